This is an optimization exercise on Yosys and OpenROAD, whose aim is small area and a short achievable clock period, not a production implementation. RTL that was checked went through simulation tests only; none was proved equivalent to the original. Order is by start time. A run may have started before the one above it ended, and the first run may already hold edits. The series may have gaps, and a smaller design here may also do less where the tests do not look. For runs 3 to 5, 7, 13 and 14, only the layout was checked, not whether the RTL still works. No activity file was given, so power comes from the tool's default toggle rates.

### design/flow/config.mk
export PLATFORM = sky130hd
export DESIGN_NAME = ALU_TOP
export DESIGN_NICKNAME = ALU_TOP
export VERILOG_FILES = /design/flow/design.v
export SDC_FILE = /design/flow/constraint.sdc
export NUM_CORES = 4
export LEC_CHECK = 0
export CAP_MARGIN = 20
export CORE_MARGIN = 2
export CORE_UTILIZATION = 40
export SLEW_MARGIN = 20
### design/flow/constraint.sdc
create_clock -name core_clock -period 110.0 [get_ports {CLK}]
set_input_delay 22.0000 -clock core_clock [delete_from_list [all_inputs] [get_ports {CLK}]]
set_output_delay 22.0000 -clock core_clock [all_outputs]
set_load 0.01 [all_outputs]
### design/flow/design.v
module Decoder_Unit (
  input wire [1:0]ALU_FUN,
  output reg Arith_Enable,
  output reg Logic_Enable,
  output reg CMP_Enable,
  output reg Shift_Enable
  );
  always @(*)
    begin
      case(ALU_FUN)
        2'b00: {Arith_Enable, Logic_Enable, CMP_Enable, Shift_Enable} = 4'b1000;
        2'b01: {Arith_Enable, Logic_Enable, CMP_Enable, Shift_Enable} = 4'b0100;
        2'b10: {Arith_Enable, Logic_Enable, CMP_Enable, Shift_Enable} = 4'b0010;
        2'b11: {Arith_Enable, Logic_Enable, CMP_Enable, Shift_Enable} = 4'b0001;
        default: {Arith_Enable, Logic_Enable, CMP_Enable, Shift_Enable} = 4'b0000;
      endcase
    end
  endmodule
module ARITHMETIC_UNIT 
#(parameter WIDTH = 16) 
(
input wire signed [WIDTH - 1 : 0]A,
input wire signed [WIDTH - 1 : 0]B,
input wire [1:0]ALU_FUN,
input wire CLK,
input wire RST,
input wire Arith_Enable,
output reg signed [2*WIDTH - 1 : 0]Arith_OUT,
output reg Carry_OUT,
output reg Arith_flag
);
reg signed [2*WIDTH - 1 : 0] Arith_OUT_comb;
reg Arith_flag_comb;
reg Carry_OUT_comb;
always @(posedge CLK or negedge RST)
begin
  if(!RST)
    begin 
      Arith_OUT <= 'b0;
      Arith_flag <= 1'b0;
      Carry_OUT <= 1'b0;
    end
  else
    begin
      Arith_OUT <= Arith_OUT_comb;
      Arith_flag <= Arith_flag_comb;
      Carry_OUT <= Carry_OUT_comb;
    end
end
always @(*)
begin
  Arith_flag_comb = 1'b0;
  Arith_OUT_comb = 'b0;
  Carry_OUT_comb = 1'b0;
  if(Arith_Enable)
    begin
      case(ALU_FUN)
        2'b00: begin
                {Carry_OUT_comb,Arith_OUT_comb} = A + B;
                Arith_flag_comb = 1'b1;
              end
        2'b01: begin
                {Carry_OUT_comb,Arith_OUT_comb} = A - B;
                Arith_flag_comb = 1'b1;
              end
        2'b10: begin
                {Carry_OUT_comb,Arith_OUT_comb} = A * B;
                Arith_flag_comb = 1'b1;
              end
        2'b11: begin
                if (B == 0)
                  {Carry_OUT_comb,Arith_OUT_comb} = 'b0;
                else
                  {Carry_OUT_comb,Arith_OUT_comb} = A / B;
                Arith_flag_comb = 1'b1;
              end                  
        default: begin
                Arith_flag_comb = 1'b0;
                Arith_OUT_comb = 'b0;
                Carry_OUT_comb = 1'b0;
               end  
          endcase      
    end
    else
      begin
        Arith_flag_comb = 1'b0;
        Arith_OUT_comb = 'b0;
        Carry_OUT_comb = 1'b0;
        end
end
endmodule
module LOGIC_UNIT
  #(parameter WIDTH = 16) 
  (
  input wire signed [WIDTH - 1 : 0] A, B,
  input wire [1:0] ALU_FUN,
  input CLK,
  input RST,
  input Logic_Enable,
  output reg signed [WIDTH - 1 : 0] Logic_OUT,
  output reg  Logic_Flag
  );
reg signed [WIDTH - 1 : 0] Logic_OUT_comb;
reg Logic_Flag_comb;
always @(posedge CLK or negedge RST)
begin
  if (!RST)
    begin
      Logic_OUT <= 'b0;
      Logic_Flag <= 1'b0;
    end
  else
    begin
      Logic_OUT <= Logic_OUT_comb;
      Logic_Flag <= Logic_Flag_comb;
    end
end
always @(*)
begin
  Logic_Flag_comb = 1'b0;
  Logic_OUT_comb = 'b0;
  if(Logic_Enable)
    begin
      case(ALU_FUN)
        2'b00: 
            begin
                Logic_OUT_comb = A & B;
                Logic_Flag_comb = 1'b1;          
            end
        2'b01: 
            begin
                Logic_OUT_comb = A | B;
                Logic_Flag_comb = 1'b1; 
            end
        2'b10: 
            begin
                Logic_OUT_comb = ~(A & B);
                Logic_Flag_comb = 1'b1; 
            end
        2'b11: 
            begin
                Logic_OUT_comb = ~(A | B);
                Logic_Flag_comb = 1'b1;           
            end      
        default: 
                begin
                  Logic_Flag_comb = 1'b0;
                  Logic_OUT_comb = 'b0;
                end
      endcase
    end
    else
        begin
            Logic_Flag_comb = 1'b0;
            Logic_OUT_comb = 'b0;
        end
end
endmodule
module CMP_UNIT
#(parameter WIDTH = 16)
(
  input wire signed [WIDTH - 1 : 0] A, B,
  input wire [1:0] ALU_FUN,
  input wire CLK, RST,
  input wire CMP_Enable,
  output reg [1:0]CMP_OUT,
  output reg CMP_Flag
);
reg [1:0]CMP_OUT_comb;
reg CMP_Flag_comb;
always @(posedge CLK or negedge RST)
  begin
    if(!RST)
      begin
        CMP_OUT <= 1'b0;
        CMP_Flag <= 1'b0;
      end
    else
      begin
        CMP_OUT <= CMP_OUT_comb;
        CMP_Flag <= CMP_Flag_comb;
      end
  end
  always @(*)
    begin
      CMP_OUT_comb = 1'b0;
      CMP_Flag_comb = 1'b0;
      if (CMP_Enable)
        begin
          case(ALU_FUN)
            2'b00:
                begin
                  CMP_OUT_comb = 1'b0;
                  CMP_Flag_comb = 1'b1;            
                end
            2'b01:
                begin
                  CMP_OUT_comb = (A == B)? 1: 0 ;
                  CMP_Flag_comb = 1'b1;
                end
            2'b10:
                begin
                  CMP_OUT_comb = (A > B)? 2: 0 ;
                  CMP_Flag_comb = 1'b1;
                end
            2'b11:
                begin
                  CMP_OUT_comb = (A < B)? 3 : 0 ;
                  CMP_Flag_comb = 1'b1;                  
                end
            default: 
                begin
                  CMP_OUT_comb = 1'b0;
                  CMP_Flag_comb = 1'b0;                    
                end                              
          endcase
        end
      else
        begin
          CMP_OUT_comb = 1'b0;
          CMP_Flag_comb = 1'b0;
        end
    end
  endmodule
module SHIFT_UNIT 
#(parameter WIDTH = 16)
(
  input wire signed [WIDTH - 1 : 0] A, B,
  input wire [1:0] ALU_FUN,
  input CLK,
  input RST,
  input Shift_Enable,
  output reg signed [WIDTH - 1 : 0] SHIFT_OUT,
  output reg  SHIFT_Flag
);
reg signed [WIDTH - 1 : 0] SHIFT_OUT_comb;
reg SHIFT_Flag_comb;
always @(posedge CLK or negedge RST)
begin
  if (!RST)
    begin
      SHIFT_OUT <= 'b0;
      SHIFT_Flag <= 1'b0;
    end
  else
    begin
      SHIFT_OUT <= SHIFT_OUT_comb;
      SHIFT_Flag <= SHIFT_Flag_comb;
    end
end
always @(*)
begin
      SHIFT_OUT_comb = 'b0;
      SHIFT_Flag_comb = 1'b0;
  if(Shift_Enable)
    begin
      case(ALU_FUN)      
        2'b00:
             begin
                SHIFT_OUT_comb = A >> 1;
                SHIFT_Flag_comb = 1'b1;
             end
        2'b01:
             begin
                SHIFT_OUT_comb = A << 1;
                SHIFT_Flag_comb = 1'b1;            
             end
        2'b10:
             begin
                SHIFT_OUT_comb = B >> 1;
                SHIFT_Flag_comb = 1'b1;             
             end                    
        2'b11:
              begin
                SHIFT_OUT_comb = B << 1;
                SHIFT_Flag_comb = 1'b1;
              end   
        default:
              begin
                SHIFT_OUT_comb = 'b0;
                SHIFT_Flag_comb = 1'b0;
              end        
      endcase
    end
else
  begin
          SHIFT_OUT_comb = 'b0;
          SHIFT_Flag_comb = 1'b0;
  end
end
endmodule
module ALU_TOP 
#(parameter WIDTH = 16) 
(
  input wire [WIDTH - 1 : 0]A, B,
  input wire [3 : 0]ALU_FUN,
  input wire CLK, RST,
  output wire [2*WIDTH - 1 : 0]Arith_OUT,
  output wire Carry_OUT,
  output wire Arith_Flag,
  output wire [WIDTH - 1 : 0]Logic_OUT,
  output wire Logic_Flag,
  output wire [1:0]CMP_OUT,
  output wire CMP_Flag,
  output wire [WIDTH - 1 : 0]SHIFT_OUT,
  output wire SHIFT_Flag
);
wire Arth_enable, Logic_enable, CMP_enable, shft_enable;
Decoder_Unit decoder (
  .ALU_FUN(ALU_FUN[3:2]),
  .Arith_Enable(Arth_enable),
  .Logic_Enable(Logic_enable),
  .CMP_Enable(CMP_enable),
  .Shift_Enable(shft_enable)
  );
ARITHMETIC_UNIT #(.WIDTH(WIDTH)) arth_unit (
        .A(A),
        .B(B),
        .ALU_FUN(ALU_FUN[1:0]),
        .CLK(CLK),
        .RST(RST),
        .Arith_Enable(Arth_enable),
        .Arith_OUT(Arith_OUT),
        .Carry_OUT(Carry_OUT),
        .Arith_flag(Arith_Flag)
);
 LOGIC_UNIT #(.WIDTH(WIDTH)) logic_unit (
  .A(A), 
  .B(B),
  .ALU_FUN(ALU_FUN[1:0]),
  .CLK(CLK),
  .RST(RST),
  .Logic_Enable(Logic_enable),
  .Logic_OUT(Logic_OUT),
  .Logic_Flag(Logic_Flag)
);  
  CMP_UNIT #(.WIDTH(WIDTH)) cmp_unit(
  .A(A),
  .B(B),
  .ALU_FUN(ALU_FUN[1 : 0]),
  .CLK(CLK), 
  .RST(RST),
  .CMP_Enable(CMP_enable),
  .CMP_OUT(CMP_OUT),
  .CMP_Flag(CMP_Flag)
);
SHIFT_UNIT #(.WIDTH(WIDTH)) shft_unit (
  .A(A), 
  .B(B),
  .ALU_FUN(ALU_FUN[1:0]),
  .CLK(CLK),
  .RST(RST),
  .Shift_Enable(shft_enable),
  .SHIFT_OUT(SHIFT_OUT),
  .SHIFT_Flag(SHIFT_Flag)
);
endmodule
### design/flow/run.sh
#!/bin/bash
# synth_recipe.tcl (not shown) runs the flow's synth.tcl, then flattens the netlist and writes it again
# the make line also repeats each setting of config.mk as NAME=value (left out here)
make -C /OpenROAD-flow-scripts/flow DESIGN_CONFIG=/design/flow/config.mk WORK_HOME=/design/flow/orfs CLKGATE_MAP_FILE= SYNTH_SCRIPT=/design/flow/synth_recipe.tcl finish
==> results of run 1 <==
cells in the final DEF (no fill, tap or decap), drive strengths merged, types with 190 or more instances in the layout:
cell type  count
fa           264
nor2         591
ha           695
nand2        650
buf          213
a21o         190
o21ai        312
a21oi        500
xnor2        295
inv          495
metrics by stage:
step	cell area, um2	hold WS (ps)	setup slack [ps]	std cells	setup TNS (ps)
2_1_floorplan	47400	21700	12480	6533	0
3_5_place_dp	51200	21890	-3470	8149	-93070
4_1_cts	51600	21460	68.8	8165	0
3_3_place_gp	51200	21880	-2200	8149	-51120
6_report	51900	21470	3910	8166	0
5_1_grt	51900	21470	-70.5	8166	-157
cells in the mapped netlist (22+ instances only):
cell type	number	share of area
or2_2	48	0.0064
nor4_1	32	0.0043
nor2_1	591	0.047
a21o_1	190	0.031
dfrtp_1	71	0.038
nor3_1	174	0.019
mux2i_1	30	0.0064
xnor2_1	295	0.055
nand2_1	649	0.052
a41oi_1	22	0.0041
nand3_1	148	0.016
o21ai_0	301	0.032
and3_1	59	0.0079
a31oi_1	68	0.0091
a221oi_1	24	0.0045
buf_1	47	0.0038
o211ai_1	88	0.014
a211o_1	34	0.0064
o31ai_1	54	0.0087
xor2_1	157	0.029
fa_1	264	0.11
o22ai_1	32	0.0043
nand4_1	64	0.0086
a21boi_0	41	0.0066
and2_1	48	0.0064
ha_1	695	0.19
mux2_2	52	0.013
or3_1	78	0.010
a211oi_1	90	0.014
o21a_1	136	0.022
a21oi_1	499	0.053
nand2b_1	45	0.0060
clkbuf_1	162	0.013
o21bai_1	43	0.0069
nor2b_1	79	0.011
inv_1	493	0.040
and4_1	23	0.0043
registers in the layout, summed over array words and instances, names as in the netlist:
name,count
cmp_unit.CMP_OUT,2
shft_unit.SHIFT_OUT,16
arth_unit.Arith_flag,1
logic_unit.Logic_OUT,16
arth_unit.Carry_OUT,1
logic_unit.Logic_Flag,1
arth_unit.Arith_OUT,32
cmp_unit.CMP_Flag,1
shft_unit.SHIFT_Flag,1
cell type report:
type | instances | share of cell area
repair buffers | 317 | 0.0512
multi-input cells | 5734 | 0.835
clock inverters | 7 | 0.00232
clock buffers | 9 | 0.00434
well taps | 1524 | 0.0368
flip-flops and latches | 71 | 0.0343
inverters | 504 | 0.0366
metal layers:
layer  track usage  wire (um)  vias to the layer above  part of all wire
met5             0         70                        -           0.00035
met1         0.464      89400                    24350              0.44
met2         0.490      84100                     2459              0.42
met4         0.119       8490                       10             0.042
met3        0.0548      19800                      427             0.098
li1              -          -                    23507                 -
cells by family (layout without fill, tap and decap cells):
family | after synthesis | in the layout | synth area share
adder cells (fa/ha/maj) | 959 | 959 | 0.299
XOR/XNOR | 452 | 452 | 0.0847
buffers and inverters | 728 | 837 | 0.0591
flip-flops | 71 | 71 | 0.0380
multiplexers | 97 | 97 | 0.0259
AND/OR/NAND/NOR | 2111 | 2111 | 0.213
AO/OA/AOI/OAI | 1945 | 1945 | 0.280
other | 2 | 170 | 0.000161
timing repair:
action / in CTS / in global routing
gates resized for setup: 15 / 55
pin swaps: 0 / 1
setup endpoints to repair: 33 / 33
buffers inserted: 0 / 1
path summary, 6_finish.rpt:
check                                      endpoint  slack, ps
min in group core_clock    logic_unit.Logic_OUT[14]      22140
min                            arth_unit.Arith_flag      21470
max                         arth_unit.Arith_OUT[30]       3910
max in group asynchronous   shft_unit.SHIFT_OUT[13]      87390
==> reports/qor.csv, run 1 <==
metric,value,unit
status,timing/DRC/antenna clean,
gp_congestion,1.03,
fp.dieW,346,um
routed_via_density,6.22,
clkTransAtPathRegs,70,ps
finalCritPeriodShare,0.964,
antenna_found_initial,6,
drv_slew,0,
synth_ff_type,dfrtp_1,
cp-end-kind,flop,
nFillCells,11934,
synth_edf_count,0,
start_util,0.403,
required,110260,ps
finalSetupViolations,0,
min_period,106090,ps
cts_tree,yes,
dr_total_vias,50753,
die-area,0.120,mm2
cts.sinks,71,
cp.arrival,106350,ps
tightestPinTransition,1030,ps
rows,125,
die_h,346,um
ys_seq_elements,71,
maxSlewHeadroom,0.303,
worstSetupStartpointType,input pin,
regArea,0.00178,mm2
grt_overflow_total,0,
critPathTopFamily,compound AO/OA/AOI/OAI gates,
final_layout_size_suffix_gt1_frac,0.0733,
critPathMaxStageDelay,780,ps
synth_cell_types,103,
async_reset_ff_frac,1.00,
coreArea,0.116,mm2
antenna_left,0,
wirelength,202000,um
grt_pass1_vias,47831,
synthCells,6365,
hold_path.class,in -> async,
crit_path_max_fanout,36,
yosysWarnings,5,
fmax,9.43,MHz
io_buffers,108,
grt_use_total,0.326,
critPathMostFrequentCell,ha_1,
fin_nets,7634,
wl_per_cell,24.7,um
ctsHoldBuffers,0,
grt_start_max_net_pins,59,
cts-root-buf,clkbuf_16,
syn_to_final_growth,10.9,%
cts_made_buffers,9,
yosysSeqAreaShare,0.0380,
hold_viol_final,0,
hpwl,163000,um
cts_htree_levels,3,
postLayoutCoreUtil,0.447,
max_cap_viol_count,0,
syn_avg_cell_area,7.34,um2
dr.pass1.iters,6,
path_buf_inv,32,
insertedDiodeCount,0,
drt-initial-drc-count,5294,
synthesis.area,0.0467,mm2
critical_path_class,in -> reg,
startpoint,B[0],
cts_buffer_depth,2,
multi_input_area,0.0433,mm2
crit_slowest_cell,clkdlybuf4s50_1,
io_pins,109,
detail_route.drc_violations,0,
path_depth,308,
grt_pass1_wl,302000,um
Power of run 1 is not shown: default switching activity piles up to over one toggle a cycle in this logic, so the estimate is an artifact.
==> run 2: changes to the inputs <==
--- a/design/flow/design.v
+++ b/design/flow/design.v
@@ -17,76 +17,614 @@
     end
   endmodule
-module ARITHMETIC_UNIT 
-#(parameter WIDTH = 16) 
-(
-input wire signed [WIDTH - 1 : 0]A,
-input wire signed [WIDTH - 1 : 0]B,
-input wire [1:0]ALU_FUN,
-input wire CLK,
-input wire RST,
-input wire Arith_Enable,
-output reg signed [2*WIDTH - 1 : 0]Arith_OUT,
-output reg Carry_OUT,
-output reg Arith_flag
+module ARITHMETIC_UNIT (
+  input  wire [15:0] A,
+  input  wire [15:0] B,
+  input  wire [1:0]  ALU_FUN,
+  input  wire        CLK,
+  input  wire        RST,
+  input  wire        Arith_Enable,
+  output reg  [31:0] Arith_OUT,
+  output reg         Carry_OUT,
+  output reg         Arith_flag
 );
-reg signed [2*WIDTH - 1 : 0] Arith_OUT_comb;
-reg Arith_flag_comb;
-reg Carry_OUT_comb;
+wire [16:0] ax = {A[15], A};
+wire bn0 = B[1];
+wire bo0 = B[0] ^ 1'b0;
+wire bt0 = (B[1] & ~B[0] & ~1'b0) | (~B[1] & B[0] & 1'b0);
+wire [16:0] pp0;
+assign pp0[0] = ((bo0 & ax[0]) | (bt0 & 1'b0)) ^ bn0;
+assign pp0[1] = ((bo0 & ax[1]) | (bt0 & ax[0])) ^ bn0;
+assign pp0[2] = ((bo0 & ax[2]) | (bt0 & ax[1])) ^ bn0;
+assign pp0[3] = ((bo0 & ax[3]) | (bt0 & ax[2])) ^ bn0;
+assign pp0[4] = ((bo0 & ax[4]) | (bt0 & ax[3])) ^ bn0;
+assign pp0[5] = ((bo0 & ax[5]) | (bt0 & ax[4])) ^ bn0;
+assign pp0[6] = ((bo0 & ax[6]) | (bt0 & ax[5])) ^ bn0;
+assign pp0[7] = ((bo0 & ax[7]) | (bt0 & ax[6])) ^ bn0;
+assign pp0[8] = ((bo0 & ax[8]) | (bt0 & ax[7])) ^ bn0;
+assign pp0[9] = ((bo0 & ax[9]) | (bt0 & ax[8])) ^ bn0;
+assign pp0[10] = ((bo0 & ax[10]) | (bt0 & ax[9])) ^ bn0;
+assign pp0[11] = ((bo0 & ax[11]) | (bt0 & ax[10])) ^ bn0;
+assign pp0[12] = ((bo0 & ax[12]) | (bt0 & ax[11])) ^ bn0;
+assign pp0[13] = ((bo0 & ax[13]) | (bt0 & ax[12])) ^ bn0;
+assign pp0[14] = ((bo0 & ax[14]) | (bt0 & ax[13])) ^ bn0;
+assign pp0[15] = ((bo0 & ax[15]) | (bt0 & ax[14])) ^ bn0;
+assign pp0[16] = ((bo0 & ax[16]) | (bt0 & ax[15])) ^ bn0;
+wire bn1 = B[3];
+wire bo1 = B[2] ^ B[1];
+wire bt1 = (B[3] & ~B[2] & ~B[1]) | (~B[3] & B[2] & B[1]);
+wire [16:0] pp1;
+assign pp1[0] = ((bo1 & ax[0]) | (bt1 & 1'b0)) ^ bn1;
+assign pp1[1] = ((bo1 & ax[1]) | (bt1 & ax[0])) ^ bn1;
+assign pp1[2] = ((bo1 & ax[2]) | (bt1 & ax[1])) ^ bn1;
+assign pp1[3] = ((bo1 & ax[3]) | (bt1 & ax[2])) ^ bn1;
+assign pp1[4] = ((bo1 & ax[4]) | (bt1 & ax[3])) ^ bn1;
+assign pp1[5] = ((bo1 & ax[5]) | (bt1 & ax[4])) ^ bn1;
+assign pp1[6] = ((bo1 & ax[6]) | (bt1 & ax[5])) ^ bn1;
+assign pp1[7] = ((bo1 & ax[7]) | (bt1 & ax[6])) ^ bn1;
+assign pp1[8] = ((bo1 & ax[8]) | (bt1 & ax[7])) ^ bn1;
+assign pp1[9] = ((bo1 & ax[9]) | (bt1 & ax[8])) ^ bn1;
+assign pp1[10] = ((bo1 & ax[10]) | (bt1 & ax[9])) ^ bn1;
+assign pp1[11] = ((bo1 & ax[11]) | (bt1 & ax[10])) ^ bn1;
+assign pp1[12] = ((bo1 & ax[12]) | (bt1 & ax[11])) ^ bn1;
+assign pp1[13] = ((bo1 & ax[13]) | (bt1 & ax[12])) ^ bn1;
+assign pp1[14] = ((bo1 & ax[14]) | (bt1 & ax[13])) ^ bn1;
+assign pp1[15] = ((bo1 & ax[15]) | (bt1 & ax[14])) ^ bn1;
+assign pp1[16] = ((bo1 & ax[16]) | (bt1 & ax[15])) ^ bn1;
+wire bn2 = B[5];
+wire bo2 = B[4] ^ B[3];
+wire bt2 = (B[5] & ~B[4] & ~B[3]) | (~B[5] & B[4] & B[3]);
+wire [16:0] pp2;
+assign pp2[0] = ((bo2 & ax[0]) | (bt2 & 1'b0)) ^ bn2;
+assign pp2[1] = ((bo2 & ax[1]) | (bt2 & ax[0])) ^ bn2;
+assign pp2[2] = ((bo2 & ax[2]) | (bt2 & ax[1])) ^ bn2;
+assign pp2[3] = ((bo2 & ax[3]) | (bt2 & ax[2])) ^ bn2;
+assign pp2[4] = ((bo2 & ax[4]) | (bt2 & ax[3])) ^ bn2;
+assign pp2[5] = ((bo2 & ax[5]) | (bt2 & ax[4])) ^ bn2;
+assign pp2[6] = ((bo2 & ax[6]) | (bt2 & ax[5])) ^ bn2;
+assign pp2[7] = ((bo2 & ax[7]) | (bt2 & ax[6])) ^ bn2;
+assign pp2[8] = ((bo2 & ax[8]) | (bt2 & ax[7])) ^ bn2;
+assign pp2[9] = ((bo2 & ax[9]) | (bt2 & ax[8])) ^ bn2;
+assign pp2[10] = ((bo2 & ax[10]) | (bt2 & ax[9])) ^ bn2;
+assign pp2[11] = ((bo2 & ax[11]) | (bt2 & ax[10])) ^ bn2;
+assign pp2[12] = ((bo2 & ax[12]) | (bt2 & ax[11])) ^ bn2;
+assign pp2[13] = ((bo2 & ax[13]) | (bt2 & ax[12])) ^ bn2;
+assign pp2[14] = ((bo2 & ax[14]) | (bt2 & ax[13])) ^ bn2;
+assign pp2[15] = ((bo2 & ax[15]) | (bt2 & ax[14])) ^ bn2;
+assign pp2[16] = ((bo2 & ax[16]) | (bt2 & ax[15])) ^ bn2;
+wire bn3 = B[7];
+wire bo3 = B[6] ^ B[5];
+wire bt3 = (B[7] & ~B[6] & ~B[5]) | (~B[7] & B[6] & B[5]);
+wire [16:0] pp3;
+assign pp3[0] = ((bo3 & ax[0]) | (bt3 & 1'b0)) ^ bn3;
+assign pp3[1] = ((bo3 & ax[1]) | (bt3 & ax[0])) ^ bn3;
+assign pp3[2] = ((bo3 & ax[2]) | (bt3 & ax[1])) ^ bn3;
+assign pp3[3] = ((bo3 & ax[3]) | (bt3 & ax[2])) ^ bn3;
+assign pp3[4] = ((bo3 & ax[4]) | (bt3 & ax[3])) ^ bn3;
+assign pp3[5] = ((bo3 & ax[5]) | (bt3 & ax[4])) ^ bn3;
+assign pp3[6] = ((bo3 & ax[6]) | (bt3 & ax[5])) ^ bn3;
+assign pp3[7] = ((bo3 & ax[7]) | (bt3 & ax[6])) ^ bn3;
+assign pp3[8] = ((bo3 & ax[8]) | (bt3 & ax[7])) ^ bn3;
+assign pp3[9] = ((bo3 & ax[9]) | (bt3 & ax[8])) ^ bn3;
+assign pp3[10] = ((bo3 & ax[10]) | (bt3 & ax[9])) ^ bn3;
+assign pp3[11] = ((bo3 & ax[11]) | (bt3 & ax[10])) ^ bn3;
+assign pp3[12] = ((bo3 & ax[12]) | (bt3 & ax[11])) ^ bn3;
+assign pp3[13] = ((bo3 & ax[13]) | (bt3 & ax[12])) ^ bn3;
+assign pp3[14] = ((bo3 & ax[14]) | (bt3 & ax[13])) ^ bn3;
+assign pp3[15] = ((bo3 & ax[15]) | (bt3 & ax[14])) ^ bn3;
+assign pp3[16] = ((bo3 & ax[16]) | (bt3 & ax[15])) ^ bn3;
+wire bn4 = B[9];
+wire bo4 = B[8] ^ B[7];
+wire bt4 = (B[9] & ~B[8] & ~B[7]) | (~B[9] & B[8] & B[7]);
+wire [16:0] pp4;
+assign pp4[0] = ((bo4 & ax[0]) | (bt4 & 1'b0)) ^ bn4;
+assign pp4[1] = ((bo4 & ax[1]) | (bt4 & ax[0])) ^ bn4;
+assign pp4[2] = ((bo4 & ax[2]) | (bt4 & ax[1])) ^ bn4;
+assign pp4[3] = ((bo4 & ax[3]) | (bt4 & ax[2])) ^ bn4;
+assign pp4[4] = ((bo4 & ax[4]) | (bt4 & ax[3])) ^ bn4;
+assign pp4[5] = ((bo4 & ax[5]) | (bt4 & ax[4])) ^ bn4;
+assign pp4[6] = ((bo4 & ax[6]) | (bt4 & ax[5])) ^ bn4;
+assign pp4[7] = ((bo4 & ax[7]) | (bt4 & ax[6])) ^ bn4;
+assign pp4[8] = ((bo4 & ax[8]) | (bt4 & ax[7])) ^ bn4;
+assign pp4[9] = ((bo4 & ax[9]) | (bt4 & ax[8])) ^ bn4;
+assign pp4[10] = ((bo4 & ax[10]) | (bt4 & ax[9])) ^ bn4;
+assign pp4[11] = ((bo4 & ax[11]) | (bt4 & ax[10])) ^ bn4;
+assign pp4[12] = ((bo4 & ax[12]) | (bt4 & ax[11])) ^ bn4;
+assign pp4[13] = ((bo4 & ax[13]) | (bt4 & ax[12])) ^ bn4;
+assign pp4[14] = ((bo4 & ax[14]) | (bt4 & ax[13])) ^ bn4;
+assign pp4[15] = ((bo4 & ax[15]) | (bt4 & ax[14])) ^ bn4;
+assign pp4[16] = ((bo4 & ax[16]) | (bt4 & ax[15])) ^ bn4;
+wire bn5 = B[11];
+wire bo5 = B[10] ^ B[9];
+wire bt5 = (B[11] & ~B[10] & ~B[9]) | (~B[11] & B[10] & B[9]);
+wire [16:0] pp5;
+assign pp5[0] = ((bo5 & ax[0]) | (bt5 & 1'b0)) ^ bn5;
+assign pp5[1] = ((bo5 & ax[1]) | (bt5 & ax[0])) ^ bn5;
+assign pp5[2] = ((bo5 & ax[2]) | (bt5 & ax[1])) ^ bn5;
+assign pp5[3] = ((bo5 & ax[3]) | (bt5 & ax[2])) ^ bn5;
+assign pp5[4] = ((bo5 & ax[4]) | (bt5 & ax[3])) ^ bn5;
+assign pp5[5] = ((bo5 & ax[5]) | (bt5 & ax[4])) ^ bn5;
+assign pp5[6] = ((bo5 & ax[6]) | (bt5 & ax[5])) ^ bn5;
+assign pp5[7] = ((bo5 & ax[7]) | (bt5 & ax[6])) ^ bn5;
+assign pp5[8] = ((bo5 & ax[8]) | (bt5 & ax[7])) ^ bn5;
+assign pp5[9] = ((bo5 & ax[9]) | (bt5 & ax[8])) ^ bn5;
+assign pp5[10] = ((bo5 & ax[10]) | (bt5 & ax[9])) ^ bn5;
+assign pp5[11] = ((bo5 & ax[11]) | (bt5 & ax[10])) ^ bn5;
+assign pp5[12] = ((bo5 & ax[12]) | (bt5 & ax[11])) ^ bn5;
+assign pp5[13] = ((bo5 & ax[13]) | (bt5 & ax[12])) ^ bn5;
+assign pp5[14] = ((bo5 & ax[14]) | (bt5 & ax[13])) ^ bn5;
+assign pp5[15] = ((bo5 & ax[15]) | (bt5 & ax[14])) ^ bn5;
+assign pp5[16] = ((bo5 & ax[16]) | (bt5 & ax[15])) ^ bn5;
+wire bn6 = B[13];
+wire bo6 = B[12] ^ B[11];
+wire bt6 = (B[13] & ~B[12] & ~B[11]) | (~B[13] & B[12] & B[11]);
+wire [16:0] pp6;
+assign pp6[0] = ((bo6 & ax[0]) | (bt6 & 1'b0)) ^ bn6;
+assign pp6[1] = ((bo6 & ax[1]) | (bt6 & ax[0])) ^ bn6;
+assign pp6[2] = ((bo6 & ax[2]) | (bt6 & ax[1])) ^ bn6;
+assign pp6[3] = ((bo6 & ax[3]) | (bt6 & ax[2])) ^ bn6;
+assign pp6[4] = ((bo6 & ax[4]) | (bt6 & ax[3])) ^ bn6;
+assign pp6[5] = ((bo6 & ax[5]) | (bt6 & ax[4])) ^ bn6;
+assign pp6[6] = ((bo6 & ax[6]) | (bt6 & ax[5])) ^ bn6;
+assign pp6[7] = ((bo6 & ax[7]) | (bt6 & ax[6])) ^ bn6;
+assign pp6[8] = ((bo6 & ax[8]) | (bt6 & ax[7])) ^ bn6;
+assign pp6[9] = ((bo6 & ax[9]) | (bt6 & ax[8])) ^ bn6;
+assign pp6[10] = ((bo6 & ax[10]) | (bt6 & ax[9])) ^ bn6;
+assign pp6[11] = ((bo6 & ax[11]) | (bt6 & ax[10])) ^ bn6;
+assign pp6[12] = ((bo6 & ax[12]) | (bt6 & ax[11])) ^ bn6;
+assign pp6[13] = ((bo6 & ax[13]) | (bt6 & ax[12])) ^ bn6;
+assign pp6[14] = ((bo6 & ax[14]) | (bt6 & ax[13])) ^ bn6;
+assign pp6[15] = ((bo6 & ax[15]) | (bt6 & ax[14])) ^ bn6;
+assign pp6[16] = ((bo6 & ax[16]) | (bt6 & ax[15])) ^ bn6;
+wire bn7 = B[15];
+wire bo7 = B[14] ^ B[13];
+wire bt7 = (B[15] & ~B[14] & ~B[13]) | (~B[15] & B[14] & B[13]);
+wire [16:0] pp7;
+assign pp7[0] = ((bo7 & ax[0]) | (bt7 & 1'b0)) ^ bn7;
+assign pp7[1] = ((bo7 & ax[1]) | (bt7 & ax[0])) ^ bn7;
+assign pp7[2] = ((bo7 & ax[2]) | (bt7 & ax[1])) ^ bn7;
+assign pp7[3] = ((bo7 & ax[3]) | (bt7 & ax[2])) ^ bn7;
+assign pp7[4] = ((bo7 & ax[4]) | (bt7 & ax[3])) ^ bn7;
+assign pp7[5] = ((bo7 & ax[5]) | (bt7 & ax[4])) ^ bn7;
+assign pp7[6] = ((bo7 & ax[6]) | (bt7 & ax[5])) ^ bn7;
+assign pp7[7] = ((bo7 & ax[7]) | (bt7 & ax[6])) ^ bn7;
+assign pp7[8] = ((bo7 & ax[8]) | (bt7 & ax[7])) ^ bn7;
+assign pp7[9] = ((bo7 & ax[9]) | (bt7 & ax[8])) ^ bn7;
+assign pp7[10] = ((bo7 & ax[10]) | (bt7 & ax[9])) ^ bn7;
+assign pp7[11] = ((bo7 & ax[11]) | (bt7 & ax[10])) ^ bn7;
+assign pp7[12] = ((bo7 & ax[12]) | (bt7 & ax[11])) ^ bn7;
+assign pp7[13] = ((bo7 & ax[13]) | (bt7 & ax[12])) ^ bn7;
+assign pp7[14] = ((bo7 & ax[14]) | (bt7 & ax[13])) ^ bn7;
+assign pp7[15] = ((bo7 & ax[15]) | (bt7 & ax[14])) ^ bn7;
+assign pp7[16] = ((bo7 & ax[16]) | (bt7 & ax[15])) ^ bn7;
+wire hs1 = pp0[10] ^ pp1[8];
+wire hc2 = pp0[10] & pp1[8];
+wire hs3 = pp0[11] ^ pp1[9];
+wire hc4 = pp0[11] & pp1[9];
+wire fs5 = pp0[12] ^ pp1[10] ^ pp2[8];
+wire fc6 = (pp0[12] & pp1[10]) | (pp0[12] & pp2[8]) | (pp1[10] & pp2[8]);
+wire hs7 = pp3[6] ^ pp4[4];
+wire hc8 = pp3[6] & pp4[4];
+wire fs9 = pp0[13] ^ pp1[11] ^ pp2[9];
+wire fc10 = (pp0[13] & pp1[11]) | (pp0[13] & pp2[9]) | (pp1[11] & pp2[9]);
+wire hs11 = pp3[7] ^ pp4[5];
+wire hc12 = pp3[7] & pp4[5];
+wire fs13 = pp0[14] ^ pp1[12] ^ pp2[10];
+wire fc14 = (pp0[14] & pp1[12]) | (pp0[14] & pp2[10]) | (pp1[12] & pp2[10]);
+wire fs15 = pp3[8] ^ pp4[6] ^ pp5[4];
+wire fc16 = (pp3[8] & pp4[6]) | (pp3[8] & pp5[4]) | (pp4[6] & pp5[4]);
+wire hs17 = pp6[2] ^ pp7[0];
+wire hc18 = pp6[2] & pp7[0];
+wire fs19 = pp0[15] ^ pp1[13] ^ pp2[11];
+wire fc20 = (pp0[15] & pp1[13]) | (pp0[15] & pp2[11]) | (pp1[13] & pp2[11]);
+wire fs21 = pp3[9] ^ pp4[7] ^ pp5[5];
+wire fc22 = (pp3[9] & pp4[7]) | (pp3[9] & pp5[5]) | (pp4[7] & pp5[5]);
+wire hs23 = pp6[3] ^ pp7[1];
+wire hc24 = pp6[3] & pp7[1];
+wire fs25 = ~pp0[16] ^ pp1[14] ^ pp2[12];
+wire fc26 = (~pp0[16] & pp1[14]) | (~pp0[16] & pp2[12]) | (pp1[14] & pp2[12]);
+wire fs27 = pp3[10] ^ pp4[8] ^ pp5[6];
+wire fc28 = (pp3[10] & pp4[8]) | (pp3[10] & pp5[6]) | (pp4[8] & pp5[6]);
+wire fs29 = pp6[4] ^ pp7[2] ^ 1'b1;
+wire fc30 = (pp6[4] & pp7[2]) | (pp6[4] & 1'b1) | (pp7[2] & 1'b1);
+wire fs31 = pp1[15] ^ pp2[13] ^ pp3[11];
+wire fc32 = (pp1[15] & pp2[13]) | (pp1[15] & pp3[11]) | (pp2[13] & pp3[11]);
+wire fs33 = pp4[9] ^ pp5[7] ^ pp6[5];
+wire fc34 = (pp4[9] & pp5[7]) | (pp4[9] & pp6[5]) | (pp5[7] & pp6[5]);
+wire hs35 = pp7[3] ^ 1'b1;
+wire hc36 = pp7[3] & 1'b1;
+wire fs37 = ~pp1[16] ^ pp2[14] ^ pp3[12];
+wire fc38 = (~pp1[16] & pp2[14]) | (~pp1[16] & pp3[12]) | (pp2[14] & pp3[12]);
+wire fs39 = pp4[10] ^ pp5[8] ^ pp6[6];
+wire fc40 = (pp4[10] & pp5[8]) | (pp4[10] & pp6[6]) | (pp5[8] & pp6[6]);
+wire fs41 = pp2[15] ^ pp3[13] ^ pp4[11];
+wire fc42 = (pp2[15] & pp3[13]) | (pp2[15] & pp4[11]) | (pp3[13] & pp4[11]);
+wire hs43 = pp5[9] ^ pp6[7];
+wire hc44 = pp5[9] & pp6[7];
+wire fs45 = ~pp2[16] ^ pp3[14] ^ pp4[12];
+wire fc46 = (~pp2[16] & pp3[14]) | (~pp2[16] & pp4[12]) | (pp3[14] & pp4[12]);
+wire hs47 = pp3[15] ^ pp4[13];
+wire hc48 = pp3[15] & pp4[13];
+wire hs49 = pp0[6] ^ pp1[4];
+wire hc50 = pp0[6] & pp1[4];
+wire hs51 = pp0[7] ^ pp1[5];
+wire hc52 = pp0[7] & pp1[5];
+wire fs53 = pp0[8] ^ pp1[6] ^ pp2[4];
+wire fc54 = (pp0[8] & pp1[6]) | (pp0[8] & pp2[4]) | (pp1[6] & pp2[4]);
+wire hs55 = pp3[2] ^ pp4[0];
+wire hc56 = pp3[2] & pp4[0];
+wire fs57 = pp0[9] ^ pp1[7] ^ pp2[5];
+wire fc58 = (pp0[9] & pp1[7]) | (pp0[9] & pp2[5]) | (pp1[7] & pp2[5]);
+wire hs59 = pp3[3] ^ pp4[1];
+wire hc60 = pp3[3] & pp4[1];
+wire fs61 = pp2[6] ^ pp3[4] ^ pp4[2];
+wire fc62 = (pp2[6] & pp3[4]) | (pp2[6] & pp4[2]) | (pp3[4] & pp4[2]);
+wire fs63 = pp5[0] ^ bn5 ^ hs1;
+wire fc64 = (pp5[0] & bn5) | (pp5[0] & hs1) | (bn5 & hs1);
+wire fs65 = pp2[7] ^ pp3[5] ^ pp4[3];
+wire fc66 = (pp2[7] & pp3[5]) | (pp2[7] & pp4[3]) | (pp3[5] & pp4[3]);
+wire fs67 = pp5[1] ^ hc2 ^ hs3;
+wire fc68 = (pp5[1] & hc2) | (pp5[1] & hs3) | (hc2 & hs3);
+wire fs69 = pp5[2] ^ pp6[0] ^ bn6;
+wire fc70 = (pp5[2] & pp6[0]) | (pp5[2] & bn6) | (pp6[0] & bn6);
+wire fs71 = hc4 ^ fs5 ^ hs7;
+wire fc72 = (hc4 & fs5) | (hc4 & hs7) | (fs5 & hs7);
+wire fs73 = pp5[3] ^ pp6[1] ^ fc6;
+wire fc74 = (pp5[3] & pp6[1]) | (pp5[3] & fc6) | (pp6[1] & fc6);
+wire fs75 = hc8 ^ fs9 ^ hs11;
+wire fc76 = (hc8 & fs9) | (hc8 & hs11) | (fs9 & hs11);
+wire fs77 = bn7 ^ fc10 ^ hc12;
+wire fc78 = (bn7 & fc10) | (bn7 & hc12) | (fc10 & hc12);
+wire fs79 = fs13 ^ fs15 ^ hs17;
+wire fc80 = (fs13 & fs15) | (fs13 & hs17) | (fs15 & hs17);
+wire fs81 = fc14 ^ fc16 ^ hc18;
+wire fc82 = (fc14 & fc16) | (fc14 & hc18) | (fc16 & hc18);
+wire fs83 = fs19 ^ fs21 ^ hs23;
+wire fc84 = (fs19 & fs21) | (fs19 & hs23) | (fs21 & hs23);
+wire fs85 = fc20 ^ fc22 ^ hc24;
+wire fc86 = (fc20 & fc22) | (fc20 & hc24) | (fc22 & hc24);
+wire fs87 = fs25 ^ fs27 ^ fs29;
+wire fc88 = (fs25 & fs27) | (fs25 & fs29) | (fs27 & fs29);
+wire fs89 = fc26 ^ fc28 ^ fc30;
+wire fc90 = (fc26 & fc28) | (fc26 & fc30) | (fc28 & fc30);
+wire fs91 = fs31 ^ fs33 ^ hs35;
+wire fc92 = (fs31 & fs33) | (fs31 & hs35) | (fs33 & hs35);
+wire fs93 = pp7[4] ^ fc32 ^ fc34;
+wire fc94 = (pp7[4] & fc32) | (pp7[4] & fc34) | (fc32 & fc34);
+wire fs95 = hc36 ^ fs37 ^ fs39;
+wire fc96 = (hc36 & fs37) | (hc36 & fs39) | (fs37 & fs39);
+wire fs97 = pp7[5] ^ 1'b1 ^ fc38;
+wire fc98 = (pp7[5] & 1'b1) | (pp7[5] & fc38) | (1'b1 & fc38);
+wire fs99 = fc40 ^ fs41 ^ hs43;
+wire fc100 = (fc40 & fs41) | (fc40 & hs43) | (fs41 & hs43);
+wire fs101 = pp5[10] ^ pp6[8] ^ pp7[6];
+wire fc102 = (pp5[10] & pp6[8]) | (pp5[10] & pp7[6]) | (pp6[8] & pp7[6]);
+wire fs103 = fc42 ^ hc44 ^ fs45;
+wire fc104 = (fc42 & hc44) | (fc42 & fs45) | (hc44 & fs45);
+wire fs105 = pp5[11] ^ pp6[9] ^ pp7[7];
+wire fc106 = (pp5[11] & pp6[9]) | (pp5[11] & pp7[7]) | (pp6[9] & pp7[7]);
+wire fs107 = 1'b1 ^ fc46 ^ hs47;
+wire fc108 = (1'b1 & fc46) | (1'b1 & hs47) | (fc46 & hs47);
+wire fs109 = ~pp3[16] ^ pp4[14] ^ pp5[12];
+wire fc110 = (~pp3[16] & pp4[14]) | (~pp3[16] & pp5[12]) | (pp4[14] & pp5[12]);
+wire fs111 = pp6[10] ^ pp7[8] ^ hc48;
+wire fc112 = (pp6[10] & pp7[8]) | (pp6[10] & hc48) | (pp7[8] & hc48);
+wire fs113 = pp4[15] ^ pp5[13] ^ pp6[11];
+wire fc114 = (pp4[15] & pp5[13]) | (pp4[15] & pp6[11]) | (pp5[13] & pp6[11]);
+wire hs115 = pp7[9] ^ 1'b1;
+wire hc116 = pp7[9] & 1'b1;
+wire fs117 = ~pp4[16] ^ pp5[14] ^ pp6[12];
+wire fc118 = (~pp4[16] & pp5[14]) | (~pp4[16] & pp6[12]) | (pp5[14] & pp6[12]);
+wire hs119 = pp5[15] ^ pp6[13];
+wire hc120 = pp5[15] & pp6[13];
+wire hs121 = pp0[4] ^ pp1[2];
+wire hc122 = pp0[4] & pp1[2];
+wire hs123 = pp0[5] ^ pp1[3];
+wire hc124 = pp0[5] & pp1[3];
+wire fs125 = pp2[2] ^ pp3[0] ^ bn3;
+wire fc126 = (pp2[2] & pp3[0]) | (pp2[2] & bn3) | (pp3[0] & bn3);
+wire fs127 = pp2[3] ^ pp3[1] ^ hc50;
+wire fc128 = (pp2[3] & pp3[1]) | (pp2[3] & hc50) | (pp3[1] & hc50);
+wire fs129 = bn4 ^ hc52 ^ fs53;
+wire fc130 = (bn4 & hc52) | (bn4 & fs53) | (hc52 & fs53);
+wire fs131 = fc54 ^ hc56 ^ fs57;
+wire fc132 = (fc54 & hc56) | (fc54 & fs57) | (hc56 & fs57);
+wire fs133 = fc58 ^ hc60 ^ fs61;
+wire fc134 = (fc58 & hc60) | (fc58 & fs61) | (hc60 & fs61);
+wire fs135 = fc62 ^ fc64 ^ fs65;
+wire fc136 = (fc62 & fc64) | (fc62 & fs65) | (fc64 & fs65);
+wire fs137 = fc66 ^ fc68 ^ fs69;
+wire fc138 = (fc66 & fc68) | (fc66 & fs69) | (fc68 & fs69);
+wire fs139 = fc70 ^ fc72 ^ fs73;
+wire fc140 = (fc70 & fc72) | (fc70 & fs73) | (fc72 & fs73);
+wire fs141 = fc74 ^ fc76 ^ fs77;
+wire fc142 = (fc74 & fc76) | (fc74 & fs77) | (fc76 & fs77);
+wire fs143 = fc78 ^ fc80 ^ fs81;
+wire fc144 = (fc78 & fc80) | (fc78 & fs81) | (fc80 & fs81);
+wire fs145 = fc82 ^ fc84 ^ fs85;
+wire fc146 = (fc82 & fc84) | (fc82 & fs85) | (fc84 & fs85);
+wire fs147 = fc86 ^ fc88 ^ fs89;
+wire fc148 = (fc86 & fc88) | (fc86 & fs89) | (fc88 & fs89);
+wire fs149 = fc90 ^ fc92 ^ fs93;
+wire fc150 = (fc90 & fc92) | (fc90 & fs93) | (fc92 & fs93);
+wire fs151 = fc94 ^ fc96 ^ fs97;
+wire fc152 = (fc94 & fc96) | (fc94 & fs97) | (fc96 & fs97);
+wire fs153 = fc98 ^ fc100 ^ fs101;
+wire fc154 = (fc98 & fc100) | (fc98 & fs101) | (fc100 & fs101);
+wire fs155 = fc102 ^ fc104 ^ fs105;
+wire fc156 = (fc102 & fc104) | (fc102 & fs105) | (fc104 & fs105);
+wire fs157 = fc106 ^ fc108 ^ fs109;
+wire fc158 = (fc106 & fc108) | (fc106 & fs109) | (fc108 & fs109);
+wire fs159 = fc110 ^ fc112 ^ fs113;
+wire fc160 = (fc110 & fc112) | (fc110 & fs113) | (fc112 & fs113);
+wire fs161 = pp7[10] ^ fc114 ^ hc116;
+wire fc162 = (pp7[10] & fc114) | (pp7[10] & hc116) | (fc114 & hc116);
+wire fs163 = pp7[11] ^ 1'b1 ^ fc118;
+wire fc164 = (pp7[11] & 1'b1) | (pp7[11] & fc118) | (1'b1 & fc118);
+wire fs165 = ~pp5[16] ^ pp6[14] ^ pp7[12];
+wire fc166 = (~pp5[16] & pp6[14]) | (~pp5[16] & pp7[12]) | (pp6[14] & pp7[12]);
+wire hs167 = pp6[15] ^ pp7[13];
+wire hc168 = pp6[15] & pp7[13];
+wire hs169 = pp0[2] ^ pp1[0];
+wire hc170 = pp0[2] & pp1[0];
+wire hs171 = pp0[3] ^ pp1[1];
+wire hc172 = pp0[3] & pp1[1];
+wire fs173 = pp2[0] ^ bn2 ^ hs121;
+wire fc174 = (pp2[0] & bn2) | (pp2[0] & hs121) | (bn2 & hs121);
+wire fs175 = pp2[1] ^ hc122 ^ hs123;
+wire fc176 = (pp2[1] & hc122) | (pp2[1] & hs123) | (hc122 & hs123);
+wire fs177 = hs49 ^ hc124 ^ fs125;
+wire fc178 = (hs49 & hc124) | (hs49 & fs125) | (hc124 & fs125);
+wire fs179 = hs51 ^ fc126 ^ fs127;
+wire fc180 = (hs51 & fc126) | (hs51 & fs127) | (fc126 & fs127);
+wire fs181 = hs55 ^ fc128 ^ fs129;
+wire fc182 = (hs55 & fc128) | (hs55 & fs129) | (fc128 & fs129);
+wire fs183 = hs59 ^ fc130 ^ fs131;
+wire fc184 = (hs59 & fc130) | (hs59 & fs131) | (fc130 & fs131);
+wire fs185 = fs63 ^ fc132 ^ fs133;
+wire fc186 = (fs63 & fc132) | (fs63 & fs133) | (fc132 & fs133);
+wire fs187 = fs67 ^ fc134 ^ fs135;
+wire fc188 = (fs67 & fc134) | (fs67 & fs135) | (fc134 & fs135);
+wire fs189 = fs71 ^ fc136 ^ fs137;
+wire fc190 = (fs71 & fc136) | (fs71 & fs137) | (fc136 & fs137);
+wire fs191 = fs75 ^ fc138 ^ fs139;
+wire fc192 = (fs75 & fc138) | (fs75 & fs139) | (fc138 & fs139);
+wire fs193 = fs79 ^ fc140 ^ fs141;
+wire fc194 = (fs79 & fc140) | (fs79 & fs141) | (fc140 & fs141);
+wire fs195 = fs83 ^ fc142 ^ fs143;
+wire fc196 = (fs83 & fc142) | (fs83 & fs143) | (fc142 & fs143);
+wire fs197 = fs87 ^ fc144 ^ fs145;
+wire fc198 = (fs87 & fc144) | (fs87 & fs145) | (fc144 & fs145);
+wire fs199 = fs91 ^ fc146 ^ fs147;
+wire fc200 = (fs91 & fc146) | (fs91 & fs147) | (fc146 & fs147);
+wire fs201 = fs95 ^ fc148 ^ fs149;
+wire fc202 = (fs95 & fc148) | (fs95 & fs149) | (fc148 & fs149);
+wire fs203 = fs99 ^ fc150 ^ fs151;
+wire fc204 = (fs99 & fc150) | (fs99 & fs151) | (fc150 & fs151);
+wire fs205 = fs103 ^ fc152 ^ fs153;
+wire fc206 = (fs103 & fc152) | (fs103 & fs153) | (fc152 & fs153);
+wire fs207 = fs107 ^ fc154 ^ fs155;
+wire fc208 = (fs107 & fc154) | (fs107 & fs155) | (fc154 & fs155);
+wire fs209 = fs111 ^ fc156 ^ fs157;
+wire fc210 = (fs111 & fc156) | (fs111 & fs157) | (fc156 & fs157);
+wire fs211 = hs115 ^ fc158 ^ fs159;
+wire fc212 = (hs115 & fc158) | (hs115 & fs159) | (fc158 & fs159);
+wire fs213 = fs117 ^ fc160 ^ fs161;
+wire fc214 = (fs117 & fc160) | (fs117 & fs161) | (fc160 & fs161);
+wire fs215 = hs119 ^ fc162 ^ fs163;
+wire fc216 = (hs119 & fc162) | (hs119 & fs163) | (fc162 & fs163);
+wire fs217 = hc120 ^ fc164 ^ fs165;
+wire fc218 = (hc120 & fc164) | (hc120 & fs165) | (fc164 & fs165);
+wire fs219 = 1'b1 ^ fc166 ^ hs167;
+wire fc220 = (1'b1 & fc166) | (1'b1 & hs167) | (fc166 & hs167);
+wire fs221 = ~pp6[16] ^ pp7[14] ^ hc168;
+wire fc222 = (~pp6[16] & pp7[14]) | (~pp6[16] & hc168) | (pp7[14] & hc168);
+wire hs223 = pp7[15] ^ 1'b1;
+wire hc224 = pp7[15] & 1'b1;
+wire [31:0] mx, my;
+assign mx[0] = pp0[0]; assign my[0] = bn0;
+assign mx[1] = pp0[1]; assign my[1] = 1'b0;
+assign mx[2] = bn1; assign my[2] = hs169;
+assign mx[3] = hc170; assign my[3] = hs171;
+assign mx[4] = hc172; assign my[4] = fs173;
+assign mx[5] = fc174; assign my[5] = fs175;
+assign mx[6] = fc176; assign my[6] = fs177;
+assign mx[7] = fc178; assign my[7] = fs179;
+assign mx[8] = fc180; assign my[8] = fs181;
+assign mx[9] = fc182; assign my[9] = fs183;
+assign mx[10] = fc184; assign my[10] = fs185;
+assign mx[11] = fc186; assign my[11] = fs187;
+assign mx[12] = fc188; assign my[12] = fs189;
+assign mx[13] = fc190; assign my[13] = fs191;
+assign mx[14] = fc192; assign my[14] = fs193;
+assign mx[15] = fc194; assign my[15] = fs195;
+assign mx[16] = fc196; assign my[16] = fs197;
+assign mx[17] = fc198; assign my[17] = fs199;
+assign mx[18] = fc200; assign my[18] = fs201;
+assign mx[19] = fc202; assign my[19] = fs203;
+assign mx[20] = fc204; assign my[20] = fs205;
+assign mx[21] = fc206; assign my[21] = fs207;
+assign mx[22] = fc208; assign my[22] = fs209;
+assign mx[23] = fc210; assign my[23] = fs211;
+assign mx[24] = fc212; assign my[24] = fs213;
+assign mx[25] = fc214; assign my[25] = fs215;
+assign mx[26] = fc216; assign my[26] = fs217;
+assign mx[27] = fc218; assign my[27] = fs219;
+assign mx[28] = fc220; assign my[28] = fs221;
+assign mx[29] = fc222; assign my[29] = hs223;
+assign mx[30] = ~pp7[16]; assign my[30] = hc224;
+assign mx[31] = 1'b1; assign my[31] = 1'b0;
+wire [32:0] mc; assign mc[0] = 1'b0;
+wire [31:0] prod;
+assign prod[0] = mx[0] ^ my[0] ^ mc[0];
+assign mc[1] = (mx[0] & my[0]) | (mx[0] & mc[0]) | (my[0] & mc[0]);
+assign prod[1] = mx[1] ^ my[1] ^ mc[1];
+assign mc[2] = (mx[1] & my[1]) | (mx[1] & mc[1]) | (my[1] & mc[1]);
+assign prod[2] = mx[2] ^ my[2] ^ mc[2];
+assign mc[3] = (mx[2] & my[2]) | (mx[2] & mc[2]) | (my[2] & mc[2]);
+assign prod[3] = mx[3] ^ my[3] ^ mc[3];
+assign mc[4] = (mx[3] & my[3]) | (mx[3] & mc[3]) | (my[3] & mc[3]);
+assign prod[4] = mx[4] ^ my[4] ^ mc[4];
+assign mc[5] = (mx[4] & my[4]) | (mx[4] & mc[4]) | (my[4] & mc[4]);
+assign prod[5] = mx[5] ^ my[5] ^ mc[5];
+assign mc[6] = (mx[5] & my[5]) | (mx[5] & mc[5]) | (my[5] & mc[5]);
+assign prod[6] = mx[6] ^ my[6] ^ mc[6];
+assign mc[7] = (mx[6] & my[6]) | (mx[6] & mc[6]) | (my[6] & mc[6]);
+assign prod[7] = mx[7] ^ my[7] ^ mc[7];
+assign mc[8] = (mx[7] & my[7]) | (mx[7] & mc[7]) | (my[7] & mc[7]);
+assign prod[8] = mx[8] ^ my[8] ^ mc[8];
+assign mc[9] = (mx[8] & my[8]) | (mx[8] & mc[8]) | (my[8] & mc[8]);
+assign prod[9] = mx[9] ^ my[9] ^ mc[9];
+assign mc[10] = (mx[9] & my[9]) | (mx[9] & mc[9]) | (my[9] & mc[9]);
+assign prod[10] = mx[10] ^ my[10] ^ mc[10];
+assign mc[11] = (mx[10] & my[10]) | (mx[10] & mc[10]) | (my[10] & mc[10]);
+assign prod[11] = mx[11] ^ my[11] ^ mc[11];
+assign mc[12] = (mx[11] & my[11]) | (mx[11] & mc[11]) | (my[11] & mc[11]);
+assign prod[12] = mx[12] ^ my[12] ^ mc[12];
+assign mc[13] = (mx[12] & my[12]) | (mx[12] & mc[12]) | (my[12] & mc[12]);
+assign prod[13] = mx[13] ^ my[13] ^ mc[13];
+assign mc[14] = (mx[13] & my[13]) | (mx[13] & mc[13]) | (my[13] & mc[13]);
+assign prod[14] = mx[14] ^ my[14] ^ mc[14];
+assign mc[15] = (mx[14] & my[14]) | (mx[14] & mc[14]) | (my[14] & mc[14]);
+assign prod[15] = mx[15] ^ my[15] ^ mc[15];
+assign mc[16] = (mx[15] & my[15]) | (mx[15] & mc[15]) | (my[15] & mc[15]);
+assign prod[16] = mx[16] ^ my[16] ^ mc[16];
+assign mc[17] = (mx[16] & my[16]) | (mx[16] & mc[16]) | (my[16] & mc[16]);
+assign prod[17] = mx[17] ^ my[17] ^ mc[17];
+assign mc[18] = (mx[17] & my[17]) | (mx[17] & mc[17]) | (my[17] & mc[17]);
+assign prod[18] = mx[18] ^ my[18] ^ mc[18];
+assign mc[19] = (mx[18] & my[18]) | (mx[18] & mc[18]) | (my[18] & mc[18]);
+assign prod[19] = mx[19] ^ my[19] ^ mc[19];
+assign mc[20] = (mx[19] & my[19]) | (mx[19] & mc[19]) | (my[19] & mc[19]);
+assign prod[20] = mx[20] ^ my[20] ^ mc[20];
+assign mc[21] = (mx[20] & my[20]) | (mx[20] & mc[20]) | (my[20] & mc[20]);
+assign prod[21] = mx[21] ^ my[21] ^ mc[21];
+assign mc[22] = (mx[21] & my[21]) | (mx[21] & mc[21]) | (my[21] & mc[21]);
+assign prod[22] = mx[22] ^ my[22] ^ mc[22];
+assign mc[23] = (mx[22] & my[22]) | (mx[22] & mc[22]) | (my[22] & mc[22]);
+assign prod[23] = mx[23] ^ my[23] ^ mc[23];
+assign mc[24] = (mx[23] & my[23]) | (mx[23] & mc[23]) | (my[23] & mc[23]);
+assign prod[24] = mx[24] ^ my[24] ^ mc[24];
+assign mc[25] = (mx[24] & my[24]) | (mx[24] & mc[24]) | (my[24] & mc[24]);
+assign prod[25] = mx[25] ^ my[25] ^ mc[25];
+assign mc[26] = (mx[25] & my[25]) | (mx[25] & mc[25]) | (my[25] & mc[25]);
+assign prod[26] = mx[26] ^ my[26] ^ mc[26];
+assign mc[27] = (mx[26] & my[26]) | (mx[26] & mc[26]) | (my[26] & mc[26]);
+assign prod[27] = mx[27] ^ my[27] ^ mc[27];
+assign mc[28] = (mx[27] & my[27]) | (mx[27] & mc[27]) | (my[27] & mc[27]);
+assign prod[28] = mx[28] ^ my[28] ^ mc[28];
+assign mc[29] = (mx[28] & my[28]) | (mx[28] & mc[28]) | (my[28] & mc[28]);
+assign prod[29] = mx[29] ^ my[29] ^ mc[29];
+assign mc[30] = (mx[29] & my[29]) | (mx[29] & mc[29]) | (my[29] & mc[29]);
+assign prod[30] = mx[30] ^ my[30] ^ mc[30];
+assign mc[31] = (mx[30] & my[30]) | (mx[30] & mc[30]) | (my[30] & mc[30]);
+assign prod[31] = mx[31] ^ my[31] ^ mc[31];
+assign mc[32] = (mx[31] & my[31]) | (mx[31] & mc[31]) | (my[31] & mc[31]);
+wire sa = A[15];
+wire sb = B[15];
+wire [15:0] ua = sa ? (~A + 16'd1) : A;
+wire [15:0] y = B ^ {16{~sb}};    
+wire cin = ~sb;
+wire [15:0] q;
+wire [15:0] r16 = ua;
+wire hz15 = sb ? ((&B[15:1]) & (|B[0:0])) : ~(|B[15:1]);
+wire [1:0] d15 = {1'b0, r16[15:15]} + {1'b0, y[0:0]} + {1'd0, cin};
+wire co15 = d15[1];
+assign q[15] = hz15 & co15;
+wire [15:0] r15 = {q[15] ? d15[0:0] : r16[15:15], r16[14:0]};
+wire hz14 = sb ? ((&B[15:2]) & (|B[1:0])) : ~(|B[15:2]);
+wire [2:0] d14 = {1'b0, r15[15:14]} + {1'b0, y[1:0]} + {2'd0, cin};
+wire co14 = d14[2];
+assign q[14] = hz14 & co14;
+wire [15:0] r14 = {q[14] ? d14[1:0] : r15[15:14], r15[13:0]};
+wire hz13 = sb ? ((&B[15:3]) & (|B[2:0])) : ~(|B[15:3]);
+wire [3:0] d13 = {1'b0, r14[15:13]} + {1'b0, y[2:0]} + {3'd0, cin};
+wire co13 = d13[3];
+assign q[13] = hz13 & co13;
+wire [15:0] r13 = {q[13] ? d13[2:0] : r14[15:13], r14[12:0]};
+wire hz12 = sb ? ((&B[15:4]) & (|B[3:0])) : ~(|B[15:4]);
+wire [4:0] d12 = {1'b0, r13[15:12]} + {1'b0, y[3:0]} + {4'd0, cin};
+wire co12 = d12[4];
+assign q[12] = hz12 & co12;
+wire [15:0] r12 = {q[12] ? d12[3:0] : r13[15:12], r13[11:0]};
+wire hz11 = sb ? ((&B[15:5]) & (|B[4:0])) : ~(|B[15:5]);
+wire [5:0] d11 = {1'b0, r12[15:11]} + {1'b0, y[4:0]} + {5'd0, cin};
+wire co11 = d11[5];
+assign q[11] = hz11 & co11;
+wire [15:0] r11 = {q[11] ? d11[4:0] : r12[15:11], r12[10:0]};
+wire hz10 = sb ? ((&B[15:6]) & (|B[5:0])) : ~(|B[15:6]);
+wire [6:0] d10 = {1'b0, r11[15:10]} + {1'b0, y[5:0]} + {6'd0, cin};
+wire co10 = d10[6];
+assign q[10] = hz10 & co10;
+wire [15:0] r10 = {q[10] ? d10[5:0] : r11[15:10], r11[9:0]};
+wire hz9 = sb ? ((&B[15:7]) & (|B[6:0])) : ~(|B[15:7]);
+wire [7:0] d9 = {1'b0, r10[15:9]} + {1'b0, y[6:0]} + {7'd0, cin};
+wire co9 = d9[7];
+assign q[9] = hz9 & co9;
+wire [15:0] r9 = {q[9] ? d9[6:0] : r10[15:9], r10[8:0]};
+wire hz8 = sb ? ((&B[15:8]) & (|B[7:0])) : ~(|B[15:8]);
+wire [8:0] d8 = {1'b0, r9[15:8]} + {1'b0, y[7:0]} + {8'd0, cin};
+wire co8 = d8[8];
+assign q[8] = hz8 & co8;
+wire [15:0] r8 = {q[8] ? d8[7:0] : r9[15:8], r9[7:0]};
+wire hz7 = sb ? ((&B[15:9]) & (|B[8:0])) : ~(|B[15:9]);
+wire [9:0] d7 = {1'b0, r8[15:7]} + {1'b0, y[8:0]} + {9'd0, cin};
+wire co7 = d7[9];
+assign q[7] = hz7 & co7;
+wire [15:0] r7 = {q[7] ? d7[8:0] : r8[15:7], r8[6:0]};
+wire hz6 = sb ? ((&B[15:10]) & (|B[9:0])) : ~(|B[15:10]);
+wire [10:0] d6 = {1'b0, r7[15:6]} + {1'b0, y[9:0]} + {10'd0, cin};
+wire co6 = d6[10];
+assign q[6] = hz6 & co6;
+wire [15:0] r6 = {q[6] ? d6[9:0] : r7[15:6], r7[5:0]};
+wire hz5 = sb ? ((&B[15:11]) & (|B[10:0])) : ~(|B[15:11]);
+wire [11:0] d5 = {1'b0, r6[15:5]} + {1'b0, y[10:0]} + {11'd0, cin};
+wire co5 = d5[11];
+assign q[5] = hz5 & co5;
+wire [15:0] r5 = {q[5] ? d5[10:0] : r6[15:5], r6[4:0]};
+wire hz4 = sb ? ((&B[15:12]) & (|B[11:0])) : ~(|B[15:12]);
+wire [12:0] d4 = {1'b0, r5[15:4]} + {1'b0, y[11:0]} + {12'd0, cin};
+wire co4 = d4[12];
+assign q[4] = hz4 & co4;
+wire [15:0] r4 = {q[4] ? d4[11:0] : r5[15:4], r5[3:0]};
+wire hz3 = sb ? ((&B[15:13]) & (|B[12:0])) : ~(|B[15:13]);
+wire [13:0] d3 = {1'b0, r4[15:3]} + {1'b0, y[12:0]} + {13'd0, cin};
+wire co3 = d3[13];
+assign q[3] = hz3 & co3;
+wire [15:0] r3 = {q[3] ? d3[12:0] : r4[15:3], r4[2:0]};
+wire hz2 = sb ? ((&B[15:14]) & (|B[13:0])) : ~(|B[15:14]);
+wire [14:0] d2 = {1'b0, r3[15:2]} + {1'b0, y[13:0]} + {14'd0, cin};
+wire co2 = d2[14];
+assign q[2] = hz2 & co2;
+wire [15:0] r2 = {q[2] ? d2[13:0] : r3[15:2], r3[1:0]};
+wire hz1 = sb ? ((&B[15:15]) & (|B[14:0])) : ~(|B[15:15]);
+wire [15:0] d1 = {1'b0, r2[15:1]} + {1'b0, y[14:0]} + {15'd0, cin};
+wire co1 = d1[15];
+assign q[1] = hz1 & co1;
+wire [15:0] r1 = {q[1] ? d1[14:0] : r2[15:1], r2[0:0]};
+wire hz0 = 1'b1;
+wire [16:0] d0 = {1'b0, r1[15:0]} + {1'b0, y[15:0]} + {16'd0, cin};
+wire co0 = d0[16];
+assign q[0] = hz0 & co0;
+wire [15:0] r0 = q[0] ? d0[15:0] : r1;
+wire bz = ~|B;
+wire [16:0] quo = (sa ^ sb) ? (~{1'b0, q} + 17'd1) : {1'b0, q};
+wire [16:0] as = {A[15], A} + ({B[15], B} ^ {17{ALU_FUN[0]}}) + {16'd0, ALU_FUN[0]};
+wire [31:0] res = ALU_FUN[1] ? (ALU_FUN[0] ? ({{15{quo[16]}}, quo} & {32{~bz}}) : prod)
+                            : {{15{as[16]}}, as};
 always @(posedge CLK or negedge RST)
 begin
-  if(!RST)
-    begin 
-      Arith_OUT <= 'b0;
+  if (!RST)
+    begin
+      Arith_OUT  <= 32'd0;
       Arith_flag <= 1'b0;
-      Carry_OUT <= 1'b0;
+      Carry_OUT  <= 1'b0;
     end
   else
     begin
-      Arith_OUT <= Arith_OUT_comb;
-      Arith_flag <= Arith_flag_comb;
-      Carry_OUT <= Carry_OUT_comb;
+      Arith_OUT  <= Arith_Enable ? res : 32'd0;
+      Carry_OUT  <= Arith_Enable & res[31];
+      Arith_flag <= Arith_Enable;
     end
 end
-always @(*)
-begin
-  Arith_flag_comb = 1'b0;
-  Arith_OUT_comb = 'b0;
-  Carry_OUT_comb = 1'b0;
-  if(Arith_Enable)
-    begin
-      case(ALU_FUN)
-        2'b00: begin
-                {Carry_OUT_comb,Arith_OUT_comb} = A + B;
-                Arith_flag_comb = 1'b1;
-              end
-        2'b01: begin
-                {Carry_OUT_comb,Arith_OUT_comb} = A - B;
-                Arith_flag_comb = 1'b1;
-              end
-        2'b10: begin
-                {Carry_OUT_comb,Arith_OUT_comb} = A * B;
-                Arith_flag_comb = 1'b1;
-              end
-        2'b11: begin
-                if (B == 0)
-                  {Carry_OUT_comb,Arith_OUT_comb} = 'b0;
-                else
-                  {Carry_OUT_comb,Arith_OUT_comb} = A / B;
-                Arith_flag_comb = 1'b1;
-              end                  
-        default: begin
-                Arith_flag_comb = 1'b0;
-                Arith_OUT_comb = 'b0;
-                Carry_OUT_comb = 1'b0;
-               end  
-          endcase      
-    end
-    else
-      begin
-        Arith_flag_comb = 1'b0;
-        Arith_OUT_comb = 'b0;
-        Carry_OUT_comb = 1'b0;
-        end
-end
 endmodule
 module LOGIC_UNIT
@@ -290,6 +828,6 @@
 end
 endmodule
-module ALU_TOP 
-#(parameter WIDTH = 16) 
+module ALU_TOP
+#(parameter WIDTH = 16)
 (
   input wire [WIDTH - 1 : 0]A, B,
@@ -314,5 +852,5 @@
   .Shift_Enable(shft_enable)
   );
-ARITHMETIC_UNIT #(.WIDTH(WIDTH)) arth_unit (
+ARITHMETIC_UNIT arth_unit (
         .A(A),
         .B(B),
@@ -325,6 +863,6 @@
         .Arith_flag(Arith_Flag)
 );
- LOGIC_UNIT #(.WIDTH(WIDTH)) logic_unit (
-  .A(A), 
+LOGIC_UNIT #(.WIDTH(WIDTH)) logic_unit (
+  .A(A),
   .B(B),
   .ALU_FUN(ALU_FUN[1:0]),
@@ -334,10 +872,10 @@
   .Logic_OUT(Logic_OUT),
   .Logic_Flag(Logic_Flag)
-);  
-  CMP_UNIT #(.WIDTH(WIDTH)) cmp_unit(
+);
+CMP_UNIT #(.WIDTH(WIDTH)) cmp_unit(
   .A(A),
   .B(B),
   .ALU_FUN(ALU_FUN[1 : 0]),
-  .CLK(CLK), 
+  .CLK(CLK),
   .RST(RST),
   .CMP_Enable(CMP_enable),
@@ -346,5 +884,5 @@
 );
 SHIFT_UNIT #(.WIDTH(WIDTH)) shft_unit (
-  .A(A), 
+  .A(A),
   .B(B),
   .ALU_FUN(ALU_FUN[1:0]),
==> reports/qor.csv, run 2 <==
metric,value,unit,change
grt_pass1_vias,18330,,was 47.8k
sw_frac_of_total,0.537,,
dr_total_vias,18994,,was 50.8k
ys_seq_elements,70,,was 71
final_common_cell,inv_1,,was ha_1
synthCells,2448,,was 6365
combPwrFrac,0.837,,
regMostFlops,arth_unit.Arith_OUT,,unchanged
cts_resized,0,,was 15
die_h,225,um,was 346 um
post-cts-setup-buffer-count,0,,unchanged
placed_area,0.0212,mm2,was 0.0512 mm2
clkPwrFrac,0.081,,
tightestPinTransition,972,ps,was 1030 ps
finalSetupViolations,0,,unchanged
postLayoutCoreUtil,0.449,,was 0.447
p_int,173,uW,
grt_use_total,0.288,,was 0.326
synth_ff_type,dfrtp_1,,unchanged
io_pins,109,,unchanged
cts_htree_levels,3,,unchanged
layout_common_cells,"inv_1 (261), ha_1 (226), xnor2_1 (224)",,"was ha_1 (695), nand2_1 (643), nor2_1 (585)"
hold_path.class,in -> async,,unchanged
coreArea,0.0479,mm2,was 0.116 mm2
synth_area_leaders,"ha_1 (14%), fa_1 (13%), xnor2_1 (10%)",,"was ha_1 (19%), fa_1 (11%), xnor2_1 (5.5%)"
synthesis.area,0.0195,mm2,was 0.0467 mm2
detail_route.drc_violations,0,,unchanged
syn_avg_cell_area,7.97,um2,was 7.34 um2
grt_start_max_net_pins,82,,was 59
final_layout_size_suffix_gt1_frac,0.0715,,was 0.0733
hpwl,55200,um,was 163000 um
yosysTopAreaCellShare,0.145,,was 0.186
yosysSeqAreaShare,0.0898,,was 0.0380
antenna_found_initial,0,,was 6
cp.arrival,58540,ps,was 106350 ps
syn_to_final_growth,10.4,%,was 10.9%
die-area,0.0505,mm2,was 0.120 mm2
cp-end-kind,flop,,unchanged
critPathMaxStageDelay,770,ps,was 780 ps
start_util,0.407,,was 0.403
regArea,0.00175,mm2,was 0.00178 mm2
nFillCells,4794,,was 11.9k
drt-initial-drc-count,2118,,was 5294
dpl_worst_slack,51760,ps,was -3470 ps
wl_per_cell,23.5,um,was 24.7 um
critPathMostFrequentCell,ha_1,,unchanged
fin_area,0.0215,mm2,was 0.0519 mm2
maxSlewHeadroom,0.335,,was 0.303
grt_pass1_wl,111000,um,was 302000 um
cts_buffer_depth,2,,unchanged
fmax,17.1,MHz,was 9.43 MHz
max_cap_viol_count,0,,unchanged
cts-root-buf,clkbuf_16,,unchanged
path_depth,131,,was 308
fin_nets,2877,,was 7634
power_density,17.3,mW/mm2,
path_buf_inv,10,,was 32
hold_viol_final,0,,unchanged
grt_overflow_total,0,,unchanged
rows,80,,was 125
crit_path_max_fanout,24,,was 36
fin_ws,51680,ps,was 3910 ps
status,timing/DRC/antenna clean,,unchanged
rsz0062_at_grt,false,,
antenna_left,0,,unchanged
async_reset_ff_frac,1.00,,unchanged
gp_congestion,0.969,,was 1.03
finalCritPeriodShare,0.530,,was 0.964
pwr-share-seq,0.082,,
top_regs,"arth_unit.Arith_OUT x32, logic_unit.Logic_OUT x16, shft_unit.SHIFT_OUT x16",,unchanged
insertedDiodeCount,0,,unchanged
cts_made_buffers,9,,unchanged
yosysMostFrequentCell,inv_1,,was ha_1
synth_edf_count,0,,unchanged
synth_cell_types,91,,was 103
critical_path_class,in -> reg,,unchanged
dr.pass1.iters,5,,was 6
drv_slew,0,,unchanged
routed_via_density,6.12,,was 6.22
ctsHoldBuffers,0,,unchanged
wirelength,73100,um,was 202000 um
leakage,9.72,nW,
crit_slowest_cell,a2111oi_1,,was clkdlybuf4s50_1
ir_drop,0.0162,mV,
synth_common_cells,"inv_1 (261), ha_1 (226), xnor2_1 (225), nand2_1 (178), nor2_1 (135)",,"was ha_1 (695), nand2_1 (649), nor2_1 (591), a21oi_1 (499), inv_1 (493)"
worstSetupStartpointType,input pin,,unchanged
cts_tree,yes,,unchanged
switching_power,200,uW,
required,110220,ps,was 110260 ps
clkTransAtPathRegs,70,ps,about the same
critPathTopFamily,compound AO/OA/AOI/OAI gates,,unchanged
multi_input_area,0.0162,mm2,was 0.0433 mm2
cts.sinks,70,,was 71
fin_total_pwr,373,uW,
synth_largest_area_cell,ha_1,,unchanged
yosysWarnings,5,,unchanged
setup_tns,0,ps,unchanged
min_period,58320,ps,was 106090 ps
io_buffers,108,,unchanged
largest_reg_flops,32,,unchanged
fp.dieW,225,um,was 346 um
[run 2: cell types whose count changed after synthesis, moves of 89 or more]
cell     previous run  this run
a21o_1            190        35
a21oi_1           499       123
fa_1              264       126
ha_1              695       226
nand2_1           649       178
nor2_1            591       135
nor3_1            174        50
xor2_1            157        46
nand3_1           148        44
inv_1             493       261
o21a_1            136        42
o21ai_0           301       116
a22oi_1            18       107
[run 2: area by class of cell]
| class | count | share of cell area |
|---|---|---|
| Multi-Input combinational cell | 1966 | 0.751 |
| Sequential cell | 70 | 0.0813 |
| Timing Repair Buffer | 172 | 0.0715 |
| Inverter | 268 | 0.0467 |
| Tap cell | 615 | 0.0357 |
| Clock buffer | 9 | 0.0105 |
| Clock inverter | 6 | 0.00296 |
[run 2: logic make-up after synthesis]
| kind of cell | count (synthesis) | share of synthesized area |
|---|---|---|
| simple gates | 605 | 0.153 |
| flops | 70 | 0.0898 |
| xor+xnor | 271 | 0.122 |
| buf+inv | 412 | 0.0814 |
| compound gates | 673 | 0.237 |
| mux | 65 | 0.0423 |
| fa+ha+maj | 352 | 0.274 |
[run 2: power groups by stage]
stage / clock network, mW / logic, mW / registers, mW
2_1_floorplan: 0 / 0.200 / 0.0324
3_3_place_gp: 0 / 0.310 / 0.0309
3_5_place_dp: 0 / 0.310 / 0.0308
4_1_cts: 0.0309 / 0.312 / 0.0305
5_1_grt: 0.0315 / 0.350 / 0.0307
6_report: 0.0303 / 0.312 / 0.0304
[run 2: stage by stage]
step	hold WS, ps	std cells
after floorplan	21700	2448
after global placement	21910	3090
after detailed placement	21920	3090
after CTS	21520	3105
after global routing	21540	3106
final	21530	3106
[run 2: final timing paths]
| kind | start | to | slack, ps |
|---|---|---|---|
| worst max-delay path | B[5] | arth_unit.Arith_OUT[30] | 51680 |
| max in group asynchronous | RST | arth_unit.Arith_OUT[23] | 87490 |
| min in group core_clock | ALU_FUN[1] | arth_unit.Arith_OUT[10] | 22040 |
| worst min-delay path | RST | arth_unit.Arith_OUT[14] | 21530 |
[run 2: routing by layer]
layer | GRT usage | wire length [um]
met1 | 0.398 | 31400
met2 | 0.456 | 32700
met3 | 0.0389 | 6200
met4 | 0.113 | 2790
met5 | 0 | 0
==> run 3: changes to the inputs <==
--- a/design/flow/design.v
+++ b/design/flow/design.v
@@ -24,4 +24,6 @@
   input  wire        RST,
   input  wire        Arith_Enable,
+  input  wire        CMP_Enable,
+  output wire [16:0] Diff,
   output reg  [31:0] Arith_OUT,
   output reg         Carry_OUT,
@@ -528,86 +530,920 @@
 wire [15:0] r16 = ua;
 wire hz15 = sb ? ((&B[15:1]) & (|B[0:0])) : ~(|B[15:1]);
-wire [1:0] d15 = {1'b0, r16[15:15]} + {1'b0, y[0:0]} + {1'd0, cin};
-wire co15 = d15[1];
+wire rw15_p0 = r16[15] ^ y[0];
+wire rw15_g0 = (r16[15] & y[0]) | (rw15_p0 & cin);
+wire rw15_s0 = rw15_p0 ^ cin;
+wire [0:0] d15 = {rw15_s0};
+wire co15 = rw15_g0;
 assign q[15] = hz15 & co15;
 wire [15:0] r15 = {q[15] ? d15[0:0] : r16[15:15], r16[14:0]};
 wire hz14 = sb ? ((&B[15:2]) & (|B[1:0])) : ~(|B[15:2]);
-wire [2:0] d14 = {1'b0, r15[15:14]} + {1'b0, y[1:0]} + {2'd0, cin};
-wire co14 = d14[2];
+wire rw14_p0 = r15[14] ^ y[0];
+wire rw14_g0 = (r15[14] & y[0]) | (rw14_p0 & cin);
+wire rw14_p1 = r15[15] ^ y[1];
+wire rw14_g1 = r15[15] & y[1];
+wire rw14_G1_1 = rw14_g1 | (rw14_p1 & rw14_g0);
+wire rw14_P1_1 = rw14_p1 & rw14_p0;
+wire rw14_s0 = rw14_p0 ^ cin;
+wire rw14_s1 = rw14_p1 ^ rw14_g0;
+wire [1:0] d14 = {rw14_s1, rw14_s0};
+wire co14 = rw14_G1_1;
 assign q[14] = hz14 & co14;
 wire [15:0] r14 = {q[14] ? d14[1:0] : r15[15:14], r15[13:0]};
 wire hz13 = sb ? ((&B[15:3]) & (|B[2:0])) : ~(|B[15:3]);
-wire [3:0] d13 = {1'b0, r14[15:13]} + {1'b0, y[2:0]} + {3'd0, cin};
-wire co13 = d13[3];
+wire rw13_p0 = r14[13] ^ y[0];
+wire rw13_g0 = (r14[13] & y[0]) | (rw13_p0 & cin);
+wire rw13_p1 = r14[14] ^ y[1];
+wire rw13_g1 = r14[14] & y[1];
+wire rw13_p2 = r14[15] ^ y[2];
+wire rw13_g2 = r14[15] & y[2];
+wire rw13_G1_1 = rw13_g1 | (rw13_p1 & rw13_g0);
+wire rw13_P1_1 = rw13_p1 & rw13_p0;
+wire rw13_G2_2 = rw13_g2 | (rw13_p2 & rw13_G1_1);
+wire rw13_P2_2 = rw13_p2 & rw13_P1_1;
+wire rw13_s0 = rw13_p0 ^ cin;
+wire rw13_s1 = rw13_p1 ^ rw13_g0;
+wire rw13_s2 = rw13_p2 ^ rw13_G1_1;
+wire [2:0] d13 = {rw13_s2, rw13_s1, rw13_s0};
+wire co13 = rw13_G2_2;
 assign q[13] = hz13 & co13;
 wire [15:0] r13 = {q[13] ? d13[2:0] : r14[15:13], r14[12:0]};
 wire hz12 = sb ? ((&B[15:4]) & (|B[3:0])) : ~(|B[15:4]);
-wire [4:0] d12 = {1'b0, r13[15:12]} + {1'b0, y[3:0]} + {4'd0, cin};
-wire co12 = d12[4];
+wire rw12_p0 = r13[12] ^ y[0];
+wire rw12_g0 = (r13[12] & y[0]) | (rw12_p0 & cin);
+wire rw12_p1 = r13[13] ^ y[1];
+wire rw12_g1 = r13[13] & y[1];
+wire rw12_p2 = r13[14] ^ y[2];
+wire rw12_g2 = r13[14] & y[2];
+wire rw12_p3 = r13[15] ^ y[3];
+wire rw12_g3 = r13[15] & y[3];
+wire rw12_G1_1 = rw12_g1 | (rw12_p1 & rw12_g0);
+wire rw12_P1_1 = rw12_p1 & rw12_p0;
+wire rw12_G1_3 = rw12_g3 | (rw12_p3 & rw12_g2);
+wire rw12_P1_3 = rw12_p3 & rw12_p2;
+wire rw12_G2_2 = rw12_g2 | (rw12_p2 & rw12_G1_1);
+wire rw12_P2_2 = rw12_p2 & rw12_P1_1;
+wire rw12_G2_3 = rw12_G1_3 | (rw12_P1_3 & rw12_G1_1);
+wire rw12_P2_3 = rw12_P1_3 & rw12_P1_1;
+wire rw12_s0 = rw12_p0 ^ cin;
+wire rw12_s1 = rw12_p1 ^ rw12_g0;
+wire rw12_s2 = rw12_p2 ^ rw12_G1_1;
+wire rw12_s3 = rw12_p3 ^ rw12_G2_2;
+wire [3:0] d12 = {rw12_s3, rw12_s2, rw12_s1, rw12_s0};
+wire co12 = rw12_G2_3;
 assign q[12] = hz12 & co12;
 wire [15:0] r12 = {q[12] ? d12[3:0] : r13[15:12], r13[11:0]};
 wire hz11 = sb ? ((&B[15:5]) & (|B[4:0])) : ~(|B[15:5]);
-wire [5:0] d11 = {1'b0, r12[15:11]} + {1'b0, y[4:0]} + {5'd0, cin};
-wire co11 = d11[5];
+wire rw11_p0 = r12[11] ^ y[0];
+wire rw11_g0 = (r12[11] & y[0]) | (rw11_p0 & cin);
+wire rw11_p1 = r12[12] ^ y[1];
+wire rw11_g1 = r12[12] & y[1];
+wire rw11_p2 = r12[13] ^ y[2];
+wire rw11_g2 = r12[13] & y[2];
+wire rw11_p3 = r12[14] ^ y[3];
+wire rw11_g3 = r12[14] & y[3];
+wire rw11_p4 = r12[15] ^ y[4];
+wire rw11_g4 = r12[15] & y[4];
+wire rw11_G1_1 = rw11_g1 | (rw11_p1 & rw11_g0);
+wire rw11_P1_1 = rw11_p1 & rw11_p0;
+wire rw11_G1_3 = rw11_g3 | (rw11_p3 & rw11_g2);
+wire rw11_P1_3 = rw11_p3 & rw11_p2;
+wire rw11_G2_2 = rw11_g2 | (rw11_p2 & rw11_G1_1);
+wire rw11_P2_2 = rw11_p2 & rw11_P1_1;
+wire rw11_G2_3 = rw11_G1_3 | (rw11_P1_3 & rw11_G1_1);
+wire rw11_P2_3 = rw11_P1_3 & rw11_P1_1;
+wire rw11_G3_4 = rw11_g4 | (rw11_p4 & rw11_G2_3);
+wire rw11_P3_4 = rw11_p4 & rw11_P2_3;
+wire rw11_s0 = rw11_p0 ^ cin;
+wire rw11_s1 = rw11_p1 ^ rw11_g0;
+wire rw11_s2 = rw11_p2 ^ rw11_G1_1;
+wire rw11_s3 = rw11_p3 ^ rw11_G2_2;
+wire rw11_s4 = rw11_p4 ^ rw11_G2_3;
+wire [4:0] d11 = {rw11_s4, rw11_s3, rw11_s2, rw11_s1, rw11_s0};
+wire co11 = rw11_G3_4;
 assign q[11] = hz11 & co11;
 wire [15:0] r11 = {q[11] ? d11[4:0] : r12[15:11], r12[10:0]};
 wire hz10 = sb ? ((&B[15:6]) & (|B[5:0])) : ~(|B[15:6]);
-wire [6:0] d10 = {1'b0, r11[15:10]} + {1'b0, y[5:0]} + {6'd0, cin};
-wire co10 = d10[6];
+wire rw10_p0 = r11[10] ^ y[0];
+wire rw10_g0 = (r11[10] & y[0]) | (rw10_p0 & cin);
+wire rw10_p1 = r11[11] ^ y[1];
+wire rw10_g1 = r11[11] & y[1];
+wire rw10_p2 = r11[12] ^ y[2];
+wire rw10_g2 = r11[12] & y[2];
+wire rw10_p3 = r11[13] ^ y[3];
+wire rw10_g3 = r11[13] & y[3];
+wire rw10_p4 = r11[14] ^ y[4];
+wire rw10_g4 = r11[14] & y[4];
+wire rw10_p5 = r11[15] ^ y[5];
+wire rw10_g5 = r11[15] & y[5];
+wire rw10_G1_1 = rw10_g1 | (rw10_p1 & rw10_g0);
+wire rw10_P1_1 = rw10_p1 & rw10_p0;
+wire rw10_G1_3 = rw10_g3 | (rw10_p3 & rw10_g2);
+wire rw10_P1_3 = rw10_p3 & rw10_p2;
+wire rw10_G1_5 = rw10_g5 | (rw10_p5 & rw10_g4);
+wire rw10_P1_5 = rw10_p5 & rw10_p4;
+wire rw10_G2_2 = rw10_g2 | (rw10_p2 & rw10_G1_1);
+wire rw10_P2_2 = rw10_p2 & rw10_P1_1;
+wire rw10_G2_3 = rw10_G1_3 | (rw10_P1_3 & rw10_G1_1);
+wire rw10_P2_3 = rw10_P1_3 & rw10_P1_1;
+wire rw10_G3_4 = rw10_g4 | (rw10_p4 & rw10_G2_3);
+wire rw10_P3_4 = rw10_p4 & rw10_P2_3;
+wire rw10_G3_5 = rw10_G1_5 | (rw10_P1_5 & rw10_G2_3);
+wire rw10_P3_5 = rw10_P1_5 & rw10_P2_3;
+wire rw10_s0 = rw10_p0 ^ cin;
+wire rw10_s1 = rw10_p1 ^ rw10_g0;
+wire rw10_s2 = rw10_p2 ^ rw10_G1_1;
+wire rw10_s3 = rw10_p3 ^ rw10_G2_2;
+wire rw10_s4 = rw10_p4 ^ rw10_G2_3;
+wire rw10_s5 = rw10_p5 ^ rw10_G3_4;
+wire [5:0] d10 = {rw10_s5, rw10_s4, rw10_s3, rw10_s2, rw10_s1, rw10_s0};
+wire co10 = rw10_G3_5;
 assign q[10] = hz10 & co10;
 wire [15:0] r10 = {q[10] ? d10[5:0] : r11[15:10], r11[9:0]};
 wire hz9 = sb ? ((&B[15:7]) & (|B[6:0])) : ~(|B[15:7]);
-wire [7:0] d9 = {1'b0, r10[15:9]} + {1'b0, y[6:0]} + {7'd0, cin};
-wire co9 = d9[7];
+wire rw9_p0 = r10[9] ^ y[0];
+wire rw9_g0 = (r10[9] & y[0]) | (rw9_p0 & cin);
+wire rw9_p1 = r10[10] ^ y[1];
+wire rw9_g1 = r10[10] & y[1];
+wire rw9_p2 = r10[11] ^ y[2];
+wire rw9_g2 = r10[11] & y[2];
+wire rw9_p3 = r10[12] ^ y[3];
+wire rw9_g3 = r10[12] & y[3];
+wire rw9_p4 = r10[13] ^ y[4];
+wire rw9_g4 = r10[13] & y[4];
+wire rw9_p5 = r10[14] ^ y[5];
+wire rw9_g5 = r10[14] & y[5];
+wire rw9_p6 = r10[15] ^ y[6];
+wire rw9_g6 = r10[15] & y[6];
+wire rw9_G1_1 = rw9_g1 | (rw9_p1 & rw9_g0);
+wire rw9_P1_1 = rw9_p1 & rw9_p0;
+wire rw9_G1_3 = rw9_g3 | (rw9_p3 & rw9_g2);
+wire rw9_P1_3 = rw9_p3 & rw9_p2;
+wire rw9_G1_5 = rw9_g5 | (rw9_p5 & rw9_g4);
+wire rw9_P1_5 = rw9_p5 & rw9_p4;
+wire rw9_G2_2 = rw9_g2 | (rw9_p2 & rw9_G1_1);
+wire rw9_P2_2 = rw9_p2 & rw9_P1_1;
+wire rw9_G2_3 = rw9_G1_3 | (rw9_P1_3 & rw9_G1_1);
+wire rw9_P2_3 = rw9_P1_3 & rw9_P1_1;
+wire rw9_G2_6 = rw9_g6 | (rw9_p6 & rw9_G1_5);
+wire rw9_P2_6 = rw9_p6 & rw9_P1_5;
+wire rw9_G3_4 = rw9_g4 | (rw9_p4 & rw9_G2_3);
+wire rw9_P3_4 = rw9_p4 & rw9_P2_3;
+wire rw9_G3_5 = rw9_G1_5 | (rw9_P1_5 & rw9_G2_3);
+wire rw9_P3_5 = rw9_P1_5 & rw9_P2_3;
+wire rw9_G3_6 = rw9_G2_6 | (rw9_P2_6 & rw9_G2_3);
+wire rw9_P3_6 = rw9_P2_6 & rw9_P2_3;
+wire rw9_s0 = rw9_p0 ^ cin;
+wire rw9_s1 = rw9_p1 ^ rw9_g0;
+wire rw9_s2 = rw9_p2 ^ rw9_G1_1;
+wire rw9_s3 = rw9_p3 ^ rw9_G2_2;
+wire rw9_s4 = rw9_p4 ^ rw9_G2_3;
+wire rw9_s5 = rw9_p5 ^ rw9_G3_4;
+wire rw9_s6 = rw9_p6 ^ rw9_G3_5;
+wire [6:0] d9 = {rw9_s6, rw9_s5, rw9_s4, rw9_s3, rw9_s2, rw9_s1, rw9_s0};
+wire co9 = rw9_G3_6;
 assign q[9] = hz9 & co9;
 wire [15:0] r9 = {q[9] ? d9[6:0] : r10[15:9], r10[8:0]};
 wire hz8 = sb ? ((&B[15:8]) & (|B[7:0])) : ~(|B[15:8]);
-wire [8:0] d8 = {1'b0, r9[15:8]} + {1'b0, y[7:0]} + {8'd0, cin};
-wire co8 = d8[8];
+wire rw8_p0 = r9[8] ^ y[0];
+wire rw8_g0 = (r9[8] & y[0]) | (rw8_p0 & cin);
+wire rw8_p1 = r9[9] ^ y[1];
+wire rw8_g1 = r9[9] & y[1];
+wire rw8_p2 = r9[10] ^ y[2];
+wire rw8_g2 = r9[10] & y[2];
+wire rw8_p3 = r9[11] ^ y[3];
+wire rw8_g3 = r9[11] & y[3];
+wire rw8_p4 = r9[12] ^ y[4];
+wire rw8_g4 = r9[12] & y[4];
+wire rw8_p5 = r9[13] ^ y[5];
+wire rw8_g5 = r9[13] & y[5];
+wire rw8_p6 = r9[14] ^ y[6];
+wire rw8_g6 = r9[14] & y[6];
+wire rw8_p7 = r9[15] ^ y[7];
+wire rw8_g7 = r9[15] & y[7];
+wire rw8_G1_1 = rw8_g1 | (rw8_p1 & rw8_g0);
+wire rw8_P1_1 = rw8_p1 & rw8_p0;
+wire rw8_G1_3 = rw8_g3 | (rw8_p3 & rw8_g2);
+wire rw8_P1_3 = rw8_p3 & rw8_p2;
+wire rw8_G1_5 = rw8_g5 | (rw8_p5 & rw8_g4);
+wire rw8_P1_5 = rw8_p5 & rw8_p4;
+wire rw8_G1_7 = rw8_g7 | (rw8_p7 & rw8_g6);
+wire rw8_P1_7 = rw8_p7 & rw8_p6;
+wire rw8_G2_2 = rw8_g2 | (rw8_p2 & rw8_G1_1);
+wire rw8_P2_2 = rw8_p2 & rw8_P1_1;
+wire rw8_G2_3 = rw8_G1_3 | (rw8_P1_3 & rw8_G1_1);
+wire rw8_P2_3 = rw8_P1_3 & rw8_P1_1;
+wire rw8_G2_6 = rw8_g6 | (rw8_p6 & rw8_G1_5);
+wire rw8_P2_6 = rw8_p6 & rw8_P1_5;
+wire rw8_G2_7 = rw8_G1_7 | (rw8_P1_7 & rw8_G1_5);
+wire rw8_P2_7 = rw8_P1_7 & rw8_P1_5;
+wire rw8_G3_4 = rw8_g4 | (rw8_p4 & rw8_G2_3);
+wire rw8_P3_4 = rw8_p4 & rw8_P2_3;
+wire rw8_G3_5 = rw8_G1_5 | (rw8_P1_5 & rw8_G2_3);
+wire rw8_P3_5 = rw8_P1_5 & rw8_P2_3;
+wire rw8_G3_6 = rw8_G2_6 | (rw8_P2_6 & rw8_G2_3);
+wire rw8_P3_6 = rw8_P2_6 & rw8_P2_3;
+wire rw8_G3_7 = rw8_G2_7 | (rw8_P2_7 & rw8_G2_3);
+wire rw8_P3_7 = rw8_P2_7 & rw8_P2_3;
+wire rw8_s0 = rw8_p0 ^ cin;
+wire rw8_s1 = rw8_p1 ^ rw8_g0;
+wire rw8_s2 = rw8_p2 ^ rw8_G1_1;
+wire rw8_s3 = rw8_p3 ^ rw8_G2_2;
+wire rw8_s4 = rw8_p4 ^ rw8_G2_3;
+wire rw8_s5 = rw8_p5 ^ rw8_G3_4;
+wire rw8_s6 = rw8_p6 ^ rw8_G3_5;
+wire rw8_s7 = rw8_p7 ^ rw8_G3_6;
+wire [7:0] d8 = {rw8_s7, rw8_s6, rw8_s5, rw8_s4, rw8_s3, rw8_s2, rw8_s1, rw8_s0};
+wire co8 = rw8_G3_7;
 assign q[8] = hz8 & co8;
 wire [15:0] r8 = {q[8] ? d8[7:0] : r9[15:8], r9[7:0]};
 wire hz7 = sb ? ((&B[15:9]) & (|B[8:0])) : ~(|B[15:9]);
-wire [9:0] d7 = {1'b0, r8[15:7]} + {1'b0, y[8:0]} + {9'd0, cin};
-wire co7 = d7[9];
+wire rw7_p0 = r8[7] ^ y[0];
+wire rw7_g0 = (r8[7] & y[0]) | (rw7_p0 & cin);
+wire rw7_p1 = r8[8] ^ y[1];
+wire rw7_g1 = r8[8] & y[1];
+wire rw7_p2 = r8[9] ^ y[2];
+wire rw7_g2 = r8[9] & y[2];
+wire rw7_p3 = r8[10] ^ y[3];
+wire rw7_g3 = r8[10] & y[3];
+wire rw7_p4 = r8[11] ^ y[4];
+wire rw7_g4 = r8[11] & y[4];
+wire rw7_p5 = r8[12] ^ y[5];
+wire rw7_g5 = r8[12] & y[5];
+wire rw7_p6 = r8[13] ^ y[6];
+wire rw7_g6 = r8[13] & y[6];
+wire rw7_p7 = r8[14] ^ y[7];
+wire rw7_g7 = r8[14] & y[7];
+wire rw7_p8 = r8[15] ^ y[8];
+wire rw7_g8 = r8[15] & y[8];
+wire rw7_G1_1 = rw7_g1 | (rw7_p1 & rw7_g0);
+wire rw7_P1_1 = rw7_p1 & rw7_p0;
+wire rw7_G1_3 = rw7_g3 | (rw7_p3 & rw7_g2);
+wire rw7_P1_3 = rw7_p3 & rw7_p2;
+wire rw7_G1_5 = rw7_g5 | (rw7_p5 & rw7_g4);
+wire rw7_P1_5 = rw7_p5 & rw7_p4;
+wire rw7_G1_7 = rw7_g7 | (rw7_p7 & rw7_g6);
+wire rw7_P1_7 = rw7_p7 & rw7_p6;
+wire rw7_G2_2 = rw7_g2 | (rw7_p2 & rw7_G1_1);
+wire rw7_P2_2 = rw7_p2 & rw7_P1_1;
+wire rw7_G2_3 = rw7_G1_3 | (rw7_P1_3 & rw7_G1_1);
+wire rw7_P2_3 = rw7_P1_3 & rw7_P1_1;
+wire rw7_G2_6 = rw7_g6 | (rw7_p6 & rw7_G1_5);
+wire rw7_P2_6 = rw7_p6 & rw7_P1_5;
+wire rw7_G2_7 = rw7_G1_7 | (rw7_P1_7 & rw7_G1_5);
+wire rw7_P2_7 = rw7_P1_7 & rw7_P1_5;
+wire rw7_G3_4 = rw7_g4 | (rw7_p4 & rw7_G2_3);
+wire rw7_P3_4 = rw7_p4 & rw7_P2_3;
+wire rw7_G3_5 = rw7_G1_5 | (rw7_P1_5 & rw7_G2_3);
+wire rw7_P3_5 = rw7_P1_5 & rw7_P2_3;
+wire rw7_G3_6 = rw7_G2_6 | (rw7_P2_6 & rw7_G2_3);
+wire rw7_P3_6 = rw7_P2_6 & rw7_P2_3;
+wire rw7_G3_7 = rw7_G2_7 | (rw7_P2_7 & rw7_G2_3);
+wire rw7_P3_7 = rw7_P2_7 & rw7_P2_3;
+wire rw7_G4_8 = rw7_g8 | (rw7_p8 & rw7_G3_7);
+wire rw7_P4_8 = rw7_p8 & rw7_P3_7;
+wire rw7_s0 = rw7_p0 ^ cin;
+wire rw7_s1 = rw7_p1 ^ rw7_g0;
+wire rw7_s2 = rw7_p2 ^ rw7_G1_1;
+wire rw7_s3 = rw7_p3 ^ rw7_G2_2;
+wire rw7_s4 = rw7_p4 ^ rw7_G2_3;
+wire rw7_s5 = rw7_p5 ^ rw7_G3_4;
+wire rw7_s6 = rw7_p6 ^ rw7_G3_5;
+wire rw7_s7 = rw7_p7 ^ rw7_G3_6;
+wire rw7_s8 = rw7_p8 ^ rw7_G3_7;
+wire [8:0] d7 = {rw7_s8, rw7_s7, rw7_s6, rw7_s5, rw7_s4, rw7_s3, rw7_s2, rw7_s1, rw7_s0};
+wire co7 = rw7_G4_8;
 assign q[7] = hz7 & co7;
 wire [15:0] r7 = {q[7] ? d7[8:0] : r8[15:7], r8[6:0]};
 wire hz6 = sb ? ((&B[15:10]) & (|B[9:0])) : ~(|B[15:10]);
-wire [10:0] d6 = {1'b0, r7[15:6]} + {1'b0, y[9:0]} + {10'd0, cin};
-wire co6 = d6[10];
+wire rw6_p0 = r7[6] ^ y[0];
+wire rw6_g0 = (r7[6] & y[0]) | (rw6_p0 & cin);
+wire rw6_p1 = r7[7] ^ y[1];
+wire rw6_g1 = r7[7] & y[1];
+wire rw6_p2 = r7[8] ^ y[2];
+wire rw6_g2 = r7[8] & y[2];
+wire rw6_p3 = r7[9] ^ y[3];
+wire rw6_g3 = r7[9] & y[3];
+wire rw6_p4 = r7[10] ^ y[4];
+wire rw6_g4 = r7[10] & y[4];
+wire rw6_p5 = r7[11] ^ y[5];
+wire rw6_g5 = r7[11] & y[5];
+wire rw6_p6 = r7[12] ^ y[6];
+wire rw6_g6 = r7[12] & y[6];
+wire rw6_p7 = r7[13] ^ y[7];
+wire rw6_g7 = r7[13] & y[7];
+wire rw6_p8 = r7[14] ^ y[8];
+wire rw6_g8 = r7[14] & y[8];
+wire rw6_p9 = r7[15] ^ y[9];
+wire rw6_g9 = r7[15] & y[9];
+wire rw6_G1_1 = rw6_g1 | (rw6_p1 & rw6_g0);
+wire rw6_P1_1 = rw6_p1 & rw6_p0;
+wire rw6_G1_3 = rw6_g3 | (rw6_p3 & rw6_g2);
+wire rw6_P1_3 = rw6_p3 & rw6_p2;
+wire rw6_G1_5 = rw6_g5 | (rw6_p5 & rw6_g4);
+wire rw6_P1_5 = rw6_p5 & rw6_p4;
+wire rw6_G1_7 = rw6_g7 | (rw6_p7 & rw6_g6);
+wire rw6_P1_7 = rw6_p7 & rw6_p6;
+wire rw6_G1_9 = rw6_g9 | (rw6_p9 & rw6_g8);
+wire rw6_P1_9 = rw6_p9 & rw6_p8;
+wire rw6_G2_2 = rw6_g2 | (rw6_p2 & rw6_G1_1);
+wire rw6_P2_2 = rw6_p2 & rw6_P1_1;
+wire rw6_G2_3 = rw6_G1_3 | (rw6_P1_3 & rw6_G1_1);
+wire rw6_P2_3 = rw6_P1_3 & rw6_P1_1;
+wire rw6_G2_6 = rw6_g6 | (rw6_p6 & rw6_G1_5);
+wire rw6_P2_6 = rw6_p6 & rw6_P1_5;
+wire rw6_G2_7 = rw6_G1_7 | (rw6_P1_7 & rw6_G1_5);
+wire rw6_P2_7 = rw6_P1_7 & rw6_P1_5;
+wire rw6_G3_4 = rw6_g4 | (rw6_p4 & rw6_G2_3);
+wire rw6_P3_4 = rw6_p4 & rw6_P2_3;
+wire rw6_G3_5 = rw6_G1_5 | (rw6_P1_5 & rw6_G2_3);
+wire rw6_P3_5 = rw6_P1_5 & rw6_P2_3;
+wire rw6_G3_6 = rw6_G2_6 | (rw6_P2_6 & rw6_G2_3);
+wire rw6_P3_6 = rw6_P2_6 & rw6_P2_3;
+wire rw6_G3_7 = rw6_G2_7 | (rw6_P2_7 & rw6_G2_3);
+wire rw6_P3_7 = rw6_P2_7 & rw6_P2_3;
+wire rw6_G4_8 = rw6_g8 | (rw6_p8 & rw6_G3_7);
+wire rw6_P4_8 = rw6_p8 & rw6_P3_7;
+wire rw6_G4_9 = rw6_G1_9 | (rw6_P1_9 & rw6_G3_7);
+wire rw6_P4_9 = rw6_P1_9 & rw6_P3_7;
+wire rw6_s0 = rw6_p0 ^ cin;
+wire rw6_s1 = rw6_p1 ^ rw6_g0;
+wire rw6_s2 = rw6_p2 ^ rw6_G1_1;
+wire rw6_s3 = rw6_p3 ^ rw6_G2_2;
+wire rw6_s4 = rw6_p4 ^ rw6_G2_3;
+wire rw6_s5 = rw6_p5 ^ rw6_G3_4;
+wire rw6_s6 = rw6_p6 ^ rw6_G3_5;
+wire rw6_s7 = rw6_p7 ^ rw6_G3_6;
+wire rw6_s8 = rw6_p8 ^ rw6_G3_7;
+wire rw6_s9 = rw6_p9 ^ rw6_G4_8;
+wire [9:0] d6 = {rw6_s9, rw6_s8, rw6_s7, rw6_s6, rw6_s5, rw6_s4, rw6_s3, rw6_s2, rw6_s1, rw6_s0};
+wire co6 = rw6_G4_9;
 assign q[6] = hz6 & co6;
 wire [15:0] r6 = {q[6] ? d6[9:0] : r7[15:6], r7[5:0]};
 wire hz5 = sb ? ((&B[15:11]) & (|B[10:0])) : ~(|B[15:11]);
-wire [11:0] d5 = {1'b0, r6[15:5]} + {1'b0, y[10:0]} + {11'd0, cin};
-wire co5 = d5[11];
+wire rw5_p0 = r6[5] ^ y[0];
+wire rw5_g0 = (r6[5] & y[0]) | (rw5_p0 & cin);
+wire rw5_p1 = r6[6] ^ y[1];
+wire rw5_g1 = r6[6] & y[1];
+wire rw5_p2 = r6[7] ^ y[2];
+wire rw5_g2 = r6[7] & y[2];
+wire rw5_p3 = r6[8] ^ y[3];
+wire rw5_g3 = r6[8] & y[3];
+wire rw5_p4 = r6[9] ^ y[4];
+wire rw5_g4 = r6[9] & y[4];
+wire rw5_p5 = r6[10] ^ y[5];
+wire rw5_g5 = r6[10] & y[5];
+wire rw5_p6 = r6[11] ^ y[6];
+wire rw5_g6 = r6[11] & y[6];
+wire rw5_p7 = r6[12] ^ y[7];
+wire rw5_g7 = r6[12] & y[7];
+wire rw5_p8 = r6[13] ^ y[8];
+wire rw5_g8 = r6[13] & y[8];
+wire rw5_p9 = r6[14] ^ y[9];
+wire rw5_g9 = r6[14] & y[9];
+wire rw5_p10 = r6[15] ^ y[10];
+wire rw5_g10 = r6[15] & y[10];
+wire rw5_G1_1 = rw5_g1 | (rw5_p1 & rw5_g0);
+wire rw5_P1_1 = rw5_p1 & rw5_p0;
+wire rw5_G1_3 = rw5_g3 | (rw5_p3 & rw5_g2);
+wire rw5_P1_3 = rw5_p3 & rw5_p2;
+wire rw5_G1_5 = rw5_g5 | (rw5_p5 & rw5_g4);
+wire rw5_P1_5 = rw5_p5 & rw5_p4;
+wire rw5_G1_7 = rw5_g7 | (rw5_p7 & rw5_g6);
+wire rw5_P1_7 = rw5_p7 & rw5_p6;
+wire rw5_G1_9 = rw5_g9 | (rw5_p9 & rw5_g8);
+wire rw5_P1_9 = rw5_p9 & rw5_p8;
+wire rw5_G2_2 = rw5_g2 | (rw5_p2 & rw5_G1_1);
+wire rw5_P2_2 = rw5_p2 & rw5_P1_1;
+wire rw5_G2_3 = rw5_G1_3 | (rw5_P1_3 & rw5_G1_1);
+wire rw5_P2_3 = rw5_P1_3 & rw5_P1_1;
+wire rw5_G2_6 = rw5_g6 | (rw5_p6 & rw5_G1_5);
+wire rw5_P2_6 = rw5_p6 & rw5_P1_5;
+wire rw5_G2_7 = rw5_G1_7 | (rw5_P1_7 & rw5_G1_5);
+wire rw5_P2_7 = rw5_P1_7 & rw5_P1_5;
+wire rw5_G2_10 = rw5_g10 | (rw5_p10 & rw5_G1_9);
+wire rw5_P2_10 = rw5_p10 & rw5_P1_9;
+wire rw5_G3_4 = rw5_g4 | (rw5_p4 & rw5_G2_3);
+wire rw5_P3_4 = rw5_p4 & rw5_P2_3;
+wire rw5_G3_5 = rw5_G1_5 | (rw5_P1_5 & rw5_G2_3);
+wire rw5_P3_5 = rw5_P1_5 & rw5_P2_3;
+wire rw5_G3_6 = rw5_G2_6 | (rw5_P2_6 & rw5_G2_3);
+wire rw5_P3_6 = rw5_P2_6 & rw5_P2_3;
+wire rw5_G3_7 = rw5_G2_7 | (rw5_P2_7 & rw5_G2_3);
+wire rw5_P3_7 = rw5_P2_7 & rw5_P2_3;
+wire rw5_G4_8 = rw5_g8 | (rw5_p8 & rw5_G3_7);
+wire rw5_P4_8 = rw5_p8 & rw5_P3_7;
+wire rw5_G4_9 = rw5_G1_9 | (rw5_P1_9 & rw5_G3_7);
+wire rw5_P4_9 = rw5_P1_9 & rw5_P3_7;
+wire rw5_G4_10 = rw5_G2_10 | (rw5_P2_10 & rw5_G3_7);
+wire rw5_P4_10 = rw5_P2_10 & rw5_P3_7;
+wire rw5_s0 = rw5_p0 ^ cin;
+wire rw5_s1 = rw5_p1 ^ rw5_g0;
+wire rw5_s2 = rw5_p2 ^ rw5_G1_1;
+wire rw5_s3 = rw5_p3 ^ rw5_G2_2;
+wire rw5_s4 = rw5_p4 ^ rw5_G2_3;
+wire rw5_s5 = rw5_p5 ^ rw5_G3_4;
+wire rw5_s6 = rw5_p6 ^ rw5_G3_5;
+wire rw5_s7 = rw5_p7 ^ rw5_G3_6;
+wire rw5_s8 = rw5_p8 ^ rw5_G3_7;
+wire rw5_s9 = rw5_p9 ^ rw5_G4_8;
+wire rw5_s10 = rw5_p10 ^ rw5_G4_9;
+wire [10:0] d5 = {rw5_s10, rw5_s9, rw5_s8, rw5_s7, rw5_s6, rw5_s5, rw5_s4, rw5_s3, rw5_s2, rw5_s1, rw5_s0};
+wire co5 = rw5_G4_10;
 assign q[5] = hz5 & co5;
 wire [15:0] r5 = {q[5] ? d5[10:0] : r6[15:5], r6[4:0]};
 wire hz4 = sb ? ((&B[15:12]) & (|B[11:0])) : ~(|B[15:12]);
-wire [12:0] d4 = {1'b0, r5[15:4]} + {1'b0, y[11:0]} + {12'd0, cin};
-wire co4 = d4[12];
+wire rw4_p0 = r5[4] ^ y[0];
+wire rw4_g0 = (r5[4] & y[0]) | (rw4_p0 & cin);
+wire rw4_p1 = r5[5] ^ y[1];
+wire rw4_g1 = r5[5] & y[1];
+wire rw4_p2 = r5[6] ^ y[2];
+wire rw4_g2 = r5[6] & y[2];
+wire rw4_p3 = r5[7] ^ y[3];
+wire rw4_g3 = r5[7] & y[3];
+wire rw4_p4 = r5[8] ^ y[4];
+wire rw4_g4 = r5[8] & y[4];
+wire rw4_p5 = r5[9] ^ y[5];
+wire rw4_g5 = r5[9] & y[5];
+wire rw4_p6 = r5[10] ^ y[6];
+wire rw4_g6 = r5[10] & y[6];
+wire rw4_p7 = r5[11] ^ y[7];
+wire rw4_g7 = r5[11] & y[7];
+wire rw4_p8 = r5[12] ^ y[8];
+wire rw4_g8 = r5[12] & y[8];
+wire rw4_p9 = r5[13] ^ y[9];
+wire rw4_g9 = r5[13] & y[9];
+wire rw4_p10 = r5[14] ^ y[10];
+wire rw4_g10 = r5[14] & y[10];
+wire rw4_p11 = r5[15] ^ y[11];
+wire rw4_g11 = r5[15] & y[11];
+wire rw4_G1_1 = rw4_g1 | (rw4_p1 & rw4_g0);
+wire rw4_P1_1 = rw4_p1 & rw4_p0;
+wire rw4_G1_3 = rw4_g3 | (rw4_p3 & rw4_g2);
+wire rw4_P1_3 = rw4_p3 & rw4_p2;
+wire rw4_G1_5 = rw4_g5 | (rw4_p5 & rw4_g4);
+wire rw4_P1_5 = rw4_p5 & rw4_p4;
+wire rw4_G1_7 = rw4_g7 | (rw4_p7 & rw4_g6);
+wire rw4_P1_7 = rw4_p7 & rw4_p6;
+wire rw4_G1_9 = rw4_g9 | (rw4_p9 & rw4_g8);
+wire rw4_P1_9 = rw4_p9 & rw4_p8;
+wire rw4_G1_11 = rw4_g11 | (rw4_p11 & rw4_g10);
+wire rw4_P1_11 = rw4_p11 & rw4_p10;
+wire rw4_G2_2 = rw4_g2 | (rw4_p2 & rw4_G1_1);
+wire rw4_P2_2 = rw4_p2 & rw4_P1_1;
+wire rw4_G2_3 = rw4_G1_3 | (rw4_P1_3 & rw4_G1_1);
+wire rw4_P2_3 = rw4_P1_3 & rw4_P1_1;
+wire rw4_G2_6 = rw4_g6 | (rw4_p6 & rw4_G1_5);
+wire rw4_P2_6 = rw4_p6 & rw4_P1_5;
+wire rw4_G2_7 = rw4_G1_7 | (rw4_P1_7 & rw4_G1_5);
+wire rw4_P2_7 = rw4_P1_7 & rw4_P1_5;
+wire rw4_G2_10 = rw4_g10 | (rw4_p10 & rw4_G1_9);
+wire rw4_P2_10 = rw4_p10 & rw4_P1_9;
+wire rw4_G2_11 = rw4_G1_11 | (rw4_P1_11 & rw4_G1_9);
+wire rw4_P2_11 = rw4_P1_11 & rw4_P1_9;
+wire rw4_G3_4 = rw4_g4 | (rw4_p4 & rw4_G2_3);
+wire rw4_P3_4 = rw4_p4 & rw4_P2_3;
+wire rw4_G3_5 = rw4_G1_5 | (rw4_P1_5 & rw4_G2_3);
+wire rw4_P3_5 = rw4_P1_5 & rw4_P2_3;
+wire rw4_G3_6 = rw4_G2_6 | (rw4_P2_6 & rw4_G2_3);
+wire rw4_P3_6 = rw4_P2_6 & rw4_P2_3;
+wire rw4_G3_7 = rw4_G2_7 | (rw4_P2_7 & rw4_G2_3);
+wire rw4_P3_7 = rw4_P2_7 & rw4_P2_3;
+wire rw4_G4_8 = rw4_g8 | (rw4_p8 & rw4_G3_7);
+wire rw4_P4_8 = rw4_p8 & rw4_P3_7;
+wire rw4_G4_9 = rw4_G1_9 | (rw4_P1_9 & rw4_G3_7);
+wire rw4_P4_9 = rw4_P1_9 & rw4_P3_7;
+wire rw4_G4_10 = rw4_G2_10 | (rw4_P2_10 & rw4_G3_7);
+wire rw4_P4_10 = rw4_P2_10 & rw4_P3_7;
+wire rw4_G4_11 = rw4_G2_11 | (rw4_P2_11 & rw4_G3_7);
+wire rw4_P4_11 = rw4_P2_11 & rw4_P3_7;
+wire rw4_s0 = rw4_p0 ^ cin;
+wire rw4_s1 = rw4_p1 ^ rw4_g0;
+wire rw4_s2 = rw4_p2 ^ rw4_G1_1;
+wire rw4_s3 = rw4_p3 ^ rw4_G2_2;
+wire rw4_s4 = rw4_p4 ^ rw4_G2_3;
+wire rw4_s5 = rw4_p5 ^ rw4_G3_4;
+wire rw4_s6 = rw4_p6 ^ rw4_G3_5;
+wire rw4_s7 = rw4_p7 ^ rw4_G3_6;
+wire rw4_s8 = rw4_p8 ^ rw4_G3_7;
+wire rw4_s9 = rw4_p9 ^ rw4_G4_8;
+wire rw4_s10 = rw4_p10 ^ rw4_G4_9;
+wire rw4_s11 = rw4_p11 ^ rw4_G4_10;
+wire [11:0] d4 = {rw4_s11, rw4_s10, rw4_s9, rw4_s8, rw4_s7, rw4_s6, rw4_s5, rw4_s4, rw4_s3, rw4_s2, rw4_s1, rw4_s0};
+wire co4 = rw4_G4_11;
 assign q[4] = hz4 & co4;
 wire [15:0] r4 = {q[4] ? d4[11:0] : r5[15:4], r5[3:0]};
 wire hz3 = sb ? ((&B[15:13]) & (|B[12:0])) : ~(|B[15:13]);
-wire [13:0] d3 = {1'b0, r4[15:3]} + {1'b0, y[12:0]} + {13'd0, cin};
-wire co3 = d3[13];
+wire rw3_p0 = r4[3] ^ y[0];
+wire rw3_g0 = (r4[3] & y[0]) | (rw3_p0 & cin);
+wire rw3_p1 = r4[4] ^ y[1];
+wire rw3_g1 = r4[4] & y[1];
+wire rw3_p2 = r4[5] ^ y[2];
+wire rw3_g2 = r4[5] & y[2];
+wire rw3_p3 = r4[6] ^ y[3];
+wire rw3_g3 = r4[6] & y[3];
+wire rw3_p4 = r4[7] ^ y[4];
+wire rw3_g4 = r4[7] & y[4];
+wire rw3_p5 = r4[8] ^ y[5];
+wire rw3_g5 = r4[8] & y[5];
+wire rw3_p6 = r4[9] ^ y[6];
+wire rw3_g6 = r4[9] & y[6];
+wire rw3_p7 = r4[10] ^ y[7];
+wire rw3_g7 = r4[10] & y[7];
+wire rw3_p8 = r4[11] ^ y[8];
+wire rw3_g8 = r4[11] & y[8];
+wire rw3_p9 = r4[12] ^ y[9];
+wire rw3_g9 = r4[12] & y[9];
+wire rw3_p10 = r4[13] ^ y[10];
+wire rw3_g10 = r4[13] & y[10];
+wire rw3_p11 = r4[14] ^ y[11];
+wire rw3_g11 = r4[14] & y[11];
+wire rw3_p12 = r4[15] ^ y[12];
+wire rw3_g12 = r4[15] & y[12];
+wire rw3_G1_1 = rw3_g1 | (rw3_p1 & rw3_g0);
+wire rw3_P1_1 = rw3_p1 & rw3_p0;
+wire rw3_G1_3 = rw3_g3 | (rw3_p3 & rw3_g2);
+wire rw3_P1_3 = rw3_p3 & rw3_p2;
+wire rw3_G1_5 = rw3_g5 | (rw3_p5 & rw3_g4);
+wire rw3_P1_5 = rw3_p5 & rw3_p4;
+wire rw3_G1_7 = rw3_g7 | (rw3_p7 & rw3_g6);
+wire rw3_P1_7 = rw3_p7 & rw3_p6;
+wire rw3_G1_9 = rw3_g9 | (rw3_p9 & rw3_g8);
+wire rw3_P1_9 = rw3_p9 & rw3_p8;
+wire rw3_G1_11 = rw3_g11 | (rw3_p11 & rw3_g10);
+wire rw3_P1_11 = rw3_p11 & rw3_p10;
+wire rw3_G2_2 = rw3_g2 | (rw3_p2 & rw3_G1_1);
+wire rw3_P2_2 = rw3_p2 & rw3_P1_1;
+wire rw3_G2_3 = rw3_G1_3 | (rw3_P1_3 & rw3_G1_1);
+wire rw3_P2_3 = rw3_P1_3 & rw3_P1_1;
+wire rw3_G2_6 = rw3_g6 | (rw3_p6 & rw3_G1_5);
+wire rw3_P2_6 = rw3_p6 & rw3_P1_5;
+wire rw3_G2_7 = rw3_G1_7 | (rw3_P1_7 & rw3_G1_5);
+wire rw3_P2_7 = rw3_P1_7 & rw3_P1_5;
+wire rw3_G2_10 = rw3_g10 | (rw3_p10 & rw3_G1_9);
+wire rw3_P2_10 = rw3_p10 & rw3_P1_9;
+wire rw3_G2_11 = rw3_G1_11 | (rw3_P1_11 & rw3_G1_9);
+wire rw3_P2_11 = rw3_P1_11 & rw3_P1_9;
+wire rw3_G3_4 = rw3_g4 | (rw3_p4 & rw3_G2_3);
+wire rw3_P3_4 = rw3_p4 & rw3_P2_3;
+wire rw3_G3_5 = rw3_G1_5 | (rw3_P1_5 & rw3_G2_3);
+wire rw3_P3_5 = rw3_P1_5 & rw3_P2_3;
+wire rw3_G3_6 = rw3_G2_6 | (rw3_P2_6 & rw3_G2_3);
+wire rw3_P3_6 = rw3_P2_6 & rw3_P2_3;
+wire rw3_G3_7 = rw3_G2_7 | (rw3_P2_7 & rw3_G2_3);
+wire rw3_P3_7 = rw3_P2_7 & rw3_P2_3;
+wire rw3_G3_12 = rw3_g12 | (rw3_p12 & rw3_G2_11);
+wire rw3_P3_12 = rw3_p12 & rw3_P2_11;
+wire rw3_G4_8 = rw3_g8 | (rw3_p8 & rw3_G3_7);
+wire rw3_P4_8 = rw3_p8 & rw3_P3_7;
+wire rw3_G4_9 = rw3_G1_9 | (rw3_P1_9 & rw3_G3_7);
+wire rw3_P4_9 = rw3_P1_9 & rw3_P3_7;
+wire rw3_G4_10 = rw3_G2_10 | (rw3_P2_10 & rw3_G3_7);
+wire rw3_P4_10 = rw3_P2_10 & rw3_P3_7;
+wire rw3_G4_11 = rw3_G2_11 | (rw3_P2_11 & rw3_G3_7);
+wire rw3_P4_11 = rw3_P2_11 & rw3_P3_7;
+wire rw3_G4_12 = rw3_G3_12 | (rw3_P3_12 & rw3_G3_7);
+wire rw3_P4_12 = rw3_P3_12 & rw3_P3_7;
+wire rw3_s0 = rw3_p0 ^ cin;
+wire rw3_s1 = rw3_p1 ^ rw3_g0;
+wire rw3_s2 = rw3_p2 ^ rw3_G1_1;
+wire rw3_s3 = rw3_p3 ^ rw3_G2_2;
+wire rw3_s4 = rw3_p4 ^ rw3_G2_3;
+wire rw3_s5 = rw3_p5 ^ rw3_G3_4;
+wire rw3_s6 = rw3_p6 ^ rw3_G3_5;
+wire rw3_s7 = rw3_p7 ^ rw3_G3_6;
+wire rw3_s8 = rw3_p8 ^ rw3_G3_7;
+wire rw3_s9 = rw3_p9 ^ rw3_G4_8;
+wire rw3_s10 = rw3_p10 ^ rw3_G4_9;
+wire rw3_s11 = rw3_p11 ^ rw3_G4_10;
+wire rw3_s12 = rw3_p12 ^ rw3_G4_11;
+wire [12:0] d3 = {rw3_s12, rw3_s11, rw3_s10, rw3_s9, rw3_s8, rw3_s7, rw3_s6, rw3_s5, rw3_s4, rw3_s3, rw3_s2, rw3_s1, rw3_s0};
+wire co3 = rw3_G4_12;
 assign q[3] = hz3 & co3;
 wire [15:0] r3 = {q[3] ? d3[12:0] : r4[15:3], r4[2:0]};
 wire hz2 = sb ? ((&B[15:14]) & (|B[13:0])) : ~(|B[15:14]);
-wire [14:0] d2 = {1'b0, r3[15:2]} + {1'b0, y[13:0]} + {14'd0, cin};
-wire co2 = d2[14];
+wire rw2_p0 = r3[2] ^ y[0];
+wire rw2_g0 = (r3[2] & y[0]) | (rw2_p0 & cin);
+wire rw2_p1 = r3[3] ^ y[1];
+wire rw2_g1 = r3[3] & y[1];
+wire rw2_p2 = r3[4] ^ y[2];
+wire rw2_g2 = r3[4] & y[2];
+wire rw2_p3 = r3[5] ^ y[3];
+wire rw2_g3 = r3[5] & y[3];
+wire rw2_p4 = r3[6] ^ y[4];
+wire rw2_g4 = r3[6] & y[4];
+wire rw2_p5 = r3[7] ^ y[5];
+wire rw2_g5 = r3[7] & y[5];
+wire rw2_p6 = r3[8] ^ y[6];
+wire rw2_g6 = r3[8] & y[6];
+wire rw2_p7 = r3[9] ^ y[7];
+wire rw2_g7 = r3[9] & y[7];
+wire rw2_p8 = r3[10] ^ y[8];
+wire rw2_g8 = r3[10] & y[8];
+wire rw2_p9 = r3[11] ^ y[9];
+wire rw2_g9 = r3[11] & y[9];
+wire rw2_p10 = r3[12] ^ y[10];
+wire rw2_g10 = r3[12] & y[10];
+wire rw2_p11 = r3[13] ^ y[11];
+wire rw2_g11 = r3[13] & y[11];
+wire rw2_p12 = r3[14] ^ y[12];
+wire rw2_g12 = r3[14] & y[12];
+wire rw2_p13 = r3[15] ^ y[13];
+wire rw2_g13 = r3[15] & y[13];
+wire rw2_G1_1 = rw2_g1 | (rw2_p1 & rw2_g0);
+wire rw2_P1_1 = rw2_p1 & rw2_p0;
+wire rw2_G1_3 = rw2_g3 | (rw2_p3 & rw2_g2);
+wire rw2_P1_3 = rw2_p3 & rw2_p2;
+wire rw2_G1_5 = rw2_g5 | (rw2_p5 & rw2_g4);
+wire rw2_P1_5 = rw2_p5 & rw2_p4;
+wire rw2_G1_7 = rw2_g7 | (rw2_p7 & rw2_g6);
+wire rw2_P1_7 = rw2_p7 & rw2_p6;
+wire rw2_G1_9 = rw2_g9 | (rw2_p9 & rw2_g8);
+wire rw2_P1_9 = rw2_p9 & rw2_p8;
+wire rw2_G1_11 = rw2_g11 | (rw2_p11 & rw2_g10);
+wire rw2_P1_11 = rw2_p11 & rw2_p10;
+wire rw2_G1_13 = rw2_g13 | (rw2_p13 & rw2_g12);
+wire rw2_P1_13 = rw2_p13 & rw2_p12;
+wire rw2_G2_2 = rw2_g2 | (rw2_p2 & rw2_G1_1);
+wire rw2_P2_2 = rw2_p2 & rw2_P1_1;
+wire rw2_G2_3 = rw2_G1_3 | (rw2_P1_3 & rw2_G1_1);
+wire rw2_P2_3 = rw2_P1_3 & rw2_P1_1;
+wire rw2_G2_6 = rw2_g6 | (rw2_p6 & rw2_G1_5);
+wire rw2_P2_6 = rw2_p6 & rw2_P1_5;
+wire rw2_G2_7 = rw2_G1_7 | (rw2_P1_7 & rw2_G1_5);
+wire rw2_P2_7 = rw2_P1_7 & rw2_P1_5;
+wire rw2_G2_10 = rw2_g10 | (rw2_p10 & rw2_G1_9);
+wire rw2_P2_10 = rw2_p10 & rw2_P1_9;
+wire rw2_G2_11 = rw2_G1_11 | (rw2_P1_11 & rw2_G1_9);
+wire rw2_P2_11 = rw2_P1_11 & rw2_P1_9;
+wire rw2_G3_4 = rw2_g4 | (rw2_p4 & rw2_G2_3);
+wire rw2_P3_4 = rw2_p4 & rw2_P2_3;
+wire rw2_G3_5 = rw2_G1_5 | (rw2_P1_5 & rw2_G2_3);
+wire rw2_P3_5 = rw2_P1_5 & rw2_P2_3;
+wire rw2_G3_6 = rw2_G2_6 | (rw2_P2_6 & rw2_G2_3);
+wire rw2_P3_6 = rw2_P2_6 & rw2_P2_3;
+wire rw2_G3_7 = rw2_G2_7 | (rw2_P2_7 & rw2_G2_3);
+wire rw2_P3_7 = rw2_P2_7 & rw2_P2_3;
+wire rw2_G3_12 = rw2_g12 | (rw2_p12 & rw2_G2_11);
+wire rw2_P3_12 = rw2_p12 & rw2_P2_11;
+wire rw2_G3_13 = rw2_G1_13 | (rw2_P1_13 & rw2_G2_11);
+wire rw2_P3_13 = rw2_P1_13 & rw2_P2_11;
+wire rw2_G4_8 = rw2_g8 | (rw2_p8 & rw2_G3_7);
+wire rw2_P4_8 = rw2_p8 & rw2_P3_7;
+wire rw2_G4_9 = rw2_G1_9 | (rw2_P1_9 & rw2_G3_7);
+wire rw2_P4_9 = rw2_P1_9 & rw2_P3_7;
+wire rw2_G4_10 = rw2_G2_10 | (rw2_P2_10 & rw2_G3_7);
+wire rw2_P4_10 = rw2_P2_10 & rw2_P3_7;
+wire rw2_G4_11 = rw2_G2_11 | (rw2_P2_11 & rw2_G3_7);
+wire rw2_P4_11 = rw2_P2_11 & rw2_P3_7;
+wire rw2_G4_12 = rw2_G3_12 | (rw2_P3_12 & rw2_G3_7);
+wire rw2_P4_12 = rw2_P3_12 & rw2_P3_7;
+wire rw2_G4_13 = rw2_G3_13 | (rw2_P3_13 & rw2_G3_7);
+wire rw2_P4_13 = rw2_P3_13 & rw2_P3_7;
+wire rw2_s0 = rw2_p0 ^ cin;
+wire rw2_s1 = rw2_p1 ^ rw2_g0;
+wire rw2_s2 = rw2_p2 ^ rw2_G1_1;
+wire rw2_s3 = rw2_p3 ^ rw2_G2_2;
+wire rw2_s4 = rw2_p4 ^ rw2_G2_3;
+wire rw2_s5 = rw2_p5 ^ rw2_G3_4;
+wire rw2_s6 = rw2_p6 ^ rw2_G3_5;
+wire rw2_s7 = rw2_p7 ^ rw2_G3_6;
+wire rw2_s8 = rw2_p8 ^ rw2_G3_7;
+wire rw2_s9 = rw2_p9 ^ rw2_G4_8;
+wire rw2_s10 = rw2_p10 ^ rw2_G4_9;
+wire rw2_s11 = rw2_p11 ^ rw2_G4_10;
+wire rw2_s12 = rw2_p12 ^ rw2_G4_11;
+wire rw2_s13 = rw2_p13 ^ rw2_G4_12;
+wire [13:0] d2 = {rw2_s13, rw2_s12, rw2_s11, rw2_s10, rw2_s9, rw2_s8, rw2_s7, rw2_s6, rw2_s5, rw2_s4, rw2_s3, rw2_s2, rw2_s1, rw2_s0};
+wire co2 = rw2_G4_13;
 assign q[2] = hz2 & co2;
 wire [15:0] r2 = {q[2] ? d2[13:0] : r3[15:2], r3[1:0]};
 wire hz1 = sb ? ((&B[15:15]) & (|B[14:0])) : ~(|B[15:15]);
-wire [15:0] d1 = {1'b0, r2[15:1]} + {1'b0, y[14:0]} + {15'd0, cin};
-wire co1 = d1[15];
+wire rw1_p0 = r2[1] ^ y[0];
+wire rw1_g0 = (r2[1] & y[0]) | (rw1_p0 & cin);
+wire rw1_p1 = r2[2] ^ y[1];
+wire rw1_g1 = r2[2] & y[1];
+wire rw1_p2 = r2[3] ^ y[2];
+wire rw1_g2 = r2[3] & y[2];
+wire rw1_p3 = r2[4] ^ y[3];
+wire rw1_g3 = r2[4] & y[3];
+wire rw1_p4 = r2[5] ^ y[4];
+wire rw1_g4 = r2[5] & y[4];
+wire rw1_p5 = r2[6] ^ y[5];
+wire rw1_g5 = r2[6] & y[5];
+wire rw1_p6 = r2[7] ^ y[6];
+wire rw1_g6 = r2[7] & y[6];
+wire rw1_p7 = r2[8] ^ y[7];
+wire rw1_g7 = r2[8] & y[7];
+wire rw1_p8 = r2[9] ^ y[8];
+wire rw1_g8 = r2[9] & y[8];
+wire rw1_p9 = r2[10] ^ y[9];
+wire rw1_g9 = r2[10] & y[9];
+wire rw1_p10 = r2[11] ^ y[10];
+wire rw1_g10 = r2[11] & y[10];
+wire rw1_p11 = r2[12] ^ y[11];
+wire rw1_g11 = r2[12] & y[11];
+wire rw1_p12 = r2[13] ^ y[12];
+wire rw1_g12 = r2[13] & y[12];
+wire rw1_p13 = r2[14] ^ y[13];
+wire rw1_g13 = r2[14] & y[13];
+wire rw1_p14 = r2[15] ^ y[14];
+wire rw1_g14 = r2[15] & y[14];
+wire rw1_G1_1 = rw1_g1 | (rw1_p1 & rw1_g0);
+wire rw1_P1_1 = rw1_p1 & rw1_p0;
+wire rw1_G1_3 = rw1_g3 | (rw1_p3 & rw1_g2);
+wire rw1_P1_3 = rw1_p3 & rw1_p2;
+wire rw1_G1_5 = rw1_g5 | (rw1_p5 & rw1_g4);
+wire rw1_P1_5 = rw1_p5 & rw1_p4;
+wire rw1_G1_7 = rw1_g7 | (rw1_p7 & rw1_g6);
+wire rw1_P1_7 = rw1_p7 & rw1_p6;
+wire rw1_G1_9 = rw1_g9 | (rw1_p9 & rw1_g8);
+wire rw1_P1_9 = rw1_p9 & rw1_p8;
+wire rw1_G1_11 = rw1_g11 | (rw1_p11 & rw1_g10);
+wire rw1_P1_11 = rw1_p11 & rw1_p10;
+wire rw1_G1_13 = rw1_g13 | (rw1_p13 & rw1_g12);
+wire rw1_P1_13 = rw1_p13 & rw1_p12;
+wire rw1_G2_2 = rw1_g2 | (rw1_p2 & rw1_G1_1);
+wire rw1_P2_2 = rw1_p2 & rw1_P1_1;
+wire rw1_G2_3 = rw1_G1_3 | (rw1_P1_3 & rw1_G1_1);
+wire rw1_P2_3 = rw1_P1_3 & rw1_P1_1;
+wire rw1_G2_6 = rw1_g6 | (rw1_p6 & rw1_G1_5);
+wire rw1_P2_6 = rw1_p6 & rw1_P1_5;
+wire rw1_G2_7 = rw1_G1_7 | (rw1_P1_7 & rw1_G1_5);
+wire rw1_P2_7 = rw1_P1_7 & rw1_P1_5;
+wire rw1_G2_10 = rw1_g10 | (rw1_p10 & rw1_G1_9);
+wire rw1_P2_10 = rw1_p10 & rw1_P1_9;
+wire rw1_G2_11 = rw1_G1_11 | (rw1_P1_11 & rw1_G1_9);
+wire rw1_P2_11 = rw1_P1_11 & rw1_P1_9;
+wire rw1_G2_14 = rw1_g14 | (rw1_p14 & rw1_G1_13);
+wire rw1_P2_14 = rw1_p14 & rw1_P1_13;
+wire rw1_G3_4 = rw1_g4 | (rw1_p4 & rw1_G2_3);
+wire rw1_P3_4 = rw1_p4 & rw1_P2_3;
+wire rw1_G3_5 = rw1_G1_5 | (rw1_P1_5 & rw1_G2_3);
+wire rw1_P3_5 = rw1_P1_5 & rw1_P2_3;
+wire rw1_G3_6 = rw1_G2_6 | (rw1_P2_6 & rw1_G2_3);
+wire rw1_P3_6 = rw1_P2_6 & rw1_P2_3;
+wire rw1_G3_7 = rw1_G2_7 | (rw1_P2_7 & rw1_G2_3);
+wire rw1_P3_7 = rw1_P2_7 & rw1_P2_3;
+wire rw1_G3_12 = rw1_g12 | (rw1_p12 & rw1_G2_11);
+wire rw1_P3_12 = rw1_p12 & rw1_P2_11;
+wire rw1_G3_13 = rw1_G1_13 | (rw1_P1_13 & rw1_G2_11);
+wire rw1_P3_13 = rw1_P1_13 & rw1_P2_11;
+wire rw1_G3_14 = rw1_G2_14 | (rw1_P2_14 & rw1_G2_11);
+wire rw1_P3_14 = rw1_P2_14 & rw1_P2_11;
+wire rw1_G4_8 = rw1_g8 | (rw1_p8 & rw1_G3_7);
+wire rw1_P4_8 = rw1_p8 & rw1_P3_7;
+wire rw1_G4_9 = rw1_G1_9 | (rw1_P1_9 & rw1_G3_7);
+wire rw1_P4_9 = rw1_P1_9 & rw1_P3_7;
+wire rw1_G4_10 = rw1_G2_10 | (rw1_P2_10 & rw1_G3_7);
+wire rw1_P4_10 = rw1_P2_10 & rw1_P3_7;
+wire rw1_G4_11 = rw1_G2_11 | (rw1_P2_11 & rw1_G3_7);
+wire rw1_P4_11 = rw1_P2_11 & rw1_P3_7;
+wire rw1_G4_12 = rw1_G3_12 | (rw1_P3_12 & rw1_G3_7);
+wire rw1_P4_12 = rw1_P3_12 & rw1_P3_7;
+wire rw1_G4_13 = rw1_G3_13 | (rw1_P3_13 & rw1_G3_7);
+wire rw1_P4_13 = rw1_P3_13 & rw1_P3_7;
+wire rw1_G4_14 = rw1_G3_14 | (rw1_P3_14 & rw1_G3_7);
+wire rw1_P4_14 = rw1_P3_14 & rw1_P3_7;
+wire rw1_s0 = rw1_p0 ^ cin;
+wire rw1_s1 = rw1_p1 ^ rw1_g0;
+wire rw1_s2 = rw1_p2 ^ rw1_G1_1;
+wire rw1_s3 = rw1_p3 ^ rw1_G2_2;
+wire rw1_s4 = rw1_p4 ^ rw1_G2_3;
+wire rw1_s5 = rw1_p5 ^ rw1_G3_4;
+wire rw1_s6 = rw1_p6 ^ rw1_G3_5;
+wire rw1_s7 = rw1_p7 ^ rw1_G3_6;
+wire rw1_s8 = rw1_p8 ^ rw1_G3_7;
+wire rw1_s9 = rw1_p9 ^ rw1_G4_8;
+wire rw1_s10 = rw1_p10 ^ rw1_G4_9;
+wire rw1_s11 = rw1_p11 ^ rw1_G4_10;
+wire rw1_s12 = rw1_p12 ^ rw1_G4_11;
+wire rw1_s13 = rw1_p13 ^ rw1_G4_12;
+wire rw1_s14 = rw1_p14 ^ rw1_G4_13;
+wire [14:0] d1 = {rw1_s14, rw1_s13, rw1_s12, rw1_s11, rw1_s10, rw1_s9, rw1_s8, rw1_s7, rw1_s6, rw1_s5, rw1_s4, rw1_s3, rw1_s2, rw1_s1, rw1_s0};
+wire co1 = rw1_G4_14;
 assign q[1] = hz1 & co1;
 wire [15:0] r1 = {q[1] ? d1[14:0] : r2[15:1], r2[0:0]};
 wire hz0 = 1'b1;
-wire [16:0] d0 = {1'b0, r1[15:0]} + {1'b0, y[15:0]} + {16'd0, cin};
-wire co0 = d0[16];
+wire rw0_p0 = r1[0] ^ y[0];
+wire rw0_g0 = (r1[0] & y[0]) | (rw0_p0 & cin);
+wire rw0_p1 = r1[1] ^ y[1];
+wire rw0_g1 = r1[1] & y[1];
+wire rw0_p2 = r1[2] ^ y[2];
+wire rw0_g2 = r1[2] & y[2];
+wire rw0_p3 = r1[3] ^ y[3];
+wire rw0_g3 = r1[3] & y[3];
+wire rw0_p4 = r1[4] ^ y[4];
+wire rw0_g4 = r1[4] & y[4];
+wire rw0_p5 = r1[5] ^ y[5];
+wire rw0_g5 = r1[5] & y[5];
+wire rw0_p6 = r1[6] ^ y[6];
+wire rw0_g6 = r1[6] & y[6];
+wire rw0_p7 = r1[7] ^ y[7];
+wire rw0_g7 = r1[7] & y[7];
+wire rw0_p8 = r1[8] ^ y[8];
+wire rw0_g8 = r1[8] & y[8];
+wire rw0_p9 = r1[9] ^ y[9];
+wire rw0_g9 = r1[9] & y[9];
+wire rw0_p10 = r1[10] ^ y[10];
+wire rw0_g10 = r1[10] & y[10];
+wire rw0_p11 = r1[11] ^ y[11];
+wire rw0_g11 = r1[11] & y[11];
+wire rw0_p12 = r1[12] ^ y[12];
+wire rw0_g12 = r1[12] & y[12];
+wire rw0_p13 = r1[13] ^ y[13];
+wire rw0_g13 = r1[13] & y[13];
+wire rw0_p14 = r1[14] ^ y[14];
+wire rw0_g14 = r1[14] & y[14];
+wire rw0_p15 = r1[15] ^ y[15];
+wire rw0_g15 = r1[15] & y[15];
+wire rw0_G1_1 = rw0_g1 | (rw0_p1 & rw0_g0);
+wire rw0_P1_1 = rw0_p1 & rw0_p0;
+wire rw0_G1_3 = rw0_g3 | (rw0_p3 & rw0_g2);
+wire rw0_P1_3 = rw0_p3 & rw0_p2;
+wire rw0_G1_5 = rw0_g5 | (rw0_p5 & rw0_g4);
+wire rw0_P1_5 = rw0_p5 & rw0_p4;
+wire rw0_G1_7 = rw0_g7 | (rw0_p7 & rw0_g6);
+wire rw0_P1_7 = rw0_p7 & rw0_p6;
+wire rw0_G1_9 = rw0_g9 | (rw0_p9 & rw0_g8);
+wire rw0_P1_9 = rw0_p9 & rw0_p8;
+wire rw0_G1_11 = rw0_g11 | (rw0_p11 & rw0_g10);
+wire rw0_P1_11 = rw0_p11 & rw0_p10;
+wire rw0_G1_13 = rw0_g13 | (rw0_p13 & rw0_g12);
+wire rw0_P1_13 = rw0_p13 & rw0_p12;
+wire rw0_G1_15 = rw0_g15 | (rw0_p15 & rw0_g14);
+wire rw0_P1_15 = rw0_p15 & rw0_p14;
+wire rw0_G2_2 = rw0_g2 | (rw0_p2 & rw0_G1_1);
+wire rw0_P2_2 = rw0_p2 & rw0_P1_1;
+wire rw0_G2_3 = rw0_G1_3 | (rw0_P1_3 & rw0_G1_1);
+wire rw0_P2_3 = rw0_P1_3 & rw0_P1_1;
+wire rw0_G2_6 = rw0_g6 | (rw0_p6 & rw0_G1_5);
+wire rw0_P2_6 = rw0_p6 & rw0_P1_5;
+wire rw0_G2_7 = rw0_G1_7 | (rw0_P1_7 & rw0_G1_5);
+wire rw0_P2_7 = rw0_P1_7 & rw0_P1_5;
+wire rw0_G2_10 = rw0_g10 | (rw0_p10 & rw0_G1_9);
+wire rw0_P2_10 = rw0_p10 & rw0_P1_9;
+wire rw0_G2_11 = rw0_G1_11 | (rw0_P1_11 & rw0_G1_9);
+wire rw0_P2_11 = rw0_P1_11 & rw0_P1_9;
+wire rw0_G2_14 = rw0_g14 | (rw0_p14 & rw0_G1_13);
+wire rw0_P2_14 = rw0_p14 & rw0_P1_13;
+wire rw0_G2_15 = rw0_G1_15 | (rw0_P1_15 & rw0_G1_13);
+wire rw0_P2_15 = rw0_P1_15 & rw0_P1_13;
+wire rw0_G3_4 = rw0_g4 | (rw0_p4 & rw0_G2_3);
+wire rw0_P3_4 = rw0_p4 & rw0_P2_3;
+wire rw0_G3_5 = rw0_G1_5 | (rw0_P1_5 & rw0_G2_3);
+wire rw0_P3_5 = rw0_P1_5 & rw0_P2_3;
+wire rw0_G3_6 = rw0_G2_6 | (rw0_P2_6 & rw0_G2_3);
+wire rw0_P3_6 = rw0_P2_6 & rw0_P2_3;
+wire rw0_G3_7 = rw0_G2_7 | (rw0_P2_7 & rw0_G2_3);
+wire rw0_P3_7 = rw0_P2_7 & rw0_P2_3;
+wire rw0_G3_12 = rw0_g12 | (rw0_p12 & rw0_G2_11);
+wire rw0_P3_12 = rw0_p12 & rw0_P2_11;
+wire rw0_G3_13 = rw0_G1_13 | (rw0_P1_13 & rw0_G2_11);
+wire rw0_P3_13 = rw0_P1_13 & rw0_P2_11;
+wire rw0_G3_14 = rw0_G2_14 | (rw0_P2_14 & rw0_G2_11);
+wire rw0_P3_14 = rw0_P2_14 & rw0_P2_11;
+wire rw0_G3_15 = rw0_G2_15 | (rw0_P2_15 & rw0_G2_11);
+wire rw0_P3_15 = rw0_P2_15 & rw0_P2_11;
+wire rw0_G4_8 = rw0_g8 | (rw0_p8 & rw0_G3_7);
+wire rw0_P4_8 = rw0_p8 & rw0_P3_7;
+wire rw0_G4_9 = rw0_G1_9 | (rw0_P1_9 & rw0_G3_7);
+wire rw0_P4_9 = rw0_P1_9 & rw0_P3_7;
+wire rw0_G4_10 = rw0_G2_10 | (rw0_P2_10 & rw0_G3_7);
+wire rw0_P4_10 = rw0_P2_10 & rw0_P3_7;
+wire rw0_G4_11 = rw0_G2_11 | (rw0_P2_11 & rw0_G3_7);
+wire rw0_P4_11 = rw0_P2_11 & rw0_P3_7;
+wire rw0_G4_12 = rw0_G3_12 | (rw0_P3_12 & rw0_G3_7);
+wire rw0_P4_12 = rw0_P3_12 & rw0_P3_7;
+wire rw0_G4_13 = rw0_G3_13 | (rw0_P3_13 & rw0_G3_7);
+wire rw0_P4_13 = rw0_P3_13 & rw0_P3_7;
+wire rw0_G4_14 = rw0_G3_14 | (rw0_P3_14 & rw0_G3_7);
+wire rw0_P4_14 = rw0_P3_14 & rw0_P3_7;
+wire rw0_G4_15 = rw0_G3_15 | (rw0_P3_15 & rw0_G3_7);
+wire rw0_P4_15 = rw0_P3_15 & rw0_P3_7;
+wire rw0_s0 = rw0_p0 ^ cin;
+wire rw0_s1 = rw0_p1 ^ rw0_g0;
+wire rw0_s2 = rw0_p2 ^ rw0_G1_1;
+wire rw0_s3 = rw0_p3 ^ rw0_G2_2;
+wire rw0_s4 = rw0_p4 ^ rw0_G2_3;
+wire rw0_s5 = rw0_p5 ^ rw0_G3_4;
+wire rw0_s6 = rw0_p6 ^ rw0_G3_5;
+wire rw0_s7 = rw0_p7 ^ rw0_G3_6;
+wire rw0_s8 = rw0_p8 ^ rw0_G3_7;
+wire rw0_s9 = rw0_p9 ^ rw0_G4_8;
+wire rw0_s10 = rw0_p10 ^ rw0_G4_9;
+wire rw0_s11 = rw0_p11 ^ rw0_G4_10;
+wire rw0_s12 = rw0_p12 ^ rw0_G4_11;
+wire rw0_s13 = rw0_p13 ^ rw0_G4_12;
+wire rw0_s14 = rw0_p14 ^ rw0_G4_13;
+wire rw0_s15 = rw0_p15 ^ rw0_G4_14;
+wire [15:0] d0 = {rw0_s15, rw0_s14, rw0_s13, rw0_s12, rw0_s11, rw0_s10, rw0_s9, rw0_s8, rw0_s7, rw0_s6, rw0_s5, rw0_s4, rw0_s3, rw0_s2, rw0_s1, rw0_s0};
+wire co0 = rw0_G4_15;
 assign q[0] = hz0 & co0;
 wire [15:0] r0 = q[0] ? d0[15:0] : r1;
 wire bz = ~|B;
 wire [16:0] quo = (sa ^ sb) ? (~{1'b0, q} + 17'd1) : {1'b0, q};
-wire [16:0] as = {A[15], A} + ({B[15], B} ^ {17{ALU_FUN[0]}}) + {16'd0, ALU_FUN[0]};
+wire sub = ALU_FUN[0] | CMP_Enable;
+wire [16:0] as = {A[15], A} + ({B[15], B} ^ {17{sub}}) + {16'd0, sub};
+assign Diff = as;
 wire [31:0] res = ALU_FUN[1] ? (ALU_FUN[0] ? ({{15{quo[16]}}, quo} & {32{~bz}}) : prod)
                             : {{15{as[16]}}, as};
@@ -695,70 +1531,30 @@
 end
 endmodule
-module CMP_UNIT
-#(parameter WIDTH = 16)
-(
-  input wire signed [WIDTH - 1 : 0] A, B,
-  input wire [1:0] ALU_FUN,
-  input wire CLK, RST,
-  input wire CMP_Enable,
-  output reg [1:0]CMP_OUT,
-  output reg CMP_Flag
+module CMP_UNIT (
+  input  wire [16:0] Diff,
+  input  wire [1:0]  ALU_FUN,
+  input  wire        CLK, RST,
+  input  wire        CMP_Enable,
+  output reg  [1:0]  CMP_OUT,
+  output reg         CMP_Flag
 );
-reg [1:0]CMP_OUT_comb;
-reg CMP_Flag_comb;
+wire lt = Diff[16];
+wire eq = ~|Diff[15:0];
+wire gt = ~lt & ~eq;
 always @(posedge CLK or negedge RST)
   begin
-    if(!RST)
+    if (!RST)
       begin
-        CMP_OUT <= 1'b0;
+        CMP_OUT  <= 2'b00;
         CMP_Flag <= 1'b0;
       end
     else
       begin
-        CMP_OUT <= CMP_OUT_comb;
-        CMP_Flag <= CMP_Flag_comb;
+        CMP_OUT[1] <= CMP_Enable & ALU_FUN[1] & (ALU_FUN[0] ? lt : gt);
+        CMP_OUT[0] <= CMP_Enable & ALU_FUN[0] & (ALU_FUN[1] ? lt : eq);
+        CMP_Flag   <= CMP_Enable;
       end
   end
-  always @(*)
-    begin
-      CMP_OUT_comb = 1'b0;
-      CMP_Flag_comb = 1'b0;
-      if (CMP_Enable)
-        begin
-          case(ALU_FUN)
-            2'b00:
-                begin
-                  CMP_OUT_comb = 1'b0;
-                  CMP_Flag_comb = 1'b1;            
-                end
-            2'b01:
-                begin
-                  CMP_OUT_comb = (A == B)? 1: 0 ;
-                  CMP_Flag_comb = 1'b1;
-                end
-            2'b10:
-                begin
-                  CMP_OUT_comb = (A > B)? 2: 0 ;
-                  CMP_Flag_comb = 1'b1;
-                end
-            2'b11:
-                begin
-                  CMP_OUT_comb = (A < B)? 3 : 0 ;
-                  CMP_Flag_comb = 1'b1;                  
-                end
-            default: 
-                begin
-                  CMP_OUT_comb = 1'b0;
-                  CMP_Flag_comb = 1'b0;                    
-                end                              
-          endcase
-        end
-      else
-        begin
-          CMP_OUT_comb = 1'b0;
-          CMP_Flag_comb = 1'b0;
-        end
-    end
-  endmodule
+endmodule
 module SHIFT_UNIT 
 #(parameter WIDTH = 16)
@@ -845,4 +1641,5 @@
 );
 wire Arth_enable, Logic_enable, CMP_enable, shft_enable;
+wire [16:0] diff;
 Decoder_Unit decoder (
   .ALU_FUN(ALU_FUN[3:2]),
@@ -859,4 +1656,6 @@
         .RST(RST),
         .Arith_Enable(Arth_enable),
+        .CMP_Enable(CMP_enable),
+        .Diff(diff),
         .Arith_OUT(Arith_OUT),
         .Carry_OUT(Carry_OUT),
@@ -873,7 +1672,6 @@
   .Logic_Flag(Logic_Flag)
 );
-CMP_UNIT #(.WIDTH(WIDTH)) cmp_unit(
-  .A(A),
-  .B(B),
+CMP_UNIT cmp_unit(
+  .Diff(diff),
   .ALU_FUN(ALU_FUN[1 : 0]),
   .CLK(CLK),
--- a/design/flow/config.mk
+++ b/design/flow/config.mk
@@ -6,6 +6,8 @@
 export NUM_CORES = 4
 export LEC_CHECK = 0
+export ABC_AREA = 1
 export CAP_MARGIN = 20
 export CORE_MARGIN = 2
-export CORE_UTILIZATION = 40
+export CORE_UTILIZATION = 60
+export PLACE_DENSITY = 0.7
 export SLEW_MARGIN = 20
==> reports/qor.csv, run 3 <==
metric,value,unit,change
grt_use_total,0.365,,was 0.288
yosysWarnings,5,,unchanged
ys_seq_elements,70,,unchanged
top_regs,"arth_unit.Arith_OUT x32, logic_unit.Logic_OUT x16, shft_unit.SHIFT_OUT x16",,unchanged
antenna_left,0,,unchanged
critPathTopFamily,simple AND/OR/NAND/NOR gates,,was compound AO/OA/AOI/OAI gates
cts_made_buffers,9,,unchanged
fp.dieW,173,um,was 225 um
async_reset_ff_frac,1.00,,unchanged
wirelength,55100,um,was 73100 um
ctsHoldBuffers,0,,unchanged
final_common_cell,inv_1,,unchanged
leakage,9.28,nW,was 9.72 nW
maxSlewHeadroom,0.309,,was 0.335
grt_overflow_total,0,,unchanged
synthCells,2192,,was 2448
worstSetupStartpointType,input pin,,unchanged
cp.arrival,56410,ps,was 58540 ps
yosysTopAreaCellShare,0.183,,was 0.145
gp_congestion,1.02,,was 0.969
cts.sinks,70,,unchanged
final_layout_size_suffix_gt1_frac,0.111,,was 0.0715
dpl_worst_slack,54080,ps,was 51760 ps
status,timing/DRC/antenna clean,,unchanged
die_h,173,um,was 225 um
required,110200,ps,was 110220 ps
synth_edf_count,0,,unchanged
ir_drop,0.0480,mV,was 0.0162 mV
regMostFlops,arth_unit.Arith_OUT,,unchanged
synth_common_cells,"inv_1 (314), nand2_1 (278), xor2_1 (208), ha_1 (166), fa_1 (157)",,"was inv_1 (261), ha_1 (226), xnor2_1 (225), nand2_1 (178), nor2_1 (135)"
critPathMostFrequentCell,nand2_1,,was ha_1
grt_pass1_wl,86500,um,was 111000 um
largest_reg_flops,32,,unchanged
synthesis.area,0.0172,mm2,was 0.0195 mm2
die-area,0.0300,mm2,was 0.0505 mm2
clkTransAtPathRegs,60,ps,was 70 ps
drv_slew,0,,unchanged
io_buffers,108,,unchanged
fmax,17.8,MHz,was 17.1 MHz
hpwl,42000,um,was 55200 um
path_depth,210,,was 131
fin_total_pwr,397,uW,was 373 uW
power_density,21.3,mW/mm2,was 17.3 mW/mm2
rsz0062_at_grt,false,,unchanged
postLayoutCoreUtil,0.664,,was 0.449
drt-initial-drc-count,1791,,was 2118
layout_common_cells,"inv_1 (314), nand2_1 (278), xor2_1 (206)",,"was inv_1 (261), ha_1 (226), xnor2_1 (224)"
detail_route.drc_violations,0,,unchanged
synth_largest_area_cell,fa_1,,was ha_1
finalHoldWorstSlack,21860,ps,was 21530 ps
min_period,56200,ps,was 58320 ps
yosysSeqAreaShare,0.102,,was 0.0898
finalCritPeriodShare,0.511,,was 0.530
hold_path.class,in -> async,,unchanged
coreArea,0.0280,mm2,was 0.0479 mm2
crit_slowest_cell,inv_1,,was a2111oi_1
grt_pass1_vias,15139,,was 18.3k
io_pins,109,,unchanged
synth_cell_types,69,,was 91
dr.pass1.iters,6,,was 5
antenna_found_initial,0,,unchanged
yosysMostFrequentCell,inv_1,,unchanged
hold_viol_final,0,,unchanged
setup_tns,0,ps,unchanged
tightestPinTransition,1030,ps,was 972 ps
cts_htree_levels,3,,unchanged
path_buf_inv,24,,was 10
critPathMaxStageDelay,570,ps,was 770 ps
synth_ff_type,dfrtp_1,,unchanged
crit_path_max_fanout,28,,was 24
routed_via_density,6.12,,about the same
fin_nets,2589,,was 2877
cp-end-kind,flop,,unchanged
cts_resized,0,,unchanged
synth_area_leaders,"fa_1 (18%), ha_1 (12%), xor2_1 (11%)",,"was ha_1 (14%), fa_1 (13%), xnor2_1 (10%)"
max_cap_viol_count,0,,unchanged
post-cts-setup-buffer-count,0,,unchanged
dr_total_vias,15988,,was 19.0k
rows,61,,was 80
critical_path_class,in -> reg,,unchanged
grt_start_max_net_pins,71,,was 82
cts_buffer_depth,2,,unchanged
fin_ws,53800,ps,was 51680 ps
syn_to_final_growth,8.40,%,was 10.4%
cts_tree,yes,,unchanged
wl_per_cell,21.1,um,was 23.5 um
start_util,0.613,,was 0.407
finalSetupViolations,0,,unchanged
cts-root-buf,clkbuf_16,,unchanged
syn_avg_cell_area,7.83,um2,was 7.97 um2
[run 3: changes by cell type in the layout (fill, tap and decap cells not counted), moves of 60 or more]
cell,previous run,this run
ha_1,226,166
o22ai_1,8,127
xor2_1,46,206
xnor2_1,224,40
nand2_1,178,278
a22oi_1,107,1
[run 3: kinds of logic (layout without fill, tap and decap cells)]
family	after synthesis	after routing	synth area share
AND/OR/NAND/NOR	568	568	0.157
XOR/XNOR	250	250	0.128
adder cells (fa/ha/maj)	323	323	0.304
flip-flops	70	70	0.102
buffers and inverters	475	516	0.121
other	0	2	0
AO/OA/AOI/OAI	502	502	0.185
multiplexers	4	4	0.00379
[run 3: per-layer routing]
layer,share of wire,GRT usage,vias up,routed length [um]
met5,0,0,-,0
met4,0.028,0.101,0,1530
met3,0.12,0.0695,144,6650
met2,0.41,0.523,1014,22600
met1,0.44,0.558,7601,24400
li1,-,-,7229,-
[run 3: power breakdown]
| part | internal (mW) | switching, mW | total, mW | leakage (nW) |
|---|---|---|---|---|
| clock network | 0.0179 | 0.0116 | 0.0295 | 0.149 |
| registers | 0.0293 | 0.00115 | 0.0304 | 0.940 |
| logic | 0.130 | 0.206 | 0.337 | 8.19 |
| total | 0.178 | 0.219 | 0.397 | 9.28 |
[run 3: layout make-up]
| cell class | instances | area [um2] |
|---|---|---|
| antenna | 2 | 5.00 |
| clock buffer | 9 | 225 |
| clock inverter | 7 | 80.1 |
| fill | 2500 | 9410 |
| inverter | 354 | 1350 |
| multi-input combinational | 1647 | 13400 |
| sequential | 70 | 1750 |
| tap | 378 | 473 |
| timing repair buffer | 146 | 1360 |
[run 3: path summary, 6_finish.rpt]
check / slack [ps] / end / from
worst max-delay path: 53800 / arth_unit.Arith_OUT[30] / A[1]
worst min-delay path: 21860 / arth_unit.Arith_OUT[25] / RST
max in group asynchronous: 87570 / arth_unit.Arith_OUT[7] / RST
min in group core_clock: 22380 / cmp_unit.CMP_Flag / ALU_FUN[3]
[run 3: per-stage QoR]
step,std cells,instance area (um2)
floorplan,2192,17200
global placement,2595,18300
detailed placement,2595,18300
CTS,2611,18600
global route,2611,18600
finish,2613,18600
==> run 4: changes to the inputs <==
--- a/design/flow/config.mk
+++ b/design/flow/config.mk
@@ -9,5 +9,4 @@
 export CAP_MARGIN = 20
 export CORE_MARGIN = 2
-export CORE_UTILIZATION = 60
-export PLACE_DENSITY = 0.7
+export CORE_UTILIZATION = 40
 export SLEW_MARGIN = 20
==> reports/qor.csv, run 4 <==
metric,value,unit,change
io_pins,109,,unchanged
wl_per_cell,21.4,um,was 21.1 um
die_h,211,um,was 173 um
cp-end-kind,flop,,unchanged
cts_buffer_depth,2,,unchanged
wirelength,59400,um,was 55100 um
fin_area,0.0189,mm2,was 0.0186 mm2
critPathTopFamily,simple AND/OR/NAND/NOR gates,,unchanged
coreArea,0.0421,mm2,was 0.0280 mm2
grt_use_total,0.272,,was 0.365
cts_tree,yes,,unchanged
synth_cell_types,69,,unchanged
required,110240,ps,was 110200 ps
detail_route.drc_violations,0,,unchanged
fin_ws,53790,ps,was 53800 ps
critical_path_class,in -> reg,,unchanged
synth_ff_type,dfrtp_1,,unchanged
syn_avg_cell_area,7.83,um2,unchanged
yosysTopAreaCellShare,0.183,,unchanged
nFillCells,4202,,was 2500
antenna_found_initial,4,,was 0
regArea,0.00175,mm2,unchanged
dr.pass1.iters,7,,was 6
start_util,0.407,,was 0.613
cp.arrival,56450,ps,was 56410 ps
max_cap_viol_count,0,,unchanged
crit_slowest_cell,inv_1,,unchanged
gp_congestion,0.948,,was 1.02
yosysSeqAreaShare,0.102,,unchanged
dr_total_vias,15668,,was 16.0k
hold_viol_final,0,,unchanged
grt_start_max_net_pins,71,,unchanged
crit_path_max_fanout,28,,unchanged
status,timing/DRC/antenna clean,,unchanged
routed_via_density,5.64,,was 6.12
finalHoldWorstSlack,21790,ps,was 21860 ps
final_layout_size_suffix_gt1_frac,0.113,,was 0.111
postLayoutCoreUtil,0.448,,was 0.664
grt_pass1_vias,15912,,was 15.1k
multi_input_area,0.0134,mm2,about the same
layout_common_cells,"inv_1 (314), nand2_1 (278), xor2_1 (206)",,unchanged
yosysWarnings,5,,unchanged
finalCritPeriodShare,0.511,,about the same
worstSetupStartpointType,input pin,,unchanged
grt_overflow_total,0,,unchanged
clkTransAtPathRegs,70,ps,was 60 ps
synthCells,2192,,unchanged
critPathMostFrequentCell,nand2_1,,unchanged
async_reset_ff_frac,1.00,,unchanged
yosysMostFrequentCell,inv_1,,unchanged
rows,75,,was 61
ir_drop,0.0313,mV,was 0.0480 mV
io_buffers,108,,unchanged
cts-root-buf,clkbuf_16,,unchanged
synth_common_cells,"inv_1 (314), nand2_1 (278), xor2_1 (208), ha_1 (166), fa_1 (157)",,unchanged
drv_slew,0,,unchanged
ys_seq_elements,70,,unchanged
synth_edf_count,0,,unchanged
power_density,19.6,mW/mm2,was 21.3 mW/mm2
synthesis.area,0.0172,mm2,unchanged
finalSetupViolations,0,,unchanged
syn_to_final_growth,9.86,%,was 8.40%
fmax,17.8,MHz,about the same
die-area,0.0446,mm2,was 0.0300 mm2
hpwl,44800,um,was 42000 um
placed_area,0.0185,mm2,was 0.0183 mm2
leakage,9.29,nW,was 9.28 nW
fp.dieW,211,um,was 173 um
setup_tns,0,ps,unchanged
rsz0062_at_grt,false,,unchanged
hold_path.class,in -> async,,unchanged
ctsHoldBuffers,0,,unchanged
cts_made_buffers,9,,unchanged
cts_htree_levels,3,,unchanged
path_buf_inv,24,,unchanged
fin_cells,2779,,was 2613
drt-initial-drc-count,1418,,was 1791
top_regs,"arth_unit.Arith_OUT x32, logic_unit.Logic_OUT x16, shft_unit.SHIFT_OUT x16",,unchanged
largest_reg_flops,32,,unchanged
final_common_cell,inv_1,,unchanged
grt_pass1_wl,92500,um,was 86500 um
regMostFlops,arth_unit.Arith_OUT,,unchanged
antenna_left,0,,unchanged
fin_total_pwr,369,uW,was 397 uW
synth_largest_area_cell,fa_1,,unchanged
tightestPinTransition,989,ps,was 1030 ps
fin_nets,2593,,was 2589
dp.cells,2760,,was 2595
synth_area_leaders,"fa_1 (18%), ha_1 (12%), xor2_1 (11%)",,unchanged
maxSlewHeadroom,0.337,,was 0.309
min_period,56210,ps,was 56200 ps
cts.sinks,70,,unchanged
critPathMaxStageDelay,600,ps,was 570 ps
cts_resized,0,,unchanged
post-cts-setup-buffer-count,0,,unchanged
dpl_worst_slack,53800,ps,was 54080 ps
-- run 4: cell counts after synthesis --
No cell type changed its count.
-- run 4: cell type report --
cell class | count | share of cell area
timing repair buffer | 150 | 0.0737
clock buffer | 10 | 0.0127
inverter | 354 | 0.0715
sequential | 70 | 0.0929
tap | 539 | 0.0358
multi-input combinational | 1647 | 0.709
clock inverter | 6 | 0.00451
antenna | 3 | 0.000398
-- run 4: final timing paths --
check / cells past startpoint / to / startpoint
worst max-delay path: 210 / arth_unit.Arith_OUT[27] / A[1]
worst min-delay path: 1 / shft_unit.SHIFT_OUT[2] / RST
max in group asynchronous: 1 / arth_unit.Arith_OUT[7] / RST
min in group core_clock: 3 / cmp_unit.CMP_Flag / ALU_FUN[3]
-- run 4: layer usage --
metal  track usage  part of all wire  routed length [um]
met5             0           0.00035                  21
met4        0.0852             0.032                1910
met1         0.367              0.43               25500
met2         0.438              0.46               27200
met3        0.0513             0.081                4800
-- run 4: logic make-up (layout without fill, tap and decap cells) --
family	Yosys count	in the layout	synth area share
adder cells (fa/ha/maj)	323	323	0.304
XOR/XNOR	250	250	0.128
AO/OA/AOI/OAI	502	502	0.185
flip-flops	70	70	0.102
multiplexers	4	4	0.00379
AND/OR/NAND/NOR	568	568	0.157
other	0	3	0
buffers and inverters	475	520	0.121
-- run 4: report_power, final --
group | internal, mW | switching [mW]
Sequential | 0.0293 | 0.00142
Combinational | 0.122 | 0.183
Clock | 0.0204 | 0.0132
==> run 5: changes to the inputs <==
==> design/flow/flow/run.sh (new file) <==
#!/bin/bash
# Layout flow: the standard synthesis and layout, with the resizer's setup
# margin raised so that repair_timing shortens the longest (divider) paths even
# though the clock period is met. Constraints (constraint.sdc) are unchanged.
set -uo pipefail
MARGIN=62
bash standard.sh synth > synth.log 2>&1 || exit 1
bash standard.sh SETUP_SLACK_MARGIN=$MARGIN finish > layout.log 2>&1 || exit 1
==> design/flow/standard.sh (new file) <==
#!/bin/bash
# synth_recipe.tcl (not shown) runs the flow's synth.tcl, then flattens the netlist and writes it again
# the make line also repeats each setting of config.mk as NAME=value (left out here)
make -C /OpenROAD-flow-scripts/flow DESIGN_CONFIG=/design/flow/config.mk WORK_HOME=/design/flow/orfs CLKGATE_MAP_FILE= SYNTH_SCRIPT=/design/flow/synth_recipe.tcl "${@:-finish}"
removed: design/flow/run.sh
==> reports/qor.csv, run 5 <==
metric,value,unit,change
yosysTopAreaCellShare,0.183,,unchanged
hold_path.class,in -> async,,unchanged
wl_per_cell,22.5,um,was 21.4 um
grt_start_max_net_pins,71,,unchanged
cts.sinks,70,,unchanged
grt_overflow_total,0,,unchanged
fin_nets,2845,,was 2593
max_cap_viol_count,0,,unchanged
drv_slew,0,,unchanged
die-area,0.0446,mm2,unchanged
maxSlewHeadroom,0.291,,was 0.337
cts-root-buf,clkbuf_16,,unchanged
synth_edf_count,0,,unchanged
final_layout_size_suffix_gt1_frac,0.297,,was 0.113
synth_area_leaders,"fa_1 (18%), ha_1 (12%), xor2_1 (11%)",,unchanged
syn_to_final_growth,30.2,%,was 9.86%
leakage,10.9,nW,was 9.29 nW
io_pins,109,,unchanged
grt_use_total,0.303,,was 0.272
hold_viol_final,0,,unchanged
cts_htree_levels,3,,unchanged
crit_path_max_fanout,14,,was 28
setup_tns,0,ps,unchanged
postLayoutCoreUtil,0.531,,was 0.448
ir_drop,0.0330,mV,was 0.0313 mV
route.met2.wl,30500,um,was 27200 um
routed_via_density,5.75,,was 5.64
critPathMostFrequentCell,nand2_2,,was nand2_1
fp.dieW,211,um,unchanged
hpwl,45100,um,was 44800 um
wirelength,68100,um,was 59400 um
drt-initial-drc-count,1833,,was 1418
wl_met1,27200,um,was 25500 um
antenna_left,0,,unchanged
route.met3.wl,6880,um,was 4800 um
cp.arrival,48540,ps,was 56450 ps
cts_tree,yes,,unchanged
synth_ff_type,dfrtp_1,,unchanged
crit_slowest_cell,clkdlybuf4s18_2,,was inv_1
finalCritPeriodShare,0.439,,was 0.511
yosysSeqAreaShare,0.102,,unchanged
dr.max_layer_used,met5,,unchanged
synth_cell_types,69,,unchanged
syn_avg_cell_area,7.83,um2,unchanged
coreArea,0.0421,mm2,unchanged
rows,75,,unchanged
finalSetupViolations,0,,unchanged
synthCells,2192,,unchanged
dr.pass1.iters,6,,was 7
rsz0062_at_grt,true,,was false
synthesis.area,0.0172,mm2,unchanged
top_regs,"arth_unit.Arith_OUT x32, logic_unit.Logic_OUT x16, shft_unit.SHIFT_OUT x16",,unchanged
worstSetupStartpointType,input pin,,unchanged
die_h,211,um,unchanged
final_common_cell,inv_1,,unchanged
synth_common_cells,"inv_1 (314), nand2_1 (278), xor2_1 (208), ha_1 (166), fa_1 (157)",,unchanged
grt_pass1_vias,17415,,was 15.9k
layout_common_cells,"inv_1 (293), buf_4 (250), nand2_1 (220)",,"was inv_1 (314), nand2_1 (278), xor2_1 (206)"
detail_route.drc_violations,0,,unchanged
gp_congestion,0.977,,was 0.948
power_density,18.6,mW/mm2,was 19.6 mW/mm2
regMostFlops,arth_unit.Arith_OUT,,unchanged
cts_buffer_depth,2,,unchanged
tightestPinTransition,1060,ps,was 989 ps
critPathMaxStageDelay,480,ps,was 600 ps
required,110240,ps,about the same
min_period,48300,ps,was 56210 ps
async_reset_ff_frac,1.00,,unchanged
antenna_found_initial,2,,was 4
yosysWarnings,5,,unchanged
yosysMostFrequentCell,inv_1,,unchanged
ys_seq_elements,70,,unchanged
clkTransAtPathRegs,60,ps,was 70 ps
synth_largest_area_cell,fa_1,,unchanged
cp-end-kind,flop,,unchanged
grt_pass1_wl,102000,um,was 92500 um
largest_reg_flops,32,,unchanged
dr_total_vias,17429,,was 15.7k
start_util,0.407,,unchanged
cts_made_buffers,9,,unchanged
io_buffers,108,,unchanged
critical_path_class,in -> reg,,unchanged
fmax,20.7,MHz,was 17.8 MHz
ctsHoldBuffers,0,,unchanged
status,timing/DRC/antenna clean,,unchanged
run 5: cell types whose count changed in the layout (fill, tap and decap cells not counted), sizes merged, moves of 4 or more:
| cell | change |
|---|---|
| buf | +250 |
| bufbuf | +4 |
| clkbuf | +6 |
| clkdlybuf4s15 | +4 |
| clkdlybuf4s50 | -30 |
| clkinvlp | +8 |
| dlygate4sd2 | +8 |
| inv | -7 |
| nand2 | +6 |
run 5: how the worst max path moves through the flow:
| stage | startpoint | end | slack, ps | cells past startpoint |
|---|---|---|---|---|
| floorplan | A[1] | arth_unit.Arith_OUT[19] | 62030 | 212 |
| global placement | A[1] | arth_unit.Arith_OUT[30] | 56480 | 206 |
| detailed placement | A[1] | arth_unit.Arith_OUT[31] | 55280 | 208 |
| CTS | B[5] | arth_unit.Arith_OUT[25] | 62010 | 209 |
| global route | A[1] | arth_unit.Arith_OUT[25] | 60310 | 204 |
| finish | A[15] | arth_unit.Arith_OUT[27] | 61700 | 195 |
run 5: report_power, final:
group	switching [mW]	leakage (nW)	internal [mW]
clock	0.0125	0.148	0.0181
sequential	0.00151	0.940	0.0293
combinational	0.202	9.78	0.152
run 5: stage by stage:
stage | instances | hold WS (ps) | instance area, um2 | setup slack [ps] | power, mW
finish | 3029 | 21800 | 22400 | 61700 | 0.415
global route | 3028 | 21890 | 22400 | 60310 | 0.460
CTS | 2961 | 21820 | 21400 | 62010 | 0.394
detailed placement | 2759 | 22220 | 18600 | 55280 | 0.331
global placement | 2759 | 22200 | 18600 | 56480 | 0.326
floorplan | 2192 | 21700 | 17300 | 62030 | 0.229
run 5: cell type report:
cell class / count / area [um2]
fill: 3907 / 19800
multi-input combinational: 1653 / 14600
clock inverter: 6 / 61.3
timing repair buffer: 393 / 3530
sequential: 70 / 1750
clock buffer: 10 / 239
inverter: 354 / 1450
tap: 539 / 674
antenna: 1 / 2.50
timing repair inverter: 3 / 16.3
run 5: timing repair:
item	4_1_cts	5_1_grt
endpoints found under the setup margin	32	32
setup buffers	173	67
gates cloned	13	0
pin swaps	100	139
resized for setup	309	150
run 5: cell families after synthesis:
group / after synthesis / synth area share
AND/OR/NAND/NOR: 568 / 0.157
AO/OA/AOI/OAI: 502 / 0.185
adder cells (fa/ha/maj): 323 / 0.304
buffers and inverters: 475 / 0.121
XOR/XNOR: 250 / 0.128
multiplexers: 4 / 0.00379
flip-flops: 70 / 0.102
run 5: critical path: cells and delay by family:
kind | cells | cell delay (ps)
AND/OR/NAND/NOR | 85 | 7840
AO/OA/AOI/OAI | 48 | 7110
adder cells (fa/ha/maj) | 20 | 6250
buffers and inverters | 34 | 3860
XOR/XNOR | 8 | 1380
run 5: layer usage:
metal,up-vias,GRT usage
li1,7768,-
met1,8466,0.405
met2,977,0.465
met3,214,0.0675
met4,4,0.140
met5,-,0
==> run 6: changes to the inputs <==
--- a/design/flow/design.v
+++ b/design/flow/design.v
@@ -524,5 +524,49 @@
 wire sa = A[15];
 wire sb = B[15];
-wire [15:0] ua = sa ? (~A + 16'd1) : A;
+wire aor1_1 = A[1] | A[0];
+wire aor1_3 = A[3] | A[2];
+wire aor1_5 = A[5] | A[4];
+wire aor1_7 = A[7] | A[6];
+wire aor1_9 = A[9] | A[8];
+wire aor1_11 = A[11] | A[10];
+wire aor1_13 = A[13] | A[12];
+wire aor2_2 = A[2] | aor1_1;
+wire aor2_3 = aor1_3 | aor1_1;
+wire aor2_6 = A[6] | aor1_5;
+wire aor2_7 = aor1_7 | aor1_5;
+wire aor2_10 = A[10] | aor1_9;
+wire aor2_11 = aor1_11 | aor1_9;
+wire aor2_14 = A[14] | aor1_13;
+wire aor3_4 = A[4] | aor2_3;
+wire aor3_5 = aor1_5 | aor2_3;
+wire aor3_6 = aor2_6 | aor2_3;
+wire aor3_7 = aor2_7 | aor2_3;
+wire aor3_12 = A[12] | aor2_11;
+wire aor3_13 = aor1_13 | aor2_11;
+wire aor3_14 = aor2_14 | aor2_11;
+wire aor4_8 = A[8] | aor3_7;
+wire aor4_9 = aor1_9 | aor3_7;
+wire aor4_10 = aor2_10 | aor3_7;
+wire aor4_11 = aor2_11 | aor3_7;
+wire aor4_12 = aor3_12 | aor3_7;
+wire aor4_13 = aor3_13 | aor3_7;
+wire aor4_14 = aor3_14 | aor3_7;
+wire [15:0] ua;
+assign ua[0] = A[0];
+assign ua[1] = A[1] ^ (sa & A[0]);
+assign ua[2] = A[2] ^ (sa & aor1_1);
+assign ua[3] = A[3] ^ (sa & aor2_2);
+assign ua[4] = A[4] ^ (sa & aor2_3);
+assign ua[5] = A[5] ^ (sa & aor3_4);
+assign ua[6] = A[6] ^ (sa & aor3_5);
+assign ua[7] = A[7] ^ (sa & aor3_6);
+assign ua[8] = A[8] ^ (sa & aor3_7);
+assign ua[9] = A[9] ^ (sa & aor4_8);
+assign ua[10] = A[10] ^ (sa & aor4_9);
+assign ua[11] = A[11] ^ (sa & aor4_10);
+assign ua[12] = A[12] ^ (sa & aor4_11);
+assign ua[13] = A[13] ^ (sa & aor4_12);
+assign ua[14] = A[14] ^ (sa & aor4_13);
+assign ua[15] = A[15] ^ (sa & aor4_14);
 wire [15:0] y = B ^ {16{~sb}};    
 wire cin = ~sb;
@@ -1442,5 +1486,48 @@
 wire [15:0] r0 = q[0] ? d0[15:0] : r1;
 wire bz = ~|B;
-wire [16:0] quo = (sa ^ sb) ? (~{1'b0, q} + 17'd1) : {1'b0, q};
+wire qor1_1 = q[3] | q[2];
+wire qor1_3 = q[5] | q[4];
+wire qor1_5 = q[7] | q[6];
+wire qor1_7 = q[9] | q[8];
+wire qor1_9 = q[11] | q[10];
+wire qor1_11 = q[13] | q[12];
+wire qor1_13 = q[15] | q[14];
+wire qor2_2 = q[4] | qor1_1;
+wire qor2_3 = qor1_3 | qor1_1;
+wire qor2_6 = q[8] | qor1_5;
+wire qor2_7 = qor1_7 | qor1_5;
+wire qor2_10 = q[12] | qor1_9;
+wire qor2_11 = qor1_11 | qor1_9;
+wire qor3_4 = q[6] | qor2_3;
+wire qor3_5 = qor1_5 | qor2_3;
+wire qor3_6 = qor2_6 | qor2_3;
+wire qor3_7 = qor2_7 | qor2_3;
+wire qor3_12 = q[14] | qor2_11;
+wire qor3_13 = qor1_13 | qor2_11;
+wire qor4_8 = q[10] | qor3_7;
+wire qor4_9 = qor1_9 | qor3_7;
+wire qor4_10 = qor2_10 | qor3_7;
+wire qor4_11 = qor2_11 | qor3_7;
+wire qor4_12 = qor3_12 | qor3_7;
+wire qor4_13 = qor3_13 | qor3_7;
+wire qneg = sa ^ sb;
+wire [16:0] quo;
+assign quo[0] = q[0];
+assign quo[1] = q[1] ^ (qneg & q[0]);
+assign quo[2] = q[2] ^ (qneg & (q[1] | q[0]));
+assign quo[3] = q[3] ^ (qneg & (q[2] | q[1] | q[0]));
+assign quo[4] = q[4] ^ (qneg & (qor1_1 | q[1] | q[0]));
+assign quo[5] = q[5] ^ (qneg & (qor2_2 | q[1] | q[0]));
+assign quo[6] = q[6] ^ (qneg & (qor2_3 | q[1] | q[0]));
+assign quo[7] = q[7] ^ (qneg & (qor3_4 | q[1] | q[0]));
+assign quo[8] = q[8] ^ (qneg & (qor3_5 | q[1] | q[0]));
+assign quo[9] = q[9] ^ (qneg & (qor3_6 | q[1] | q[0]));
+assign quo[10] = q[10] ^ (qneg & (qor3_7 | q[1] | q[0]));
+assign quo[11] = q[11] ^ (qneg & (qor4_8 | q[1] | q[0]));
+assign quo[12] = q[12] ^ (qneg & (qor4_9 | q[1] | q[0]));
+assign quo[13] = q[13] ^ (qneg & (qor4_10 | q[1] | q[0]));
+assign quo[14] = q[14] ^ (qneg & (qor4_11 | q[1] | q[0]));
+assign quo[15] = q[15] ^ (qneg & (qor4_12 | q[1] | q[0]));
+assign quo[16] = 1'b0 ^ (qneg & (qor4_13 | q[1] | q[0]));
 wire sub = ALU_FUN[0] | CMP_Enable;
 wire [16:0] as = {A[15], A} + ({B[15], B} ^ {17{sub}}) + {16'd0, sub};
==> design/flow/run.sh (new file) <==
#!/bin/bash
# synth_recipe.tcl (not shown) runs the flow's synth.tcl, then flattens the netlist and writes it again
# the make line also repeats each setting of config.mk as NAME=value (left out here)
make -C /OpenROAD-flow-scripts/flow DESIGN_CONFIG=/design/flow/config.mk WORK_HOME=/design/flow/orfs CLKGATE_MAP_FILE= SYNTH_SCRIPT=/design/flow/synth_recipe.tcl finish
removed: design/flow/flow/run.sh
removed: design/flow/standard.sh
==> reports/qor.csv, run 6 <==
metric,value,unit,change
fmax,18.6,MHz,was 20.7 MHz
top_regs,"arth_unit.Arith_OUT x32, logic_unit.Logic_OUT x16, shft_unit.SHIFT_OUT x16",,unchanged
synth_largest_area_cell,fa_1,,unchanged
rsz0062_at_grt,false,,was true
leakage,9.58,nW,was 10.9 nW
yosysWarnings,5,,unchanged
layout_common_cells,"nand2_1 (339), inv_1 (323), xor2_1 (204)",,"was inv_1 (293), buf_4 (250), nand2_1 (220)"
finalHoldWorstSlack,21780,ps,was 21800 ps
drv_slew,0,,unchanged
min_period,53670,ps,was 48300 ps
cts_htree_levels,3,,unchanged
postLayoutCoreUtil,0.445,,was 0.531
cts_made_buffers,9,,unchanged
post-cts-setup-buffer-count,0,,was 173
grt_pass1_wl,92200,um,was 102000 um
multi_input_area,0.0136,mm2,was 0.0146 mm2
yosysMostFrequentCell,nand2_1,,was inv_1
start_util,0.404,,was 0.407
setup_tns,0,ps,unchanged
required,110230,ps,was 110240 ps
critical_path_class,in -> reg,,unchanged
synthesis.area,0.0174,mm2,was 0.0172 mm2
rows,76,,was 75
final_common_cell,nand2_1,,was inv_1
die_h,213,um,was 211 um
max_cap_viol_count,0,,unchanged
synth_cell_types,68,,was 69
fin_ws,56330,ps,was 61700 ps
syn_to_final_growth,9.96,%,was 30.2%
io_buffers,108,,unchanged
synth_area_leaders,"fa_1 (18%), ha_1 (12%), xor2_1 (10%)",,"was fa_1 (18%), ha_1 (12%), xor2_1 (11%)"
worstSetupStartpointType,input pin,,unchanged
hold_path.class,in -> async,,unchanged
maxSlewHeadroom,0.293,,was 0.291
synth_common_cells,"nand2_1 (339), inv_1 (324), xor2_1 (205), ha_1 (164), fa_1 (157)",,"was inv_1 (314), nand2_1 (278), xor2_1 (208), ha_1 (166), fa_1 (157)"
gp_congestion,0.952,,was 0.977
grt_overflow_total,0,,unchanged
regMostFlops,arth_unit.Arith_OUT,,unchanged
final_layout_size_suffix_gt1_frac,0.110,,was 0.297
yosysSeqAreaShare,0.101,,was 0.102
ir_drop,0.0315,mV,was 0.0330 mV
cp.arrival,53900,ps,was 48540 ps
critPathMostFrequentCell,nand2_1,,was nand2_2
cts-root-buf,clkbuf_16,,unchanged
cp-end-kind,flop,,unchanged
cts_tree,yes,,unchanged
detail_route.drc_violations,0,,unchanged
hold_viol_final,0,,unchanged
dr_total_vias,15962,,was 17.4k
wirelength,59600,um,was 68100 um
power_density,18.2,mW/mm2,was 18.6 mW/mm2
insertedDiodeCount,0,,was 1
fin_cells,2878,,was 3029
dp.cells,2862,,was 2759
ctsHoldBuffers,0,,unchanged
crit_slowest_cell,a211oi_4,,was clkdlybuf4s18_2
critPathMaxStageDelay,670,ps,was 480 ps
drt-initial-drc-count,1630,,was 1833
async_reset_ff_frac,1.00,,unchanged
yosysTopAreaCellShare,0.180,,was 0.183
die-area,0.0452,mm2,was 0.0446 mm2
wl_per_cell,20.7,um,was 22.5 um
nFillCells,4329,,was 3907
largest_reg_flops,32,,unchanged
io_pins,109,,unchanged
crit_path_max_fanout,29,,was 14
grt_pass1_vias,16106,,was 17.4k
regArea,0.00175,mm2,unchanged
coreArea,0.0431,mm2,was 0.0421 mm2
antenna_found_initial,0,,was 2
fin_nets,2647,,was 2845
syn_avg_cell_area,7.75,um2,was 7.83 um2
status,timing/DRC/antenna clean,,unchanged
finalSetupViolations,0,,unchanged
clkTransAtPathRegs,60,ps,about the same
routed_via_density,5.55,,was 5.75
grt_start_max_net_pins,71,,unchanged
synthCells,2249,,was 2192
ys_seq_elements,70,,unchanged
dr.pass1.iters,6,,unchanged
tightestPinTransition,1060,ps,about the same
fp.dieW,213,um,was 211 um
synth_edf_count,0,,unchanged
antenna_left,0,,unchanged
cts_buffer_depth,2,,unchanged
grt_use_total,0.267,,was 0.303
cts.sinks,70,,unchanged
finalCritPeriodShare,0.488,,was 0.439
hpwl,44700,um,was 45100 um
synth_ff_type,dfrtp_1,,unchanged
cts_resized,0,,was 309
dpl_worst_slack,56170,ps,was 55280 ps
run 6: worst max-delay path by stage:
stage	startpoint	slack [ps]	endpoint	cells after the start
floorplan	B[15]	61330	arth_unit.Arith_OUT[21]	198
global placement	B[3]	57330	arth_unit.Arith_OUT[20]	200
detailed placement	B[3]	56170	arth_unit.Arith_OUT[18]	201
CTS	B[3]	56530	arth_unit.Arith_OUT[18]	201
global route	B[3]	53010	arth_unit.Arith_OUT[31]	201
finish	B[3]	56330	arth_unit.Arith_OUT[18]	201
run 6: through the flow:
step,power [mW],instance area [um2]
2_1_floorplan,0.228,17400
3_3_place_gp,0.315,18800
3_5_place_dp,0.317,18800
4_1_cts,0.351,19200
5_1_grt,0.390,19200
6_report,0.349,19200
run 6: logic make-up after synthesis:
logic type      share of synthesized area
simple gates                        0.185
fa+ha+maj                           0.298
flops                               0.101
mux                               0.00115
xor+xnor                            0.125
compound gates                      0.172
buf+inv                             0.119
run 6: per-layer routing:
layer / global-route usage / up-vias / share of wire
met4: 0.108 / 0 / 0.042
met1: 0.369 / 7650 / 0.44
met2: 0.411 / 753 / 0.44
met5: 0 / - / 0
li1: - / 7409 / -
met3: 0.0485 / 150 / 0.084
run 6: critical path, delay by kind of cell:
kind	cells	cell delay, ps
simple gates	95	10320
compound gates	46	7740
mux	1	250
buf+inv	31	4880
fa+ha+maj	19	6950
xor+xnor	9	1560
run 6: cell type report:
cell class / count / area share
flip-flops and latches: 70 / 0.0914
clock inverters: 5 / 0.00300
repair buffers: 152 / 0.0733
inverters: 354 / 0.0703
well taps: 585 / 0.0382
multi-input cells: 1701 / 0.711
clock buffers: 11 / 0.0132
run 6: report_power, final:
part,internal [mW],total (mW),leakage (nW),switching (mW)
clock network,0.0187,0.0308,0.144,0.0121
registers,0.0292,0.0309,0.939,0.00162
logic,0.114,0.287,8.50,0.173
--- run 7: outline of the changes from run 6 ---
design/flow/design.v: 1780 -> 2274 lines; modules unchanged: 5
  ARITHMETIC_UNIT: edited, 1534 -> 2028 lines, shown in part
==> module ARITHMETIC_UNIT as of run 7, first 43 of 2028 lines <==
module ARITHMETIC_UNIT (
  input  wire [15:0] A,
  input  wire [15:0] B,
  input  wire [1:0]  ALU_FUN,
  input  wire        CLK,
  input  wire        RST,
  input  wire        Arith_Enable,
  input  wire        CMP_Enable,
  output wire [16:0] Diff,
  output reg  [31:0] Arith_OUT,
  output reg         Carry_OUT,
  output reg         Arith_flag
);
wire [16:0] ax = {A[15], A};
wire bn0 = B[1];
wire bo0 = B[0] ^ 1'b0;
wire bt0 = (B[1] & ~B[0] & ~1'b0) | (~B[1] & B[0] & 1'b0);
wire [16:0] pp0;
assign pp0[0] = ((bo0 & ax[0]) | (bt0 & 1'b0)) ^ bn0;
assign pp0[1] = ((bo0 & ax[1]) | (bt0 & ax[0])) ^ bn0;
assign pp0[2] = ((bo0 & ax[2]) | (bt0 & ax[1])) ^ bn0;
assign pp0[3] = ((bo0 & ax[3]) | (bt0 & ax[2])) ^ bn0;
assign pp0[4] = ((bo0 & ax[4]) | (bt0 & ax[3])) ^ bn0;
assign pp0[5] = ((bo0 & ax[5]) | (bt0 & ax[4])) ^ bn0;
assign pp0[6] = ((bo0 & ax[6]) | (bt0 & ax[5])) ^ bn0;
assign pp0[7] = ((bo0 & ax[7]) | (bt0 & ax[6])) ^ bn0;
assign pp0[8] = ((bo0 & ax[8]) | (bt0 & ax[7])) ^ bn0;
assign pp0[9] = ((bo0 & ax[9]) | (bt0 & ax[8])) ^ bn0;
assign pp0[10] = ((bo0 & ax[10]) | (bt0 & ax[9])) ^ bn0;
assign pp0[11] = ((bo0 & ax[11]) | (bt0 & ax[10])) ^ bn0;
assign pp0[12] = ((bo0 & ax[12]) | (bt0 & ax[11])) ^ bn0;
assign pp0[13] = ((bo0 & ax[13]) | (bt0 & ax[12])) ^ bn0;
assign pp0[14] = ((bo0 & ax[14]) | (bt0 & ax[13])) ^ bn0;
assign pp0[15] = ((bo0 & ax[15]) | (bt0 & ax[14])) ^ bn0;
assign pp0[16] = ((bo0 & ax[16]) | (bt0 & ax[15])) ^ bn0;
wire bn1 = B[3];
wire bo1 = B[2] ^ B[1];
wire bt1 = (B[3] & ~B[2] & ~B[1]) | (~B[3] & B[2] & B[1]);
wire [16:0] pp1;
assign pp1[0] = ((bo1 & ax[0]) | (bt1 & 1'b0)) ^ bn1;
assign pp1[1] = ((bo1 & ax[1]) | (bt1 & ax[0])) ^ bn1;
assign pp1[2] = ((bo1 & ax[2]) | (bt1 & ax[1])) ^ bn1;
assign pp1[3] = ((bo1 & ax[3]) | (bt1 & ax[2])) ^ bn1;
==> reports/qor.csv, run 7 <==
metric,value,unit,change
critPathTopFamily,simple AND/OR/NAND/NOR gates,,unchanged
syn_to_final_growth,11.4,%,was 9.96%
cts_resized,0,,unchanged
layout_common_cells,"inv_1 (377), nand2_1 (360), ha_1 (255)",,"was nand2_1 (339), inv_1 (323), xor2_1 (204)"
status,timing/DRC/antenna clean,,unchanged
critPathMostFrequentCell,nand2_1,,unchanged
power_density,17.3,mW/mm2,was 18.2 mW/mm2
fin_nets,3163,,was 2647
hold_viol_final,0,,unchanged
io_pins,109,,unchanged
synth_ff_type,dfrtp_1,,unchanged
cts_tree,yes,,unchanged
gp_congestion,0.967,,was 0.952
drv_slew,0,,unchanged
start_util,0.403,,was 0.404
max_cap_viol_count,0,,unchanged
busiest_layer,met2,,unchanged
maxSlewHeadroom,0.276,,was 0.293
cts_made_buffers,9,,unchanged
crit_slowest_cell,o21ai_0,,was a211oi_4
leakage,10.9,nW,was 9.58 nW
met3_usage,0.0505,,was 0.0485
rows,82,,was 76
ir_drop,0.0402,mV,was 0.0315 mV
tightestPinTransition,1080,ps,was 1060 ps
antenna_found_initial,0,,unchanged
synth_largest_area_cell,fa_1,,unchanged
ys_seq_elements,70,,unchanged
nFillCells,5112,,was 4329
finalSetupViolations,0,,unchanged
fp.dieW,228,um,was 213 um
antenna_left,0,,unchanged
crit_path_max_fanout,20,,was 29
wirelength,77600,um,was 59600 um
fmax,22.4,MHz,was 18.6 MHz
synth_edf_count,0,,unchanged
die_h,228,um,was 213 um
min_period,44710,ps,was 53670 ps
yosysTopAreaCellShare,0.175,,was 0.180
cts_buffer_depth,2,,unchanged
top_regs,"arth_unit.Arith_OUT x32, logic_unit.Logic_OUT x16, shft_unit.SHIFT_OUT x16",,unchanged
synthCells,2629,,was 2249
synthesis.area,0.0201,mm2,was 0.0174 mm2
wl_per_cell,23.0,um,was 20.7 um
dr.pass1.iters,7,,was 6
required,110280,ps,was 110230 ps
insertedDiodeCount,0,,unchanged
worstSetupStartpointType,input pin,,unchanged
synth_common_cells,"inv_1 (377), nand2_1 (360), ha_1 (255), xor2_1 (217), a21oi_1 (191)",,"was nand2_1 (339), inv_1 (324), xor2_1 (205), ha_1 (164), fa_1 (157)"
final_common_cell,inv_1,,was nand2_1
syn_avg_cell_area,7.64,um2,was 7.75 um2
finalCritPeriodShare,0.406,,was 0.488
hpwl,59800,um,was 44700 um
grt_overflow_total,0,,unchanged
hold_path.class,in -> async,,unchanged
cts_htree_levels,3,,unchanged
critical_path_class,in -> reg,,unchanged
path_buf_inv,16,,was 31
setup_tns,0,ps,unchanged
met2_usage,0.467,,was 0.411
grt_use_total,0.294,,was 0.267
largest_reg_flops,32,,unchanged
synth_cell_types,75,,was 68
async_reset_ff_frac,1.00,,unchanged
synth_area_leaders,"fa_1 (17%), ha_1 (16%), xor2_1 (9.5%)",,"was fa_1 (18%), ha_1 (12%), xor2_1 (10%)"
cp.arrival,44990,ps,was 53900 ps
rsz0062_at_grt,false,,unchanged
detail_route.drc_violations,0,,unchanged
cp-end-kind,flop,,unchanged
die-area,0.0520,mm2,was 0.0452 mm2
post-cts-setup-buffer-count,0,,unchanged
postLayoutCoreUtil,0.448,,was 0.445
finalHoldWorstSlack,21880,ps,was 21780 ps
yosysWarnings,5,,unchanged
yosysSeqAreaShare,0.0873,,was 0.101
routed_via_density,5.77,,was 5.55
use_met1,0.405,,was 0.369
yosysMostFrequentCell,inv_1,,was nand2_1
ctsHoldBuffers,0,,unchanged
io_buffers,108,,unchanged
final_layout_size_suffix_gt1_frac,0.0926,,was 0.110
fin_total_pwr,386,uW,was 349 uW
cts.sinks,70,,unchanged
critPathMaxStageDelay,640,ps,was 670 ps
dr_total_vias,19463,,was 16.0k
clkTransAtPathRegs,90,ps,was 60 ps
grt_pass1_vias,19265,,was 16.1k
coreArea,0.0499,mm2,was 0.0431 mm2
grt_pass1_wl,117000,um,was 92200 um
drt-initial-drc-count,1859,,was 1630
regMostFlops,arth_unit.Arith_OUT,,unchanged
grt_start_max_net_pins,71,,unchanged
cts-root-buf,clkbuf_16,,unchanged
[run 7: cell count changes in the layout (fill, tap and decap cells not counted), sizes merged, moves of 12 or more]
cell / before / now
xor2: 205 / 217
fa: 157 / 175
inv: 348 / 411
o22ai: 121 / 136
xnor2: 41 / 54
a21oi: 126 / 207
ha: 164 / 255
nand2: 377 / 402
buf: 46 / 63
nand3: 113 / 86
nor2: 107 / 132
a211oi: 26 / 40
[run 7: metrics by stage]
stage | setup slack [ps] | std cells | cell area [um2]
after floorplan | 69070 | 2629 | 20100
after global placement | 65870 | 3355 | 22000
after detailed placement | 65270 | 3355 | 22000
after CTS | 65530 | 3371 | 22300
after global routing | 63140 | 3372 | 22400
final | 65290 | 3372 | 22400
[run 7: final timing paths]
check	end	slack, ps	cells past startpoint	from
hold / removal	arth_unit.Arith_OUT[8]	21880	2	RST
setup / recovery	arth_unit.Arith_OUT[9]	65290	122	A[7]
min in group core_clock	cmp_unit.CMP_OUT[0]	22380	3	ALU_FUN[3]
max in group asynchronous	arth_unit.Arith_OUT[15]	87490	2	RST
[run 7: kinds of logic (layout without fill, tap and decap cells)]
kind of cell    count (synthesis)  in the layout  synth area share
compound gates                639            639             0.199
fa+ha+maj                     430            430             0.333
flops                          70             70            0.0873
xor+xnor                      271            271             0.119
buf+inv                       538            609             0.104
simple gates                  678            678             0.156
mux                             3              3           0.00150
[run 7: per-layer routing]
layer	up-vias	wire length, um	share of wire
met3	159	6790	0.087
met4	0	2810	0.036
met5	-	0	0
met2	955	34500	0.44
met1	9481	33500	0.43
li1	8868	-	-
[run 7: final cells by class]
class	count	area, um2	share of cell area
Clock inverter	7	105	0.00470
Inverter	424	1610	0.0718
Timing Repair Buffer	169	1540	0.0687
Sequential cell	70	1750	0.0783
Multi-Input combinational cell	2021	16300	0.729
Tap cell	672	841	0.0376
Clock buffer	9	225	0.0101
[run 7: where the power goes]
group | internal (mW) | leakage [nW] | switching, mW
Clock | 0.0203 | 0.159 | 0.0151
Combinational | 0.125 | 9.79 | 0.194
Sequential | 0.0293 | 0.939 | 0.00257
Total | 0.175 | 10.9 | 0.211
==> run 8: changes to the inputs <==
--- a/design/flow/design.v
+++ b/design/flow/design.v
@@ -590,13 +590,14 @@
 wire hz0 = 1'b1;
 wire [17:0] b3 = {{2{B[15]}}, B} + {B[15], B, 1'b0};    
+wire signed [15:0] bsg = B;
 wire [17:0] y3 = b3 ^ {18{~sb}};
-wire hz3_14 = sb ? ($signed(B) >= -16'sd1) : (B <= 16'd1);
-wire hz3_12 = sb ? ($signed(B) >= -16'sd5) : (B <= 16'd5);
-wire hz3_10 = sb ? ($signed(B) >= -16'sd21) : (B <= 16'd21);
-wire hz3_8 = sb ? ($signed(B) >= -16'sd85) : (B <= 16'd85);
-wire hz3_6 = sb ? ($signed(B) >= -16'sd341) : (B <= 16'd341);
-wire hz3_4 = sb ? ($signed(B) >= -16'sd1365) : (B <= 16'd1365);
-wire hz3_2 = sb ? ($signed(B) >= -16'sd5461) : (B <= 16'd5461);
-wire hz3_0 = sb ? ($signed(B) >= -16'sd21845) : (B <= 16'd21845);
+wire hz3_14 = sb ? (bsg >= -16'sd1) : (B <= 16'd1);
+wire hz3_12 = sb ? (bsg >= -16'sd5) : (B <= 16'd5);
+wire hz3_10 = sb ? (bsg >= -16'sd21) : (B <= 16'd21);
+wire hz3_8 = sb ? (bsg >= -16'sd85) : (B <= 16'd85);
+wire hz3_6 = sb ? (bsg >= -16'sd341) : (B <= 16'd341);
+wire hz3_4 = sb ? (bsg >= -16'sd1365) : (B <= 16'd1365);
+wire hz3_2 = sb ? (bsg >= -16'sd5461) : (B <= 16'd5461);
+wire hz3_0 = sb ? (bsg >= -16'sd21845) : (B <= 16'd21845);
 wire ra14_p0 = r16[15] ^ y[0];
 wire ra14_g0 = (r16[15] & y[0]) | (ra14_p0 & cin);
==> reports/qor.csv, run 8 <==
metric,value,unit,change
switching_power,218,uW,was 211 uW
hold_viol_final,0,,unchanged
grt_start_max_net_pins,71,,unchanged
required,110210,ps,was 110280 ps
status,timing/DRC/antenna clean,,unchanged
hpwl,62800,um,was 59800 um
dr.max_layer_used,met4,,unchanged
cp-end-kind,flop,,unchanged
route.met3.wl,7260,um,was 6790 um
synth_common_cells,"inv_1 (372), nand2_1 (372), ha_1 (255), xor2_1 (219), a21oi_1 (201)",,"was inv_1 (377), nand2_1 (360), ha_1 (255), xor2_1 (217), a21oi_1 (191)"
critPathMostFrequentCell,nand2_1,,unchanged
maxSlewHeadroom,0.209,,was 0.276
fp.dieW,229,um,was 228 um
power_density,17.4,mW/mm2,was 17.3 mW/mm2
io_buffers,108,,unchanged
largest_reg_flops,32,,unchanged
p_int,173,uW,was 175 uW
cts_htree_levels,3,,unchanged
cts_made_buffers,9,,unchanged
regMostFlops,arth_unit.Arith_OUT,,unchanged
syn_avg_cell_area,7.63,um2,was 7.64 um2
synth_edf_count,0,,unchanged
dr.pass1.iters,8,,was 7
rsz0062_at_grt,false,,unchanged
route.met2.wl,35600,um,was 34500 um
async_reset_ff_frac,1.00,,unchanged
routed_via_density,5.82,,was 5.77
cts_buffer_depth,2,,unchanged
rows,82,,unchanged
nFillCells,5038,,was 5112
ys_seq_elements,70,,unchanged
regArea,0.00175,mm2,unchanged
post-cts-setup-buffer-count,0,,unchanged
finalHoldWorstSlack,21800,ps,was 21880 ps
critical_path_class,in -> reg,,unchanged
synth_largest_area_cell,fa_1,,unchanged
final_layout_size_suffix_gt1_frac,0.0917,,was 0.0926
finalCritPeriodShare,0.415,,was 0.406
crit_slowest_cell,clkdlybuf4s50_1,,was o21ai_0
cp.arrival,45870,ps,was 44990 ps
antenna_found_initial,1,,was 0
synthesis.area,0.0202,mm2,was 0.0201 mm2
start_util,0.404,,was 0.403
gp_congestion,1.02,,was 0.967
critPathMaxStageDelay,790,ps,was 640 ps
layout_common_cells,"inv_1 (372), nand2_1 (372), ha_1 (255)",,"was inv_1 (377), nand2_1 (360), ha_1 (255)"
grt_overflow_total,0,,unchanged
wl_per_cell,24.1,um,was 23.0 um
cts_resized,0,,unchanged
min_period,45660,ps,was 44710 ps
syn_to_final_growth,10.6,%,was 11.4%
finalSetupViolations,0,,unchanged
antenna_left,0,,unchanged
grt_use_total,0.307,,was 0.294
die-area,0.0524,mm2,was 0.0520 mm2
detail_route.drc_violations,0,,unchanged
wl_met1,34500,um,was 33500 um
leakage,10.9,nW,about the same
dr_total_vias,19724,,was 19.5k
hold_path.class,in -> async,,unchanged
yosysTopAreaCellShare,0.173,,was 0.175
cts-root-buf,clkbuf_16,,unchanged
clkTransAtPathRegs,90,ps,about the same
fin_nets,3178,,was 3163
coreArea,0.0501,mm2,was 0.0499 mm2
crit_path_max_fanout,24,,was 20
ctsHoldBuffers,0,,unchanged
drt-initial-drc-count,2169,,was 1859
yosysSeqAreaShare,0.0865,,was 0.0873
worstSetupStartpointType,input pin,,unchanged
setup_tns,0,ps,unchanged
yosysWarnings,5,,unchanged
multi_input_area,0.0165,mm2,was 0.0163 mm2
clkPwrFrac,0.083,,was 0.092
pwr-share-seq,0.082,,about the same
combPwrFrac,0.835,,was 0.826
grt_pass1_vias,19742,,was 19.3k
io_pins,109,,unchanged
cts_tree,yes,,unchanged
top_regs,"arth_unit.Arith_OUT x32, logic_unit.Logic_OUT x16, shft_unit.SHIFT_OUT x16",,unchanged
cts.sinks,70,,unchanged
fmax,21.9,MHz,was 22.4 MHz
ir_drop,0.0308,mV,was 0.0402 mV
sw_frac_of_total,0.558,,was 0.547
max_cap_viol_count,0,,unchanged
grt_pass1_wl,122000,um,was 117000 um
synth_area_leaders,"fa_1 (17%), ha_1 (16%), xor2_1 (9.5%)",,unchanged
synthCells,2655,,was 2629
die_h,229,um,was 228 um
synth_ff_type,dfrtp_1,,unchanged
drv_slew,0,,unchanged
tightestPinTransition,1190,ps,was 1080 ps
wirelength,81500,um,was 77600 um
synth_cell_types,76,,was 75
==> run 8: cell count changes after synthesis, moves of 6 or more <==
cell,before,now
nand2_1,360,372
nand3_2,8,19
a21oi_1,191,201
nand2_2,34,24
a31oi_1,4,10
o22ai_1,136,130
==> run 8: cell type report <==
cell class | instances | area share
antenna | 1 | 0.000112
clock buffer | 9 | 0.0101
clock inverter | 7 | 0.00285
inverter | 420 | 0.0706
multi-input combinational | 2051 | 0.736
sequential | 70 | 0.0782
tap | 672 | 0.0375
timing repair buffer | 158 | 0.0648
==> run 8: cell families (layout without fill, tap and decap cells) <==
logic type / count (synthesis) / after routing / share of synthesized area
AOI/OAI and AO/OA: 649 / 649 / 0.198
xor gates and xnor gates: 277 / 277 / 0.121
adders and majority gates: 430 / 430 / 0.331
buffers and inverters: 534 / 594 / 0.102
DFF: 70 / 70 / 0.0865
muxes: 2 / 2 / 0.000989
other: 0 / 1 / 0
and+or+nand+nor: 693 / 693 / 0.161
==> run 8: path summary, 6_finish.rpt <==
check,startpoint,to,slack [ps],cells past startpoint
max,A[15],arth_unit.Arith_OUT[31],64340,121
min,RST,logic_unit.Logic_OUT[1],21800,1
max in group asynchronous,RST,arth_unit.Arith_OUT[17],87590,1
min in group core_clock,ALU_FUN[2],arth_unit.Arith_flag,22270,2
==> run 8: stage by stage <==
stage / std cells / power, mW / setup WS [ps] / util / instance area [um2]
after detailed placement: 3371 / 0.356 / 64410 / 0.441 / 22100
after floorplan: 2655 / 0.238 / 68580 / - / 20200
after global routing: 3387 / 0.431 / 62370 / 0.447 / 22400
final: 3388 / 0.391 / 64340 / 0.447 / 22400
after CTS: 3387 / 0.389 / 64730 / 0.447 / 22400
after global placement: 3371 / 0.352 / 65240 / 0.441 / 22100
==> run 8: routing by layer <==
layer,vias to the layer above,global-route usage
li1,8912,-
met1,9542,0.422
met3,216,0.0504
met5,-,0.00276
met4,0,0.132
met2,1054,0.474
==> run 8: worst max-delay path: cells and delay by family <==
kind	cells	cell delay, ps
AND/OR/NAND/NOR	56	7580
AO/OA/AOI/OAI	32	5960
adder cells (fa/ha/maj)	11	4210
buffers and inverters	16	3700
XOR/XNOR	6	2330
==> run 8: power by group through the flow <==
stage | combinational [mW] | sequential, mW | clock, mW
floorplan | 0.206 | 0.0326 | 0
global placement | 0.319 | 0.0324 | 0
detailed placement | 0.323 | 0.0324 | 0
CTS | 0.324 | 0.0319 | 0.0326
global route | 0.365 | 0.0322 | 0.0336
finish | 0.326 | 0.0320 | 0.0326
--- run 9: outline of the changes from run 8 ---
design/flow/design.v: 2275 -> 2130 lines; modules unchanged: 5
  ARITHMETIC_UNIT: edited, 2029 -> 1884 lines, shown in part
==> module ARITHMETIC_UNIT as of run 9, first 43 of 1884 lines <==
module ARITHMETIC_UNIT (
  input  wire [15:0] A,
  input  wire [15:0] B,
  input  wire [1:0]  ALU_FUN,
  input  wire        CLK,
  input  wire        RST,
  input  wire        Arith_Enable,
  input  wire        CMP_Enable,
  output wire [16:0] Diff,
  output reg  [31:0] Arith_OUT,
  output reg         Carry_OUT,
  output reg         Arith_flag
);
wire [16:0] ax = {A[15], A};
wire bn0 = B[1];
wire bo0 = B[0] ^ 1'b0;
wire bt0 = (B[1] & ~B[0] & ~1'b0) | (~B[1] & B[0] & 1'b0);
wire [16:0] pp0;
assign pp0[0] = ((bo0 & ax[0]) | (bt0 & 1'b0)) ^ bn0;
assign pp0[1] = ((bo0 & ax[1]) | (bt0 & ax[0])) ^ bn0;
assign pp0[2] = ((bo0 & ax[2]) | (bt0 & ax[1])) ^ bn0;
assign pp0[3] = ((bo0 & ax[3]) | (bt0 & ax[2])) ^ bn0;
assign pp0[4] = ((bo0 & ax[4]) | (bt0 & ax[3])) ^ bn0;
assign pp0[5] = ((bo0 & ax[5]) | (bt0 & ax[4])) ^ bn0;
assign pp0[6] = ((bo0 & ax[6]) | (bt0 & ax[5])) ^ bn0;
assign pp0[7] = ((bo0 & ax[7]) | (bt0 & ax[6])) ^ bn0;
assign pp0[8] = ((bo0 & ax[8]) | (bt0 & ax[7])) ^ bn0;
assign pp0[9] = ((bo0 & ax[9]) | (bt0 & ax[8])) ^ bn0;
assign pp0[10] = ((bo0 & ax[10]) | (bt0 & ax[9])) ^ bn0;
assign pp0[11] = ((bo0 & ax[11]) | (bt0 & ax[10])) ^ bn0;
assign pp0[12] = ((bo0 & ax[12]) | (bt0 & ax[11])) ^ bn0;
assign pp0[13] = ((bo0 & ax[13]) | (bt0 & ax[12])) ^ bn0;
assign pp0[14] = ((bo0 & ax[14]) | (bt0 & ax[13])) ^ bn0;
assign pp0[15] = ((bo0 & ax[15]) | (bt0 & ax[14])) ^ bn0;
assign pp0[16] = ((bo0 & ax[16]) | (bt0 & ax[15])) ^ bn0;
wire bn1 = B[3];
wire bo1 = B[2] ^ B[1];
wire bt1 = (B[3] & ~B[2] & ~B[1]) | (~B[3] & B[2] & B[1]);
wire [16:0] pp1;
assign pp1[0] = ((bo1 & ax[0]) | (bt1 & 1'b0)) ^ bn1;
assign pp1[1] = ((bo1 & ax[1]) | (bt1 & ax[0])) ^ bn1;
assign pp1[2] = ((bo1 & ax[2]) | (bt1 & ax[1])) ^ bn1;
assign pp1[3] = ((bo1 & ax[3]) | (bt1 & ax[2])) ^ bn1;
==> reports/qor.csv, run 9 <==
metric,value,unit,change
grt_pass1_wl,132000,um,was 122000 um
tightestPinTransition,1050,ps,was 1190 ps
fmax,27.4,MHz,was 21.9 MHz
critPathMostFrequentCell,nand2_1,,unchanged
detail_route.drc_violations,0,,unchanged
yosysSeqAreaShare,0.0826,,was 0.0865
cts-root-buf,clkbuf_16,,unchanged
dr_total_vias,23688,,was 19.7k
fin_cells,4164,,was 3388
hold_viol_final,0,,unchanged
crit_path_max_fanout,18,,was 24
crit_slowest_cell,clkdlybuf4s50_1,,unchanged
syn_to_final_growth,9.37,%,was 10.6%
wirelength,86900,um,was 81500 um
max_cap_viol_count,0,,unchanged
grt_start_max_net_pins,71,,unchanged
path_buf_inv,8,,was 16
setup_tns,0,ps,unchanged
start_util,0.404,,about the same
fp.dieW,234,um,was 229 um
dp.cells,4146,,was 3371
ys_seq_elements,70,,unchanged
cts_resized,0,,unchanged
synth_largest_area_cell,nand2_1,,was fa_1
synthCells,3428,,was 2655
coreArea,0.0524,mm2,was 0.0501 mm2
rsz0062_at_grt,false,,unchanged
yosysTopAreaCellShare,0.160,,was 0.173
die_h,234,um,was 229 um
cts_made_buffers,9,,unchanged
clkTransAtPathRegs,70,ps,was 90 ps
yosysWarnings,5,,unchanged
die-area,0.0548,mm2,was 0.0524 mm2
rows,84,,was 82
antenna_left,0,,unchanged
leakage,11.9,nW,was 10.9 nW
post-cts-setup-buffer-count,0,,unchanged
io_buffers,108,,unchanged
synth_area_leaders,"nand2_1 (16%), xor2_1 (12%), fa_1 (9.4%)",,"was fa_1 (17%), ha_1 (16%), xor2_1 (9.5%)"
maxSlewHeadroom,0.296,,was 0.209
min_period,36510,ps,was 45660 ps
finalCritPeriodShare,0.332,,was 0.415
top_regs,"arth_unit.Arith_OUT x32, logic_unit.Logic_OUT x16, shft_unit.SHIFT_OUT x16",,unchanged
antenna_found_initial,1,,unchanged
critPathTopFamily,simple AND/OR/NAND/NOR gates,,unchanged
largest_reg_flops,32,,unchanged
drv_slew,0,,unchanged
hold_path.class,in -> async,,unchanged
finalSetupViolations,0,,unchanged
gp_congestion,0.983,,was 1.02
synth_cell_types,72,,was 76
cts_tree,yes,,unchanged
cts_htree_levels,3,,unchanged
critical_path_class,in -> reg,,unchanged
hpwl,66600,um,was 62800 um
syn_avg_cell_area,6.18,um2,was 7.63 um2
synth_common_cells,"nand2_1 (903), inv_1 (405), nand3_1 (377), xor2_1 (283), a21oi_1 (200)",,"was inv_1 (372), nand2_1 (372), ha_1 (255), xor2_1 (219), a21oi_1 (201)"
yosysMostFrequentCell,nand2_1,,
grt_pass1_vias,22237,,was 19.7k
synth_ff_type,dfrtp_1,,unchanged
power_density,17.5,mW/mm2,was 17.4 mW/mm2
drt-initial-drc-count,2738,,was 2169
worstSetupStartpointType,input pin,,unchanged
regMostFlops,arth_unit.Arith_OUT,,unchanged
status,timing/DRC/antenna clean,,unchanged
cp.arrival,36820,ps,was 45870 ps
async_reset_ff_frac,1.00,,unchanged
grt_overflow_total,0,,unchanged
fin_ws,73490,ps,was 64340 ps
grt_use_total,0.315,,was 0.307
cp-end-kind,flop,,unchanged
final_layout_size_suffix_gt1_frac,0.0788,,was 0.0917
synthesis.area,0.0212,mm2,was 0.0202 mm2
io_pins,109,,unchanged
fin_nets,3720,,was 3178
layout_common_cells,"nand2_1 (903), inv_1 (405), nand3_1 (377)",,"was inv_1 (372), nand2_1 (372), ha_1 (255)"
dpl_worst_slack,73590,ps,was 64410 ps
cts_buffer_depth,2,,unchanged
critPathMaxStageDelay,900,ps,was 790 ps
cts.sinks,70,,unchanged
required,110310,ps,was 110210 ps
ctsHoldBuffers,0,,unchanged
wl_per_cell,20.9,um,was 24.1 um
dr.pass1.iters,6,,was 8
routed_via_density,5.69,,was 5.82
synth_edf_count,0,,unchanged
final_common_cell,nand2_1,,
ir_drop,0.0297,mV,was 0.0308 mV
==> run 9: cell types whose count changed after synthesis, moves of 13 or more <==
cell | previous run | this run
a211oi_1 | 32 | 1
ha_1 | 255 | 112
buf_2 | 8 | 21
nand3_1 | 76 | 377
nor2_1 | 113 | 164
nand2_1 | 372 | 903
o21ai_0 | 109 | 143
o21ai_1 | 35 | 48
xnor2_1 | 56 | 11
nand2_2 | 24 | 50
clkbuf_1 | 77 | 63
xor2_1 | 219 | 283
inv_1 | 372 | 405
fa_1 | 175 | 100
==> run 9: logic make-up after synthesis <==
family / Yosys count / share of synthesized area
multiplexers: 1 / 0.000472
buffers and inverters: 602 / 0.118
XOR/XNOR: 296 / 0.124
adder cells (fa/ha/maj): 212 / 0.161
flip-flops: 70 / 0.0826
AND/OR/NAND/NOR: 1629 / 0.345
AO/OA/AOI/OAI: 618 / 0.169
==> run 9: final timing paths <==
kind / from / end / slack, ps / cells past startpoint
max: B[12] / arth_unit.Arith_OUT[2] / 73490 / 96
min: RST / logic_unit.Logic_OUT[3] / 21780 / 1
max in group asynchronous: RST / arth_unit.Arith_OUT[9] / 87570 / 1
min in group core_clock: ALU_FUN[1] / logic_unit.Logic_OUT[0] / 22240 / 3
==> run 9: cell type report <==
cell class / instances / area (um2)
diodes: 1 / 2.50
clock buffers: 10 / 229
clock inverters: 6 / 70.1
fillers: 5676 / 29300
inverters: 467 / 1760
multi-input cells: 2756 / 17000
flip-flops and latches: 70 / 1750
well taps: 688 / 861
repair buffers: 166 / 1510
==> run 9: where the power goes <==
group | internal, mW | switching [mW]
Combinational | 0.129 | 0.215
Clock | 0.0177 | 0.0144
Sequential | 0.0289 | 0.00125
==> run 9: per-stage QoR <==
step	hold WS [ps]	utilization	total power, mW	area, um2
floorplan	21700	-	0.271	21200
global placement	22230	0.436	0.368	22900
detailed placement	22220	0.436	0.368	22900
CTS	21820	0.442	0.403	23200
global route	21870	0.442	0.449	23200
finish	21780	0.442	0.406	23200
==> run 9: per-layer routing <==
| layer | track usage | part of all wire |
|---|---|---|
| met1 | 0.417 | 0.42 |
| met2 | 0.514 | 0.45 |
| met3 | 0.0379 | 0.082 |
| met4 | 0.142 | 0.052 |
| met5 | 0 | 0 |
==> run 10: changes to the inputs <==
==> design/flow/flow/run.sh (new file) <==
#!/bin/bash
# Layout flow: the standard synthesis and layout, with the resizer's setup
# margin raised so that repair_timing shortens the longest (divider) paths even
# though the clock period is met. Constraints (constraint.sdc) are unchanged.
set -uo pipefail
MARGIN=75
bash standard.sh synth > synth.log 2>&1 || exit 1
bash standard.sh SETUP_SLACK_MARGIN=$MARGIN finish > layout.log 2>&1 || exit 1
==> design/flow/standard.sh (new file) <==
#!/bin/bash
# synth_recipe.tcl (not shown) runs the flow's synth.tcl, then flattens the netlist and writes it again
# the make line also repeats each setting of config.mk as NAME=value (left out here)
make -C /OpenROAD-flow-scripts/flow DESIGN_CONFIG=/design/flow/config.mk WORK_HOME=/design/flow/orfs CLKGATE_MAP_FILE= SYNTH_SCRIPT=/design/flow/synth_recipe.tcl "${@:-finish}"
removed: design/flow/run.sh
==> reports/qor.csv, run 10 <==
metric,value,unit,change
top_regs,"arth_unit.Arith_OUT x32, logic_unit.Logic_OUT x16, shft_unit.SHIFT_OUT x16",,unchanged
synth_edf_count,0,,unchanged
drv_slew,0,,unchanged
die-area,0.0548,mm2,unchanged
cts_buffer_depth,2,,unchanged
crit_slowest_cell,clkdlybuf4s50_1,,unchanged
wl_per_cell,21.2,um,was 20.9 um
power_density,16.9,mW/mm2,was 17.5 mW/mm2
tightestPinTransition,1050,ps,about the same
async_reset_ff_frac,1.00,,unchanged
drt-initial-drc-count,2958,,was 2738
fmax,29.2,MHz,was 27.4 MHz
detail_route.drc_violations,0,,unchanged
required,110280,ps,was 110310 ps
coreArea,0.0524,mm2,unchanged
synth_compound_gate_area_share,0.169,,unchanged
synth_largest_area_cell,nand2_1,,unchanged
synthesis.area,0.0212,mm2,unchanged
clkTransAtPathRegs,80,ps,was 70 ps
regMostFlops,arth_unit.Arith_OUT,,unchanged
grt_pass1_vias,22346,,was 22.2k
synth_area_leaders,"nand2_1 (16%), xor2_1 (12%), fa_1 (9.4%)",,unchanged
dr.pass1.iters,7,,was 6
grt_start_max_net_pins,71,,unchanged
final_common_cell,nand2_1,,unchanged
clkPwrFrac,0.077,,was 0.079
setup_tns,0,ps,unchanged
fin_cells,4247,,was 4164
min_period,34270,ps,was 36510 ps
yosysSeqAreaShare,0.0826,,unchanged
cp-end-kind,flop,,unchanged
rows,84,,unchanged
critPathMaxStageDelay,790,ps,was 900 ps
largest_reg_flops,32,,unchanged
cts-root-buf,clkbuf_16,,unchanged
yosysTopAreaCellShare,0.160,,unchanged
ys_seq_elements,70,,unchanged
crit_path_max_fanout,15,,was 18
nFillCells,5556,,was 5676
combPwrFrac,0.850,,was 0.846
yosysMostFrequentCell,nand2_1,,unchanged
finalCritPeriodShare,0.312,,was 0.332
synthCells,3428,,unchanged
grt_pass1_wl,132000,um,about the same
fp.dieW,234,um,unchanged
cts_made_buffers,9,,unchanged
synth_adder_area_share,0.161,,unchanged
start_util,0.404,,unchanged
die_h,234,um,unchanged
critPathMostFrequentCell,nand2_1,,unchanged
cts_htree_levels,3,,unchanged
ir_drop,0.0295,mV,was 0.0297 mV
io_pins,109,,unchanged
insertedDiodeCount,0,,was 1
syn_to_final_growth,16.4,%,was 9.37%
worstSetupStartpointType,input pin,,unchanged
rsz0062_at_grt,false,,unchanged
cts.sinks,70,,unchanged
postLayoutCoreUtil,0.470,,was 0.442
muxShareOfSynthArea,0.000472,,unchanged
maxSlewHeadroom,0.297,,was 0.296
switching_power,235,uW,was 230 uW
leakage,12.5,nW,was 11.9 nW
cts_tree,yes,,unchanged
finalSetupViolations,0,,unchanged
fin_nets,3804,,was 3720
synth_ff_type,dfrtp_1,,unchanged
yosys.area_share.simple,0.345,,unchanged
fin_ws,75730,ps,was 73490 ps
synth-xor-area-share,0.124,,unchanged
critical_path_class,in -> reg,,unchanged
dp.cells,4146,,unchanged
gp_congestion,0.983,,unchanged
max_cap_viol_count,0,,unchanged
antenna_left,0,,unchanged
yosysWarnings,5,,unchanged
hold_path.class,in -> async,,unchanged
routed_via_density,5.69,,about the same
grt_use_total,0.317,,was 0.315
synth_common_cells,"nand2_1 (903), inv_1 (405), nand3_1 (377), xor2_1 (283), a21oi_1 (200)",,unchanged
dr_total_vias,24181,,was 23.7k
sw_frac_of_total,0.566,,was 0.567
cp.arrival,34550,ps,was 36820 ps
synth_top_family_by_area,simple AND/OR/NAND/NOR gates,,unchanged
wirelength,90000,um,was 86900 um
grt_overflow_total,0,,unchanged
hpwl,66600,um,unchanged
syn_avg_cell_area,6.18,um2,unchanged
dpl_worst_slack,73590,ps,unchanged
pwr-share-seq,0.072,,was 0.074
antenna_found_initial,1,,unchanged
p_int,181,uW,was 175 uW
synth_cell_types,72,,unchanged
io_buffers,108,,unchanged
hold_viol_final,0,,unchanged
layout_common_cells,"nand2_1 (870), inv_1 (391), nand3_1 (364)",,"was nand2_1 (903), inv_1 (405), nand3_1 (377)"
status,timing/DRC/antenna clean,,unchanged
final_layout_size_suffix_gt1_frac,0.124,,was 0.0788
==> run 10: changes by cell type in the layout (fill, tap and decap cells not counted), moves of 8 or more <==
cell             change
nand2_1             -33
inv_1               -14
clkdlybuf4s50_1      -9
nand2_2             +21
buf_12              +12
nand2_8             +12
buf_4               +49
a21oi_1              -9
nand3_2              +8
nand3_1             -13
nand2_4              +9
==> run 10: worst max path at each step <==
stage                     startpoint                       to  slack [ps]  cells past startpoint
after CTS                      B[13]  arth_unit.Arith_OUT[15]       75030                    103
after global placement         B[12]   arth_unit.Arith_OUT[2]       73840                     96
after detailed placement       B[13]   arth_unit.Arith_OUT[2]       73590                     98
final                           A[5]   arth_unit.Arith_OUT[7]       75730                     88
after global routing            B[6]  arth_unit.Arith_OUT[26]       74810                    110
after floorplan                B[15]  arth_unit.Arith_OUT[24]       77170                    106
==> run 10: cell type report <==
type	instances	area, um2	share of cell area
Sequential cell	70	1750	0.0710
Tap cell	688	861	0.0349
Inverter	467	1820	0.0738
Clock inverter	6	70.1	0.00284
Timing Repair Buffer	240	2340	0.0948
Multi-Input combinational cell	2766	17600	0.713
Clock buffer	10	229	0.00929
==> run 10: per-layer routing <==
metal	vias up	global-route usage	routed length [um]
met5	-	0	0
met4	0	0.147	4920
met3	272	0.0395	7710
met2	1255	0.514	40500
met1	11235	0.418	36800
li1	11419	-	-
==> run 10: what timing repair did <==
action,4_1_cts,5_1_grt
buffers inserted,8,61
hold buffers,0,0
pin swaps,2,28
cloned,0,15
resized for setup,34,165
setup endpoints to repair,32,32
==> run 10: power groups by stage <==
stage               combinational (mW)  sequential, mW  clock, mW
floorplan                        0.239          0.0321          0
global placement                 0.337          0.0307          0
detailed placement               0.337          0.0307          0
CTS                              0.342          0.0302     0.0325
global route                     0.396          0.0304     0.0334
finish                           0.354          0.0302     0.0321
==> run 10: cells by family after synthesis <==
group / Yosys count
adder cells (fa/ha/maj): 212
buffers and inverters: 602
XOR/XNOR: 296
AND/OR/NAND/NOR: 1629
multiplexers: 1
flip-flops: 70
AO/OA/AOI/OAI: 618
==> run 10: per-stage QoR <==
step	area (um2)	hold slack [ps]	total power, mW
2_1_floorplan	21200	21700	0.271
3_3_place_gp	22900	22230	0.368
3_5_place_dp	22900	22220	0.368
4_1_cts	23300	21820	0.404
5_1_grt	24700	21870	0.460
6_report	24700	21790	0.416
==> run 10: worst max-delay path: cells and delay by family <==
kind            cells  cell delay (ps)
compound gates     13             2600
xor+xnor            1              310
buf+inv             7             1550
simple gates       67             8060
==> run 11: changes to the inputs <==
--- a/design/flow/design.v
+++ b/design/flow/design.v
@@ -690,7 +690,123 @@
 wire hz1 = sb ? ((&B[15:15]) & (|B[14:0])) : ~(|B[15:15]);
 wire hz0 = 1'b1;
-wire [17:0] b3 = {{2{B[15]}}, B} + {B[15], B, 1'b0};    
 wire signed [15:0] bsg = B;
-wire [17:0] y3 = b3 ^ {18{~sb}};
+wire b3c_g0 = (B[1] & B[0]) | ((B[1] | B[0]) & 1'b0);
+wire b3c_g1 = B[2] & B[1];
+wire b3c_t1 = B[2] | B[1];
+wire b3c_g2 = B[3] & B[2];
+wire b3c_t2 = B[3] | B[2];
+wire b3c_g3 = B[4] & B[3];
+wire b3c_t3 = B[4] | B[3];
+wire b3c_g4 = B[5] & B[4];
+wire b3c_t4 = B[5] | B[4];
+wire b3c_g5 = B[6] & B[5];
+wire b3c_t5 = B[6] | B[5];
+wire b3c_g6 = B[7] & B[6];
+wire b3c_t6 = B[7] | B[6];
+wire b3c_g7 = B[8] & B[7];
+wire b3c_t7 = B[8] | B[7];
+wire b3c_g8 = B[9] & B[8];
+wire b3c_t8 = B[9] | B[8];
+wire b3c_g9 = B[10] & B[9];
+wire b3c_t9 = B[10] | B[9];
+wire b3c_g10 = B[11] & B[10];
+wire b3c_t10 = B[11] | B[10];
+wire b3c_g11 = B[12] & B[11];
+wire b3c_t11 = B[12] | B[11];
+wire b3c_g12 = B[13] & B[12];
+wire b3c_t12 = B[13] | B[12];
+wire b3c_g13 = B[14] & B[13];
+wire b3c_t13 = B[14] | B[13];
+wire b3c_g14 = B[15] & B[14];
+wire b3c_t14 = B[15] | B[14];
+wire b3c_g15 = B[15] & B[15];
+wire b3c_t15 = B[15] | B[15];
+wire b3c_g16 = B[15] & B[15];
+wire b3c_t16 = B[15] | B[15];
+wire b3c_G1_1 = b3c_g1 | (b3c_t1 & b3c_g0);
+wire b3c_T1_1 = b3c_t1 & 1'b0;
+wire b3c_G1_3 = b3c_g3 | (b3c_t3 & b3c_g2);
+wire b3c_T1_3 = b3c_t3 & b3c_t2;
+wire b3c_G1_5 = b3c_g5 | (b3c_t5 & b3c_g4);
+wire b3c_T1_5 = b3c_t5 & b3c_t4;
+wire b3c_G1_7 = b3c_g7 | (b3c_t7 & b3c_g6);
+wire b3c_T1_7 = b3c_t7 & b3c_t6;
+wire b3c_G1_9 = b3c_g9 | (b3c_t9 & b3c_g8);
+wire b3c_T1_9 = b3c_t9 & b3c_t8;
+wire b3c_G1_11 = b3c_g11 | (b3c_t11 & b3c_g10);
+wire b3c_T1_11 = b3c_t11 & b3c_t10;
+wire b3c_G1_13 = b3c_g13 | (b3c_t13 & b3c_g12);
+wire b3c_T1_13 = b3c_t13 & b3c_t12;
+wire b3c_G1_15 = b3c_g15 | (b3c_t15 & b3c_g14);
+wire b3c_T1_15 = b3c_t15 & b3c_t14;
+wire b3c_G2_2 = b3c_g2 | (b3c_t2 & b3c_G1_1);
+wire b3c_T2_2 = b3c_t2 & b3c_T1_1;
+wire b3c_G2_3 = b3c_G1_3 | (b3c_T1_3 & b3c_G1_1);
+wire b3c_T2_3 = b3c_T1_3 & b3c_T1_1;
+wire b3c_G2_6 = b3c_g6 | (b3c_t6 & b3c_G1_5);
+wire b3c_T2_6 = b3c_t6 & b3c_T1_5;
+wire b3c_G2_7 = b3c_G1_7 | (b3c_T1_7 & b3c_G1_5);
+wire b3c_T2_7 = b3c_T1_7 & b3c_T1_5;
+wire b3c_G2_10 = b3c_g10 | (b3c_t10 & b3c_G1_9);
+wire b3c_T2_10 = b3c_t10 & b3c_T1_9;
+wire b3c_G2_11 = b3c_G1_11 | (b3c_T1_11 & b3c_G1_9);
+wire b3c_T2_11 = b3c_T1_11 & b3c_T1_9;
+wire b3c_G2_14 = b3c_g14 | (b3c_t14 & b3c_G1_13);
+wire b3c_T2_14 = b3c_t14 & b3c_T1_13;
+wire b3c_G2_15 = b3c_G1_15 | (b3c_T1_15 & b3c_G1_13);
+wire b3c_T2_15 = b3c_T1_15 & b3c_T1_13;
+wire b3c_G3_4 = b3c_g4 | (b3c_t4 & b3c_G2_3);
+wire b3c_T3_4 = b3c_t4 & b3c_T2_3;
+wire b3c_G3_5 = b3c_G1_5 | (b3c_T1_5 & b3c_G2_3);
+wire b3c_T3_5 = b3c_T1_5 & b3c_T2_3;
+wire b3c_G3_6 = b3c_G2_6 | (b3c_T2_6 & b3c_G2_3);
+wire b3c_T3_6 = b3c_T2_6 & b3c_T2_3;
+wire b3c_G3_7 = b3c_G2_7 | (b3c_T2_7 & b3c_G2_3);
+wire b3c_T3_7 = b3c_T2_7 & b3c_T2_3;
+wire b3c_G3_12 = b3c_g12 | (b3c_t12 & b3c_G2_11);
+wire b3c_T3_12 = b3c_t12 & b3c_T2_11;
+wire b3c_G3_13 = b3c_G1_13 | (b3c_T1_13 & b3c_G2_11);
+wire b3c_T3_13 = b3c_T1_13 & b3c_T2_11;
+wire b3c_G3_14 = b3c_G2_14 | (b3c_T2_14 & b3c_G2_11);
+wire b3c_T3_14 = b3c_T2_14 & b3c_T2_11;
+wire b3c_G3_15 = b3c_G2_15 | (b3c_T2_15 & b3c_G2_11);
+wire b3c_T3_15 = b3c_T2_15 & b3c_T2_11;
+wire b3c_G4_8 = b3c_g8 | (b3c_t8 & b3c_G3_7);
+wire b3c_T4_8 = b3c_t8 & b3c_T3_7;
+wire b3c_G4_9 = b3c_G1_9 | (b3c_T1_9 & b3c_G3_7);
+wire b3c_T4_9 = b3c_T1_9 & b3c_T3_7;
+wire b3c_G4_10 = b3c_G2_10 | (b3c_T2_10 & b3c_G3_7);
+wire b3c_T4_10 = b3c_T2_10 & b3c_T3_7;
+wire b3c_G4_11 = b3c_G2_11 | (b3c_T2_11 & b3c_G3_7);
+wire b3c_T4_11 = b3c_T2_11 & b3c_T3_7;
+wire b3c_G4_12 = b3c_G3_12 | (b3c_T3_12 & b3c_G3_7);
+wire b3c_T4_12 = b3c_T3_12 & b3c_T3_7;
+wire b3c_G4_13 = b3c_G3_13 | (b3c_T3_13 & b3c_G3_7);
+wire b3c_T4_13 = b3c_T3_13 & b3c_T3_7;
+wire b3c_G4_14 = b3c_G3_14 | (b3c_T3_14 & b3c_G3_7);
+wire b3c_T4_14 = b3c_T3_14 & b3c_T3_7;
+wire b3c_G4_15 = b3c_G3_15 | (b3c_T3_15 & b3c_G3_7);
+wire b3c_T4_15 = b3c_T3_15 & b3c_T3_7;
+wire b3c_G5_16 = b3c_g16 | (b3c_t16 & b3c_G4_15);
+wire b3c_T5_16 = b3c_t16 & b3c_T4_15;
+wire [17:0] y3;
+assign y3[0] = B[0] ^ ~sb;
+assign y3[1] = (B[1] ^ ~sb) ^ (B[0] ^ 1'b0);
+assign y3[2] = (B[2] ^ ~sb) ^ (B[1] ^ b3c_g0);
+assign y3[3] = (B[3] ^ ~sb) ^ (B[2] ^ b3c_G1_1);
+assign y3[4] = (B[4] ^ ~sb) ^ (B[3] ^ b3c_G2_2);
+assign y3[5] = (B[5] ^ ~sb) ^ (B[4] ^ b3c_G2_3);
+assign y3[6] = (B[6] ^ ~sb) ^ (B[5] ^ b3c_G3_4);
+assign y3[7] = (B[7] ^ ~sb) ^ (B[6] ^ b3c_G3_5);
+assign y3[8] = (B[8] ^ ~sb) ^ (B[7] ^ b3c_G3_6);
+assign y3[9] = (B[9] ^ ~sb) ^ (B[8] ^ b3c_G3_7);
+assign y3[10] = (B[10] ^ ~sb) ^ (B[9] ^ b3c_G4_8);
+assign y3[11] = (B[11] ^ ~sb) ^ (B[10] ^ b3c_G4_9);
+assign y3[12] = (B[12] ^ ~sb) ^ (B[11] ^ b3c_G4_10);
+assign y3[13] = (B[13] ^ ~sb) ^ (B[12] ^ b3c_G4_11);
+assign y3[14] = (B[14] ^ ~sb) ^ (B[13] ^ b3c_G4_12);
+assign y3[15] = (B[15] ^ ~sb) ^ (B[14] ^ b3c_G4_13);
+assign y3[16] = (B[15] ^ ~sb) ^ (B[15] ^ b3c_G4_14);
+assign y3[17] = (B[15] ^ ~sb) ^ (B[15] ^ b3c_G4_15);
 wire hz3_14 = sb ? (bsg >= -16'sd1) : (B <= 16'd1);
 wire hz3_12 = sb ? (bsg >= -16'sd5) : (B <= 16'd5);
==> design/flow/run.sh (new file) <==
#!/bin/bash
# synth_recipe.tcl (not shown) runs the flow's synth.tcl, then flattens the netlist and writes it again
# the make line also repeats each setting of config.mk as NAME=value (left out here)
make -C /OpenROAD-flow-scripts/flow DESIGN_CONFIG=/design/flow/config.mk WORK_HOME=/design/flow/orfs CLKGATE_MAP_FILE= SYNTH_SCRIPT=/design/flow/synth_recipe.tcl finish
removed: design/flow/flow/run.sh
removed: design/flow/standard.sh
==> reports/qor.csv, run 11 <==
metric,value,unit,change
finalCritPeriodShare,0.334,,was 0.312
required,110270,ps,was 110280 ps
min_period,36750,ps,was 34270 ps
drt-initial-drc-count,2209,,was 2958
start_util,0.406,,was 0.404
ctsHoldBuffers,0,,unchanged
finalHoldWorstSlack,21470,ps,was 21790 ps
setup_tns,0,ps,unchanged
drv_slew,0,,unchanged
ys_seq_elements,70,,unchanged
crit_path_max_fanout,23,,was 15
hold_viol_final,0,,unchanged
leakage,11.5,nW,was 12.5 nW
cp.arrival,37020,ps,was 34550 ps
top_regs,"arth_unit.Arith_OUT x32, logic_unit.Logic_OUT x16, shft_unit.SHIFT_OUT x16",,unchanged
grt_pass1_vias,21944,,was 22.3k
rsz0062_at_grt,false,,unchanged
layout_common_cells,"nand2_1 (962), inv_1 (376), nand3_1 (350)",,"was nand2_1 (870), inv_1 (391), nand3_1 (364)"
insertedDiodeCount,0,,unchanged
tightestPinTransition,1050,ps,about the same
cts.sinks,70,,unchanged
coreArea,0.0502,mm2,was 0.0524 mm2
finalSetupViolations,0,,unchanged
grt_pass1_wl,128000,um,was 132000 um
clkTransAtPathRegs,60,ps,was 80 ps
critPathTopFamily,simple AND/OR/NAND/NOR gates,,unchanged
final_common_cell,nand2_1,,unchanged
critPathMostFrequentCell,nand2_1,,unchanged
hpwl,63200,um,was 66600 um
io_buffers,108,,unchanged
yosysMostFrequentCell,nand2_1,,unchanged
startpoint,B[13],,was A[5]
cts_buffer_depth,2,,unchanged
synth_edf_count,0,,unchanged
cp-end-kind,flop,,unchanged
ir_drop,0.0204,mV,was 0.0295 mV
antenna_found_initial,0,,was 1
cts-root-buf,clkbuf_16,,unchanged
hold_path.class,in -> async,,unchanged
syn_to_final_growth,9.90,%,was 16.4%
fin_nets,3642,,was 3804
yosysTopAreaCellShare,0.177,,was 0.160
wl_per_cell,20.2,um,was 21.2 um
die_h,230,um,was 234 um
cts_htree_levels,3,,unchanged
yosysSeqAreaShare,0.0860,,was 0.0826
synth_area_leaders,"nand2_1 (18%), xor2_1 (11%), fa_1 (9.7%)",,"was nand2_1 (16%), xor2_1 (12%), fa_1 (9.4%)"
synth_cell_types,64,,was 72
routed_via_density,5.70,,was 5.69
grt_overflow_total,0,,unchanged
synthCells,3405,,was 3428
cts_made_buffers,9,,unchanged
rows,82,,was 84
path_buf_inv,7,,unchanged
post-cts-setup-buffer-count,0,,was 8
maxSlewHeadroom,0.292,,was 0.297
syn_avg_cell_area,5.98,um2,was 6.18 um2
grt_use_total,0.310,,was 0.317
fin_cells,4102,,was 4247
crit_slowest_cell,clkinv_1,,was clkdlybuf4s50_1
status,timing/DRC/antenna clean,,unchanged
power_density,17.7,mW/mm2,was 16.9 mW/mm2
gp_congestion,1.01,,was 0.983
detail_route.drc_violations,0,,unchanged
fp.dieW,230,um,was 234 um
fmax,27.2,MHz,was 29.2 MHz
synth_ff_type,dfrtp_1,,unchanged
regMostFlops,arth_unit.Arith_OUT,,unchanged
cts_resized,0,,was 34
die-area,0.0528,mm2,was 0.0548 mm2
dr.pass1.iters,6,,was 7
dr_total_vias,23376,,was 24.2k
largest_reg_flops,32,,unchanged
io_pins,109,,unchanged
critPathMaxStageDelay,550,ps,was 790 ps
synthesis.area,0.0204,mm2,was 0.0212 mm2
postLayoutCoreUtil,0.446,,was 0.470
dp.cells,4086,,was 4146
nFillCells,5492,,was 5556
fin_total_pwr,397,uW,was 416 uW
final_layout_size_suffix_gt1_frac,0.0723,,was 0.124
worstSetupStartpointType,input pin,,unchanged
async_reset_ff_frac,1.00,,unchanged
antenna_left,0,,unchanged
wirelength,82900,um,was 90000 um
cts_tree,yes,,unchanged
synth_largest_area_cell,nand2_1,,unchanged
synth_common_cells,"nand2_1 (962), inv_1 (376), nand3_1 (350), xor2_1 (257), a21oi_1 (187)",,"was nand2_1 (903), inv_1 (405), nand3_1 (377), xor2_1 (283), a21oi_1 (200)"
max_cap_viol_count,0,,unchanged
yosysWarnings,5,,unchanged
critical_path_class,in -> reg,,unchanged
grt_start_max_net_pins,56,,was 71
[run 11: cell count changes in the layout (fill, tap and decap cells not counted), moves of 14 or more]
cell | before | now
buf_4 | 107 | 57
ha_1 | 110 | 80
inv_1 | 391 | 376
nand2_1 | 870 | 962
nand2_2 | 71 | 46
nand2_4 | 26 | 9
nand3_1 | 364 | 350
nor2_1 | 157 | 173
o21ai_0 | 139 | 155
xor2_1 | 278 | 254
[run 11: per-stage QoR]
step / instance area, um2 / setup slack, ps
global route: 22400 / 71770
CTS: 22400 / 73560
floorplan: 20400 / 77310
detailed placement: 22000 / 73210
finish: 22400 / 73250
global placement: 22000 / 73400
[run 11: cells by family after synthesis]
family | count (synthesis) | synth area share
xor+xnor | 276 | 0.119
buf+inv | 602 | 0.118
compound gates | 626 | 0.176
fa+ha+maj | 179 | 0.146
simple gates | 1652 | 0.355
flops | 70 | 0.0860
[run 11: path summary, 6_finish.rpt]
kind / end / slack (ps) / cells past startpoint
setup / recovery: arth_unit.Arith_OUT[7] / 73250 / 101
hold / removal: arth_unit.Arith_OUT[14] / 21470 / 1
max in group asynchronous: arth_unit.Arith_OUT[29] / 87560 / 2
min in group core_clock: cmp_unit.CMP_Flag / 22280 / 3
[run 11: cell type report]
type	instances	area, um2	area share
well taps	672	841	0.0376
multi-input cells	2733	16300	0.726
flip-flops and latches	70	1750	0.0782
inverters	447	1680	0.0749
clock inverters	5	129	0.00576
repair buffers	164	1490	0.0665
clock buffers	11	243	0.0108
[run 11: power by group]
group / switching [mW] / internal (mW)
combinational: 0.202 / 0.127
clock: 0.0124 / 0.0251
sequential: 0.000958 / 0.0291
[run 11: per-layer routing]
metal | share of wire | track usage
met3 | 0.076 | 0.0448
met5 | 0 | 0
met2 | 0.45 | 0.507
met4 | 0.049 | 0.146
met1 | 0.42 | 0.402
==> run 12: changes to the inputs <==
==> design/flow/flow/run.sh (new file) <==
#!/bin/bash
# Layout flow: the standard synthesis and layout (standard.sh), except that
# the port buffers that global placement inserts use the smallest buffer
# (buf_1) instead of the default pick; every input and output still gets its
# own buffer. Each step's full output goes to a log file in this folder.
set -uo pipefail
bash standard.sh synth > synth.log 2>&1 || exit 1
bash standard.sh "BUFFER_PORTS_ARGS=-buffer_cell sky130_fd_sc_hd__buf_1" finish > layout.log 2>&1 || exit 1
==> design/flow/standard.sh (new file) <==
#!/bin/bash
# synth_recipe.tcl (not shown) runs the flow's synth.tcl, then flattens the netlist and writes it again
# the make line also repeats each setting of config.mk as NAME=value (left out here)
make -C /OpenROAD-flow-scripts/flow DESIGN_CONFIG=/design/flow/config.mk WORK_HOME=/design/flow/orfs CLKGATE_MAP_FILE= SYNTH_SCRIPT=/design/flow/synth_recipe.tcl "${@:-finish}"
removed: design/flow/run.sh
==> reports/qor.csv, run 12 <==
metric,value,unit,change
synth_largest_area_cell,nand2_1,,unchanged
dpl_worst_slack,73450,ps,was 73210 ps
ctsHoldBuffers,0,,unchanged
crit_slowest_cell,o21ai_0,,was clkinv_1
cts_resized,0,,unchanged
cts_tree,yes,,unchanged
gp_congestion,1.02,,was 1.01
startpoint,B[15],,was B[13]
path_depth,96,,was 101
tightestPinTransition,1190,ps,was 1050 ps
power_density,18.0,mW/mm2,was 17.7 mW/mm2
worstSetupStartpointType,input pin,,unchanged
fin_ws,73400,ps,was 73250 ps
final_common_cell,nand2_1,,unchanged
finalSetupViolations,0,,unchanged
crit_path_max_fanout,33,,was 23
grt_pass1_vias,21718,,was 21.9k
rsz0062_at_grt,false,,unchanged
regArea,0.00175,mm2,unchanged
sw_frac_of_total,0.552,,was 0.542
hold_viol_final,0,,unchanged
antenna_left,0,,unchanged
synthesis.area,0.0204,mm2,unchanged
drv_slew,0,,unchanged
leakage,11.2,nW,was 11.5 nW
final_layout_size_suffix_gt1_frac,0.0739,,was 0.0723
p_int,176,uW,was 182 uW
maxSlewHeadroom,0.209,,was 0.292
io_buffers,108,,unchanged
nFillCells,5488,,was 5492
regMostFlops,arth_unit.Arith_OUT,,unchanged
switching_power,217,uW,was 215 uW
wl_per_cell,20.3,um,was 20.2 um
yosysSeqAreaShare,0.0860,,unchanged
synth_area_leaders,"nand2_1 (18%), xor2_1 (11%), fa_1 (9.7%)",,unchanged
critPathTopFamily,simple AND/OR/NAND/NOR gates,,unchanged
largest_reg_flops,32,,unchanged
drt-initial-drc-count,2447,,was 2209
synth_common_cells,"nand2_1 (962), inv_1 (376), nand3_1 (350), xor2_1 (257), a21oi_1 (187)",,unchanged
routed_via_density,5.68,,was 5.70
fmax,27.3,MHz,was 27.2 MHz
fp.dieW,230,um,unchanged
async_reset_ff_frac,1.00,,unchanged
synth_ff_type,dfrtp_1,,unchanged
cts_made_buffers,9,,unchanged
die_h,230,um,unchanged
yosysTopAreaCellShare,0.177,,unchanged
yosysMostFrequentCell,nand2_1,,unchanged
finalHoldWorstSlack,21530,ps,was 21470 ps
rows,82,,unchanged
fin_area,0.0218,mm2,was 0.0224 mm2
clkTransAtPathRegs,60,ps,about the same
syn_to_final_growth,6.93,%,was 9.90%
combPwrFrac,0.828,,was 0.830
critPathMostFrequentCell,nand2_1,,unchanged
endpoint,arth_unit.Arith_OUT[4],,was arth_unit.Arith_OUT[7]
die-area,0.0528,mm2,unchanged
hpwl,64200,um,was 63200 um
syn_avg_cell_area,5.98,um2,unchanged
setup_tns,0,ps,unchanged
synthCells,3405,,unchanged
max_cap_viol_count,0,,unchanged
synth_cell_types,64,,unchanged
cp-end-kind,flop,,unchanged
dr_total_vias,23326,,was 23.4k
cts.sinks,70,,unchanged
grt_use_total,0.310,,about the same
yosysWarnings,5,,unchanged
ys_seq_elements,70,,unchanged
min_period,36600,ps,was 36750 ps
critPathMaxStageDelay,540,ps,was 550 ps
layout_common_cells,"nand2_1 (962), inv_1 (375), nand3_1 (350)",,"was nand2_1 (962), inv_1 (376), nand3_1 (350)"
cts-root-buf,clkbuf_16,,unchanged
io_pins,109,,unchanged
top_regs,"arth_unit.Arith_OUT x32, logic_unit.Logic_OUT x16, shft_unit.SHIFT_OUT x16",,unchanged
ir_drop,0.0222,mV,was 0.0204 mV
critical_path_class,in -> reg,,unchanged
fin_nets,3647,,was 3642
grt_overflow_total,0,,unchanged
start_util,0.406,,unchanged
post-cts-setup-buffer-count,0,,unchanged
required,110200,ps,was 110270 ps
fin_cells,4108,,was 4102
clkPwrFrac,0.095,,about the same
wirelength,83400,um,was 82900 um
grt_pass1_wl,128000,um,about the same
antenna_found_initial,2,,was 0
hold_path.class,in -> async,,unchanged
path_buf_inv,6,,was 7
placed_area,0.0214,mm2,was 0.0220 mm2
synth_edf_count,0,,unchanged
finalCritPeriodShare,0.333,,was 0.334
dp.cells,4089,,was 4086
pwr-share-seq,0.077,,was 0.076
cts_buffer_depth,2,,unchanged
coreArea,0.0502,mm2,unchanged
cp.arrival,36810,ps,was 37020 ps
detail_route.drc_violations,0,,unchanged
grt_start_max_net_pins,50,,was 56
multi_input_area,0.0163,mm2,about the same
cts_htree_levels,3,,unchanged
status,timing/DRC/antenna clean,,unchanged
dr.pass1.iters,9,,was 6
## run 12: worst min-delay path by stage
stage | endpoint | slack [ps] | depth (start not counted)
floorplan | arth_unit.Arith_OUT[0] | 21700 | 0
global placement | arth_unit.Arith_flag | 21930 | 1
detailed placement | arth_unit.Arith_flag | 21930 | 1
CTS | arth_unit.Arith_OUT[6] | 21530 | 1
global route | arth_unit.Arith_OUT[6] | 21550 | 1
finish | arth_unit.Arith_OUT[6] | 21530 | 1
## run 12: kinds of logic (layout without fill, tap and decap cells)
kind of cell / count (synthesis) / after routing / share of synthesized area
other: 0 / 1 / 0
AO/OA/AOI/OAI: 626 / 626 / 0.176
AND/OR/NAND/NOR: 1652 / 1652 / 0.355
flip-flops: 70 / 70 / 0.0860
buffers and inverters: 602 / 632 / 0.118
XOR/XNOR: 276 / 276 / 0.119
adder cells (fa/ha/maj): 179 / 179 / 0.146
## run 12: stage by stage
step / utilization / power [mW]
floorplan: - / 0.260
global placement: 0.426 / 0.351
detailed placement: 0.426 / 0.350
CTS: 0.434 / 0.390
global route: 0.434 / 0.433
finish: 0.434 / 0.393
## run 12: area by class of cell
cell class	count	share of cell area
tap	672	0.0386
antenna	1	0.000115
clock buffer	9	0.0103
timing repair buffer	169	0.0403
inverter	447	0.0770
clock inverter	7	0.00666
sequential	70	0.0804
multi-input combinational	2733	0.747
## run 12: routing by layer
layer / vias to the layer above / part of all wire / global-route usage
met2: 1151 / 0.45 / 0.504
met1: 10828 / 0.42 / 0.407
met5: - / 0.00014 / 0
met4: 2 / 0.051 / 0.146
met3: 215 / 0.087 / 0.0409
li1: 11130 / - / -
## run 12: power by group through the flow
stage	Clock (mW)	Sequential (mW)	Combinational (mW)
final	0.0373	0.0301	0.326
after global placement	0	0.0306	0.320
after floorplan	0	0.0324	0.227
after CTS	0.0380	0.0302	0.322
after detailed placement	0	0.0306	0.319
after global routing	0.0389	0.0305	0.363
==> run 13: changes to the inputs <==
--- a/design/flow/design.v
+++ b/design/flow/design.v
@@ -831,6 +831,6 @@
 assign q[14] = q[15] ? (hz3_14 & rc14_G1_1) : (hz14 & rb14_G1_1);
 wire [1:0] n14;
-assign n14[0] = r16[14] ^ (q[15] ? (q[14] ? (y3[0] ^ cin) : 1'b0) : (q[14] & (y[0] ^ cin)));
-assign n14[1] = r16[15] ^ (q[15] ? (q[14] ? (y3[1] ^ rc14_g0) : (y[0] ^ cin)) : (q[14] & (y[1] ^ rb14_g0)));
+assign n14[0] = r16[14] ^ (q[14] ? (q[15] ? (y3[0] ^ cin) : (y[0] ^ cin)) : (q[15] & 1'b0));
+assign n14[1] = r16[15] ^ (q[14] ? (q[15] ? (y3[1] ^ rc14_g0) : (y[1] ^ rb14_g0)) : (q[15] & (y[0] ^ cin)));
 wire [15:0] r14 = {n14, r16[13:0]};
 wire ra12_g0 = (r14[13] & y[0]) | ((r14[13] | y[0]) & cin);
@@ -876,8 +876,8 @@
 assign q[12] = q[13] ? (hz3_12 & rc12_G2_3) : (hz12 & rb12_G2_3);
 wire [3:0] n12;
-assign n12[0] = r14[12] ^ (q[13] ? (q[12] ? (y3[0] ^ cin) : 1'b0) : (q[12] & (y[0] ^ cin)));
-assign n12[1] = r14[13] ^ (q[13] ? (q[12] ? (y3[1] ^ rc12_g0) : (y[0] ^ cin)) : (q[12] & (y[1] ^ rb12_g0)));
-assign n12[2] = r14[14] ^ (q[13] ? (q[12] ? (y3[2] ^ rc12_G1_1) : (y[1] ^ ra12_g0)) : (q[12] & (y[2] ^ rb12_G1_1)));
-assign n12[3] = r14[15] ^ (q[13] ? (q[12] ? (y3[3] ^ rc12_G2_2) : (y[2] ^ ra12_G1_1)) : (q[12] & (y[3] ^ rb12_G2_2)));
+assign n12[0] = r14[12] ^ (q[12] ? (q[13] ? (y3[0] ^ cin) : (y[0] ^ cin)) : (q[13] & 1'b0));
+assign n12[1] = r14[13] ^ (q[12] ? (q[13] ? (y3[1] ^ rc12_g0) : (y[1] ^ rb12_g0)) : (q[13] & (y[0] ^ cin)));
+assign n12[2] = r14[14] ^ (q[12] ? (q[13] ? (y3[2] ^ rc12_G1_1) : (y[2] ^ rb12_G1_1)) : (q[13] & (y[1] ^ ra12_g0)));
+assign n12[3] = r14[15] ^ (q[12] ? (q[13] ? (y3[3] ^ rc12_G2_2) : (y[3] ^ rb12_G2_2)) : (q[13] & (y[2] ^ ra12_G1_1)));
 wire [15:0] r12 = {n12, r14[11:0]};
 wire ra10_g0 = (r12[11] & y[0]) | ((r12[11] | y[0]) & cin);
@@ -953,10 +953,10 @@
 assign q[10] = q[11] ? (hz3_10 & rc10_G3_5) : (hz10 & rb10_G3_5);
 wire [5:0] n10;
-assign n10[0] = r12[10] ^ (q[11] ? (q[10] ? (y3[0] ^ cin) : 1'b0) : (q[10] & (y[0] ^ cin)));
-assign n10[1] = r12[11] ^ (q[11] ? (q[10] ? (y3[1] ^ rc10_g0) : (y[0] ^ cin)) : (q[10] & (y[1] ^ rb10_g0)));
-assign n10[2] = r12[12] ^ (q[11] ? (q[10] ? (y3[2] ^ rc10_G1_1) : (y[1] ^ ra10_g0)) : (q[10] & (y[2] ^ rb10_G1_1)));
-assign n10[3] = r12[13] ^ (q[11] ? (q[10] ? (y3[3] ^ rc10_G2_2) : (y[2] ^ ra10_G1_1)) : (q[10] & (y[3] ^ rb10_G2_2)));
-assign n10[4] = r12[14] ^ (q[11] ? (q[10] ? (y3[4] ^ rc10_G2_3) : (y[3] ^ ra10_G2_2)) : (q[10] & (y[4] ^ rb10_G2_3)));
-assign n10[5] = r12[15] ^ (q[11] ? (q[10] ? (y3[5] ^ rc10_G3_4) : (y[4] ^ ra10_G2_3)) : (q[10] & (y[5] ^ rb10_G3_4)));
+assign n10[0] = r12[10] ^ (q[10] ? (q[11] ? (y3[0] ^ cin) : (y[0] ^ cin)) : (q[11] & 1'b0));
+assign n10[1] = r12[11] ^ (q[10] ? (q[11] ? (y3[1] ^ rc10_g0) : (y[1] ^ rb10_g0)) : (q[11] & (y[0] ^ cin)));
+assign n10[2] = r12[12] ^ (q[10] ? (q[11] ? (y3[2] ^ rc10_G1_1) : (y[2] ^ rb10_G1_1)) : (q[11] & (y[1] ^ ra10_g0)));
+assign n10[3] = r12[13] ^ (q[10] ? (q[11] ? (y3[3] ^ rc10_G2_2) : (y[3] ^ rb10_G2_2)) : (q[11] & (y[2] ^ ra10_G1_1)));
+assign n10[4] = r12[14] ^ (q[10] ? (q[11] ? (y3[4] ^ rc10_G2_3) : (y[4] ^ rb10_G2_3)) : (q[11] & (y[3] ^ ra10_G2_2)));
+assign n10[5] = r12[15] ^ (q[10] ? (q[11] ? (y3[5] ^ rc10_G3_4) : (y[5] ^ rb10_G3_4)) : (q[11] & (y[4] ^ ra10_G2_3)));
 wire [15:0] r10 = {n10, r12[9:0]};
 wire ra8_g0 = (r10[9] & y[0]) | ((r10[9] | y[0]) & cin);
@@ -1072,12 +1072,12 @@
 assign q[8] = q[9] ? (hz3_8 & rc8_G3_7) : (hz8 & rb8_G3_7);
 wire [7:0] n8;
-assign n8[0] = r10[8] ^ (q[9] ? (q[8] ? (y3[0] ^ cin) : 1'b0) : (q[8] & (y[0] ^ cin)));
-assign n8[1] = r10[9] ^ (q[9] ? (q[8] ? (y3[1] ^ rc8_g0) : (y[0] ^ cin)) : (q[8] & (y[1] ^ rb8_g0)));
-assign n8[2] = r10[10] ^ (q[9] ? (q[8] ? (y3[2] ^ rc8_G1_1) : (y[1] ^ ra8_g0)) : (q[8] & (y[2] ^ rb8_G1_1)));
-assign n8[3] = r10[11] ^ (q[9] ? (q[8] ? (y3[3] ^ rc8_G2_2) : (y[2] ^ ra8_G1_1)) : (q[8] & (y[3] ^ rb8_G2_2)));
-assign n8[4] = r10[12] ^ (q[9] ? (q[8] ? (y3[4] ^ rc8_G2_3) : (y[3] ^ ra8_G2_2)) : (q[8] & (y[4] ^ rb8_G2_3)));
-assign n8[5] = r10[13] ^ (q[9] ? (q[8] ? (y3[5] ^ rc8_G3_4) : (y[4] ^ ra8_G2_3)) : (q[8] & (y[5] ^ rb8_G3_4)));
-assign n8[6] = r10[14] ^ (q[9] ? (q[8] ? (y3[6] ^ rc8_G3_5) : (y[5] ^ ra8_G3_4)) : (q[8] & (y[6] ^ rb8_G3_5)));
-assign n8[7] = r10[15] ^ (q[9] ? (q[8] ? (y3[7] ^ rc8_G3_6) : (y[6] ^ ra8_G3_5)) : (q[8] & (y[7] ^ rb8_G3_6)));
+assign n8[0] = r10[8] ^ (q[8] ? (q[9] ? (y3[0] ^ cin) : (y[0] ^ cin)) : (q[9] & 1'b0));
+assign n8[1] = r10[9] ^ (q[8] ? (q[9] ? (y3[1] ^ rc8_g0) : (y[1] ^ rb8_g0)) : (q[9] & (y[0] ^ cin)));
+assign n8[2] = r10[10] ^ (q[8] ? (q[9] ? (y3[2] ^ rc8_G1_1) : (y[2] ^ rb8_G1_1)) : (q[9] & (y[1] ^ ra8_g0)));
+assign n8[3] = r10[11] ^ (q[8] ? (q[9] ? (y3[3] ^ rc8_G2_2) : (y[3] ^ rb8_G2_2)) : (q[9] & (y[2] ^ ra8_G1_1)));
+assign n8[4] = r10[12] ^ (q[8] ? (q[9] ? (y3[4] ^ rc8_G2_3) : (y[4] ^ rb8_G2_3)) : (q[9] & (y[3] ^ ra8_G2_2)));
+assign n8[5] = r10[13] ^ (q[8] ? (q[9] ? (y3[5] ^ rc8_G3_4) : (y[5] ^ rb8_G3_4)) : (q[9] & (y[4] ^ ra8_G2_3)));
+assign n8[6] = r10[14] ^ (q[8] ? (q[9] ? (y3[6] ^ rc8_G3_5) : (y[6] ^ rb8_G3_5)) : (q[9] & (y[5] ^ ra8_G3_4)));
+assign n8[7] = r10[15] ^ (q[8] ? (q[9] ? (y3[7] ^ rc8_G3_6) : (y[7] ^ rb8_G3_6)) : (q[9] & (y[6] ^ ra8_G3_5)));
 wire [15:0] r8 = {n8, r10[7:0]};
 wire ra6_g0 = (r8[7] & y[0]) | ((r8[7] | y[0]) & cin);
@@ -1225,14 +1225,14 @@
 assign q[6] = q[7] ? (hz3_6 & rc6_G4_9) : (hz6 & rb6_G4_9);
 wire [9:0] n6;
-assign n6[0] = r8[6] ^ (q[7] ? (q[6] ? (y3[0] ^ cin) : 1'b0) : (q[6] & (y[0] ^ cin)));
-assign n6[1] = r8[7] ^ (q[7] ? (q[6] ? (y3[1] ^ rc6_g0) : (y[0] ^ cin)) : (q[6] & (y[1] ^ rb6_g0)));
-assign n6[2] = r8[8] ^ (q[7] ? (q[6] ? (y3[2] ^ rc6_G1_1) : (y[1] ^ ra6_g0)) : (q[6] & (y[2] ^ rb6_G1_1)));
-assign n6[3] = r8[9] ^ (q[7] ? (q[6] ? (y3[3] ^ rc6_G2_2) : (y[2] ^ ra6_G1_1)) : (q[6] & (y[3] ^ rb6_G2_2)));
-assign n6[4] = r8[10] ^ (q[7] ? (q[6] ? (y3[4] ^ rc6_G2_3) : (y[3] ^ ra6_G2_2)) : (q[6] & (y[4] ^ rb6_G2_3)));
-assign n6[5] = r8[11] ^ (q[7] ? (q[6] ? (y3[5] ^ rc6_G3_4) : (y[4] ^ ra6_G2_3)) : (q[6] & (y[5] ^ rb6_G3_4)));
-assign n6[6] = r8[12] ^ (q[7] ? (q[6] ? (y3[6] ^ rc6_G3_5) : (y[5] ^ ra6_G3_4)) : (q[6] & (y[6] ^ rb6_G3_5)));
-assign n6[7] = r8[13] ^ (q[7] ? (q[6] ? (y3[7] ^ rc6_G3_6) : (y[6] ^ ra6_G3_5)) : (q[6] & (y[7] ^ rb6_G3_6)));
-assign n6[8] = r8[14] ^ (q[7] ? (q[6] ? (y3[8] ^ rc6_G3_7) : (y[7] ^ ra6_G3_6)) : (q[6] & (y[8] ^ rb6_G3_7)));
-assign n6[9] = r8[15] ^ (q[7] ? (q[6] ? (y3[9] ^ rc6_G4_8) : (y[8] ^ ra6_G3_7)) : (q[6] & (y[9] ^ rb6_G4_8)));
+assign n6[0] = r8[6] ^ (q[6] ? (q[7] ? (y3[0] ^ cin) : (y[0] ^ cin)) : (q[7] & 1'b0));
+assign n6[1] = r8[7] ^ (q[6] ? (q[7] ? (y3[1] ^ rc6_g0) : (y[1] ^ rb6_g0)) : (q[7] & (y[0] ^ cin)));
+assign n6[2] = r8[8] ^ (q[6] ? (q[7] ? (y3[2] ^ rc6_G1_1) : (y[2] ^ rb6_G1_1)) : (q[7] & (y[1] ^ ra6_g0)));
+assign n6[3] = r8[9] ^ (q[6] ? (q[7] ? (y3[3] ^ rc6_G2_2) : (y[3] ^ rb6_G2_2)) : (q[7] & (y[2] ^ ra6_G1_1)));
+assign n6[4] = r8[10] ^ (q[6] ? (q[7] ? (y3[4] ^ rc6_G2_3) : (y[4] ^ rb6_G2_3)) : (q[7] & (y[3] ^ ra6_G2_2)));
+assign n6[5] = r8[11] ^ (q[6] ? (q[7] ? (y3[5] ^ rc6_G3_4) : (y[5] ^ rb6_G3_4)) : (q[7] & (y[4] ^ ra6_G2_3)));
+assign n6[6] = r8[12] ^ (q[6] ? (q[7] ? (y3[6] ^ rc6_G3_5) : (y[6] ^ rb6_G3_5)) : (q[7] & (y[5] ^ ra6_G3_4)));
+assign n6[7] = r8[13] ^ (q[6] ? (q[7] ? (y3[7] ^ rc6_G3_6) : (y[7] ^ rb6_G3_6)) : (q[7] & (y[6] ^ ra6_G3_5)));
+assign n6[8] = r8[14] ^ (q[6] ? (q[7] ? (y3[8] ^ rc6_G3_7) : (y[8] ^ rb6_G3_7)) : (q[7] & (y[7] ^ ra6_G3_6)));
+assign n6[9] = r8[15] ^ (q[6] ? (q[7] ? (y3[9] ^ rc6_G4_8) : (y[9] ^ rb6_G4_8)) : (q[7] & (y[8] ^ ra6_G3_7)));
 wire [15:0] r6 = {n6, r8[5:0]};
 wire ra4_g0 = (r6[5] & y[0]) | ((r6[5] | y[0]) & cin);
@@ -1420,16 +1420,16 @@
 assign q[4] = q[5] ? (hz3_4 & rc4_G4_11) : (hz4 & rb4_G4_11);
 wire [11:0] n4;
-assign n4[0] = r6[4] ^ (q[5] ? (q[4] ? (y3[0] ^ cin) : 1'b0) : (q[4] & (y[0] ^ cin)));
-assign n4[1] = r6[5] ^ (q[5] ? (q[4] ? (y3[1] ^ rc4_g0) : (y[0] ^ cin)) : (q[4] & (y[1] ^ rb4_g0)));
-assign n4[2] = r6[6] ^ (q[5] ? (q[4] ? (y3[2] ^ rc4_G1_1) : (y[1] ^ ra4_g0)) : (q[4] & (y[2] ^ rb4_G1_1)));
-assign n4[3] = r6[7] ^ (q[5] ? (q[4] ? (y3[3] ^ rc4_G2_2) : (y[2] ^ ra4_G1_1)) : (q[4] & (y[3] ^ rb4_G2_2)));
-assign n4[4] = r6[8] ^ (q[5] ? (q[4] ? (y3[4] ^ rc4_G2_3) : (y[3] ^ ra4_G2_2)) : (q[4] & (y[4] ^ rb4_G2_3)));
-assign n4[5] = r6[9] ^ (q[5] ? (q[4] ? (y3[5] ^ rc4_G3_4) : (y[4] ^ ra4_G2_3)) : (q[4] & (y[5] ^ rb4_G3_4)));
-assign n4[6] = r6[10] ^ (q[5] ? (q[4] ? (y3[6] ^ rc4_G3_5) : (y[5] ^ ra4_G3_4)) : (q[4] & (y[6] ^ rb4_G3_5)));
-assign n4[7] = r6[11] ^ (q[5] ? (q[4] ? (y3[7] ^ rc4_G3_6) : (y[6] ^ ra4_G3_5)) : (q[4] & (y[7] ^ rb4_G3_6)));
-assign n4[8] = r6[12] ^ (q[5] ? (q[4] ? (y3[8] ^ rc4_G3_7) : (y[7] ^ ra4_G3_6)) : (q[4] & (y[8] ^ rb4_G3_7)));
-assign n4[9] = r6[13] ^ (q[5] ? (q[4] ? (y3[9] ^ rc4_G4_8) : (y[8] ^ ra4_G3_7)) : (q[4] & (y[9] ^ rb4_G4_8)));
-assign n4[10] = r6[14] ^ (q[5] ? (q[4] ? (y3[10] ^ rc4_G4_9) : (y[9] ^ ra4_G4_8)) : (q[4] & (y[10] ^ rb4_G4_9)));
-assign n4[11] = r6[15] ^ (q[5] ? (q[4] ? (y3[11] ^ rc4_G4_10) : (y[10] ^ ra4_G4_9)) : (q[4] & (y[11] ^ rb4_G4_10)));
+assign n4[0] = r6[4] ^ (q[4] ? (q[5] ? (y3[0] ^ cin) : (y[0] ^ cin)) : (q[5] & 1'b0));
+assign n4[1] = r6[5] ^ (q[4] ? (q[5] ? (y3[1] ^ rc4_g0) : (y[1] ^ rb4_g0)) : (q[5] & (y[0] ^ cin)));
+assign n4[2] = r6[6] ^ (q[4] ? (q[5] ? (y3[2] ^ rc4_G1_1) : (y[2] ^ rb4_G1_1)) : (q[5] & (y[1] ^ ra4_g0)));
+assign n4[3] = r6[7] ^ (q[4] ? (q[5] ? (y3[3] ^ rc4_G2_2) : (y[3] ^ rb4_G2_2)) : (q[5] & (y[2] ^ ra4_G1_1)));
+assign n4[4] = r6[8] ^ (q[4] ? (q[5] ? (y3[4] ^ rc4_G2_3) : (y[4] ^ rb4_G2_3)) : (q[5] & (y[3] ^ ra4_G2_2)));
+assign n4[5] = r6[9] ^ (q[4] ? (q[5] ? (y3[5] ^ rc4_G3_4) : (y[5] ^ rb4_G3_4)) : (q[5] & (y[4] ^ ra4_G2_3)));
+assign n4[6] = r6[10] ^ (q[4] ? (q[5] ? (y3[6] ^ rc4_G3_5) : (y[6] ^ rb4_G3_5)) : (q[5] & (y[5] ^ ra4_G3_4)));
+assign n4[7] = r6[11] ^ (q[4] ? (q[5] ? (y3[7] ^ rc4_G3_6) : (y[7] ^ rb4_G3_6)) : (q[5] & (y[6] ^ ra4_G3_5)));
+assign n4[8] = r6[12] ^ (q[4] ? (q[5] ? (y3[8] ^ rc4_G3_7) : (y[8] ^ rb4_G3_7)) : (q[5] & (y[7] ^ ra4_G3_6)));
+assign n4[9] = r6[13] ^ (q[4] ? (q[5] ? (y3[9] ^ rc4_G4_8) : (y[9] ^ rb4_G4_8)) : (q[5] & (y[8] ^ ra4_G3_7)));
+assign n4[10] = r6[14] ^ (q[4] ? (q[5] ? (y3[10] ^ rc4_G4_9) : (y[10] ^ rb4_G4_9)) : (q[5] & (y[9] ^ ra4_G4_8)));
+assign n4[11] = r6[15] ^ (q[4] ? (q[5] ? (y3[11] ^ rc4_G4_10) : (y[11] ^ rb4_G4_10)) : (q[5] & (y[10] ^ ra4_G4_9)));
 wire [15:0] r4 = {n4, r6[3:0]};
 wire ra2_g0 = (r4[3] & y[0]) | ((r4[3] | y[0]) & cin);
@@ -1659,18 +1659,18 @@
 assign q[2] = q[3] ? (hz3_2 & rc2_G4_13) : (hz2 & rb2_G4_13);
 wire [13:0] n2;
-assign n2[0] = r4[2] ^ (q[3] ? (q[2] ? (y3[0] ^ cin) : 1'b0) : (q[2] & (y[0] ^ cin)));
-assign n2[1] = r4[3] ^ (q[3] ? (q[2] ? (y3[1] ^ rc2_g0) : (y[0] ^ cin)) : (q[2] & (y[1] ^ rb2_g0)));
-assign n2[2] = r4[4] ^ (q[3] ? (q[2] ? (y3[2] ^ rc2_G1_1) : (y[1] ^ ra2_g0)) : (q[2] & (y[2] ^ rb2_G1_1)));
-assign n2[3] = r4[5] ^ (q[3] ? (q[2] ? (y3[3] ^ rc2_G2_2) : (y[2] ^ ra2_G1_1)) : (q[2] & (y[3] ^ rb2_G2_2)));
-assign n2[4] = r4[6] ^ (q[3] ? (q[2] ? (y3[4] ^ rc2_G2_3) : (y[3] ^ ra2_G2_2)) : (q[2] & (y[4] ^ rb2_G2_3)));
-assign n2[5] = r4[7] ^ (q[3] ? (q[2] ? (y3[5] ^ rc2_G3_4) : (y[4] ^ ra2_G2_3)) : (q[2] & (y[5] ^ rb2_G3_4)));
-assign n2[6] = r4[8] ^ (q[3] ? (q[2] ? (y3[6] ^ rc2_G3_5) : (y[5] ^ ra2_G3_4)) : (q[2] & (y[6] ^ rb2_G3_5)));
-assign n2[7] = r4[9] ^ (q[3] ? (q[2] ? (y3[7] ^ rc2_G3_6) : (y[6] ^ ra2_G3_5)) : (q[2] & (y[7] ^ rb2_G3_6)));
-assign n2[8] = r4[10] ^ (q[3] ? (q[2] ? (y3[8] ^ rc2_G3_7) : (y[7] ^ ra2_G3_6)) : (q[2] & (y[8] ^ rb2_G3_7)));
-assign n2[9] = r4[11] ^ (q[3] ? (q[2] ? (y3[9] ^ rc2_G4_8) : (y[8] ^ ra2_G3_7)) : (q[2] & (y[9] ^ rb2_G4_8)));
-assign n2[10] = r4[12] ^ (q[3] ? (q[2] ? (y3[10] ^ rc2_G4_9) : (y[9] ^ ra2_G4_8)) : (q[2] & (y[10] ^ rb2_G4_9)));
-assign n2[11] = r4[13] ^ (q[3] ? (q[2] ? (y3[11] ^ rc2_G4_10) : (y[10] ^ ra2_G4_9)) : (q[2] & (y[11] ^ rb2_G4_10)));
-assign n2[12] = r4[14] ^ (q[3] ? (q[2] ? (y3[12] ^ rc2_G4_11) : (y[11] ^ ra2_G4_10)) : (q[2] & (y[12] ^ rb2_G4_11)));
-assign n2[13] = r4[15] ^ (q[3] ? (q[2] ? (y3[13] ^ rc2_G4_12) : (y[12] ^ ra2_G4_11)) : (q[2] & (y[13] ^ rb2_G4_12)));
+assign n2[0] = r4[2] ^ (q[2] ? (q[3] ? (y3[0] ^ cin) : (y[0] ^ cin)) : (q[3] & 1'b0));
+assign n2[1] = r4[3] ^ (q[2] ? (q[3] ? (y3[1] ^ rc2_g0) : (y[1] ^ rb2_g0)) : (q[3] & (y[0] ^ cin)));
+assign n2[2] = r4[4] ^ (q[2] ? (q[3] ? (y3[2] ^ rc2_G1_1) : (y[2] ^ rb2_G1_1)) : (q[3] & (y[1] ^ ra2_g0)));
+assign n2[3] = r4[5] ^ (q[2] ? (q[3] ? (y3[3] ^ rc2_G2_2) : (y[3] ^ rb2_G2_2)) : (q[3] & (y[2] ^ ra2_G1_1)));
+assign n2[4] = r4[6] ^ (q[2] ? (q[3] ? (y3[4] ^ rc2_G2_3) : (y[4] ^ rb2_G2_3)) : (q[3] & (y[3] ^ ra2_G2_2)));
+assign n2[5] = r4[7] ^ (q[2] ? (q[3] ? (y3[5] ^ rc2_G3_4) : (y[5] ^ rb2_G3_4)) : (q[3] & (y[4] ^ ra2_G2_3)));
+assign n2[6] = r4[8] ^ (q[2] ? (q[3] ? (y3[6] ^ rc2_G3_5) : (y[6] ^ rb2_G3_5)) : (q[3] & (y[5] ^ ra2_G3_4)));
+assign n2[7] = r4[9] ^ (q[2] ? (q[3] ? (y3[7] ^ rc2_G3_6) : (y[7] ^ rb2_G3_6)) : (q[3] & (y[6] ^ ra2_G3_5)));
+assign n2[8] = r4[10] ^ (q[2] ? (q[3] ? (y3[8] ^ rc2_G3_7) : (y[8] ^ rb2_G3_7)) : (q[3] & (y[7] ^ ra2_G3_6)));
+assign n2[9] = r4[11] ^ (q[2] ? (q[3] ? (y3[9] ^ rc2_G4_8) : (y[9] ^ rb2_G4_8)) : (q[3] & (y[8] ^ ra2_G3_7)));
+assign n2[10] = r4[12] ^ (q[2] ? (q[3] ? (y3[10] ^ rc2_G4_9) : (y[10] ^ rb2_G4_9)) : (q[3] & (y[9] ^ ra2_G4_8)));
+assign n2[11] = r4[13] ^ (q[2] ? (q[3] ? (y3[11] ^ rc2_G4_10) : (y[11] ^ rb2_G4_10)) : (q[3] & (y[10] ^ ra2_G4_9)));
+assign n2[12] = r4[14] ^ (q[2] ? (q[3] ? (y3[12] ^ rc2_G4_11) : (y[12] ^ rb2_G4_11)) : (q[3] & (y[11] ^ ra2_G4_10)));
+assign n2[13] = r4[15] ^ (q[2] ? (q[3] ? (y3[13] ^ rc2_G4_12) : (y[13] ^ rb2_G4_12)) : (q[3] & (y[12] ^ ra2_G4_11)));
 wire [15:0] r2 = {n2, r4[1:0]};
 wire ra0_g0 = (r2[1] & y[0]) | ((r2[1] | y[0]) & cin);
==> design/flow/run.sh (new file) <==
#!/bin/bash
# synth_recipe.tcl (not shown) runs the flow's synth.tcl, then flattens the netlist and writes it again
# the make line also repeats each setting of config.mk as NAME=value (left out here)
make -C /OpenROAD-flow-scripts/flow DESIGN_CONFIG=/design/flow/config.mk WORK_HOME=/design/flow/orfs CLKGATE_MAP_FILE= SYNTH_SCRIPT=/design/flow/synth_recipe.tcl finish
removed: design/flow/flow/run.sh
removed: design/flow/standard.sh
==> reports/qor.csv, run 13 <==
metric,value,unit,change
critical_path_class,in -> reg,,unchanged
synth_edf_count,0,,unchanged
grt_use_total,0.317,,was 0.310
cp.arrival,37120,ps,was 36810 ps
min_period,36930,ps,was 36600 ps
hold_viol_final,0,,unchanged
critPathMaxStageDelay,950,ps,was 540 ps
cts_htree_levels,3,,unchanged
wirelength,91300,um,was 83400 um
die_h,237,um,was 230 um
required,110190,ps,was 110200 ps
synthCells,3700,,was 3405
worstSetupStartpointType,input pin,,unchanged
regMostFlops,arth_unit.Arith_OUT,,unchanged
synth_ff_type,dfrtp_1,,unchanged
yosysTopAreaCellShare,0.193,,was 0.177
async_reset_ff_frac,1.00,,unchanged
synth_area_leaders,"nand2_1 (19%), nand3_1 (10%), fa_1 (9.1%)",,"was nand2_1 (18%), xor2_1 (11%), fa_1 (9.7%)"
cp-end-kind,flop,,unchanged
antenna_left,0,,unchanged
start_util,0.403,,was 0.406
synthesis.area,0.0217,mm2,was 0.0204 mm2
ir_drop,0.0383,mV,was 0.0222 mV
yosysMostFrequentCell,nand2_1,,unchanged
fin_nets,3927,,was 3647
leakage,12.2,nW,was 11.2 nW
grt_pass1_wl,138000,um,was 128000 um
wl_per_cell,20.7,um,was 20.3 um
cts-root-buf,clkbuf_16,,unchanged
final_layout_size_suffix_gt1_frac,0.0764,,was 0.0739
yosysSeqAreaShare,0.0809,,was 0.0860
synth_cell_types,64,,unchanged
routed_via_density,5.74,,was 5.68
finalHoldWorstSlack,21840,ps,was 21530 ps
ctsHoldBuffers,0,,unchanged
crit_slowest_cell,clkdlybuf4s50_1,,was o21ai_0
cts_resized,0,,unchanged
largest_reg_flops,32,,unchanged
synth_common_cells,"nand2_1 (1116), nand3_1 (444), inv_1 (406), nor2_1 (225), xor2_1 (212)",,"was nand2_1 (962), inv_1 (376), nand3_1 (350), xor2_1 (257), a21oi_1 (187)"
dr.pass1.iters,6,,was 9
detail_route.drc_violations,0,,unchanged
hold_path.class,in -> async,,unchanged
max_cap_viol_count,0,,unchanged
cts_buffer_depth,2,,unchanged
dr_total_vias,25322,,was 23.3k
nFillCells,5869,,was 5488
fmax,27.1,MHz,was 27.3 MHz
grt_start_max_net_pins,71,,was 50
drv_slew,0,,unchanged
final_common_cell,nand2_1,,unchanged
post-cts-setup-buffer-count,0,,unchanged
hpwl,69700,um,was 64200 um
synth_largest_area_cell,nand2_1,,unchanged
ys_seq_elements,70,,unchanged
power_density,17.8,mW/mm2,was 18.0 mW/mm2
finalSetupViolations,0,,unchanged
fin_total_pwr,418,uW,was 393 uW
io_pins,109,,unchanged
critPathMostFrequentCell,nand2_1,,unchanged
io_buffers,108,,unchanged
cts_tree,yes,,unchanged
maxSlewHeadroom,0.271,,was 0.209
drt-initial-drc-count,2837,,was 2447
gp_congestion,1.01,,was 1.02
grt_pass1_vias,23456,,was 21.7k
cts.sinks,70,,unchanged
fp.dieW,237,um,was 230 um
antenna_found_initial,5,,was 2
finalCritPeriodShare,0.336,,was 0.333
yosysWarnings,5,,unchanged
layout_common_cells,"nand2_1 (1116), nand3_1 (444), inv_1 (405)",,"was nand2_1 (962), inv_1 (375), nand3_1 (350)"
die-area,0.0560,mm2,was 0.0528 mm2
rsz0062_at_grt,false,,unchanged
top_regs,"arth_unit.Arith_OUT x32, logic_unit.Logic_OUT x16, shft_unit.SHIFT_OUT x16",,unchanged
cts_made_buffers,9,,unchanged
postLayoutCoreUtil,0.439,,was 0.434
tightestPinTransition,1090,ps,was 1190 ps
status,timing/DRC/antenna clean,,unchanged
clkTransAtPathRegs,50,ps,was 60 ps
syn_to_final_growth,8.80,%,was 6.93%
rows,85,,was 82
syn_avg_cell_area,5.85,um2,was 5.98 um2
setup_tns,0,ps,unchanged
grt_overflow_total,0,,unchanged
crit_path_max_fanout,27,,was 33
coreArea,0.0537,mm2,was 0.0502 mm2
==> run 13: cell count changes in the layout (fill, tap and decap cells not counted), moves of 7 or more <==
cell	before	now
nand2_1	962	1116
buf_1	105	0
clkdlybuf4s50_1	0	105
nand3_1	350	444
nor2_1	174	225
xor2_1	253	209
o21ai_1	56	21
inv_1	375	405
nand4_1	22	39
nand2_4	9	20
or2_2	12	19
==> run 13: worst max path at each step <==
stage               startpoint                      end  slack, ps  cells past startpoint
floorplan                B[15]  arth_unit.Arith_OUT[21]      77570                     96
global placement         A[14]  arth_unit.Arith_OUT[25]      73380                     92
detailed placement       A[14]  arth_unit.Arith_OUT[17]      73190                     92
CTS                      A[14]  arth_unit.Arith_OUT[17]      73510                     92
global route             B[13]  arth_unit.Arith_OUT[22]      71700                     99
finish                   A[14]  arth_unit.Arith_OUT[17]      73070                     92
==> run 13: routing by layer <==
metal	GRT usage	vias up	wire, um
li1	-	12027	-
met5	0	-	43
met4	0.117	6	3820
met2	0.516	1282	41100
met1	0.415	11762	37600
met3	0.0642	245	8740
==> run 13: cell families (layout without fill, tap and decap cells) <==
| family | Yosys count | after routing | share of synthesized area |
|---|---|---|---|
| buffers and inverters | 637 | 652 | 0.120 |
| other | 0 | 3 | 0 |
| and+or+nand+nor | 1995 | 1995 | 0.407 |
| adders and majority gates | 179 | 179 | 0.138 |
| AOI/OAI and AO/OA | 586 | 586 | 0.159 |
| DFF | 70 | 70 | 0.0809 |
| xor gates and xnor gates | 233 | 233 | 0.0954 |
==> run 13: where the power goes <==
part | leakage (nW) | internal [mW] | switching (mW) | total (mW)
registers | 0.940 | 0.0291 | 0.00116 | 0.0302
clock network | 0.160 | 0.0205 | 0.0117 | 0.0322
logic | 11.1 | 0.129 | 0.227 | 0.356
total | 12.2 | 0.178 | 0.240 | 0.418
==> run 13: layout make-up <==
type | instances | area, um2 | area share
multi-input cells | 2993 | 17300 | 0.736
inverters | 468 | 1760 | 0.0746
flip-flops and latches | 70 | 1750 | 0.0743
repair buffers | 168 | 1520 | 0.0643
well taps | 696 | 871 | 0.0370
clock buffers | 11 | 243 | 0.0103
clock inverters | 5 | 82.6 | 0.00350
diodes | 3 | 7.51 | 0.000319
==> run 13: stage by stage <==
step / worst slack, ps / instances / instance area (um2)
6_report: 73070 / 4414 / 23600
5_1_grt: 71700 / 4411 / 23600
4_1_cts: 73510 / 4411 / 23600
3_5_place_dp: 73190 / 4395 / 23200
3_3_place_gp: 73380 / 4395 / 23200
2_1_floorplan: 77570 / 3700 / 21700
==> run 13: critical path, delay by kind of cell <==
| family | cells | cell delay [ps] |
|---|---|---|
| simple gates | 77 | 10790 |
| buf+inv | 10 | 2810 |
| compound gates | 5 | 1410 |
==> run 14: changes to the inputs <==
--- a/design/flow/design.v
+++ b/design/flow/design.v
@@ -456,5 +456,5 @@
 assign mx[30] = ~pp7[16]; assign my[30] = hc224;
 assign mx[31] = 1'b1; assign my[31] = 1'b0;
-wire [12:0] mc; assign mc[0] = 1'b0;
+wire [20:0] mc; assign mc[0] = 1'b0;
 wire [31:0] prod;
 assign prod[0] = mx[0] ^ my[0] ^ mc[0];
@@ -482,44 +482,44 @@
 assign prod[11] = mx[11] ^ my[11] ^ mc[11];
 assign mc[12] = (mx[11] & my[11]) | (mx[11] & mc[11]) | (my[11] & mc[11]);
-wire mf_p0 = mx[12] ^ my[12];
-wire mf_g0 = (mx[12] & my[12]) | (mf_p0 & mc[12]);
-wire mf_p1 = mx[13] ^ my[13];
-wire mf_g1 = mx[13] & my[13];
-wire mf_p2 = mx[14] ^ my[14];
-wire mf_g2 = mx[14] & my[14];
-wire mf_p3 = mx[15] ^ my[15];
-wire mf_g3 = mx[15] & my[15];
-wire mf_p4 = mx[16] ^ my[16];
-wire mf_g4 = mx[16] & my[16];
-wire mf_p5 = mx[17] ^ my[17];
-wire mf_g5 = mx[17] & my[17];
-wire mf_p6 = mx[18] ^ my[18];
-wire mf_g6 = mx[18] & my[18];
-wire mf_p7 = mx[19] ^ my[19];
-wire mf_g7 = mx[19] & my[19];
-wire mf_p8 = mx[20] ^ my[20];
-wire mf_g8 = mx[20] & my[20];
-wire mf_p9 = mx[21] ^ my[21];
-wire mf_g9 = mx[21] & my[21];
-wire mf_p10 = mx[22] ^ my[22];
-wire mf_g10 = mx[22] & my[22];
-wire mf_p11 = mx[23] ^ my[23];
-wire mf_g11 = mx[23] & my[23];
-wire mf_p12 = mx[24] ^ my[24];
-wire mf_g12 = mx[24] & my[24];
-wire mf_p13 = mx[25] ^ my[25];
-wire mf_g13 = mx[25] & my[25];
-wire mf_p14 = mx[26] ^ my[26];
-wire mf_g14 = mx[26] & my[26];
-wire mf_p15 = mx[27] ^ my[27];
-wire mf_g15 = mx[27] & my[27];
-wire mf_p16 = mx[28] ^ my[28];
-wire mf_g16 = mx[28] & my[28];
-wire mf_p17 = mx[29] ^ my[29];
-wire mf_g17 = mx[29] & my[29];
-wire mf_p18 = mx[30] ^ my[30];
-wire mf_g18 = mx[30] & my[30];
-wire mf_p19 = mx[31] ^ my[31];
-wire mf_g19 = mx[31] & my[31];
+assign prod[12] = mx[12] ^ my[12] ^ mc[12];
+assign mc[13] = (mx[12] & my[12]) | (mx[12] & mc[12]) | (my[12] & mc[12]);
+assign prod[13] = mx[13] ^ my[13] ^ mc[13];
+assign mc[14] = (mx[13] & my[13]) | (mx[13] & mc[13]) | (my[13] & mc[13]);
+assign prod[14] = mx[14] ^ my[14] ^ mc[14];
+assign mc[15] = (mx[14] & my[14]) | (mx[14] & mc[14]) | (my[14] & mc[14]);
+assign prod[15] = mx[15] ^ my[15] ^ mc[15];
+assign mc[16] = (mx[15] & my[15]) | (mx[15] & mc[15]) | (my[15] & mc[15]);
+assign prod[16] = mx[16] ^ my[16] ^ mc[16];
+assign mc[17] = (mx[16] & my[16]) | (mx[16] & mc[16]) | (my[16] & mc[16]);
+assign prod[17] = mx[17] ^ my[17] ^ mc[17];
+assign mc[18] = (mx[17] & my[17]) | (mx[17] & mc[17]) | (my[17] & mc[17]);
+assign prod[18] = mx[18] ^ my[18] ^ mc[18];
+assign mc[19] = (mx[18] & my[18]) | (mx[18] & mc[18]) | (my[18] & mc[18]);
+assign prod[19] = mx[19] ^ my[19] ^ mc[19];
+assign mc[20] = (mx[19] & my[19]) | (mx[19] & mc[19]) | (my[19] & mc[19]);
+wire mf_p0 = mx[20] ^ my[20];
+wire mf_g0 = (mx[20] & my[20]) | (mf_p0 & mc[20]);
+wire mf_p1 = mx[21] ^ my[21];
+wire mf_g1 = mx[21] & my[21];
+wire mf_p2 = mx[22] ^ my[22];
+wire mf_g2 = mx[22] & my[22];
+wire mf_p3 = mx[23] ^ my[23];
+wire mf_g3 = mx[23] & my[23];
+wire mf_p4 = mx[24] ^ my[24];
+wire mf_g4 = mx[24] & my[24];
+wire mf_p5 = mx[25] ^ my[25];
+wire mf_g5 = mx[25] & my[25];
+wire mf_p6 = mx[26] ^ my[26];
+wire mf_g6 = mx[26] & my[26];
+wire mf_p7 = mx[27] ^ my[27];
+wire mf_g7 = mx[27] & my[27];
+wire mf_p8 = mx[28] ^ my[28];
+wire mf_g8 = mx[28] & my[28];
+wire mf_p9 = mx[29] ^ my[29];
+wire mf_g9 = mx[29] & my[29];
+wire mf_p10 = mx[30] ^ my[30];
+wire mf_g10 = mx[30] & my[30];
+wire mf_p11 = mx[31] ^ my[31];
+wire mf_g11 = mx[31] & my[31];
 wire mf_G1_1 = mf_g1 | (mf_p1 & mf_g0);
 wire mf_P1_1 = mf_p1 & mf_p0;
@@ -534,12 +534,4 @@
 wire mf_G1_11 = mf_g11 | (mf_p11 & mf_g10);
 wire mf_P1_11 = mf_p11 & mf_p10;
-wire mf_G1_13 = mf_g13 | (mf_p13 & mf_g12);
-wire mf_P1_13 = mf_p13 & mf_p12;
-wire mf_G1_15 = mf_g15 | (mf_p15 & mf_g14);
-wire mf_P1_15 = mf_p15 & mf_p14;
-wire mf_G1_17 = mf_g17 | (mf_p17 & mf_g16);
-wire mf_P1_17 = mf_p17 & mf_p16;
-wire mf_G1_19 = mf_g19 | (mf_p19 & mf_g18);
-wire mf_P1_19 = mf_p19 & mf_p18;
 wire mf_G2_2 = mf_g2 | (mf_p2 & mf_G1_1);
 wire mf_P2_2 = mf_p2 & mf_P1_1;
@@ -554,12 +546,4 @@
 wire mf_G2_11 = mf_G1_11 | (mf_P1_11 & mf_G1_9);
 wire mf_P2_11 = mf_P1_11 & mf_P1_9;
-wire mf_G2_14 = mf_g14 | (mf_p14 & mf_G1_13);
-wire mf_P2_14 = mf_p14 & mf_P1_13;
-wire mf_G2_15 = mf_G1_15 | (mf_P1_15 & mf_G1_13);
-wire mf_P2_15 = mf_P1_15 & mf_P1_13;
-wire mf_G2_18 = mf_g18 | (mf_p18 & mf_G1_17);
-wire mf_P2_18 = mf_p18 & mf_P1_17;
-wire mf_G2_19 = mf_G1_19 | (mf_P1_19 & mf_G1_17);
-wire mf_P2_19 = mf_P1_19 & mf_P1_17;
 wire mf_G3_4 = mf_g4 | (mf_p4 & mf_G2_3);
 wire mf_P3_4 = mf_p4 & mf_P2_3;
@@ -570,12 +554,4 @@
 wire mf_G3_7 = mf_G2_7 | (mf_P2_7 & mf_G2_3);
 wire mf_P3_7 = mf_P2_7 & mf_P2_3;
-wire mf_G3_12 = mf_g12 | (mf_p12 & mf_G2_11);
-wire mf_P3_12 = mf_p12 & mf_P2_11;
-wire mf_G3_13 = mf_G1_13 | (mf_P1_13 & mf_G2_11);
-wire mf_P3_13 = mf_P1_13 & mf_P2_11;
-wire mf_G3_14 = mf_G2_14 | (mf_P2_14 & mf_G2_11);
-wire mf_P3_14 = mf_P2_14 & mf_P2_11;
-wire mf_G3_15 = mf_G2_15 | (mf_P2_15 & mf_G2_11);
-wire mf_P3_15 = mf_P2_15 & mf_P2_11;
 wire mf_G4_8 = mf_g8 | (mf_p8 & mf_G3_7);
 wire mf_P4_8 = mf_p8 & mf_P3_7;
@@ -586,21 +562,5 @@
 wire mf_G4_11 = mf_G2_11 | (mf_P2_11 & mf_G3_7);
 wire mf_P4_11 = mf_P2_11 & mf_P3_7;
-wire mf_G4_12 = mf_G3_12 | (mf_P3_12 & mf_G3_7);
-wire mf_P4_12 = mf_P3_12 & mf_P3_7;
-wire mf_G4_13 = mf_G3_13 | (mf_P3_13 & mf_G3_7);
-wire mf_P4_13 = mf_P3_13 & mf_P3_7;
-wire mf_G4_14 = mf_G3_14 | (mf_P3_14 & mf_G3_7);
-wire mf_P4_14 = mf_P3_14 & mf_P3_7;
-wire mf_G4_15 = mf_G3_15 | (mf_P3_15 & mf_G3_7);
-wire mf_P4_15 = mf_P3_15 & mf_P3_7;
-wire mf_G5_16 = mf_g16 | (mf_p16 & mf_G4_15);
-wire mf_P5_16 = mf_p16 & mf_P4_15;
-wire mf_G5_17 = mf_G1_17 | (mf_P1_17 & mf_G4_15);
-wire mf_P5_17 = mf_P1_17 & mf_P4_15;
-wire mf_G5_18 = mf_G2_18 | (mf_P2_18 & mf_G4_15);
-wire mf_P5_18 = mf_P2_18 & mf_P4_15;
-wire mf_G5_19 = mf_G2_19 | (mf_P2_19 & mf_G4_15);
-wire mf_P5_19 = mf_P2_19 & mf_P4_15;
-wire mf_s0 = mf_p0 ^ mc[12];
+wire mf_s0 = mf_p0 ^ mc[20];
 wire mf_s1 = mf_p1 ^ mf_g0;
 wire mf_s2 = mf_p2 ^ mf_G1_1;
@@ -614,13 +574,5 @@
 wire mf_s10 = mf_p10 ^ mf_G4_9;
 wire mf_s11 = mf_p11 ^ mf_G4_10;
-wire mf_s12 = mf_p12 ^ mf_G4_11;
-wire mf_s13 = mf_p13 ^ mf_G4_12;
-wire mf_s14 = mf_p14 ^ mf_G4_13;
-wire mf_s15 = mf_p15 ^ mf_G4_14;
-wire mf_s16 = mf_p16 ^ mf_G4_15;
-wire mf_s17 = mf_p17 ^ mf_G5_16;
-wire mf_s18 = mf_p18 ^ mf_G5_17;
-wire mf_s19 = mf_p19 ^ mf_G5_18;
-assign prod[31:12] = {mf_s19, mf_s18, mf_s17, mf_s16, mf_s15, mf_s14, mf_s13, mf_s12, mf_s11, mf_s10, mf_s9, mf_s8, mf_s7, mf_s6, mf_s5, mf_s4, mf_s3, mf_s2, mf_s1, mf_s0};
+assign prod[31:20] = {mf_s11, mf_s10, mf_s9, mf_s8, mf_s7, mf_s6, mf_s5, mf_s4, mf_s3, mf_s2, mf_s1, mf_s0};
 wire sa = A[15];
 wire sb = B[15];
@@ -831,6 +783,6 @@
 assign q[14] = q[15] ? (hz3_14 & rc14_G1_1) : (hz14 & rb14_G1_1);
 wire [1:0] n14;
-assign n14[0] = r16[14] ^ (q[14] ? (q[15] ? (y3[0] ^ cin) : (y[0] ^ cin)) : (q[15] & 1'b0));
-assign n14[1] = r16[15] ^ (q[14] ? (q[15] ? (y3[1] ^ rc14_g0) : (y[1] ^ rb14_g0)) : (q[15] & (y[0] ^ cin)));
+assign n14[0] = r16[14] ^ (q[15] ? (q[14] ? (y3[0] ^ cin) : 1'b0) : (q[14] & (y[0] ^ cin)));
+assign n14[1] = r16[15] ^ (q[15] ? (q[14] ? (y3[1] ^ rc14_g0) : (y[0] ^ cin)) : (q[14] & (y[1] ^ rb14_g0)));
 wire [15:0] r14 = {n14, r16[13:0]};
 wire ra12_g0 = (r14[13] & y[0]) | ((r14[13] | y[0]) & cin);
@@ -876,8 +828,8 @@
 assign q[12] = q[13] ? (hz3_12 & rc12_G2_3) : (hz12 & rb12_G2_3);
 wire [3:0] n12;
-assign n12[0] = r14[12] ^ (q[12] ? (q[13] ? (y3[0] ^ cin) : (y[0] ^ cin)) : (q[13] & 1'b0));
-assign n12[1] = r14[13] ^ (q[12] ? (q[13] ? (y3[1] ^ rc12_g0) : (y[1] ^ rb12_g0)) : (q[13] & (y[0] ^ cin)));
-assign n12[2] = r14[14] ^ (q[12] ? (q[13] ? (y3[2] ^ rc12_G1_1) : (y[2] ^ rb12_G1_1)) : (q[13] & (y[1] ^ ra12_g0)));
-assign n12[3] = r14[15] ^ (q[12] ? (q[13] ? (y3[3] ^ rc12_G2_2) : (y[3] ^ rb12_G2_2)) : (q[13] & (y[2] ^ ra12_G1_1)));
+assign n12[0] = r14[12] ^ (q[13] ? (q[12] ? (y3[0] ^ cin) : 1'b0) : (q[12] & (y[0] ^ cin)));
+assign n12[1] = r14[13] ^ (q[13] ? (q[12] ? (y3[1] ^ rc12_g0) : (y[0] ^ cin)) : (q[12] & (y[1] ^ rb12_g0)));
+assign n12[2] = r14[14] ^ (q[13] ? (q[12] ? (y3[2] ^ rc12_G1_1) : (y[1] ^ ra12_g0)) : (q[12] & (y[2] ^ rb12_G1_1)));
+assign n12[3] = r14[15] ^ (q[13] ? (q[12] ? (y3[3] ^ rc12_G2_2) : (y[2] ^ ra12_G1_1)) : (q[12] & (y[3] ^ rb12_G2_2)));
 wire [15:0] r12 = {n12, r14[11:0]};
 wire ra10_g0 = (r12[11] & y[0]) | ((r12[11] | y[0]) & cin);
@@ -953,10 +905,10 @@
 assign q[10] = q[11] ? (hz3_10 & rc10_G3_5) : (hz10 & rb10_G3_5);
 wire [5:0] n10;
-assign n10[0] = r12[10] ^ (q[10] ? (q[11] ? (y3[0] ^ cin) : (y[0] ^ cin)) : (q[11] & 1'b0));
-assign n10[1] = r12[11] ^ (q[10] ? (q[11] ? (y3[1] ^ rc10_g0) : (y[1] ^ rb10_g0)) : (q[11] & (y[0] ^ cin)));
-assign n10[2] = r12[12] ^ (q[10] ? (q[11] ? (y3[2] ^ rc10_G1_1) : (y[2] ^ rb10_G1_1)) : (q[11] & (y[1] ^ ra10_g0)));
-assign n10[3] = r12[13] ^ (q[10] ? (q[11] ? (y3[3] ^ rc10_G2_2) : (y[3] ^ rb10_G2_2)) : (q[11] & (y[2] ^ ra10_G1_1)));
-assign n10[4] = r12[14] ^ (q[10] ? (q[11] ? (y3[4] ^ rc10_G2_3) : (y[4] ^ rb10_G2_3)) : (q[11] & (y[3] ^ ra10_G2_2)));
-assign n10[5] = r12[15] ^ (q[10] ? (q[11] ? (y3[5] ^ rc10_G3_4) : (y[5] ^ rb10_G3_4)) : (q[11] & (y[4] ^ ra10_G2_3)));
+assign n10[0] = r12[10] ^ (q[11] ? (q[10] ? (y3[0] ^ cin) : 1'b0) : (q[10] & (y[0] ^ cin)));
+assign n10[1] = r12[11] ^ (q[11] ? (q[10] ? (y3[1] ^ rc10_g0) : (y[0] ^ cin)) : (q[10] & (y[1] ^ rb10_g0)));
+assign n10[2] = r12[12] ^ (q[11] ? (q[10] ? (y3[2] ^ rc10_G1_1) : (y[1] ^ ra10_g0)) : (q[10] & (y[2] ^ rb10_G1_1)));
+assign n10[3] = r12[13] ^ (q[11] ? (q[10] ? (y3[3] ^ rc10_G2_2) : (y[2] ^ ra10_G1_1)) : (q[10] & (y[3] ^ rb10_G2_2)));
+assign n10[4] = r12[14] ^ (q[11] ? (q[10] ? (y3[4] ^ rc10_G2_3) : (y[3] ^ ra10_G2_2)) : (q[10] & (y[4] ^ rb10_G2_3)));
+assign n10[5] = r12[15] ^ (q[11] ? (q[10] ? (y3[5] ^ rc10_G3_4) : (y[4] ^ ra10_G2_3)) : (q[10] & (y[5] ^ rb10_G3_4)));
 wire [15:0] r10 = {n10, r12[9:0]};
 wire ra8_g0 = (r10[9] & y[0]) | ((r10[9] | y[0]) & cin);
@@ -1072,12 +1024,12 @@
 assign q[8] = q[9] ? (hz3_8 & rc8_G3_7) : (hz8 & rb8_G3_7);
 wire [7:0] n8;
-assign n8[0] = r10[8] ^ (q[8] ? (q[9] ? (y3[0] ^ cin) : (y[0] ^ cin)) : (q[9] & 1'b0));
-assign n8[1] = r10[9] ^ (q[8] ? (q[9] ? (y3[1] ^ rc8_g0) : (y[1] ^ rb8_g0)) : (q[9] & (y[0] ^ cin)));
-assign n8[2] = r10[10] ^ (q[8] ? (q[9] ? (y3[2] ^ rc8_G1_1) : (y[2] ^ rb8_G1_1)) : (q[9] & (y[1] ^ ra8_g0)));
-assign n8[3] = r10[11] ^ (q[8] ? (q[9] ? (y3[3] ^ rc8_G2_2) : (y[3] ^ rb8_G2_2)) : (q[9] & (y[2] ^ ra8_G1_1)));
-assign n8[4] = r10[12] ^ (q[8] ? (q[9] ? (y3[4] ^ rc8_G2_3) : (y[4] ^ rb8_G2_3)) : (q[9] & (y[3] ^ ra8_G2_2)));
-assign n8[5] = r10[13] ^ (q[8] ? (q[9] ? (y3[5] ^ rc8_G3_4) : (y[5] ^ rb8_G3_4)) : (q[9] & (y[4] ^ ra8_G2_3)));
-assign n8[6] = r10[14] ^ (q[8] ? (q[9] ? (y3[6] ^ rc8_G3_5) : (y[6] ^ rb8_G3_5)) : (q[9] & (y[5] ^ ra8_G3_4)));
-assign n8[7] = r10[15] ^ (q[8] ? (q[9] ? (y3[7] ^ rc8_G3_6) : (y[7] ^ rb8_G3_6)) : (q[9] & (y[6] ^ ra8_G3_5)));
+assign n8[0] = r10[8] ^ (q[9] ? (q[8] ? (y3[0] ^ cin) : 1'b0) : (q[8] & (y[0] ^ cin)));
+assign n8[1] = r10[9] ^ (q[9] ? (q[8] ? (y3[1] ^ rc8_g0) : (y[0] ^ cin)) : (q[8] & (y[1] ^ rb8_g0)));
+assign n8[2] = r10[10] ^ (q[9] ? (q[8] ? (y3[2] ^ rc8_G1_1) : (y[1] ^ ra8_g0)) : (q[8] & (y[2] ^ rb8_G1_1)));
+assign n8[3] = r10[11] ^ (q[9] ? (q[8] ? (y3[3] ^ rc8_G2_2) : (y[2] ^ ra8_G1_1)) : (q[8] & (y[3] ^ rb8_G2_2)));
+assign n8[4] = r10[12] ^ (q[9] ? (q[8] ? (y3[4] ^ rc8_G2_3) : (y[3] ^ ra8_G2_2)) : (q[8] & (y[4] ^ rb8_G2_3)));
+assign n8[5] = r10[13] ^ (q[9] ? (q[8] ? (y3[5] ^ rc8_G3_4) : (y[4] ^ ra8_G2_3)) : (q[8] & (y[5] ^ rb8_G3_4)));
+assign n8[6] = r10[14] ^ (q[9] ? (q[8] ? (y3[6] ^ rc8_G3_5) : (y[5] ^ ra8_G3_4)) : (q[8] & (y[6] ^ rb8_G3_5)));
+assign n8[7] = r10[15] ^ (q[9] ? (q[8] ? (y3[7] ^ rc8_G3_6) : (y[6] ^ ra8_G3_5)) : (q[8] & (y[7] ^ rb8_G3_6)));
 wire [15:0] r8 = {n8, r10[7:0]};
 wire ra6_g0 = (r8[7] & y[0]) | ((r8[7] | y[0]) & cin);
@@ -1225,14 +1177,14 @@
 assign q[6] = q[7] ? (hz3_6 & rc6_G4_9) : (hz6 & rb6_G4_9);
 wire [9:0] n6;
-assign n6[0] = r8[6] ^ (q[6] ? (q[7] ? (y3[0] ^ cin) : (y[0] ^ cin)) : (q[7] & 1'b0));
-assign n6[1] = r8[7] ^ (q[6] ? (q[7] ? (y3[1] ^ rc6_g0) : (y[1] ^ rb6_g0)) : (q[7] & (y[0] ^ cin)));
-assign n6[2] = r8[8] ^ (q[6] ? (q[7] ? (y3[2] ^ rc6_G1_1) : (y[2] ^ rb6_G1_1)) : (q[7] & (y[1] ^ ra6_g0)));
-assign n6[3] = r8[9] ^ (q[6] ? (q[7] ? (y3[3] ^ rc6_G2_2) : (y[3] ^ rb6_G2_2)) : (q[7] & (y[2] ^ ra6_G1_1)));
-assign n6[4] = r8[10] ^ (q[6] ? (q[7] ? (y3[4] ^ rc6_G2_3) : (y[4] ^ rb6_G2_3)) : (q[7] & (y[3] ^ ra6_G2_2)));
-assign n6[5] = r8[11] ^ (q[6] ? (q[7] ? (y3[5] ^ rc6_G3_4) : (y[5] ^ rb6_G3_4)) : (q[7] & (y[4] ^ ra6_G2_3)));
-assign n6[6] = r8[12] ^ (q[6] ? (q[7] ? (y3[6] ^ rc6_G3_5) : (y[6] ^ rb6_G3_5)) : (q[7] & (y[5] ^ ra6_G3_4)));
-assign n6[7] = r8[13] ^ (q[6] ? (q[7] ? (y3[7] ^ rc6_G3_6) : (y[7] ^ rb6_G3_6)) : (q[7] & (y[6] ^ ra6_G3_5)));
-assign n6[8] = r8[14] ^ (q[6] ? (q[7] ? (y3[8] ^ rc6_G3_7) : (y[8] ^ rb6_G3_7)) : (q[7] & (y[7] ^ ra6_G3_6)));
-assign n6[9] = r8[15] ^ (q[6] ? (q[7] ? (y3[9] ^ rc6_G4_8) : (y[9] ^ rb6_G4_8)) : (q[7] & (y[8] ^ ra6_G3_7)));
+assign n6[0] = r8[6] ^ (q[7] ? (q[6] ? (y3[0] ^ cin) : 1'b0) : (q[6] & (y[0] ^ cin)));
+assign n6[1] = r8[7] ^ (q[7] ? (q[6] ? (y3[1] ^ rc6_g0) : (y[0] ^ cin)) : (q[6] & (y[1] ^ rb6_g0)));
+assign n6[2] = r8[8] ^ (q[7] ? (q[6] ? (y3[2] ^ rc6_G1_1) : (y[1] ^ ra6_g0)) : (q[6] & (y[2] ^ rb6_G1_1)));
+assign n6[3] = r8[9] ^ (q[7] ? (q[6] ? (y3[3] ^ rc6_G2_2) : (y[2] ^ ra6_G1_1)) : (q[6] & (y[3] ^ rb6_G2_2)));
+assign n6[4] = r8[10] ^ (q[7] ? (q[6] ? (y3[4] ^ rc6_G2_3) : (y[3] ^ ra6_G2_2)) : (q[6] & (y[4] ^ rb6_G2_3)));
+assign n6[5] = r8[11] ^ (q[7] ? (q[6] ? (y3[5] ^ rc6_G3_4) : (y[4] ^ ra6_G2_3)) : (q[6] & (y[5] ^ rb6_G3_4)));
+assign n6[6] = r8[12] ^ (q[7] ? (q[6] ? (y3[6] ^ rc6_G3_5) : (y[5] ^ ra6_G3_4)) : (q[6] & (y[6] ^ rb6_G3_5)));
+assign n6[7] = r8[13] ^ (q[7] ? (q[6] ? (y3[7] ^ rc6_G3_6) : (y[6] ^ ra6_G3_5)) : (q[6] & (y[7] ^ rb6_G3_6)));
+assign n6[8] = r8[14] ^ (q[7] ? (q[6] ? (y3[8] ^ rc6_G3_7) : (y[7] ^ ra6_G3_6)) : (q[6] & (y[8] ^ rb6_G3_7)));
+assign n6[9] = r8[15] ^ (q[7] ? (q[6] ? (y3[9] ^ rc6_G4_8) : (y[8] ^ ra6_G3_7)) : (q[6] & (y[9] ^ rb6_G4_8)));
 wire [15:0] r6 = {n6, r8[5:0]};
 wire ra4_g0 = (r6[5] & y[0]) | ((r6[5] | y[0]) & cin);
@@ -1420,16 +1372,16 @@
 assign q[4] = q[5] ? (hz3_4 & rc4_G4_11) : (hz4 & rb4_G4_11);
 wire [11:0] n4;
-assign n4[0] = r6[4] ^ (q[4] ? (q[5] ? (y3[0] ^ cin) : (y[0] ^ cin)) : (q[5] & 1'b0));
-assign n4[1] = r6[5] ^ (q[4] ? (q[5] ? (y3[1] ^ rc4_g0) : (y[1] ^ rb4_g0)) : (q[5] & (y[0] ^ cin)));
-assign n4[2] = r6[6] ^ (q[4] ? (q[5] ? (y3[2] ^ rc4_G1_1) : (y[2] ^ rb4_G1_1)) : (q[5] & (y[1] ^ ra4_g0)));
-assign n4[3] = r6[7] ^ (q[4] ? (q[5] ? (y3[3] ^ rc4_G2_2) : (y[3] ^ rb4_G2_2)) : (q[5] & (y[2] ^ ra4_G1_1)));
-assign n4[4] = r6[8] ^ (q[4] ? (q[5] ? (y3[4] ^ rc4_G2_3) : (y[4] ^ rb4_G2_3)) : (q[5] & (y[3] ^ ra4_G2_2)));
-assign n4[5] = r6[9] ^ (q[4] ? (q[5] ? (y3[5] ^ rc4_G3_4) : (y[5] ^ rb4_G3_4)) : (q[5] & (y[4] ^ ra4_G2_3)));
-assign n4[6] = r6[10] ^ (q[4] ? (q[5] ? (y3[6] ^ rc4_G3_5) : (y[6] ^ rb4_G3_5)) : (q[5] & (y[5] ^ ra4_G3_4)));
-assign n4[7] = r6[11] ^ (q[4] ? (q[5] ? (y3[7] ^ rc4_G3_6) : (y[7] ^ rb4_G3_6)) : (q[5] & (y[6] ^ ra4_G3_5)));
-assign n4[8] = r6[12] ^ (q[4] ? (q[5] ? (y3[8] ^ rc4_G3_7) : (y[8] ^ rb4_G3_7)) : (q[5] & (y[7] ^ ra4_G3_6)));
-assign n4[9] = r6[13] ^ (q[4] ? (q[5] ? (y3[9] ^ rc4_G4_8) : (y[9] ^ rb4_G4_8)) : (q[5] & (y[8] ^ ra4_G3_7)));
-assign n4[10] = r6[14] ^ (q[4] ? (q[5] ? (y3[10] ^ rc4_G4_9) : (y[10] ^ rb4_G4_9)) : (q[5] & (y[9] ^ ra4_G4_8)));
-assign n4[11] = r6[15] ^ (q[4] ? (q[5] ? (y3[11] ^ rc4_G4_10) : (y[11] ^ rb4_G4_10)) : (q[5] & (y[10] ^ ra4_G4_9)));
+assign n4[0] = r6[4] ^ (q[5] ? (q[4] ? (y3[0] ^ cin) : 1'b0) : (q[4] & (y[0] ^ cin)));
+assign n4[1] = r6[5] ^ (q[5] ? (q[4] ? (y3[1] ^ rc4_g0) : (y[0] ^ cin)) : (q[4] & (y[1] ^ rb4_g0)));
+assign n4[2] = r6[6] ^ (q[5] ? (q[4] ? (y3[2] ^ rc4_G1_1) : (y[1] ^ ra4_g0)) : (q[4] & (y[2] ^ rb4_G1_1)));
+assign n4[3] = r6[7] ^ (q[5] ? (q[4] ? (y3[3] ^ rc4_G2_2) : (y[2] ^ ra4_G1_1)) : (q[4] & (y[3] ^ rb4_G2_2)));
+assign n4[4] = r6[8] ^ (q[5] ? (q[4] ? (y3[4] ^ rc4_G2_3) : (y[3] ^ ra4_G2_2)) : (q[4] & (y[4] ^ rb4_G2_3)));
+assign n4[5] = r6[9] ^ (q[5] ? (q[4] ? (y3[5] ^ rc4_G3_4) : (y[4] ^ ra4_G2_3)) : (q[4] & (y[5] ^ rb4_G3_4)));
+assign n4[6] = r6[10] ^ (q[5] ? (q[4] ? (y3[6] ^ rc4_G3_5) : (y[5] ^ ra4_G3_4)) : (q[4] & (y[6] ^ rb4_G3_5)));
+assign n4[7] = r6[11] ^ (q[5] ? (q[4] ? (y3[7] ^ rc4_G3_6) : (y[6] ^ ra4_G3_5)) : (q[4] & (y[7] ^ rb4_G3_6)));
+assign n4[8] = r6[12] ^ (q[5] ? (q[4] ? (y3[8] ^ rc4_G3_7) : (y[7] ^ ra4_G3_6)) : (q[4] & (y[8] ^ rb4_G3_7)));
+assign n4[9] = r6[13] ^ (q[5] ? (q[4] ? (y3[9] ^ rc4_G4_8) : (y[8] ^ ra4_G3_7)) : (q[4] & (y[9] ^ rb4_G4_8)));
+assign n4[10] = r6[14] ^ (q[5] ? (q[4] ? (y3[10] ^ rc4_G4_9) : (y[9] ^ ra4_G4_8)) : (q[4] & (y[10] ^ rb4_G4_9)));
+assign n4[11] = r6[15] ^ (q[5] ? (q[4] ? (y3[11] ^ rc4_G4_10) : (y[10] ^ ra4_G4_9)) : (q[4] & (y[11] ^ rb4_G4_10)));
 wire [15:0] r4 = {n4, r6[3:0]};
 wire ra2_g0 = (r4[3] & y[0]) | ((r4[3] | y[0]) & cin);
@@ -1659,18 +1611,18 @@
 assign q[2] = q[3] ? (hz3_2 & rc2_G4_13) : (hz2 & rb2_G4_13);
 wire [13:0] n2;
-assign n2[0] = r4[2] ^ (q[2] ? (q[3] ? (y3[0] ^ cin) : (y[0] ^ cin)) : (q[3] & 1'b0));
-assign n2[1] = r4[3] ^ (q[2] ? (q[3] ? (y3[1] ^ rc2_g0) : (y[1] ^ rb2_g0)) : (q[3] & (y[0] ^ cin)));
-assign n2[2] = r4[4] ^ (q[2] ? (q[3] ? (y3[2] ^ rc2_G1_1) : (y[2] ^ rb2_G1_1)) : (q[3] & (y[1] ^ ra2_g0)));
-assign n2[3] = r4[5] ^ (q[2] ? (q[3] ? (y3[3] ^ rc2_G2_2) : (y[3] ^ rb2_G2_2)) : (q[3] & (y[2] ^ ra2_G1_1)));
-assign n2[4] = r4[6] ^ (q[2] ? (q[3] ? (y3[4] ^ rc2_G2_3) : (y[4] ^ rb2_G2_3)) : (q[3] & (y[3] ^ ra2_G2_2)));
-assign n2[5] = r4[7] ^ (q[2] ? (q[3] ? (y3[5] ^ rc2_G3_4) : (y[5] ^ rb2_G3_4)) : (q[3] & (y[4] ^ ra2_G2_3)));
-assign n2[6] = r4[8] ^ (q[2] ? (q[3] ? (y3[6] ^ rc2_G3_5) : (y[6] ^ rb2_G3_5)) : (q[3] & (y[5] ^ ra2_G3_4)));
-assign n2[7] = r4[9] ^ (q[2] ? (q[3] ? (y3[7] ^ rc2_G3_6) : (y[7] ^ rb2_G3_6)) : (q[3] & (y[6] ^ ra2_G3_5)));
-assign n2[8] = r4[10] ^ (q[2] ? (q[3] ? (y3[8] ^ rc2_G3_7) : (y[8] ^ rb2_G3_7)) : (q[3] & (y[7] ^ ra2_G3_6)));
-assign n2[9] = r4[11] ^ (q[2] ? (q[3] ? (y3[9] ^ rc2_G4_8) : (y[9] ^ rb2_G4_8)) : (q[3] & (y[8] ^ ra2_G3_7)));
-assign n2[10] = r4[12] ^ (q[2] ? (q[3] ? (y3[10] ^ rc2_G4_9) : (y[10] ^ rb2_G4_9)) : (q[3] & (y[9] ^ ra2_G4_8)));
-assign n2[11] = r4[13] ^ (q[2] ? (q[3] ? (y3[11] ^ rc2_G4_10) : (y[11] ^ rb2_G4_10)) : (q[3] & (y[10] ^ ra2_G4_9)));
-assign n2[12] = r4[14] ^ (q[2] ? (q[3] ? (y3[12] ^ rc2_G4_11) : (y[12] ^ rb2_G4_11)) : (q[3] & (y[11] ^ ra2_G4_10)));
-assign n2[13] = r4[15] ^ (q[2] ? (q[3] ? (y3[13] ^ rc2_G4_12) : (y[13] ^ rb2_G4_12)) : (q[3] & (y[12] ^ ra2_G4_11)));
+assign n2[0] = r4[2] ^ (q[3] ? (q[2] ? (y3[0] ^ cin) : 1'b0) : (q[2] & (y[0] ^ cin)));
+assign n2[1] = r4[3] ^ (q[3] ? (q[2] ? (y3[1] ^ rc2_g0) : (y[0] ^ cin)) : (q[2] & (y[1] ^ rb2_g0)));
+assign n2[2] = r4[4] ^ (q[3] ? (q[2] ? (y3[2] ^ rc2_G1_1) : (y[1] ^ ra2_g0)) : (q[2] & (y[2] ^ rb2_G1_1)));
+assign n2[3] = r4[5] ^ (q[3] ? (q[2] ? (y3[3] ^ rc2_G2_2) : (y[2] ^ ra2_G1_1)) : (q[2] & (y[3] ^ rb2_G2_2)));
+assign n2[4] = r4[6] ^ (q[3] ? (q[2] ? (y3[4] ^ rc2_G2_3) : (y[3] ^ ra2_G2_2)) : (q[2] & (y[4] ^ rb2_G2_3)));
+assign n2[5] = r4[7] ^ (q[3] ? (q[2] ? (y3[5] ^ rc2_G3_4) : (y[4] ^ ra2_G2_3)) : (q[2] & (y[5] ^ rb2_G3_4)));
+assign n2[6] = r4[8] ^ (q[3] ? (q[2] ? (y3[6] ^ rc2_G3_5) : (y[5] ^ ra2_G3_4)) : (q[2] & (y[6] ^ rb2_G3_5)));
+assign n2[7] = r4[9] ^ (q[3] ? (q[2] ? (y3[7] ^ rc2_G3_6) : (y[6] ^ ra2_G3_5)) : (q[2] & (y[7] ^ rb2_G3_6)));
+assign n2[8] = r4[10] ^ (q[3] ? (q[2] ? (y3[8] ^ rc2_G3_7) : (y[7] ^ ra2_G3_6)) : (q[2] & (y[8] ^ rb2_G3_7)));
+assign n2[9] = r4[11] ^ (q[3] ? (q[2] ? (y3[9] ^ rc2_G4_8) : (y[8] ^ ra2_G3_7)) : (q[2] & (y[9] ^ rb2_G4_8)));
+assign n2[10] = r4[12] ^ (q[3] ? (q[2] ? (y3[10] ^ rc2_G4_9) : (y[9] ^ ra2_G4_8)) : (q[2] & (y[10] ^ rb2_G4_9)));
+assign n2[11] = r4[13] ^ (q[3] ? (q[2] ? (y3[11] ^ rc2_G4_10) : (y[10] ^ ra2_G4_9)) : (q[2] & (y[11] ^ rb2_G4_10)));
+assign n2[12] = r4[14] ^ (q[3] ? (q[2] ? (y3[12] ^ rc2_G4_11) : (y[11] ^ ra2_G4_10)) : (q[2] & (y[12] ^ rb2_G4_11)));
+assign n2[13] = r4[15] ^ (q[3] ? (q[2] ? (y3[13] ^ rc2_G4_12) : (y[12] ^ ra2_G4_11)) : (q[2] & (y[13] ^ rb2_G4_12)));
 wire [15:0] r2 = {n2, r4[1:0]};
 wire ra0_g0 = (r2[1] & y[0]) | ((r2[1] | y[0]) & cin);
==> design/flow/flow/run.sh (new file) <==
#!/bin/bash
# Layout flow: the standard synthesis and layout (standard.sh), except that
# the port buffers that global placement inserts use the smallest buffer
# (buf_1) instead of the default pick; every input and output still gets its
# own buffer. Each step's full output goes to a log file in this folder.
set -uo pipefail
bash standard.sh synth > synth.log 2>&1 || exit 1
bash standard.sh "BUFFER_PORTS_ARGS=-buffer_cell sky130_fd_sc_hd__buf_1" finish > layout.log 2>&1 || exit 1
==> design/flow/standard.sh (new file) <==
#!/bin/bash
# synth_recipe.tcl (not shown) runs the flow's synth.tcl, then flattens the netlist and writes it again
# the make line also repeats each setting of config.mk as NAME=value (left out here)
make -C /OpenROAD-flow-scripts/flow DESIGN_CONFIG=/design/flow/config.mk WORK_HOME=/design/flow/orfs CLKGATE_MAP_FILE= SYNTH_SCRIPT=/design/flow/synth_recipe.tcl "${@:-finish}"
removed: design/flow/run.sh
==> reports/qor.csv, run 14 <==
metric,value,unit,change
antenna_left,0,,unchanged
synthCells,3421,,was 3700
synth_cell_types,68,,was 64
gp_congestion,1.01,,about the same
async_reset_ff_frac,1.00,,unchanged
final_layout_size_suffix_gt1_frac,0.116,,was 0.0764
die-area,0.0557,mm2,was 0.0560 mm2
routed_via_density,5.70,,was 5.74
cts.sinks,70,,unchanged
status,timing/DRC/antenna clean,,unchanged
use_met1,0.397,,was 0.415
hpwl,65600,um,was 69700 um
max_cap_viol_count,0,,unchanged
synthesis.area,0.0215,mm2,was 0.0217 mm2
fin_total_pwr,377,uW,was 418 uW
layout_common_cells,"nand2_1 (815), inv_1 (414), nand3_1 (348)",,"was nand2_1 (1116), nand3_1 (444), inv_1 (405)"
detail_route.drc_violations,0,,unchanged
cp.arrival,37180,ps,was 37120 ps
tightestPinTransition,1160,ps,was 1090 ps
yosysSeqAreaShare,0.0813,,was 0.0809
maxSlewHeadroom,0.223,,was 0.271
ctsHoldBuffers,0,,unchanged
rows,85,,unchanged
start_util,0.403,,about the same
setup_tns,0,ps,unchanged
min_period,36900,ps,was 36930 ps
fp.dieW,236,um,was 237 um
wl_per_cell,20.6,um,was 20.7 um
grt_start_max_net_pins,71,,unchanged
finalSetupViolations,0,,unchanged
post-cts-setup-buffer-count,0,,unchanged
cts_made_buffers,9,,unchanged
wirelength,85200,um,was 91300 um
synth_common_cells,"nand2_1 (815), inv_1 (414), nand3_1 (348), xor2_1 (265), a21oi_1 (174)",,"was nand2_1 (1116), nand3_1 (444), inv_1 (406), nor2_1 (225), xor2_1 (212)"
met2_usage,0.480,,was 0.516
grt_overflow_total,0,,unchanged
clkTransAtPathRegs,70,ps,was 50 ps
ys_seq_elements,70,,unchanged
met3_usage,0.0454,,was 0.0642
busiest_layer,met2,,unchanged
syn_to_final_growth,4.51,%,was 8.80%
syn_avg_cell_area,6.30,um2,was 5.85 um2
cts_htree_levels,3,,unchanged
crit_path_max_fanout,49,,was 27
coreArea,0.0535,mm2,was 0.0537 mm2
fin_cells,4142,,was 4414
grt_use_total,0.299,,was 0.317
critPathMostFrequentCell,nand2_1,,unchanged
finalCritPeriodShare,0.335,,was 0.336
hold_viol_final,0,,unchanged
fmax,27.1,MHz,about the same
power_density,16.8,mW/mm2,was 17.8 mW/mm2
dr_total_vias,23616,,was 25.3k
drv_slew,0,,unchanged
cts_tree,yes,,unchanged
worstSetupStartpointType,input pin,,unchanged
cts_resized,0,,unchanged
antenna_found_initial,1,,was 5
fin_area,0.0225,mm2,was 0.0236 mm2
final_common_cell,nand2_1,,unchanged
regMostFlops,arth_unit.Arith_OUT,,unchanged
dp.cells,4125,,was 4395
yosysWarnings,5,,unchanged
hold_path.class,in -> async,,unchanged
largest_reg_flops,32,,unchanged
synth_area_leaders,"nand2_1 (14%), xor2_1 (11%), fa_1 (9.8%)",,"was nand2_1 (19%), nand3_1 (10%), fa_1 (9.1%)"
leakage,11.4,nW,was 12.2 nW
yosysMostFrequentCell,nand2_1,,unchanged
top_regs,"arth_unit.Arith_OUT x32, logic_unit.Logic_OUT x16, shft_unit.SHIFT_OUT x16",,unchanged
required,110270,ps,was 110190 ps
ir_drop,0.0633,mV,was 0.0383 mV
io_pins,109,,unchanged
critical_path_class,in -> reg,,unchanged
cts-root-buf,clkbuf_16,,unchanged
finalHoldWorstSlack,21850,ps,was 21840 ps
fin_nets,3656,,was 3927
critPathMaxStageDelay,730,ps,was 950 ps
io_buffers,108,,unchanged
cts_buffer_depth,2,,unchanged
grt_pass1_wl,130000,um,was 138000 um
dr.pass1.iters,8,,was 6
rsz0062_at_grt,false,,unchanged
synth_ff_type,dfrtp_1,,unchanged
synth_largest_area_cell,nand2_1,,unchanged
die_h,236,um,was 237 um
yosysTopAreaCellShare,0.142,,was 0.193
crit_slowest_cell,a21oi_2,,was clkdlybuf4s50_1
grt_pass1_vias,22240,,was 23.5k
placed_area,0.0222,mm2,was 0.0232 mm2
drt-initial-drc-count,2687,,was 2837
cp-end-kind,flop,,unchanged
synth_edf_count,0,,unchanged
-- run 14: cell count changes in the layout (fill, tap and decap cells not counted), moves of 27 or more --
| cell | delta |
|---|---|
| nand2_1 | -301 |
| clkdlybuf4s50_1 | -105 |
| buf_1 | +104 |
| nand3_1 | -96 |
| nor2_1 | -75 |
| nand2_2 | +62 |
| xor2_1 | +53 |
| o21ai_1 | +40 |
| nand3_2 | +27 |
-- run 14: critical path: cells and delay by family --
kind | cells | cell delay (ps)
XOR/XNOR | 1 | 470
AND/OR/NAND/NOR | 88 | 11670
buffers and inverters | 8 | 1580
AO/OA/AOI/OAI | 6 | 1330
-- run 14: logic make-up after synthesis --
family                   after synthesis  synth area share
AO/OA/AOI/OAI                        643             0.173
XOR/XNOR                             273             0.111
adder cells (fa/ha/maj)              178             0.140
buffers and inverters                639             0.134
flip-flops                            70            0.0813
AND/OR/NAND/NOR                     1618             0.360
-- run 14: through the flow --
step                setup WS [ps]   util
floorplan                   77560      -
global placement            73220  0.415
detailed placement          73000  0.415
CTS                         73320  0.421
global route                71860  0.421
finish                      73100  0.421
-- run 14: path summary, 6_finish.rpt --
kind,start,end,slack (ps)
max,B[15],arth_unit.Arith_OUT[6],73100
min,RST,arth_unit.Arith_OUT[30],21850
max in group asynchronous,RST,shft_unit.SHIFT_OUT[11],87530
min in group core_clock,ALU_FUN[3],cmp_unit.CMP_Flag,21950
-- run 14: layout make-up --
| class | instances | area, um2 |
|---|---|---|
| Fill cell | 5832 | 31000 |
| Multi-Input combinational cell | 2712 | 16900 |
| Inverter | 483 | 1820 |
| Sequential cell | 70 | 1750 |
| Tap cell | 696 | 871 |
| Timing Repair Buffer | 164 | 831 |
| Clock buffer | 9 | 225 |
| Clock inverter | 7 | 66.3 |
| Antenna cell | 1 | 2.50 |
-- run 14: power by group --
part | internal [mW] | total (mW) | switching (mW)
clock | 0.0157 | 0.0287 | 0.0130
sequential | 0.0291 | 0.0303 | 0.00127
combinational | 0.113 | 0.318 | 0.205
total | 0.157 | 0.377 | 0.220
-- run 14: routing by layer --
layer,share of wire,wire [um]
met2,0.45,38000
met3,0.088,7540
met4,0.050,4270
met1,0.41,35400
met5,0.00015,13
==> run 15: changes to the inputs <==
==> design/flow/design.v: back to that of run 11 <==
==> design/flow/flow/run.sh (replaced) <==
#!/bin/bash
# Layout flow: the standard synthesis and layout (standard.sh), except that
# - the port buffers that global placement inserts use the smallest buffer
#   (buf_1) instead of the default pick; every input and output still gets its
#   own buffer;
# - the repair_timing run after clock tree synthesis is given a setup margin,
#   so it shortens the longest (divider) paths though the period is met.
# Constraints (constraint.sdc) are unchanged. Each step's output goes to a log
# file in this folder.
set -uo pipefail
BUF="BUFFER_PORTS_ARGS=-buffer_cell sky130_fd_sc_hd__buf_1"
bash standard.sh synth > synth.log 2>&1 || exit 1
bash standard.sh "$BUF" place > place.log 2>&1 || exit 1
bash standard.sh "$BUF" SETUP_SLACK_MARGIN=75 cts > cts.log 2>&1 || exit 1
bash standard.sh "$BUF" finish > finish.log 2>&1 || exit 1
==> reports/qor.csv, run 15 <==
metric,value,unit,change
status,timing/DRC/antenna clean,,unchanged
async_reset_ff_frac,1.00,,unchanged
dr.pass1.iters,8,,unchanged
power_density,18.0,mW/mm2,was 16.8 mW/mm2
fp.dieW,230,um,was 236 um
cts_tree,yes,,unchanged
cp-end-kind,flop,,unchanged
grt_use_total,0.310,,was 0.299
fmax,28.3,MHz,was 27.1 MHz
die-area,0.0528,mm2,was 0.0557 mm2
layout_common_cells,"nand2_1 (960), inv_1 (375), nand3_1 (350)",,"was nand2_1 (815), inv_1 (414), nand3_1 (348)"
dr_total_vias,23411,,was 23.6k
fin_total_pwr,394,uW,was 377 uW
fin_nets,3648,,was 3656
wirelength,83400,um,was 85200 um
synth_area_leaders,"nand2_1 (18%), xor2_1 (11%), fa_1 (9.7%)",,"was nand2_1 (14%), xor2_1 (11%), fa_1 (9.8%)"
synth_ff_type,dfrtp_1,,unchanged
min_period,35320,ps,was 36900 ps
yosys.area_share.simple,0.355,,was 0.360
nFillCells,5479,,was 5832
synthesis.area,0.0204,mm2,was 0.0215 mm2
synth_cell_types,64,,was 68
cts-root-buf,clkbuf_16,,unchanged
antenna_left,0,,unchanged
routed_via_density,5.70,,about the same
start_util,0.406,,was 0.403
ir_drop,0.0220,mV,was 0.0633 mV
synth-xor-area-share,0.119,,was 0.111
fin_ws,74680,ps,was 73100 ps
hold_path.class,in -> async,,unchanged
hpwl,64200,um,was 65600 um
syn_avg_cell_area,5.98,um2,was 6.30 um2
drv_slew,0,,unchanged
cp.arrival,35590,ps,was 37180 ps
synth_top_family_by_area,simple AND/OR/NAND/NOR gates,,unchanged
dpl_worst_slack,73450,ps,was 73000 ps
crit_slowest_cell,clkdlybuf4s15_2,,was a21oi_2
insertedDiodeCount,0,,was 1
clkTransAtPathRegs,70,ps,about the same
hold_viol_final,0,,unchanged
yosysMostFrequentCell,nand2_1,,unchanged
synth_edf_count,0,,unchanged
gp_congestion,1.02,,was 1.01
synth_compound_gate_area_share,0.176,,was 0.173
regMostFlops,arth_unit.Arith_OUT,,unchanged
finalCritPeriodShare,0.321,,was 0.335
worstSetupStartpointType,input pin,,unchanged
rsz0062_at_grt,false,,unchanged
cts.sinks,70,,unchanged
crit_path_max_fanout,19,,was 49
required,110270,ps,about the same
ys_seq_elements,70,,unchanged
synthCells,3405,,was 3421
finalSetupViolations,0,,unchanged
final_layout_size_suffix_gt1_frac,0.0763,,was 0.116
grt_start_max_net_pins,50,,was 71
rows,82,,was 85
critPathMaxStageDelay,440,ps,was 730 ps
yosysTopAreaCellShare,0.177,,was 0.142
synth_largest_area_cell,nand2_1,,unchanged
largest_reg_flops,32,,unchanged
coreArea,0.0502,mm2,was 0.0535 mm2
leakage,11.2,nW,was 11.4 nW
grt_pass1_vias,21710,,was 22.2k
finalHoldWorstSlack,21520,ps,was 21850 ps
grt_pass1_wl,128000,um,was 130000 um
die_h,230,um,was 236 um
wl_per_cell,20.3,um,was 20.6 um
grt_overflow_total,0,,unchanged
cts_htree_levels,3,,unchanged
final_common_cell,nand2_1,,unchanged
yosysWarnings,5,,unchanged
maxSlewHeadroom,0.318,,was 0.223
dp.cells,4089,,was 4125
yosysSeqAreaShare,0.0860,,was 0.0813
cts_buffer_depth,2,,unchanged
synth_adder_area_share,0.146,,was 0.140
synth_common_cells,"nand2_1 (962), inv_1 (376), nand3_1 (350), xor2_1 (257), a21oi_1 (187)",,"was nand2_1 (815), inv_1 (414), nand3_1 (348), xor2_1 (265), a21oi_1 (174)"
antenna_found_initial,1,,unchanged
io_buffers,108,,unchanged
critPathMostFrequentCell,nand2_1,,unchanged
tightestPinTransition,1020,ps,was 1160 ps
max_cap_viol_count,0,,unchanged
fin_cells,4108,,was 4142
ctsHoldBuffers,0,,unchanged
detail_route.drc_violations,0,,unchanged
cts_made_buffers,9,,unchanged
top_regs,"arth_unit.Arith_OUT x32, logic_unit.Logic_OUT x16, shft_unit.SHIFT_OUT x16",,unchanged
syn_to_final_growth,7.41,%,was 4.51%
drt-initial-drc-count,2586,,was 2687
critical_path_class,in -> reg,,unchanged
muxShareOfSynthArea,0,,unchanged
setup_tns,0,ps,unchanged
io_pins,109,,unchanged
## run 15: per-layer routing
metal	vias to the layer above	share of wire	global-route usage
met2	1147	0.45	0.508
met5	-	0.00016	0
met3	221	0.083	0.0378
li1	11150	-	-
met1	10891	0.42	0.409
met4	2	0.051	0.140
## run 15: through the flow
step / util / instance area [um2]
floorplan: - / 20400
detailed placement: 0.426 / 21400
global placement: 0.426 / 21400
global route: 0.436 / 21900
CTS: 0.436 / 21900
finish: 0.436 / 21900
## run 15: timing repair
item	CTS	global route
setup buffers	1	0
setup endpoints to repair	32	0
resized for setup	21	0
## run 15: worst paths after layout
kind	start	end	slack [ps]	cells after the start
max	B[12]	arth_unit.Arith_OUT[7]	74680	97
min	RST	arth_unit.Arith_OUT[6]	21520	1
max in group asynchronous	RST	arth_unit.Arith_OUT[30]	87500	2
min in group core_clock	ALU_FUN[3]	cmp_unit.CMP_Flag	21890	3
## run 15: cell families after synthesis
kind of cell / after synthesis
and+or+nand+nor: 1652
AOI/OAI and AO/OA: 626
buffers and inverters: 602
xor gates and xnor gates: 276
adders and majority gates: 179
DFF: 70
## run 15: where the power goes
| group | total [mW] | internal [mW] | switching, mW |
|---|---|---|---|
| registers | 0.0301 | 0.0291 | 0.00101 |
| logic | 0.326 | 0.123 | 0.203 |
| clock network | 0.0374 | 0.0245 | 0.0129 |
## run 15: layout make-up
class	count	area, um2	area share
clock buffers	9	225	0.0103
clock inverters	7	145	0.00663
inverters	447	1690	0.0771
multi-input cells	2733	16300	0.745
flip-flops and latches	70	1750	0.0800
well taps	672	841	0.0384
repair buffers	170	922	0.0421
## run 15: critical path: cells and delay by family
kind	cells	cell delay, ps
and+or+nand+nor	85	10760
AOI/OAI and AO/OA	4	1270
buffers and inverters	7	1270
adders and majority gates	1	270
==> run 16: changes to the inputs <==
--- a/design/flow/flow/run.sh
+++ b/design/flow/flow/run.sh
@@ -13,3 +13,3 @@
 bash standard.sh "$BUF" place > place.log 2>&1 || exit 1
 bash standard.sh "$BUF" SETUP_SLACK_MARGIN=75 cts > cts.log 2>&1 || exit 1
-bash standard.sh "$BUF" finish > finish.log 2>&1 || exit 1
+bash standard.sh "$BUF" SETUP_SLACK_MARGIN=74 finish > finish.log 2>&1 || exit 1
==> reports/qor.csv, run 16 <==
metric,value,unit,change
worstSetupStartpointType,input pin,,unchanged
critical_path_class,in -> reg,,unchanged
coreArea,0.0502,mm2,unchanged
rsz0062_at_grt,false,,unchanged
grt_pass1_wl,128000,um,unchanged
gp_congestion,1.02,,unchanged
dr_total_vias,23345,,was 23.4k
regMostFlops,arth_unit.Arith_OUT,,unchanged
required,110270,ps,about the same
yosysMostFrequentCell,nand2_1,,unchanged
cts.sinks,70,,unchanged
fp.dieW,230,um,unchanged
insertedDiodeCount,0,,unchanged
synth_cell_types,64,,unchanged
fin_cells,4111,,was 4108
maxSlewHeadroom,0.0900,,was 0.318
detail_route.drc_violations,0,,unchanged
wirelength,83600,um,was 83400 um
leakage,11.3,nW,was 11.2 nW
synthesis.area,0.0204,mm2,unchanged
clkPwrFrac,0.094,,was 0.095
grt_pass1_vias,21710,,unchanged
pwr-share-seq,0.076,,was 0.077
cts_buffer_depth,2,,unchanged
hpwl,64200,um,unchanged
antenna_found_initial,1,,unchanged
synth_largest_area_cell,nand2_1,,unchanged
tightestPinTransition,1350,ps,was 1020 ps
setup_tns,0,ps,unchanged
crit_path_max_fanout,33,,was 19
cp.arrival,35150,ps,was 35590 ps
final_common_cell,nand2_1,,unchanged
sw_frac_of_total,0.552,,was 0.551
antenna_left,0,,unchanged
largest_reg_flops,32,,unchanged
top_regs,"arth_unit.Arith_OUT x32, logic_unit.Logic_OUT x16, shft_unit.SHIFT_OUT x16",,unchanged
grt_overflow_total,0,,unchanged
max_cap_viol_count,0,,unchanged
synth_edf_count,0,,unchanged
yosysWarnings,5,,unchanged
dp.cells,4089,,unchanged
fin_area,0.0221,mm2,was 0.0219 mm2
final_layout_size_suffix_gt1_frac,0.0805,,was 0.0763
ys_seq_elements,70,,unchanged
io_pins,109,,unchanged
clkTransAtPathRegs,70,ps,about the same
cts_htree_levels,3,,unchanged
status,timing/DRC/antenna clean,,unchanged
critPathMaxStageDelay,470,ps,was 440 ps
die-area,0.0528,mm2,unchanged
min_period,34870,ps,was 35320 ps
fin_nets,3651,,was 3648
fmax,28.7,MHz,was 28.3 MHz
io_buffers,108,,unchanged
critPathMostFrequentCell,nand2_1,,unchanged
hold_path.class,in -> async,,unchanged
start_util,0.406,,unchanged
routed_via_density,5.68,,was 5.70
synth_common_cells,"nand2_1 (962), inv_1 (376), nand3_1 (350), xor2_1 (257), a21oi_1 (187)",,unchanged
synth_ff_type,dfrtp_1,,unchanged
die_h,230,um,unchanged
syn_to_final_growth,8.30,%,was 7.41%
yosysSeqAreaShare,0.0860,,unchanged
layout_common_cells,"nand2_1 (955), inv_1 (373), nand3_1 (349)",,"was nand2_1 (960), inv_1 (375), nand3_1 (350)"
startpoint,B[15],,was B[12]
placed_area,0.0214,mm2,unchanged
cts_made_buffers,9,,unchanged
cp-end-kind,flop,,unchanged
grt_start_max_net_pins,50,,unchanged
drt-initial-drc-count,2316,,was 2586
cts-root-buf,clkbuf_16,,unchanged
syn_avg_cell_area,5.98,um2,unchanged
combPwrFrac,0.829,,about the same
synth_area_leaders,"nand2_1 (18%), xor2_1 (11%), fa_1 (9.7%)",,unchanged
async_reset_ff_frac,1.00,,unchanged
hold_viol_final,0,,unchanged
crit_slowest_cell,nor2_1,,was clkdlybuf4s15_2
dr.pass1.iters,8,,unchanged
cts_tree,yes,,unchanged
wl_per_cell,20.3,um,about the same
grt_use_total,0.310,,unchanged
power_density,17.9,mW/mm2,was 18.0 mW/mm2
finalSetupViolations,0,,unchanged
yosysTopAreaCellShare,0.177,,unchanged
switching_power,218,uW,was 217 uW
drv_slew,0,,unchanged
p_int,177,uW,about the same
ir_drop,0.0221,mV,was 0.0220 mV
synthCells,3405,,unchanged
rows,82,,unchanged
finalCritPeriodShare,0.317,,was 0.321
-- run 16: cell counts after synthesis --
Identical to the previous run, type by type.
-- run 16: area by class of cell --
| class | count | area, um2 |
|---|---|---|
| multi-input cells | 2733 | 16400 |
| repair buffers | 173 | 967 |
| fillers | 5475 | 28100 |
| clock buffers | 9 | 225 |
| well taps | 672 | 841 |
| clock inverters | 7 | 145 |
| flip-flops and latches | 70 | 1750 |
| inverters | 447 | 1700 |
-- run 16: what timing repair did --
action | in CTS | in global routing
setup endpoints to repair | 32 | 32
pin swaps | 1 | 4
gates resized for setup | 21 | 35
setup buffers | 1 | 3
hold buffers | 0 | 0
-- run 16: path summary, 6_finish.rpt --
check / to / slack, ps
max: arth_unit.Arith_OUT[7] / 75130
min: arth_unit.Arith_OUT[6] / 21520
max in group asynchronous: arth_unit.Arith_OUT[30] / 87490
min in group core_clock: cmp_unit.CMP_Flag / 21890
-- run 16: cells by family (layout without fill, tap and decap cells) --
family                   count (synthesis)  in the layout  synth area share
AO/OA/AOI/OAI                          626            626             0.176
XOR/XNOR                               276            276             0.119
adder cells (fa/ha/maj)                179            179             0.146
buffers and inverters                  602            636             0.118
flip-flops                              70             70            0.0860
AND/OR/NAND/NOR                       1652           1652             0.355
-- run 16: metal layers --
metal / vias up / part of all wire / global-route usage
met3: 204 / 0.081 / 0.0378
li1: 11153 / - / -
met2: 1114 / 0.45 / 0.508
met5: - / 0.00016 / 0
met1: 10872 / 0.42 / 0.409
met4: 2 / 0.049 / 0.140
-- run 16: stage by stage --
step,hold WS [ps],setup slack [ps],util,power (mW)
final,21520,75130,0.440,0.395
after global routing,21550,74000,0.440,0.435
after CTS,21530,75050,0.436,0.391
after detailed placement,21930,73450,0.426,0.350
after global placement,21930,73580,0.426,0.351
after floorplan,21700,77310,-,0.260
-- run 16: power by group through the flow --
| stage | Clock [mW] | Combinational [mW] | Sequential, mW |
|---|---|---|---|
| floorplan | 0 | 0.227 | 0.0324 |
| global placement | 0 | 0.320 | 0.0306 |
| detailed placement | 0 | 0.319 | 0.0306 |
| CTS | 0.0380 | 0.323 | 0.0302 |
| global route | 0.0389 | 0.366 | 0.0305 |
| finish | 0.0374 | 0.328 | 0.0301 |
-- run 16: worst max-delay path, delay by kind of cell --
kind	cells	cell delay, ps
simple gates	83	10200
buf+inv	8	1500
compound gates	6	1390
==> run 17: changes to the inputs <==
--- a/design/flow/flow/run.sh
+++ b/design/flow/flow/run.sh
@@ -12,4 +12,4 @@
 bash standard.sh synth > synth.log 2>&1 || exit 1
 bash standard.sh "$BUF" place > place.log 2>&1 || exit 1
-bash standard.sh "$BUF" SETUP_SLACK_MARGIN=75 cts > cts.log 2>&1 || exit 1
-bash standard.sh "$BUF" SETUP_SLACK_MARGIN=74 finish > finish.log 2>&1 || exit 1
+bash standard.sh "$BUF" SETUP_SLACK_MARGIN=78 cts > cts.log 2>&1 || exit 1
+bash standard.sh "$BUF" finish > finish.log 2>&1 || exit 1
==> reports/qor.csv, run 17 <==
metric,value,unit,change
min_period,32970,ps,was 34870 ps
maxSlewHeadroom,0.225,,was 0.0900
worstSetupStartpointType,input pin,,unchanged
io_pins,109,,unchanged
dpl_worst_slack,73450,ps,unchanged
drv_slew,0,,unchanged
ys_seq_elements,70,,unchanged
required,110290,ps,was 110270 ps
syn_to_final_growth,28.7,%,was 8.30%
yosysMostFrequentCell,nand2_1,,unchanged
regMostFlops,arth_unit.Arith_OUT,,unchanged
hpwl,64200,um,unchanged
finalSetupViolations,0,,unchanged
layout_common_cells,"nand2_1 (790), inv_1 (359), xor2_1 (252)",,"was nand2_1 (955), inv_1 (373), nand3_1 (349)"
rows,82,,unchanged
start_util,0.406,,unchanged
grt_use_total,0.341,,was 0.310
yosysSeqAreaShare,0.0860,,unchanged
synth_area_leaders,"nand2_1 (18%), xor2_1 (11%), fa_1 (9.7%)",,unchanged
synth_largest_area_cell,nand2_1,,unchanged
cts_buffer_depth,2,,unchanged
fp.dieW,230,um,unchanged
cp.arrival,33270,ps,was 35150 ps
hold_viol_final,0,,unchanged
cts-root-buf,clkbuf_16,,unchanged
status,timing/DRC/antenna clean,,unchanged
setup_tns,0,ps,unchanged
routed_via_density,5.81,,was 5.68
synth_adder_area_share,0.146,,unchanged
antenna_left,0,,unchanged
async_reset_ff_frac,1.00,,unchanged
rsz0062_at_grt,false,,unchanged
antenna_found_initial,1,,unchanged
muxShareOfSynthArea,0,,unchanged
critPathMostFrequentCell,nand2_2,,was nand2_1
die-area,0.0528,mm2,unchanged
fin_ws,77030,ps,was 75130 ps
synth_common_cells,"nand2_1 (962), inv_1 (376), nand3_1 (350), xor2_1 (257), a21oi_1 (187)",,unchanged
cts_made_buffers,9,,unchanged
synthesis.area,0.0204,mm2,unchanged
coreArea,0.0502,mm2,unchanged
clkPwrFrac,0.085,,was 0.094
syn_avg_cell_area,5.98,um2,unchanged
detail_route.drc_violations,0,,unchanged
final_layout_size_suffix_gt1_frac,0.240,,was 0.0805
grt_pass1_wl,141000,um,was 128000 um
dr_total_vias,25271,,was 23.3k
cts_htree_levels,3,,unchanged
synth_top_family_by_area,simple AND/OR/NAND/NOR gates,,unchanged
synthCells,3405,,unchanged
synth_edf_count,0,,unchanged
combPwrFrac,0.846,,was 0.829
clkTransAtPathRegs,60,ps,was 70 ps
wl_per_cell,21.0,um,was 20.3 um
power_density,16.7,mW/mm2,was 17.9 mW/mm2
fmax,30.3,MHz,was 28.7 MHz
critPathTopFamily,simple AND/OR/NAND/NOR gates,,unchanged
largest_reg_flops,32,,unchanged
max_cap_viol_count,0,,unchanged
synth-xor-area-share,0.119,,unchanged
finalCritPeriodShare,0.300,,was 0.317
p_int,199,uW,was 177 uW
hold_path.class,in -> async,,unchanged
critPathMaxStageDelay,280,ps,was 470 ps
die_h,230,um,unchanged
io_buffers,108,,unchanged
drt-initial-drc-count,2878,,was 2316
crit_slowest_cell,ha_1,,was nor2_1
synth_cell_types,64,,unchanged
cp-end-kind,flop,,unchanged
top_regs,"arth_unit.Arith_OUT x32, logic_unit.Logic_OUT x16, shft_unit.SHIFT_OUT x16",,unchanged
crit_path_max_fanout,8,,was 33
cts.sinks,70,,unchanged
switching_power,239,uW,was 218 uW
path_buf_inv,14,,was 8
grt_pass1_vias,24500,,was 21.7k
ir_drop,0.0221,mV,about the same
wirelength,91500,um,was 83600 um
grt_overflow_total,0,,unchanged
final_common_cell,nand2_1,,unchanged
yosysWarnings,5,,unchanged
postLayoutCoreUtil,0.523,,was 0.440
tightestPinTransition,1160,ps,was 1350 ps
dr.pass1.iters,8,,unchanged
critical_path_class,in -> reg,,unchanged
pwr-share-seq,0.069,,was 0.076
gp_congestion,1.02,,unchanged
fin_nets,3890,,was 3651
synth_ff_type,dfrtp_1,,unchanged
cts_tree,yes,,unchanged
leakage,13.0,nW,was 11.3 nW
grt_start_max_net_pins,50,,unchanged
sw_frac_of_total,0.545,,was 0.552
finalHoldWorstSlack,21530,ps,was 21520 ps
yosysTopAreaCellShare,0.177,,unchanged
synth_compound_gate_area_share,0.176,,unchanged
yosys.area_share.simple,0.355,,unchanged
==> run 17: power groups by stage <==
stage	logic [mW]	clock network (mW)	registers, mW
floorplan	0.227	0	0.0324
global placement	0.320	0	0.0306
detailed placement	0.319	0	0.0306
CTS	0.363	0.0380	0.0302
global route	0.407	0.0389	0.0305
finish	0.370	0.0373	0.0301
==> run 17: area by class of cell <==
| class | instances | area [um2] |
|---|---|---|
| flip-flops and latches | 70 | 1750 |
| clock inverters | 7 | 145 |
| diodes | 1 | 2.50 |
| repair buffers | 403 | 3110 |
| fillers | 5022 | 23900 |
| multi-input cells | 2742 | 18400 |
| clock buffers | 9 | 225 |
| well taps | 672 | 841 |
| inverters | 447 | 1800 |
==> run 17: worst paths after layout <==
kind                       startpoint                       to  depth (start not counted)
max                              B[6]   arth_unit.Arith_OUT[8]                         96
min                               RST   arth_unit.Arith_OUT[6]                          1
max in group asynchronous         RST  arth_unit.Arith_OUT[30]                          2
min in group core_clock    ALU_FUN[3]        cmp_unit.CMP_Flag                          3
==> run 17: cell families after synthesis <==
family / count (synthesis)
adders and majority gates: 179
xor gates and xnor gates: 276
AOI/OAI and AO/OA: 626
and+or+nand+nor: 1652
DFF: 70
buffers and inverters: 602
==> run 17: per-layer routing <==
metal	up-vias	track usage	part of all wire
li1	11662	-	-
met3	349	0.0500	0.087
met4	0	0.207	0.065
met2	1448	0.549	0.45
met5	-	0	0
met1	11812	0.432	0.40
==> run 17: timing repair <==
| action | CTS | global route |
|---|---|---|
| setup buffers | 230 | 0 |
| resized for setup | 621 | 0 |
| endpoints found under the setup margin | 32 | 0 |
| hold buffers | 0 | 0 |
==> run 17: per-stage QoR <==
step                      area, um2  total power [mW]  std cells
after floorplan               20400             0.260       3405
after global placement        21400             0.351       4089
after detailed placement      21400             0.350       4089
after CTS                     26200             0.431       4349
after global routing          26200             0.477       4350
final                         26200             0.438       4351
==> run 18: changes to the inputs <==
==> design/flow/flow/run.sh (replaced) <==
#!/bin/bash
# Layout flow: the standard synthesis and layout (standard.sh), except that
# - the port buffers that global placement inserts use the smallest buffer
#   (buf_1) instead of the default pick; every input and output still gets its
#   own buffer;
# - the repair_timing runs after clock tree synthesis and after global routing
#   are given a setup margin,
#   so it shortens the longest (divider) paths though the period is met.
# Constraints (constraint.sdc) are unchanged. Each step's output goes to a log
# file in this folder.
set -uo pipefail
BUF="BUFFER_PORTS_ARGS=-buffer_cell sky130_fd_sc_hd__buf_1"
bash standard.sh synth > synth.log 2>&1 || exit 1
bash standard.sh "$BUF" place > place.log 2>&1 || exit 1
bash standard.sh "$BUF" SETUP_SLACK_MARGIN=75 cts > cts.log 2>&1 || exit 1
bash standard.sh "$BUF" SETUP_SLACK_MARGIN=74 finish > finish.log 2>&1 || exit 1
==> reports/qor.csv, run 18 <==
metric,value,unit,change
met3_usage,0.0378,,was 0.0500
regMostFlops,arth_unit.Arith_OUT,,unchanged
yosysMostFrequentCell,nand2_1,,unchanged
cts.sinks,70,,unchanged
rows,82,,unchanged
fp.dieW,230,um,unchanged
maxSlewHeadroom,0.0900,,was 0.225
required,110270,ps,was 110290 ps
met2_usage,0.508,,was 0.549
path_buf_inv,8,,was 14
synth_edf_count,0,,unchanged
drv_slew,0,,unchanged
yosysSeqAreaShare,0.0860,,unchanged
wirelength,83600,um,was 91500 um
cts-root-buf,clkbuf_16,,unchanged
grt_start_max_net_pins,50,,unchanged
synth_ff_type,dfrtp_1,,unchanged
cts_buffer_depth,2,,unchanged
cts_made_buffers,9,,unchanged
wl_per_cell,20.3,um,was 21.0 um
cts_htree_levels,3,,unchanged
yosysTopAreaCellShare,0.177,,unchanged
async_reset_ff_frac,1.00,,unchanged
syn_to_final_growth,8.30,%,was 28.7%
routed_via_density,5.68,,was 5.81
synth_largest_area_cell,nand2_1,,unchanged
fmax,28.7,MHz,was 30.3 MHz
top_regs,"arth_unit.Arith_OUT x32, logic_unit.Logic_OUT x16, shft_unit.SHIFT_OUT x16",,unchanged
fin_ws,75130,ps,was 77030 ps
grt_use_total,0.310,,was 0.341
start_util,0.406,,unchanged
critical_path_class,in -> reg,,unchanged
synth_area_leaders,"nand2_1 (18%), xor2_1 (11%), fa_1 (9.7%)",,unchanged
worstSetupStartpointType,input pin,,unchanged
leakage,11.3,nW,was 13.0 nW
power_density,17.9,mW/mm2,was 16.7 mW/mm2
hpwl,64200,um,unchanged
use_met1,0.409,,was 0.432
fin_total_pwr,395,uW,was 438 uW
cp-end-kind,flop,,unchanged
nFillCells,5475,,was 5022
tightestPinTransition,1350,ps,was 1160 ps
startpoint,B[15],,was B[6]
synth_cell_types,64,,unchanged
die-area,0.0528,mm2,unchanged
final_layout_size_suffix_gt1_frac,0.0805,,was 0.240
grt_pass1_wl,128000,um,was 141000 um
dr_total_vias,23345,,was 25.3k
insertedDiodeCount,0,,was 1
hold_path.class,in -> async,,unchanged
grt_pass1_vias,21710,,was 24.5k
hold_viol_final,0,,unchanged
antenna_found_initial,1,,unchanged
critPathMostFrequentCell,nand2_1,,was nand2_2
finalSetupViolations,0,,unchanged
critPathMaxStageDelay,470,ps,was 280 ps
crit_slowest_cell,nor2_1,,was ha_1
cts_tree,yes,,unchanged
synthesis.area,0.0204,mm2,unchanged
max_cap_viol_count,0,,unchanged
crit_path_max_fanout,33,,was 8
ir_drop,0.0221,mV,about the same
io_buffers,108,,unchanged
synthCells,3405,,unchanged
ys_seq_elements,70,,unchanged
coreArea,0.0502,mm2,unchanged
layout_common_cells,"nand2_1 (955), inv_1 (373), nand3_1 (349)",,"was nand2_1 (790), inv_1 (359), xor2_1 (252)"
grt_overflow_total,0,,unchanged
dpl_worst_slack,73450,ps,unchanged
synth_common_cells,"nand2_1 (962), inv_1 (376), nand3_1 (350), xor2_1 (257), a21oi_1 (187)",,unchanged
cp.arrival,35150,ps,was 33270 ps
syn_avg_cell_area,5.98,um2,unchanged
rsz0062_at_grt,false,,unchanged
antenna_left,0,,unchanged
status,timing/DRC/antenna clean,,unchanged
fin_nets,3651,,was 3890
io_pins,109,,unchanged
die_h,230,um,unchanged
finalCritPeriodShare,0.317,,was 0.300
final_common_cell,nand2_1,,unchanged
gp_congestion,1.02,,unchanged
busiest_layer,met2,,unchanged
setup_tns,0,ps,unchanged
detail_route.drc_violations,0,,unchanged
largest_reg_flops,32,,unchanged
clkTransAtPathRegs,70,ps,was 60 ps
yosysWarnings,5,,unchanged
min_period,34870,ps,was 32970 ps
ctsHoldBuffers,0,,unchanged
critPathTopFamily,simple AND/OR/NAND/NOR gates,,unchanged
dr.pass1.iters,8,,unchanged
drt-initial-drc-count,2316,,was 2878
run 18: cell counts after synthesis:
Identical to the previous run, type by type.
run 18: cell type report:
class / count / area (um2) / area share
sequential: 70 / 1750 / 0.0794
tap: 672 / 841 / 0.0381
clock inverter: 7 / 145 / 0.00658
timing repair buffer: 173 / 967 / 0.0438
clock buffer: 9 / 225 / 0.0102
multi-input combinational: 2733 / 16400 / 0.745
inverter: 447 / 1700 / 0.0771
run 18: repair_timing:
action | in CTS | in global routing
hold endpoints to repair | 0 | 0
endpoints found under the setup margin | 32 | 32
resized for setup | 21 | 35
pin swaps | 1 | 4
buffers inserted | 1 | 3
run 18: how the worst max path moves through the flow:
stage	endpoint	cells after the start
6_report	arth_unit.Arith_OUT[7]	97
2_1_floorplan	arth_unit.Arith_OUT[21]	104
3_3_place_gp	arth_unit.Arith_OUT[7]	96
3_5_place_dp	arth_unit.Arith_OUT[4]	96
5_1_grt	arth_unit.Arith_OUT[7]	105
4_1_cts	arth_unit.Arith_OUT[7]	107
run 18: stage by stage:
step	std cells	hold WS (ps)	utilization	area [um2]
CTS	4106	21530	0.436	21900
floorplan	3405	21700	-	20400
global route	4111	21550	0.440	22100
detailed placement	4089	21930	0.426	21400
global placement	4089	21930	0.426	21400
finish	4111	21520	0.440	22100
run 18: layer usage:
metal	vias up	part of all wire
met2	1114	0.45
met3	204	0.081
met4	2	0.049
met1	10872	0.42
met5	-	0.00016
li1	11153	-
run 18: power breakdown:
| part | internal (mW) | switching, mW | total (mW) |
|---|---|---|---|
| Combinational | 0.124 | 0.204 | 0.328 |
| Clock | 0.0245 | 0.0128 | 0.0374 |
| Sequential | 0.0291 | 0.000999 | 0.0301 |
run 18: cell families after synthesis:
family / count (synthesis) / synth area share
simple gates: 1652 / 0.355
flops: 70 / 0.0860
compound gates: 626 / 0.176
buf+inv: 602 / 0.118
fa+ha+maj: 179 / 0.146
xor+xnor: 276 / 0.119
==> run 19: changes to the inputs <==
==> design/flow/flow/run.sh (replaced) <==
#!/bin/bash
# Layout flow: the standard synthesis and layout (standard.sh), except that
# - the port buffers that global placement inserts use the smallest buffer
#   (buf_1) instead of the default pick; every input and output still gets its
#   own buffer;
# - the repair_timing run after clock tree synthesis is given a setup margin,
#   so it shortens the longest (divider) paths though the period is met.
# Constraints (constraint.sdc) are unchanged. Each step's output goes to a log
# file in this folder.
set -uo pipefail
BUF="BUFFER_PORTS_ARGS=-buffer_cell sky130_fd_sc_hd__buf_1"
bash standard.sh synth > synth.log 2>&1 || exit 1
bash standard.sh "$BUF" place > place.log 2>&1 || exit 1
bash standard.sh "$BUF" SETUP_SLACK_MARGIN=76 cts > cts.log 2>&1 || exit 1
bash standard.sh "$BUF" SETUP_SLACK_MARGIN=75 finish > finish.log 2>&1 || exit 1
==> reports/qor.csv, run 19 <==
metric,value,unit,change
finalCritPeriodShare,0.309,,was 0.317
synthesis.area,0.0204,mm2,unchanged
synth_ff_type,dfrtp_1,,unchanged
ctsHoldBuffers,0,,unchanged
crit_slowest_cell,a21boi_1,,was nor2_1
combPwrFrac,0.832,,was 0.829
worstSetupStartpointType,input pin,,unchanged
power_density,17.7,mW/mm2,was 17.9 mW/mm2
leakage,11.5,nW,was 11.3 nW
synth_common_cells,"nand2_1 (962), inv_1 (376), nand3_1 (350), xor2_1 (257), a21oi_1 (187)",,unchanged
top_regs,"arth_unit.Arith_OUT x32, logic_unit.Logic_OUT x16, shft_unit.SHIFT_OUT x16",,unchanged
yosysWarnings,5,,unchanged
fin_nets,3675,,was 3651
clkPwrFrac,0.093,,was 0.094
status,timing/DRC/antenna clean,,unchanged
synth_area_leaders,"nand2_1 (18%), xor2_1 (11%), fa_1 (9.7%)",,unchanged
cts_made_buffers,9,,unchanged
clkTransAtPathRegs,60,ps,was 70 ps
ys_seq_elements,70,,unchanged
critical_path_class,in -> reg,,unchanged
rows,82,,unchanged
grt_pass1_vias,21918,,was 21.7k
wirelength,84800,um,was 83600 um
setup_tns,0,ps,unchanged
hpwl,64200,um,unchanged
critPathTopFamily,simple AND/OR/NAND/NOR gates,,unchanged
dr_total_vias,23601,,was 23.3k
maxSlewHeadroom,0.213,,was 0.0900
syn_to_final_growth,11.0,%,was 8.30%
fin_cells,4137,,was 4111
required,110290,ps,was 110270 ps
io_buffers,108,,unchanged
dr.pass1.iters,6,,was 8
io_pins,109,,unchanged
antenna_found_initial,0,,was 1
cp-end-kind,flop,,unchanged
start_util,0.406,,unchanged
hold_viol_final,0,,unchanged
cts_htree_levels,3,,unchanged
yosysTopAreaCellShare,0.177,,unchanged
drv_slew,0,,unchanged
hold_path.class,in -> async,,unchanged
grt_pass1_wl,129000,um,was 128000 um
synth_edf_count,0,,unchanged
cts_tree,yes,,unchanged
largest_reg_flops,32,,unchanged
ir_drop,0.0221,mV,about the same
grt_overflow_total,0,,unchanged
final_layout_size_suffix_gt1_frac,0.0979,,was 0.0805
switching_power,221,uW,was 218 uW
coreArea,0.0502,mm2,unchanged
sw_frac_of_total,0.552,,about the same
critPathMaxStageDelay,400,ps,was 470 ps
cts_buffer_depth,2,,unchanged
antenna_left,0,,unchanged
regMostFlops,arth_unit.Arith_OUT,,unchanged
synth_largest_area_cell,nand2_1,,unchanged
cp.arrival,34270,ps,was 35150 ps
cts-root-buf,clkbuf_16,,unchanged
max_cap_viol_count,0,,unchanged
fp.dieW,230,um,unchanged
synth_cell_types,64,,unchanged
p_int,179,uW,was 177 uW
async_reset_ff_frac,1.00,,unchanged
crit_path_max_fanout,19,,was 33
rsz0062_at_grt,false,,unchanged
die_h,230,um,unchanged
finalHoldWorstSlack,21530,ps,was 21520 ps
grt_use_total,0.314,,was 0.310
gp_congestion,1.02,,unchanged
die-area,0.0528,mm2,unchanged
grt_start_max_net_pins,50,,unchanged
routed_via_density,5.70,,was 5.68
final_common_cell,nand2_1,,unchanged
layout_common_cells,"nand2_1 (946), inv_1 (370), nand3_1 (341)",,"was nand2_1 (955), inv_1 (373), nand3_1 (349)"
cts.sinks,70,,unchanged
synthCells,3405,,unchanged
path_buf_inv,10,,was 8
wl_per_cell,20.5,um,was 20.3 um
drt-initial-drc-count,2530,,was 2316
dp.cells,4089,,unchanged
tightestPinTransition,1180,ps,was 1350 ps
pwr-share-seq,0.075,,was 0.076
detail_route.drc_violations,0,,unchanged
critPathMostFrequentCell,nand2_1,,unchanged
yosysSeqAreaShare,0.0860,,unchanged
min_period,33980,ps,was 34870 ps
syn_avg_cell_area,5.98,um2,unchanged
fmax,29.4,MHz,was 28.7 MHz
yosysMostFrequentCell,nand2_1,,unchanged
finalSetupViolations,0,,unchanged
run 19: final cells by class:
class | instances | area, um2
fill | 5428 | 27600
multi-input combinational | 2736 | 16700
sequential | 70 | 1750
inverter | 447 | 1730
timing repair buffer | 194 | 1190
tap | 672 | 841
clock buffer | 9 | 225
clock inverter | 7 | 145
antenna | 2 | 5.00
run 19: logic make-up after synthesis:
family                     Yosys count  share of synthesized area
buffers and inverters              602                      0.118
and+or+nand+nor                   1652                      0.355
xor gates and xnor gates           276                      0.119
adders and majority gates          179                      0.146
AOI/OAI and AO/OA                  626                      0.176
DFF                                 70                     0.0860
run 19: worst paths after layout:
kind,depth (start not counted),start,endpoint
min in group core_clock,3,ALU_FUN[3],cmp_unit.CMP_Flag
max,103,B[15],arth_unit.Arith_OUT[15]
max in group asynchronous,2,RST,arth_unit.Arith_OUT[30]
min,1,RST,arth_unit.Arith_OUT[6]
run 19: power by group through the flow:
stage | registers [mW] | logic [mW] | clock network (mW)
after detailed placement | 0.0306 | 0.319 | 0
after global placement | 0.0306 | 0.320 | 0
after global routing | 0.0305 | 0.371 | 0.0388
after CTS | 0.0302 | 0.328 | 0.0380
after floorplan | 0.0324 | 0.227 | 0
final | 0.0301 | 0.333 | 0.0373
run 19: per-layer routing:
| metal | GRT usage | part of all wire | vias to the layer above |
|---|---|---|---|
| met2 | 0.512 | 0.45 | 1181 |
| met5 | 0 | 0 | - |
| met3 | 0.0377 | 0.084 | 210 |
| met4 | 0.147 | 0.048 | 0 |
| li1 | - | - | 11212 |
| met1 | 0.414 | 0.41 | 10998 |
run 19: timing repair:
item                                    in CTS  in global routing
cloned                                       4                  1
gates resized for setup                     94                 35
endpoints found under the setup margin      32                 32
buffers inserted                            13                 11
pin swaps                                   11                  9
run 19: metrics by stage:
stage          worst slack (ps)  instance area, um2  power (mW)  utilization
4_1_cts                   76020               22400       0.396        0.446
3_3_place_gp              73580               21400       0.351        0.426
5_1_grt                   74980               22600       0.440        0.451
2_1_floorplan             77310               20400       0.260            -
6_report                  76020               22600       0.401        0.451
3_5_place_dp              73450               21400       0.350        0.426

## afterwards: timing with drivers on the ports
In the flow no input, the clock included, has a driving cell. The finished layouts below were timed again as built, in two steps. Step 1 (the two cells are an assumption about what drives the block):
set clk [get_ports {CLK}]
set_driving_cell -lib_cell sky130_fd_sc_hd__clkbuf_16 $clk
set_driving_cell -lib_cell sky130_fd_sc_hd__buf_2 [delete_from_list [all_inputs] $clk]
Step 2 also shifts input and output timing later by t, the mid clock arrival at the registers, as if the neighbouring blocks saw the same clock. Slacks: ideal / step 1 / step 2; pairs: ideal / step 1.
run | t (ns) | setup slack, ns | worst slew at a driven data input, ns | pins driven straight from the clock port
run 1 | 0.445 | 3.913 / 3.928 / 3.484 | 0.05 | 1
run 2 | 0.408 | 51.679 / 51.705 / 51.297 | 0.05 | 1
run 3 | 0.371 | 53.795 / 53.779 / 53.408 | 0.07 | 1
run 4 | 0.411 | 53.787 / 53.791 / 53.380 | 0.07 | 1
run 5 | 0.413 | 61.697 / 61.692 / 61.278 | 0.12 | 1
run 6 | 0.406 | 56.330 / 56.355 / 55.949 | 0.05 | 1
run 7 | 0.404 | 65.290 / 65.305 / 64.901 | 0.04 | 1
run 8 | 0.404 | 64.341 / 64.362 / 63.958 | 0.06 | 1
run 9 | 0.429 | 73.492 / 73.514 / 73.085 | 0.04 | 1
run 10 | 0.425 | 75.734 / 75.763 / 75.338 | 0.04 | 1
run 11 | 0.415 | 73.252 / 73.272 / 72.856 | 0.05 | 1
run 12 | 0.413 | 73.399 / 73.422 / 73.008 | 0.12 | 1
run 13 | 0.386 | 73.075 / 73.083 / 72.697 | 0.09 | 1
run 14 | 0.377 | 73.095 / 73.112 / 72.735 | 0.07 | 1
run 15 | 0.415 | 74.681 / 74.689 / 74.274 | 0.12 | 1
run 16 | 0.413 | 75.127 / 75.142 / 74.728 | 0.11 | 1
run 17 | 0.413 | 77.027 / 76.985 / 76.572 | 0.14 | 1
run 18 | 0.413 | 75.127 / 75.142 / 74.728 | 0.11 | 1
run 19 | 0.413 | 76.017 / 76.002 / 75.588 | 0.12 | 1
After both steps every run listed still meets setup and hold. The setup slack of run 17, which loses most, moves by -0.042 ns with the drivers and by -0.455 ns with both steps.
